From an optimization exercise on the open Yosys and OpenROAD flow, aimed at small area, a short achievable clock period and few clock cycles per item; shortcuts taken in it are not production practice. RTL that was checked went through simulation tests only; none was proved equivalent to the original. Order is by start time. A run may have started before the one above it ended, and the first run may already hold edits. The series may have gaps, and a smaller design here may also do less where the tests do not look. The RTL of runs 2 to 7, 15, 22 and 26 was laid out without a check of its function.

--- config.mk ---
export PLATFORM = sky130hd
export DESIGN_NAME = polinomio
export DESIGN_NICKNAME = polinomio
export VERILOG_FILES = /design/flow/design.v
export SDC_FILE = /design/flow/constraint.sdc
export NUM_CORES = 4
export LEC_CHECK = 0
export CAP_MARGIN = 20
export CORE_MARGIN = 2
export CORE_UTILIZATION = 40
export SLEW_MARGIN = 20
--- constraint.sdc ---
create_clock -name core_clock -period 9.0 [get_ports {clk}]
set_input_delay 1.8000 -clock core_clock [delete_from_list [all_inputs] [get_ports {clk}]]
set_output_delay 1.8000 -clock core_clock [all_outputs]
set_load 0.01 [all_outputs]
--- design.v ---
module multiplexador_4x1_16b(entrada_0, entrada_1, entrada_2, entrada_3, entrada_controle, saida);
    input [15:0] entrada_0;
    input [15:0] entrada_1;
    input [15:0] entrada_2;
    input [15:0] entrada_3;
    input [1:0] entrada_controle;
    output reg [15:0] saida;
    always @(entrada_controle or entrada_0 or entrada_1 or entrada_2 or entrada_3) begin
        case (entrada_controle)
            2'b00: saida = entrada_0;
            2'b01: saida = entrada_1;
            2'b10: saida = entrada_2;
            2'b11: saida = entrada_3; 
        endcase
    end 
endmodule
module registrador_16b(clk, l, d, q);
    input clk;
    input l;
    input [15:0] d;
    output reg [15:0] q;
    always @(posedge clk) begin 
        if (l == 1) begin
            q <= d;
        end
    end
endmodule
module ula(e0, e1, h, s);
    input [15:0] e0;
    input [15:0] e1;
    input h;
    output reg [15:0] s;
    wire [15:0] soma, mult;
    assign soma = e0 + e1;
    assign mult = e0 * e1;
    always @(h or e0 or e1) begin
        case (h)
            1'b0:  s = soma;
            1'b1:  s = mult;
        endcase
    end 
endmodule
module BC (inicio, clk, rst, m0, m1, m2, lx, ls, lh, h, pronto, livre);
    input inicio, clk, rst;
    output reg [1:0] m0;
    output reg [1:0] m1;
    output reg [1:0] m2;
    output reg lx, ls, lh, h;
    output reg pronto;
    output livre;
    parameter s0 = 3'b000, s1 = 3'b001, s2 = 3'b010, s3 = 3'b011, s4 = 3'b100, s5 = 3'b101, s6 = 3'b110;
    reg [2:0] estado;
    assign livre = (estado == s0);
    always @(posedge clk) begin
        if (rst == 1) begin 
            estado <= s0;
            m0 <= 01;
            m1 <= 01;
            m2 <= 00;
            lx <= 1;
            ls <= 0;
            lh <= 0;
            h <= 1;
            pronto <= 0;
        end
        else
            case (estado)
                s0: 
                    if (inicio == 1) begin
                        estado <= s1;
                        m0 <= 01;
                        m1 <= 01;
                        m2 <= 00;
                        lx <= 0;
                        ls <= 0;
                        lh <= 1;
                        h <= 1;
                    end
                s1: 
                    begin
                        estado <= s2;
                        m0 <= 01;
                        m1 <= 00;
                        m2 <= 11;
                        lx <= 0;
                        ls <= 1;
                        lh <= 0;
                        h <= 1;
                    end
                s2: 
                    begin
                        estado <= s3;
                        m0 <= 10;
                        m1 <= 00;
                        m2 <= 00;
                        lx <= 0;
                        ls <= 0;
                        lh <= 1;
                        h <= 1;
                    end
                s3: 
                    begin
                        estado <= s4;
                        m0 <= 10;
                        m1 <= 11;
                        m2 <= 10;
                        lx <= 0;
                        ls <= 1;
                        lh <= 0;
                        h <= 0;
                    end
                s4: 
                    begin
                        estado <= s5;
                        m0 <= 11;
                        m1 <= 00;
                        m2 <= 10;
                        lx <= 0;
                        ls <= 1;
                        lh <= 0;
                        h <= 0;
                    end
                s5: 
                    begin
                        estado <= s6;
                        pronto <= 1;
                        m0 <= 00;
                        m1 <= 00;
                        m2 <= 00;
                        lx <= 0;
                        ls <= 0;
                        lh <= 0;
                        h <= 0;
                    end
                s6: 
                    begin
                        estado <= s0;
                        pronto <= 0;
                        m0 <= 01;
                        m1 <= 01;
                        m2 <= 00;
                        lx <= 1;
                        ls <= 0;
                        lh <= 0;
                        h <= 1;
                    end
            endcase
    end
endmodule
module BO(a, b, c, x, m0, m1, m2, lx, ls, lh, h, clk, resultado);
    input [15:0] a;
    input [15:0] b;
    input [15:0] c;
    input [15:0] x;
    input [1:0] m0;
    input [1:0] m1;
    input [1:0] m2;
    input lx;
    input ls;
    input lh;
    input h;
    input clk;
    output [15:0] resultado;
    parameter exx = 16'b0000000000000000;
    wire [15:0] re_x_to_mu;
    wire [15:0] mu_0_to_mu_1;
    wire [15:0] mu_0_to_mu_2;
    wire [15:0] mu_2_to_u0;
    wire [15:0] mu_1_to_u0;
    wire [15:0] u0_to_re;
    wire [15:0] re_s_to_mu;
    wire [15:0] re_h_to_mu;
    registrador_16b re_x(clk, lx, x, re_x_to_mu);
    multiplexador_4x1_16b mu_0(exx, a, b, c, m0, mu_0_to_mu_1);
    multiplexador_4x1_16b mu_1(mu_0_to_mu_1, re_x_to_mu, re_s_to_mu, re_h_to_mu, m1, mu_1_to_u0);
    multiplexador_4x1_16b mu_2(re_x_to_mu, mu_0_to_mu_2, re_s_to_mu, re_h_to_mu, m2, mu_2_to_u0);
    ula u0(mu_2_to_u0, mu_1_to_u0, h, u0_to_re);
    registrador_16b re_s(clk, ls, u0_to_re, re_s_to_mu);
    registrador_16b re_h(clk, lh, u0_to_re, re_h_to_mu);
    assign resultado = re_s_to_mu;
endmodule
module polinomio(clk, inicio, reset, a, b, c, x, saida, pronto, livre);
    input clk;
    input inicio;
    input reset;
    input [15:0] a;
    input [15:0] b;
    input [15:0] c;
    input [15:0] x;
    output [15:0] saida;
    output pronto;
    output livre;
    wire [1:0] m0_to_m0;
    wire [1:0] m1_to_m1;
    wire [1:0] m2_to_m2;
    wire lx_to_lx, ls_to_ls, lh_to_lh, h_to_h;
    wire [15:0] s;
    BC bc_0(inicio, clk, reset, m0_to_m0, m1_to_m1, m2_to_m2, lx_to_lx, ls_to_ls, lh_to_lh, h_to_h, pronto, livre);
    BO bo_0(a, b, c, x, m0_to_m0, m1_to_m1, m2_to_m2, lx_to_lx, ls_to_ls, lh_to_lh, h_to_h, clk, s);
    assign saida = s;
endmodule
--- run.sh ---
#!/bin/bash
# synth_recipe.tcl (not shown) runs the flow's synth.tcl, then flattens the netlist and writes it again
# the make line also repeats each setting of config.mk as NAME=value (left out here)
make -C /OpenROAD-flow-scripts/flow DESIGN_CONFIG=/design/flow/config.mk WORK_HOME=/design/flow/orfs CLKGATE_MAP_FILE= SYNTH_SCRIPT=/design/flow/synth_recipe.tcl finish
==> impl_results.md, run 1 <==
* HPWL Detailed at roughly 18 mm
* Post-synth EDFFs at 48
* Fill count at about 1900
* Hold Startpoint: bc_0.pronto
* Gr usage total at around 22%
* Commonest cells after routing, fill and taps aside: 145 x inv_1, 96 x nand2_1, 95 x nor2_1
* I/O pins at 85
* Post-route ant nets at 0
* Initial drt markers at 589
* Final hold slack at 0.551 ns
* Final Max Tran Viols at 0
* Cell Rows at 50
* Post-CTS sizing at 0
* Dominant cell type by area after synthesis: fa_1
* Worst r2r src: bc_0.m1[1]
* CTS max path bufs at 2
* CP most frequent cell: inv_1
* Clk Tree Root Cell: clkbuf_16
* Mapped Cells at ~870
* CTS buffer count at 9
* Fin crit share at between 80% and 90%
* Per-cell routed wire length at about 18 um
* Vias at ~6300
* Area of placed instances at 8910 um^2
* Synth cell types at 58
* Setup_tns at 0 ns
* Final GP Congestion at 0.917
* # nets final at 1160
* I/O Buffers at 84
* Post-Syn Area at just under 8000 um^2
* Critical Path RT at a little over 9 ns
* Register area share after synthesis at around 22%
* Synth Flop Type: edfxtp_1
* Setup crit start: c[3]
* Setup CP Type: in -> reg
* Drt total wl at 21.9 mm
* Design area at between 9000 and 10000 um^2
* Tmin final at 8.09 ns
* Die area at 20600 um^2
* DIE HEIGHT at ~140 um
* Setup bufs post-CTS at 0
* Ranking of synthesized cells by area: fa_1 21%, edfxtp_1 19%, ha_1 10%
* Reg clk slew, reported paths at 0.06 ns
* Global route overflow at 0
* Largest net degree at the start of global routing at 32
* Die X at 143 um
* Share of layout cells above drive strength 1 at under 10%
* Clock Skew at 0.0144 ns
* Ant. Diodes at 0
* Crit path DAT at between 8 and 9 ns
* Yosys reg bits at 62
* H-tree Lvls at 3
* Max Cap Viol at 0
* Worst-Margin Slew at between 0.9 and 1 ns
* Vias in the first global route at between 6000 and 7000
* Commonest non-fill, non-tap cell in the layout: inv_1
* Tightest Hold Check Type: reg -> reg
* Flip-flop and latch area at 1720 um^2
* # setup viols final at 0
* Status: complete, no violations
* Placed instance count at about 1200
* CP Capture Type: register
* Clock latency (worst-skew pair) at approximately 0.34 ns
* CP delay by family, top: adder cells
* Max Freq at between 100 and 150 MHz
* RSZ-0062 raised after global routing: no
* Max FO, Critical Path at 8
* First-pass detailed-route iteration total at 5
* Avg Vias per Cell at 5.18
* CTS tree: built
* Non-filler cells, final at ~1200
* Clock sink count at between 60 and 70
* DRC at 0
* Synth warn at 20
* Crit path buf inv count at 9
* Footprint of the multi-input gates at roughly 5300 um^2
* Final hold viol count at 0
* Max stage delay on crit path at 0.49 ns
* Crit-path slowest cell: fa_1
* Post-synth top area share at a little over a fifth
* Async set or reset register ratio after synthesis at 0%
* Initial Util at between 40% and 50%
* Slew headroom at a little over a third
* Area Overhead vs Synth at 18.1%
* Syn_area_per_cell at roughly 9 um^2
* Core Region at about 19000 um^2
* Critical Path Source Type: primary input
* Global-route wire length before repair at roughly 35 mm
* Antenna violations before repair at 0
* Cts hold-fix bufs at 0
-- state kept, by name (all words and copies together) (netlist names) --
register	cells
bc_0.lx	1
bo_0.re_s.q	16
bc_0.m0	2
bo_0.re_h.q	16
bc_0.lh	1
bo_0.re_x.q	16
bc_0.ls	1
bc_0.h	1
bc_0.m1	2
bc_0.estado	3
bc_0.m2	2
bc_0.pronto	1
-- worst register-to-register path, delay by kind of cell (launching register included) --
family,cells,cell delay [ns]
AND/OR/NAND/NOR,2,0.31
adder cells (fa/ha/maj),8,2.87
buffers and inverters,9,0.97
XOR/XNOR,1,0.14
flip-flops,1,0.95
multiplexers,1,0.11
AO/OA/AOI/OAI,7,1.79
-- through the flow --
stage / utilization [%] / setup WS, ns
finish: 48.6 / 0.913
global route: 48.6 / 0.526
CTS: 48.6 / 0.931
detailed placement: 47.1 / 0.608
global placement: 47.1 / 0.712
floorplan: - / 1.44
-- metal layers --
metal	global-route usage (%)	wire length, um	vias up
met4	6.24	468	0
met5	0	0	-
met2	37.1	10300	253
met1	29.4	9550	3001
met3	3.80	1560	34
li1	-	-	2998
-- path summary, 6_finish.rpt --
kind	slack, ns	to	depth (start not counted)
setup / recovery	0.91	bo_0.re_h.q[15]	28
hold / removal	0.55	bc_0.pronto	2
hold reg to reg	0.55	bc_0.pronto	2
setup reg to reg	1.61	bo_0.re_h.q[15]	28
-- kinds of logic (layout without fill, tap and decap cells) --
| family | Yosys count | in the layout | synth area share [%] |
|---|---|---|---|
| compound gates | 147 | 147 | 12.0 |
| buf+inv | 180 | 266 | 9.17 |
| fa+ha+maj | 145 | 145 | 31.2 |
| xor+xnor | 51 | 51 | 6.20 |
| flops | 62 | 62 | 22.1 |
| simple gates | 229 | 229 | 12.2 |
| mux | 53 | 53 | 7.18 |
-- final cells by class --
| cell class | count | area share [%] |
|---|---|---|
| Tap cell | 260 | 3.54 |
| Timing Repair Buffer | 99 | 10.4 |
| Multi-Input combinational cell | 625 | 58.2 |
| Clock inverter | 7 | 0.545 |
| Clock buffer | 9 | 2.45 |
| Sequential cell | 62 | 18.7 |
| Inverter | 151 | 6.17 |
-- synthesized netlist by cell type, types with 3 or more instances --
cell	count
a211oi_1	5
a21o_1	14
a21oi_1	48
a221oi_1	3
a22oi_1	11
and2_1	12
buf_1	3
buf_2	6
buf_4	8
clkbuf_1	12
clkinv_1	3
dfxtp_1	14
edfxtp_1	48
fa_1	81
ha_1	64
inv_1	145
inv_2	3
mux2_2	18
mux2i_1	34
nand2_1	96
nand3_1	4
nor2_1	95
nor2b_1	6
nor3_1	6
o21ai_0	27
o21ai_1	6
o21bai_1	5
o31ai_1	5
xnor2_1	37
xor2_1	11
Testbench counts, summed over its fixed seeds: cycles 22,392, items 3,200.
Power of run 1 is not shown: default switching activity piles up to over one toggle a cycle in this logic, so the estimate is an artifact.
==> run 2: changes to the inputs <==
==> design.v (replaced) <==
module polinomio(clk, inicio, reset, a, b, c, x, saida, pronto, livre);
    input clk;
    input inicio;
    input reset;
    input [15:0] a;
    input [15:0] b;
    input [15:0] c;
    input [15:0] x;
    output [15:0] saida;
    output pronto;
    output livre;
    reg [15:0] acc;
    reg livre_r;    
    reg pronto_r;
    wire [15:0] m = livre_r ? a : acc;
    wire [15:0] k = livre_r ? b : c;
    wire [15:0] y = m * x + k;
    always @(posedge clk) begin
        acc <= y;
        if (reset) begin
            livre_r <= 1'b1;
            pronto_r <= 1'b0;
        end else begin
            livre_r <= ~(livre_r & inicio);
            pronto_r <= ~livre_r;
        end
    end
    assign saida = acc;
    assign pronto = pronto_r;
    assign livre = livre_r;
endmodule
==> impl_results.md, run 2 <==
* Status: complete, no violations
* Tightest Hold Check Type: reg -> reg
* Tmin final at 7.67 ns (-0.420 ns)
* Slew headroom at 31.0% (-4.8 points)
* Setup CP Type: in -> reg
* Top flop regs: acc: 16 flops, livre_r: 1 flops, pronto_r: 1 flops
* Cell Rows at 41 (-18%)
* I/O pins at 85 (unchanged)
* Gr usage total at 19.7% (-2.4 points)
* Ant. Diodes at 0 (unchanged)
* Max FO, Critical Path at 6 (-2)
* Final hold viol count at 0 (unchanged)
* Vias at 3927 (-38%)
* Crit path DAT at 7.85 ns (-0.29 ns)
* # nets final at 865 (-25%)
* Initial Util at 41.1% (-0.046 points)
* Clk Tree Root Cell: clkbuf_16
* HPWL Detailed at 10.8 mm (-39%)
* Die X at 118 um (-18%)
* Initial drt markers at 129 (-78%)
* Per-cell routed wire length at 15.7 um (-13%)
* Async set or reset register ratio after synthesis at 0% (unchanged)
* Setup bufs post-CTS at 0 (unchanged)
* Commonest cells after routing, fill and taps aside: 148 x inv_1, 94 x fa_1, 84 x clkdlybuf4s50_1
* Clock Skew at 0.00567 ns (-0.00868 ns)
* Drt total wl at 12.9 mm (-41%)
* Yosys reg bits at 18 (-71%)
* Post-synth EDFFs at 0 (-100%)
* Synth cell types at 44 (-24%)
* Area Overhead vs Synth at 20.4%
* Reg clk slew, reported paths at 0.06 ns (about the same)
* Fill count at 1216 (-35%)
* Dominant cell type by area after synthesis: fa_1
* Setup_tns at 0 ns (unchanged)
* DRC at 0 (unchanged)
* I/O Buffers at 84 (unchanged)
* Footprint of the multi-input gates at 4180 um^2 (-22%)
* Fin crit share at 85.2% (-4.7 points)
* Antenna violations before repair at 0 (unchanged)
* Vias in the first global route at 4488 (-30%)
* DIE HEIGHT at 118 um (-18%)
* Max Freq at 130 MHz (+5.5%)
* Core Region at 12600 um^2 (-33%)
* Global-route wire length before repair at 22.0 mm (-36%)
* Critical Path Source Type: primary input
* Largest net degree at the start of global routing at 39 (+22%)
* CTS max path bufs at 2 (unchanged)
* Clock sink count at 18 (-71%)
* Count leader, synth: inv_1
* Mapped Cells at 581 (-33%)
* Share of layout cells above drive strength 1 at 4.30% (-2.0 points)
* Commonest non-fill, non-tap cell in the layout: inv_1
* Worst-Margin Slew at 1.03 ns (+0.0739 ns)
* Critical Path RT at 9.18 ns (+0.13 ns)
* Syn_area_per_cell at 8.93 um^2 (-0.44%)
* Synth warn at 1 (-95%)
* Flip-flop and latch area at 362 um^2 (-79%)
* # setup viols final at 0 (unchanged)
* Ranking of synthesized cells by area: fa_1 36%, ha_1 13%, inv_1 11%
* Die area at 13900 um^2 (-32%)
* Design area at 6250 um^2 (-32%)
* Synth Flop Type: dfxtp_1
* Commonest cells post-synth: 148 x inv_1, 94 x fa_1, 80 x nand2_1
* Register area share after synthesis at 6.95% (-15 points)
* CP Capture Type: register
* Post-Syn Area at 5190 um^2 (-33%)
* CTS tree: built
* Post-synth top area share at 36.3% (+15 points)
* CTS buffer count at 3 (-6)
* Area of placed instances at 6160 um^2 (-31%)
* Max reg flops at 16
* Global route overflow at 0 (unchanged)
* Cts hold-fix bufs at 0 (unchanged)
* Final Max Tran Viols at 0 (unchanged)
* RSZ-0062 raised after global routing: no
* Biggest register: acc
* Avg Vias per Cell at 4.77 (-7.9%)
* First-pass detailed-route iteration total at 4 (-1)
* Max Cap Viol at 0 (unchanged)
* Final GP Congestion at 0.857 (-6.6%)
* Post-CTS sizing at 0 (unchanged)
* Post-route ant nets at 0 (unchanged)
* Clock latency (worst-skew pair) at 0.26 ns (-0.08 ns)
* H-tree Lvls at 1 (-2)
run 2: changes by cell type after synthesis, moves of 12 or more:
| cell | before | now |
|---|---|---|
| a21oi_1 | 48 | 9 |
| and2_1 | 12 | 51 |
| edfxtp_1 | 48 | 0 |
| fa_1 | 81 | 94 |
| ha_1 | 64 | 52 |
| mux2i_1 | 34 | 12 |
| nand2_1 | 96 | 80 |
| nor2_1 | 95 | 4 |
| o21ai_0 | 27 | 3 |
run 2: kinds of logic after synthesis:
group	share of synthesized area, %
and+or+nand+nor	14.5
buffers and inverters	12.4
AOI/OAI and AO/OA	3.71
xor gates and xnor gates	6.97
adders and majority gates	48.8
DFF	6.95
muxes	6.66
run 2: area by class of cell:
class,count,share of cell area (%)
clock buffer,4,1.42
timing repair buffer,84,13.5
inverter,148,8.89
multi-input combinational,397,67.0
sequential,18,5.79
tap,172,3.45
run 2: final timing paths:
path,from,endpoint,slack (ns),depth (start not counted)
hold reg to reg,livre_r,livre_r,0.88,1
hold / removal,livre_r,livre_r,0.88,1
setup / recovery,a[9],acc[15],1.33,22
setup reg to reg,livre_r,acc[15],2.18,21
run 2: worst max-delay path, cell delays in order:
cell and delay [ns]:
clkdlybuf4s50_1 0.44, mux2i_1 0.49, nor2b_1 0.14, fa_1 0.52, inv_1 0.05, fa_1 0.53, inv_1 0.05, fa_1 0.49
inv_1 0.05, fa_1 0.53, inv_1 0.05, fa_1 0.48, inv_1 0.05, fa_1 0.48, inv_1 0.05, ha_1 0.35
a21oi_1 0.17, o21bai_1 0.13, or3_1 0.33, a311oi_1 0.34, o31a_1 0.22, xnor2_1 0.11
run 2: per-stage QoR:
step,hold WS [ns],util [%],std cells,worst slack (ns)
6_report,0.876,49.5,823,1.33
5_1_grt,0.958,49.5,823,1.00
4_1_cts,0.888,49.5,823,1.32
3_5_place_dp,0.872,48.8,819,1.08
3_3_place_gp,0.862,48.8,819,1.22
2_1_floorplan,0.824,-,581,1.95
run 2: layer usage:
layer | up-vias | wire [um] | GRT usage, %
li1 | 1858 | - | -
met1 | 1945 | 5600 | 25.9
met2 | 112 | 6500 | 35.4
met3 | 12 | 672 | 2.37
met4 | 0 | 130 | 2.64
met5 | - | 0 | 0
Power of run 2 is left out for the same reason.
==> run 3: changes to the inputs <==
--- a/design.v
+++ b/design.v
@@ -1 +1,479 @@
+module mac16(m, x, k, y);
+    input [15:0] m;
+    input [15:0] x;
+    input [15:0] k;
+    output [15:0] y;
+    wire p1 = m[0] & x[0];
+    wire p2 = m[0] & x[1];
+    wire p3 = m[0] & x[2];
+    wire p4 = m[0] & x[3];
+    wire p5 = m[0] & x[4];
+    wire p6 = m[0] & x[5];
+    wire p7 = m[0] & x[6];
+    wire p8 = m[0] & x[7];
+    wire p9 = m[0] & x[8];
+    wire p10 = m[0] & x[9];
+    wire p11 = m[0] & x[10];
+    wire p12 = m[0] & x[11];
+    wire p13 = m[0] & x[12];
+    wire p14 = m[0] & x[13];
+    wire p15 = m[0] & x[14];
+    wire p16 = m[0] & x[15];
+    wire p17 = m[1] & x[0];
+    wire p18 = m[1] & x[1];
+    wire p19 = m[1] & x[2];
+    wire p20 = m[1] & x[3];
+    wire p21 = m[1] & x[4];
+    wire p22 = m[1] & x[5];
+    wire p23 = m[1] & x[6];
+    wire p24 = m[1] & x[7];
+    wire p25 = m[1] & x[8];
+    wire p26 = m[1] & x[9];
+    wire p27 = m[1] & x[10];
+    wire p28 = m[1] & x[11];
+    wire p29 = m[1] & x[12];
+    wire p30 = m[1] & x[13];
+    wire p31 = m[1] & x[14];
+    wire p32 = m[2] & x[0];
+    wire p33 = m[2] & x[1];
+    wire p34 = m[2] & x[2];
+    wire p35 = m[2] & x[3];
+    wire p36 = m[2] & x[4];
+    wire p37 = m[2] & x[5];
+    wire p38 = m[2] & x[6];
+    wire p39 = m[2] & x[7];
+    wire p40 = m[2] & x[8];
+    wire p41 = m[2] & x[9];
+    wire p42 = m[2] & x[10];
+    wire p43 = m[2] & x[11];
+    wire p44 = m[2] & x[12];
+    wire p45 = m[2] & x[13];
+    wire p46 = m[3] & x[0];
+    wire p47 = m[3] & x[1];
+    wire p48 = m[3] & x[2];
+    wire p49 = m[3] & x[3];
+    wire p50 = m[3] & x[4];
+    wire p51 = m[3] & x[5];
+    wire p52 = m[3] & x[6];
+    wire p53 = m[3] & x[7];
+    wire p54 = m[3] & x[8];
+    wire p55 = m[3] & x[9];
+    wire p56 = m[3] & x[10];
+    wire p57 = m[3] & x[11];
+    wire p58 = m[3] & x[12];
+    wire p59 = m[4] & x[0];
+    wire p60 = m[4] & x[1];
+    wire p61 = m[4] & x[2];
+    wire p62 = m[4] & x[3];
+    wire p63 = m[4] & x[4];
+    wire p64 = m[4] & x[5];
+    wire p65 = m[4] & x[6];
+    wire p66 = m[4] & x[7];
+    wire p67 = m[4] & x[8];
+    wire p68 = m[4] & x[9];
+    wire p69 = m[4] & x[10];
+    wire p70 = m[4] & x[11];
+    wire p71 = m[5] & x[0];
+    wire p72 = m[5] & x[1];
+    wire p73 = m[5] & x[2];
+    wire p74 = m[5] & x[3];
+    wire p75 = m[5] & x[4];
+    wire p76 = m[5] & x[5];
+    wire p77 = m[5] & x[6];
+    wire p78 = m[5] & x[7];
+    wire p79 = m[5] & x[8];
+    wire p80 = m[5] & x[9];
+    wire p81 = m[5] & x[10];
+    wire p82 = m[6] & x[0];
+    wire p83 = m[6] & x[1];
+    wire p84 = m[6] & x[2];
+    wire p85 = m[6] & x[3];
+    wire p86 = m[6] & x[4];
+    wire p87 = m[6] & x[5];
+    wire p88 = m[6] & x[6];
+    wire p89 = m[6] & x[7];
+    wire p90 = m[6] & x[8];
+    wire p91 = m[6] & x[9];
+    wire p92 = m[7] & x[0];
+    wire p93 = m[7] & x[1];
+    wire p94 = m[7] & x[2];
+    wire p95 = m[7] & x[3];
+    wire p96 = m[7] & x[4];
+    wire p97 = m[7] & x[5];
+    wire p98 = m[7] & x[6];
+    wire p99 = m[7] & x[7];
+    wire p100 = m[7] & x[8];
+    wire p101 = m[8] & x[0];
+    wire p102 = m[8] & x[1];
+    wire p103 = m[8] & x[2];
+    wire p104 = m[8] & x[3];
+    wire p105 = m[8] & x[4];
+    wire p106 = m[8] & x[5];
+    wire p107 = m[8] & x[6];
+    wire p108 = m[8] & x[7];
+    wire p109 = m[9] & x[0];
+    wire p110 = m[9] & x[1];
+    wire p111 = m[9] & x[2];
+    wire p112 = m[9] & x[3];
+    wire p113 = m[9] & x[4];
+    wire p114 = m[9] & x[5];
+    wire p115 = m[9] & x[6];
+    wire p116 = m[10] & x[0];
+    wire p117 = m[10] & x[1];
+    wire p118 = m[10] & x[2];
+    wire p119 = m[10] & x[3];
+    wire p120 = m[10] & x[4];
+    wire p121 = m[10] & x[5];
+    wire p122 = m[11] & x[0];
+    wire p123 = m[11] & x[1];
+    wire p124 = m[11] & x[2];
+    wire p125 = m[11] & x[3];
+    wire p126 = m[11] & x[4];
+    wire p127 = m[12] & x[0];
+    wire p128 = m[12] & x[1];
+    wire p129 = m[12] & x[2];
+    wire p130 = m[12] & x[3];
+    wire p131 = m[13] & x[0];
+    wire p132 = m[13] & x[1];
+    wire p133 = m[13] & x[2];
+    wire p134 = m[14] & x[0];
+    wire p135 = m[14] & x[1];
+    wire p136 = m[15] & x[0];
+    wire s137, c138;
+    ha_cell h138(k[1], p17, s137, c138);
+    wire s139, c140;
+    fa_cell f140(k[2], p18, p3, s139, c140);
+    wire s141, c142;
+    ha_cell h142(p32, c138, s141, c142);
+    wire s143, c144;
+    fa_cell f144(k[3], p19, p33, s143, c144);
+    wire s145, c146;
+    fa_cell f146(p4, p46, c140, s145, c146);
+    wire s147, c148;
+    ha_cell h148(s143, c142, s147, c148);
+    wire s149, c150;
+    fa_cell f150(k[4], p20, p34, s149, c150);
+    wire s151, c152;
+    fa_cell f152(p47, p5, p59, s151, c152);
+    wire s153, c154;
+    fa_cell f154(c144, s149, s151, s153, c154);
+    wire s155, c156;
+    ha_cell h156(c146, c148, s155, c156);
+    wire s157, c158;
+    fa_cell f158(k[5], p21, p35, s157, c158);
+    wire s159, c160;
+    fa_cell f160(p48, p6, p60, s159, c160);
+    wire s161, c162;
+    fa_cell f162(p71, c150, c152, s161, c162);
+    wire s163, c164;
+    fa_cell f164(s157, s159, c154, s163, c164);
+    wire s165, c166;
+    ha_cell h166(s161, c156, s165, c166);
+    wire s167, c168;
+    fa_cell f168(k[6], p22, p36, s167, c168);
+    wire s169, c170;
+    fa_cell f170(p49, p61, p7, s169, c170);
+    wire s171, c172;
+    fa_cell f172(p72, p82, c158, s171, c172);
+    wire s173, c174;
+    fa_cell f174(c160, s167, s169, s173, c174);
+    wire s175, c176;
+    fa_cell f176(c162, s171, s173, s175, c176);
+    wire s177, c178;
+    ha_cell h178(c164, c166, s177, c178);
+    wire s179, c180;
+    fa_cell f180(k[7], p23, p37, s179, c180);
+    wire s181, c182;
+    fa_cell f182(p50, p62, p73, s181, c182);
+    wire s183, c184;
+    fa_cell f184(p8, p83, p92, s183, c184);
+    wire s185, c186;
+    fa_cell f186(c168, c170, s179, s185, c186);
+    wire s187, c188;
+    fa_cell f188(s181, s183, c172, s187, c188);
+    wire s189, c190;
+    fa_cell f190(c174, s185, s187, s189, c190);
+    wire s191, c192;
+    ha_cell h192(c176, c178, s191, c192);
+    wire s193, c194;
+    fa_cell f194(k[8], p101, p24, s193, c194);
+    wire s195, c196;
+    fa_cell f196(p38, p51, p63, s195, c196);
+    wire s197, c198;
+    fa_cell f198(p74, p84, p9, s197, c198);
+    wire s199, c200;
+    fa_cell f200(p93, c180, c182, s199, c200);
+    wire s201, c202;
+    fa_cell f202(c184, s193, s195, s201, c202);
+    wire s203, c204;
+    fa_cell f204(s197, c186, s199, s203, c204);
+    wire s205, c206;
+    fa_cell f206(s201, c188, s203, s205, c206);
+    wire s207, c208;
+    ha_cell h208(c190, s205, s207, c208);
+    wire s209, c210;
+    fa_cell f210(k[9], p10, p102, s209, c210);
+    wire s211, c212;
+    fa_cell f212(p109, p25, p39, s211, c212);
+    wire s213, c214;
+    fa_cell f214(p52, p64, p75, s213, c214);
+    wire s215, c216;
+    fa_cell f216(p85, p94, c194, s215, c216);
+    wire s217, c218;
+    fa_cell f218(c196, c198, s209, s217, c218);
+    wire s219, c220;
+    fa_cell f220(s211, s213, c200, s219, c220);
+    wire s221, c222;
+    fa_cell f222(c202, s215, s217, s221, c222);
+    wire s223, c224;
+    fa_cell f224(c204, s219, s221, s223, c224);
+    wire s225, c226;
+    ha_cell h226(c206, s223, s225, c226);
+    wire s227, c228;
+    fa_cell f228(k[10], p103, p11, s227, c228);
+    wire s229, c230;
+    fa_cell f230(p110, p116, p26, s229, c230);
+    wire s231, c232;
+    fa_cell f232(p40, p53, p65, s231, c232);
+    wire s233, c234;
+    fa_cell f234(p76, p86, p95, s233, c234);
+    wire s235, c236;
+    fa_cell f236(c210, c212, c214, s235, c236);
+    wire s237, c238;
+    fa_cell f238(s227, s229, s231, s237, c238);
+    wire s239, c240;
+    fa_cell f240(s233, c216, c218, s239, c240);
+    wire s241, c242;
+    fa_cell f242(s235, s237, c220, s241, c242);
+    wire s243, c244;
+    fa_cell f244(c222, s239, s241, s243, c244);
+    wire s245, c246;
+    ha_cell h246(c224, s243, s245, c246);
+    wire s247, c248;
+    fa_cell f248(k[11], p104, p111, s247, c248);
+    wire s249, c250;
+    fa_cell f250(p117, p12, p122, s249, c250);
+    wire s251, c252;
+    fa_cell f252(p27, p41, p54, s251, c252);
+    wire s253, c254;
+    fa_cell f254(p66, p77, p87, s253, c254);
+    wire s255, c256;
+    fa_cell f256(p96, c228, c230, s255, c256);
+    wire s257, c258;
+    fa_cell f258(c232, c234, s247, s257, c258);
+    wire s259, c260;
+    fa_cell f260(s249, s251, s253, s259, c260);
+    wire s261, c262;
+    fa_cell f262(c236, c238, s255, s261, c262);
+    wire s263, c264;
+    fa_cell f264(s257, s259, c240, s263, c264);
+    wire s265, c266;
+    fa_cell f266(s261, c242, s263, s265, c266);
+    wire s267, c268;
+    ha_cell h268(c244, s265, s267, c268);
+    wire s269, c270;
+    fa_cell f270(k[12], p105, p112, s269, c270);
+    wire s271, c272;
+    fa_cell f272(p118, p123, p127, s271, c272);
+    wire s273, c274;
+    fa_cell f274(p13, p28, p42, s273, c274);
+    wire s275, c276;
+    fa_cell f276(p55, p67, p78, s275, c276);
+    wire s277, c278;
+    fa_cell f278(p88, p97, c248, s277, c278);
+    wire s279, c280;
+    fa_cell f280(c250, c252, c254, s279, c280);
+    wire s281, c282;
+    fa_cell f282(s269, s271, s273, s281, c282);
+    wire s283, c284;
+    fa_cell f284(s275, c256, c258, s283, c284);
+    wire s285, c286;
+    fa_cell f286(c260, s277, s279, s285, c286);
+    wire s287, c288;
+    fa_cell f288(s281, c262, s283, s287, c288);
+    wire s289, c290;
+    fa_cell f290(s285, c264, s287, s289, c290);
+    wire s291, c292;
+    ha_cell h292(c266, s289, s291, c292);
+    wire s293, c294;
+    fa_cell f294(k[13], p106, p113, s293, c294);
+    wire s295, c296;
+    fa_cell f296(p119, p124, p128, s295, c296);
+    wire s297, c298;
+    fa_cell f298(p131, p14, p29, s297, c298);
+    wire s299, c300;
+    fa_cell f300(p43, p56, p68, s299, c300);
+    wire s301, c302;
+    fa_cell f302(p79, p89, p98, s301, c302);
+    wire s303, c304;
+    fa_cell f304(c270, c272, c274, s303, c304);
+    wire s305, c306;
+    fa_cell f306(c276, s293, s295, s305, c306);
+    wire s307, c308;
+    fa_cell f308(s297, s299, s301, s307, c308);
+    wire s309, c310;
+    fa_cell f310(c278, c280, c282, s309, c310);
+    wire s311, c312;
+    fa_cell f312(s303, s305, s307, s311, c312);
+    wire s313, c314;
+    fa_cell f314(c284, c286, s309, s313, c314);
+    wire s315, c316;
+    fa_cell f316(s311, c288, s313, s315, c316);
+    wire s317, c318;
+    ha_cell h318(c290, s315, s317, c318);
+    wire s319, c320;
+    fa_cell f320(k[14], p107, p114, s319, c320);
+    wire s321, c322;
+    fa_cell f322(p120, p125, p129, s321, c322);
+    wire s323, c324;
+    fa_cell f324(p132, p134, p15, s323, c324);
+    wire s325, c326;
+    fa_cell f326(p30, p44, p57, s325, c326);
+    wire s327, c328;
+    fa_cell f328(p69, p80, p90, s327, c328);
+    wire s329, c330;
+    fa_cell f330(p99, c294, c296, s329, c330);
+    wire s331, c332;
+    fa_cell f332(c298, c300, c302, s331, c332);
+    wire s333, c334;
+    fa_cell f334(s319, s321, s323, s333, c334);
+    wire s335, c336;
+    fa_cell f336(s325, s327, c304, s335, c336);
+    wire s337, c338;
+    fa_cell f338(c306, c308, s329, s337, c338);
+    wire s339, c340;
+    fa_cell f340(s331, s333, c310, s339, c340);
+    wire s341, c342;
+    fa_cell f342(s335, c312, s337, s341, c342);
+    wire s343, c344;
+    fa_cell f344(c314, s339, s341, s343, c344);
+    wire s345, c346;
+    ha_cell h346(c316, s343, s345, c346);
+    wire s347, c348;
+    fa_cell f348(k[15], p100, p108, s347, c348);
+    wire s349, c350;
+    fa_cell f350(p115, p121, p126, s349, c350);
+    wire s351, c352;
+    fa_cell f352(p130, p133, p135, s351, c352);
+    wire s353, c354;
+    fa_cell f354(p136, p16, p31, s353, c354);
+    wire s355, c356;
+    fa_cell f356(p45, p58, p70, s355, c356);
+    wire s357, c358;
+    fa_cell f358(p81, p91, c320, s357, c358);
+    wire s359, c360;
+    fa_cell f360(c322, c324, c326, s359, c360);
+    wire s361, c362;
+    fa_cell f362(c328, s347, s349, s361, c362);
+    wire s363, c364;
+    fa_cell f364(s351, s353, s355, s363, c364);
+    wire s365, c366;
+    fa_cell f366(c330, c332, c334, s365, c366);
+    wire s367, c368;
+    fa_cell f368(s357, s359, s361, s367, c368);
+    wire s369, c370;
+    fa_cell f370(s363, c336, c338, s369, c370);
+    wire s371, c372;
+    fa_cell f372(s365, s367, c340, s371, c372);
+    wire s373, c374;
+    fa_cell f374(c342, s369, s371, s373, c374);
+    wire s375, c376;
+    ha_cell h376(c344, c346, s375, c376);
+    wire [15:0] r0 = {s373, c318, c292, c268, c246, c226, c208, c192, s189, s175, s163, s153, s147, s139, p2, k[0]};
+    wire [15:0] r1 = {s375, s345, s317, s291, s267, s245, s225, s207, s191, s177, s165, s155, s145, s141, s137, p1};
+    wire [15:0] g0 = r0 & r1;
+    wire [15:0] p0 = r0 ^ r1;
+    wire g377 = g0[1] | (p0[1] & g0[0]);
+    wire q378 = p0[1] & p0[0];
+    wire g379 = g0[3] | (p0[3] & g0[2]);
+    wire q380 = p0[3] & p0[2];
+    wire g381 = g0[5] | (p0[5] & g0[4]);
+    wire q382 = p0[5] & p0[4];
+    wire g383 = g0[7] | (p0[7] & g0[6]);
+    wire q384 = p0[7] & p0[6];
+    wire g385 = g0[9] | (p0[9] & g0[8]);
+    wire q386 = p0[9] & p0[8];
+    wire g387 = g0[11] | (p0[11] & g0[10]);
+    wire q388 = p0[11] & p0[10];
+    wire g389 = g0[13] | (p0[13] & g0[12]);
+    wire q390 = p0[13] & p0[12];
+    wire g391 = g0[15] | (p0[15] & g0[14]);
+    wire q392 = p0[15] & p0[14];
+    wire g393 = g0[2] | (p0[2] & g377);
+    wire q394 = p0[2] & q378;
+    wire g395 = g379 | (q380 & g377);
+    wire q396 = q380 & q378;
+    wire g397 = g0[6] | (p0[6] & g381);
+    wire q398 = p0[6] & q382;
+    wire g399 = g383 | (q384 & g381);
+    wire q400 = q384 & q382;
+    wire g401 = g0[10] | (p0[10] & g385);
+    wire q402 = p0[10] & q386;
+    wire g403 = g387 | (q388 & g385);
+    wire q404 = q388 & q386;
+    wire g405 = g0[14] | (p0[14] & g389);
+    wire q406 = p0[14] & q390;
+    wire g407 = g391 | (q392 & g389);
+    wire q408 = q392 & q390;
+    wire g409 = g0[4] | (p0[4] & g395);
+    wire q410 = p0[4] & q396;
+    wire g411 = g381 | (q382 & g395);
+    wire q412 = q382 & q396;
+    wire g413 = g397 | (q398 & g395);
+    wire q414 = q398 & q396;
+    wire g415 = g399 | (q400 & g395);
+    wire q416 = q400 & q396;
+    wire g417 = g0[12] | (p0[12] & g403);
+    wire q418 = p0[12] & q404;
+    wire g419 = g389 | (q390 & g403);
+    wire q420 = q390 & q404;
+    wire g421 = g405 | (q406 & g403);
+    wire q422 = q406 & q404;
+    wire g423 = g407 | (q408 & g403);
+    wire q424 = q408 & q404;
+    wire g425 = g0[8] | (p0[8] & g415);
+    wire q426 = p0[8] & q416;
+    wire g427 = g385 | (q386 & g415);
+    wire q428 = q386 & q416;
+    wire g429 = g401 | (q402 & g415);
+    wire q430 = q402 & q416;
+    wire g431 = g403 | (q404 & g415);
+    wire q432 = q404 & q416;
+    wire g433 = g417 | (q418 & g415);
+    wire q434 = q418 & q416;
+    wire g435 = g419 | (q420 & g415);
+    wire q436 = q420 & q416;
+    wire g437 = g421 | (q422 & g415);
+    wire q438 = q422 & q416;
+    wire g439 = g423 | (q424 & g415);
+    wire q440 = q424 & q416;
+    assign y[0] = p0[0];
+    assign y[1] = p0[1] ^ g0[0];
+    assign y[2] = p0[2] ^ g377;
+    assign y[3] = p0[3] ^ g393;
+    assign y[4] = p0[4] ^ g395;
+    assign y[5] = p0[5] ^ g409;
+    assign y[6] = p0[6] ^ g411;
+    assign y[7] = p0[7] ^ g413;
+    assign y[8] = p0[8] ^ g415;
+    assign y[9] = p0[9] ^ g425;
+    assign y[10] = p0[10] ^ g427;
+    assign y[11] = p0[11] ^ g429;
+    assign y[12] = p0[12] ^ g431;
+    assign y[13] = p0[13] ^ g433;
+    assign y[14] = p0[14] ^ g435;
+    assign y[15] = p0[15] ^ g437;
+endmodule
+module fa_cell(a, b, c, s, co);
+    input a, b, c;
+    output s, co;
+    assign s = a ^ b ^ c;
+    assign co = (a & b) | (a & c) | (b & c);
+endmodule
+module ha_cell(a, b, s, co);
+    input a, b;
+    output s, co;
+    assign s = a ^ b;
+    assign co = a & b;
+endmodule
 module polinomio(clk, inicio, reset, a, b, c, x, saida, pronto, livre);
@@ -16,3 +494,4 @@
     wire [15:0] k = livre_r ? b : c;
-    wire [15:0] y = m * x + k;
+    wire [15:0] y;
+    mac16 u0(m, x, k, y);
     always @(posedge clk) begin
--- a/config.mk
+++ b/config.mk
@@ -11 +11,2 @@
 export SLEW_MARGIN = 20
+export SYNTH_HIERARCHICAL = 1
==> impl_results.md, run 3 <==
* Simple-gate share of the synthesized area at 20.6% (+6.1 points)
* Antenna violations before repair at 0 (unchanged)
* Reg clk slew, reported paths at 0.05 ns (about the same)
* Biggest register: acc
* Synth Flop Type: dfxtp_1
* Die area at 12800 um^2 (-7.9%)
* GR Util met2 at 36.8% (+1.4 points)
* Area Overhead vs Synth at 21.0%
* Max reg flops at 16 (unchanged)
* Largest net degree at the start of global routing at 27 (-31%)
* Mapped Cells at 409 (-30%)
* DIE HEIGHT at 113 um (-4.0%)
* Vias at 3229 (-18%)
* Gr usage total at 21.7% (+2.0 points)
* Clock latency (worst-skew pair) at 0.26 ns (about the same)
* Post-Syn Area at 4760 um^2 (-8.2%)
* Status: complete, no violations
* Global-route wire length before repair at 21.2 mm (-3.6%)
* Clock sink count at 18 (unchanged)
* Final Max Tran Viols at 0 (unchanged)
* Per-cell routed wire length at 20.6 um (+31%)
* GR peak layer: met2
* Post-synth top area share at 45.8% (+9.5 points)
* Clk Tree Root Cell: clkbuf_16
* Core Region at 11500 um^2 (-8.7%)
* Compound-cell area share of the yosys netlist at 3.34% (-0.38 points)
* Tightest Hold Check Type: reg -> reg
* # nets final at 688 (-20%)
* Max FO, Critical Path at 15 (+9)
* XOR/XNOR share of the synthesized area at 1.47% (-5.5 points)
* Final GP Congestion at 0.862 (+0.65%)
* Tmin final at 6.48 ns (-1.19 ns)
* I/O pins at 85 (unchanged)
* DRC at 0 (unchanged)
* Ant. Diodes at 0 (unchanged)
* # setup viols final at 0 (unchanged)
* I/O Buffers at 84 (unchanged)
* Async set or reset register ratio after synthesis at 0% (unchanged)
* CTS max path bufs at 2 (unchanged)
* RSZ-0062 raised after global routing: no
* Setup CP Type: in -> reg
* CTS buffer count at 3 (unchanged)
* Slew headroom at 57.1% (+26 points)
* Initial Util at 41.4% (+0.25 points)
* Synth cell types at 36 (-18%)
* Synth Area in Adders at 53.4% (+4.6 points)
* Critical Path Source Type: primary input
* Crit path DAT at 6.67 ns (-1.18 ns)
* Drt total wl at 12.9 mm (-0.29%)
* Global route overflow at 0 (unchanged)
* Worst-Margin Slew at 0.641 ns (-0.393 ns)
* Yosys reg bits at 18 (unchanged)
* Met1 Use GR at 30.1% (+4.2 points)
* Clock Skew at 0.00730 ns (+0.00163 ns)
* Syn_area_per_cell at 11.6 um^2 (+30%)
* Final hold viol count at 0 (unchanged)
* Avg Vias per Cell at 5.17 (+8.3%)
* Die X at 113 um (-4.0%)
* First-pass detailed-route iteration total at 15 (+11)
* Top flop regs: acc: 16 flops, livre_r: 1 flops, pronto_r: 1 flops
* Post-CTS sizing at 0 (unchanged)
* Synth warn at 7 (+6)
* Critical Path RT at 9.19 ns (about the same)
* HPWL Detailed at 10.3 mm (-4.6%)
* Max Freq at 154 MHz (+18%)
* Post-route ant nets at 0 (unchanged)
* Share of layout cells above drive strength 1 at 8.51% (+4.2 points)
* CTS tree: built
* Grt met3 use at 3.70% (+1.3 points)
* Dominant cell type by area after synthesis: fa_1
* Vias in the first global route at 3891 (-13%)
* Ranking of synthesized cells by area: fa_1 46%, and2_1 18%, mux2_4 8.8%
* H-tree Lvls at 1 (unchanged)
* Commonest cells post-synth: 137 x and2_1, 109 x fa_1, 29 x ha_1
* Placed instance count at 621 (-24%)
* Initial drt markers at 106 (-18%)
* Cell Rows at 39 (-4.9%)
* Max Cap Viol at 0 (unchanged)
* Largest family of logic cells by synthesized area: adder cells
* Setup_tns at 0 ns (unchanged)
* Cts hold-fix bufs at 0 (unchanged)
* Post-synth EDFFs at 0 (unchanged)
* Commonest cells after routing, fill and taps aside: 137 x and2_1, 109 x fa_1, 84 x clkdlybuf4s50_1
* Post-synthesis mux area share at 10.2% (+3.5 points)
* Setup bufs post-CTS at 0 (unchanged)
* Fin crit share at 72.0% (-13 points)
* Commonest non-fill, non-tap cell in the layout: and2_1
* Count leader, synth: and2_1
* Register area share after synthesis at 7.57% (+0.62 points)
* CP Capture Type: register
* Non-filler cells, final at 625 (-24%)
run 3: area by class of cell:
class                           count  area, um^2
Sequential cell                    18         362
Fill cell                        1056        5750
Clock buffer                        4        88.8
Inverter                           12        45.0
Tap cell                          143         179
Multi-Input combinational cell    363        4240
Timing Repair Buffer               85         848
run 3: cells by family after synthesis:
kind of cell,count (synthesis)
fa+ha+maj,138
compound gates,22
xor+xnor,8
buf+inv,28
flops,18
simple gates,161
mux,34
run 3: per-stage QoR:
stage / util [%] / cell area, um^2 / setup WS, ns / hold WS (ns)
2_1_floorplan: - / 4760 / 2.90 / 0.717
3_3_place_gp: 49.3 / 5670 / 2.32 / 0.919
3_5_place_dp: 49.3 / 5670 / 2.28 / 0.928
4_1_cts: 50.0 / 5760 / 2.52 / 0.958
5_1_grt: 50.0 / 5760 / 2.30 / 1.00
6_report: 50.0 / 5760 / 2.52 / 0.957
run 3: path summary, 6_finish.rpt:
path	depth (start not counted)	slack, ns	end	from
max	14	2.52	acc[14]	x[1]
min	3	0.96	acc[0]	acc[0]
max reg2reg	15	3.34	acc[14]	livre_r
min reg2reg	3	0.96	acc[0]	acc[0]
run 3: critical path, cell delays in order:
cell	delay [ns]
clkdlybuf4s50_1	0.74
and2_1	0.35
fa_1	0.45
fa_1	0.39
fa_1	0.40
fa_1	0.52
fa_1	0.42
ha_1	0.28
ha_1	0.34
a21oi_1	0.16
o21ai_1	0.13
a21o_1	0.23
a2111o_1	0.37
nand3_1	0.07
run 3: routing by layer:
metal,vias to the layer above,wire length (um)
li1,1442,-
met1,1676,5860
met2,101,6200
met3,10,713
met4,0,90
met5,-,0
run 3: modules after synthesis (local to each module, per instance):
module     copies in the design  flops+latches  area (um^2)  cells inside
fa_cell                     105              0         20.0             1
ha_cell                      15              0         12.5             1
mac16                         1              0         1560           233
polinomio                     1             18          908            56
Power of run 3 is not shown: the default activity estimate is doubtful for this run.
==> run 4: changes to the inputs <==
--- a/design.v
+++ b/design.v
@@ -387,64 +387,98 @@
     wire q378 = p0[1] & p0[0];
-    wire g379 = g0[3] | (p0[3] & g0[2]);
-    wire q380 = p0[3] & p0[2];
-    wire g381 = g0[5] | (p0[5] & g0[4]);
-    wire q382 = p0[5] & p0[4];
-    wire g383 = g0[7] | (p0[7] & g0[6]);
-    wire q384 = p0[7] & p0[6];
-    wire g385 = g0[9] | (p0[9] & g0[8]);
-    wire q386 = p0[9] & p0[8];
-    wire g387 = g0[11] | (p0[11] & g0[10]);
-    wire q388 = p0[11] & p0[10];
-    wire g389 = g0[13] | (p0[13] & g0[12]);
-    wire q390 = p0[13] & p0[12];
-    wire g391 = g0[15] | (p0[15] & g0[14]);
-    wire q392 = p0[15] & p0[14];
-    wire g393 = g0[2] | (p0[2] & g377);
-    wire q394 = p0[2] & q378;
-    wire g395 = g379 | (q380 & g377);
-    wire q396 = q380 & q378;
-    wire g397 = g0[6] | (p0[6] & g381);
-    wire q398 = p0[6] & q382;
-    wire g399 = g383 | (q384 & g381);
-    wire q400 = q384 & q382;
-    wire g401 = g0[10] | (p0[10] & g385);
-    wire q402 = p0[10] & q386;
-    wire g403 = g387 | (q388 & g385);
-    wire q404 = q388 & q386;
-    wire g405 = g0[14] | (p0[14] & g389);
-    wire q406 = p0[14] & q390;
-    wire g407 = g391 | (q392 & g389);
-    wire q408 = q392 & q390;
-    wire g409 = g0[4] | (p0[4] & g395);
-    wire q410 = p0[4] & q396;
-    wire g411 = g381 | (q382 & g395);
-    wire q412 = q382 & q396;
-    wire g413 = g397 | (q398 & g395);
-    wire q414 = q398 & q396;
-    wire g415 = g399 | (q400 & g395);
-    wire q416 = q400 & q396;
-    wire g417 = g0[12] | (p0[12] & g403);
-    wire q418 = p0[12] & q404;
-    wire g419 = g389 | (q390 & g403);
-    wire q420 = q390 & q404;
-    wire g421 = g405 | (q406 & g403);
-    wire q422 = q406 & q404;
-    wire g423 = g407 | (q408 & g403);
-    wire q424 = q408 & q404;
-    wire g425 = g0[8] | (p0[8] & g415);
-    wire q426 = p0[8] & q416;
-    wire g427 = g385 | (q386 & g415);
-    wire q428 = q386 & q416;
-    wire g429 = g401 | (q402 & g415);
-    wire q430 = q402 & q416;
-    wire g431 = g403 | (q404 & g415);
-    wire q432 = q404 & q416;
-    wire g433 = g417 | (q418 & g415);
-    wire q434 = q418 & q416;
-    wire g435 = g419 | (q420 & g415);
-    wire q436 = q420 & q416;
-    wire g437 = g421 | (q422 & g415);
-    wire q438 = q422 & q416;
-    wire g439 = g423 | (q424 & g415);
-    wire q440 = q424 & q416;
+    wire g379 = g0[2] | (p0[2] & g0[1]);
+    wire q380 = p0[2] & p0[1];
+    wire g381 = g0[3] | (p0[3] & g0[2]);
+    wire q382 = p0[3] & p0[2];
+    wire g383 = g0[4] | (p0[4] & g0[3]);
+    wire q384 = p0[4] & p0[3];
+    wire g385 = g0[5] | (p0[5] & g0[4]);
+    wire q386 = p0[5] & p0[4];
+    wire g387 = g0[6] | (p0[6] & g0[5]);
+    wire q388 = p0[6] & p0[5];
+    wire g389 = g0[7] | (p0[7] & g0[6]);
+    wire q390 = p0[7] & p0[6];
+    wire g391 = g0[8] | (p0[8] & g0[7]);
+    wire q392 = p0[8] & p0[7];
+    wire g393 = g0[9] | (p0[9] & g0[8]);
+    wire q394 = p0[9] & p0[8];
+    wire g395 = g0[10] | (p0[10] & g0[9]);
+    wire q396 = p0[10] & p0[9];
+    wire g397 = g0[11] | (p0[11] & g0[10]);
+    wire q398 = p0[11] & p0[10];
+    wire g399 = g0[12] | (p0[12] & g0[11]);
+    wire q400 = p0[12] & p0[11];
+    wire g401 = g0[13] | (p0[13] & g0[12]);
+    wire q402 = p0[13] & p0[12];
+    wire g403 = g0[14] | (p0[14] & g0[13]);
+    wire q404 = p0[14] & p0[13];
+    wire g405 = g0[15] | (p0[15] & g0[14]);
+    wire q406 = p0[15] & p0[14];
+    wire g407 = g379 | (q380 & g0[0]);
+    wire q408 = q380 & p0[0];
+    wire g409 = g381 | (q382 & g377);
+    wire q410 = q382 & q378;
+    wire g411 = g383 | (q384 & g379);
+    wire q412 = q384 & q380;
+    wire g413 = g385 | (q386 & g381);
+    wire q414 = q386 & q382;
+    wire g415 = g387 | (q388 & g383);
+    wire q416 = q388 & q384;
+    wire g417 = g389 | (q390 & g385);
+    wire q418 = q390 & q386;
+    wire g419 = g391 | (q392 & g387);
+    wire q420 = q392 & q388;
+    wire g421 = g393 | (q394 & g389);
+    wire q422 = q394 & q390;
+    wire g423 = g395 | (q396 & g391);
+    wire q424 = q396 & q392;
+    wire g425 = g397 | (q398 & g393);
+    wire q426 = q398 & q394;
+    wire g427 = g399 | (q400 & g395);
+    wire q428 = q400 & q396;
+    wire g429 = g401 | (q402 & g397);
+    wire q430 = q402 & q398;
+    wire g431 = g403 | (q404 & g399);
+    wire q432 = q404 & q400;
+    wire g433 = g405 | (q406 & g401);
+    wire q434 = q406 & q402;
+    wire g435 = g411 | (q412 & g0[0]);
+    wire q436 = q412 & p0[0];
+    wire g437 = g413 | (q414 & g377);
+    wire q438 = q414 & q378;
+    wire g439 = g415 | (q416 & g407);
+    wire q440 = q416 & q408;
+    wire g441 = g417 | (q418 & g409);
+    wire q442 = q418 & q410;
+    wire g443 = g419 | (q420 & g411);
+    wire q444 = q420 & q412;
+    wire g445 = g421 | (q422 & g413);
+    wire q446 = q422 & q414;
+    wire g447 = g423 | (q424 & g415);
+    wire q448 = q424 & q416;
+    wire g449 = g425 | (q426 & g417);
+    wire q450 = q426 & q418;
+    wire g451 = g427 | (q428 & g419);
+    wire q452 = q428 & q420;
+    wire g453 = g429 | (q430 & g421);
+    wire q454 = q430 & q422;
+    wire g455 = g431 | (q432 & g423);
+    wire q456 = q432 & q424;
+    wire g457 = g433 | (q434 & g425);
+    wire q458 = q434 & q426;
+    wire g459 = g443 | (q444 & g0[0]);
+    wire q460 = q444 & p0[0];
+    wire g461 = g445 | (q446 & g377);
+    wire q462 = q446 & q378;
+    wire g463 = g447 | (q448 & g407);
+    wire q464 = q448 & q408;
+    wire g465 = g449 | (q450 & g409);
+    wire q466 = q450 & q410;
+    wire g467 = g451 | (q452 & g435);
+    wire q468 = q452 & q436;
+    wire g469 = g453 | (q454 & g437);
+    wire q470 = q454 & q438;
+    wire g471 = g455 | (q456 & g439);
+    wire q472 = q456 & q440;
+    wire g473 = g457 | (q458 & g441);
+    wire q474 = q458 & q442;
     assign y[0] = p0[0];
@@ -452,15 +486,15 @@
     assign y[2] = p0[2] ^ g377;
-    assign y[3] = p0[3] ^ g393;
-    assign y[4] = p0[4] ^ g395;
-    assign y[5] = p0[5] ^ g409;
-    assign y[6] = p0[6] ^ g411;
-    assign y[7] = p0[7] ^ g413;
-    assign y[8] = p0[8] ^ g415;
-    assign y[9] = p0[9] ^ g425;
-    assign y[10] = p0[10] ^ g427;
-    assign y[11] = p0[11] ^ g429;
-    assign y[12] = p0[12] ^ g431;
-    assign y[13] = p0[13] ^ g433;
-    assign y[14] = p0[14] ^ g435;
-    assign y[15] = p0[15] ^ g437;
+    assign y[3] = p0[3] ^ g407;
+    assign y[4] = p0[4] ^ g409;
+    assign y[5] = p0[5] ^ g435;
+    assign y[6] = p0[6] ^ g437;
+    assign y[7] = p0[7] ^ g439;
+    assign y[8] = p0[8] ^ g441;
+    assign y[9] = p0[9] ^ g459;
+    assign y[10] = p0[10] ^ g461;
+    assign y[11] = p0[11] ^ g463;
+    assign y[12] = p0[12] ^ g465;
+    assign y[13] = p0[13] ^ g467;
+    assign y[14] = p0[14] ^ g469;
+    assign y[15] = p0[15] ^ g471;
 endmodule
==> impl_results.md, run 4 <==
* Top flop regs: acc: 16 flops, livre_r: 1 flops, pronto_r: 1 flops
* Avg Vias per Cell at 5.12 (-0.81%)
* Crit-path slowest cell: clkdlybuf4s50_1
* Tightest Hold Check Type: reg -> reg
* Final GP Congestion at 0.795 (-7.8%)
* Post-synth EDFFs at 0 (unchanged)
* Setup bufs post-CTS at 0 (unchanged)
* CTS tree: built
* Synth Area in Adders at 52.9% (-0.54 points)
* Ranking of synthesized cells by area: fa_1 45%, and2_1 18%, mux2_4 8.9%
* Post-synth top area share at 45.0% (-0.87 points)
* Final core utilization at 49.9% (-0.15 points)
* H-tree Lvls at 1 (unchanged)
* CP Capture Type: register
* Max FO, Critical Path at 16 (+1)
* Biggest register: acc
* R2R setup slack at 3.39 ns (+0.05 ns)
* Simple-gate share of the synthesized area at 19.7% (-0.93 points)
* Post-Syn Area at 4720 um^2 (-0.87%)
* Worst-Margin Slew at 0.619 ns (-0.0221 ns)
* Area Overhead vs Synth at 21.2%
* Commonest cells after routing, fill and taps aside: 137 x and2_1, 106 x fa_1, 84 x clkdlybuf4s50_1
* DIE HEIGHT at 113 um (-0.42%)
* Non-filler cells, final at 617 (-1.3%)
* Post-CTS sizing at 0 (unchanged)
* XOR/XNOR share of the synthesized area at 2.78% (+1.3 points)
* Slew headroom at 58.6% (+1.5 points)
* Clock sink count at 18 (unchanged)
* Initial drt markers at 102 (-3.8%)
* Commonest cells post-synth: 137 x and2_1, 106 x fa_1, 30 x ha_1
* Vias at 3162 (-2.1%)
* Initial Util at 41.2% (-0.18 points)
* HPWL Detailed at 10.0 mm (-2.4%)
* Clock latency (worst-skew pair) at 0.25 ns (about the same)
* Clock Skew at 0.00371 ns (-0.00359 ns)
* Post-synthesis mux area share at 9.86% (-0.33 points)
* Largest net degree at the start of global routing at 28 (+3.7%)
* GR Util met2 at 35.5% (-1.2 points)
* Die area at 12700 um^2 (-0.84%)
* Final hold viol count at 0 (unchanged)
* CP Cell Sequence: clkdlybuf4s50_1, and2_1, fa_1, fa_1, fa_1, fa_1, fa_1, ha_1, ha_1, a21oi_1, nand2_1, a221oi_2, xnor2_1
* CTS buffer count at 3 (unchanged)
* Synth cell types at 33 (-8.3%)
* Ant. Diodes at 0 (unchanged)
* Share of layout cells above drive strength 1 at 9.49% (+0.99 points)
* Setup CP Type: in -> reg
* I/O pins at 85 (unchanged)
* Antenna violations before repair at 0 (unchanged)
* Gr usage total at 21.1% (-0.58 points)
* First-pass detailed-route iteration total at 4 (-11)
* Post-route ant nets at 0 (unchanged)
* Tmin final at 6.46 ns (-0.0184 ns)
* Drt total wl at 12.6 mm (-2.1%)
* Critical Path Source Type: primary input
* Reg clk slew, reported paths at 0.06 ns (about the same)
* GR peak layer: met2
* Status: complete, no violations
* Crit path DAT at 6.64 ns (-0.03 ns)
* Synth Flop Type: dfxtp_1
* Commonest non-fill, non-tap cell in the layout: and2_1
* Critical Path RT at 9.18 ns (about the same)
* Global route overflow at 0 (unchanged)
* Compound-cell area share of the yosys netlist at 4.53% (+1.2 points)
* Die X at 113 um (-0.42%)
* Clk Tree Root Cell: clkbuf_16
* Count leader, synth: and2_1
* Synth warn at 7 (unchanged)
* Syn_area_per_cell at 11.8 um^2 (+1.1%)
* Yosys reg bits at 18 (unchanged)
* Per-cell routed wire length at 20.4 um (-0.85%)
* Crit path buf inv count at 1 (unchanged)
* CP delay by family, top: adder cells
* Final Max Tran Viols at 0 (unchanged)
* Cts hold-fix bufs at 0 (unchanged)
* CTS max path bufs at 2 (unchanged)
* DRC at 0 (unchanged)
* Register area share after synthesis at 7.63% (+0.066 points)
* Fin crit share at 71.8% (-0.20 points)
* Max Freq at 155 MHz (+0.29%)
* Setup_tns at 0 ns (unchanged)
* Core Region at 11500 um^2 (-0.42%)
* Mapped Cells at 401 (-2.0%)
* Dominant cell type by area after synthesis: fa_1
* Placed instance count at 613 (-1.3%)
* Max stage delay on crit path at 0.73 ns (about the same)
* Vias in the first global route at 3682 (-5.4%)
* Max reg flops at 16 (unchanged)
* Global-route wire length before repair at 20.5 mm (-3.5%)
* Met1 Use GR at 30.0% (-0.12 points)
* RSZ-0062 raised after global routing: no
* Grt met3 use at 3.29% (-0.40 points)
* CP most frequent cell: fa_1
* Largest family of logic cells by synthesized area: adder cells
* Max Cap Viol at 0 (unchanged)
* # setup viols final at 0 (unchanged)
* I/O Buffers at 84 (unchanged)
* Cell Rows at 39 (unchanged)
* Final hold slack at 0.918 ns (-0.0394 ns)
* # nets final at 678 (-1.5%)
* Async set or reset register ratio after synthesis at 0% (unchanged)
## run 4: kinds of logic after synthesis
logic type / count (synthesis)
compound gates: 30
simple gates: 152
mux: 32
fa+ha+maj: 136
buf+inv: 18
flops: 18
xor+xnor: 15
## run 4: through the flow
step / worst slack [ns] / area (um^2)
floorplan: 2.98 / 4720
global placement: 2.37 / 5630
detailed placement: 2.28 / 5630
CTS: 2.55 / 5720
global route: 2.33 / 5720
finish: 2.54 / 5720
## run 4: per-module statistics from Yosys, one instance, submodules excluded
module / flip-flops and latches / cell area, um^2 / times used
polinomio: 18 / 908 / 1
mac16: 0 / 1520 / 1
fa_cell: 0 / 20.0 / 105
ha_cell: 0 / 12.5 / 15
## run 4: per-layer routing
layer	up-vias	routed length [um]
met1	1637	5700
met4	0	38
met3	4	686
met2	87	6160
met5	-	0
li1	1434	-
## run 4: cell type report
type,instances,area (um^2)
timing repair buffer,85,848
multi-input combinational,365,4240
tap,143,179
fill,1061,5750
inverter,2,7.51
sequential,18,362
clock buffer,4,88.8
## run 4: worst min-delay path: cells and delay by family (launching register included)
| kind | cells | cell delay, ns |
|---|---|---|
| flops | 1 | 0.33 |
| mux | 1 | 0.28 |
| simple gates | 1 | 0.16 |
| fa+ha+maj | 1 | 0.12 |
## run 4: final timing paths
check | start | end | cells after the start
worst max-delay path | x[0] | acc[14] | 13
worst min-delay path | acc[0] | acc[0] | 3
worst max register to register | livre_r | acc[13] | 15
worst min register to register | acc[0] | acc[0] | 3
Power of run 4 is not shown: the default activity estimate is doubtful for this run.
==> run 5: changes to the inputs <==
==> design.v (replaced) <==
module mac16(m, x, kn, y);
    input [15:0] m;
    input [15:0] x;
    input [15:0] kn;
    output [15:0] y;
    wire p1 = ~(m[0] & x[0]);
    wire p2 = ~(m[0] & x[1]);
    wire p3 = ~(m[0] & x[2]);
    wire p4 = ~(m[0] & x[3]);
    wire p5 = ~(m[0] & x[4]);
    wire p6 = ~(m[0] & x[5]);
    wire p7 = ~(m[0] & x[6]);
    wire p8 = ~(m[0] & x[7]);
    wire p9 = ~(m[0] & x[8]);
    wire p10 = ~(m[0] & x[9]);
    wire p11 = ~(m[0] & x[10]);
    wire p12 = ~(m[0] & x[11]);
    wire p13 = ~(m[0] & x[12]);
    wire p14 = ~(m[0] & x[13]);
    wire p15 = ~(m[0] & x[14]);
    wire p16 = ~(m[0] & x[15]);
    wire p17 = ~(m[1] & x[0]);
    wire p18 = ~(m[1] & x[1]);
    wire p19 = ~(m[1] & x[2]);
    wire p20 = ~(m[1] & x[3]);
    wire p21 = ~(m[1] & x[4]);
    wire p22 = ~(m[1] & x[5]);
    wire p23 = ~(m[1] & x[6]);
    wire p24 = ~(m[1] & x[7]);
    wire p25 = ~(m[1] & x[8]);
    wire p26 = ~(m[1] & x[9]);
    wire p27 = ~(m[1] & x[10]);
    wire p28 = ~(m[1] & x[11]);
    wire p29 = ~(m[1] & x[12]);
    wire p30 = ~(m[1] & x[13]);
    wire p31 = ~(m[1] & x[14]);
    wire p32 = ~(m[2] & x[0]);
    wire p33 = ~(m[2] & x[1]);
    wire p34 = ~(m[2] & x[2]);
    wire p35 = ~(m[2] & x[3]);
    wire p36 = ~(m[2] & x[4]);
    wire p37 = ~(m[2] & x[5]);
    wire p38 = ~(m[2] & x[6]);
    wire p39 = ~(m[2] & x[7]);
    wire p40 = ~(m[2] & x[8]);
    wire p41 = ~(m[2] & x[9]);
    wire p42 = ~(m[2] & x[10]);
    wire p43 = ~(m[2] & x[11]);
    wire p44 = ~(m[2] & x[12]);
    wire p45 = ~(m[2] & x[13]);
    wire p46 = ~(m[3] & x[0]);
    wire p47 = ~(m[3] & x[1]);
    wire p48 = ~(m[3] & x[2]);
    wire p49 = ~(m[3] & x[3]);
    wire p50 = ~(m[3] & x[4]);
    wire p51 = ~(m[3] & x[5]);
    wire p52 = ~(m[3] & x[6]);
    wire p53 = ~(m[3] & x[7]);
    wire p54 = ~(m[3] & x[8]);
    wire p55 = ~(m[3] & x[9]);
    wire p56 = ~(m[3] & x[10]);
    wire p57 = ~(m[3] & x[11]);
    wire p58 = ~(m[3] & x[12]);
    wire p59 = ~(m[4] & x[0]);
    wire p60 = ~(m[4] & x[1]);
    wire p61 = ~(m[4] & x[2]);
    wire p62 = ~(m[4] & x[3]);
    wire p63 = ~(m[4] & x[4]);
    wire p64 = ~(m[4] & x[5]);
    wire p65 = ~(m[4] & x[6]);
    wire p66 = ~(m[4] & x[7]);
    wire p67 = ~(m[4] & x[8]);
    wire p68 = ~(m[4] & x[9]);
    wire p69 = ~(m[4] & x[10]);
    wire p70 = ~(m[4] & x[11]);
    wire p71 = ~(m[5] & x[0]);
    wire p72 = ~(m[5] & x[1]);
    wire p73 = ~(m[5] & x[2]);
    wire p74 = ~(m[5] & x[3]);
    wire p75 = ~(m[5] & x[4]);
    wire p76 = ~(m[5] & x[5]);
    wire p77 = ~(m[5] & x[6]);
    wire p78 = ~(m[5] & x[7]);
    wire p79 = ~(m[5] & x[8]);
    wire p80 = ~(m[5] & x[9]);
    wire p81 = ~(m[5] & x[10]);
    wire p82 = ~(m[6] & x[0]);
    wire p83 = ~(m[6] & x[1]);
    wire p84 = ~(m[6] & x[2]);
    wire p85 = ~(m[6] & x[3]);
    wire p86 = ~(m[6] & x[4]);
    wire p87 = ~(m[6] & x[5]);
    wire p88 = ~(m[6] & x[6]);
    wire p89 = ~(m[6] & x[7]);
    wire p90 = ~(m[6] & x[8]);
    wire p91 = ~(m[6] & x[9]);
    wire p92 = ~(m[7] & x[0]);
    wire p93 = ~(m[7] & x[1]);
    wire p94 = ~(m[7] & x[2]);
    wire p95 = ~(m[7] & x[3]);
    wire p96 = ~(m[7] & x[4]);
    wire p97 = ~(m[7] & x[5]);
    wire p98 = ~(m[7] & x[6]);
    wire p99 = ~(m[7] & x[7]);
    wire p100 = ~(m[7] & x[8]);
    wire p101 = ~(m[8] & x[0]);
    wire p102 = ~(m[8] & x[1]);
    wire p103 = ~(m[8] & x[2]);
    wire p104 = ~(m[8] & x[3]);
    wire p105 = ~(m[8] & x[4]);
    wire p106 = ~(m[8] & x[5]);
    wire p107 = ~(m[8] & x[6]);
    wire p108 = ~(m[8] & x[7]);
    wire p109 = ~(m[9] & x[0]);
    wire p110 = ~(m[9] & x[1]);
    wire p111 = ~(m[9] & x[2]);
    wire p112 = ~(m[9] & x[3]);
    wire p113 = ~(m[9] & x[4]);
    wire p114 = ~(m[9] & x[5]);
    wire p115 = ~(m[9] & x[6]);
    wire p116 = ~(m[10] & x[0]);
    wire p117 = ~(m[10] & x[1]);
    wire p118 = ~(m[10] & x[2]);
    wire p119 = ~(m[10] & x[3]);
    wire p120 = ~(m[10] & x[4]);
    wire p121 = ~(m[10] & x[5]);
    wire p122 = ~(m[11] & x[0]);
    wire p123 = ~(m[11] & x[1]);
    wire p124 = ~(m[11] & x[2]);
    wire p125 = ~(m[11] & x[3]);
    wire p126 = ~(m[11] & x[4]);
    wire p127 = ~(m[12] & x[0]);
    wire p128 = ~(m[12] & x[1]);
    wire p129 = ~(m[12] & x[2]);
    wire p130 = ~(m[12] & x[3]);
    wire p131 = ~(m[13] & x[0]);
    wire p132 = ~(m[13] & x[1]);
    wire p133 = ~(m[13] & x[2]);
    wire p134 = ~(m[14] & x[0]);
    wire p135 = ~(m[14] & x[1]);
    wire p136 = ~(m[15] & x[0]);
    wire s137, c138;
    han_cell h138(kn[1], p17, s137, c138);
    wire s139, c140;
    fa_cell f140(kn[2], p18, p3, s139, c140);
    wire s141, c142;
    han_cell h142(p32, c138, s141, c142);
    wire s143, c144;
    fa_cell f144(kn[3], p19, p33, s143, c144);
    wire s145, c146;
    fa_cell f146(p4, p46, c140, s145, c146);
    wire s147, c148;
    han_cell h148(s143, c142, s147, c148);
    wire s149, c150;
    fa_cell f150(kn[4], p20, p34, s149, c150);
    wire s151, c152;
    fa_cell f152(p47, p5, p59, s151, c152);
    wire s153, c154;
    fa_cell f154(c144, s149, s151, s153, c154);
    wire s155, c156;
    han_cell h156(c146, c148, s155, c156);
    wire s157, c158;
    fa_cell f158(kn[5], p21, p35, s157, c158);
    wire s159, c160;
    fa_cell f160(p48, p6, p60, s159, c160);
    wire s161, c162;
    fa_cell f162(p71, c150, c152, s161, c162);
    wire s163, c164;
    fa_cell f164(s157, s159, c154, s163, c164);
    wire s165, c166;
    han_cell h166(s161, c156, s165, c166);
    wire s167, c168;
    fa_cell f168(kn[6], p22, p36, s167, c168);
    wire s169, c170;
    fa_cell f170(p49, p61, p7, s169, c170);
    wire s171, c172;
    fa_cell f172(p72, p82, c158, s171, c172);
    wire s173, c174;
    fa_cell f174(c160, s167, s169, s173, c174);
    wire s175, c176;
    fa_cell f176(c162, s171, s173, s175, c176);
    wire s177, c178;
    han_cell h178(c164, c166, s177, c178);
    wire s179, c180;
    fa_cell f180(kn[7], p23, p37, s179, c180);
    wire s181, c182;
    fa_cell f182(p50, p62, p73, s181, c182);
    wire s183, c184;
    fa_cell f184(p8, p83, p92, s183, c184);
    wire s185, c186;
    fa_cell f186(c168, c170, s179, s185, c186);
    wire s187, c188;
    fa_cell f188(s181, s183, c172, s187, c188);
    wire s189, c190;
    fa_cell f190(c174, s185, s187, s189, c190);
    wire s191, c192;
    han_cell h192(c176, c178, s191, c192);
    wire s193, c194;
    fa_cell f194(kn[8], p101, p24, s193, c194);
    wire s195, c196;
    fa_cell f196(p38, p51, p63, s195, c196);
    wire s197, c198;
    fa_cell f198(p74, p84, p9, s197, c198);
    wire s199, c200;
    fa_cell f200(p93, c180, c182, s199, c200);
    wire s201, c202;
    fa_cell f202(c184, s193, s195, s201, c202);
    wire s203, c204;
    fa_cell f204(s197, c186, s199, s203, c204);
    wire s205, c206;
    fa_cell f206(s201, c188, s203, s205, c206);
    wire s207, c208;
    han_cell h208(c190, s205, s207, c208);
    wire s209, c210;
    fa_cell f210(kn[9], p10, p102, s209, c210);
    wire s211, c212;
    fa_cell f212(p109, p25, p39, s211, c212);
    wire s213, c214;
    fa_cell f214(p52, p64, p75, s213, c214);
    wire s215, c216;
    fa_cell f216(p85, p94, c194, s215, c216);
    wire s217, c218;
    fa_cell f218(c196, c198, s209, s217, c218);
    wire s219, c220;
    fa_cell f220(s211, s213, c200, s219, c220);
    wire s221, c222;
    fa_cell f222(c202, s215, s217, s221, c222);
    wire s223, c224;
    fa_cell f224(c204, s219, s221, s223, c224);
    wire s225, c226;
    han_cell h226(c206, s223, s225, c226);
    wire s227, c228;
    fa_cell f228(kn[10], p103, p11, s227, c228);
    wire s229, c230;
    fa_cell f230(p110, p116, p26, s229, c230);
    wire s231, c232;
    fa_cell f232(p40, p53, p65, s231, c232);
    wire s233, c234;
    fa_cell f234(p76, p86, p95, s233, c234);
    wire s235, c236;
    fa_cell f236(c210, c212, c214, s235, c236);
    wire s237, c238;
    fa_cell f238(s227, s229, s231, s237, c238);
    wire s239, c240;
    fa_cell f240(s233, c216, c218, s239, c240);
    wire s241, c242;
    fa_cell f242(s235, s237, c220, s241, c242);
    wire s243, c244;
    fa_cell f244(c222, s239, s241, s243, c244);
    wire s245, c246;
    han_cell h246(c224, s243, s245, c246);
    wire s247, c248;
    fa_cell f248(kn[11], p104, p111, s247, c248);
    wire s249, c250;
    fa_cell f250(p117, p12, p122, s249, c250);
    wire s251, c252;
    fa_cell f252(p27, p41, p54, s251, c252);
    wire s253, c254;
    fa_cell f254(p66, p77, p87, s253, c254);
    wire s255, c256;
    fa_cell f256(p96, c228, c230, s255, c256);
    wire s257, c258;
    fa_cell f258(c232, c234, s247, s257, c258);
    wire s259, c260;
    fa_cell f260(s249, s251, s253, s259, c260);
    wire s261, c262;
    fa_cell f262(c236, c238, s255, s261, c262);
    wire s263, c264;
    fa_cell f264(s257, s259, c240, s263, c264);
    wire s265, c266;
    fa_cell f266(s261, c242, s263, s265, c266);
    wire s267, c268;
    han_cell h268(c244, s265, s267, c268);
    wire s269, c270;
    fa_cell f270(kn[12], p105, p112, s269, c270);
    wire s271, c272;
    fa_cell f272(p118, p123, p127, s271, c272);
    wire s273, c274;
    fa_cell f274(p13, p28, p42, s273, c274);
    wire s275, c276;
    fa_cell f276(p55, p67, p78, s275, c276);
    wire s277, c278;
    fa_cell f278(p88, p97, c248, s277, c278);
    wire s279, c280;
    fa_cell f280(c250, c252, c254, s279, c280);
    wire s281, c282;
    fa_cell f282(s269, s271, s273, s281, c282);
    wire s283, c284;
    fa_cell f284(s275, c256, c258, s283, c284);
    wire s285, c286;
    fa_cell f286(c260, s277, s279, s285, c286);
    wire s287, c288;
    fa_cell f288(s281, c262, s283, s287, c288);
    wire s289, c290;
    fa_cell f290(s285, c264, s287, s289, c290);
    wire s291, c292;
    han_cell h292(c266, s289, s291, c292);
    wire s293, c294;
    fa_cell f294(kn[13], p106, p113, s293, c294);
    wire s295, c296;
    fa_cell f296(p119, p124, p128, s295, c296);
    wire s297, c298;
    fa_cell f298(p131, p14, p29, s297, c298);
    wire s299, c300;
    fa_cell f300(p43, p56, p68, s299, c300);
    wire s301, c302;
    fa_cell f302(p79, p89, p98, s301, c302);
    wire s303, c304;
    fa_cell f304(c270, c272, c274, s303, c304);
    wire s305, c306;
    fa_cell f306(c276, s293, s295, s305, c306);
    wire s307, c308;
    fa_cell f308(s297, s299, s301, s307, c308);
    wire s309, c310;
    fa_cell f310(c278, c280, c282, s309, c310);
    wire s311, c312;
    fa_cell f312(s303, s305, s307, s311, c312);
    wire s313, c314;
    fa_cell f314(c284, c286, s309, s313, c314);
    wire s315, c316;
    fa_cell f316(s311, c288, s313, s315, c316);
    wire s317, c318;
    han_cell h318(c290, s315, s317, c318);
    wire s319, c320;
    fa_cell f320(kn[14], p107, p114, s319, c320);
    wire s321, c322;
    fa_cell f322(p120, p125, p129, s321, c322);
    wire s323, c324;
    fa_cell f324(p132, p134, p15, s323, c324);
    wire s325, c326;
    fa_cell f326(p30, p44, p57, s325, c326);
    wire s327, c328;
    fa_cell f328(p69, p80, p90, s327, c328);
    wire s329, c330;
    fa_cell f330(p99, c294, c296, s329, c330);
    wire s331, c332;
    fa_cell f332(c298, c300, c302, s331, c332);
    wire s333, c334;
    fa_cell f334(s319, s321, s323, s333, c334);
    wire s335, c336;
    fa_cell f336(s325, s327, c304, s335, c336);
    wire s337, c338;
    fa_cell f338(c306, c308, s329, s337, c338);
    wire s339, c340;
    fa_cell f340(s331, s333, c310, s339, c340);
    wire s341, c342;
    fa_cell f342(s335, c312, s337, s341, c342);
    wire s343, c344;
    fa_cell f344(c314, s339, s341, s343, c344);
    wire s345, c346;
    han_cell h346(c316, s343, s345, c346);
    wire s347, c348;
    fa_cell f348(kn[15], p100, p108, s347, c348);
    wire s349, c350;
    fa_cell f350(p115, p121, p126, s349, c350);
    wire s351, c352;
    fa_cell f352(p130, p133, p135, s351, c352);
    wire s353, c354;
    fa_cell f354(p136, p16, p31, s353, c354);
    wire s355, c356;
    fa_cell f356(p45, p58, p70, s355, c356);
    wire s357, c358;
    fa_cell f358(p81, p91, c320, s357, c358);
    wire s359, c360;
    fa_cell f360(c322, c324, c326, s359, c360);
    wire s361, c362;
    fa_cell f362(c328, s347, s349, s361, c362);
    wire s363, c364;
    fa_cell f364(s351, s353, s355, s363, c364);
    wire s365, c366;
    fa_cell f366(c330, c332, c334, s365, c366);
    wire s367, c368;
    fa_cell f368(s357, s359, s361, s367, c368);
    wire s369, c370;
    fa_cell f370(s363, c336, c338, s369, c370);
    wire s371, c372;
    fa_cell f372(s365, s367, c340, s371, c372);
    wire s373, c374;
    fa_cell f374(c342, s369, s371, s373, c374);
    wire s375, c376;
    han_cell h376(c344, c346, s375, c376);
    wire [15:0] r0n = {s373, c318, c292, c268, c246, c226, c208, c192, s189, s175, s163, s153, s147, s139, p2, kn[0]};
    wire [15:0] r1n = {s375, s345, s317, s291, s267, s245, s225, s207, s191, s177, s165, s155, s145, s141, s137, p1};
    wire [15:0] r0 = ~r0n;
    wire [15:0] r1 = ~r1n;
    wire [15:0] g0 = r0 & r1;
    wire [15:0] p0 = r0 ^ r1;
    wire g377 = g0[1] | (p0[1] & g0[0]);
    wire q378 = p0[1] & p0[0];
    wire g379 = g0[3] | (p0[3] & g0[2]);
    wire q380 = p0[3] & p0[2];
    wire g381 = g0[5] | (p0[5] & g0[4]);
    wire q382 = p0[5] & p0[4];
    wire g383 = g0[7] | (p0[7] & g0[6]);
    wire q384 = p0[7] & p0[6];
    wire g385 = g0[9] | (p0[9] & g0[8]);
    wire q386 = p0[9] & p0[8];
    wire g387 = g0[11] | (p0[11] & g0[10]);
    wire q388 = p0[11] & p0[10];
    wire g389 = g0[13] | (p0[13] & g0[12]);
    wire q390 = p0[13] & p0[12];
    wire g391 = g0[15] | (p0[15] & g0[14]);
    wire q392 = p0[15] & p0[14];
    wire g393 = g0[2] | (p0[2] & g377);
    wire q394 = p0[2] & q378;
    wire g395 = g379 | (q380 & g377);
    wire q396 = q380 & q378;
    wire g397 = g0[6] | (p0[6] & g381);
    wire q398 = p0[6] & q382;
    wire g399 = g383 | (q384 & g381);
    wire q400 = q384 & q382;
    wire g401 = g0[10] | (p0[10] & g385);
    wire q402 = p0[10] & q386;
    wire g403 = g387 | (q388 & g385);
    wire q404 = q388 & q386;
    wire g405 = g0[14] | (p0[14] & g389);
    wire q406 = p0[14] & q390;
    wire g407 = g391 | (q392 & g389);
    wire q408 = q392 & q390;
    wire g409 = g0[4] | (p0[4] & g395);
    wire q410 = p0[4] & q396;
    wire g411 = g381 | (q382 & g395);
    wire q412 = q382 & q396;
    wire g413 = g397 | (q398 & g395);
    wire q414 = q398 & q396;
    wire g415 = g399 | (q400 & g395);
    wire q416 = q400 & q396;
    wire g417 = g0[12] | (p0[12] & g403);
    wire q418 = p0[12] & q404;
    wire g419 = g389 | (q390 & g403);
    wire q420 = q390 & q404;
    wire g421 = g405 | (q406 & g403);
    wire q422 = q406 & q404;
    wire g423 = g407 | (q408 & g403);
    wire q424 = q408 & q404;
    wire g425 = g0[8] | (p0[8] & g415);
    wire q426 = p0[8] & q416;
    wire g427 = g385 | (q386 & g415);
    wire q428 = q386 & q416;
    wire g429 = g401 | (q402 & g415);
    wire q430 = q402 & q416;
    wire g431 = g403 | (q404 & g415);
    wire q432 = q404 & q416;
    wire g433 = g417 | (q418 & g415);
    wire q434 = q418 & q416;
    wire g435 = g419 | (q420 & g415);
    wire q436 = q420 & q416;
    wire g437 = g421 | (q422 & g415);
    wire q438 = q422 & q416;
    wire g439 = g423 | (q424 & g415);
    wire q440 = q424 & q416;
    assign y[0] = p0[0];
    assign y[1] = p0[1] ^ g0[0];
    assign y[2] = p0[2] ^ g377;
    assign y[3] = p0[3] ^ g393;
    assign y[4] = p0[4] ^ g395;
    assign y[5] = p0[5] ^ g409;
    assign y[6] = p0[6] ^ g411;
    assign y[7] = p0[7] ^ g413;
    assign y[8] = p0[8] ^ g415;
    assign y[9] = p0[9] ^ g425;
    assign y[10] = p0[10] ^ g427;
    assign y[11] = p0[11] ^ g429;
    assign y[12] = p0[12] ^ g431;
    assign y[13] = p0[13] ^ g433;
    assign y[14] = p0[14] ^ g435;
    assign y[15] = p0[15] ^ g437;
endmodule
module fa_cell(a, b, c, s, co);
    input a, b, c;
    output s, co;
    assign s = a ^ b ^ c;
    assign co = (a & b) | (a & c) | (b & c);
endmodule
module ha_cell(a, b, s, co);
    input a, b;
    output s, co;
    assign s = a ^ b;
    assign co = a & b;
endmodule
module han_cell(a, b, s, co);
    input a, b;
    output s, co;
    assign s = ~(a ^ b);
    assign co = a | b;
endmodule
module polinomio(clk, inicio, reset, a, b, c, x, saida, pronto, livre);
    input clk;
    input inicio;
    input reset;
    input [15:0] a;
    input [15:0] b;
    input [15:0] c;
    input [15:0] x;
    output [15:0] saida;
    output pronto;
    output livre;
    reg [15:0] acc;
    reg livre_r;    
    reg pronto_r;
    wire [15:0] m = livre_r ? a : acc;
    wire [15:0] kn = livre_r ? ~b : ~c;    
    wire [15:0] y;
    mac16 u0(m, x, kn, y);
    always @(posedge clk) begin
        acc <= y;
        if (reset) begin
            livre_r <= 1'b1;
            pronto_r <= 1'b0;
        end else begin
            livre_r <= ~(livre_r & inicio);
            pronto_r <= ~livre_r;
        end
    end
    assign saida = acc;
    assign pronto = pronto_r;
    assign livre = livre_r;
endmodule
==> flow/run.sh (new file) <==
#!/bin/bash
# Standard ORFS layout, except that the port buffers are sky130_fd_sc_hd__buf_1.
set -o pipefail
cp standard.sh standard.sh.txt
export BUFFER_PORTS_ARGS="-buffer_cell sky130_fd_sc_hd__buf_1"
bash standard.sh > standard.log 2>&1
==> standard.sh (new file) <==
#!/bin/bash
# synth_recipe.tcl (not shown) runs the flow's synth.tcl, then flattens the netlist and writes it again
# the make line also repeats each setting of config.mk as NAME=value (left out here)
make -C /OpenROAD-flow-scripts/flow DESIGN_CONFIG=/design/flow/config.mk WORK_HOME=/design/flow/orfs CLKGATE_MAP_FILE= SYNTH_SCRIPT=/design/flow/synth_recipe.tcl "${@:-finish}"
removed: run.sh
==> impl_results.md, run 5 <==
* Status: complete, no violations
* Final GP Congestion at 0.869 (+9.2%)
* Die X at 111 um (-1.2%)
* Avg Vias per Cell at 4.99 (-2.5%)
* Worst-Margin Slew at 0.826 ns (+0.207 ns)
* Tmin final at 6.63 ns (+0.171 ns)
* Global route overflow at 0 (unchanged)
* Fin crit share at 73.7% (+1.9 points)
* Crit path DAT at 6.76 ns (+0.12 ns)
* Clock sink count at 18 (unchanged)
* Final hold viol count at 0 (unchanged)
* Commonest cells after routing, fill and taps aside: 138 x nand2_1, 109 x fa_1, 92 x inv_1
* Vias at 3481 (+10%)
* Design area at 5080 um^2 (-11%)
* Ant. Diodes at 0 (unchanged)
* Flip-flop and latch area at 362 um^2 (unchanged)
* Biggest register: acc
* Final core utilization at 44.9% (-5.0 points)
* Fill count at 1131 (+6.6%)
* First-pass detailed-route iteration total at 4 (unchanged)
* Cts hold-fix bufs at 0 (unchanged)
* Area Overhead vs Synth at 10.2%
* Worst r2r src: livre_r
* CTS tree: built
* I/O pins at 85 (unchanged)
* Global-route wire length before repair at 20.2 mm (-1.1%)
* I/O Buffers at 84 (unchanged)
* Commonest non-fill, non-tap cell in the layout: nand2_1
* Max Cap Viol at 0 (unchanged)
* Worst R2R Path Depth at 18 (+3)
* Tightest Hold Check Type: reg -> reg
* Critical Path RT at 9.13 ns (-0.05 ns)
* Met2 routed WL at 5.65 mm (-8.2%)
* Critical Path Source Type: primary input
* CTS max path bufs at 2 (unchanged)
* Max Freq at 151 MHz (-2.6%)
* CTS buffer count at 3 (unchanged)
* Top flop regs: acc: 16 flops, livre_r: 1 flops, pronto_r: 1 flops
* Highest routed layer: met4
* Worst hold path cell count at 1 (-2)
* Post-CTS sizing at 0 (unchanged)
* Crit-path slowest cell: buf_1
* Post-route ant nets at 0 (unchanged)
* Antenna violations before repair at 0 (unchanged)
* CP Cell Sequence: buf_1, nand2_1, fa_1, fa_1, fa_1, fa_1, fa_1, inv_1, ha_1, inv_1, inv_1, ha_1, and3_1, a221o_1, a31o_1, a211oi_1, a211oi_1
* Share of layout cells above drive strength 1 at 4.33% (-5.2 points)
* Final Max Tran Viols at 0 (unchanged)
* R2R setup slack at 2.98 ns (-0.41 ns)
* HPWL Detailed at 9.69 mm (-3.5%)
* Hold Startpoint: livre_r
* Die area at 12400 um^2 (-2.3%)
* DIE HEIGHT at 111 um (-1.2%)
* Initial Util at 40.7% (-0.46 points)
* Max reg flops at 16 (unchanged)
* Per-cell routed wire length at 17.4 um (-15%)
* Drt total wl at 12.1 mm (-3.9%)
* H-tree Lvls at 1 (unchanged)
* Clock latency (worst-skew pair) at 0.25 ns (about the same)
* RR Endpoint: acc[12]
* Hold endpoint: pronto_r
* Syn_area_per_cell at 9.46 um^2 (-20%)
* Cell Rows at 39 (unchanged)
* # setup viols final at 0 (unchanged)
* CP most frequent cell: fa_1
* Synth warn at 7 (unchanged)
* Post-Syn Area at 4610 um^2 (-2.4%)
* Footprint of the multi-input gates at 3780 um^2 (-11%)
* WL met3 at 785 um (+14%)
* Vias in the first global route at 3941 (+7.0%)
* Clock Skew at 0.00342 ns (-0.000297 ns)
* Mapped Cells at 487 (+21%)
* Slew headroom at 45.0% (-14 points)
* Setup CP Type: in -> reg
* Reg clk slew, reported paths at 0.06 ns (about the same)
* DRC at 0 (unchanged)
* Setup bufs post-CTS at 0 (unchanged)
* Largest net degree at the start of global routing at 22 (-21%)
* Gr usage total at 20.6% (-0.45 points)
* Initial drt markers at 151 (+48%)
* RSZ-0062 raised after global routing: no
* Setup_tns at 0 ns (unchanged)
* Core Region at 11300 um^2 (-1.3%)
* Clk Tree Root Cell: clkbuf_16
* Max stage delay on crit path at 0.59 ns (-0.14 ns)
* Max FO, Critical Path at 13 (-3)
* Post-Route M1 WL at 5.45 mm (-4.5%)
* # nets final at 760 (+12%)
* CP Capture Type: register
* Area of placed instances at 4990 um^2 (-11%)
-- run 5: cell count changes in the layout (fill, tap and decap cells not counted), sizes merged, moves of 3 or more --
cell,previous run,this run
a21o,1,5
a21oi,11,4
and2,137,1
buf,1,85
clkdlybuf4s50,84,0
fa,106,109
inv,2,92
mux2,32,16
mux2i,0,16
nand2,8,138
nand2b,0,4
nor2,2,5
xnor2,10,6
-- run 5: stage by stage --
step	cells	worst slack, ns	hold slack, ns
2_1_floorplan	487	2.65	0.756
3_3_place_gp	693	2.33	0.610
3_5_place_dp	693	2.27	0.626
4_1_cts	697	2.48	0.639
5_1_grt	697	2.23	0.682
6_report	697	2.37	0.636
-- run 5: area by class of cell --
class	count	area share (%)
tap	143	3.52
clock buffer	4	1.75
sequential	18	7.12
inverter	92	6.80
multi-input combinational	355	74.5
timing repair buffer	85	6.36
-- run 5: metal layers --
metal / vias up / GRT usage [%]
met5: - / 0
met4: 0 / 4.53
met3: 21 / 1.80
met2: 149 / 34.0
met1: 1746 / 30.0
li1: 1565 / -
-- run 5: critical path, delay by kind of cell --
kind / cells / cell delay (ns)
AO/OA/AOI/OAI: 4 / 0.94
adder cells (fa/ha/maj): 7 / 2.88
buffers and inverters: 4 / 0.73
AND/OR/NAND/NOR: 2 / 0.38
-- run 5: worst max-delay path by stage --
stage | startpoint | end | slack, ns | cells after the start
6_report | x[3] | acc[12] | 2.37 | 17
2_1_floorplan | a[1] | acc[15] | 2.65 | 18
3_5_place_dp | x[4] | acc[12] | 2.27 | 17
3_3_place_gp | x[3] | acc[15] | 2.33 | 17
5_1_grt | x[3] | acc[12] | 2.23 | 17
4_1_cts | x[4] | acc[12] | 2.48 | 17
Power of run 5 is not shown: default switching activity piles up to over one toggle a cycle in this logic, so the estimate is an artifact.
==> run 6: changes to the inputs <==
--- a/config.mk
+++ b/config.mk
@@ -10,2 +10,3 @@
 export CORE_UTILIZATION = 40
+export SETUP_SLACK_MARGIN = 3.3
 export SLEW_MARGIN = 20
==> impl_results.md, run 6 <==
* Initial Util at 40.7% (unchanged)
* Core Region at 11300 um^2 (unchanged)
* Per-cell routed wire length at 17.7 um (+1.7%)
* Area of placed instances at 5100 um^2 (+2.1%)
* Mapped Cells at 487 (unchanged)
* Drt total wl at 12.8 mm (+5.5%)
* Die area at 12400 um^2 (unchanged)
* HPWL Detailed at 9.89 mm (+2.1%)
* I/O pins at 85 (unchanged)
* Cts hold-fix bufs at 0 (unchanged)
* Gr usage total at 21.1% (+0.49 points)
* Tmin final at 5.94 ns (-0.689 ns)
* Status: complete, no violations
* Clk Tree Root Cell: clkbuf_16
* Setup_tns at 0 ns (unchanged)
* Syn_area_per_cell at 9.46 um^2 (unchanged)
* I/O Buffers at 84 (unchanged)
* Post-Syn Area at 4610 um^2 (unchanged)
* Vias at 3604 (+3.5%)
* Ant. Diodes at 0 (unchanged)
* Fin crit share at 66.0% (-7.7 points)
* Clock latency (worst-skew pair) at 0.25 ns (about the same)
* Die X at 111 um (unchanged)
* Final hold viol count at 0 (unchanged)
* CTS tree: built
* Clock sink count at 18 (unchanged)
* Global route overflow at 0 (unchanged)
* CTS max path bufs at 2 (unchanged)
* Critical Path RT at 9.13 ns (about the same)
* Synth warn at 7 (unchanged)
* Antenna violations before repair at 0 (unchanged)
* CP Capture Type: register
* First-pass detailed-route iteration total at 4 (unchanged)
* Commonest non-fill, non-tap cell in the layout: nand2_1
* Max Cap Viol at 0 (unchanged)
* Largest net degree at the start of global routing at 37 (+68%)
* Final Max Tran Viols at 0 (unchanged)
* CP Cell Sequence: buf_1, mux2_4, buf_4, nand2_1, fa_2, fa_2, fa_1, fa_1, inv_1, ha_1, inv_1, inv_2, ha_4, and3_4, a221o_1, a31o_4, a221oi_2, xnor2_1
* Cell Rows at 39 (unchanged)
* H-tree Lvls at 1 (unchanged)
* CP delay by family, top: adder cells
* Global-route wire length before repair at 20.5 mm (+1.4%)
* Critical Path Source Type: primary input
* Max Freq at 168 MHz (+12%)
* Crit-path slowest cell: fa_2
* Max reg flops at 16 (unchanged)
* Worst-Margin Slew at 0.649 ns (-0.176 ns)
* Area Overhead vs Synth at 20.7%
* Slew headroom at 56.7% (+12 points)
* Vias in the first global route at 3938 (-0.076%)
* Clock Skew at 0.000986 ns (-0.00243 ns)
* Crit path DAT at 6.07 ns (-0.69 ns)
* Avg Vias per Cell at 4.98 (-0.19%)
* Crit path buf inv count at 5 (+1)
* Top flop regs: acc: 16 flops, livre_r: 1 flops, pronto_r: 1 flops
* RSZ-0062 raised after global routing: yes
* Reg clk slew, reported paths at 0.05 ns (about the same)
* # setup viols final at 0 (unchanged)
* Final GP Congestion at 0.882 (+1.6%)
* DRC at 0 (unchanged)
* Commonest cells after routing, fill and taps aside: 129 x nand2_1, 87 x inv_1, 87 x fa_1
* Post-route ant nets at 0 (unchanged)
* Tightest Hold Check Type: reg -> reg
* Biggest register: acc
* Design area at 5560 um^2 (+9.5%)
* Initial drt markers at 220 (+46%)
* DIE HEIGHT at 111 um (unchanged)
* Max stage delay on crit path at 0.58 ns (about the same)
* Share of layout cells above drive strength 1 at 18.6% (+14 points)
* Max FO, Critical Path at 6 (-7)
* Setup CP Type: in -> reg
* Final hold slack at 0.734 ns (+0.0975 ns)
* CTS buffer count at 3 (unchanged)
* # nets final at 786 (+3.4%)
run 6: cell types whose count changed in the layout (fill, tap and decap cells not counted), sizes merged:
cell	before	now
buf	85	106
mux2	16	17
clkbuf	4	8
run 6: through the flow:
stage / utilization, % / instances / worst slack (ns)
floorplan: - / 487 / 3.08
global placement: 45.0 / 692 / 2.59
detailed placement: 45.0 / 692 / 2.49
CTS: 47.9 / 717 / 3.10
global route: 49.1 / 723 / 3.00
finish: 49.1 / 723 / 3.06
run 6: area by class of cell:
type                            count  area (um^2)
Multi-Input combinational cell    356         4010
Clock buffer                        4         88.8
Inverter                           92          345
Fill cell                        1069         5760
Sequential cell                    18          364
Tap cell                          143          179
Timing Repair Buffer              110          579
run 6: routing by layer:
metal / wire [um] / up-vias / part of all wire [%] / global-route usage, %
li1: - / 1625 / - / -
met1: 5360 / 1796 / 42 / 29.3
met2: 5960 / 164 / 47 / 34.3
met3: 1170 / 19 / 9.2 / 4.08
met4: 275 / 0 / 2.2 / 5.60
met5: 0 / - / 0 / 0
run 6: what timing repair did:
item	in CTS	in global routing
gates resized for setup	25	21
setup endpoints to repair	6	6
pin swaps	6	13
gates cloned	1	0
hold endpoints to repair	0	0
setup buffers	20	6
run 6: final timing paths:
| path | start | endpoint | slack [ns] | cells past startpoint |
|---|---|---|---|---|
| max reg2reg | livre_r | acc[15] | 3.80 | 17 |
| min reg2reg | livre_r | pronto_r | 0.73 | 1 |
| max | a[8] | acc[15] | 3.06 | 18 |
| min | livre_r | pronto_r | 0.73 | 1 |
run 6: worst reg2reg max path: stages (launching register included):
cell and delay [ns]:
dfxtp_4 0.77, mux2_4 0.43, buf_4 0.18, nand2_1 0.07
fa_2 0.45, fa_2 0.58, fa_1 0.44, fa_1 0.49
inv_1 0.04, ha_1 0.26, inv_1 0.06, inv_2 0.04
ha_4 0.21, and3_4 0.18, a221o_1 0.31, a31o_4 0.24
a221oi_2 0.24, xnor2_1 0.09
Power of run 6 is left out for the same reason.
==> run 7: changes to the inputs <==
--- a/config.mk
+++ b/config.mk
@@ -10,3 +10,3 @@
 export CORE_UTILIZATION = 40
-export SETUP_SLACK_MARGIN = 3.3
+export SETUP_SLACK_MARGIN = 2.8
 export SLEW_MARGIN = 20
==> impl_results.md, run 7 <==
* Status: complete, no violations
* Share of layout cells above drive strength 1 at 10.3% (-8.3 points)
* Global-route wire length before repair at 20.8 mm (+1.7%)
* I/O pins at 85 (unchanged)
* Critical Path Stages at 18 (unchanged)
* RR Endpoint: acc[15]
* CP Cell Sequence: buf_1, mux2_4, buf_4, nand2_1, fa_1, fa_2, fa_1, fa_1, inv_1, ha_1, inv_1, inv_1, ha_4, and3_1, a221o_1, a31o_1, a221oi_2, xnor2_1
* Reg clk slew, reported paths at 0.05 ns (about the same)
* Fill count at 1085 (+1.5%)
* Post-route ant nets at 0 (unchanged)
* I/O Buffers at 84 (unchanged)
* Gr usage total at 21.4% (+0.24 points)
* Final GP Congestion at 0.841 (-4.7%)
* Max Cap Viol at 0 (unchanged)
* Vias in the first global route at 3973 (+0.89%)
* Syn_area_per_cell at 9.46 um^2 (unchanged)
* # nets final at 778 (-1.0%)
* Commonest cells after routing, fill and taps aside: 138 x nand2_1, 106 x fa_1, 92 x inv_1
* Die area at 12400 um^2 (unchanged)
* Final hold viol count at 0 (unchanged)
* Clock sink count at 18 (unchanged)
* Critical Path RT at 9.13 ns (about the same)
* Max FO, Critical Path at 7 (+1)
* H-tree Lvls at 1 (unchanged)
* Critical Path Source Type: primary input
* Synth warn at 7 (unchanged)
* Initial drt markers at 152 (-31%)
* Crit-path slowest cell: fa_2
* Avg Vias per Cell at 4.85 (-2.7%)
* Area Overhead vs Synth at 15.7%
* CTS buffer count at 3 (unchanged)
* Clk Tree Root Cell: clkbuf_16
* Cell Rows at 39 (unchanged)
* Max reg flops at 16 (unchanged)
* RSZ-0062 raised after global routing: no
* Mapped Cells at 487 (unchanged)
* Hold Startpoint: livre_r
* Final WS setup at 2.94 ns (-0.119 ns)
* CTS tree: built
* Setup_tns at 0 ns (unchanged)
* Drt total wl at 12.4 mm (-2.7%)
* CP delay by family, top: adder cells
* Top flop regs: acc: 16 flops, livre_r: 1 flops, pronto_r: 1 flops
* Tightest Hold Check Type: reg -> reg
* HPWL Detailed at 9.82 mm (-0.64%)
* Worst-Margin Slew at 0.504 ns (-0.146 ns)
* CP Capture Type: register
* Worst hold path cell count at 1 (unchanged)
* Tmin final at 6.06 ns (+0.119 ns)
* CTS max path bufs at 2 (unchanged)
* Pre-CTS setup slack at 2.30 ns (-0.191 ns)
* Crit path DAT at 6.19 ns (+0.12 ns)
* Crit path buf inv count at 5 (unchanged)
* Setup CP Type: in -> reg
* Global route overflow at 0 (unchanged)
* # setup viols final at 0 (unchanged)
* Max Freq at 165 MHz (-2.0%)
* Commonest non-fill, non-tap cell in the layout: nand2_1
* Fin crit share at 67.3% (+1.3 points)
* Worst R2R Path Depth at 18 (+1)
* Die X at 111 um (unchanged)
* Largest net degree at the start of global routing at 22 (-41%)
* Antenna violations before repair at 0 (unchanged)
* Cts hold-fix bufs at 0 (unchanged)
* DIE HEIGHT at 111 um (unchanged)
* Vias at 3469 (-3.7%)
* Clock Skew at 0.00258 ns (+0.00160 ns)
* Per-cell routed wire length at 17.4 um (-1.6%)
* Clock latency (worst-skew pair) at 0.25 ns (about the same)
* Hold endpoint: pronto_r
* Max stage delay on crit path at 0.57 ns (about the same)
* Biggest register: acc
* Slew headroom at 66.4% (+9.7 points)
* DRC at 0 (unchanged)
* Initial Util at 40.7% (unchanged)
* Post-Syn Area at 4610 um^2 (unchanged)
* Worst r2r src: livre_r
* Ant. Diodes at 0 (unchanged)
* First-pass detailed-route iteration total at 4 (unchanged)
* R2R setup slack at 3.36 ns (-0.44 ns)
* Final Max Tran Viols at 0 (unchanged)
* Core Region at 11300 um^2 (unchanged)
==> run 7: stage by stage <==
stage | util, % | instances | cell area, um^2 | hold WS (ns)
6_report | 47.1 | 715 | 5330 | 0.654
2_1_floorplan | - | 487 | 4620 | 0.756
3_3_place_gp | 44.1 | 693 | 4990 | 0.651
3_5_place_dp | 44.1 | 693 | 4990 | 0.653
4_1_cts | 46.1 | 712 | 5220 | 0.664
5_1_grt | 47.1 | 715 | 5330 | 0.698
==> run 7: how the worst max path moves through the flow <==
stage / endpoint / slack (ns) / start
floorplan: acc[15] / 2.80 / a[1]
global placement: acc[15] / 2.33 / x[4]
detailed placement: acc[15] / 2.30 / x[3]
CTS: acc[15] / 2.81 / a[0]
global route: acc[14] / 2.79 / a[1]
finish: acc[15] / 2.94 / a[1]
==> run 7: layout make-up <==
| class | count | area (um^2) | area share (%) |
|---|---|---|---|
| Sequential cell | 18 | 362 | 6.78 |
| Timing Repair Buffer | 103 | 504 | 9.45 |
| Clock buffer | 4 | 88.8 | 1.67 |
| Multi-Input combinational cell | 355 | 3850 | 72.3 |
| Tap cell | 143 | 179 | 3.35 |
| Inverter | 92 | 345 | 6.47 |
==> run 7: routing by layer <==
metal	up-vias	GRT usage, %	part of all wire [%]	routed length [um]
met3	15	4.90	7.8	972
met2	136	33.2	45	5620
li1	1603	-	-	-
met4	0	4.03	1.4	172
met5	-	0	0	0
met1	1715	31.2	46	5650
==> run 7: what timing repair did <==
item                                    4_1_cts  5_1_grt
pin swaps                                     0        3
setup buffers                                15        3
endpoints found under the setup margin        5        5
resized for setup                             9       15
==> run 7: worst reg2reg max path: stages (launching register included) <==
cell and delay (ns):
dfxtp_2 0.65, buf_4 0.46, mux2_4 0.38, buf_4 0.17, nand2_1 0.10, fa_1 0.46
fa_2 0.57, fa_1 0.43, fa_1 0.53, inv_1 0.06, ha_1 0.26, inv_1 0.05
inv_1 0.05, ha_4 0.23, and3_1 0.19, a221o_1 0.29, a31o_1 0.25, a221oi_2 0.27
xnor2_1 0.11
Power of run 7 is left out for the same reason.
==> run 8: changes to the inputs <==
--- a/design.v
+++ b/design.v
@@ -142,3 +142,4 @@
     wire s137, c138;
-    han_cell h138(kn[1], p17, s137, c138);
+    xnor_cell h138(kn[1], p17, s137);
+    or_cell o138(kn[1], p17, c138);
     wire s139, c140;
@@ -146,3 +147,4 @@
     wire s141, c142;
-    han_cell h142(p32, c138, s141, c142);
+    xnor_cell h142(p32, c138, s141);
+    or_cell o142(p32, c138, c142);
     wire s143, c144;
@@ -152,3 +154,4 @@
     wire s147, c148;
-    han_cell h148(s143, c142, s147, c148);
+    xnor_cell h148(s143, c142, s147);
+    or_cell o148(s143, c142, c148);
     wire s149, c150;
@@ -160,3 +163,4 @@
     wire s155, c156;
-    han_cell h156(c146, c148, s155, c156);
+    xnor_cell h156(c146, c148, s155);
+    or_cell o156(c146, c148, c156);
     wire s157, c158;
@@ -170,3 +174,4 @@
     wire s165, c166;
-    han_cell h166(s161, c156, s165, c166);
+    xnor_cell h166(s161, c156, s165);
+    or_cell o166(s161, c156, c166);
     wire s167, c168;
@@ -182,3 +187,4 @@
     wire s177, c178;
-    han_cell h178(c164, c166, s177, c178);
+    xnor_cell h178(c164, c166, s177);
+    or_cell o178(c164, c166, c178);
     wire s179, c180;
@@ -196,3 +202,4 @@
     wire s191, c192;
-    han_cell h192(c176, c178, s191, c192);
+    xnor_cell h192(c176, c178, s191);
+    or_cell o192(c176, c178, c192);
     wire s193, c194;
@@ -212,3 +219,4 @@
     wire s207, c208;
-    han_cell h208(c190, s205, s207, c208);
+    xnor_cell h208(c190, s205, s207);
+    or_cell o208(c190, s205, c208);
     wire s209, c210;
@@ -230,3 +238,4 @@
     wire s225, c226;
-    han_cell h226(c206, s223, s225, c226);
+    xnor_cell h226(c206, s223, s225);
+    or_cell o226(c206, s223, c226);
     wire s227, c228;
@@ -250,3 +259,4 @@
     wire s245, c246;
-    han_cell h246(c224, s243, s245, c246);
+    xnor_cell h246(c224, s243, s245);
+    or_cell o246(c224, s243, c246);
     wire s247, c248;
@@ -272,3 +282,4 @@
     wire s267, c268;
-    han_cell h268(c244, s265, s267, c268);
+    xnor_cell h268(c244, s265, s267);
+    or_cell o268(c244, s265, c268);
     wire s269, c270;
@@ -296,3 +307,4 @@
     wire s291, c292;
-    han_cell h292(c266, s289, s291, c292);
+    xnor_cell h292(c266, s289, s291);
+    or_cell o292(c266, s289, c292);
     wire s293, c294;
@@ -322,3 +334,4 @@
     wire s317, c318;
-    han_cell h318(c290, s315, s317, c318);
+    xnor_cell h318(c290, s315, s317);
+    or_cell o318(c290, s315, c318);
     wire s319, c320;
@@ -350,3 +363,4 @@
     wire s345, c346;
-    han_cell h346(c316, s343, s345, c346);
+    xnor_cell h346(c316, s343, s345);
+    or_cell o346(c316, s343, c346);
     wire s347, c348;
@@ -380,3 +394,3 @@
     wire s375, c376;
-    han_cell h376(c344, c346, s375, c376);
+    xnor_cell h376(c344, c346, s375);
     wire [15:0] r0n = {s373, c318, c292, c268, c246, c226, c208, c192, s189, s175, s163, s153, s147, s139, p2, kn[0]};
@@ -385,4 +399,35 @@
     wire [15:0] r1 = ~r1n;
-    wire [15:0] g0 = r0 & r1;
-    wire [15:0] p0 = r0 ^ r1;
+    wire [15:0] g0, p0;
+    nor_cell gn0(r0n[0], r1n[0], g0[0]);
+    xor_cell pn0(r0n[0], r1n[0], p0[0]);
+    nor_cell gn1(r0n[1], r1n[1], g0[1]);
+    xor_cell pn1(r0n[1], r1n[1], p0[1]);
+    nor_cell gn2(r0n[2], r1n[2], g0[2]);
+    xor_cell pn2(r0n[2], r1n[2], p0[2]);
+    nor_cell gn3(r0n[3], r1n[3], g0[3]);
+    xor_cell pn3(r0n[3], r1n[3], p0[3]);
+    nor_cell gn4(r0n[4], r1n[4], g0[4]);
+    xor_cell pn4(r0n[4], r1n[4], p0[4]);
+    nor_cell gn5(r0n[5], r1n[5], g0[5]);
+    xor_cell pn5(r0n[5], r1n[5], p0[5]);
+    nor_cell gn6(r0n[6], r1n[6], g0[6]);
+    xor_cell pn6(r0n[6], r1n[6], p0[6]);
+    nor_cell gn7(r0n[7], r1n[7], g0[7]);
+    xor_cell pn7(r0n[7], r1n[7], p0[7]);
+    nor_cell gn8(r0n[8], r1n[8], g0[8]);
+    xor_cell pn8(r0n[8], r1n[8], p0[8]);
+    nor_cell gn9(r0n[9], r1n[9], g0[9]);
+    xor_cell pn9(r0n[9], r1n[9], p0[9]);
+    nor_cell gn10(r0n[10], r1n[10], g0[10]);
+    xor_cell pn10(r0n[10], r1n[10], p0[10]);
+    nor_cell gn11(r0n[11], r1n[11], g0[11]);
+    xor_cell pn11(r0n[11], r1n[11], p0[11]);
+    nor_cell gn12(r0n[12], r1n[12], g0[12]);
+    xor_cell pn12(r0n[12], r1n[12], p0[12]);
+    nor_cell gn13(r0n[13], r1n[13], g0[13]);
+    xor_cell pn13(r0n[13], r1n[13], p0[13]);
+    nor_cell gn14(r0n[14], r1n[14], g0[14]);
+    xor_cell pn14(r0n[14], r1n[14], p0[14]);
+    nor_cell gn15(r0n[15], r1n[15], g0[15]);
+    xor_cell pn15(r0n[15], r1n[15], p0[15]);
     wire g377 = g0[1] | (p0[1] & g0[0]);
@@ -480,8 +525,22 @@
 endmodule
-module han_cell(a, b, s, co);
+module xnor_cell(a, b, s);
     input a, b;
-    output s, co;
+    output s;
     assign s = ~(a ^ b);
+endmodule
+module or_cell(a, b, co);
+    input a, b;
+    output co;
     assign co = a | b;
 endmodule
+module nor_cell(a, b, y);
+    input a, b;
+    output y;
+    assign y = ~(a | b);
+endmodule
+module xor_cell(a, b, y);
+    input a, b;
+    output y;
+    assign y = a ^ b;
+endmodule
 module polinomio(clk, inicio, reset, a, b, c, x, saida, pronto, livre);
--- a/config.mk
+++ b/config.mk
@@ -10,3 +10,3 @@
 export CORE_UTILIZATION = 40
-export SETUP_SLACK_MARGIN = 2.8
+export SETUP_SLACK_MARGIN = 0
 export SLEW_MARGIN = 20
==> impl_results.md, run 8 <==
* Vias in the first global route at 3617 (-9.0%)
* Die area at 11600 um^2 (-6.1%)
* Global route overflow at 0 (unchanged)
* Synth cell types at 34
* CTS max path bufs at 2 (unchanged)
* Post-synth top area share at 48.7%
* Fin crit share at 68.8% (+1.5 points)
* CTS tree: built
* CP most frequent cell: fa_1
* Die X at 108 um (-3.1%)
* Core Region at 10400 um^2 (-8.0%)
* R2R setup slack at 3.44 ns (+0.08 ns)
* Critical Path Source Type: primary input
* Gr usage total at 21.1% (-0.31 points)
* Max Freq at 161 MHz (-2.2%)
* H-tree Lvls at 1 (unchanged)
* Top flop regs: acc: 16 flops, livre_r: 1 flops, pronto_r: 1 flops
* Ranking of synthesized cells by area: fa_1 49%, nand2_1 12%, dfxtp_1 8.4%
* Post-CTS sizing at 0 (-9)
* Global-route wire length before repair at 18.6 mm (-11%)
* First-pass detailed-route iteration total at 5 (+1)
* Setup bufs post-CTS at 0 (-15)
* Post-route ant nets at 0 (unchanged)
* Synth warn at 7 (unchanged)
* Final Max Tran Viols at 0 (unchanged)
* Dominant cell type by area after synthesis: fa_1
* Reg clk slew, reported paths at 0.08 ns (+0.03 ns)
* Max Cap Viol at 0 (unchanged)
* Clk Tree Root Cell: clkbuf_8
* Async set or reset register ratio after synthesis at 0%
* Initial drt markers at 103 (-32%)
* Initial Util at 41.4% (+0.72 points)
* Ant. Diodes at 0 (unchanged)
* Critical Path RT at 9.19 ns (+0.06 ns)
* Commonest non-fill, non-tap cell in the layout: nand2_1
* # nets final at 673 (-13%)
* Register area share after synthesis at 8.35%
* Crit path buf inv count at 1 (-4)
* # setup viols final at 0 (unchanged)
* Synth Flop Type: dfxtp_1
* Commonest cells after routing, fill and taps aside: 140 x nand2_1, 105 x fa_1, 84 x buf_1
* Final hold viol count at 0 (unchanged)
* Share of layout cells above drive strength 1 at 6.06% (-4.3 points)
* Clock Skew at 0.00267 ns (+0.0000924 ns)
* I/O Buffers at 84 (unchanged)
* CP Capture Type: register
* Avg Vias per Cell at 5.19 (+7.0%)
* Area Overhead vs Synth at 9.25%
* Vias at 3276 (-5.6%)
* Setup_tns at 0 ns (unchanged)
* Antenna violations before repair at 0 (unchanged)
* Tightest Hold Check Type: reg -> reg
* Largest net degree at the start of global routing at 23 (+4.5%)
* Tmin final at 6.19 ns (+0.134 ns)
* DIE HEIGHT at 108 um (-3.1%)
* Per-cell routed wire length at 18.0 um (+3.9%)
* Max stage delay on crit path at 0.63 ns (+0.06 ns)
* Clock latency (worst-skew pair) at 0.26 ns (about the same)
* Crit-path slowest cell: buf_1
* Yosys reg bits at 18
* Biggest register: acc
* CP Cell Sequence: buf_1, nand2_1, fa_1, fa_1, fa_1, fa_1, fa_1, xnor2_1, xor2_1, and4_2, a221oi_2, o21ai_2, a221oi_2, xnor2_1
* Cell Rows at 37 (-5.1%)
* Setup crit start: x[0]
* Slew headroom at 42.9% (-24 points)
* Commonest cells post-synth: 140 x nand2_1, 105 x fa_1, 23 x nor2_1, 23 x xnor2_1, 20 x clkbuf_1
* CP delay by family, top: adder cells
* Count leader, synth: nand2_1
* Setup CP Type: in -> reg
* Max FO, Critical Path at 16 (+9)
* Drt total wl at 11.4 mm (-8.3%)
* Hold Startpoint: livre_r
* Worst r2r src: livre_r
* Max reg flops at 16 (unchanged)
* RSZ-0062 raised after global routing: no
* I/O pins at 85 (unchanged)
* Syn_area_per_cell at 9.99 um^2 (+5.6%)
* Worst-Margin Slew at 0.857 ns (+0.353 ns)
* Mapped Cells at 432 (-11%)
* Post-synth EDFFs at 0
* CTS buffer count at 3 (unchanged)
* Cts hold-fix bufs at 0 (unchanged)
* Clock sink count at 18 (unchanged)
* Fill count at 1040 (-4.1%)
* DRC at 0 (unchanged)
* Post-Syn Area at 4320 um^2 (-6.4%)
* Final GP Congestion at 0.912 (+8.4%)
* Status: complete, no violations
* HPWL Detailed at 9.26 mm (-5.7%)
* Crit path DAT at 6.39 ns (+0.20 ns)
==> run 8: cell count changes in the layout (fill, tap and decap cells not counted), sizes merged, moves of 3 or more <==
cell | previous run | this run
inv | 92 | 0
or2 | 0 | 16
nand3 | 0 | 3
ha | 29 | 4
buf | 97 | 85
clkbuf | 10 | 3
nor2 | 5 | 23
fa | 109 | 105
xor2 | 4 | 18
xnor2 | 6 | 23
==> run 8: stage by stage <==
step | worst slack, ns | instances | utilization, % | hold slack, ns | instance area, um^2
5_1_grt | 2.59 | 631 | 45.3 | 0.659 | 4710
4_1_cts | 2.85 | 631 | 45.3 | 0.646 | 4710
2_1_floorplan | 2.89 | 432 | - | 0.756 | 4320
3_3_place_gp | 2.78 | 628 | 44.9 | 0.620 | 4670
6_report | 2.81 | 631 | 45.3 | 0.634 | 4710
3_5_place_dp | 2.58 | 628 | 44.9 | 0.626 | 4670
==> run 8: kinds of logic after synthesis <==
logic type | after synthesis | share of synthesized area (%)
AO/OA/AOI/OAI | 19 | 3.54
flip-flops | 18 | 8.35
buffers and inverters | 25 | 3.16
multiplexers | 32 | 8.93
XOR/XNOR | 41 | 8.32
AND/OR/NAND/NOR | 188 | 17.8
adder cells (fa/ha/maj) | 109 | 49.9
==> run 8: layer usage <==
| layer | track usage (%) | routed length [um] | vias up |
|---|---|---|---|
| li1 | - | - | 1462 |
| met1 | 29.5 | 4940 | 1647 |
| met2 | 35.9 | 5630 | 157 |
| met3 | 2.54 | 708 | 10 |
| met4 | 3.11 | 104 | 0 |
| met5 | 0 | 0 | - |
==> run 8: layout make-up <==
type / count / area, um^2 / share of cell area, %
sequential: 18 / 362 / 7.67
clock buffer: 3 / 41.3 / 0.876
multi-input combinational: 389 / 3820 / 81.0
tap: 136 / 170 / 3.61
timing repair buffer: 85 / 323 / 6.85
==> run 8: worst reg2reg max path, delay by kind of cell (launching register included) <==
family,cells,cell delay (ns)
AOI/OAI and AO/OA,3,0.64
and+or+nand+nor,2,0.43
DFF,1,0.61
adders and majority gates,5,2.19
buffers and inverters,1,0.43
muxes,1,0.56
xor gates and xnor gates,3,0.63
==> run 8: final timing paths <==
kind,to,cells after the start
min,livre_r,1
max,acc[15],14
min reg2reg,livre_r,1
max reg2reg,acc[15],15
==> run 8: per-module statistics from Yosys, one instance, submodules excluded <==
module     cells inside  cell area [um^2]
fa_cell               1              20.0
mac16               211               987
nor_cell              1              3.75
or_cell               1              6.26
polinomio            56               811
xnor_cell             1              8.76
xor_cell              1              8.76
Testbench counts for the RTL of run 8, summed over its fixed seeds: cycles 6,400, items 3,200.
Power of run 8 is not shown: the default activity estimate is doubtful for this run.
==> run 9: changes to the inputs <==
--- a/config.mk
+++ b/config.mk
@@ -10,3 +10,3 @@
 export CORE_UTILIZATION = 40
-export SETUP_SLACK_MARGIN = 0
+export SETUP_SLACK_MARGIN = 2.8
 export SLEW_MARGIN = 20
==> impl_results.md, run 9 <==
* Post-CTS sizing at 0 (unchanged)
* Worst-Margin Slew at 0.536 ns (-0.320 ns)
* Async set or reset register ratio after synthesis at 0% (unchanged)
* Commonest cells post-synth: 140 x nand2_1, 105 x fa_1, 23 x nor2_1, 23 x xnor2_1, 20 x clkbuf_1
* Setup CP Type: in -> reg
* Area Overhead vs Synth at 9.71%
* Clock Skew at 0.00269 ns (+0.0000139 ns)
* Final hold slack at 0.632 ns (-0.00148 ns)
* Final Max Tran Viols at 0 (unchanged)
* Final core utilization at 45.5% (+0.19 points)
* DRC at 0 (unchanged)
* Core Region at 10400 um^2 (unchanged)
* RSZ-0062 raised after global routing: no
* Ant. Diodes at 0 (unchanged)
* Worst R2R Path Depth at 15 (unchanged)
* Critical Path RT at 9.19 ns (about the same)
* Drt total wl at 11.3 mm (-0.44%)
* Cts hold-fix bufs at 0 (unchanged)
* Initial Util at 41.4% (unchanged)
* I/O Buffers at 84 (unchanged)
* Avg Vias per Cell at 5.16 (-0.52%)
* Vias at 3259 (-0.52%)
* Per-cell routed wire length at 18.0 um (-0.44%)
* Max Freq at 168 MHz (+4.1%)
* Setup bufs post-CTS at 0 (unchanged)
* Max reg flops at 16 (unchanged)
* Commonest cells after routing, fill and taps aside: 140 x nand2_1, 105 x fa_1, 77 x buf_1
* Max FO, Critical Path at 9 (-7)
* Worst r2r src: livre_r
* DIE HEIGHT at 108 um (unchanged)
* Gr usage total at 21.1% (unchanged)
* Tmin final at 5.95 ns (-0.246 ns)
* Initial drt markers at 140 (+36%)
* Global route overflow at 0 (unchanged)
* I/O pins at 85 (unchanged)
* Post-synth EDFFs at 0 (unchanged)
* Syn_area_per_cell at 9.99 um^2 (unchanged)
* Reg clk slew, reported paths at 0.08 ns (about the same)
* Non-filler cells, final at 631 (unchanged)
* CP Capture Type: register
* Dominant cell type by area after synthesis: fa_1
* Placed instance count at 628 (unchanged)
* Vias in the first global route at 3617 (unchanged)
* Clk Tree Root Cell: clkbuf_8
* Status: complete, no violations
* Setup crit start: x[7]
* Share of layout cells above drive strength 1 at 7.47% (+1.4 points)
* CTS buffer count at 3 (unchanged)
* Max Cap Viol at 0 (unchanged)
* Clock sink count at 18 (unchanged)
* Mapped Cells at 432 (unchanged)
* Setup_tns at 0 ns (unchanged)
* Antenna violations before repair at 0 (unchanged)
* Hold Startpoint: livre_r
* Count leader, synth: nand2_1
* Register area share after synthesis at 8.35% (unchanged)
* Post-synth top area share at 48.7% (unchanged)
* Biggest register: acc
* Fill count at 1038 (-0.19%)
* Critical Path Source Type: primary input
* Fin crit share at 66.1% (-2.7 points)
* CTS tree: built
* Final hold viol count at 0 (unchanged)
* Commonest non-fill, non-tap cell in the layout: nand2_1
* Clock latency (worst-skew pair) at 0.26 ns (about the same)
* Synth cell types at 34 (unchanged)
* H-tree Lvls at 1 (unchanged)
* Crit path DAT at 6.14 ns (-0.25 ns)
* Synth warn at 7 (unchanged)
* Ranking of synthesized cells by area: fa_1 49%, nand2_1 12%, dfxtp_1 8.4%
* First-pass detailed-route iteration total at 4 (-1)
* HPWL Detailed at 9.26 mm (unchanged)
* Top flop regs: acc: 16 flops, livre_r: 1 flops, pronto_r: 1 flops
* Die X at 108 um (unchanged)
* Largest net degree at the start of global routing at 23 (unchanged)
* Global-route wire length before repair at 18.6 mm (unchanged)
* Final GP Congestion at 0.912 (unchanged)
* Slew headroom at 64.2% (+21 points)
* Post-route ant nets at 0 (unchanged)
* Post-Syn Area at 4320 um^2 (unchanged)
* Yosys reg bits at 18 (unchanged)
* Worst hold path cell count at 1 (unchanged)
* Cell Rows at 37 (unchanged)
* Synth Flop Type: dfxtp_1
* # setup viols final at 0 (unchanged)
* Die area at 11600 um^2 (unchanged)
* Tightest Hold Check Type: reg -> reg
* # nets final at 673 (unchanged)
* CTS max path bufs at 2 (unchanged)
## run 9: cell counts after synthesis
Identical to the previous run, type by type.
## run 9: final cells by class
class | instances | area (um^2) | area share (%)
sequential | 18 | 362 | 7.64
timing repair buffer | 85 | 332 | 7.00
clock buffer | 3 | 41.3 | 0.872
tap | 136 | 170 | 3.59
multi-input combinational | 389 | 3830 | 80.9
## run 9: layer usage
metal	track usage (%)	share of wire, %	up-vias	wire length, um
met2	35.9	50	142	5700
met5	0	0	-	0
li1	-	-	1463	-
met4	3.11	1.1	0	119
met3	2.54	7.1	12	801
met1	29.5	42	1642	4720
## run 9: cell families after synthesis
family | count (synthesis) | share of synthesized area (%)
and+or+nand+nor | 188 | 17.8
adders and majority gates | 109 | 49.9
xor gates and xnor gates | 41 | 8.32
muxes | 32 | 8.93
buffers and inverters | 25 | 3.16
AOI/OAI and AO/OA | 19 | 3.54
DFF | 18 | 8.35
## run 9: through the flow
step                instance area, um^2  setup WS [ns]
finish                             4730           3.05
global route                       4730           2.83
CTS                                4710           2.85
detailed placement                 4670           2.58
global placement                   4670           2.78
floorplan                          4320           2.89
## run 9: critical path, cell delays in order
cell and delay, ns:
buf_1 0.41, nand2_1 0.18, fa_1 0.43, fa_1 0.41
fa_1 0.42, fa_1 0.51, fa_1 0.44, xnor2_1 0.30
xor2_1 0.19, and4_2 0.27, a221oi_2 0.23, o21ai_2 0.15
a221oi_2 0.27, xnor2_1 0.14
## run 9: per-module statistics from Yosys, one instance, submodules excluded
module | area (um^2) | flip-flops and latches | cells | times used
or_cell | 6.26 | 0 | 1 | 14
polinomio | 811 | 18 | 56 | 1
fa_cell | 20.0 | 0 | 1 | 105
xnor_cell | 8.76 | 0 | 1 | 15
nor_cell | 3.75 | 0 | 1 | 15
mac16 | 987 | 0 | 211 | 1
xor_cell | 8.76 | 0 | 1 | 16
## run 9: final timing paths
check	end	slack [ns]
max	acc[15]	3.05
min	livre_r	0.63
max reg2reg	acc[15]	3.56
min reg2reg	livre_r	0.63
Power of run 9 is not shown: the default activity estimate is doubtful for this run.
==> run 10: changes to the inputs <==
--- a/config.mk
+++ b/config.mk
@@ -10,3 +10,3 @@
 export CORE_UTILIZATION = 40
-export SETUP_SLACK_MARGIN = 2.8
+export SETUP_SLACK_MARGIN = 3.5
 export SLEW_MARGIN = 20
==> impl_results.md, run 10 <==
* DIE HEIGHT at 108 um (unchanged)
* CP delay by family, top: adder cells
* Footprint of the multi-input gates at 4010 um^2 (+4.7%)
* Setup_tns at 0 ns (unchanged)
* Max reg flops at 16 (unchanged)
* Synth Flop Type: dfxtp_1
* Final Max Tran Viols at 0 (unchanged)
* Vias at 3365 (+3.3%)
* Async set or reset register ratio after synthesis at 0% (unchanged)
* # setup viols final at 0 (unchanged)
* DRC at 0 (unchanged)
* Initial drt markers at 155 (+11%)
* Commonest cells after routing, fill and taps aside: 135 x nand2_1, 95 x fa_1, 72 x buf_1
* Tmin final at 5.66 ns (-0.293 ns)
* Biggest register: acc
* Tightest Hold Check Type: reg -> reg
* Max FO, Critical Path at 6 (-3)
* Post-synth EDFFs at 0 (unchanged)
* CTS max path bufs at 2 (unchanged)
* Hold endpoint: pronto_r
* Share of layout cells above drive strength 1 at 17.9% (+10 points)
* Cts hold-fix bufs at 0 (unchanged)
* Worst hold path cell count at 1 (unchanged)
* Setup CP Type: in -> reg
* Global-route wire length before repair at 18.7 mm (+1.0%)
* Clk Tree Root Cell: clkbuf_8
* Vias in the first global route at 3648 (+0.86%)
* Ranking of synthesized cells by area: fa_1 49%, nand2_1 12%, dfxtp_1 8.4%
* Register area share after synthesis at 8.35% (unchanged)
* Antenna violations before repair at 0 (unchanged)
* Worst r2r src: livre_r
* Core Region at 10400 um^2 (unchanged)
* Per-cell routed wire length at 17.8 um (-0.71%)
* Crit path buf inv count at 3 (+2)
* Synth cell types at 34 (unchanged)
* Cell Rows at 37 (unchanged)
* Die area at 11600 um^2 (unchanged)
* Slew headroom at 56.5% (-7.8 points)
* Commonest cells post-synth: 140 x nand2_1, 105 x fa_1, 23 x nor2_1, 23 x xnor2_1, 20 x clkbuf_1
* Ant. Diodes at 0 (unchanged)
* Yosys reg bits at 18 (unchanged)
* Clock latency (worst-skew pair) at 0.27 ns (about the same)
* Reg clk slew, reported paths at 0.08 ns (about the same)
* # nets final at 692 (+2.8%)
* Critical Path Source Type: primary input
* Syn_area_per_cell at 9.99 um^2 (unchanged)
* CP Cell Sequence: buf_6, mux2_4, buf_12, nand2_4, fa_1, fa_1, fa_1, fa_1, xnor2_2, xor2_4, buf_4, and4_4, a221oi_4, o21ai_4, o31ai_2, xnor2_1
* Max Freq at 177 MHz (+5.2%)
* H-tree Lvls at 1 (unchanged)
* Final GP Congestion at 0.854 (-6.3%)
* RR Endpoint: acc[14]
* First-pass detailed-route iteration total at 4 (unchanged)
* Hold Startpoint: livre_r
* CTS tree: built
* Worst R2R Path Depth at 15 (unchanged)
* Gr usage total at 21.5% (+0.48 points)
* Drt total wl at 11.6 mm (+2.4%)
* Flip-flop and latch area at 364 um^2 (+0.69%)
* HPWL Detailed at 8.86 mm (-4.3%)
* Count leader, synth: nand2_1
* Post-Syn Area at 4320 um^2 (unchanged)
* Top flop regs: acc: 16 flops, livre_r: 1 flops, pronto_r: 1 flops
* Dominant cell type by area after synthesis: fa_1
* Worst-Margin Slew at 0.653 ns (+0.116 ns)
* Final hold slack at 0.737 ns (+0.105 ns)
* Critical Path RT at 9.20 ns (about the same)
* Status: complete, no violations
* Max stage delay on crit path at 0.52 ns (about the same)
* Setup crit start: a[1]
* Fill count at 969 (-6.6%)
* Synth warn at 7 (unchanged)
* RSZ-0062 raised after global routing: yes
* Global route overflow at 0 (unchanged)
* Mapped Cells at 432 (unchanged)
* CP most frequent cell: fa_1
* Post-route ant nets at 0 (unchanged)
* Fin crit share at 62.8% (-3.3 points)
* Max Cap Viol at 0 (unchanged)
* I/O Buffers at 84 (unchanged)
* Avg Vias per Cell at 5.17 (about the same)
* CP Capture Type: register
* Final hold viol count at 0 (unchanged)
* Clock Skew at 0.00555 ns (+0.00286 ns)
* I/O pins at 85 (unchanged)
* Commonest non-fill, non-tap cell in the layout: nand2_1
* Clock sink count at 18 (unchanged)
* Largest net degree at the start of global routing at 37 (+61%)
* CTS buffer count at 3 (unchanged)
* R2R setup slack at 4.05 ns (+0.49 ns)
* Crit-path slowest cell: fa_1
* Area Overhead vs Synth at 18.5%
* Post-synth top area share at 48.7% (unchanged)
* Initial Util at 41.4% (unchanged)
* Crit path DAT at 5.86 ns (-0.28 ns)
* Die X at 108 um (unchanged)
## run 10: layout make-up
cell class	count	share of cell area, %
well taps	136	3.33
clock buffers	4	1.08
multi-input cells	390	78.4
flip-flops and latches	18	7.12
repair buffers	103	10.1
## run 10: modules after synthesis, one instance, submodules excluded
module     cells  times used  cell area (um^2)
fa_cell        1         105              20.0
mac16        211           1               987
nor_cell       1          15              3.75
or_cell        1          14              6.26
polinomio     56           1               811
xnor_cell      1          15              8.76
xor_cell       1          16              8.76
## run 10: metal layers
metal  vias to the layer above  share of wire (%)  GRT usage (%)
met1                      1694                 42           28.9
met2                       160                 50           37.1
li1                       1495                  -              -
met3                        16                7.2           3.15
met4                         0               0.97           4.58
met5                         -                  0              0
## run 10: timing repair
item / CTS / global route
setup endpoints to repair: 5 / 5
gates resized for setup: 38 / 13
pin swaps: 17 / 4
buffers inserted: 16 / 3
cloned: 1 / 0
## run 10: worst max path at each step
| stage | to | cells after the start |
|---|---|---|
| floorplan | acc[14] | 16 |
| CTS | acc[15] | 16 |
| global route | acc[15] | 16 |
| finish | acc[14] | 16 |
| global placement | acc[14] | 14 |
| detailed placement | acc[14] | 14 |
## run 10: cells by family (layout without fill, tap and decap cells)
logic type,after synthesis,after routing,synth area share [%]
muxes,32,33,8.93
DFF,18,18,8.35
buffers and inverters,25,107,3.16
adders and majority gates,109,109,49.9
and+or+nand+nor,188,188,17.8
xor gates and xnor gates,41,41,8.32
AOI/OAI and AO/OA,19,19,3.54
## run 10: metrics by stage
stage,cell area (um^2),worst slack (ns),instances,util [%]
final,5110,3.34,651,49.1
after floorplan,4410,3.17,432,-
after detailed placement,4710,2.61,627,45.2
after global placement,4710,2.80,627,45.2
after CTS,5020,3.38,648,48.2
after global routing,5110,3.19,651,49.1
Power of run 10 is left out: the tool's default activity adds up to more than one toggle a clock period on the data nets, which glitch-free logic cannot reach.
==> run 11: changes to the inputs <==
--- a/config.mk
+++ b/config.mk
@@ -9,4 +9,4 @@
 export CORE_MARGIN = 2
-export CORE_UTILIZATION = 40
-export SETUP_SLACK_MARGIN = 3.5
+export CORE_UTILIZATION = 60
+export SETUP_SLACK_MARGIN = 2.8
 export SLEW_MARGIN = 20
==> impl_results.md, run 11 <==
* Crit path buf inv count at 1 (-2)
* Initial Util at 62.8% (+21 points)
* Async set or reset register ratio after synthesis at 0% (unchanged)
* Commonest cells after routing, fill and taps aside: 140 x nand2_1, 105 x fa_1, 79 x buf_1
* Vias in the first global route at 3551 (-2.7%)
* I/O pins at 85 (unchanged)
* Mapped Cells at 432 (unchanged)
* Setup bufs post-CTS at 0 (-16)
* Antenna violations before repair at 0 (unchanged)
* Synth cell types at 34 (unchanged)
* Slew headroom at 27.5% (-29 points)
* CP Capture Type: register
* Commonest cells post-synth: 140 x nand2_1, 105 x fa_1, 23 x nor2_1, 23 x xnor2_1, 20 x clkbuf_1
* Max FO, Critical Path at 15 (+9)
* DRC at 0 (unchanged)
* Gr usage total at 31.0% (+9.5 points)
* CP most frequent cell: fa_1
* Post-synth top area share at 48.7% (unchanged)
* HPWL Detailed at 8.74 mm (-1.4%)
* Post-Syn Area at 4320 um^2 (unchanged)
* Die area at 7890 um^2 (-32%)
* Global-route wire length before repair at 17.9 mm (-4.6%)
* Tmin final at 6.00 ns (+0.340 ns)
* Clock sink count at 18 (unchanged)
* Critical Path Source Type: primary input
* Syn_area_per_cell at 9.99 um^2 (unchanged)
* Fin crit share at 66.6% (+3.8 points)
* RSZ-0062 raised after global routing: no
* Final GP Congestion at 0.843 (-1.3%)
* H-tree Lvls at 1 (unchanged)
* CTS max path bufs at 2 (unchanged)
* Area Overhead vs Synth at 8.15%
* Critical Path RT at 9.15 ns (-0.05 ns)
* DIE HEIGHT at 88.8 um (-18%)
* Count leader, synth: nand2_1
* Biggest register: acc
* Clk Tree Root Cell: clkbuf_8
* CTS buffer count at 3 (unchanged)
* Commonest non-fill, non-tap cell in the layout: nand2_1
* Core Region at 6870 um^2 (-34%)
* Ranking of synthesized cells by area: fa_1 49%, nand2_1 12%, dfxtp_1 8.4%
* CTS tree: built
* Clock latency (worst-skew pair) at 0.27 ns (about the same)
* Tightest Hold Check Type: reg -> reg
* Die X at 88.8 um (-18%)
* Max reg flops at 16 (unchanged)
* Setup CP Type: in -> reg
* CP Cell Sequence: buf_1, mux2_2, nand2_1, fa_1, fa_1, fa_1, fa_1, fa_1, xnor2_1, xor2_1, and4_2, a221oi_2, o21ai_2, a21oi_1, xnor2_1
* Area of placed instances at 4620 um^2 (-2.0%)
* Avg Vias per Cell at 5.68 (+9.9%)
* Vias at 3351 (-0.42%)
* Initial drt markers at 258 (+66%)
* Worst-Margin Slew at 1.09 ns (+0.435 ns)
* Crit path DAT at 6.15 ns (+0.29 ns)
* Register area share after synthesis at 8.35% (unchanged)
* # setup viols final at 0 (unchanged)
* Share of layout cells above drive strength 1 at 6.88% (-11 points)
* Max Cap Viol at 0 (unchanged)
* Drt total wl at 10.9 mm (-5.7%)
* Setup_tns at 0 ns (unchanged)
* Final hold viol count at 0 (unchanged)
* Reg clk slew, reported paths at 0.08 ns (about the same)
* Post-synth EDFFs at 0 (unchanged)
* Setup crit start: a[1]
* Clock Skew at 0.00425 ns (-0.00130 ns)
* Dominant cell type by area after synthesis: fa_1
* I/O Buffers at 84 (unchanged)
* First-pass detailed-route iteration total at 5 (+1)
* Top flop regs: acc: 16 flops, livre_r: 1 flops, pronto_r: 1 flops
* Largest net degree at the start of global routing at 36 (-2.7%)
* # nets final at 672 (-2.9%)
* Worst r2r src: livre_r
* Cell Rows at 30 (-19%)
* Hold Startpoint: livre_r
* Global route overflow at 0 (unchanged)
* Post-route ant nets at 0 (unchanged)
* Synth warn at 7 (unchanged)
* Yosys reg bits at 18 (unchanged)
* CP delay by family, top: adder cells
* Per-cell routed wire length at 18.6 um (+4.0%)
* Ant. Diodes at 0 (unchanged)
* Status: complete, no violations
* Crit-path slowest cell: fa_1
* Final Max Tran Viols at 0 (unchanged)
* Synth Flop Type: dfxtp_1
* Max Freq at 167 MHz (-5.7%)
* Design area at 4670 um^2 (-8.8%)
* Max stage delay on crit path at 0.51 ns (about the same)
[run 11: cell counts after synthesis]
No cell type changed its count.
[run 11: what timing repair did]
item / CTS / global route
setup endpoints to repair: 0 / 3
hold buffers: 0 / 0
endpoints found under the hold margin: 0 / 0
gates resized for setup: 0 / 7
[run 11: cell type report]
class,count,area (um^2)
multi-input combinational,389,3820
fill,598,2200
sequential,18,362
timing repair buffer,84,322
tap,96,120
clock buffer,3,41.3
[run 11: worst paths after layout]
kind,endpoint,slack (ns),cells after the start
worst max-delay path,acc[13],3.00,15
worst min-delay path,pronto_r,0.89,1
worst max register to register,acc[13],3.37,14
worst min register to register,pronto_r,0.89,1
[run 11: cell families (layout without fill, tap and decap cells)]
group / after synthesis / in the layout / synth area share (%)
flops: 18 / 18 / 8.35
simple gates: 188 / 188 / 17.8
xor+xnor: 41 / 41 / 8.32
fa+ha+maj: 109 / 109 / 49.9
mux: 32 / 32 / 8.93
buf+inv: 25 / 87 / 3.16
compound gates: 19 / 19 / 3.54
[run 11: per-stage QoR]
| step | util, % | worst slack (ns) | hold slack, ns | cells |
|---|---|---|---|---|
| after floorplan | - | 2.89 | 0.756 | 432 |
| after global placement | 67.2 | 2.77 | 0.854 | 587 |
| after detailed placement | 67.2 | 2.63 | 0.879 | 587 |
| after CTS | 67.8 | 2.87 | 0.895 | 590 |
| after global routing | 67.9 | 2.81 | 0.947 | 590 |
| final | 67.9 | 3.00 | 0.890 | 590 |
[run 11: metal layers]
layer,part of all wire [%],global-route usage (%),routed length (um),vias up
met5,0,0,0,-
met4,1.7,8.13,184,0
met3,6.1,2.52,667,18
met2,52,53.6,5720,165
met1,40,42.8,4380,1708
li1,-,-,-,1460
[run 11: modules after synthesis, one instance, submodules excluded]
module     copies in the design  area (um^2)  flip-flops and latches
fa_cell                     105         20.0                       0
mac16                         1          987                       0
nor_cell                     15         3.75                       0
or_cell                      14         6.26                       0
polinomio                     1          811                      18
xnor_cell                    15         8.76                       0
xor_cell                     16         8.76                       0
Power of run 11 is left out for the same reason.
==> run 12: changes to the inputs <==
--- a/config.mk
+++ b/config.mk
@@ -9,3 +9,3 @@
 export CORE_MARGIN = 2
-export CORE_UTILIZATION = 60
+export CORE_UTILIZATION = 75
 export SETUP_SLACK_MARGIN = 2.8
==> impl_results.md, run 12 <==
* Commonest cells post-synth: 140 x nand2_1, 105 x fa_1, 23 x nor2_1, 23 x xnor2_1, 20 x clkbuf_1
* Dominant cell type by area after synthesis: fa_1
* Die X at 79.9 um (-10%)
* CP Cell Sequence: buf_1, mux2_2, nand2_1, fa_1, fa_1, fa_1, fa_1, fa_1, xnor2_1, xor2_1, and4_2, a221oi_2, o21ai_2, o31ai_2, xnor2_1
* Crit-path slowest cell: fa_1
* Avg Vias per Cell at 6.18 (+8.8%)
* Core Region at 5540 um^2 (-19%)
* Die area at 6380 um^2 (-19%)
* Share of layout cells above drive strength 1 at 7.66% (+0.78 points)
* Synth Flop Type: dfxtp_1
* CP delay by family, top: adder cells
* Clock latency (worst-skew pair) at 0.27 ns (about the same)
* Setup CP Type: in -> reg
* DIE HEIGHT at 79.9 um (-10%)
* CP Capture Type: register
* Ant. Diodes at 0 (unchanged)
* Per-cell routed wire length at 19.6 um (+5.6%)
* Max Cap Viol at 0 (unchanged)
* Clock sink count at 18 (unchanged)
* Synth cell types at 34 (unchanged)
* Clk Tree Root Cell: clkbuf_8
* Post-route ant nets at 0 (unchanged)
* I/O pins at 85 (unchanged)
* Status: complete, no violations
* Setup_tns at 0 ns (unchanged)
* Vias in the first global route at 3780 (+6.4%)
* Fill count at 315 (-47%)
* Reg clk slew, reported paths at 0.09 ns (about the same)
* Cell Rows at 27 (-10%)
* CTS buffer count at 3 (unchanged)
* DRC at 0 (unchanged)
* Antenna violations before repair at 0 (unchanged)
* Fin crit share at 66.7% (about the same)
* CP most frequent cell: fa_1
* Max stage delay on crit path at 0.50 ns (about the same)
* Max Freq at 167 MHz (about the same)
* Post-synth EDFFs at 0 (unchanged)
* Tmin final at 6.00 ns (+0.00499 ns)
* # nets final at 673 (+0.15%)
* Final Max Tran Viols at 0 (unchanged)
* Drt total wl at 11.1 mm (+1.6%)
* Commonest cells after routing, fill and taps aside: 140 x nand2_1, 105 x fa_1, 77 x buf_1
* Critical Path Source Type: primary input
* Largest net degree at the start of global routing at 21 (-42%)
* Register area share after synthesis at 8.35% (unchanged)
* I/O Buffers at 84 (unchanged)
* Vias at 3510 (+4.7%)
* Area Overhead vs Synth at 8.09% (about the same)
* CTS max path bufs at 2 (unchanged)
* Clock Skew at 0.00381 ns (-0.000438 ns)
* Count leader, synth: nand2_1
* Global route overflow at 0 (unchanged)
* Ranking of synthesized cells by area: fa_1 49%, nand2_1 12%, dfxtp_1 8.4%
* Post-Syn Area at 4320 um^2 (unchanged)
* Syn_area_per_cell at 9.99 um^2 (unchanged)
* Final GP Congestion at 0.911 (+8.1%)
* Worst-Margin Slew at 0.539 ns (-0.549 ns)
* RSZ-0062 raised after global routing: no
* Commonest non-fill, non-tap cell in the layout: nand2_1
* H-tree Lvls at 1 (unchanged)
* Tightest Hold Check Type: reg -> reg
* Final hold viol count at 0 (unchanged)
* WL met3 at 1.08 mm (+62%)
* CTS tree: built
* Biggest register: acc
* HPWL Detailed at 8.80 mm (+0.62%)
* Crit path DAT at 6.21 ns (+0.06 ns)
* # setup viols final at 0 (unchanged)
* Yosys reg bits at 18 (unchanged)
* Post-synth top area share at 48.7% (unchanged)
* Post-Route M1 WL at 3.85 mm (-12%)
* Max FO, Critical Path at 16 (+1)
* Async set or reset register ratio after synthesis at 0% (unchanged)
* Max reg flops at 16 (unchanged)
* Met2 routed WL at 5.62 mm (-1.7%)
* Global-route wire length before repair at 18.3 mm (+2.5%)
* First-pass detailed-route iteration total at 6 (+1)
* Initial drt markers at 327 (+27%)
* Initial Util at 77.9% (+15 points)
* Slew headroom at 64.1% (+37 points)
* Mapped Cells at 432 (unchanged)
* Top flop regs: acc: 16 flops, livre_r: 1 flops, pronto_r: 1 flops
* Crit path buf inv count at 1 (unchanged)
* Synth warn at 7 (unchanged)
* Gr usage total at 39.0% (+8.0 points)
* Critical Path RT at 9.21 ns (+0.06 ns)
* Highest routed layer: met4
==> run 12: area by class of cell <==
type | count | area (um^2) | area share (%)
Clock buffer | 4 | 55.1 | 1.18
Multi-Input combinational cell | 389 | 3830 | 82.0
Sequential cell | 18 | 362 | 7.75
Tap cell | 72 | 90.1 | 1.93
Timing Repair Buffer | 85 | 332 | 7.11
==> run 12: what timing repair did <==
action | 4_1_cts | 5_1_grt
buffers inserted | 0 | 0
endpoints found under the hold margin | 0 | 0
setup endpoints to repair | 0 | 4
gates resized for setup | 0 | 9
hold buffers | 0 | 0
==> run 12: per-stage QoR <==
stage               instance area (um^2)  instances  hold WS [ns]  worst slack [ns]  util [%]
CTS                                 4650        568         0.660              2.87      83.9
floorplan                           4320        432         0.756              2.89         -
detailed placement                  4590        564         0.640              2.60      82.9
finish                              4660        568         0.650              3.00      84.2
global route                        4660        568         0.679              2.82      84.2
global placement                    4590        564         0.624              2.80      82.9
==> run 12: logic make-up (layout without fill, tap and decap cells) <==
group                      after synthesis  after routing  share of synthesized area (%)
and+or+nand+nor                        188            188                           17.8
DFF                                     18             18                           8.35
muxes                                   32             32                           8.93
xor gates and xnor gates                41             41                           8.32
AOI/OAI and AO/OA                       19             19                           3.54
buffers and inverters                   25             89                           3.16
adders and majority gates              109            109                           49.9
==> run 12: path summary, 6_finish.rpt <==
path | startpoint | end | cells past startpoint | slack [ns]
min | livre_r | livre_r | 1 | 0.65
max reg2reg | livre_r | acc[14] | 15 | 3.43
max | a[0] | acc[14] | 15 | 3.00
min reg2reg | livre_r | livre_r | 1 | 0.65
==> run 12: routing by layer <==
| layer | global-route usage, % | up-vias |
|---|---|---|
| met2 | 65.7 | 273 |
| met5 | 0 | - |
| li1 | - | 1464 |
| met4 | 21.2 | 0 |
| met3 | 5.88 | 52 |
| met1 | 48.7 | 1721 |
==> run 12: per-module statistics from Yosys, one instance, submodules excluded <==
module,cell area [um^2],cells inside,copies in the design
fa_cell,20.0,1,105
mac16,987,211,1
nor_cell,3.75,1,15
or_cell,6.26,1,14
polinomio,811,56,1
xnor_cell,8.76,1,15
xor_cell,8.76,1,16
Power of run 12 is left out for the same reason.
==> run 13: changes to the inputs <==
--- a/design.v
+++ b/design.v
@@ -141,4 +141,5 @@
     wire p136 = ~(m[15] & x[0]);
-    wire s137, c138;
+    wire s137;
     xnor_cell h138(kn[1], p17, s137);
+    wire c138;
     or_cell o138(kn[1], p17, c138);
@@ -146,4 +147,5 @@
     fa_cell f140(kn[2], p18, p3, s139, c140);
-    wire s141, c142;
+    wire s141;
     xnor_cell h142(p32, c138, s141);
+    wire c142;
     or_cell o142(p32, c138, c142);
@@ -152,6 +154,7 @@
     wire s145, c146;
-    fa_cell f146(p4, p46, c140, s145, c146);
-    wire s147, c148;
-    xnor_cell h148(s143, c142, s147);
-    or_cell o148(s143, c142, c148);
+    fa_cell f146(p4, p46, c142, s145, c146);
+    wire s147;
+    xnor_cell h148(c140, s143, s147);
+    wire c148;
+    or_cell o148(c140, s143, c148);
     wire s149, c150;
@@ -162,5 +165,6 @@
     fa_cell f154(c144, s149, s151, s153, c154);
-    wire s155, c156;
-    xnor_cell h156(c146, c148, s155);
-    or_cell o156(c146, c148, c156);
+    wire s155;
+    xnor_cell h156(c148, c146, s155);
+    wire c156;
+    or_cell o156(c148, c146, c156);
     wire s157, c158;
@@ -172,6 +176,7 @@
     wire s163, c164;
-    fa_cell f164(s157, s159, c154, s163, c164);
-    wire s165, c166;
-    xnor_cell h166(s161, c156, s165);
-    or_cell o166(s161, c156, c166);
+    fa_cell f164(s157, s159, s161, s163, c164);
+    wire s165;
+    xnor_cell h166(c154, c156, s165);
+    wire c166;
+    or_cell o166(c154, c156, c166);
     wire s167, c168;
@@ -186,5 +191,6 @@
     fa_cell f176(c162, s171, s173, s175, c176);
-    wire s177, c178;
-    xnor_cell h178(c164, c166, s177);
-    or_cell o178(c164, c166, c178);
+    wire s177;
+    xnor_cell h178(c166, c164, s177);
+    wire c178;
+    or_cell o178(c166, c164, c178);
     wire s179, c180;
@@ -201,4 +207,5 @@
     fa_cell f190(c174, s185, s187, s189, c190);
-    wire s191, c192;
+    wire s191;
     xnor_cell h192(c176, c178, s191);
+    wire c192;
     or_cell o192(c176, c178, c192);
@@ -218,5 +225,6 @@
     fa_cell f206(s201, c188, s203, s205, c206);
-    wire s207, c208;
-    xnor_cell h208(c190, s205, s207);
-    or_cell o208(c190, s205, c208);
+    wire s207;
+    xnor_cell h208(c190, c192, s207);
+    wire c208;
+    or_cell o208(c190, c192, c208);
     wire s209, c210;
@@ -234,8 +242,9 @@
     wire s221, c222;
-    fa_cell f222(c202, s215, s217, s221, c222);
+    fa_cell f222(s215, c202, s217, s221, c222);
     wire s223, c224;
     fa_cell f224(c204, s219, s221, s223, c224);
-    wire s225, c226;
-    xnor_cell h226(c206, s223, s225);
-    or_cell o226(c206, s223, c226);
+    wire s225;
+    xnor_cell h226(c206, c208, s225);
+    wire c226;
+    or_cell o226(c206, c208, c226);
     wire s227, c228;
@@ -258,5 +267,6 @@
     fa_cell f244(c222, s239, s241, s243, c244);
-    wire s245, c246;
-    xnor_cell h246(c224, s243, s245);
-    or_cell o246(c224, s243, c246);
+    wire s245;
+    xnor_cell h246(c224, c226, s245);
+    wire c246;
+    or_cell o246(c224, c226, c246);
     wire s247, c248;
@@ -276,3 +286,3 @@
     wire s261, c262;
-    fa_cell f262(c236, c238, s255, s261, c262);
+    fa_cell f262(c236, s255, c238, s261, c262);
     wire s263, c264;
@@ -281,4 +291,5 @@
     fa_cell f266(s261, c242, s263, s265, c266);
-    wire s267, c268;
+    wire s267;
     xnor_cell h268(c244, s265, s267);
+    wire c268;
     or_cell o268(c244, s265, c268);
@@ -301,3 +312,3 @@
     wire s285, c286;
-    fa_cell f286(c260, s277, s279, s285, c286);
+    fa_cell f286(s277, c260, s279, s285, c286);
     wire s287, c288;
@@ -306,4 +317,5 @@
     fa_cell f290(s285, c264, s287, s289, c290);
-    wire s291, c292;
+    wire s291;
     xnor_cell h292(c266, s289, s291);
+    wire c292;
     or_cell o292(c266, s289, c292);
@@ -333,4 +345,5 @@
     fa_cell f316(s311, c288, s313, s315, c316);
-    wire s317, c318;
+    wire s317;
     xnor_cell h318(c290, s315, s317);
+    wire c318;
     or_cell o318(c290, s315, c318);
@@ -355,3 +368,3 @@
     wire s337, c338;
-    fa_cell f338(c306, c308, s329, s337, c338);
+    fa_cell f338(s329, c306, c308, s337, c338);
     wire s339, c340;
@@ -359,7 +372,8 @@
     wire s341, c342;
-    fa_cell f342(s335, c312, s337, s341, c342);
+    fa_cell f342(s335, s337, c312, s341, c342);
     wire s343, c344;
     fa_cell f344(c314, s339, s341, s343, c344);
-    wire s345, c346;
+    wire s345;
     xnor_cell h346(c316, s343, s345);
+    wire c346;
     or_cell o346(c316, s343, c346);
@@ -384,5 +398,5 @@
     wire s365, c366;
-    fa_cell f366(c330, c332, c334, s365, c366);
+    fa_cell f366(c330, c332, s357, s365, c366);
     wire s367, c368;
-    fa_cell f368(s357, s359, s361, s367, c368);
+    fa_cell f368(c334, s359, s361, s367, c368);
     wire s369, c370;
@@ -392,122 +406,94 @@
     wire s373, c374;
-    fa_cell f374(c342, s369, s371, s373, c374);
-    wire s375, c376;
+    fa_cell f374(s369, c342, s371, s373, c374);
+    wire s375;
     xnor_cell h376(c344, c346, s375);
-    wire [15:0] r0n = {s373, c318, c292, c268, c246, c226, c208, c192, s189, s175, s163, s153, s147, s139, p2, kn[0]};
-    wire [15:0] r1n = {s375, s345, s317, s291, s267, s245, s225, s207, s191, s177, s165, s155, s145, s141, s137, p1};
-    wire [15:0] r0 = ~r0n;
-    wire [15:0] r1 = ~r1n;
-    wire [15:0] g0, p0;
-    nor_cell gn0(r0n[0], r1n[0], g0[0]);
-    xor_cell pn0(r0n[0], r1n[0], p0[0]);
-    nor_cell gn1(r0n[1], r1n[1], g0[1]);
-    xor_cell pn1(r0n[1], r1n[1], p0[1]);
-    nor_cell gn2(r0n[2], r1n[2], g0[2]);
-    xor_cell pn2(r0n[2], r1n[2], p0[2]);
-    nor_cell gn3(r0n[3], r1n[3], g0[3]);
-    xor_cell pn3(r0n[3], r1n[3], p0[3]);
-    nor_cell gn4(r0n[4], r1n[4], g0[4]);
-    xor_cell pn4(r0n[4], r1n[4], p0[4]);
-    nor_cell gn5(r0n[5], r1n[5], g0[5]);
-    xor_cell pn5(r0n[5], r1n[5], p0[5]);
-    nor_cell gn6(r0n[6], r1n[6], g0[6]);
-    xor_cell pn6(r0n[6], r1n[6], p0[6]);
-    nor_cell gn7(r0n[7], r1n[7], g0[7]);
-    xor_cell pn7(r0n[7], r1n[7], p0[7]);
-    nor_cell gn8(r0n[8], r1n[8], g0[8]);
-    xor_cell pn8(r0n[8], r1n[8], p0[8]);
-    nor_cell gn9(r0n[9], r1n[9], g0[9]);
-    xor_cell pn9(r0n[9], r1n[9], p0[9]);
-    nor_cell gn10(r0n[10], r1n[10], g0[10]);
-    xor_cell pn10(r0n[10], r1n[10], p0[10]);
-    nor_cell gn11(r0n[11], r1n[11], g0[11]);
-    xor_cell pn11(r0n[11], r1n[11], p0[11]);
-    nor_cell gn12(r0n[12], r1n[12], g0[12]);
-    xor_cell pn12(r0n[12], r1n[12], p0[12]);
-    nor_cell gn13(r0n[13], r1n[13], g0[13]);
-    xor_cell pn13(r0n[13], r1n[13], p0[13]);
-    nor_cell gn14(r0n[14], r1n[14], g0[14]);
-    xor_cell pn14(r0n[14], r1n[14], p0[14]);
-    nor_cell gn15(r0n[15], r1n[15], g0[15]);
-    xor_cell pn15(r0n[15], r1n[15], p0[15]);
-    wire g377 = g0[1] | (p0[1] & g0[0]);
-    wire q378 = p0[1] & p0[0];
-    wire g379 = g0[3] | (p0[3] & g0[2]);
-    wire q380 = p0[3] & p0[2];
-    wire g381 = g0[5] | (p0[5] & g0[4]);
-    wire q382 = p0[5] & p0[4];
-    wire g383 = g0[7] | (p0[7] & g0[6]);
-    wire q384 = p0[7] & p0[6];
-    wire g385 = g0[9] | (p0[9] & g0[8]);
-    wire q386 = p0[9] & p0[8];
-    wire g387 = g0[11] | (p0[11] & g0[10]);
-    wire q388 = p0[11] & p0[10];
-    wire g389 = g0[13] | (p0[13] & g0[12]);
-    wire q390 = p0[13] & p0[12];
-    wire g391 = g0[15] | (p0[15] & g0[14]);
-    wire q392 = p0[15] & p0[14];
-    wire g393 = g0[2] | (p0[2] & g377);
-    wire q394 = p0[2] & q378;
-    wire g395 = g379 | (q380 & g377);
-    wire q396 = q380 & q378;
-    wire g397 = g0[6] | (p0[6] & g381);
-    wire q398 = p0[6] & q382;
-    wire g399 = g383 | (q384 & g381);
-    wire q400 = q384 & q382;
-    wire g401 = g0[10] | (p0[10] & g385);
-    wire q402 = p0[10] & q386;
-    wire g403 = g387 | (q388 & g385);
-    wire q404 = q388 & q386;
-    wire g405 = g0[14] | (p0[14] & g389);
-    wire q406 = p0[14] & q390;
-    wire g407 = g391 | (q392 & g389);
-    wire q408 = q392 & q390;
-    wire g409 = g0[4] | (p0[4] & g395);
-    wire q410 = p0[4] & q396;
-    wire g411 = g381 | (q382 & g395);
-    wire q412 = q382 & q396;
-    wire g413 = g397 | (q398 & g395);
-    wire q414 = q398 & q396;
-    wire g415 = g399 | (q400 & g395);
-    wire q416 = q400 & q396;
-    wire g417 = g0[12] | (p0[12] & g403);
-    wire q418 = p0[12] & q404;
-    wire g419 = g389 | (q390 & g403);
-    wire q420 = q390 & q404;
-    wire g421 = g405 | (q406 & g403);
-    wire q422 = q406 & q404;
-    wire g423 = g407 | (q408 & g403);
-    wire q424 = q408 & q404;
-    wire g425 = g0[8] | (p0[8] & g415);
-    wire q426 = p0[8] & q416;
-    wire g427 = g385 | (q386 & g415);
-    wire q428 = q386 & q416;
-    wire g429 = g401 | (q402 & g415);
-    wire q430 = q402 & q416;
-    wire g431 = g403 | (q404 & g415);
-    wire q432 = q404 & q416;
-    wire g433 = g417 | (q418 & g415);
-    wire q434 = q418 & q416;
-    wire g435 = g419 | (q420 & g415);
-    wire q436 = q420 & q416;
-    wire g437 = g421 | (q422 & g415);
-    wire q438 = q422 & q416;
-    wire g439 = g423 | (q424 & g415);
-    wire q440 = q424 & q416;
-    assign y[0] = p0[0];
-    assign y[1] = p0[1] ^ g0[0];
-    assign y[2] = p0[2] ^ g377;
-    assign y[3] = p0[3] ^ g393;
-    assign y[4] = p0[4] ^ g395;
-    assign y[5] = p0[5] ^ g409;
-    assign y[6] = p0[6] ^ g411;
-    assign y[7] = p0[7] ^ g413;
-    assign y[8] = p0[8] ^ g415;
-    assign y[9] = p0[9] ^ g425;
-    assign y[10] = p0[10] ^ g427;
-    assign y[11] = p0[11] ^ g429;
-    assign y[12] = p0[12] ^ g431;
-    assign y[13] = p0[13] ^ g433;
-    assign y[14] = p0[14] ^ g435;
-    assign y[15] = p0[15] ^ g437;
+    wire [15:0] g, p;
+    nor_cell gn0(kn[0], p1, g[0]);
+    xor_cell pn0(kn[0], p1, p[0]);
+    nor_cell gn1(p2, s137, g[1]);
+    xor_cell pn1(p2, s137, p[1]);
+    nor_cell gn2(s141, s139, g[2]);
+    xor_cell pn2(s141, s139, p[2]);
+    nor_cell gn3(s147, s145, g[3]);
+    xor_cell pn3(s147, s145, p[3]);
+    nor_cell gn4(s155, s153, g[4]);
+    xor_cell pn4(s155, s153, p[4]);
+    nor_cell gn5(s165, s163, g[5]);
+    xor_cell pn5(s165, s163, p[5]);
+    nor_cell gn6(s177, s175, g[6]);
+    xor_cell pn6(s177, s175, p[6]);
+    nor_cell gn7(s191, s189, g[7]);
+    xor_cell pn7(s191, s189, p[7]);
+    nor_cell gn8(s207, s205, g[8]);
+    xor_cell pn8(s207, s205, p[8]);
+    nor_cell gn9(s223, s225, g[9]);
+    xor_cell pn9(s223, s225, p[9]);
+    nor_cell gn10(s243, s245, g[10]);
+    xor_cell pn10(s243, s245, p[10]);
+    nor_cell gn11(c246, s267, g[11]);
+    xor_cell pn11(c246, s267, p[11]);
+    nor_cell gn12(c268, s291, g[12]);
+    xor_cell pn12(c268, s291, p[12]);
+    nor_cell gn13(c292, s317, g[13]);
+    xor_cell pn13(c292, s317, p[13]);
+    nor_cell gn14(c318, s345, g[14]);
+    xor_cell pn14(c318, s345, p[14]);
+    nor_cell gn15(s373, s375, g[15]);
+    xor_cell pn15(s373, s375, p[15]);
+    wire G377;
+    ao21_cell a377(g[1], p[1], g[0], G377);
+    wire G378;
+    ao21_cell a378(g[2], p[2], G377, G378);
+    wire G379;
+    ao21_cell a379(g[3], p[3], G378, G379);
+    wire G380;
+    ao21_cell a380(g[4], p[4], G379, G380);
+    wire G381;
+    ao21_cell a381(g[5], p[5], G380, G381);
+    wire G382;
+    ao21_cell a382(g[6], p[6], G381, G382);
+    wire G383;
+    ao21_cell a383(g[7], p[7], G382, G383);
+    wire G384;
+    ao21_cell a384(g[8], p[8], G383, G384);
+    wire G385;
+    ao21_cell a385(g[9], p[9], G384, G385);
+    wire G386;
+    ao21_cell a386(g[10], p[10], G385, G386);
+    wire C387;
+    ao21_cell a387(g[11], p[11], G386, C387);
+    wire G388;
+    wire G389;
+    ao21_cell a389(g[12], p[12], g[11], G389);
+    wire P390;
+    and2_cell n390(p[12], p[11], P390);
+    ao21_cell a388(G389, P390, G386, G388);
+    wire C391;
+    wire G392;
+    ao21_cell a392(g[13], p[13], g[12], G392);
+    wire P393;
+    and2_cell n393(p[13], p[12], P393);
+    ao21_cell a391(G392, P393, C387, C391);
+    wire G394;
+    wire G395;
+    ao21_cell a395(g[14], p[14], g[13], G395);
+    wire P396;
+    and2_cell n396(p[14], p[13], P396);
+    ao21_cell a394(G395, P396, G388, G394);
+    assign y[0] = p[0];
+    xor_cell sn1(p[1], g[0], y[1]);
+    xor_cell sn2(p[2], G377, y[2]);
+    xor_cell sn3(p[3], G378, y[3]);
+    xor_cell sn4(p[4], G379, y[4]);
+    xor_cell sn5(p[5], G380, y[5]);
+    xor_cell sn6(p[6], G381, y[6]);
+    xor_cell sn7(p[7], G382, y[7]);
+    xor_cell sn8(p[8], G383, y[8]);
+    xor_cell sn9(p[9], G384, y[9]);
+    xor_cell sn10(p[10], G385, y[10]);
+    xor_cell sn11(p[11], G386, y[11]);
+    xor_cell sn12(p[12], C387, y[12]);
+    xor_cell sn13(p[13], G388, y[13]);
+    xor_cell sn14(p[14], C391, y[14]);
+    xor_cell sn15(p[15], G394, y[15]);
 endmodule
@@ -519,17 +505,11 @@
 endmodule
-module ha_cell(a, b, s, co);
+module xnor_cell(a, b, y);
     input a, b;
-    output s, co;
-    assign s = a ^ b;
-    assign co = a & b;
-endmodule
-module xnor_cell(a, b, s);
-    input a, b;
-    output s;
-    assign s = ~(a ^ b);
+    output y;
+    assign y = ~(a ^ b);
 endmodule
-module or_cell(a, b, co);
+module or_cell(a, b, y);
     input a, b;
-    output co;
-    assign co = a | b;
+    output y;
+    assign y = a | b;
 endmodule
@@ -545,2 +525,12 @@
 endmodule
+module and2_cell(a, b, y);
+    input a, b;
+    output y;
+    assign y = a & b;
+endmodule
+module ao21_cell(a, b, c, y);
+    input a, b, c;
+    output y;
+    assign y = a | (b & c);
+endmodule
 module polinomio(clk, inicio, reset, a, b, c, x, saida, pronto, livre);
--- a/config.mk
+++ b/config.mk
@@ -9,4 +9,4 @@
 export CORE_MARGIN = 2
-export CORE_UTILIZATION = 75
-export SETUP_SLACK_MARGIN = 2.8
+export CORE_UTILIZATION = 40
+export SETUP_SLACK_MARGIN = 3.3
 export SLEW_MARGIN = 20
==> impl_results.md, run 13 <==
* Status: complete, no violations
* CP Capture Type: register
* Synth warn at 7 (unchanged)
* Worst r2r src: livre_r
* I/O Buffers at 84 (unchanged)
* Setup_tns at 0 ns (unchanged)
* Worst-Margin Slew at 0.457 ns (-0.0814 ns)
* Worst R2R Path Depth at 14 (-1)
* Max Cap Viol at 0 (unchanged)
* Initial Util at 41.3% (-37 points)
* Largest family of logic cells by synthesized area: adder cells
* Post-synth EDFFs at 0 (unchanged)
* I/O pins at 85 (unchanged)
* Post-synth top area share at 49.3% (+0.59 points)
* Commonest cells after routing, fill and taps aside: 136 x nand2_1, 92 x fa_1, 75 x buf_1
* Final Max Tran Viols at 0 (unchanged)
* Vias in the first global route at 3465 (-8.3%)
* Hold Startpoint: livre_r
* Global route overflow at 0 (unchanged)
* Clk Tree Root Cell: clkbuf_8
* Yosys reg bits at 18 (unchanged)
* Critical Path RT at 9.14 ns (-0.07 ns)
* Post-route ant nets at 0 (unchanged)
* Fin crit share at 62.4% (-4.3 points)
* Die area at 11500 um^2 (+80%)
* Largest net degree at the start of global routing at 36 (+71%)
* Clock sink count at 18 (unchanged)
* Post-Syn Area at 4260 um^2 (-1.2%)
* Commonest non-fill, non-tap cell in the layout: nand2_1
* CTS tree: built
* Max reg flops at 16 (unchanged)
* Mapped Cells at 413 (-4.4%)
* Drt total wl at 11.4 mm (+2.7%)
* Cell Rows at 37 (+37%)
* Critical Path Source Type: primary input
* Final core utilization at 47.1% (-37 points)
* Max Freq at 178 MHz (+6.9%)
* Tmin final at 5.61 ns (-0.388 ns)
* DIE HEIGHT at 107 um (+34%)
* Tightest Hold Check Type: reg -> reg
* Final GP Congestion at 0.857 (-5.9%)
* Global-route wire length before repair at 17.6 mm (-3.8%)
* Setup crit end: acc[15]
* Per-cell routed wire length at 18.2 um (-6.9%)
* Simple-gate share of the synthesized area at 16.1% (-1.8 points)
* Avg Vias per Cell at 5.11 (-17%)
* Top flop regs: acc: 16 flops, livre_r: 1 flops, pronto_r: 1 flops
* Die X at 107 um (+34%)
* Setup crit start: a[2]
* Final hold slack at 0.639 ns (-0.0112 ns)
* Syn_area_per_cell at 10.3 um^2 (+3.4%)
* Initial drt markers at 238 (-27%)
* RSZ-0062 raised after global routing: no
* Slew headroom at 69.5% (+5.4 points)
* Count leader, synth: nand2_1
* First-pass detailed-route iteration total at 4 (-2)
* Pre-CTS setup slack at 2.71 ns (+0.112 ns)
* # setup viols final at 0 (unchanged)
* Antenna violations before repair at 0 (unchanged)
* Gr usage total at 20.3% (-19 points)
* R2R setup slack at 4.03 ns (+0.60 ns)
* CTS max path bufs at 2 (unchanged)
* Post-synthesis mux area share at 9.04% (+0.11 points)
* Final hold viol count at 0 (unchanged)
* RR Endpoint: acc[15]
* Commonest cells post-synth: 136 x nand2_1, 105 x fa_1, 31 x xor2_1
* # nets final at 664 (-1.3%)
* Setup CP Type: in -> reg
* Max FO, Critical Path at 7 (-9)
* XOR/XNOR share of the synthesized area at 9.45% (+1.1 points)
* DRC at 0 (unchanged)
* Ranking of synthesized cells by area: fa_1 49%, nand2_1 12%, dfxtp_1 8.5%
* Reg clk slew, reported paths at 0.09 ns (about the same)
* Crit path DAT at 5.76 ns (-0.45 ns)
* HPWL Detailed at 8.58 mm (-2.5%)
* Share of layout cells above drive strength 1 at 13.9% (+6.2 points)
* Register area share after synthesis at 8.45% (+0.10 points)
* Final WS setup at 3.39 ns (+0.388 ns)
* Area Overhead vs Synth at 14.1%
* Clock Skew at 0.0120 ns (+0.00816 ns)
* Synth Flop Type: dfxtp_1
* Core Region at 10300 um^2 (+86%)
* Biggest register: acc
* CTS buffer count at 3 (unchanged)
* Clock latency (worst-skew pair) at 0.26 ns (about the same)
* Compound-cell area share of the yosys netlist at 2.99% (-0.54 points)
* H-tree Lvls at 1 (unchanged)
* Vias at 3201 (-8.8%)
* Dominant cell type by area after synthesis: fa_1
* Async set or reset register ratio after synthesis at 0% (unchanged)
* Synth cell types at 18 (-47%)
* Synth Area in Adders at 49.3% (-0.57 points)
* Ant. Diodes at 0 (unchanged)
[run 13: changes by cell type after synthesis, sizes merged, moves of 4 or more]
cell and delta:
buf +20, clkbuf -20, a21o +14, xor2 +13, xnor2 -8, nor2 -7
a21oi -5, ha -4, nand2 -4
[run 13: cell families (layout without fill, tap and decap cells)]
family,count (synthesis),count (layout)
AOI/OAI and AO/OA,17,17
xor gates and xnor gates,46,46
adders and majority gates,105,105
buffers and inverters,25,100
DFF,18,18
muxes,32,34
and+or+nand+nor,170,170
[run 13: final cells by class]
class                      count  area [um^2]
clock buffer                   3         41.3
fill                        1000         5460
multi-input combinational    372         3840
sequential                    18          362
tap                          136          170
timing repair buffer          97          454
[run 13: worst max-delay path, cell delays in order]
cell	delay [ns]
buf_1	0.15
mux2_4	0.26
nand2_1	0.11
fa_2	0.41
fa_1	0.44
fa_2	0.36
fa_1	0.48
fa_1	0.56
or2_4	0.27
xor2_2	0.19
and2_1	0.17
a21o_1	0.21
a21o_1	0.18
xor2_1	0.15
[run 13: worst min-delay path by stage]
stage	end	slack, ns	cells after the start
3_3_place_gp	pronto_r	0.87	1
4_1_cts	pronto_r	0.92	1
2_1_floorplan	livre_r	0.76	3
5_1_grt	livre_r	0.69	1
6_report	pronto_r	0.64	1
3_5_place_dp	pronto_r	0.89	1
[run 13: Yosys stat by module, one instance, submodules excluded, a selection]
module	flops+latches	area [um^2]
mac16	0	658
polinomio	18	811
fa_cell	0	20.0
nor_cell	0	3.75
xor_cell	0	8.76
ao21_cell	0	7.51
[run 13: timing repair]
action                     4_1_cts  5_1_grt
cloned                           0        2
gates resized for setup          9       30
hold endpoints to repair         0        0
setup endpoints to repair        4        4
pin swaps                        0       15
buffers inserted                 4        8
hold buffers                     0        0
[run 13: stage by stage]
| step | cell area (um^2) | cells |
|---|---|---|
| CTS | 4640 | 615 |
| finish | 4870 | 626 |
| detailed placement | 4550 | 608 |
| floorplan | 4270 | 413 |
| global placement | 4550 | 608 |
| global route | 4870 | 626 |
[run 13: metal layers]
layer	routed length (um)	global-route usage, %	vias to the layer above
li1	-	-	1411
met5	0	0	-
met4	259	6.59	0
met1	4410	26.3	1622
met3	867	2.36	17
met2	5880	35.5	151
Testbench counts for the RTL of run 13, summed over its fixed seeds: cycles 6,400, items 3,200.
Power of run 13 is not shown: the default activity estimate is doubtful for this run.
==> run 14: changes to the inputs <==
--- a/config.mk
+++ b/config.mk
@@ -10,3 +10,3 @@
 export CORE_UTILIZATION = 40
-export SETUP_SLACK_MARGIN = 3.3
+export SETUP_SLACK_MARGIN = 3.0
 export SLEW_MARGIN = 20
==> impl_results.md, run 14 <==
* Final hold viol count at 0 (unchanged)
* # nets final at 650 (-2.1%)
* Final Max Tran Viols at 0 (unchanged)
* CTS buffer count at 3 (unchanged)
* DIE HEIGHT at 107 um (unchanged)
* Global route overflow at 0 (unchanged)
* Synth cell types at 18 (unchanged)
* Synth Flop Type: dfxtp_1
* Max FO, Critical Path at 16 (+9)
* Initial drt markers at 144 (-39%)
* Final GP Congestion at 0.848 (-1.1%)
* Final WS setup at 3.21 ns (-0.172 ns)
* Cell Rows at 37 (unchanged)
* CP Capture Type: register
* Vias in the first global route at 3498 (+0.95%)
* Post-synth EDFFs at 0 (unchanged)
* Vias at 3065 (-4.2%)
* # setup viols final at 0 (unchanged)
* Per-cell routed wire length at 17.5 um (-4.3%)
* First-pass detailed-route iteration total at 4 (unchanged)
* Clock Skew at 0.00195 ns (-0.0100 ns)
* I/O Buffers at 84 (unchanged)
* Max reg flops at 16 (unchanged)
* Setup_tns at 0 ns (unchanged)
* I/O pins at 85 (unchanged)
* CTS max path bufs at 2 (unchanged)
* Syn_area_per_cell at 10.3 um^2 (unchanged)
* CTS tree: built
* Global-route wire length before repair at 17.9 mm (+1.7%)
* Post-synth top area share at 49.3% (unchanged)
* Count leader, synth: nand2_1
* Commonest cells after routing, fill and taps aside: 136 x nand2_1, 105 x fa_1, 79 x buf_1
* Worst hold path cell count at 1 (unchanged)
* Dominant cell type by area after synthesis: fa_1
* Critical Path RT at 9.16 ns (+0.02 ns)
* Ant. Diodes at 0 (unchanged)
* Biggest register: acc
* Top flop regs: acc: 16 flops, livre_r: 1 flops, pronto_r: 1 flops
* Mapped Cells at 413 (unchanged)
* Commonest cells post-synth: 136 x nand2_1, 105 x fa_1, 31 x xor2_1
* Clock latency (worst-skew pair) at 0.26 ns (about the same)
* Antenna violations before repair at 0 (unchanged)
* Die area at 11500 um^2 (unchanged)
* Critical Path Source Type: primary input
* Tmin final at 5.79 ns (+0.172 ns)
* Setup bufs post-CTS at 0 (-4)
* Core Region at 10300 um^2 (unchanged)
* Placed instance count at 609 (+0.16%)
* Fin crit share at 64.3% (+1.9 points)
* RSZ-0062 raised after global routing: no
* Yosys reg bits at 18 (unchanged)
* Crit path DAT at 5.94 ns (+0.18 ns)
* Area Overhead vs Synth at 8.39%
* Worst-Margin Slew at 0.620 ns (+0.162 ns)
* Non-filler cells, final at 613 (-2.1%)
* Post-route ant nets at 0 (unchanged)
* Max Cap Viol at 0 (unchanged)
* Register area share after synthesis at 8.45% (unchanged)
* Commonest non-fill, non-tap cell in the layout: nand2_1
* Async set or reset register ratio after synthesis at 0% (unchanged)
* Pre-CTS setup slack at 2.74 ns (+0.0312 ns)
* Synth warn at 7 (unchanged)
* DRC at 0 (unchanged)
* H-tree Lvls at 1 (unchanged)
* Tightest Hold Check Type: reg -> reg
* Max Freq at 173 MHz (-3.0%)
* Avg Vias per Cell at 5.00 (-2.2%)
* Slew headroom at 58.7% (-11 points)
* HPWL Detailed at 8.63 mm (+0.60%)
* Largest net degree at the start of global routing at 29 (-19%)
* Share of layout cells above drive strength 1 at 5.66% (-8.2 points)
* Reg clk slew, reported paths at 0.08 ns (about the same)
* Post-Syn Area at 4260 um^2 (unchanged)
* Worst R2R Path Depth at 16 (+2)
* Ranking of synthesized cells by area: fa_1 49%, nand2_1 12%, dfxtp_1 8.5%
* Gr usage total at 20.6% (+0.30 points)
* Setup CP Type: in -> reg
* Clk Tree Root Cell: clkbuf_8
* Initial Util at 41.3% (unchanged)
* Status: complete, no violations
* Clock sink count at 18 (unchanged)
* Drt total wl at 10.7 mm (-6.3%)
* Die X at 107 um (unchanged)
==> run 14: cell count changes in the layout (fill, tap and decap cells not counted), moves of 4 or more <==
cell and change:
buf_2 -4, fa_2 -13, buf_1 +4, xnor2_2 -5, fa_1 +13, xnor2_1 +5, buf_4 -11
==> run 14: path summary, 6_finish.rpt <==
kind	from	to	slack [ns]
max reg2reg	livre_r	acc[15]	3.77
min reg2reg	livre_r	livre_r	0.51
min	livre_r	livre_r	0.51
max	a[0]	acc[15]	3.21
==> run 14: area by class of cell <==
| class | instances | area, um^2 |
|---|---|---|
| clock buffers | 4 | 55.1 |
| flip-flops and latches | 18 | 362 |
| multi-input cells | 370 | 3710 |
| fillers | 1025 | 5700 |
| repair buffers | 85 | 329 |
| well taps | 136 | 170 |
==> run 14: critical path, cell delays in order <==
cell,delay (ns)
buf_1,0.06
mux2_2,0.39
nand2_1,0.15
fa_1,0.44
fa_1,0.46
fa_1,0.41
or2_1,0.29
or2_1,0.27
or2_1,0.26
or2_1,0.27
or2_1,0.26
xor2_1,0.18
and2_1,0.16
a21o_1,0.20
a21o_1,0.17
xor2_1,0.15
==> run 14: routing by layer <==
| layer | up-vias | GRT usage (%) | wire, um |
|---|---|---|---|
| met2 | 131 | 35.0 | 5300 |
| met4 | 0 | 6.77 | 275 |
| met1 | 1539 | 27.2 | 4410 |
| li1 | 1383 | - | - |
| met5 | - | 0 | 0 |
| met3 | 12 | 2.91 | 719 |
==> run 14: cells by family after synthesis <==
group	Yosys count	synth area share (%)
buffers and inverters	25	4.72
AOI/OAI and AO/OA	17	2.99
xor gates and xnor gates	46	9.45
and+or+nand+nor	170	16.1
adders and majority gates	105	49.3
DFF	18	8.45
muxes	32	9.04
==> run 14: through the flow <==
step / instance area, um^2 / utilization [%] / hold slack (ns)
after CTS: 4610 / 44.7 / 0.533
after floorplan: 4260 / - / 0.756
after detailed placement: 4560 / 44.1 / 0.512
final: 4620 / 44.8 / 0.514
after global placement: 4560 / 44.1 / 0.494
after global routing: 4620 / 44.8 / 0.541
==> run 14: per-module statistics from Yosys, one instance, submodules excluded <==
module	flops+latches	area, um^2
and2_cell	0	6.26
ao21_cell	0	7.51
fa_cell	0	20.0
mac16	0	658
nor_cell	0	3.75
or_cell	0	6.26
polinomio	18	811
xnor_cell	0	8.76
xor_cell	0	8.76
==> run 14: what timing repair did <==
item                                    4_1_cts  5_1_grt
hold buffers                                  0        0
resized for setup                             0        6
endpoints found under the setup margin        0        4
Power of run 14 is not shown: the default activity estimate is doubtful for this run.
==> run 15: changes to the inputs <==
==> design.v (replaced) <==
module mac16(m, x, kn, y);
    input [15:0] m;
    input [15:0] x;
    input [15:0] kn;
    output [15:0] y;
    wire one0, two0;
    booth_enc e0(x[1], x[0], 1'b0, one0, two0);
    wire b1;
    booth_sel s1(one0, m[0], two0, 1'b0, x[1], b1);
    wire b2;
    booth_sel s2(one0, m[1], two0, m[0], x[1], b2);
    wire b3;
    booth_sel s3(one0, m[2], two0, m[1], x[1], b3);
    wire b4;
    booth_sel s4(one0, m[3], two0, m[2], x[1], b4);
    wire b5;
    booth_sel s5(one0, m[4], two0, m[3], x[1], b5);
    wire b6;
    booth_sel s6(one0, m[5], two0, m[4], x[1], b6);
    wire b7;
    booth_sel s7(one0, m[6], two0, m[5], x[1], b7);
    wire b8;
    booth_sel s8(one0, m[7], two0, m[6], x[1], b8);
    wire b9;
    booth_sel s9(one0, m[8], two0, m[7], x[1], b9);
    wire b10;
    booth_sel s10(one0, m[9], two0, m[8], x[1], b10);
    wire b11;
    booth_sel s11(one0, m[10], two0, m[9], x[1], b11);
    wire b12;
    booth_sel s12(one0, m[11], two0, m[10], x[1], b12);
    wire b13;
    booth_sel s13(one0, m[12], two0, m[11], x[1], b13);
    wire b14;
    booth_sel s14(one0, m[13], two0, m[12], x[1], b14);
    wire b15;
    booth_sel s15(one0, m[14], two0, m[13], x[1], b15);
    wire b16;
    booth_sel s16(one0, m[15], two0, m[14], x[1], b16);
    wire negn0 = ~x[1];
    wire one1, two1;
    booth_enc e1(x[3], x[2], x[1], one1, two1);
    wire b17;
    booth_sel s17(one1, m[0], two1, 1'b0, x[3], b17);
    wire b18;
    booth_sel s18(one1, m[1], two1, m[0], x[3], b18);
    wire b19;
    booth_sel s19(one1, m[2], two1, m[1], x[3], b19);
    wire b20;
    booth_sel s20(one1, m[3], two1, m[2], x[3], b20);
    wire b21;
    booth_sel s21(one1, m[4], two1, m[3], x[3], b21);
    wire b22;
    booth_sel s22(one1, m[5], two1, m[4], x[3], b22);
    wire b23;
    booth_sel s23(one1, m[6], two1, m[5], x[3], b23);
    wire b24;
    booth_sel s24(one1, m[7], two1, m[6], x[3], b24);
    wire b25;
    booth_sel s25(one1, m[8], two1, m[7], x[3], b25);
    wire b26;
    booth_sel s26(one1, m[9], two1, m[8], x[3], b26);
    wire b27;
    booth_sel s27(one1, m[10], two1, m[9], x[3], b27);
    wire b28;
    booth_sel s28(one1, m[11], two1, m[10], x[3], b28);
    wire b29;
    booth_sel s29(one1, m[12], two1, m[11], x[3], b29);
    wire b30;
    booth_sel s30(one1, m[13], two1, m[12], x[3], b30);
    wire negn1 = ~x[3];
    wire one2, two2;
    booth_enc e2(x[5], x[4], x[3], one2, two2);
    wire b31;
    booth_sel s31(one2, m[0], two2, 1'b0, x[5], b31);
    wire b32;
    booth_sel s32(one2, m[1], two2, m[0], x[5], b32);
    wire b33;
    booth_sel s33(one2, m[2], two2, m[1], x[5], b33);
    wire b34;
    booth_sel s34(one2, m[3], two2, m[2], x[5], b34);
    wire b35;
    booth_sel s35(one2, m[4], two2, m[3], x[5], b35);
    wire b36;
    booth_sel s36(one2, m[5], two2, m[4], x[5], b36);
    wire b37;
    booth_sel s37(one2, m[6], two2, m[5], x[5], b37);
    wire b38;
    booth_sel s38(one2, m[7], two2, m[6], x[5], b38);
    wire b39;
    booth_sel s39(one2, m[8], two2, m[7], x[5], b39);
    wire b40;
    booth_sel s40(one2, m[9], two2, m[8], x[5], b40);
    wire b41;
    booth_sel s41(one2, m[10], two2, m[9], x[5], b41);
    wire b42;
    booth_sel s42(one2, m[11], two2, m[10], x[5], b42);
    wire negn2 = ~x[5];
    wire one3, two3;
    booth_enc e3(x[7], x[6], x[5], one3, two3);
    wire b43;
    booth_sel s43(one3, m[0], two3, 1'b0, x[7], b43);
    wire b44;
    booth_sel s44(one3, m[1], two3, m[0], x[7], b44);
    wire b45;
    booth_sel s45(one3, m[2], two3, m[1], x[7], b45);
    wire b46;
    booth_sel s46(one3, m[3], two3, m[2], x[7], b46);
    wire b47;
    booth_sel s47(one3, m[4], two3, m[3], x[7], b47);
    wire b48;
    booth_sel s48(one3, m[5], two3, m[4], x[7], b48);
    wire b49;
    booth_sel s49(one3, m[6], two3, m[5], x[7], b49);
    wire b50;
    booth_sel s50(one3, m[7], two3, m[6], x[7], b50);
    wire b51;
    booth_sel s51(one3, m[8], two3, m[7], x[7], b51);
    wire b52;
    booth_sel s52(one3, m[9], two3, m[8], x[7], b52);
    wire negn3 = ~x[7];
    wire one4, two4;
    booth_enc e4(x[9], x[8], x[7], one4, two4);
    wire b53;
    booth_sel s53(one4, m[0], two4, 1'b0, x[9], b53);
    wire b54;
    booth_sel s54(one4, m[1], two4, m[0], x[9], b54);
    wire b55;
    booth_sel s55(one4, m[2], two4, m[1], x[9], b55);
    wire b56;
    booth_sel s56(one4, m[3], two4, m[2], x[9], b56);
    wire b57;
    booth_sel s57(one4, m[4], two4, m[3], x[9], b57);
    wire b58;
    booth_sel s58(one4, m[5], two4, m[4], x[9], b58);
    wire b59;
    booth_sel s59(one4, m[6], two4, m[5], x[9], b59);
    wire b60;
    booth_sel s60(one4, m[7], two4, m[6], x[9], b60);
    wire negn4 = ~x[9];
    wire one5, two5;
    booth_enc e5(x[11], x[10], x[9], one5, two5);
    wire b61;
    booth_sel s61(one5, m[0], two5, 1'b0, x[11], b61);
    wire b62;
    booth_sel s62(one5, m[1], two5, m[0], x[11], b62);
    wire b63;
    booth_sel s63(one5, m[2], two5, m[1], x[11], b63);
    wire b64;
    booth_sel s64(one5, m[3], two5, m[2], x[11], b64);
    wire b65;
    booth_sel s65(one5, m[4], two5, m[3], x[11], b65);
    wire b66;
    booth_sel s66(one5, m[5], two5, m[4], x[11], b66);
    wire negn5 = ~x[11];
    wire one6, two6;
    booth_enc e6(x[13], x[12], x[11], one6, two6);
    wire b67;
    booth_sel s67(one6, m[0], two6, 1'b0, x[13], b67);
    wire b68;
    booth_sel s68(one6, m[1], two6, m[0], x[13], b68);
    wire b69;
    booth_sel s69(one6, m[2], two6, m[1], x[13], b69);
    wire b70;
    booth_sel s70(one6, m[3], two6, m[2], x[13], b70);
    wire negn6 = ~x[13];
    wire one7, two7;
    booth_enc e7(x[15], x[14], x[13], one7, two7);
    wire b71;
    booth_sel s71(one7, m[0], two7, 1'b0, x[15], b71);
    wire b72;
    booth_sel s72(one7, m[1], two7, m[0], x[15], b72);
    wire negn7 = ~x[15];
    wire s73;
    xnor_cell h74(kn[0], negn0, s73);
    wire c74;
    or_cell o74(kn[0], negn0, c74);
    wire s75;
    xnor_cell h76(kn[1], c74, s75);
    wire c76;
    or_cell o76(kn[1], c74, c76);
    wire s77, c78;
    fa_cell f78(kn[2], negn1, b17, s77, c78);
    wire s79;
    xnor_cell h80(b3, c76, s79);
    wire c80;
    or_cell o80(b3, c76, c80);
    wire s81, c82;
    fa_cell f82(kn[3], b18, b4, s81, c82);
    wire s83;
    xnor_cell h84(c80, c78, s83);
    wire c84;
    or_cell o84(c80, c78, c84);
    wire s85, c86;
    fa_cell f86(kn[4], negn2, b19, s85, c86);
    wire s87, c88;
    fa_cell f88(b31, b5, c82, s87, c88);
    wire s89;
    xnor_cell h90(s85, c84, s89);
    wire c90;
    or_cell o90(s85, c84, c90);
    wire s91, c92;
    fa_cell f92(kn[5], b20, b32, s91, c92);
    wire s93, c94;
    fa_cell f94(b6, c86, s91, s93, c94);
    wire s95;
    xnor_cell h96(c88, c90, s95);
    wire c96;
    or_cell o96(c88, c90, c96);
    wire s97, c98;
    fa_cell f98(kn[6], negn3, b21, s97, c98);
    wire s99, c100;
    fa_cell f100(b33, b43, b7, s99, c100);
    wire s101, c102;
    fa_cell f102(c92, s97, s99, s101, c102);
    wire s103;
    xnor_cell h104(c94, s101, s103);
    wire c104;
    or_cell o104(c94, s101, c104);
    wire s105, c106;
    fa_cell f106(kn[7], b22, b34, s105, c106);
    wire s107, c108;
    fa_cell f108(b44, b8, c98, s107, c108);
    wire s109, c110;
    fa_cell f110(c100, s105, s107, s109, c110);
    wire s111;
    xnor_cell h112(c102, c104, s111);
    wire c112;
    or_cell o112(c102, c104, c112);
    wire s113, c114;
    fa_cell f114(kn[8], negn4, b23, s113, c114);
    wire s115, c116;
    fa_cell f116(b35, b45, b53, s115, c116);
    wire s117, c118;
    fa_cell f118(b9, c106, s113, s117, c118);
    wire s119, c120;
    fa_cell f120(s115, c108, s117, s119, c120);
    wire s121;
    xnor_cell h122(c110, s119, s121);
    wire c122;
    or_cell o122(c110, s119, c122);
    wire s123, c124;
    fa_cell f124(kn[9], b10, b24, s123, c124);
    wire s125, c126;
    fa_cell f126(b36, b46, b54, s125, c126);
    wire s127, c128;
    fa_cell f128(c114, c116, s123, s127, c128);
    wire s129, c130;
    fa_cell f130(s125, c118, s127, s129, c130);
    wire s131;
    xnor_cell h132(c120, s129, s131);
    wire c132;
    or_cell o132(c120, s129, c132);
    wire s133, c134;
    fa_cell f134(kn[10], negn5, b11, s133, c134);
    wire s135, c136;
    fa_cell f136(b25, b37, b47, s135, c136);
    wire s137, c138;
    fa_cell f138(b55, b61, c124, s137, c138);
    wire s139, c140;
    fa_cell f140(c126, s133, s135, s139, c140);
    wire s141, c142;
    fa_cell f142(c128, s137, s139, s141, c142);
    wire s143;
    xnor_cell h144(c130, s141, s143);
    wire c144;
    or_cell o144(c130, s141, c144);
    wire s145, c146;
    fa_cell f146(kn[11], b12, b26, s145, c146);
    wire s147, c148;
    fa_cell f148(b38, b48, b56, s147, c148);
    wire s149, c150;
    fa_cell f150(b62, c134, c136, s149, c150);
    wire s151, c152;
    fa_cell f152(s145, s147, c138, s151, c152);
    wire s153, c154;
    fa_cell f154(c140, s149, s151, s153, c154);
    wire s155;
    xnor_cell h156(c142, s153, s155);
    wire c156;
    or_cell o156(c142, s153, c156);
    wire s157, c158;
    fa_cell f158(kn[12], negn6, b13, s157, c158);
    wire s159, c160;
    fa_cell f160(b27, b39, b49, s159, c160);
    wire s161, c162;
    fa_cell f162(b57, b63, b67, s161, c162);
    wire s163, c164;
    fa_cell f164(c146, c148, s157, s163, c164);
    wire s165, c166;
    fa_cell f166(s159, s161, c150, s165, c166);
    wire s167, c168;
    fa_cell f168(s163, c152, s165, s167, c168);
    wire s169;
    xnor_cell h170(c154, s167, s169);
    wire c170;
    or_cell o170(c154, s167, c170);
    wire s171, c172;
    fa_cell f172(kn[13], b14, b28, s171, c172);
    wire s173, c174;
    fa_cell f174(b40, b50, b58, s173, c174);
    wire s175, c176;
    fa_cell f176(b64, b68, c158, s175, c176);
    wire s177, c178;
    fa_cell f178(c160, c162, s171, s177, c178);
    wire s179, c180;
    fa_cell f180(s173, c164, s175, s179, c180);
    wire s181, c182;
    fa_cell f182(s177, c166, s179, s181, c182);
    wire s183;
    xnor_cell h184(c168, s181, s183);
    wire c184;
    or_cell o184(c168, s181, c184);
    wire s185, c186;
    fa_cell f186(kn[14], negn7, b15, s185, c186);
    wire s187, c188;
    fa_cell f188(b29, b41, b51, s187, c188);
    wire s189, c190;
    fa_cell f190(b59, b65, b69, s189, c190);
    wire s191, c192;
    fa_cell f192(b71, c172, c174, s191, c192);
    wire s193, c194;
    fa_cell f194(s185, s187, s189, s193, c194);
    wire s195, c196;
    fa_cell f196(c176, c178, s191, s195, c196);
    wire s197, c198;
    fa_cell f198(s193, c180, s195, s197, c198);
    wire s199;
    xnor_cell h200(c182, s197, s199);
    wire c200;
    or_cell o200(c182, s197, c200);
    wire s201, c202;
    fa_cell f202(kn[15], b16, b30, s201, c202);
    wire s203, c204;
    fa_cell f204(b42, b52, b60, s203, c204);
    wire s205, c206;
    fa_cell f206(b66, b70, b72, s205, c206);
    wire s207, c208;
    fa_cell f208(c186, c188, c190, s207, c208);
    wire s209, c210;
    fa_cell f210(s201, s203, s205, s209, c210);
    wire s211, c212;
    fa_cell f212(c192, s207, c194, s211, c212);
    wire s213, c214;
    fa_cell f214(s209, c196, s211, s213, c214);
    wire s215;
    xnor_cell h216(c198, s213, s215);
    wire [15:0] g, p;
    nor_cell gn0(s73, b1, g[0]);
    xor_cell pn0(s73, b1, p[0]);
    nor_cell gn1(b2, s75, g[1]);
    xor_cell pn1(b2, s75, p[1]);
    nor_cell gn2(s79, s77, g[2]);
    xor_cell pn2(s79, s77, p[2]);
    nor_cell gn3(s81, s83, g[3]);
    xor_cell pn3(s81, s83, p[3]);
    nor_cell gn4(s89, s87, g[4]);
    xor_cell pn4(s89, s87, p[4]);
    nor_cell gn5(s93, s95, g[5]);
    xor_cell pn5(s93, s95, p[5]);
    nor_cell gn6(c96, s103, g[6]);
    xor_cell pn6(c96, s103, p[6]);
    nor_cell gn7(s109, s111, g[7]);
    xor_cell pn7(s109, s111, p[7]);
    nor_cell gn8(c112, s121, g[8]);
    xor_cell pn8(c112, s121, p[8]);
    nor_cell gn9(s131, c122, g[9]);
    xor_cell pn9(s131, c122, p[9]);
    nor_cell gn10(s143, c132, g[10]);
    xor_cell pn10(s143, c132, p[10]);
    nor_cell gn11(c144, s155, g[11]);
    xor_cell pn11(c144, s155, p[11]);
    nor_cell gn12(s169, c156, g[12]);
    xor_cell pn12(s169, c156, p[12]);
    nor_cell gn13(c170, s183, g[13]);
    xor_cell pn13(c170, s183, p[13]);
    nor_cell gn14(s199, c184, g[14]);
    xor_cell pn14(s199, c184, p[14]);
    nor_cell gn15(c200, s215, g[15]);
    xor_cell pn15(c200, s215, p[15]);
    wire G217;
    ao21_cell a217(g[1], p[1], g[0], G217);
    wire G218;
    ao21_cell a218(g[2], p[2], G217, G218);
    wire G219;
    ao21_cell a219(g[3], p[3], G218, G219);
    wire G220;
    ao21_cell a220(g[4], p[4], G219, G220);
    wire G221;
    ao21_cell a221(g[5], p[5], G220, G221);
    wire G222;
    ao21_cell a222(g[6], p[6], G221, G222);
    wire G223;
    ao21_cell a223(g[7], p[7], G222, G223);
    wire G224;
    ao21_cell a224(g[8], p[8], G223, G224);
    wire G225;
    ao21_cell a225(g[9], p[9], G224, G225);
    wire G226;
    wire G227;
    ao21_cell a227(g[10], p[10], g[9], G227);
    wire P228;
    and2_cell n228(p[10], p[9], P228);
    ao21_cell a226(G227, P228, G224, G226);
    wire G229;
    ao21_cell a229(g[11], p[11], G226, G229);
    wire G230;
    wire G231;
    ao21_cell a231(g[12], p[12], g[11], G231);
    wire P232;
    and2_cell n232(p[12], p[11], P232);
    ao21_cell a230(G231, P232, G226, G230);
    wire G233;
    wire G234;
    ao21_cell a234(g[13], p[13], g[12], G234);
    wire P235;
    and2_cell n235(p[13], p[12], P235);
    ao21_cell a233(G234, P235, G229, G233);
    wire G236;
    wire G237;
    ao21_cell a237(g[14], p[14], g[13], G237);
    wire P238;
    and2_cell n238(p[14], p[13], P238);
    ao21_cell a236(G237, P238, G230, G236);
    assign y[0] = p[0];
    xor_cell sn1(p[1], g[0], y[1]);
    xor_cell sn2(p[2], G217, y[2]);
    xor_cell sn3(p[3], G218, y[3]);
    xor_cell sn4(p[4], G219, y[4]);
    xor_cell sn5(p[5], G220, y[5]);
    xor_cell sn6(p[6], G221, y[6]);
    xor_cell sn7(p[7], G222, y[7]);
    xor_cell sn8(p[8], G223, y[8]);
    xor_cell sn9(p[9], G224, y[9]);
    xor_cell sn10(p[10], G225, y[10]);
    xor_cell sn11(p[11], G226, y[11]);
    xor_cell sn12(p[12], G229, y[12]);
    xor_cell sn13(p[13], G230, y[13]);
    xor_cell sn14(p[14], G233, y[14]);
    xor_cell sn15(p[15], G236, y[15]);
endmodule
module fa_cell(a, b, c, s, co);
    input a, b, c;
    output s, co;
    assign s = a ^ b ^ c;
    assign co = (a & b) | (a & c) | (b & c);
endmodule
module xnor_cell(a, b, y);
    input a, b;
    output y;
    assign y = ~(a ^ b);
endmodule
module or_cell(a, b, y);
    input a, b;
    output y;
    assign y = a | b;
endmodule
module nor_cell(a, b, y);
    input a, b;
    output y;
    assign y = ~(a | b);
endmodule
module xor_cell(a, b, y);
    input a, b;
    output y;
    assign y = a ^ b;
endmodule
module and2_cell(a, b, y);
    input a, b;
    output y;
    assign y = a & b;
endmodule
module booth_enc(x1, x0, xm1, one, two);
    input x1, x0, xm1;
    output one, two;
    assign one = x0 ^ xm1;
    assign two = (x1 & ~x0 & ~xm1) | (~x1 & x0 & xm1);
endmodule
module booth_sel(one, mj, two, mjm1, neg, ppn);
    input one, mj, two, mjm1, neg;
    output ppn;
    assign ppn = ~(((one & mj) | (two & mjm1)) ^ neg);
endmodule
module ao21_cell(a, b, c, y);
    input a, b, c;
    output y;
    assign y = a | (b & c);
endmodule
module polinomio(clk, inicio, reset, a, b, c, x, saida, pronto, livre);
    input clk;
    input inicio;
    input reset;
    input [15:0] a;
    input [15:0] b;
    input [15:0] c;
    input [15:0] x;
    output [15:0] saida;
    output pronto;
    output livre;
    reg [15:0] acc;
    reg livre_r;    
    reg pronto_r;
    wire [15:0] m = livre_r ? a : acc;
    wire [15:0] kn = livre_r ? ~b : ~c;    
    wire [15:0] y;
    mac16 u0(m, x, kn, y);
    always @(posedge clk) begin
        acc <= y;
        if (reset) begin
            livre_r <= 1'b1;
            pronto_r <= 1'b0;
        end else begin
            livre_r <= ~(livre_r & inicio);
            pronto_r <= ~livre_r;
        end
    end
    assign saida = acc;
    assign pronto = pronto_r;
    assign livre = livre_r;
endmodule
==> impl_results.md, run 15 <==
* Largest net degree at the start of global routing at 22 (-24%)
* Post-Route M1 WL at 4.95 mm (+12%)
* Commonest cells post-synth: 111 x xor2_1, 72 x a22oi_2, 56 x fa_1
* CP most frequent cell: fa_1
* # setup viols final at 0 (unchanged)
* Post-route ant nets at 0 (unchanged)
* Critical Path Source Type: primary input
* Setup_tns at 0 ns (unchanged)
* Drt total wl at 10.9 mm (+1.4%)
* First-pass detailed-route iteration total at 4 (unchanged)
* Cell Rows at 38 (+2.7%)
* DRC at 0 (unchanged)
* Vias at 3360 (+9.6%)
* Final hold viol count at 0 (unchanged)
* Gr usage total at 19.5% (-1.1 points)
* Vias in the first global route at 3516 (+0.51%)
* Max stage delay on crit path at 0.53 ns (+0.07 ns)
* Post-Syn Area at 4480 um^2 (+5.0%)
* Initial drt markers at 92 (-36%)
* Global route overflow at 0 (unchanged)
* Critical Path RT at 9.16 ns (about the same)
* I/O pins at 85 (unchanged)
* Max FO, Critical Path at 20 (+4)
* Post-synth top area share at 25.0% (-24 points)
* Commonest cells after routing, fill and taps aside: 106 x xor2_1, 80 x buf_1, 72 x a22oi_2
* Clock Skew at 0.00905 ns (+0.00709 ns)
* Max reg flops at 16 (unchanged)
* Dominant cell type by area after synthesis: fa_1
* Setup crit end: acc[15]
* Final GP Congestion at 0.855 (+0.79%)
* Setup CP Type: in -> reg
* Per-cell routed wire length at 16.6 um (-5.1%)
* Share of layout cells above drive strength 1 at 26.2% (+21 points)
* RSZ-0062 raised after global routing: yes
* Biggest register: acc
* Worst-Margin Slew at 0.587 ns (-0.0329 ns)
* Area Overhead vs Synth at 20.0%
* I/O Buffers at 84 (unchanged)
* Slew headroom at 60.8% (+2.1 points)
* Max Freq at 173 MHz (about the same)
* Reg clk slew, reported paths at 0.08 ns (about the same)
* Tightest Hold Check Type: reg -> reg
* Crit-path slowest cell: fa_1
* Clock latency (worst-skew pair) at 0.27 ns (about the same)
* CTS buffer count at 3 (unchanged)
* Global-route wire length before repair at 18.0 mm (+0.50%)
* Die area at 12100 um^2 (+4.8%)
* RR Endpoint: acc[14]
* CTS tree: built
* Highest routed layer: met4
* Die X at 110 um (+2.4%)
* Max Cap Viol at 0 (unchanged)
* Fill count at 1024 (-0.098%)
* R2R setup slack at 4.05 ns (+0.28 ns)
* Synth cell types at 22 (+4)
* Flip-flop and latch area at 362 um^2 (unchanged)
* # nets final at 639 (-1.7%)
* Fin crit share at 64.2% (about the same)
* Setup crit start: x[3]
* Ant. Diodes at 0 (unchanged)
* Core Region at 10900 um^2 (+5.5%)
* WL met3 at 359 um (-50%)
* Synth Flop Type: dfxtp_1
* Clock sink count at 18 (unchanged)
* Post-synth EDFFs at 0 (unchanged)
* Antenna violations before repair at 0 (unchanged)
* Ranking of synthesized cells by area: fa_1 25%, xor2_1 22%, a22oi_2 20%
* Syn_area_per_cell at 11.3 um^2 (+9.2%)
* Mapped Cells at 397 (-3.9%)
* Worst r2r src: livre_r
* CTS max path bufs at 2 (unchanged)
* Worst R2R Path Depth at 17 (+1)
* Status: complete, no violations
* Crit path DAT at 5.94 ns (about the same)
* Async set or reset register ratio after synthesis at 0% (unchanged)
* Tmin final at 5.78 ns (-0.00522 ns)
* Initial Util at 41.1% (-0.19 points)
* HPWL Detailed at 8.75 mm (+1.3%)
* Count leader, synth: xor2_1
* Commonest non-fill, non-tap cell in the layout: xor2_1
* CP Capture Type: register
* Top flop regs: acc: 16 flops, livre_r: 1 flops, pronto_r: 1 flops
* Register area share after synthesis at 8.05% (-0.40 points)
* Avg Vias per Cell at 5.13 (+2.6%)
* DIE HEIGHT at 110 um (+2.4%)
* Footprint of the multi-input gates at 4180 um^2 (+13%)
* Final Max Tran Viols at 0 (unchanged)
* Yosys reg bits at 18 (unchanged)
* Cts hold-fix bufs at 0 (unchanged)
* CP Cell Sequence: buf_1, buf_4, nand2b_1, o22ai_4, buf_12, a22oi_2, xor2_1, fa_1, fa_1, fa_1, fa_1, or2_1, xor2_1, and2_1, a21o_1, a21o_1, xor2_1
* Met2 routed WL at 5.39 mm (+1.8%)
* Clk Tree Root Cell: clkbuf_8
* Synth warn at 7 (unchanged)
* H-tree Lvls at 1 (unchanged)
[run 15: cell count changes after synthesis, sizes merged, moves of 20 or more]
cell,change
fa,-49
nand2,-128
a22oi,+72
buf,-20
xor2,+80
[run 15: cell type report]
type	instances	area share, %
Clock buffer	4	1.02
Inverter	8	0.559
Multi-Input combinational cell	376	77.9
Sequential cell	18	6.73
Tap cell	140	3.26
Timing Repair Buffer	109	10.6
[run 15: how the worst min path moves through the flow]
stage,from,to,slack (ns),cells past startpoint
finish,livre_r,livre_r,0.62,1
global route,livre_r,pronto_r,0.66,1
CTS,livre_r,pronto_r,0.64,1
detailed placement,livre_r,pronto_r,0.62,1
global placement,livre_r,pronto_r,0.61,1
floorplan,livre_r,livre_r,0.76,3
[run 15: metal layers]
metal  vias to the layer above  global-route usage [%]
met5                         -                       0
met4                         0                    4.43
met3                        11                    1.42
met2                        74                    33.7
met1                      1662                    26.6
li1                       1613                       -
[run 15: worst max-delay path, delay by kind of cell]
family / cells / cell delay (ns)
compound gates: 4 / 0.65
xor+xnor: 3 / 0.53
fa+ha+maj: 4 / 1.77
buf+inv: 3 / 0.56
simple gates: 3 / 0.61
[run 15: per-module statistics from Yosys (local to each module, per instance)]
| module | area (um^2) | times used | flip-flops and latches |
|---|---|---|---|
| polinomio | 811 | 1 | 18 |
| mac16 | 41.3 | 1 | 0 |
| booth_enc | 31.3 | 8 | 0 |
| booth_sel | 21.3 | 72 | 0 |
| fa_cell | 20.0 | 56 | 0 |
| xnor_cell | 8.76 | 16 | 0 |
| xor_cell | 8.76 | 31 | 0 |
| ao21_cell | 7.51 | 18 | 0 |
| and2_cell | 6.26 | 4 | 0 |
| or_cell | 6.26 | 15 | 0 |
| nor_cell | 3.75 | 15 | 0 |
[run 15: per-stage QoR]
| step | cell area, um^2 | utilization, % | instances | hold slack, ns | setup slack, ns |
|---|---|---|---|---|---|
| after global routing | 5370 | 49.3 | 655 | 0.659 | 2.99 |
| final | 5370 | 49.3 | 655 | 0.620 | 3.22 |
| after detailed placement | 5010 | 46.0 | 633 | 0.619 | 2.26 |
| after CTS | 5150 | 47.3 | 637 | 0.642 | 2.98 |
| after global placement | 5010 | 46.0 | 633 | 0.609 | 2.36 |
| after floorplan | 4530 | - | 407 | 0.756 | 3.12 |
[run 15: logic make-up after synthesis]
logic type / Yosys count / share of synthesized area, %
compound gates: 98 / 25.4
xor+xnor: 127 / 24.8
fa+ha+maj: 56 / 25.0
buf+inv: 13 / 2.04
flops: 18 / 8.05
mux: 32 / 8.61
other cells: 1 / 0.0838
simple gates: 52 / 5.95
[run 15: repair_timing]
action                     CTS  global route
resized for setup           13            12
pin swaps                    0             5
setup endpoints to repair    4             3
buffers inserted             0            18
Power of run 15 is not shown: the default activity estimate is doubtful for this run.
==> run 16: changes to the inputs <==
==> design.v (replaced) <==
module mac16(m, x, kn, y);
    input [15:0] m;
    input [15:0] x;
    input [15:0] kn;
    output [15:0] y;
    wire p1 = ~(m[0] & x[0]);
    wire p2 = ~(m[0] & x[1]);
    wire p3 = ~(m[0] & x[2]);
    wire p4 = ~(m[0] & x[3]);
    wire p5 = ~(m[0] & x[4]);
    wire p6 = ~(m[0] & x[5]);
    wire p7 = ~(m[0] & x[6]);
    wire p8 = ~(m[0] & x[7]);
    wire p9 = ~(m[0] & x[8]);
    wire p10 = ~(m[0] & x[9]);
    wire p11 = ~(m[0] & x[10]);
    wire p12 = ~(m[0] & x[11]);
    wire p13 = ~(m[0] & x[12]);
    wire p14 = ~(m[0] & x[13]);
    wire p15 = ~(m[0] & x[14]);
    wire p16 = ~(m[0] & x[15]);
    wire p17 = ~(m[1] & x[0]);
    wire p18 = ~(m[1] & x[1]);
    wire p19 = ~(m[1] & x[2]);
    wire p20 = ~(m[1] & x[3]);
    wire p21 = ~(m[1] & x[4]);
    wire p22 = ~(m[1] & x[5]);
    wire p23 = ~(m[1] & x[6]);
    wire p24 = ~(m[1] & x[7]);
    wire p25 = ~(m[1] & x[8]);
    wire p26 = ~(m[1] & x[9]);
    wire p27 = ~(m[1] & x[10]);
    wire p28 = ~(m[1] & x[11]);
    wire p29 = ~(m[1] & x[12]);
    wire p30 = ~(m[1] & x[13]);
    wire p31 = ~(m[1] & x[14]);
    wire p32 = ~(m[2] & x[0]);
    wire p33 = ~(m[2] & x[1]);
    wire p34 = ~(m[2] & x[2]);
    wire p35 = ~(m[2] & x[3]);
    wire p36 = ~(m[2] & x[4]);
    wire p37 = ~(m[2] & x[5]);
    wire p38 = ~(m[2] & x[6]);
    wire p39 = ~(m[2] & x[7]);
    wire p40 = ~(m[2] & x[8]);
    wire p41 = ~(m[2] & x[9]);
    wire p42 = ~(m[2] & x[10]);
    wire p43 = ~(m[2] & x[11]);
    wire p44 = ~(m[2] & x[12]);
    wire p45 = ~(m[2] & x[13]);
    wire p46 = ~(m[3] & x[0]);
    wire p47 = ~(m[3] & x[1]);
    wire p48 = ~(m[3] & x[2]);
    wire p49 = ~(m[3] & x[3]);
    wire p50 = ~(m[3] & x[4]);
    wire p51 = ~(m[3] & x[5]);
    wire p52 = ~(m[3] & x[6]);
    wire p53 = ~(m[3] & x[7]);
    wire p54 = ~(m[3] & x[8]);
    wire p55 = ~(m[3] & x[9]);
    wire p56 = ~(m[3] & x[10]);
    wire p57 = ~(m[3] & x[11]);
    wire p58 = ~(m[3] & x[12]);
    wire p59 = ~(m[4] & x[0]);
    wire p60 = ~(m[4] & x[1]);
    wire p61 = ~(m[4] & x[2]);
    wire p62 = ~(m[4] & x[3]);
    wire p63 = ~(m[4] & x[4]);
    wire p64 = ~(m[4] & x[5]);
    wire p65 = ~(m[4] & x[6]);
    wire p66 = ~(m[4] & x[7]);
    wire p67 = ~(m[4] & x[8]);
    wire p68 = ~(m[4] & x[9]);
    wire p69 = ~(m[4] & x[10]);
    wire p70 = ~(m[4] & x[11]);
    wire p71 = ~(m[5] & x[0]);
    wire p72 = ~(m[5] & x[1]);
    wire p73 = ~(m[5] & x[2]);
    wire p74 = ~(m[5] & x[3]);
    wire p75 = ~(m[5] & x[4]);
    wire p76 = ~(m[5] & x[5]);
    wire p77 = ~(m[5] & x[6]);
    wire p78 = ~(m[5] & x[7]);
    wire p79 = ~(m[5] & x[8]);
    wire p80 = ~(m[5] & x[9]);
    wire p81 = ~(m[5] & x[10]);
    wire p82 = ~(m[6] & x[0]);
    wire p83 = ~(m[6] & x[1]);
    wire p84 = ~(m[6] & x[2]);
    wire p85 = ~(m[6] & x[3]);
    wire p86 = ~(m[6] & x[4]);
    wire p87 = ~(m[6] & x[5]);
    wire p88 = ~(m[6] & x[6]);
    wire p89 = ~(m[6] & x[7]);
    wire p90 = ~(m[6] & x[8]);
    wire p91 = ~(m[6] & x[9]);
    wire p92 = ~(m[7] & x[0]);
    wire p93 = ~(m[7] & x[1]);
    wire p94 = ~(m[7] & x[2]);
    wire p95 = ~(m[7] & x[3]);
    wire p96 = ~(m[7] & x[4]);
    wire p97 = ~(m[7] & x[5]);
    wire p98 = ~(m[7] & x[6]);
    wire p99 = ~(m[7] & x[7]);
    wire p100 = ~(m[7] & x[8]);
    wire p101 = ~(m[8] & x[0]);
    wire p102 = ~(m[8] & x[1]);
    wire p103 = ~(m[8] & x[2]);
    wire p104 = ~(m[8] & x[3]);
    wire p105 = ~(m[8] & x[4]);
    wire p106 = ~(m[8] & x[5]);
    wire p107 = ~(m[8] & x[6]);
    wire p108 = ~(m[8] & x[7]);
    wire p109 = ~(m[9] & x[0]);
    wire p110 = ~(m[9] & x[1]);
    wire p111 = ~(m[9] & x[2]);
    wire p112 = ~(m[9] & x[3]);
    wire p113 = ~(m[9] & x[4]);
    wire p114 = ~(m[9] & x[5]);
    wire p115 = ~(m[9] & x[6]);
    wire p116 = ~(m[10] & x[0]);
    wire p117 = ~(m[10] & x[1]);
    wire p118 = ~(m[10] & x[2]);
    wire p119 = ~(m[10] & x[3]);
    wire p120 = ~(m[10] & x[4]);
    wire p121 = ~(m[10] & x[5]);
    wire p122 = ~(m[11] & x[0]);
    wire p123 = ~(m[11] & x[1]);
    wire p124 = ~(m[11] & x[2]);
    wire p125 = ~(m[11] & x[3]);
    wire p126 = ~(m[11] & x[4]);
    wire p127 = ~(m[12] & x[0]);
    wire p128 = ~(m[12] & x[1]);
    wire p129 = ~(m[12] & x[2]);
    wire p130 = ~(m[12] & x[3]);
    wire p131 = ~(m[13] & x[0]);
    wire p132 = ~(m[13] & x[1]);
    wire p133 = ~(m[13] & x[2]);
    wire p134 = ~(m[14] & x[0]);
    wire p135 = ~(m[14] & x[1]);
    wire p136 = ~(m[15] & x[0]);
    wire s137;
    xnor_cell h138(kn[1], p17, s137);
    wire c138;
    or_cell o138(kn[1], p17, c138);
    wire s139, c140;
    fa_cell f140(kn[2], p18, p3, s139, c140);
    wire s141;
    xnor_cell h142(p32, c138, s141);
    wire c142;
    or_cell o142(p32, c138, c142);
    wire s143, c144;
    fa_cell f144(kn[3], p19, p33, s143, c144);
    wire s145, c146;
    fa_cell f146(p4, p46, c140, s145, c146);
    wire s147;
    xnor_cell h148(s143, c142, s147);
    wire c148;
    or_cell o148(s143, c142, c148);
    wire s149, c150;
    fa_cell f150(kn[4], p20, p34, s149, c150);
    wire s151, c152;
    fa_cell f152(p47, p5, p59, s151, c152);
    wire s153, c154;
    fa_cell f154(c144, s149, s151, s153, c154);
    wire s155;
    xnor_cell h156(c146, c148, s155);
    wire c156;
    or_cell o156(c146, c148, c156);
    wire s157, c158;
    fa_cell f158(kn[5], p21, p35, s157, c158);
    wire s159, c160;
    fa_cell f160(p48, p6, p60, s159, c160);
    wire s161, c162;
    fa_cell f162(p71, c150, c152, s161, c162);
    wire s163, c164;
    fa_cell f164(s157, s159, s161, s163, c164);
    wire s165;
    xnor_cell h166(c154, c156, s165);
    wire c166;
    or_cell o166(c154, c156, c166);
    wire s167, c168;
    fa_cell f168(kn[6], p22, p36, s167, c168);
    wire s169, c170;
    fa_cell f170(p49, p61, p7, s169, c170);
    wire s171, c172;
    fa_cell f172(p72, p82, c158, s171, c172);
    wire s173, c174;
    fa_cell f174(c160, s167, s169, s173, c174);
    wire s175, c176;
    fa_cell f176(c162, s171, s173, s175, c176);
    wire s177;
    xnor_cell h178(c164, c166, s177);
    wire c178;
    or_cell o178(c164, c166, c178);
    wire s179, c180;
    fa_cell f180(kn[7], p23, p37, s179, c180);
    wire s181, c182;
    fa_cell f182(p50, p62, p73, s181, c182);
    wire s183, c184;
    fa_cell f184(p8, p83, p92, s183, c184);
    wire s185, c186;
    fa_cell f186(c168, c170, s179, s185, c186);
    wire s187, c188;
    fa_cell f188(s181, s183, c172, s187, c188);
    wire s189, c190;
    fa_cell f190(c174, s185, s187, s189, c190);
    wire s191;
    xnor_cell h192(c176, c178, s191);
    wire c192;
    or_cell o192(c176, c178, c192);
    wire s193, c194;
    fa_cell f194(kn[8], p101, p24, s193, c194);
    wire s195, c196;
    fa_cell f196(p38, p51, p63, s195, c196);
    wire s197, c198;
    fa_cell f198(p74, p84, p9, s197, c198);
    wire s199, c200;
    fa_cell f200(p93, c180, c182, s199, c200);
    wire s201, c202;
    fa_cell f202(c184, s193, s195, s201, c202);
    wire s203, c204;
    fa_cell f204(s197, c186, s199, s203, c204);
    wire s205, c206;
    fa_cell f206(s201, c188, s203, s205, c206);
    wire s207;
    xnor_cell h208(c190, c192, s207);
    wire c208;
    or_cell o208(c190, c192, c208);
    wire s209, c210;
    fa_cell f210(kn[9], p10, p102, s209, c210);
    wire s211, c212;
    fa_cell f212(p109, p25, p39, s211, c212);
    wire s213, c214;
    fa_cell f214(p52, p64, p75, s213, c214);
    wire s215, c216;
    fa_cell f216(p85, p94, c194, s215, c216);
    wire s217, c218;
    fa_cell f218(c196, c198, s209, s217, c218);
    wire s219, c220;
    fa_cell f220(s211, s213, c200, s219, c220);
    wire s221, c222;
    fa_cell f222(s215, c202, s217, s221, c222);
    wire s223, c224;
    fa_cell f224(c204, s219, s221, s223, c224);
    wire s225;
    xnor_cell h226(c206, s223, s225);
    wire c226;
    or_cell o226(c206, s223, c226);
    wire s227, c228;
    fa_cell f228(kn[10], p103, p11, s227, c228);
    wire s229, c230;
    fa_cell f230(p110, p116, p26, s229, c230);
    wire s231, c232;
    fa_cell f232(p40, p53, p65, s231, c232);
    wire s233, c234;
    fa_cell f234(p76, p86, p95, s233, c234);
    wire s235, c236;
    fa_cell f236(c210, c212, c214, s235, c236);
    wire s237, c238;
    fa_cell f238(s227, s229, s231, s237, c238);
    wire s239, c240;
    fa_cell f240(s233, c216, c218, s239, c240);
    wire s241, c242;
    fa_cell f242(s235, s237, c220, s241, c242);
    wire s243, c244;
    fa_cell f244(c222, s239, s241, s243, c244);
    wire s245;
    xnor_cell h246(c224, s243, s245);
    wire c246;
    or_cell o246(c224, s243, c246);
    wire s247, c248;
    fa_cell f248(kn[11], p104, p111, s247, c248);
    wire s249, c250;
    fa_cell f250(p117, p12, p122, s249, c250);
    wire s251, c252;
    fa_cell f252(p27, p41, p54, s251, c252);
    wire s253, c254;
    fa_cell f254(p66, p77, p87, s253, c254);
    wire s255, c256;
    fa_cell f256(p96, c228, c230, s255, c256);
    wire s257, c258;
    fa_cell f258(c232, c234, s247, s257, c258);
    wire s259, c260;
    fa_cell f260(s249, s251, s253, s259, c260);
    wire s261, c262;
    fa_cell f262(c236, s255, c238, s261, c262);
    wire s263, c264;
    fa_cell f264(s257, s259, c240, s263, c264);
    wire s265, c266;
    fa_cell f266(s261, c242, s263, s265, c266);
    wire s267;
    xnor_cell h268(c244, s265, s267);
    wire c268;
    or_cell o268(c244, s265, c268);
    wire s269, c270;
    fa_cell f270(kn[12], p105, p112, s269, c270);
    wire s271, c272;
    fa_cell f272(p118, p123, p127, s271, c272);
    wire s273, c274;
    fa_cell f274(p13, p28, p42, s273, c274);
    wire s275, c276;
    fa_cell f276(p55, p67, p78, s275, c276);
    wire s277, c278;
    fa_cell f278(p88, p97, c248, s277, c278);
    wire s279, c280;
    fa_cell f280(c250, c252, c254, s279, c280);
    wire s281, c282;
    fa_cell f282(s269, s271, s273, s281, c282);
    wire s283, c284;
    fa_cell f284(s275, c256, c258, s283, c284);
    wire s285, c286;
    fa_cell f286(s277, c260, s279, s285, c286);
    wire s287, c288;
    fa_cell f288(s281, c262, s283, s287, c288);
    wire s289, c290;
    fa_cell f290(s285, c264, s287, s289, c290);
    wire s291;
    xnor_cell h292(c266, s289, s291);
    wire c292;
    or_cell o292(c266, s289, c292);
    wire s293, c294;
    fa_cell f294(kn[13], p106, p113, s293, c294);
    wire s295, c296;
    fa_cell f296(p119, p124, p128, s295, c296);
    wire s297, c298;
    fa_cell f298(p131, p14, p29, s297, c298);
    wire s299, c300;
    fa_cell f300(p43, p56, p68, s299, c300);
    wire s301, c302;
    fa_cell f302(p79, p89, p98, s301, c302);
    wire s303, c304;
    fa_cell f304(c270, c272, c274, s303, c304);
    wire s305, c306;
    fa_cell f306(c276, s293, s295, s305, c306);
    wire s307, c308;
    fa_cell f308(s297, s299, s301, s307, c308);
    wire s309, c310;
    fa_cell f310(c278, c280, c282, s309, c310);
    wire s311, c312;
    fa_cell f312(s303, s305, s307, s311, c312);
    wire s313, c314;
    fa_cell f314(c284, c286, s309, s313, c314);
    wire s315, c316;
    fa_cell f316(s311, c288, s313, s315, c316);
    wire s317;
    xnor_cell h318(c290, s315, s317);
    wire c318;
    or_cell o318(c290, s315, c318);
    wire s319, c320;
    fa_cell f320(kn[14], p107, p114, s319, c320);
    wire s321, c322;
    fa_cell f322(p120, p125, p129, s321, c322);
    wire s323, c324;
    fa_cell f324(p132, p134, p15, s323, c324);
    wire s325, c326;
    fa_cell f326(p30, p44, p57, s325, c326);
    wire s327, c328;
    fa_cell f328(p69, p80, p90, s327, c328);
    wire s329, c330;
    fa_cell f330(p99, c294, c296, s329, c330);
    wire s331, c332;
    fa_cell f332(c298, c300, c302, s331, c332);
    wire s333, c334;
    fa_cell f334(s319, s321, s323, s333, c334);
    wire s335, c336;
    fa_cell f336(s325, s327, c304, s335, c336);
    wire s337, c338;
    fa_cell f338(s329, c306, c308, s337, c338);
    wire s339, c340;
    fa_cell f340(s331, s333, c310, s339, c340);
    wire s341, c342;
    fa_cell f342(s335, s337, c312, s341, c342);
    wire s343, c344;
    fa_cell f344(c314, s339, s341, s343, c344);
    wire s345;
    xnor_cell h346(c316, s343, s345);
    wire c346;
    or_cell o346(c316, s343, c346);
    wire s347, c348;
    fa_cell f348(kn[15], p100, p108, s347, c348);
    wire s349, c350;
    fa_cell f350(p115, p121, p126, s349, c350);
    wire s351, c352;
    fa_cell f352(p130, p133, p135, s351, c352);
    wire s353, c354;
    fa_cell f354(p136, p16, p31, s353, c354);
    wire s355, c356;
    fa_cell f356(p45, p58, p70, s355, c356);
    wire s357, c358;
    fa_cell f358(p81, p91, c320, s357, c358);
    wire s359, c360;
    fa_cell f360(c322, c324, c326, s359, c360);
    wire s361, c362;
    fa_cell f362(c328, s347, s349, s361, c362);
    wire s363, c364;
    fa_cell f364(s351, s353, s355, s363, c364);
    wire s365, c366;
    fa_cell f366(c330, c332, s357, s365, c366);
    wire s367, c368;
    fa_cell f368(c334, s359, s361, s367, c368);
    wire s369, c370;
    fa_cell f370(s363, c336, c338, s369, c370);
    wire s371, c372;
    fa_cell f372(s365, s367, c340, s371, c372);
    wire s373, c374;
    fa_cell f374(s369, c342, s371, s373, c374);
    wire s375;
    xnor_cell h376(c344, s373, s375);
    wire [15:0] g, p;
    nor_cell gn0(kn[0], p1, g[0]);
    xor_cell pn0(kn[0], p1, p[0]);
    nor_cell gn1(p2, s137, g[1]);
    xor_cell pn1(p2, s137, p[1]);
    nor_cell gn2(s141, s139, g[2]);
    xor_cell pn2(s141, s139, p[2]);
    nor_cell gn3(s147, s145, g[3]);
    xor_cell pn3(s147, s145, p[3]);
    nor_cell gn4(s155, s153, g[4]);
    xor_cell pn4(s155, s153, p[4]);
    nor_cell gn5(s165, s163, g[5]);
    xor_cell pn5(s165, s163, p[5]);
    nor_cell gn6(s175, s177, g[6]);
    xor_cell pn6(s175, s177, p[6]);
    nor_cell gn7(s189, s191, g[7]);
    xor_cell pn7(s189, s191, p[7]);
    nor_cell gn8(s205, s207, g[8]);
    xor_cell pn8(s205, s207, p[8]);
    nor_cell gn9(c208, s225, g[9]);
    xor_cell pn9(c208, s225, p[9]);
    nor_cell gn10(c226, s245, g[10]);
    xor_cell pn10(c226, s245, p[10]);
    nor_cell gn11(c246, s267, g[11]);
    xor_cell pn11(c246, s267, p[11]);
    nor_cell gn12(c268, s291, g[12]);
    xor_cell pn12(c268, s291, p[12]);
    nor_cell gn13(c292, s317, g[13]);
    xor_cell pn13(c292, s317, p[13]);
    nor_cell gn14(c318, s345, g[14]);
    xor_cell pn14(c318, s345, p[14]);
    nor_cell gn15(c346, s375, g[15]);
    xor_cell pn15(c346, s375, p[15]);
    wire G377;
    ao21_cell a377(g[1], p[1], g[0], G377);
    wire G378;
    ao21_cell a378(g[2], p[2], G377, G378);
    wire G379;
    ao21_cell a379(g[3], p[3], G378, G379);
    wire G380;
    ao21_cell a380(g[4], p[4], G379, G380);
    wire G381;
    ao21_cell a381(g[5], p[5], G380, G381);
    wire G382;
    ao21_cell a382(g[6], p[6], G381, G382);
    wire G383;
    ao21_cell a383(g[7], p[7], G382, G383);
    wire G384;
    ao21_cell a384(g[8], p[8], G383, G384);
    wire G385;
    ao21_cell a385(g[9], p[9], G384, G385);
    wire G386;
    ao21_cell a386(g[10], p[10], G385, G386);
    wire G387;
    ao21_cell a387(g[11], p[11], G386, G387);
    wire C388;
    ao21_cell a388(g[12], p[12], G387, C388);
    wire G389;
    wire G390;
    ao21_cell a390(g[13], p[13], g[12], G390);
    wire P391;
    and2_cell n391(p[13], p[12], P391);
    ao21_cell a389(G390, P391, G387, G389);
    wire C392;
    ao21_cell a392(g[14], p[14], G389, C392);
    assign y[0] = p[0];
    xor_cell sn1(p[1], g[0], y[1]);
    xor_cell sn2(p[2], G377, y[2]);
    xor_cell sn3(p[3], G378, y[3]);
    xor_cell sn4(p[4], G379, y[4]);
    xor_cell sn5(p[5], G380, y[5]);
    xor_cell sn6(p[6], G381, y[6]);
    xor_cell sn7(p[7], G382, y[7]);
    xor_cell sn8(p[8], G383, y[8]);
    xor_cell sn9(p[9], G384, y[9]);
    xor_cell sn10(p[10], G385, y[10]);
    xor_cell sn11(p[11], G386, y[11]);
    xor_cell sn12(p[12], G387, y[12]);
    xor_cell sn13(p[13], C388, y[13]);
    xor_cell sn14(p[14], G389, y[14]);
    xor_cell sn15(p[15], C392, y[15]);
endmodule
module fa_cell(a, b, c, s, co);
    input a, b, c;
    output s, co;
    assign s = a ^ b ^ c;
    assign co = (a & b) | (a & c) | (b & c);
endmodule
module xnor_cell(a, b, y);
    input a, b;
    output y;
    assign y = ~(a ^ b);
endmodule
module or_cell(a, b, y);
    input a, b;
    output y;
    assign y = a | b;
endmodule
module nor_cell(a, b, y);
    input a, b;
    output y;
    assign y = ~(a | b);
endmodule
module xor_cell(a, b, y);
    input a, b;
    output y;
    assign y = a ^ b;
endmodule
module and2_cell(a, b, y);
    input a, b;
    output y;
    assign y = a & b;
endmodule
module ao21_cell(a, b, c, y);
    input a, b, c;
    output y;
    assign y = a | (b & c);
endmodule
module polinomio(clk, inicio, reset, a, b, c, x, saida, pronto, livre);
    input clk;
    input inicio;
    input reset;
    input [15:0] a;
    input [15:0] b;
    input [15:0] c;
    input [15:0] x;
    output [15:0] saida;
    output pronto;
    output livre;
    reg [15:0] acc;
    reg livre_r;    
    reg pronto_r;
    wire [15:0] m = livre_r ? a : acc;
    wire [15:0] kn = livre_r ? ~b : ~c;    
    wire [15:0] y;
    mac16 u0(m, x, kn, y);
    always @(posedge clk) begin
        acc <= y;
        if (reset) begin
            livre_r <= 1'b1;
            pronto_r <= 1'b0;
        end else begin
            livre_r <= ~(livre_r & inicio);
            pronto_r <= ~livre_r;
        end
    end
    assign saida = acc;
    assign pronto = pronto_r;
    assign livre = livre_r;
endmodule
==> impl_results.md, run 16 <==
* Status: complete, no violations
* Mapped Cells at 409 (+3.0%)
* Die area at 11400 um^2 (-5.2%)
* Post-CTS sizing at 0 (-13)
* Setup_tns at 0 ns (unchanged)
* R2R setup slack at 3.85 ns (-0.20 ns)
* Synth Flop Type: dfxtp_1
* Final GP Congestion at 0.898 (+5.1%)
* Max Freq at 173 MHz (+0.18%)
* Commonest cells after routing, fill and taps aside: 136 x nand2_1, 105 x fa_1, 77 x buf_1
* Final WS setup at 3.23 ns (+0.0107 ns)
* Commonest non-fill, non-tap cell in the layout: nand2_1
* Synth Area in Adders at 49.6% (+25 points)
* Biggest register: acc
* Yosys reg bits at 18 (unchanged)
* XOR/XNOR share of the synthesized area at 9.51% (-15 points)
* Post-synth top area share at 49.6% (+25 points)
* Setup bufs post-CTS at 0 (unchanged)
* Dominant cell type by area after synthesis: fa_1
* Tmin final at 5.77 ns (-0.0107 ns)
* Core Region at 10300 um^2 (-5.2%)
* Count leader, synth: nand2_1
* Crit path DAT at 5.92 ns (-0.02 ns)
* Fin crit share at 64.1% (-0.12 points)
* HPWL Detailed at 8.50 mm (-2.8%)
* Ranking of synthesized cells by area: fa_1 50%, nand2_1 12%, dfxtp_1 8.5%
* Die X at 107 um (-2.6%)
* Setup crit start: a[1]
* # nets final at 646 (+1.1%)
* Worst r2r src: livre_r
* Cell Rows at 37 (-2.6%)
* Max reg flops at 16 (unchanged)
* Global-route wire length before repair at 17.8 mm (-1.3%)
* Simple-gate share of the synthesized area at 15.9% (+9.9 points)
* Pre-CTS setup slack at 2.78 ns (+0.527 ns)
* Reg clk slew, reported paths at 0.09 ns (about the same)
* Critical Path Source Type: primary input
* Clk Tree Root Cell: clkbuf_8
* Gr usage total at 20.5% (+0.97 points)
* Top flop regs: acc: 16 flops, livre_r: 1 flops, pronto_r: 1 flops
* Compound-cell area share of the yosys netlist at 2.66% (-23 points)
* CTS max path bufs at 2 (unchanged)
* First-pass detailed-route iteration total at 4 (unchanged)
* Post-synth EDFFs at 0 (unchanged)
* Vias in the first global route at 3401 (-3.3%)
* Per-cell routed wire length at 17.7 um (+6.6%)
* I/O Buffers at 84 (unchanged)
* Ant. Diodes at 0 (unchanged)
* Critical Path RT at 9.15 ns (about the same)
* # setup viols final at 0 (unchanged)
* Largest family of logic cells by synthesized area: adder cells
* Worst-Margin Slew at 0.639 ns (+0.0525 ns)
* Clock Skew at 0.0104 ns (+0.00131 ns)
* Syn_area_per_cell at 10.4 um^2 (-8.1%)
* Largest net degree at the start of global routing at 32 (+45%)
* Clock sink count at 18 (unchanged)
* Vias at 3059 (-9.0%)
* Hold Startpoint: livre_r
* Drt total wl at 10.7 mm (-1.0%)
* Max Cap Viol at 0 (unchanged)
* Max FO, Critical Path at 15 (-25%)
* Post-route ant nets at 0 (unchanged)
* Tightest Hold Check Type: reg -> reg
* CTS buffer count at 3 (unchanged)
* Post-Syn Area at 4240 um^2 (-5.4%)
* Commonest cells post-synth: 136 x nand2_1, 105 x fa_1, 31 x xor2_1
* Async set or reset register ratio after synthesis at 0% (unchanged)
* Avg Vias per Cell at 5.03 (-1.9%)
* Clock latency (worst-skew pair) at 0.27 ns (about the same)
* DIE HEIGHT at 107 um (-2.6%)
* CP Capture Type: register
* Cts hold-fix bufs at 0 (unchanged)
* Antenna violations before repair at 0 (unchanged)
* Share of layout cells above drive strength 1 at 5.93% (-20 points)
* DRC at 0 (unchanged)
* Final Max Tran Viols at 0 (unchanged)
* I/O pins at 85 (unchanged)
* CTS tree: built
* Initial drt markers at 186 (+100%)
* Area Overhead vs Synth at 8.09%
* H-tree Lvls at 1 (unchanged)
* Final hold viol count at 0 (unchanged)
* Synth warn at 7 (unchanged)
* Post-synthesis mux area share at 9.10% (+0.49 points)
* Register area share after synthesis at 8.51% (+0.46 points)
* Synth cell types at 18 (-18%)
* Setup CP Type: in -> reg
* RSZ-0062 raised after global routing: no
* Global route overflow at 0 (unchanged)
* Slew headroom at 57.4% (-3.4 points)
* Initial Util at 41.0% (-0.080 points)
==> run 16: cell count changes after synthesis, moves of 4 or more <==
cell | before | now
buf_2 | 0 | 10
buf_4 | 2 | 8
nand2b_1 | 8 | 0
o22ai_2 | 8 | 0
fa_1 | 56 | 105
buf_6 | 1 | 5
a22oi_2 | 72 | 0
xor2_1 | 111 | 31
nand2_1 | 8 | 136
inv_1 | 8 | 0
==> run 16: area by class of cell <==
| cell class | count | area [um^2] |
|---|---|---|
| Clock buffer | 3 | 41.3 |
| Timing Repair Buffer | 85 | 332 |
| Tap cell | 136 | 170 |
| Fill cell | 1024 | 5740 |
| Sequential cell | 18 | 362 |
| Multi-Input combinational cell | 366 | 3670 |
==> run 16: kinds of logic (layout without fill, tap and decap cells) <==
kind of cell	Yosys count	count (layout)
simple gates	168	168
compound gates	15	15
flops	18	18
buf+inv	25	88
mux	32	32
xor+xnor	46	46
fa+ha+maj	105	105
==> run 16: critical path: stages <==
cell and delay, ns:
buf_1 0.06, mux2_2 0.39, nand2_1 0.14, fa_1 0.44
fa_1 0.42, fa_1 0.43, fa_1 0.52, fa_1 0.44
xnor2_1 0.24, xor2_1 0.12, a21o_1 0.21, a21o_1 0.20
a21o_1 0.18, a21o_1 0.16, xor2_1 0.15
==> run 16: path summary, 6_finish.rpt <==
check,to,depth (start not counted)
setup / recovery,acc[15],15
hold / removal,pronto_r,1
setup reg to reg,acc[15],15
hold reg to reg,pronto_r,1
==> run 16: layer usage <==
layer  up-vias  track usage [%]  routed length, um
met5         -                0                  0
met4         0             6.49                238
met3        14             3.04                778
met2       125             33.7               5290
met1      1554             28.1               4430
li1       1366                -                  -
==> run 16: modules after synthesis, one instance, submodules excluded <==
module	cells inside	area (um^2)	times used	flops+latches
and2_cell	1	6.26	1	0
fa_cell	1	20.0	105	0
mac16	157	658	1	0
xnor_cell	1	8.76	15	0
ao21_cell	1	7.51	15	0
or_cell	1	6.26	14	0
xor_cell	1	8.76	31	0
nor_cell	1	3.75	15	0
polinomio	56	811	1	18
==> run 16: metrics by stage <==
stage / area [um^2] / utilization, % / instances / hold WS (ns)
floorplan: 4240 / - / 409 / 0.756
global placement: 4530 / 43.9 / 605 / 0.423
detailed placement: 4530 / 43.9 / 605 / 0.446
CTS: 4570 / 44.3 / 608 / 0.464
global route: 4580 / 44.4 / 608 / 0.493
finish: 4580 / 44.4 / 608 / 0.458
Testbench counts for the RTL of run 16, summed over its fixed seeds: cycles 6,400, items 3,200.
Power of run 16 is not shown: the default activity estimate is doubtful for this run.
==> run 17: changes to the inputs <==
==> flow/run.sh (replaced) <==
#!/bin/bash
# Standard ORFS layout with two changes: the port buffers are
# sky130_fd_sc_hd__buf_1, and after the floorplan every combinational cell is
# set to its smallest drive strength (downsize.tcl), so that the later timing
# repair only upsizes the cells that need it.
set -euo pipefail
export BUFFER_PORTS_ARGS="-buffer_cell sky130_fd_sc_hd__buf_1"
bash standard.sh floorplan > floorplan.log 2>&1
R=orfs/results/$FLOW_PLATFORM/polinomio/base
openroad -no_init -exit flow/downsize.tcl > downsize.log 2>&1
bash standard.sh finish > finish.log 2>&1
==> flow/downsize.tcl (new file) <==
# Set each combinational cell of the floorplan to the smallest drive strength
# of its function (same name with _1, or _0 where that exists).
set r orfs/results/$::env(FLOW_PLATFORM)/polinomio/base
foreach lib [glob $::env(FLOW_HOME)/platforms/$::env(FLOW_PLATFORM)/lib/*tt*.lib] { read_liberty $lib }
read_db $r/2_floorplan.odb
set n 0
foreach inst [[ord::get_db_block] getInsts] {
  set m [[$inst getMaster] getName]
  if {![regexp {^(sky130_fd_sc_hd__)(mux2i?|a\w+|o\w+|nand\w*|nor\w*|and\w*|or\w*|xor\w*|xnor\w*|inv|ha|fa)_(\d+)$} $m -> pre fn sz]} { continue }
  if {$sz <= 1} { continue }
  foreach s {1} {
    set cand ${pre}${fn}_$s
    if {[[ord::get_db] findMaster $cand] ne "NULL"} {
      if {[catch {replace_cell [$inst getName] $cand} err]} { puts "skip [$inst getName]: $err" } else { incr n; puts "[$inst getName] $m -> $cand" }
      break
    }
  }
}
puts "downsized $n cells"
write_db $r/2_floorplan.odb
==> impl_results.md, run 17 <==
* # nets final at 646 (unchanged)
* Clock latency (worst-skew pair) at 0.27 ns (about the same)
* H-tree Lvls at 1 (unchanged)
* Final GP Congestion at 0.871 (-3.0%)
* R2R setup slack at 3.69 ns (-0.16 ns)
* Critical Path Source Type: primary input
* Worst R2R Path Depth at 15 (unchanged)
* Post-synth EDFFs at 0 (unchanged)
* CTS max path bufs at 2 (unchanged)
* Top flop regs: acc: 16 flops, livre_r: 1 flops, pronto_r: 1 flops
* Global route overflow at 0 (unchanged)
* CTS tree: built
* Post-synthesis mux area share at 9.10% (unchanged)
* Commonest non-fill, non-tap cell in the layout: nand2_1
* Tmin final at 5.83 ns (+0.0565 ns)
* Global-route wire length before repair at 17.4 mm (-2.3%)
* Area Overhead vs Synth at 7.29%
* CP Cell Sequence: buf_1, mux2_1, nand2_1, fa_1, fa_1, fa_1, fa_1, fa_1, xnor2_1, xor2_1, a21o_1, a21o_1, a21o_1, a21o_1, xor2_1
* Final Max Tran Viols at 0 (unchanged)
* Dominant cell type by area after synthesis: fa_1
* Antenna violations before repair at 0 (unchanged)
* Max Freq at 172 MHz (-0.97%)
* Mapped Cells at 409 (unchanged)
* Gr usage total at 20.1% (-0.35 points)
* Simple-gate share of the synthesized area at 15.9% (unchanged)
* DRC at 0 (unchanged)
* Drt total wl at 10.6 mm (-1.5%)
* Setup CP Type: in -> reg
* Clk Tree Root Cell: clkbuf_8
* Compound-cell area share of the yosys netlist at 2.66% (unchanged)
* Register area share after synthesis at 8.51% (unchanged)
* Fill count at 1023 (-0.098%)
* Setup_tns at 0 ns (unchanged)
* Cts hold-fix bufs at 0 (unchanged)
* Final core utilization at 44.0% (-0.33 points)
* Fin crit share at 64.7% (+0.63 points)
* Die area at 11400 um^2 (unchanged)
* Core Region at 10300 um^2 (unchanged)
* Setup crit start: a[5]
* Yosys reg bits at 18 (unchanged)
* HPWL Detailed at 8.55 mm (+0.60%)
* Synth cell types at 18 (unchanged)
* RR Endpoint: acc[15]
* Commonest cells post-synth: 136 x nand2_1, 105 x fa_1, 31 x xor2_1
* I/O pins at 85 (unchanged)
* Crit path DAT at 5.98 ns (+0.06 ns)
* Placed instance count at 605 (unchanged)
* Commonest cells after routing, fill and taps aside: 136 x nand2_1, 105 x fa_1, 79 x buf_1
* Per-cell routed wire length at 17.4 um (-1.7%)
* Largest family of logic cells by synthesized area: adder cells
* Count leader, synth: nand2_1
* Post-synth top area share at 49.6% (unchanged)
* Final hold viol count at 0 (unchanged)
* CP most frequent cell: fa_1
* RSZ-0062 raised after global routing: no
* Clock Skew at 0.00852 ns (-0.00184 ns)
* Cell Rows at 37 (unchanged)
* Slew headroom at 56.2% (-1.1 points)
* Worst-Margin Slew at 0.656 ns (+0.0171 ns)
* Die X at 107 um (unchanged)
* Max Cap Viol at 0 (unchanged)
* Status: complete, no violations
* Async set or reset register ratio after synthesis at 0% (unchanged)
* Non-filler cells, final at 609 (+0.16%)
* Reg clk slew, reported paths at 0.08 ns (about the same)
* Max reg flops at 16 (unchanged)
* DIE HEIGHT at 107 um (unchanged)
* Initial drt markers at 202 (+8.6%)
* Syn_area_per_cell at 10.4 um^2 (unchanged)
* Vias in the first global route at 3399 (-0.059%)
* # setup viols final at 0 (unchanged)
* Max FO, Critical Path at 11 (-4)
* XOR/XNOR share of the synthesized area at 9.51% (unchanged)
* Clock sink count at 18 (unchanged)
* Setup crit end: acc[15]
* Avg Vias per Cell at 5.05 (+0.33%)
* Vias at 3074 (+0.49%)
* First-pass detailed-route iteration total at 4 (unchanged)
* Crit-path slowest cell: fa_1
* Ant. Diodes at 0 (unchanged)
* Ranking of synthesized cells by area: fa_1 50%, nand2_1 12%, dfxtp_1 8.5%
* I/O Buffers at 84 (unchanged)
* Max stage delay on crit path at 0.53 ns (about the same)
* Largest net degree at the start of global routing at 24 (-25%)
* Post-route ant nets at 0 (unchanged)
* Critical Path RT at 9.15 ns (about the same)
* CP Capture Type: register
* Synth warn at 7 (unchanged)
* Post-Syn Area at 4240 um^2 (unchanged)
* Tightest Hold Check Type: reg -> reg
* Synth Area in Adders at 49.6% (unchanged)
* Share of layout cells above drive strength 1 at 3.38% (-2.5 points)
* Biggest register: acc
* Synth Flop Type: dfxtp_1
* CTS buffer count at 3 (unchanged)
* Worst r2r src: livre_r
* Initial Util at 41.0% (unchanged)
## run 17: cell type report
type                    instances  area, um^2  share of cell area, %
clock buffers                   4        55.1                   1.21
flip-flops and latches         18         362                   7.95
repair buffers                 85         329                   7.24
well taps                     136         170                   3.74
multi-input cells             366        3630                   79.9
## run 17: routing by layer
metal	share of wire [%]	wire length, um	track usage (%)	up-vias
met5	0	0	0	-
met4	2.2	232	6.40	0
met3	7.9	831	2.49	13
met2	50	5290	34.8	135
met1	40	4230	26.4	1559
li1	-	-	-	1367
## run 17: Yosys stat by module, one instance, submodules excluded
module | cells | flops+latches
and2_cell | 1 | 0
ao21_cell | 1 | 0
fa_cell | 1 | 0
mac16 | 157 | 0
nor_cell | 1 | 0
or_cell | 1 | 0
polinomio | 56 | 18
xnor_cell | 1 | 0
xor_cell | 1 | 0
## run 17: how the worst min path moves through the flow
stage	from	end	slack, ns	cells past startpoint
2_1_floorplan	livre_r	livre_r	0.76	3
3_3_place_gp	livre_r	livre_r	0.60	1
3_5_place_dp	livre_r	livre_r	0.61	1
4_1_cts	livre_r	livre_r	0.63	1
5_1_grt	livre_r	pronto_r	0.63	1
6_report	livre_r	livre_r	0.62	1
## run 17: logic make-up (layout without fill, tap and decap cells)
family          Yosys count  after routing
simple gates            168            168
fa+ha+maj               105            105
xor+xnor                 46             46
mux                      32             32
buf+inv                  25             89
flops                    18             18
compound gates           15             15
## run 17: critical path, delay by kind of cell
kind | cells | cell delay [ns]
adders and majority gates | 5 | 2.17
AOI/OAI and AO/OA | 4 | 0.76
xor gates and xnor gates | 3 | 0.55
muxes | 1 | 0.48
and+or+nand+nor | 1 | 0.14
buffers and inverters | 1 | 0.07
## run 17: stage by stage
step / worst slack [ns] / hold WS (ns) / instance area (um^2)
after floorplan: 3.21 / 0.756 / 4240
after global placement: 2.79 / 0.602 / 4480
after detailed placement: 2.75 / 0.609 / 4480
after CTS: 3.02 / 0.628 / 4540
after global routing: 3.02 / 0.634 / 4550
final: 3.17 / 0.616 / 4550
## run 17: repair_timing
item | 4_1_cts | 5_1_grt
gates resized for setup | 0 | 11
setup buffers | 0 | 0
endpoints found under the setup margin | 0 | 3
Power of run 17 is not shown: the default activity estimate is doubtful for this run.
==> run 18: changes to the inputs <==
==> flow/run.sh (replaced) <==
#!/bin/bash
# Standard ORFS layout, except that the port buffers are sky130_fd_sc_hd__buf_1.
set -o pipefail
cp standard.sh standard.sh.txt
export BUFFER_PORTS_ARGS="-buffer_cell sky130_fd_sc_hd__buf_1"
bash standard.sh > standard.log 2>&1
--- a/config.mk
+++ b/config.mk
@@ -10,3 +10,3 @@
 export CORE_UTILIZATION = 40
-export SETUP_SLACK_MARGIN = 3.0
+export SETUP_SLACK_MARGIN = 3.2
 export SLEW_MARGIN = 20
removed: flow/downsize.tcl
==> impl_results.md, run 18 <==
* Status: complete, no violations
* Count leader, synth: nand2_1
* Syn_area_per_cell at 10.4 um^2 (unchanged)
* Synth Area in Adders at 49.6% (unchanged)
* Biggest register: acc
* XOR/XNOR share of the synthesized area at 9.51% (unchanged)
* Share of layout cells above drive strength 1 at 8.00% (+4.6 points)
* CTS tree: built
* DIE HEIGHT at 107 um (unchanged)
* Drt total wl at 11.0 mm (+4.4%)
* Avg Vias per Cell at 5.05 (about the same)
* HPWL Detailed at 8.50 mm (-0.60%)
* Compound-cell area share of the yosys netlist at 2.66% (unchanged)
* Setup_tns at 0 ns (unchanged)
* Max FO, Critical Path at 7 (-4)
* Clock Skew at 0.0104 ns (+0.00186 ns)
* Global-route wire length before repair at 17.8 mm (+2.3%)
* Post-Syn Area at 4240 um^2 (unchanged)
* Global route overflow at 0 (unchanged)
* Vias at 3087 (+0.42%)
* Initial drt markers at 243 (+20%)
* Ant. Diodes at 0 (unchanged)
* Worst-Margin Slew at 0.590 ns (-0.0660 ns)
* DRC at 0 (unchanged)
* Final GP Congestion at 0.898 (+3.1%)
* Cell Rows at 37 (unchanged)
* Largest net degree at the start of global routing at 32 (+33%)
* Post-route ant nets at 0 (unchanged)
* WL met3 at 998 um (+20%)
* Clock latency (worst-skew pair) at 0.27 ns (about the same)
* Largest family of logic cells by synthesized area: adder cells
* Gr usage total at 20.5% (+0.35 points)
* Simple-gate share of the synthesized area at 15.9% (unchanged)
* Commonest cells post-synth: 136 x nand2_1, 105 x fa_1, 31 x xor2_1
* Mapped Cells at 409 (unchanged)
* CTS max path bufs at 2 (unchanged)
* H-tree Lvls at 1 (unchanged)
* Crit path DAT at 5.80 ns (-0.18 ns)
* Core Region at 10300 um^2 (unchanged)
* Reg clk slew, reported paths at 0.09 ns (about the same)
* Cts hold-fix bufs at 0 (unchanged)
* Vias in the first global route at 3401 (+0.059%)
* CP Capture Type: register
* Met2 routed WL at 5.42 mm (+2.5%)
* Die X at 107 um (unchanged)
* Die area at 11400 um^2 (unchanged)
* Tightest Hold Check Type: reg -> reg
* Top flop regs: acc: 16 flops, livre_r: 1 flops, pronto_r: 1 flops
* Tmin final at 5.66 ns (-0.170 ns)
* Post-synth top area share at 49.6% (unchanged)
* Post-synth EDFFs at 0 (unchanged)
* Commonest non-fill, non-tap cell in the layout: nand2_1
* Synth cell types at 18 (unchanged)
* Highest routed layer: met4
* Register area share after synthesis at 8.51% (unchanged)
* Final hold viol count at 0 (unchanged)
* I/O Buffers at 84 (unchanged)
* Critical Path Source Type: primary input
* Area Overhead vs Synth at 9.69%
* Final Max Tran Viols at 0 (unchanged)
* Initial Util at 41.0% (unchanged)
* Dominant cell type by area after synthesis: fa_1
* Async set or reset register ratio after synthesis at 0% (unchanged)
* Max Cap Viol at 0 (unchanged)
* Ranking of synthesized cells by area: fa_1 50%, nand2_1 12%, dfxtp_1 8.5%
* Synth warn at 7 (unchanged)
* Slew headroom at 60.6% (+4.4 points)
* Post-synthesis mux area share at 9.10% (unchanged)
* Fin crit share at 62.9% (-1.9 points)
* Yosys reg bits at 18 (unchanged)
* Clock sink count at 18 (unchanged)
* Synth Flop Type: dfxtp_1
* I/O pins at 85 (unchanged)
* CTS buffer count at 3 (unchanged)
* # setup viols final at 0 (unchanged)
* Post-Route M1 WL at 4.35 mm (+2.9%)
* Clk Tree Root Cell: clkbuf_8
* Antenna violations before repair at 0 (unchanged)
* First-pass detailed-route iteration total at 4 (unchanged)
* Setup CP Type: in -> reg
* Per-cell routed wire length at 18.1 um (+4.1%)
* Critical Path RT at 9.15 ns (about the same)
* Commonest cells after routing, fill and taps aside: 136 x nand2_1, 103 x fa_1, 75 x buf_1
* RSZ-0062 raised after global routing: no
* # nets final at 649 (+0.46%)
* Max reg flops at 16 (unchanged)
* Max Freq at 177 MHz (+3.0%)
==> run 18: cell counts after synthesis <==
No cell type changed its count.
==> run 18: stage by stage <==
step                hold slack, ns  util, %  area [um^2]  std cells  setup slack, ns
finish                       0.457     45.0         4650        611             3.34
global route                 0.493     45.0         4650        611             3.18
CTS                          0.464     44.3         4580        608             3.21
detailed placement           0.446     43.9         4530        605             2.78
global placement             0.423     43.9         4530        605             2.81
floorplan                    0.756        -         4240        409             3.21
==> run 18: critical path, cell delays in order <==
cell     delay (ns)
buf_1          0.10
mux2_2         0.37
nand2_1        0.12
fa_1           0.46
fa_1           0.42
fa_1           0.53
fa_1           0.43
fa_1           0.50
xnor2_2        0.18
xor2_1         0.20
and2_1         0.18
a21o_1         0.19
a21o_1         0.16
xor2_1         0.15
==> run 18: area by class of cell <==
class                      count  area, um^2
clock buffer                   3        41.3
fill                        1019        5680
multi-input combinational    367        3720
sequential                    18         362
tap                          136         170
timing repair buffer          87         349
==> run 18: repair_timing <==
item,CTS,global route
setup buffers,0,2
endpoints found under the setup margin,2,3
endpoints found under the hold margin,0,0
resized for setup,4,13
gates cloned,0,1
==> run 18: final timing paths <==
path / slack, ns / end / cells past startpoint / from
max: 3.34 / acc[15] / 14 / a[1]
min: 0.46 / pronto_r / 1 / livre_r
max reg2reg: 3.97 / acc[15] / 14 / livre_r
min reg2reg: 0.46 / pronto_r / 1 / livre_r
==> run 18: cell families (layout without fill, tap and decap cells) <==
kind of cell	count (synthesis)	after routing
AND/OR/NAND/NOR	168	168
adder cells (fa/ha/maj)	105	105
XOR/XNOR	46	46
multiplexers	32	33
buffers and inverters	25	90
flip-flops	18	18
AO/OA/AOI/OAI	15	15
==> run 18: modules after synthesis (local to each module, per instance) <==
module | flops+latches | copies in the design | cells
and2_cell | 0 | 1 | 1
ao21_cell | 0 | 15 | 1
fa_cell | 0 | 105 | 1
mac16 | 0 | 1 | 157
nor_cell | 0 | 15 | 1
or_cell | 0 | 14 | 1
polinomio | 18 | 1 | 56
xnor_cell | 0 | 15 | 1
xor_cell | 0 | 31 | 1
==> run 18: routing by layer <==
metal	vias up	GRT usage [%]
li1	1377	-
met1	1554	28.1
met2	140	33.7
met3	16	3.04
met4	0	6.49
met5	-	0
Power of run 18 is not shown: the default activity estimate is doubtful for this run.
==> run 19: changes to the inputs <==
--- a/config.mk
+++ b/config.mk
@@ -10,3 +10,3 @@
 export CORE_UTILIZATION = 40
-export SETUP_SLACK_MARGIN = 3.2
+export SETUP_SLACK_MARGIN = 3.4
 export SLEW_MARGIN = 20
==> impl_results.md, run 19 <==
* Status: complete, no violations
* DRC at 0 (unchanged)
* Post-Syn Area at 4240 um^2 (unchanged)
* CP Capture Type: register
* Biggest register: acc
* # setup viols final at 0 (unchanged)
* Setup_tns at 0 ns (unchanged)
* Post-synth EDFFs at 0 (unchanged)
* Vias in the first global route at 3613 (+6.2%)
* I/O pins at 85 (unchanged)
* Reg clk slew, reported paths at 0.08 ns (about the same)
* Vias at 3243 (+5.1%)
* Count leader, synth: nand2_1
* Clk Tree Root Cell: clkbuf_8
* Critical Path RT at 9.14 ns (about the same)
* R2R setup slack at 3.82 ns (-0.15 ns)
* Final hold slack at 0.617 ns (+0.160 ns)
* Final Max Tran Viols at 0 (unchanged)
* Cell Rows at 37 (unchanged)
* Clock sink count at 18 (unchanged)
* Worst R2R Path Depth at 15 (+1)
* Worst hold path cell count at 1 (unchanged)
* CP delay by family, top: adder cells
* RSZ-0062 raised after global routing: yes
* Post-route ant nets at 0 (unchanged)
* Mapped Cells at 409 (unchanged)
* CTS tree: built
* Hold Startpoint: livre_r
* First-pass detailed-route iteration total at 5 (+1)
* Fill count at 971 (-4.7%)
* Initial drt markers at 233 (-4.1%)
* Crit path buf inv count at 2 (+1)
* Gr usage total at 21.3% (+0.76 points)
* Worst r2r src: livre_r
* Synth warn at 7 (unchanged)
* Hold endpoint: livre_r
* Slew headroom at 69.9% (+9.3 points)
* DIE HEIGHT at 107 um (unchanged)
* Global-route wire length before repair at 18.4 mm (+3.6%)
* Max FO, Critical Path at 6 (-1)
* Final GP Congestion at 0.853 (-5.0%)
* Largest net degree at the start of global routing at 25 (-22%)
* CTS buffer count at 3 (unchanged)
* Setup CP Type: in -> reg
* Commonest cells post-synth: 136 x nand2_1, 105 x fa_1, 31 x xor2_1
* Max reg flops at 16 (unchanged)
* Share of layout cells above drive strength 1 at 18.1% (+10 points)
* Global route overflow at 0 (unchanged)
* Ranking of synthesized cells by area: fa_1 50%, nand2_1 12%, dfxtp_1 8.5%
* Max stage delay on crit path at 0.54 ns (about the same)
* CP most frequent cell: fa_2
* Syn_area_per_cell at 10.4 um^2 (unchanged)
* Drt total wl at 11.4 mm (+3.5%)
* Cts hold-fix bufs at 0 (unchanged)
* Die X at 107 um (unchanged)
* Synth cell types at 18 (unchanged)
* RR Endpoint: acc[15]
* Tmin final at 5.58 ns (-0.0768 ns)
* Crit-path slowest cell: fa_1
* Area Overhead vs Synth at 17.4%
* Final core utilization at 48.2% (+3.2 points)
* Clock Skew at 0.0105 ns (+0.0000794 ns)
* Yosys reg bits at 18 (unchanged)
* Commonest cells after routing, fill and taps aside: 132 x nand2_1, 86 x fa_1, 72 x buf_1
* Crit path DAT at 5.72 ns (-0.08 ns)
* I/O Buffers at 84 (unchanged)
* Dominant cell type by area after synthesis: fa_1
* Commonest non-fill, non-tap cell in the layout: nand2_1
* Register area share after synthesis at 8.51% (unchanged)
* Tightest Hold Check Type: reg -> reg
* Max Freq at 179 MHz (+1.4%)
* Async set or reset register ratio after synthesis at 0% (unchanged)
* Per-cell routed wire length at 18.1 um (about the same)
* Post-synth top area share at 49.6% (unchanged)
* Core Region at 10300 um^2 (unchanged)
* CP Cell Sequence: buf_1, mux2_4, buf_4, nand2_1, fa_2, fa_2, fa_2, fa_1, fa_1, or2_4, xor2_2, and2_1, a21o_1, a21o_1, xor2_1
* HPWL Detailed at 8.62 mm (+1.4%)
* Die area at 11400 um^2 (unchanged)
* Critical Path Stages at 15 (+1)
* Footprint of the multi-input gates at 3840 um^2 (+3.1%)
* Critical Path Source Type: primary input
* Clock latency (worst-skew pair) at 0.27 ns (about the same)
* # nets final at 670 (+3.2%)
* Top flop regs: acc: 16 flops, livre_r: 1 flops, pronto_r: 1 flops
* Ant. Diodes at 0 (unchanged)
* Fin crit share at 62.0% (-0.85 points)
* H-tree Lvls at 1 (unchanged)
* Synth Flop Type: dfxtp_1
* Avg Vias per Cell at 5.13 (+1.6%)
* CTS max path bufs at 2 (unchanged)
* Pre-CTS setup slack at 2.75 ns (-0.0351 ns)
* Initial Util at 41.0% (unchanged)
* Final hold viol count at 0 (unchanged)
* Final WS setup at 3.42 ns (+0.0768 ns)
* Flip-flop and latch area at 362 um^2 (unchanged)
* Max Cap Viol at 0 (unchanged)
* Worst-Margin Slew at 0.451 ns (-0.139 ns)
* Antenna violations before repair at 0 (unchanged)
==> run 19: modules after synthesis, one instance, submodules excluded <==
| module | flops+latches | cells inside | times used |
|---|---|---|---|
| polinomio | 18 | 56 | 1 |
| mac16 | 0 | 157 | 1 |
| fa_cell | 0 | 1 | 105 |
| xnor_cell | 0 | 1 | 15 |
| xor_cell | 0 | 1 | 31 |
| ao21_cell | 0 | 1 | 15 |
| and2_cell | 0 | 1 | 1 |
| or_cell | 0 | 1 | 14 |
| nor_cell | 0 | 1 | 15 |
==> run 19: worst max-delay path by stage <==
stage | slack (ns) | to | start
CTS | 3.38 | acc[15] | a[1]
global placement | 2.77 | acc[15] | x[1]
floorplan | 3.31 | acc[15] | a[0]
finish | 3.42 | acc[15] | a[8]
global route | 3.30 | acc[15] | a[8]
detailed placement | 2.75 | acc[15] | x[0]
==> run 19: repair_timing <==
action	in CTS	in global routing
endpoints found under the setup margin	4	3
hold endpoints to repair	0	0
gates cloned	1	1
pin swaps	10	24
setup buffers	12	10
resized for setup	28	25
==> run 19: worst reg2reg max path, cell delays in order, from the launching register on <==
cell and delay, ns:
dfxtp_2 0.60, buf_4 0.48, mux2_4 0.43, buf_4 0.18
nand2_1 0.08, fa_2 0.44, fa_2 0.36, fa_2 0.35
fa_1 0.54, fa_1 0.47, or2_4 0.27, xor2_2 0.19
and2_1 0.16, a21o_1 0.18, a21o_1 0.16, xor2_1 0.16
==> run 19: cell families after synthesis <==
kind of cell / count (synthesis) / share of synthesized area [%]
flip-flops: 18 / 8.51
buffers and inverters: 25 / 4.75
AO/OA/AOI/OAI: 15 / 2.66
multiplexers: 32 / 9.10
XOR/XNOR: 46 / 9.51
AND/OR/NAND/NOR: 168 / 15.9
adder cells (fa/ha/maj): 105 / 49.6
==> run 19: per-layer routing <==
metal	GRT usage, %	part of all wire [%]	wire, um
met1	27.0	40	4540
met5	0	0	0
met2	35.9	50	5680
met3	3.04	6.4	728
met4	9.93	4.2	484
==> run 19: stage by stage <==
step | cell area, um^2 | cells
finish | 4970 | 632
global route | 4970 | 632
detailed placement | 4540 | 605
floorplan | 4250 | 409
CTS | 4790 | 621
global placement | 4540 | 605
==> run 19: cell type report <==
cell class | count | share of cell area [%]
timing repair buffer | 107 | 11.3
tap | 136 | 3.42
clock buffer | 3 | 0.830
sequential | 18 | 7.27
multi-input combinational | 368 | 77.2
Power of run 19 is not shown: the default activity estimate is doubtful for this run.
==> run 20: changes to the inputs <==
==> flow/run.sh (replaced) <==
#!/bin/bash
# Standard ORFS layout with two changes: the port buffers are
# sky130_fd_sc_hd__buf_1, and after the floorplan every combinational cell is
# set to its smallest drive strength (downsize.tcl), so that the later timing
# repair only upsizes the cells that need it.
set -euo pipefail
export BUFFER_PORTS_ARGS="-buffer_cell sky130_fd_sc_hd__buf_1"
bash standard.sh floorplan > floorplan.log 2>&1
R=orfs/results/$FLOW_PLATFORM/polinomio/base
openroad -no_init -exit flow/downsize.tcl > downsize.log 2>&1
bash standard.sh finish > finish.log 2>&1
==> flow/downsize.tcl (new file) <==
# Set each combinational cell of the floorplan to the smallest drive strength
# of its function (same name with _1, or _0 where that exists).
set r orfs/results/$::env(FLOW_PLATFORM)/polinomio/base
foreach lib [glob $::env(FLOW_HOME)/platforms/$::env(FLOW_PLATFORM)/lib/*tt*.lib] { read_liberty $lib }
read_db $r/2_floorplan.odb
set n 0
foreach inst [[ord::get_db_block] getInsts] {
  set m [[$inst getMaster] getName]
  if {![regexp {^(sky130_fd_sc_hd__)(mux2i?|a\w+|o\w+|nand\w*|nor\w*|and\w*|or\w*|xor\w*|xnor\w*|inv|ha|fa)_(\d+)$} $m -> pre fn sz]} { continue }
  if {$sz <= 1} { continue }
  foreach s {1} {
    set cand ${pre}${fn}_$s
    if {[[ord::get_db] findMaster $cand] ne "NULL"} {
      if {[catch {replace_cell [$inst getName] $cand} err]} { puts "skip [$inst getName]: $err" } else { incr n; puts "[$inst getName] $m -> $cand" }
      break
    }
  }
}
puts "downsized $n cells"
write_db $r/2_floorplan.odb
--- a/config.mk
+++ b/config.mk
@@ -10,3 +10,3 @@
 export CORE_UTILIZATION = 40
-export SETUP_SLACK_MARGIN = 3.4
+export SETUP_SLACK_MARGIN = 3.2
 export SLEW_MARGIN = 20
==> impl_results.md, run 20 <==
* HPWL Detailed at 8.55 mm (-0.76%)
* Critical Path RT at 9.15 ns (about the same)
* CTS max path bufs at 2 (unchanged)
* Clk Tree Root Cell: clkbuf_8
* Tmin final at 5.65 ns (+0.0731 ns)
* Register area share after synthesis at 8.51% (unchanged)
* Max FO, Critical Path at 11 (+5)
* Global-route wire length before repair at 17.4 mm (-5.4%)
* CTS tree: built
* Vias at 3081 (-5.0%)
* DIE HEIGHT at 107 um (unchanged)
* CP Cell Sequence: buf_1, mux2_2, nand2_1, fa_1, fa_1, fa_1, fa_1, fa_1, xnor2_1, xor2_1, a21o_1, a21o_1, a21o_1, a21o_1, xor2_1
* RSZ-0062 raised after global routing: no
* Cts hold-fix bufs at 0 (unchanged)
* Crit path DAT at 5.81 ns (+0.09 ns)
* Max reg flops at 16 (unchanged)
* Post-route ant nets at 0 (unchanged)
* H-tree Lvls at 1 (unchanged)
* Clock sink count at 18 (unchanged)
* DRC at 0 (unchanged)
* Vias in the first global route at 3396 (-6.0%)
* Mapped Cells at 409 (unchanged)
* Post-Route M1 WL at 4.15 mm (-8.6%)
* Post-synth top area share at 49.6% (unchanged)
* Final hold viol count at 0 (unchanged)
* # setup viols final at 0 (unchanged)
* Met2 routed WL at 5.33 mm (-6.3%)
* Fin crit share at 62.8% (+0.81 points)
* Global route overflow at 0 (unchanged)
* Initial Util at 41.0% (unchanged)
* Gr usage total at 20.2% (-1.1 points)
* CTS buffer count at 3 (unchanged)
* CP most frequent cell: fa_1
* Post-synth EDFFs at 0 (unchanged)
* Per-cell routed wire length at 17.4 um (-3.8%)
* Avg Vias per Cell at 5.06 (-1.4%)
* Setup bufs post-CTS at 0 (-12)
* Core Region at 10300 um^2 (unchanged)
* Commonest non-fill, non-tap cell in the layout: nand2_1
* Status: complete, no violations
* Async set or reset register ratio after synthesis at 0% (unchanged)
* Synth warn at 7 (unchanged)
* Post-Syn Area at 4240 um^2 (unchanged)
* Top flop regs: acc: 16 flops, livre_r: 1 flops, pronto_r: 1 flops
* Tightest Hold Check Type: reg -> reg
* Die X at 107 um (unchanged)
* Final Max Tran Viols at 0 (unchanged)
* First-pass detailed-route iteration total at 4 (-1)
* Final GP Congestion at 0.871 (+2.1%)
* Drt total wl at 10.6 mm (-7.3%)
* Setup_tns at 0 ns (unchanged)
* # nets final at 646 (-3.6%)
* Max stage delay on crit path at 0.53 ns (about the same)
* Cell Rows at 37 (unchanged)
* Clock Skew at 0.00944 ns (-0.00101 ns)
* Clock latency (worst-skew pair) at 0.27 ns (about the same)
* Highest routed layer: met4
* I/O pins at 85 (unchanged)
* Share of layout cells above drive strength 1 at 5.71% (-12 points)
* Biggest register: acc
* Commonest cells after routing, fill and taps aside: 136 x nand2_1, 105 x fa_1, 75 x buf_1
* R2R setup slack at 3.79 ns (-0.03 ns)
* Worst-Margin Slew at 0.433 ns (-0.0179 ns)
* Yosys reg bits at 18 (unchanged)
* Max Freq at 177 MHz (-1.3%)
* Largest net degree at the start of global routing at 24 (-4.0%)
* Crit-path slowest cell: fa_1
* WL met3 at 873 um (+20%)
* Slew headroom at 71.1% (+1.2 points)
* CP Capture Type: register
* Reg clk slew, reported paths at 0.08 ns (about the same)
* Setup CP Type: in -> reg
* I/O Buffers at 84 (unchanged)
* Dominant cell type by area after synthesis: fa_1
* Ranking of synthesized cells by area: fa_1 50%, nand2_1 12%, dfxtp_1 8.5%
* Count leader, synth: nand2_1
* Synth Flop Type: dfxtp_1
* Synth cell types at 18 (unchanged)
* Ant. Diodes at 0 (unchanged)
* Commonest cells post-synth: 136 x nand2_1, 105 x fa_1, 31 x xor2_1
* Antenna violations before repair at 0 (unchanged)
* Max Cap Viol at 0 (unchanged)
* Syn_area_per_cell at 10.4 um^2 (unchanged)
* Initial drt markers at 164 (-30%)
* Die area at 11400 um^2 (unchanged)
* Critical Path Source Type: primary input
* Area Overhead vs Synth at 8.03%
run 20: metrics by stage:
stage	utilization, %	setup WS (ns)	cell area [um^2]	hold slack, ns	instances
floorplan	-	3.21	4240	0.756	409
global placement	43.4	2.79	4480	0.602	605
detailed placement	43.4	2.75	4480	0.609	605
CTS	44.1	3.21	4550	0.628	609
global route	44.3	3.21	4580	0.637	609
finish	44.3	3.35	4580	0.621	609
run 20: layout make-up:
class | count | area [um^2]
clock buffers | 4 | 55.1
flip-flops and latches | 18 | 362
multi-input cells | 366 | 3660
repair buffers | 85 | 334
fillers | 1014 | 5750
well taps | 136 | 170
run 20: per-layer routing:
metal | global-route usage, % | vias up
met5 | 0 | -
met4 | 6.40 | 0
met3 | 2.49 | 15
met2 | 34.7 | 134
met1 | 26.7 | 1565
li1 | - | 1367
run 20: cell families (layout without fill, tap and decap cells):
logic type,count (synthesis),in the layout,synth area share [%]
AOI/OAI and AO/OA,15,15,2.66
xor gates and xnor gates,46,46,9.51
adders and majority gates,105,105,49.6
buffers and inverters,25,89,4.75
DFF,18,18,8.51
muxes,32,32,9.10
and+or+nand+nor,168,168,15.9
run 20: path summary, 6_finish.rpt:
| kind | from | to | depth (start not counted) |
|---|---|---|---|
| worst max-delay path | a[5] | acc[15] | 15 |
| worst min-delay path | livre_r | livre_r | 1 |
| worst max register to register | livre_r | acc[15] | 14 |
| worst min register to register | livre_r | livre_r | 1 |
run 20: worst max-delay path, delay by kind of cell:
family | cells | cell delay (ns)
xor gates and xnor gates | 3 | 0.55
adders and majority gates | 5 | 2.16
muxes | 1 | 0.34
buffers and inverters | 1 | 0.07
AOI/OAI and AO/OA | 4 | 0.76
and+or+nand+nor | 1 | 0.12
run 20: Yosys stat by module (local to each module, per instance):
module | cell area [um^2] | flip-flops and latches
and2_cell | 6.26 | 0
fa_cell | 20.0 | 0
mac16 | 658 | 0
polinomio | 811 | 18
ao21_cell | 7.51 | 0
xor_cell | 8.76 | 0
nor_cell | 3.75 | 0
xnor_cell | 8.76 | 0
or_cell | 6.26 | 0
run 20: timing repair:
action                     4_1_cts  5_1_grt
pin swaps                        0        1
resized for setup               10       19
cloned                           0        0
setup endpoints to repair        2        3
Power of run 20 is not shown: the default activity estimate is doubtful for this run.
==> run 21: changes to the inputs <==
--- a/config.mk
+++ b/config.mk
@@ -10,3 +10,3 @@
 export CORE_UTILIZATION = 40
-export SETUP_SLACK_MARGIN = 3.2
+export SETUP_SLACK_MARGIN = 3.4
 export SLEW_MARGIN = 20
==> impl_results.md, run 21 <==
* Final GP Congestion at 0.885 (+1.6%)
* Area Overhead vs Synth at 15.1%
* Antenna violations before repair at 0 (unchanged)
* RSZ-0062 raised after global routing: yes
* HPWL Detailed at 8.68 mm (+1.5%)
* Design area at 4870 um^2 (+6.5%)
* CP delay by family, top: adder cells
* Clock latency (worst-skew pair) at 0.27 ns (about the same)
* CP Capture Type: register
* Vias at 3279 (+6.4%)
* Dominant cell type by area after synthesis: fa_1
* CTS max path bufs at 2 (unchanged)
* Worst hold path cell count at 2 (+1)
* Post-synth top area share at 49.6% (unchanged)
* Crit-path slowest cell: fa_1
* Vias in the first global route at 3508 (+3.3%)
* Biggest register: acc
* # nets final at 663 (+2.6%)
* # setup viols final at 0 (unchanged)
* Slew headroom at 44.7% (-26 points)
* Hold endpoint: acc[0]
* Max reg flops at 16 (unchanged)
* Gr usage total at 21.2% (+1.0 points)
* Status: complete, no violations
* Top flop regs: acc: 16 flops, livre_r: 1 flops, pronto_r: 1 flops
* Mapped Cells at 409 (unchanged)
* Hold Startpoint: livre_r
* Count leader, synth: nand2_1
* Area of placed instances at 4480 um^2 (unchanged)
* Post-Syn Area at 4240 um^2 (unchanged)
* R2R setup slack at 3.67 ns (-0.12 ns)
* Fin crit share at 62.1% (-0.69 points)
* Max stage delay on crit path at 0.53 ns (about the same)
* Critical Path Source Type: primary input
* Setup CP Type: in -> reg
* Worst R2R Path Depth at 14 (unchanged)
* Max Cap Viol at 0 (unchanged)
* Commonest cells post-synth: 136 x nand2_1, 105 x fa_1, 31 x xor2_1
* Crit path DAT at 5.74 ns (-0.07 ns)
* Commonest cells after routing, fill and taps aside: 131 x nand2_1, 88 x fa_1, 71 x buf_1
* Post-synth EDFFs at 0 (unchanged)
* Global-route wire length before repair at 18.1 mm (+3.8%)
* Setup_tns at 0 ns (unchanged)
* RR Endpoint: acc[15]
* I/O Buffers at 84 (unchanged)
* Global route overflow at 0 (unchanged)
* Drt total wl at 11.8 mm (+11%)
* First-pass detailed-route iteration total at 7 (+3)
* Reg clk slew, reported paths at 0.08 ns (about the same)
* Clk Tree Root Cell: clkbuf_8
* Post-route ant nets at 0 (unchanged)
* Critical Path Stages at 13 (-2)
* CP most frequent cell: fa_1
* Per-cell routed wire length at 18.9 um (+8.3%)
* Largest net degree at the start of global routing at 25 (+4.2%)
* Max Freq at 179 MHz (+1.1%)
* Tightest Hold Check Type: reg -> reg
* Critical Path RT at 9.15 ns (about the same)
* Commonest non-fill, non-tap cell in the layout: nand2_1
* Async set or reset register ratio after synthesis at 0% (unchanged)
* Worst r2r src: livre_r
* Initial drt markers at 200 (+22%)
* DIE HEIGHT at 107 um (unchanged)
* Cell Rows at 37 (unchanged)
* Tmin final at 5.59 ns (-0.0623 ns)
* H-tree Lvls at 1 (unchanged)
* Ranking of synthesized cells by area: fa_1 50%, nand2_1 12%, dfxtp_1 8.5%
* Synth warn at 7 (unchanged)
* CP Cell Sequence: buf_1, nand2_1, fa_1, fa_1, fa_1, fa_1, fa_1, xnor2_2, xor2_1, a21o_1, a21o_1, a21o_1, xor2_1
* Worst-Margin Slew at 0.830 ns (+0.397 ns)
* Setup crit start: x[9]
* Core Region at 10300 um^2 (unchanged)
* DRC at 0 (unchanged)
* Die X at 107 um (unchanged)
* Crit path buf inv count at 1 (unchanged)
* Register area share after synthesis at 8.51% (unchanged)
* CTS tree: built
* Max FO, Critical Path at 7 (-4)
* Clock Skew at 0.00685 ns (-0.00259 ns)
* Syn_area_per_cell at 10.4 um^2 (unchanged)
* I/O pins at 85 (unchanged)
* Final core utilization at 47.2% (+2.9 points)
* Synth Flop Type: dfxtp_1
* Die area at 11400 um^2 (unchanged)
* Final hold viol count at 0 (unchanged)
* Synth cell types at 18 (unchanged)
* Clock sink count at 18 (unchanged)
* Yosys reg bits at 18 (unchanged)
* Ant. Diodes at 0 (unchanged)
* Avg Vias per Cell at 5.24 (+3.5%)
* Final Max Tran Viols at 0 (unchanged)
* CTS buffer count at 3 (unchanged)
* Initial Util at 41.0% (unchanged)
* Share of layout cells above drive strength 1 at 16.1% (+10 points)
## run 21: modules after synthesis, one instance, submodules excluded
module / area, um^2 / cells / flops+latches
and2_cell: 6.26 / 1 / 0
xor_cell: 8.76 / 1 / 0
nor_cell: 3.75 / 1 / 0
fa_cell: 20.0 / 1 / 0
mac16: 658 / 157 / 0
xnor_cell: 8.76 / 1 / 0
polinomio: 811 / 56 / 18
or_cell: 6.26 / 1 / 0
ao21_cell: 7.51 / 1 / 0
## run 21: kinds of logic (layout without fill, tap and decap cells)
kind of cell	count (synthesis)	after routing	synth area share, %
simple gates	168	168	15.9
buf+inv	25	102	4.75
fa+ha+maj	105	105	49.6
compound gates	15	15	2.66
mux	32	36	9.10
flops	18	18	8.51
xor+xnor	46	46	9.51
## run 21: worst max path at each step
stage               to  slack (ns)
2_1_floorplan  acc[15]        3.31
3_3_place_gp   acc[15]        2.78
3_5_place_dp   acc[15]        2.74
4_1_cts        acc[15]        3.41
5_1_grt        acc[15]        3.32
6_report       acc[15]        3.41
## run 21: stage by stage
step,worst slack [ns],std cells,hold WS (ns)
finish,3.41,626,1.06
global route,3.32,626,1.09
CTS,3.41,615,0.919
detailed placement,2.74,605,0.891
global placement,2.78,605,0.870
floorplan,3.31,409,0.756
## run 21: per-layer routing
| metal | wire length, um | share of wire, % | vias to the layer above | track usage (%) |
|---|---|---|---|---|
| met5 | 0 | 0 | - | 0 |
| met4 | 395 | 3.3 | 0 | 7.98 |
| met3 | 1080 | 9.1 | 33 | 3.34 |
| met2 | 5960 | 51 | 173 | 36.6 |
| met1 | 4370 | 37 | 1662 | 27.0 |
| li1 | - | - | 1411 | - |
## run 21: tightest hold or removal path: stages, from the launching register on
cell and delay [ns]:
dfxtp_2 0.58, mux2i_1 0.26, xor2_1 0.17
## run 21: area by class of cell
| cell class | count | area [um^2] |
|---|---|---|
| clock buffer | 4 | 55.1 |
| fill | 1003 | 5450 |
| multi-input combinational | 370 | 3840 |
| sequential | 18 | 362 |
| tap | 136 | 170 |
| timing repair buffer | 98 | 450 |
## run 21: what timing repair did
item	in CTS	in global routing
gates cloned	2	2
gates resized for setup	37	38
pin swaps	2	23
buffers inserted	4	9
setup endpoints to repair	4	3
hold buffers	0	0
Power of run 21 is not shown: the default activity estimate is doubtful for this run.
==> run 22: changes to the inputs <==
--- a/design.v
+++ b/design.v
@@ -461,15 +461,31 @@
     wire G386;
-    ao21_cell a386(g[10], p[10], G385, G386);
     wire G387;
-    ao21_cell a387(g[11], p[11], G386, G387);
-    wire C388;
-    ao21_cell a388(g[12], p[12], G387, C388);
+    ao21_cell a387(g[10], p[10], g[9], G387);
+    wire P388;
+    and2_cell n388(p[10], p[9], P388);
+    ao21_cell a386(G387, P388, G384, G386);
     wire G389;
+    ao21_cell a389(g[11], p[11], G386, G389);
     wire G390;
-    ao21_cell a390(g[13], p[13], g[12], G390);
-    wire P391;
-    and2_cell n391(p[13], p[12], P391);
-    ao21_cell a389(G390, P391, G387, G389);
-    wire C392;
-    ao21_cell a392(g[14], p[14], G389, C392);
+    wire G391;
+    ao21_cell a391(g[12], p[12], g[11], G391);
+    wire P392;
+    and2_cell n392(p[12], p[11], P392);
+    ao21_cell a390(G391, P392, G386, G390);
+    wire G393;
+    wire G394;
+    ao21_cell a394(g[13], p[13], G391, G394);
+    wire P395;
+    and2_cell n395(p[13], P392, P395);
+    ao21_cell a393(G394, P395, G386, G393);
+    wire G396;
+    wire G397;
+    wire G398;
+    ao21_cell a398(g[14], p[14], g[13], G398);
+    wire P399;
+    and2_cell n399(p[14], p[13], P399);
+    ao21_cell a397(G398, P399, G391, G397);
+    wire P400;
+    and2_cell n400(P399, P392, P400);
+    ao21_cell a396(G397, P400, G386, G396);
     assign y[0] = p[0];
@@ -486,6 +502,6 @@
     xor_cell sn11(p[11], G386, y[11]);
-    xor_cell sn12(p[12], G387, y[12]);
-    xor_cell sn13(p[13], C388, y[13]);
-    xor_cell sn14(p[14], G389, y[14]);
-    xor_cell sn15(p[15], C392, y[15]);
+    xor_cell sn12(p[12], G389, y[12]);
+    xor_cell sn13(p[13], G390, y[13]);
+    xor_cell sn14(p[14], G393, y[14]);
+    xor_cell sn15(p[15], G396, y[15]);
 endmodule
@@ -522,2 +538,13 @@
 endmodule
+module booth_enc(x1, x0, xm1, one, two);
+    input x1, x0, xm1;
+    output one, two;
+    assign one = x0 ^ xm1;
+    assign two = (x1 & ~x0 & ~xm1) | (~x1 & x0 & xm1);
+endmodule
+module booth_sel(one, mj, two, mjm1, neg, ppn);
+    input one, mj, two, mjm1, neg;
+    output ppn;
+    assign ppn = ~(((one & mj) | (two & mjm1)) ^ neg);
+endmodule
 module ao21_cell(a, b, c, y);
--- a/config.mk
+++ b/config.mk
@@ -10,3 +10,3 @@
 export CORE_UTILIZATION = 40
-export SETUP_SLACK_MARGIN = 3.4
+export SETUP_SLACK_MARGIN = 3.2
 export SLEW_MARGIN = 20
==> impl_results.md, run 22 <==
* Final hold viol count at 0 (unchanged)
* Synth Flop Type: dfxtp_1
* Initial Util at 41.4% (+0.35 points)
* Syn_area_per_cell at 10.3 um^2 (-0.64%)
* Commonest non-fill, non-tap cell in the layout: nand2_1
* Max Freq at 175 MHz (-2.0%)
* CP delay by family, top: adder cells
* Area Overhead vs Synth at 8.66%
* Worst hold path cell count at 1 (-1)
* I/O pins at 85 (unchanged)
* Dominant cell type by area after synthesis: fa_1
* Ant. Diodes at 0 (unchanged)
* Commonest cells post-synth: 136 x nand2_1, 105 x fa_1, 31 x xor2_1
* Vias in the first global route at 3590 (+2.3%)
* Max stage delay on crit path at 0.54 ns (about the same)
* Crit path DAT at 5.85 ns (+0.11 ns)
* Share of layout cells above drive strength 1 at 6.65% (-9.5 points)
* Mapped Cells at 417 (+2.0%)
* Core Region at 10400 um^2 (+0.45%)
* Initial drt markers at 168 (-16%)
* Clock Skew at 0.00218 ns (-0.00467 ns)
* Post-synth EDFFs at 0 (unchanged)
* DIE HEIGHT at 108 um (+0.62%)
* Biggest register: acc
* Synth warn at 7 (unchanged)
* Register area share after synthesis at 8.40% (-0.11 points)
* Yosys reg bits at 18 (unchanged)
* Critical Path RT at 9.15 ns (about the same)
* First-pass detailed-route iteration total at 4 (-3)
* Per-cell routed wire length at 17.9 um (-5.1%)
* Top flop regs: acc: 16 flops, livre_r: 1 flops, pronto_r: 1 flops
* Clock latency (worst-skew pair) at 0.26 ns (about the same)
* Flip-flop and latch area at 362 um^2 (unchanged)
* Max FO, Critical Path at 12 (+5)
* Fin crit share at 63.4% (+1.3 points)
* Async set or reset register ratio after synthesis at 0% (unchanged)
* DRC at 0 (unchanged)
* RSZ-0062 raised after global routing: no
* Die area at 11600 um^2 (+1.2%)
* Tightest Hold Check Type: reg -> reg
* Tmin final at 5.70 ns (+0.113 ns)
* Avg Vias per Cell at 5.13 (-2.0%)
* Drt total wl at 11.0 mm (-6.5%)
* Setup bufs post-CTS at 0 (-4)
* Global route overflow at 0 (unchanged)
* Max reg flops at 16 (unchanged)
* Footprint of the multi-input gates at 3760 um^2 (-2.1%)
* Cell Rows at 37 (unchanged)
* HPWL Detailed at 8.73 mm (+0.58%)
* I/O Buffers at 84 (unchanged)
* Status: complete, no violations
* Count leader, synth: nand2_1
* Cts hold-fix bufs at 0 (unchanged)
* Max Cap Viol at 0 (unchanged)
* Clock sink count at 18 (unchanged)
* H-tree Lvls at 1 (unchanged)
* CP Capture Type: register
* Post-synth top area share at 49.0% (-0.64 points)
* # nets final at 655 (-1.2%)
* Ranking of synthesized cells by area: fa_1 49%, nand2_1 12%, dfxtp_1 8.4%
* CP Cell Sequence: buf_1, mux2_2, nand2_1, fa_1, fa_1, fa_1, fa_1, fa_1, or2_1, xor2_2, and2_1, and2_1, a21o_1, xor2_1
* Final Max Tran Viols at 0 (unchanged)
* Crit-path slowest cell: fa_1
* Largest net degree at the start of global routing at 29 (+16%)
* Vias at 3168 (-3.4%)
* Global-route wire length before repair at 17.5 mm (-3.3%)
* Clk Tree Root Cell: clkbuf_8
* Fill count at 1040 (+3.7%)
* Commonest cells after routing, fill and taps aside: 136 x nand2_1, 105 x fa_1, 75 x buf_1
* CTS buffer count at 3 (unchanged)
* Die X at 108 um (+0.62%)
* # setup viols final at 0 (unchanged)
* Reg clk slew, reported paths at 0.08 ns (about the same)
* Antenna violations before repair at 0 (unchanged)
* Synth cell types at 18 (unchanged)
* Critical Path Source Type: primary input
* Slew headroom at 67.8% (+23 points)
* Setup_tns at 0 ns (unchanged)
* Crit path buf inv count at 1 (unchanged)
* Worst R2R Path Depth at 14 (unchanged)
* CP most frequent cell: fa_1
* CTS max path bufs at 2 (unchanged)
* Final GP Congestion at 0.955 (+7.9%)
* Post-route ant nets at 0 (unchanged)
* CTS tree: built
* Post-Syn Area at 4290 um^2 (+1.3%)
* Setup CP Type: in -> reg
* Critical Path Stages at 14 (+1)
* Gr usage total at 20.2% (-1.0 points)
* Worst-Margin Slew at 0.482 ns (-0.348 ns)
==> run 22: final cells by class <==
class	count	share of cell area [%]
timing repair buffer	85	7.16
clock buffer	3	0.885
sequential	18	7.75
multi-input combinational	375	80.5
tap	136	3.65
==> run 22: modules after synthesis, one instance, submodules excluded <==
| module | flip-flops and latches | copies in the design | cells inside | area (um^2) |
|---|---|---|---|---|
| polinomio | 18 | 1 | 56 | 811 |
| mac16 | 0 | 1 | 157 | 658 |
| fa_cell | 0 | 105 | 1 | 20.0 |
| xnor_cell | 0 | 15 | 1 | 8.76 |
| xor_cell | 0 | 31 | 1 | 8.76 |
| ao21_cell | 0 | 19 | 1 | 7.51 |
| and2_cell | 0 | 5 | 1 | 6.26 |
| or_cell | 0 | 14 | 1 | 6.26 |
| nor_cell | 0 | 15 | 1 | 3.75 |
==> run 22: kinds of logic after synthesis <==
kind of cell	share of synthesized area, %
xor gates and xnor gates	9.39
AOI/OAI and AO/OA	3.32
muxes	8.98
DFF	8.40
buffers and inverters	4.69
adders and majority gates	49.0
and+or+nand+nor	16.2
==> run 22: per-layer routing <==
metal | global-route usage [%] | up-vias | share of wire, %
li1 | - | 1399 | -
met1 | 25.0 | 1549 | 38
met2 | 34.8 | 190 | 49
met3 | 3.51 | 30 | 9.0
met4 | 8.70 | 0 | 4.3
met5 | 0 | - | 0
==> run 22: timing repair <==
item / CTS / global route
pin swaps: 0 / 2
gates cloned: 0 / 1
setup endpoints to repair: 4 / 4
resized for setup: 8 / 26
==> run 22: stage by stage <==
stage	instance area, um^2	setup WS [ns]	std cells	hold WS (ns)	utilization, %
detailed placement	4540	2.82	613	0.504	43.8
CTS	4590	3.21	616	0.524	44.2
floorplan	4290	3.21	417	0.756	-
global route	4660	3.20	617	0.550	45.0
global placement	4540	2.85	613	0.498	43.8
finish	4660	3.30	617	0.510	45.0
==> run 22: final timing paths <==
path           start  endpoint  slack [ns]
max             a[4]   acc[15]        3.30
min          livre_r   livre_r        0.51
max reg2reg  livre_r   acc[15]        3.89
min reg2reg  livre_r   livre_r        0.51
==> run 22: worst reg2reg max path: stages, from the launching register on <==
cell	delay, ns
dfxtp_2	0.45
buf_4	0.46
mux2_2	0.45
nand2_1	0.14
fa_1	0.46
fa_1	0.42
fa_1	0.54
fa_1	0.43
fa_1	0.50
or2_1	0.30
xor2_2	0.20
and2_1	0.18
and2_1	0.15
a21o_1	0.18
xor2_1	0.15
Power of run 22 is not shown: the default activity estimate is doubtful for this run.
==> run 23: changes to the inputs <==
--- a/design.v
+++ b/design.v
@@ -461,31 +461,15 @@
     wire G386;
+    ao21_cell a386(g[10], p[10], G385, G386);
     wire G387;
-    ao21_cell a387(g[10], p[10], g[9], G387);
-    wire P388;
-    and2_cell n388(p[10], p[9], P388);
-    ao21_cell a386(G387, P388, G384, G386);
+    ao21_cell a387(g[11], p[11], G386, G387);
+    wire C388;
+    ao21_cell a388(g[12], p[12], G387, C388);
     wire G389;
-    ao21_cell a389(g[11], p[11], G386, G389);
     wire G390;
-    wire G391;
-    ao21_cell a391(g[12], p[12], g[11], G391);
-    wire P392;
-    and2_cell n392(p[12], p[11], P392);
-    ao21_cell a390(G391, P392, G386, G390);
-    wire G393;
-    wire G394;
-    ao21_cell a394(g[13], p[13], G391, G394);
-    wire P395;
-    and2_cell n395(p[13], P392, P395);
-    ao21_cell a393(G394, P395, G386, G393);
-    wire G396;
-    wire G397;
-    wire G398;
-    ao21_cell a398(g[14], p[14], g[13], G398);
-    wire P399;
-    and2_cell n399(p[14], p[13], P399);
-    ao21_cell a397(G398, P399, G391, G397);
-    wire P400;
-    and2_cell n400(P399, P392, P400);
-    ao21_cell a396(G397, P400, G386, G396);
+    ao21_cell a390(g[13], p[13], g[12], G390);
+    wire P391;
+    and2_cell n391(p[13], p[12], P391);
+    ao21_cell a389(G390, P391, G387, G389);
+    wire C392;
+    ao21_cell a392(g[14], p[14], G389, C392);
     assign y[0] = p[0];
@@ -502,6 +486,6 @@
     xor_cell sn11(p[11], G386, y[11]);
-    xor_cell sn12(p[12], G389, y[12]);
-    xor_cell sn13(p[13], G390, y[13]);
-    xor_cell sn14(p[14], G393, y[14]);
-    xor_cell sn15(p[15], G396, y[15]);
+    xor_cell sn12(p[12], G387, y[12]);
+    xor_cell sn13(p[13], C388, y[13]);
+    xor_cell sn14(p[14], G389, y[14]);
+    xor_cell sn15(p[15], C392, y[15]);
 endmodule
@@ -538,13 +522,2 @@
 endmodule
-module booth_enc(x1, x0, xm1, one, two);
-    input x1, x0, xm1;
-    output one, two;
-    assign one = x0 ^ xm1;
-    assign two = (x1 & ~x0 & ~xm1) | (~x1 & x0 & xm1);
-endmodule
-module booth_sel(one, mj, two, mjm1, neg, ppn);
-    input one, mj, two, mjm1, neg;
-    output ppn;
-    assign ppn = ~(((one & mj) | (two & mjm1)) ^ neg);
-endmodule
 module ao21_cell(a, b, c, y);
--- a/config.mk
+++ b/config.mk
@@ -10,3 +10,3 @@
 export CORE_UTILIZATION = 40
-export SETUP_SLACK_MARGIN = 3.2
+export SETUP_SLACK_MARGIN = 3.3
 export SLEW_MARGIN = 20
==> impl_results.md, run 23 <==
* Worst R2R Path Depth at 14 (unchanged)
* Per-cell routed wire length at 18.8 um (+5.2%)
* Cell Rows at 37 (unchanged)
* Antenna violations before repair at 0 (unchanged)
* Global-route wire length before repair at 17.9 mm (+2.2%)
* Post-synth top area share at 49.6% (+0.64 points)
* Drt total wl at 11.7 mm (+6.1%)
* Synth Flop Type: dfxtp_1
* Critical Path Source Type: primary input
* Share of layout cells above drive strength 1 at 11.1% (+4.5 points)
* CP most frequent cell: fa_1
* Post-Syn Area at 4240 um^2 (-1.3%)
* Tmin final at 5.67 ns (-0.0381 ns)
* Yosys reg bits at 18 (unchanged)
* Reg clk slew, reported paths at 0.08 ns (about the same)
* Max reg flops at 16 (unchanged)
* Synth warn at 7 (unchanged)
* Register area share after synthesis at 8.51% (+0.11 points)
* Commonest cells post-synth: 136 x nand2_1, 105 x fa_1, 31 x xor2_1
* Die X at 107 um (-0.62%)
* CP Capture Type: register
* Count leader, synth: nand2_1
* Core Region at 10300 um^2 (-0.45%)
* Max Freq at 176 MHz (+0.67%)
* Post-route ant nets at 0 (unchanged)
* Flip-flop and latch area at 362 um^2 (unchanged)
* H-tree Lvls at 1 (unchanged)
* Status: complete, no violations
* Cts hold-fix bufs at 0 (unchanged)
* Top flop regs: acc: 16 flops, livre_r: 1 flops, pronto_r: 1 flops
* Max Cap Viol at 0 (unchanged)
* Syn_area_per_cell at 10.4 um^2 (+0.65%)
* Vias in the first global route at 3515 (-2.1%)
* Tightest Hold Check Type: reg -> reg
* Post-synth EDFFs at 0 (unchanged)
* I/O pins at 85 (unchanged)
* Largest net degree at the start of global routing at 26 (-10%)
* # setup viols final at 0 (unchanged)
* I/O Buffers at 84 (unchanged)
* CTS buffer count at 3 (unchanged)
* Ranking of synthesized cells by area: fa_1 50%, nand2_1 12%, dfxtp_1 8.5%
* Avg Vias per Cell at 5.21 (+1.4%)
* Setup_tns at 0 ns (unchanged)
* RR Endpoint: acc[15]
* Clock latency (worst-skew pair) at 0.26 ns (about the same)
* Clock sink count at 18 (unchanged)
* Worst r2r src: livre_r
* Final GP Congestion at 0.879 (-8.0%)
* Global route overflow at 0 (unchanged)
* Fin crit share at 63.0% (-0.42 points)
* R2R setup slack at 3.83 ns (-0.06 ns)
* Footprint of the multi-input gates at 3750 um^2 (about the same)
* Area Overhead vs Synth at 13.0%
* Setup CP Type: in -> reg
* Worst-Margin Slew at 0.487 ns (+0.00426 ns)
* Fill count at 958 (-7.9%)
* Dominant cell type by area after synthesis: fa_1
* Synth cell types at 18 (unchanged)
* Clock Skew at 0.00550 ns (+0.00331 ns)
* Crit path buf inv count at 1 (unchanged)
* Slew headroom at 67.6% (-0.28 points)
* Crit-path slowest cell: fa_1
* Vias at 3239 (+2.2%)
* Max stage delay on crit path at 0.55 ns (about the same)
* DIE HEIGHT at 107 um (-0.62%)
* Gr usage total at 20.9% (+0.67 points)
* Biggest register: acc
* Mapped Cells at 409 (-1.9%)
* Max FO, Critical Path at 6 (-6)
* # nets final at 660 (+0.76%)
* Worst hold path cell count at 1 (unchanged)
* Hold Startpoint: livre_r
* Initial Util at 41.0% (-0.35 points)
* CTS tree: built
* Commonest cells after routing, fill and taps aside: 136 x nand2_1, 99 x fa_1, 74 x buf_1
* Initial drt markers at 282 (+68%)
* RSZ-0062 raised after global routing: yes
* Final hold viol count at 0 (unchanged)
* CTS max path bufs at 2 (unchanged)
* Hold endpoint: livre_r
* DRC at 0 (unchanged)
* Async set or reset register ratio after synthesis at 0% (unchanged)
* Critical Path RT at 9.15 ns (about the same)
* CP Cell Sequence: buf_1, mux2_4, nand2_1, fa_2, fa_1, fa_1, fa_1, fa_1, or2_1, xor2_1, a21o_1, a21o_1, a21o_1, xor2_1
* Final Max Tran Viols at 0 (unchanged)
* Commonest non-fill, non-tap cell in the layout: nand2_1
* CP delay by family, top: adder cells
* Crit path DAT at 5.81 ns (-0.04 ns)
* Ant. Diodes at 0 (unchanged)
* HPWL Detailed at 8.90 mm (+2.0%)
* First-pass detailed-route iteration total at 5 (+1)
* Die area at 11400 um^2 (-1.2%)
* Clk Tree Root Cell: clkbuf_8
run 23: layout make-up:
type,count,share of cell area (%)
Timing Repair Buffer,97,9.62
Clock buffer,3,0.863
Tap cell,136,3.56
Sequential cell,18,7.56
Multi-Input combinational cell,368,78.4
run 23: logic make-up (layout without fill, tap and decap cells):
group / Yosys count / count (layout) / synth area share [%]
AOI/OAI and AO/OA: 15 / 15 / 2.66
xor gates and xnor gates: 46 / 46 / 9.51
adders and majority gates: 105 / 105 / 49.6
buffers and inverters: 25 / 100 / 4.75
DFF: 18 / 18 / 8.51
muxes: 32 / 34 / 9.10
and+or+nand+nor: 168 / 168 / 15.9
run 23: repair_timing:
action,4_1_cts,5_1_grt
cloned,0,2
gates resized for setup,24,25
endpoints found under the setup margin,3,2
pin swaps,0,3
setup buffers,0,12
run 23: modules after synthesis, one instance, submodules excluded:
module	flip-flops and latches	cells	cell area, um^2
polinomio	18	56	811
mac16	0	157	658
fa_cell	0	1	20.0
xnor_cell	0	1	8.76
xor_cell	0	1	8.76
ao21_cell	0	1	7.51
and2_cell	0	1	6.26
or_cell	0	1	6.26
nor_cell	0	1	3.75
run 23: layer usage:
metal	GRT usage [%]	part of all wire (%)
met1	27.0	39
met2	36.3	50
met3	2.31	8.2
met4	7.61	3.3
met5	0	0
run 23: worst register-to-register path, delay by kind of cell, from the launching register on:
kind	cells	cell delay [ns]
and+or+nand+nor	2	0.39
buffers and inverters	1	0.49
xor gates and xnor gates	2	0.32
adders and majority gates	5	2.30
muxes	1	0.53
DFF	1	0.52
AOI/OAI and AO/OA	3	0.53
run 23: metrics by stage:
stage	hold slack (ns)	std cells	area [um^2]	util [%]	setup slack [ns]
finish	0.565	622	4790	46.4	3.33
detailed placement	0.555	605	4480	43.4	2.73
global route	0.581	622	4790	46.4	3.22
global placement	0.540	605	4480	43.4	2.80
floorplan	0.756	409	4250	-	3.30
CTS	0.574	608	4550	44.1	3.32
run 23: how the worst max path moves through the flow:
stage                     start  endpoint  slack, ns  cells after the start
after floorplan            a[0]   acc[15]       3.30                     15
after global routing       a[2]   acc[15]       3.22                     15
after CTS                  a[2]   acc[15]       3.32                     14
after global placement     a[1]   acc[15]       2.80                     15
final                      a[2]   acc[15]       3.33                     14
after detailed placement   a[1]   acc[15]       2.73                     18
Testbench counts for the RTL of run 23, summed over its fixed seeds: cycles 6,400, items 3,200.
Power of run 23 is not shown: the default activity estimate is doubtful for this run.
==> run 24: changes to the inputs <==
--- a/config.mk
+++ b/config.mk
@@ -10,3 +10,3 @@
 export CORE_UTILIZATION = 40
-export SETUP_SLACK_MARGIN = 3.3
+export SETUP_SLACK_MARGIN = 3.1
 export SLEW_MARGIN = 20
==> impl_results.md, run 24 <==
* Clock sink count at 18 (unchanged)
* CTS max path bufs at 2 (unchanged)
* Synth Flop Type: dfxtp_1
* Initial Util at 41.0% (unchanged)
* DIE HEIGHT at 107 um (unchanged)
* Cts hold-fix bufs at 0 (unchanged)
* Gr usage total at 20.2% (-0.73 points)
* Post-synth EDFFs at 0 (unchanged)
* Max reg flops at 16 (unchanged)
* Post-route ant nets at 0 (unchanged)
* Worst R2R Path Depth at 15 (+1)
* GR Util met2 at 34.7% (-1.6 points)
* I/O Buffers at 84 (unchanged)
* Critical Path Source Type: primary input
* Global route overflow at 0 (unchanged)
* Clock latency (worst-skew pair) at 0.27 ns (about the same)
* Share of layout cells above drive strength 1 at 4.44% (-6.7 points)
* Final GP Congestion at 0.871 (-0.82%)
* Tightest Hold Check Type: reg -> reg
* Status: complete, no violations
* Initial drt markers at 194 (-31%)
* DRC at 0 (unchanged)
* Synth cell types at 18 (unchanged)
* Yosys reg bits at 18 (unchanged)
* Post-synth top area share at 49.6% (unchanged)
* Async set or reset register ratio after synthesis at 0% (unchanged)
* Drt total wl at 10.6 mm (-9.5%)
* Hold endpoint: livre_r
* Vias at 3071 (-5.2%)
* Antenna violations before repair at 0 (unchanged)
* HPWL Detailed at 8.55 mm (-3.9%)
* Final hold viol count at 0 (unchanged)
* CP Capture Type: register
* Grt met3 use at 2.49% (+0.18 points)
* Footprint of the multi-input gates at 3640 um^2 (-3.1%)
* Commonest cells after routing, fill and taps aside: 136 x nand2_1, 105 x fa_1, 77 x buf_1
* Ant. Diodes at 0 (unchanged)
* Dominant cell type by area after synthesis: fa_1
* Final Max Tran Viols at 0 (unchanged)
* Commonest non-fill, non-tap cell in the layout: nand2_1
* RSZ-0062 raised after global routing: no
* Per-cell routed wire length at 17.4 um (-7.5%)
* Biggest register: acc
* Worst-Margin Slew at 0.548 ns (+0.0612 ns)
* Ranking of synthesized cells by area: fa_1 50%, nand2_1 12%, dfxtp_1 8.5%
* Vias in the first global route at 3403 (-3.2%)
* Core Region at 10300 um^2 (unchanged)
* Count leader, synth: nand2_1
* Area Overhead vs Synth at 7.53%
* Flip-flop and latch area at 362 um^2 (unchanged)
* Largest net degree at the start of global routing at 24 (-7.7%)
* Worst r2r src: livre_r
* Clock Skew at 0.0106 ns (+0.00510 ns)
* CTS buffer count at 3 (unchanged)
* Fill count at 1020 (+6.5%)
* Critical Path RT at 9.15 ns (about the same)
* Die area at 11400 um^2 (unchanged)
* Slew headroom at 63.5% (-4.1 points)
* Max FO, Critical Path at 13 (+7)
* Max Cap Viol at 0 (unchanged)
* Met1 Use GR at 26.6% (-0.42 points)
* R2R setup slack at 3.75 ns (-0.08 ns)
* CTS tree: built
* Cell Rows at 37 (unchanged)
* # setup viols final at 0 (unchanged)
* Hold Startpoint: livre_r
* Post-Syn Area at 4240 um^2 (unchanged)
* First-pass detailed-route iteration total at 4 (-1)
* Fin crit share at 63.6% (+0.65 points)
* Mapped Cells at 409 (unchanged)
* I/O pins at 85 (unchanged)
* Tmin final at 5.72 ns (+0.0588 ns)
* # nets final at 646 (-2.1%)
* Setup_tns at 0 ns (unchanged)
* Global-route wire length before repair at 17.4 mm (-2.6%)
* Crit path DAT at 5.88 ns (+0.07 ns)
* Avg Vias per Cell at 5.04 (-3.2%)
* RR Endpoint: acc[15]
* Top flop regs: acc: 16 flops, livre_r: 1 flops, pronto_r: 1 flops
* Die X at 107 um (unchanged)
* Worst hold path cell count at 1 (unchanged)
* GR peak layer: met2
* H-tree Lvls at 1 (unchanged)
* Clk Tree Root Cell: clkbuf_8
* Setup CP Type: in -> reg
* Commonest cells post-synth: 136 x nand2_1, 105 x fa_1, 31 x xor2_1
* Register area share after synthesis at 8.51% (unchanged)
* Synth warn at 7 (unchanged)
* Max Freq at 175 MHz (-1.0%)
* Syn_area_per_cell at 10.4 um^2 (unchanged)
* Reg clk slew, reported paths at 0.09 ns (about the same)
run 24: final cells by class:
class                      instances  share of cell area [%]
timing repair buffer              85                    7.28
clock buffer                       4                    1.21
multi-input combinational        366                    79.8
tap                              136                    3.74
sequential                        18                    7.94
run 24: what timing repair did:
action                     4_1_cts  5_1_grt
pin swaps                        0        1
resized for setup                5       15
setup endpoints to repair        1        3
setup buffers                    0        0
run 24: modules after synthesis, one instance, submodules excluded:
| module | cell area (um^2) | flops+latches |
|---|---|---|
| xnor_cell | 8.76 | 0 |
| ao21_cell | 7.51 | 0 |
| polinomio | 811 | 18 |
| and2_cell | 6.26 | 0 |
| nor_cell | 3.75 | 0 |
| xor_cell | 8.76 | 0 |
| mac16 | 658 | 0 |
| fa_cell | 20.0 | 0 |
| or_cell | 6.26 | 0 |
run 24: kinds of logic (layout without fill, tap and decap cells):
| family | after synthesis | after routing | synth area share [%] |
|---|---|---|---|
| and+or+nand+nor | 168 | 168 | 15.9 |
| DFF | 18 | 18 | 8.51 |
| adders and majority gates | 105 | 105 | 49.6 |
| AOI/OAI and AO/OA | 15 | 15 | 2.66 |
| xor gates and xnor gates | 46 | 46 | 9.51 |
| muxes | 32 | 32 | 9.10 |
| buffers and inverters | 25 | 89 | 4.75 |
run 24: layer usage:
layer,part of all wire (%),wire length [um],up-vias
li1,-,-,1367
met1,38,4060,1539
met2,50,5310,150
met3,9.0,956,15
met4,2.5,264,0
met5,0,0,-
run 24: worst max-delay path, stage by stage:
cell and delay (ns):
buf_1 0.06, mux2_2 0.36, nand2_1 0.13, fa_1 0.46, fa_1 0.39, fa_1 0.39, fa_1 0.53, fa_1 0.44
xnor2_1 0.26, xor2_1 0.14, a21o_1 0.22, a21o_1 0.20, a21o_1 0.18, a21o_1 0.16, xor2_1 0.15
run 24: metrics by stage:
step                cell area (um^2)  hold slack, ns  worst slack [ns]  instances  utilization, %
finish                          4560           0.621              3.28        609            44.1
global route                    4560           0.634              3.10        609            44.1
CTS                             4550           0.628              3.11        609            44.1
detailed placement              4480           0.609              2.75        605            43.4
global placement                4480           0.602              2.79        605            43.4
floorplan                       4240           0.756              3.21        409               -
run 24: worst max-delay path by stage:
stage | start | end | slack [ns] | cells after the start
after floorplan | a[0] | acc[15] | 3.21 | 15
after global placement | x[0] | acc[15] | 2.79 | 13
after detailed placement | x[0] | acc[15] | 2.75 | 13
after CTS | a[1] | acc[15] | 3.11 | 18
after global routing | a[3] | acc[15] | 3.10 | 17
final | a[3] | acc[15] | 3.28 | 15
Power of run 24 is not shown: the default activity estimate is doubtful for this run.
==> run 25: changes to the inputs <==
--- a/config.mk
+++ b/config.mk
@@ -9,4 +9,4 @@
 export CORE_MARGIN = 2
-export CORE_UTILIZATION = 40
-export SETUP_SLACK_MARGIN = 3.1
+export CORE_UTILIZATION = 55
+export SETUP_SLACK_MARGIN = 3.2
 export SLEW_MARGIN = 20
==> impl_results.md, run 25 <==
* Antenna violations before repair at 0 (unchanged)
* DIE HEIGHT at 91.8 um (-14%)
* Mapped Cells at 409 (unchanged)
* Hold Startpoint: livre_r
* Setup_tns at 0 ns (unchanged)
* # nets final at 661 (+2.3%)
* Ranking of synthesized cells by area: fa_1 50%, nand2_1 12%, dfxtp_1 8.5%
* DRC at 0 (unchanged)
* Critical Path RT at 9.15 ns (about the same)
* Post-synth EDFFs at 0 (unchanged)
* Synth cell types at 18 (unchanged)
* Synth warn at 7 (unchanged)
* Per-cell routed wire length at 18.3 um (+5.0%)
* Die area at 8420 um^2 (-26%)
* Status: complete, no violations
* CTS max path bufs at 2 (unchanged)
* Hold endpoint: pronto_r
* H-tree Lvls at 1 (unchanged)
* Slew headroom at 71.8% (+8.3 points)
* Clk Tree Root Cell: clkbuf_8
* Core Region at 7610 um^2 (-26%)
* Largest net degree at the start of global routing at 24 (unchanged)
* HPWL Detailed at 8.12 mm (-5.0%)
* Drt total wl at 10.8 mm (+1.5%)
* Vias at 3125 (+1.8%)
* I/O Buffers at 84 (unchanged)
* CP most frequent cell: fa_1
* Initial drt markers at 180 (-7.2%)
* Die X at 91.8 um (-14%)
* Setup CP Type: in -> reg
* Critical Path Source Type: primary input
* Max stage delay on crit path at 0.51 ns (-0.02 ns)
* Clock latency (worst-skew pair) at 0.26 ns (about the same)
* Post-route ant nets at 0 (unchanged)
* Crit path DAT at 5.83 ns (-0.05 ns)
* Tmin final at 5.67 ns (-0.0512 ns)
* RSZ-0062 raised after global routing: no
* Global-route wire length before repair at 17.1 mm (-2.1%)
* # setup viols final at 0 (unchanged)
* Tightest Hold Check Type: reg -> reg
* Max Cap Viol at 0 (unchanged)
* R2R setup slack at 3.80 ns (+0.05 ns)
* Syn_area_per_cell at 10.4 um^2 (unchanged)
* Final Max Tran Viols at 0 (unchanged)
* Area Overhead vs Synth at 11.3%
* Dominant cell type by area after synthesis: fa_1
* Post-synth top area share at 49.6% (unchanged)
* Final hold viol count at 0 (unchanged)
* Share of layout cells above drive strength 1 at 10.3% (+5.8 points)
* Max FO, Critical Path at 9 (-4)
* Synth Flop Type: dfxtp_1
* Crit-path slowest cell: fa_1
* Commonest cells after routing, fill and taps aside: 136 x nand2_1, 100 x fa_1, 76 x buf_1
* Async set or reset register ratio after synthesis at 0% (unchanged)
* CTS tree: built
* Final GP Congestion at 0.858 (-1.6%)
* Global route overflow at 0 (unchanged)
* Post-Syn Area at 4240 um^2 (unchanged)
* Worst hold path cell count at 1 (unchanged)
* Ant. Diodes at 0 (unchanged)
* I/O pins at 85 (unchanged)
* Biggest register: acc
* Vias in the first global route at 3377 (-0.76%)
* Worst-Margin Slew at 0.423 ns (-0.125 ns)
* Max reg flops at 16 (unchanged)
* Count leader, synth: nand2_1
* RR Endpoint: acc[15]
* Register area share after synthesis at 8.51% (unchanged)
* Commonest cells post-synth: 136 x nand2_1, 105 x fa_1, 31 x xor2_1
* Max Freq at 176 MHz (+0.90%)
* Fin crit share at 63.0% (-0.57 points)
* Top flop regs: acc: 16 flops, livre_r: 1 flops, pronto_r: 1 flops
* First-pass detailed-route iteration total at 5 (+1)
* Reg clk slew, reported paths at 0.08 ns (about the same)
* Clock Skew at 0.00197 ns (-0.00862 ns)
* Commonest non-fill, non-tap cell in the layout: nand2_1
* Avg Vias per Cell at 5.31 (+5.2%)
* Worst r2r src: livre_r
* Yosys reg bits at 18 (unchanged)
* CP Capture Type: register
* Gr usage total at 26.8% (+6.6 points)
* Clock sink count at 18 (unchanged)
* Cell Rows at 32 (-14%)
* Initial Util at 55.7% (+15 points)
* CP Cell Sequence: buf_1, mux2_4, buf_12, nand2_1, fa_1, fa_1, fa_1, fa_1, fa_1, or2_4, xor2_2, a21o_1, a21o_1, a21o_1, xor2_1
* CTS buffer count at 3 (unchanged)
* Worst R2R Path Depth at 15 (unchanged)
[run 25: cell counts after synthesis]
Identical to the previous run, type by type.
[run 25: worst max-delay path by stage]
stage | start | to | slack [ns] | cells past startpoint
final | a[2] | acc[15] | 3.33 | 15
after global routing | a[0] | acc[15] | 3.18 | 17
after CTS | x[6] | acc[15] | 3.21 | 14
after detailed placement | x[0] | acc[15] | 2.68 | 18
after global placement | x[0] | acc[15] | 2.73 | 13
after floorplan | a[0] | acc[15] | 3.21 | 15
[run 25: cells by family (layout without fill, tap and decap cells)]
kind of cell	count (synthesis)	in the layout	synth area share, %
flip-flops	18	18	8.51
XOR/XNOR	46	46	9.51
buffers and inverters	25	101	4.75
adder cells (fa/ha/maj)	105	105	49.6
multiplexers	32	34	9.10
AO/OA/AOI/OAI	15	15	2.66
AND/OR/NAND/NOR	168	168	15.9
[run 25: repair_timing]
action	4_1_cts	5_1_grt
resized for setup	13	30
gates cloned	0	2
pin swaps	0	5
setup buffers	0	13
setup endpoints to repair	3	4
hold buffers	0	0
[run 25: critical path: cells and delay by family]
family / cells / cell delay, ns
simple gates: 2 / 0.36
buf+inv: 2 / 0.21
mux: 1 / 0.23
compound gates: 3 / 0.53
xor+xnor: 2 / 0.34
fa+ha+maj: 5 / 2.35
[run 25: layout make-up]
type / instances / area [um^2]
fillers: 685 / 2890
repair buffers: 98 / 465
well taps: 102 / 128
clock buffers: 3 / 41.3
multi-input cells: 368 / 3720
flip-flops and latches: 18 / 362
[run 25: through the flow]
stage	cell area [um^2]	std cells	hold slack [ns]	utilization (%)	setup slack [ns]
finish	4720	589	0.628	62.0	3.33
global route	4720	589	0.655	62.0	3.18
CTS	4500	574	0.624	59.2	3.21
detailed placement	4440	571	0.598	58.4	2.68
global placement	4440	571	0.593	58.4	2.73
floorplan	4240	409	0.756	-	3.21
[run 25: Yosys stat by module, one instance, submodules excluded]
module | times used | cells inside
ao21_cell | 15 | 1
and2_cell | 1 | 1
mac16 | 1 | 157
xor_cell | 31 | 1
or_cell | 14 | 1
fa_cell | 105 | 1
nor_cell | 15 | 1
xnor_cell | 15 | 1
polinomio | 1 | 56
[run 25: metal layers]
metal  part of all wire (%)  track usage [%]  vias up  wire, um
li1                       -                -     1404         -
met1                     41             34.5     1568      4360
met2                     51             47.7      133      5470
met3                    6.0             2.88       20       649
met4                    2.5             8.21        0       272
met5                      0                0        -         0
Power of run 25 is not shown: the default activity estimate is doubtful for this run.
==> run 26: changes to the inputs <==
--- a/design.v
+++ b/design.v
@@ -464,12 +464,20 @@
     ao21_cell a387(g[11], p[11], G386, G387);
-    wire C388;
-    ao21_cell a388(g[12], p[12], G387, C388);
+    wire G388;
     wire G389;
-    wire G390;
-    ao21_cell a390(g[13], p[13], g[12], G390);
-    wire P391;
-    and2_cell n391(p[13], p[12], P391);
-    ao21_cell a389(G390, P391, G387, G389);
-    wire C392;
-    ao21_cell a392(g[14], p[14], G389, C392);
+    ao21_cell a389(g[12], p[12], g[11], G389);
+    wire P390;
+    and2_cell n390(p[12], p[11], P390);
+    ao21_cell a388(G389, P390, G386, G388);
+    wire G391;
+    wire G392;
+    ao21_cell a392(g[13], p[13], g[12], G392);
+    wire P393;
+    and2_cell n393(p[13], p[12], P393);
+    ao21_cell a391(G392, P393, G387, G391);
+    wire G394;
+    wire G395;
+    ao21_cell a395(g[14], p[14], g[13], G395);
+    wire P396;
+    and2_cell n396(p[14], p[13], P396);
+    ao21_cell a394(G395, P396, G388, G394);
     assign y[0] = p[0];
@@ -487,5 +495,5 @@
     xor_cell sn12(p[12], G387, y[12]);
-    xor_cell sn13(p[13], C388, y[13]);
-    xor_cell sn14(p[14], G389, y[14]);
-    xor_cell sn15(p[15], C392, y[15]);
+    xor_cell sn13(p[13], G388, y[13]);
+    xor_cell sn14(p[14], G391, y[14]);
+    xor_cell sn15(p[15], G394, y[15]);
 endmodule
@@ -522,2 +530,13 @@
 endmodule
+module booth_enc(x1, x0, xm1, one, two);
+    input x1, x0, xm1;
+    output one, two;
+    assign one = x0 ^ xm1;
+    assign two = (x1 & ~x0 & ~xm1) | (~x1 & x0 & xm1);
+endmodule
+module booth_sel(one, mj, two, mjm1, neg, ppn);
+    input one, mj, two, mjm1, neg;
+    output ppn;
+    assign ppn = ~(((one & mj) | (two & mjm1)) ^ neg);
+endmodule
 module ao21_cell(a, b, c, y);
--- a/config.mk
+++ b/config.mk
@@ -9,3 +9,3 @@
 export CORE_MARGIN = 2
-export CORE_UTILIZATION = 55
+export CORE_UTILIZATION = 40
 export SETUP_SLACK_MARGIN = 3.2
==> impl_results.md, run 26 <==
* Status: complete, no violations
* Clk Tree Root Cell: clkbuf_8
* Yosys reg bits at 18 (unchanged)
* Drt total wl at 10.7 mm (-0.87%)
* Count leader, synth: nand2_1
* Setup crit start: a[10]
* Syn_area_per_cell at 10.3 um^2 (-0.33%)
* Vias in the first global route at 3473 (+2.8%)
* Gr usage total at 20.2% (-6.5 points)
* Post-Syn Area at 4260 um^2 (+0.65%)
* Area Overhead vs Synth at 7.78%
* Top flop regs: acc: 16 flops, livre_r: 1 flops, pronto_r: 1 flops
* Share of layout cells above drive strength 1 at 4.82% (-5.4 points)
* Max stage delay on crit path at 0.54 ns (+0.03 ns)
* Final hold viol count at 0 (unchanged)
* Synth warn at 7 (unchanged)
* Final Max Tran Viols at 0 (unchanged)
* Synth cell types at 18 (unchanged)
* Global-route wire length before repair at 17.6 mm (+3.1%)
* Setup CP Type: in -> reg
* Max Cap Viol at 0 (unchanged)
* Fill count at 1025 (+50%)
* # nets final at 651 (-1.5%)
* Commonest cells post-synth: 136 x nand2_1, 105 x fa_1, 31 x xor2_1
* Commonest cells after routing, fill and taps aside: 136 x nand2_1, 105 x fa_1, 77 x buf_1
* H-tree Lvls at 1 (unchanged)
* Async set or reset register ratio after synthesis at 0% (unchanged)
* Mapped Cells at 413 (+0.98%)
* Tightest Hold Check Type: reg -> reg
* Setup_tns at 0 ns (unchanged)
* CTS max path bufs at 2 (unchanged)
* Dominant cell type by area after synthesis: fa_1
* Vias at 3073 (-1.7%)
* Commonest non-fill, non-tap cell in the layout: nand2_1
* Max FO, Critical Path at 6 (-3)
* Clock Skew at 0.00261 ns (+0.000636 ns)
* DIE HEIGHT at 107 um (+17%)
* Biggest register: acc
* Initial drt markers at 202 (+12%)
* Hold Startpoint: livre_r
* I/O Buffers at 84 (unchanged)
* I/O pins at 85 (unchanged)
* Ranking of synthesized cells by area: fa_1 49%, nand2_1 12%, dfxtp_1 8.5%
* Core Region at 10300 um^2 (+36%)
* Per-cell routed wire length at 17.4 um (-4.8%)
* Fin crit share at 63.3% (+0.27 points)
* Ant. Diodes at 0 (unchanged)
* Tmin final at 5.70 ns (+0.0245 ns)
* CTS buffer count at 3 (unchanged)
* RSZ-0062 raised after global routing: no
* First-pass detailed-route iteration total at 4 (-1)
* DRC at 0 (unchanged)
* Avg Vias per Cell at 5.01 (-5.5%)
* Post-synth EDFFs at 0 (unchanged)
* Largest net degree at the start of global routing at 29 (+21%)
* Reg clk slew, reported paths at 0.08 ns (about the same)
* Crit path DAT at 5.84 ns (about the same)
* Crit-path slowest cell: fa_1
* Global route overflow at 0 (unchanged)
* Worst-Margin Slew at 0.547 ns (+0.124 ns)
* Cell Rows at 37 (+16%)
* Die X at 107 um (+17%)
* Final GP Congestion at 0.931 (+8.5%)
* Critical Path Source Type: primary input
* Register area share after synthesis at 8.45% (-0.055 points)
* Clock sink count at 18 (unchanged)
* Antenna violations before repair at 0 (unchanged)
* Slew headroom at 63.5% (-8.3 points)
* Critical Path RT at 9.14 ns (about the same)
* CP Cell Sequence: buf_1, mux2_1, nand2_1, fa_1, fa_1, fa_1, fa_1, fa_1, xnor2_1, xor2_1, and2_1, a21o_1, a21o_1, xor2_1
* CP Capture Type: register
* Synth Flop Type: dfxtp_1
* # setup viols final at 0 (unchanged)
* HPWL Detailed at 8.62 mm (+6.2%)
* Post-route ant nets at 0 (unchanged)
* CP most frequent cell: fa_1
* Cts hold-fix bufs at 0 (unchanged)
* Initial Util at 41.3% (-14 points)
* CTS tree: built
* Max reg flops at 16 (unchanged)
* Max Freq at 176 MHz (-0.43%)
* Worst r2r src: livre_r
* Final core utilization at 44.5% (-17 points)
* Clock latency (worst-skew pair) at 0.25 ns (about the same)
* Die area at 11500 um^2 (+37%)
* Post-synth top area share at 49.3% (-0.32 points)
run 26: changes by cell type in the layout (fill, tap and decap cells not counted), moves of 3 or more:
cell,previous run,this run
xnor2_2,3,0
buf_4,12,2
clkbuf_4,4,0
fa_2,5,0
mux2_1,4,7
mux2_2,8,4
fa_1,100,105
xnor2_1,12,15
run 26: final timing paths:
check        endpoint  slack, ns  cells past startpoint
max           acc[15]       3.30                     14
min           livre_r       0.51                      1
max reg2reg   acc[15]       3.91                     14
min reg2reg   livre_r       0.51                      1
run 26: critical path, delay by kind of cell:
family / cells / cell delay, ns
AO/OA/AOI/OAI: 2 / 0.36
XOR/XNOR: 3 / 0.53
adder cells (fa/ha/maj): 5 / 2.28
buffers and inverters: 1 / 0.07
multiplexers: 1 / 0.45
AND/OR/NAND/NOR: 2 / 0.35
run 26: routing by layer:
metal	GRT usage (%)	vias to the layer above	wire, um
met2	35.2	117	5310
met4	5.94	0	226
met5	0	-	0
met1	26.1	1564	4390
li1	-	1382	-
met3	3.21	10	736
run 26: repair_timing:
item                                    4_1_cts  5_1_grt
endpoints found under the setup margin        1        4
resized for setup                             7       15
pin swaps                                     0        3
setup buffers                                 0        1
run 26: area by class of cell:
type                            count  area (um^2)  area share [%]
Timing Repair Buffer               86          339            7.38
Tap cell                          136          170            3.70
Sequential cell                    18          362            7.87
Multi-Input combinational cell    370         3680            80.2
Clock buffer                        3         41.3           0.898
run 26: per-module statistics from Yosys (local to each module, per instance):
module     times used  cells inside
nor_cell           15             1
xor_cell           31             1
fa_cell           105             1
mac16               1           157
and2_cell           3             1
ao21_cell          17             1
xnor_cell          15             1
or_cell            14             1
polinomio           1            56
run 26: cells by family after synthesis:
logic type	after synthesis	synth area share, %
simple gates	170	16.1
buf+inv	25	4.72
xor+xnor	46	9.45
fa+ha+maj	105	49.3
compound gates	17	2.99
mux	32	9.04
flops	18	8.45
run 26: metrics by stage:
stage | std cells | setup WS [ns] | hold WS, ns | area [um^2]
2_1_floorplan | 413 | 3.27 | 0.756 | 4260
3_3_place_gp | 609 | 2.90 | 0.502 | 4510
3_5_place_dp | 609 | 2.82 | 0.508 | 4510
4_1_cts | 612 | 3.21 | 0.527 | 4560
5_1_grt | 613 | 3.20 | 0.550 | 4600
6_report | 613 | 3.30 | 0.512 | 4600
Power of run 26 is not shown: the default activity estimate is doubtful for this run.

==> afterwards: timing with drivers on the ports <==
How much do the figures lean on ideal ports? The routed layouts below were timed once more, with nothing changed but the port constraints.
Step 1 (the two cells are an assumption about what drives the block):
set clk [get_ports {clk}]
set_driving_cell -lib_cell sky130_fd_sc_hd__clkbuf_16 $clk
set_driving_cell -lib_cell sky130_fd_sc_hd__buf_2 [delete_from_list [all_inputs] $clk]
Step 2, shift: input delay + t, output delay - t, t = (earliest + latest rising clock arrival at the registers) / 2. This alone moves slack from input paths to output paths.
a / b / c = no drivers / after step 1 / after step 2; a / b = the first two.
run | t, ns | setup slack, ns | pins driven straight from the clock port
run 1 | 0.362 | 0.913 / 0.924 / 0.562 | 1
run 2 | 0.283 | 1.333 / 1.337 / 1.054 | 1
run 3 | 0.278 | 2.522 / 2.524 / 2.246 | 1
run 4 | 0.282 | 2.540 / 2.550 / 2.268 | 1
run 5 | 0.280 | 2.370 / 2.372 / 2.092 | 1
run 6 | 0.279 | 3.059 / 3.066 / 2.787 | 1
run 7 | 0.279 | 2.940 / 2.951 / 2.673 | 1
run 8 | 0.288 | 2.805 / 2.810 / 2.522 | 1
run 9 | 0.287 | 3.051 / 3.055 / 2.768 | 1
run 10 | 0.302 | 3.344 / 3.339 / 3.037 | 1
run 11 | 0.294 | 3.004 / 3.010 / 2.716 | 1
run 12 | 0.299 | 2.999 / 3.005 / 2.706 | 1
run 13 | 0.293 | 3.386 / 3.399 / 3.106 | 1
run 14 | 0.297 | 3.214 / 3.225 / 2.927 | 1
run 15 | 0.303 | 3.219 / 3.229 / 2.925 | 1
run 16 | 0.291 | 3.230 / 3.239 / 2.948 | 1
run 17 | 0.298 | 3.173 / 3.171 / 2.873 | 1
run 18 | 0.291 | 3.343 / 3.355 / 3.064 | 1
run 19 | 0.292 | 3.420 / 3.433 / 3.141 | 1
run 20 | 0.298 | 3.347 / 3.345 / 3.047 | 1
run 21 | 0.294 | 3.409 / 3.417 / 3.123 | 1
run 22 | 0.296 | 3.296 / 3.309 / 3.013 | 1
run 23 | 0.292 | 3.334 / 3.347 / 3.055 | 1
run 24 | 0.299 | 3.275 / 3.285 / 2.985 | 1
run 25 | 0.292 | 3.327 / 3.337 / 3.045 | 1
run 26 | 0.288 | 3.302 / 3.308 / 3.019 | 1
After both steps setup and hold are still met in every run listed. The setup slack of run 1, which loses most, moves by +0.011 ns with the drivers and by -0.351 ns with both steps.
